This is an optimization exercise on Yosys and OpenROAD, whose aim is small area and a short achievable clock period, not a production implementation.
RTL that was checked went through simulation tests only; none was proved equivalent to the original.
Order is by start time. A run may have started before the one above it ended, and the first run may already hold edits.
The series may have gaps, and a smaller design here may also do less where the tests do not look.
Function not checked in runs 2 to 19, 21, 25 to 31, 34 and 36 to 41: the RTL went through the layout flow alone.

==> flow/design.v <==
module perceptron_ctrl (
    input      clk,
    input      reset,
    input  [1:0] W1W0b_en_i,
    output     en_egress,
    output     en_ingress,
    input      val_i,
    output     rdy_o,
    output reg val_o,
    input      rdy_i
);
reg  val_o_reg;
wire reset_internal;
assign rdy_o = ((rdy_i || (~(val_o && val_o_reg)))) && (~reset_internal);
assign en_ingress  = rdy_o;
assign en_egress = rdy_i || (!val_o);
assign reset_internal = reset || (|W1W0b_en_i);
always @ (posedge clk)
begin
  if (reset_internal == 1)
  begin
    val_o_reg <= 0;
    val_o     <= 0;
  end else begin
    if (en_ingress == 1) begin
      val_o_reg <= (val_i && rdy_o);
    end
    if (en_egress == 1) begin
      val_o <= val_o_reg;
    end
  end
end
endmodule
module perceptron_dp #(
    parameter WIDTH = 16
  ) (
    input clk,
    input reset,
    input en_egress,
    input en_ingress,
    input  [1:0] W1W0b_en_i,
    input        b_i,
    input        W0_i,
    input        W1_i,
    input signed [WIDTH-1:0] X0_i,
    input signed [WIDTH-1:0] X1_i,
    output reg Y_o
);
reg  signed [WIDTH-1:0]     w0, w1, b;  
reg  signed [WIDTH-1:0]     x0, x1;     
wire signed [WIDTH*2+2-1:0] y;          
always @ (posedge clk)
begin
  if (reset == 1)
  begin
    w0 <= 0;
    w1 <= 0;
    b  <= 0;
  end else begin
    if (W1W0b_en_i == 2'b11)
    begin
      w1 <= {w1[WIDTH-2:0] , W1_i};
    end
    if (W1W0b_en_i == 2'b10)
    begin
      w0 <= {w0[WIDTH-2:0] , W0_i};
    end
    if (W1W0b_en_i == 2'b01)
    begin
      b <= {b[WIDTH-2:0] , b_i};
    end
  end
end
assign y = b + x0*w0 + x1*w1;
always @ (posedge clk)
begin
  if (reset == 1)
  begin
    x0  <= 0;
    x1  <= 0;
    Y_o <= 0;
  end else begin
    if (en_ingress == 1)
    begin
      x0 <= X0_i;
      x1 <= X1_i;
    end
    if (en_egress == 1) begin
      Y_o <= ~y[WIDTH*2+2-1];
    end
  end
end
endmodule
module perceptron_top #(
    parameter WIDTH = 16
  ) (
    input clk,
    input reset,
    input      val_i,
    output     rdy_o,
    output reg val_o,
    input      rdy_i,
    input  [1:0] W1W0b_en_i,
    input        b_i,
    input        W0_i,
    input        W1_i,
    input signed [WIDTH-1:0] X0_i,
    input signed [WIDTH-1:0] X1_i,
    output reg Y_o
);
wire en_egress;
wire en_ingress;
    perceptron_ctrl ctrl(
      .clk        (clk),
      .reset      (reset),
      .W1W0b_en_i (W1W0b_en_i),
      .en_egress  (en_egress),
      .en_ingress (en_ingress),
      .val_i      (val_i),
      .rdy_o      (rdy_o),
      .val_o      (val_o),
      .rdy_i      (rdy_i)
    );
    perceptron_dp #(WIDTH) dp(
      .clk        (clk),
      .reset      (reset),
      .en_egress  (en_egress),
      .en_ingress (en_ingress),
      .W1W0b_en_i (W1W0b_en_i),
      .b_i        (b_i),
      .W0_i       (W0_i),
      .W1_i       (W1_i),
      .X0_i       (X0_i),
      .X1_i       (X1_i),
      .Y_o        (Y_o)
    );
endmodule
==> flow/run.sh <==
#!/bin/bash
# synth_recipe.tcl (not shown) runs the flow's synth.tcl, then flattens the netlist and writes it again
# the make line also repeats each setting of config.mk as NAME=value (left out here)
make -C /OpenROAD-flow-scripts/flow DESIGN_CONFIG=/design/flow/config.mk WORK_HOME=/design/flow/orfs CLKGATE_MAP_FILE= SYNTH_SCRIPT=/design/flow/synth_recipe.tcl finish
==> flow/config.mk <==
export PLATFORM = sky130hd
export DESIGN_NAME = perceptron_top
export DESIGN_NICKNAME = perceptron_top
export VERILOG_FILES = /design/flow/design.v
export SDC_FILE = /design/flow/constraint.sdc
export NUM_CORES = 4
export LEC_CHECK = 0
export CAP_MARGIN = 20
export CORE_MARGIN = 2
export CORE_UTILIZATION = 40
export SLEW_MARGIN = 20
==> flow/constraint.sdc <==
create_clock -name core_clock -period 9.0 [get_ports {clk}]
set_input_delay 1.8000 -clock core_clock [delete_from_list [all_inputs] [get_ports {clk}]]
set_output_delay 1.8000 -clock core_clock [all_outputs]
set_load 0.01 [all_outputs]
==> results.json, run 1 <==
{
  "outcome": "timing/DRC/antenna clean",
  "avgSynthCellArea_um2": 8.95,
  "cp_num_buf_inv": 3,
  "endpoint_kind": "register",
  "fp.dieH_um": 248,
  "async_reset_ff_frac": 0,
  "synth_ff_type": "dfxtp_1",
  "setup_viol": 0,
  "firstDrtPassIters": 5,
  "port_buffers": 43,
  "grt_max_degree": 84,
  "grt_first_pass_wirelength_mm": 96.5,
  "cts_tree": "built",
  "die_w_um": 248,
  "drt-total-wl_mm": 57.3,
  "post_cts_buffers": 0,
  "relSlewSlack": 0.327,
  "ios": 44,
  "max_stage_delay_ns": 0.87,
  "ys_warn_count": 2,
  "layout-drive-gt1-share": 0.0193,
  "cp-start-kind": "register",
  "worstPathRequired_ns": 9.26,
  "cts_hold_buf": 0,
  "syn_inst": 2666,
  "cp_slowest_cell": "dfxtp_1",
  "synth_edf_count": 0,
  "ant_nets": 0,
  "vias": 17100,
  "finalCritPeriodShare": 0.936,
  "ff2ff_setup_slack_ns": 0.57,
  "place_hpwl_mm": 46.3,
  "period_needed_ns": 8.43,
  "grtUsageTotal": 0.199,
  "cp_max_fo": 18,
  "drcViolationCount": 0,
  "arrival_ns": 8.69,
  "via_per_inst": 5.01,
  "insertion_delay_ns": 0.37,
  "ys_ff_latch": 83,
  "design.die.area_um2": 61600,
  "layout_commonest_cell": "inv_1",
  "routedWlPerCell_um": 16.8,
  "report.final.slew_viol_count": 0,
  "grt_pass1_vias": 18800,
  "fp.coreArea_um2": 59000,
  "clk_path_buf_depth": 2,
  "nets": 3426,
  "fmax_mhz": 119,
  "path_common_cell": "fa_1",
  "fin_skew_ns": 0.0110,
  "critical_path.top_delay_family": "adder cells",
  "synth.distinct_cells": 53,
  "mostFrequentLayoutCells": "inv_1, fa_1, nand2_1",
  "grt_antenna_before_repair": 1,
  "cts_sinks": 83,
  "area_growth_pct": 6.21,
  "cts_buffers": 9,
  "fillCellCount": 5762,
  "max_cap_violations": 0,
  "first_iter_violations": 894,
  "start_util": 0.404,
  "rows": 89,
  "crit_type": "reg2reg",
  "fin_setup_tns_ns": 0,
  "clkTransAtPathRegs_ns": 0.07,
  "overflow": 0,
  "ys_seq_area_frac": 0.0697,
  "rsz0062_at_grt": "false",
  "hold_viol": 0,
  "syn-cell-area_um2": 23900,
  "cts_root_buffer": "clkbuf_16",
  "hold_class": "reg2reg",
  "worst_pin_slew_ns": 1.01,
  "gp_congestion": 0.862,
  "htree_levels": 3,
  "cts_resized": 0
}
==> layout make-up <==
type / instances / area [um2] / share of cell area
clock buffer: 10 / 239 / 0.00943
clock inverter: 6 / 93.8 / 0.00370
antenna: 1 / 2.50 / 0.0000988
tap: 773 / 967 / 0.0382
multi-input combinational: 1863 / 19500 / 0.769
sequential: 83 / 1660 / 0.0657
inverter: 615 / 2310 / 0.0911
timing repair buffer: 62 / 568 / 0.0224
==> worst paths after layout <==
path,startpoint,to,cells past startpoint
max,dp.w0[7],dp.Y_o,28
min,dp.b[0],dp.b[1],2
max reg2reg,dp.w0[7],dp.Y_o,28
min reg2reg,dp.b[0],dp.b[1],2
==> per-layer routing <==
layer / wire [um] / up-vias / GRT usage
met5: 0 / - / 0
met4: 1290 / 0 / 0.0511
met3: 1860 / 73 / 0.0138
met2: 28900 / 329 / 0.350
met1: 25300 / 8884 / 0.265
li1: - / 7799 / -
==> cells in the mapped netlist (all sizes together), types with 2 or more instances <==
master / n / area, um2
o211ai: 6 / 45.0
clkbuf: 104 / 390
o31ai: 3 / 27.5
dfxtp: 83 / 1660
fa: 555 / 11100
a2111oi: 3 / 51.3
nor2b: 13 / 81.3
nand3: 15 / 75.1
o22ai: 3 / 18.8
a21o: 29 / 218
a21oi: 132 / 668
a22o: 2 / 17.5
xor2: 17 / 149
a221oi: 2 / 23.8
inv: 615 / 2310
a211oi: 6 / 50.1
o21a: 10 / 75.1
a311oi: 2 / 17.5
or3: 3 / 18.8
o2111ai: 3 / 26.3
a21boi: 3 / 22.5
o21bai: 3 / 22.5
a31oi: 4 / 25.0
nand4: 5 / 31.3
and3: 5 / 31.3
nand3b: 2 / 15.0
nand2: 425 / 1600
o41ai: 2 / 17.5
nor3: 9 / 45.0
and2: 249 / 1560
ha: 196 / 2450
o21ai: 29 / 145
nor2: 43 / 161
or2: 2 / 12.5
xnor2: 55 / 482
nand2b: 19 / 119
==> per-stage QoR <==
stage	util	hold slack (ns)	area, um2	instances	worst slack, ns
after floorplan	-	0.445	23900	2666	1.40
after global placement	0.424	0.459	25000	3396	0.868
after detailed placement	0.424	0.473	25000	3396	0.672
after CTS	0.429	0.486	25300	3412	0.577
after global routing	0.429	0.520	25300	3412	0.0904
final	0.429	0.490	25300	3413	0.574
==> worst min-delay path: stages (launching register included) <==
cell     delay [ns]
dfxtp_1        0.33
nand2_1        0.06
a21oi_1        0.05
==> kinds of logic after synthesis <==
kind of cell,Yosys count,share of synthesized area
AND/OR/NAND/NOR,792,0.158
adder cells (fa/ha/maj),751,0.569
buffers and inverters,720,0.113
AO/OA/AOI/OAI,248,0.0643
flip-flops,83,0.0697
XOR/XNOR,72,0.0264
Power of run 1 is not shown: the default activity estimate is doubtful for this run.
--- run 2: outline of the changes from run 1 ---
flow/design.v: 137 -> 1165 lines; modules unchanged: 1
  perceptron_dp: edited, 60 -> 1088 lines, shown in part
  perceptron_top: edited, 44 -> 44 lines
==> module perceptron_dp, changes in run 2, first 73 of 1121 lines <==
@@ -1,6 +1,4 @@
-module perceptron_dp #(
-    parameter WIDTH = 16
-  ) (
+module perceptron_dp (
     input clk,
     input reset,
     input en_egress,
@@ -9,13 +7,12 @@
     input        b_i,
     input        W0_i,
     input        W1_i,
-    input signed [WIDTH-1:0] X0_i,
-    input signed [WIDTH-1:0] X1_i,
+    input  [15:0] X0_i,
+    input  [15:0] X1_i,
     output reg Y_o
 );
-reg  signed [WIDTH-1:0]     w0, w1, b;  
-reg  signed [WIDTH-1:0]     x0, x1;     
-wire signed [WIDTH*2+2-1:0] y;          
+reg [15:0] w0, w1, b;
+reg [15:0] x0, x1;
 always @ (posedge clk)
 begin
   if (reset == 1)
@@ -24,37 +21,1068 @@
     w1 <= 0;
     b  <= 0;
   end else begin
-    if (W1W0b_en_i == 2'b11)
-    begin
-      w1 <= {w1[WIDTH-2:0] , W1_i};
-    end
-    if (W1W0b_en_i == 2'b10)
-    begin
-      w0 <= {w0[WIDTH-2:0] , W0_i};
-    end
-    if (W1W0b_en_i == 2'b01)
-    begin
-      b <= {b[WIDTH-2:0] , b_i};
-    end
+    if (W1W0b_en_i == 2'b11) w1 <= {w1[14:0], W1_i};
+    if (W1W0b_en_i == 2'b10) w0 <= {w0[14:0], W0_i};
+    if (W1W0b_en_i == 2'b01) b  <= {b[14:0], b_i};
   end
 end
-assign y = b + x0*w0 + x1*w1;
 always @ (posedge clk)
 begin
-  if (reset == 1)
+  if (en_ingress == 1)
   begin
-    x0  <= 0;
-    x1  <= 0;
-    Y_o <= 0;
-  end else begin
-    if (en_ingress == 1)
-    begin
-      x0 <= X0_i;
-      x1 <= X1_i;
-    end
-    if (en_egress == 1) begin
-      Y_o <= ~y[WIDTH*2+2-1];
-    end
+    x0 <= X0_i;
+    x1 <= X1_i;
   end
 end
+wire one0_0, two0_0, p1, p2, p3, p4, p5, p6, p7, p8, p9, p10;
+wire p11, p12, p13, p14, p15, p16, p17, one0_1, two0_1, p18, p19, p20;
+wire p21, p22, p23, p24, p25, p26, p27, p28, p29, p30, p31, p32;
+wire p33, p34, one0_2, two0_2, p35, p36, p37, p38, p39, p40, p41, p42;
==> module perceptron_top, changes in run 2 <==
@@ -28,7 +28,7 @@
       .val_o      (val_o),
       .rdy_i      (rdy_i)
     );
-    perceptron_dp #(WIDTH) dp(
+    perceptron_dp dp(
       .clk        (clk),
       .reset      (reset),
       .en_egress  (en_egress),
==> results.json, run 2 <==
{
  "cp_max_fo": 23,
  "synth_top_family_by_area": "adder cells",
  "synth_xor_area_frac": 0.0241,
  "grt_pass1_vias": 19100,
  "arrival_ns": 7.09,
  "worstPathRequired_ns": 9.11,
  "worst_pin_slew_ns": 1.06,
  "fin_setup_tns_ns": 0,
  "clk_path_buf_depth": 2,
  "async_reset_ff_frac": 0,
  "cts_hold_buf": 0,
  "grt_antenna_before_repair": 0,
  "syn_inst": 3283,
  "first_iter_violations": 2476,
  "cp_num_buf_inv": 4,
  "synth.distinct_cells": 58,
  "cts_root_buffer": "clkbuf_16",
  "path_common_cell": "fa_1",
  "routedWlPerCell_um": 18.2,
  "layout-drive-gt1-share": 0.0418,
  "setup_viol": 0,
  "cp-start-kind": "register",
  "fin_skew_ns": 0.0128,
  "synth_top_cell_by_area": "fa_1",
  "ant_nets": 0,
  "hold_viol": 0,
  "relSlewSlack": 0.276,
  "crit_path_start": "dp.x0[6]",
  "fmax_mhz": 143,
  "post_cts_buffers": 0,
  "cp_cell_sequence": "inv_2, maj3_1, a22oi_1, o21ai_0, fa_1, inv_1, fa_1, fa_1, inv_1, fa_1, fa_1, inv_1, fa_1, nand2b_1, o2111ai_1, nor2_1, o21ba_1, a2111oi_0, o21ai_1",
  "rsz0062_at_grt": "false",
  "max_cap_violations": 0,
  "gp_congestion": 0.868,
  "vias": 21400,
  "insertion_delay_ns": 0.40,
  "rows": 85,
  "mostFrequentLayoutCells": "nand2_1, o21ai_0, a21oi_1",
  "diodes": 0,
  "nets": 3319,
  "design.die.area_um2": 56400,
  "finalCritPeriodShare": 0.775,
  "start_util": 0.405,
  "outcome": "timing/DRC/antenna clean",
  "layout_commonest_cell": "nand2_1",
  "fp.coreArea_um2": 53900,
  "grt_max_degree": 100,
  "cts_tree": "built",
  "grtUsageTotal": 0.240,
  "synth_edf_count": 33,
  "muxShareOfSynthArea": 0.000459,
  "avgSynthCellArea_um2": 6.65,
  "drt-total-wl_mm": 67.3,
  "max_stage_delay_ns": 1.04,
  "overflow": 0,
  "firstDrtPassIters": 7,
  "crit_type": "reg2reg",
  "critical_path.top_delay_family": "adder cells",
  "fp.dieH_um": 238,
  "ys_warn_count": 2,
  "place_hpwl_mm": 47.8,
  "clkTransAtPathRegs_ns": 0.08,
  "yosysMostFrequentCell": "nand2_1",
  "synth_ff_type": "dfxtp_1",
  "synth_common_cells": "nand2_1, o21ai_0, a21oi_1",
  "cts_sinks": 83,
  "die_w_um": 238,
  "cts_resized": 0,
  "synth_top_cell_area_share": 0.219,
  "worstReg2RegStart": "dp.x0[6]",
  "grt_first_pass_wirelength_mm": 108,
  "port_buffers": 43,
  "area_growth_pct": 2.75,
  "report.final.slew_viol_count": 0,
  "syn-cell-area_um2": 21800,
  "place_ws_ns": 2.08,
  "cts_buffers": 9,
  "synthTopCellsByArea": "fa_1, nand2_1, o21ai_0",
  "htree_levels": 3,
  "drcViolationCount": 0,
  "yosys.area_share.adder": 0.308,
  "synth-simple-area-share": 0.185,
  "cp_slowest_cell": "edfxtp_1",
  "via_per_inst": 5.78,
  "endpoint_kind": "register",
  "setup_slack_ns": 2.02,
  "ios": 44,
  "ys_seq_area_frac": 0.0913,
  "hold_class": "reg2reg",
  "period_needed_ns": 6.98,
  "synth_compound_area_frac": 0.274,
  "hp-start": "dp.b[0]",
  "ys_ff_latch": 83
}
-- run 2: cell types whose count changed in the layout (fill, tap and decap cells not counted), sizes merged, moves of 230 or more --
cell | previous run | this run
inv | 618 | 270
fa | 555 | 239
o21ai | 29 | 374
a21oi | 132 | 362
and2 | 249 | 2
nor2 | 43 | 360
-- run 2: cell families (layout without fill, tap and decap cells) --
group                      Yosys count  in the layout
AOI/OAI and AO/OA                 1045           1045
adders and majority gates          424            424
DFF                                 83             83
muxes                                1              1
buffers and inverters              667            395
xor gates and xnor gates            60             60
and+or+nand+nor                   1003           1003
-- run 2: path summary, 6_finish.rpt --
path / endpoint / slack (ns) / depth (start not counted)
worst max-delay path: dp.Y_o / 2.02 / 19
worst min-delay path: dp.b[1] / 0.48 / 2
worst max register to register: dp.Y_o / 2.02 / 19
worst min register to register: dp.b[1] / 0.48 / 2
-- run 2: layout make-up --
type	count	area, um2
repair buffers	107	926
flip-flops and latches	83	2030
fillers	5456	31500
inverters	272	1020
clock buffers	9	225
clock inverters	7	80.1
multi-input cells	2533	17300
well taps	696	871
-- run 2: worst min-delay path, delay by kind of cell, from the launching register on --
family,cells,cell delay (ns)
AOI/OAI and AO/OA,1,0.05
DFF,1,0.32
and+or+nand+nor,1,0.06
-- run 2: stage by stage --
stage | util | cells | cell area (um2) | hold WS, ns
after floorplan | - | 3283 | 21800 | 0.440
after global placement | 0.410 | 3690 | 22100 | 0.454
after detailed placement | 0.410 | 3690 | 22100 | 0.464
after CTS | 0.415 | 3706 | 22400 | 0.476
after global routing | 0.416 | 3707 | 22400 | 0.500
final | 0.416 | 3707 | 22400 | 0.476
-- run 2: per-layer routing --
layer / global-route usage / wire length [um] / part of all wire
met5: 0 / 0 / 0
met2: 0.363 / 29200 / 0.43
met4: 0.0663 / 1460 / 0.022
met1: 0.365 / 32200 / 0.48
met3: 0.0204 / 4450 / 0.066
Power of run 2 is not shown: the default activity estimate is doubtful for this run.
==> run 3, diff against run 2 <==
--- a/flow/config.mk
+++ b/flow/config.mk
@@ -8,4 +8,5 @@
 export CAP_MARGIN = 20
 export CORE_MARGIN = 2
 export CORE_UTILIZATION = 40
+export SETUP_SLACK_MARGIN = 4.0
 export SLEW_MARGIN = 20
==> results.json, run 3 <==
{
  "mostFrequentLayoutCells": "nand2_1, nor2_1, a21oi_1",
  "setup_slack_ns": 3.56,
  "firstDrtPassIters": 8,
  "ys_seq_area_frac": 0.0913,
  "crit_type": "reg2reg",
  "layout_commonest_cell": "nand2_1",
  "hp-start": "dp.b[5]",
  "first_iter_violations": 2641,
  "avgSynthCellArea_um2": 6.65,
  "overflow": 0,
  "fin_setup_tns_ns": 0,
  "synth_edf_count": 33,
  "cts_tree": "built",
  "hold_viol": 0,
  "synth.distinct_cells": 58,
  "start_util": 0.405,
  "finalCritPeriodShare": 0.605,
  "worst_pin_slew_ns": 0.781,
  "yosys.area_share.adder": 0.308,
  "synth_ff_type": "dfxtp_1",
  "fmax_mhz": 184,
  "diodes": 0,
  "port_buffers": 43,
  "htree_levels": 3,
  "gp_congestion": 0.839,
  "ant_nets": 0,
  "dpl_cell_area_um2": 22200,
  "grt_max_degree": 90,
  "arrival_ns": 5.61,
  "rows": 85,
  "die_w_um": 238,
  "synth_top_cell_by_area": "fa_1",
  "drcViolationCount": 0,
  "muxShareOfSynthArea": 0.000459,
  "period_needed_ns": 5.44,
  "async_reset_ff_frac": 0,
  "endpoint_kind": "register",
  "final_core_util": 0.444,
  "synth_common_cells": "nand2_1, o21ai_0, a21oi_1",
  "area_growth_pct": 9.74,
  "relSlewSlack": 0.479,
  "clkTransAtPathRegs_ns": 0.09,
  "place_ws_ns": 2.64,
  "synth_compound_area_frac": 0.274,
  "report.final.slew_viol_count": 0,
  "ys_warn_count": 2,
  "layout-drive-gt1-share": 0.0801,
  "synthTopCellsByArea": "fa_1, nand2_1, o21ai_0",
  "crit_path_start": "dp.w1[13]",
  "insertion_delay_ns": 0.41,
  "worstPathRequired_ns": 9.17,
  "setup_viol": 0,
  "yosysMostFrequentCell": "nand2_1",
  "synth-simple-area-share": 0.185,
  "cts_root_buffer": "clkbuf_16",
  "place_hpwl_mm": 47.5,
  "fp.coreArea_um2": 53900,
  "cts_buffers": 9,
  "vias": 22300,
  "synth_top_family_by_area": "adder cells",
  "ff2ff_setup_slack_ns": 3.56,
  "hold_class": "reg2reg",
  "worstReg2RegStart": "dp.w1[13]",
  "cp_max_fo": 11,
  "cp-start-kind": "register",
  "grt_pass1_vias": 20200,
  "max_cap_violations": 0,
  "cts_sinks": 83,
  "synth_top_cell_area_share": 0.219,
  "fillCellCount": 5290,
  "ys_ff_latch": 83,
  "outcome": "timing/DRC/antenna clean",
  "routedWlPerCell_um": 19.4,
  "fp.dieH_um": 238,
  "via_per_inst": 5.89,
  "fin_skew_ns": 0.0163,
  "fin_area_um2": 23900,
  "grt_first_pass_wirelength_mm": 116,
  "nets": 3392,
  "drt-total-wl_mm": 73.3,
  "synth_xor_area_frac": 0.0241,
  "ios": 44,
  "grtUsageTotal": 0.261,
  "grt_antenna_before_repair": 0,
  "clk_path_buf_depth": 2,
  "rsz0062_at_grt": "true",
  "design.die.area_um2": 56400,
  "syn_inst": 3283,
  "syn-cell-area_um2": 21800
}
## run 3: path summary, 6_finish.rpt
check                                to  cells after the start
worst max-delay path             dp.Y_o                     17
worst min-delay path            dp.b[6]                      2
worst max register to register   dp.Y_o                     17
worst min register to register  dp.b[6]                      2
## run 3: layer usage
| layer | up-vias | share of wire | global-route usage |
|---|---|---|---|
| li1 | 10600 | - | - |
| met3 | 99 | 0.078 | 0.0391 |
| met2 | 895 | 0.45 | 0.407 |
| met4 | 0 | 0.028 | 0.0804 |
| met5 | - | 0 | 0 |
| met1 | 10700 | 0.44 | 0.372 |
## run 3: kinds of logic after synthesis
group,Yosys count
AOI/OAI and AO/OA,1045
and+or+nand+nor,1003
buffers and inverters,667
adders and majority gates,424
DFF,83
xor gates and xnor gates,60
muxes,1
## run 3: repair_timing
| item | in CTS | in global routing |
|---|---|---|
| setup endpoints to repair | 2 | 2 |
| gates cloned | 9 | 0 |
| hold buffers | 0 | 0 |
| pin swaps | 11 | 6 |
| resized for setup | 137 | 35 |
| buffers inserted | 53 | 10 |
## run 3: per-stage QoR
stage	hold slack (ns)	cells
after detailed placement	0.467	3692
after global routing	0.498	3780
final	0.478	3780
after global placement	0.456	3690
after floorplan	0.440	3283
after CTS	0.478	3770
## run 3: cell type report
type                            instances  area, um2  area share
Clock buffer                            9        225     0.00941
Clock inverter                          7       80.1     0.00334
Inverter                              272       1070      0.0448
Multi-Input combinational cell       2533      17400       0.728
Sequential cell                        83       2070      0.0864
Tap cell                              696        871      0.0364
Timing Repair Buffer                  180       2190      0.0917
## run 3: critical path, stage by stage, from the launching register on
cell and delay, ns:
dfxtp_2 0.38, clkinvlp_4 0.37, fa_1 0.54, fa_1 0.50, fa_1 0.52, fa_1 0.18
inv_1 0.05, fa_1 0.35, inv_1 0.08, fa_1 0.45, fa_2 0.39, fa_1 0.53
a2bb2oi_2 0.14, nor2_1 0.06, o21ba_2 0.23, a2111oi_4 0.18, buf_4 0.19, o21ai_1 0.06
Power of run 3 is not shown: the default activity estimate is doubtful for this run.
==> run 4, diff against run 3 <==
--- a/flow/config.mk
+++ b/flow/config.mk
@@ -5,8 +5,9 @@
 export SDC_FILE = /design/flow/constraint.sdc
 export NUM_CORES = 4
 export LEC_CHECK = 0
+export ABC_CLOCK_PERIOD_IN_PS = 4000
 export CAP_MARGIN = 20
 export CORE_MARGIN = 2
 export CORE_UTILIZATION = 40
-export SETUP_SLACK_MARGIN = 4.0
+export SETUP_SLACK_MARGIN = 5.0
 export SLEW_MARGIN = 20
==> results.json, run 4 <==
{
  "cp_max_fo": 6,
  "port_buffers": 43,
  "fmax_mhz": 182,
  "finalCritPeriodShare": 0.610,
  "clk_path_buf_depth": 2,
  "fin_setup_tns_ns": 0,
  "setup_viol": 0,
  "hp-start": "dp.b[8]",
  "hold_viol": 0,
  "cp_num_buf_inv": 4,
  "rsz0062_at_grt": "true",
  "grt_pass1_vias": 19600,
  "cts_buffers": 9,
  "min_to": "dp.b[9]",
  "hold_slack_ns": 0.472,
  "fp.coreArea_um2": 53900,
  "yosysMostFrequentCell": "nand2_1",
  "path_common_cell": "fa_1",
  "syn-cell-area_um2": 21800,
  "ios": 44,
  "overflow": 0,
  "max_cap_violations": 0,
  "rows": 85,
  "mostFrequentLayoutCells": "nand2_1, nor2_1, a21oi_1",
  "cp_slowest_cell": "fa_1",
  "reg2reg_to": "dp.Y_o",
  "place_hpwl_mm": 47.6,
  "synth_ff_type": "dfxtp_1",
  "clkTransAtPathRegs_ns": 0.08,
  "drcViolationCount": 0,
  "via_per_inst": 5.91,
  "ys_ff_latch": 83,
  "cts_tree": "built",
  "ys_warn_count": 2,
  "insertion_delay_ns": 0.40,
  "min_path_cells": 2,
  "cp_cell_sequence": "clkinvlp_4, fa_1, fa_1, fa_1, fa_1, inv_1, fa_1, inv_1, fa_1, fa_2, fa_1, a2bb2oi_2, nor2_2, o21ba_4, a2111oi_4, buf_4, o21ai_1",
  "async_reset_ff_frac": 0,
  "critical_path.top_delay_family": "adder cells",
  "endpoint_kind": "register",
  "worstReg2RegStart": "dp.w1[13]",
  "design.die.area_um2": 56400,
  "gr-usage-met1": 0.384,
  "drt-total-wl_mm": 77.9,
  "ff2ff_setup_slack_ns": 3.51,
  "hold_class": "reg2reg",
  "layout-drive-gt1-share": 0.0989,
  "start_util": 0.405,
  "grt_use_met2": 0.390,
  "finalNonFillerCells": 3810,
  "place_ws_ns": 2.68,
  "area_growth_pct": 13.7,
  "routedWlPerCell_um": 20.5,
  "relSlewSlack": 0.435,
  "busiest_layer": "met2",
  "htree_levels": 3,
  "synth_top_cell_area_share": 0.219,
  "ant_nets": 0,
  "layout_commonest_cell": "nand2_1",
  "arrival_ns": 5.65,
  "vias": 22500,
  "cp-start-kind": "register",
  "reg2reg_depth": 17,
  "gp_congestion": 0.878,
  "worst_pin_slew_ns": 0.847,
  "synthTopCellsByArea": "fa_1, nand2_1, o21ai_0",
  "nets": 3422,
  "outcome": "timing/DRC/antenna clean",
  "report.final.slew_viol_count": 0,
  "syn_inst": 3283,
  "grtUsageTotal": 0.257,
  "avgSynthCellArea_um2": 6.65,
  "place_inst": 3693,
  "max_stage_delay_ns": 0.53,
  "period_needed_ns": 5.49,
  "synth_top_cell_by_area": "fa_1",
  "worstPathRequired_ns": 9.16,
  "cts_root_buffer": "clkbuf_16",
  "cts_sinks": 83,
  "synth_edf_count": 33,
  "first_iter_violations": 2703,
  "grt_first_pass_wirelength_mm": 114,
  "grt_antenna_before_repair": 0,
  "diodes": 0,
  "firstDrtPassIters": 6,
  "ys_seq_area_frac": 0.0913,
  "synth.distinct_cells": 58,
  "setup_slack_ns": 3.51,
  "grtUsageMet3": 0.0226,
  "fin_skew_ns": 0.0168,
  "crit_type": "reg2reg",
  "die_w_um": 238,
  "grt_max_degree": 90,
  "fp.dieH_um": 238,
  "crit_path_start": "dp.w1[13]",
  "synth_common_cells": "nand2_1, o21ai_0, a21oi_1"
}
run 4: timing repair:
| item | in CTS | in global routing |
|---|---|---|
| setup endpoints to repair | 18 | 2 |
| pin swaps | 2 | 9 |
| gates resized for setup | 146 | 115 |
| gates cloned | 8 | 22 |
| setup buffers | 32 | 39 |
| hold buffers | 0 | 0 |
run 4: how the worst max path moves through the flow:
stage	cells past startpoint	slack, ns	endpoint
after floorplan	2	3.93	rdy_o
after global placement	22	1.45	dp.Y_o
after detailed placement	23	2.68	dp.Y_o
after CTS	19	3.47	dp.Y_o
after global routing	17	3.36	dp.Y_o
final	17	3.51	dp.Y_o
run 4: cell families (layout without fill, tap and decap cells):
group | after synthesis | after routing | synth area share
AO/OA/AOI/OAI | 1045 | 1045 | 0.274
AND/OR/NAND/NOR | 1003 | 1003 | 0.185
buffers and inverters | 667 | 498 | 0.118
adder cells (fa/ha/maj) | 424 | 424 | 0.308
flip-flops | 83 | 83 | 0.0913
XOR/XNOR | 60 | 60 | 0.0241
multiplexers | 1 | 1 | 0.000459
run 4: metal layers:
layer  routed length (um)  share of wire  up-vias
met5                    0              0        -
met4                 2980          0.038        0
met3                 6120          0.079      130
met2                33800           0.43     1032
met1                35000           0.45    10700
li1                     -              -    10700
run 4: layout make-up:
type                    count  area (um2)
fillers                  5222       29100
inverters                 272        1080
clock inverters             5        36.3
multi-input cells        2533       17500
flip-flops and latches     83        2080
clock buffers              11         233
repair inverters            1        5.00
repair buffers            209        2980
well taps                 696         871
run 4: metrics by stage:
step	util	cell area [um2]
global route	0.460	24800
global placement	0.412	22200
detailed placement	0.413	22300
floorplan	-	22500
CTS	0.437	23600
finish	0.460	24800
run 4: worst min-delay path, delay by kind of cell, from the launching register on:
family | cells | cell delay [ns]
flops | 1 | 0.33
compound gates | 1 | 0.05
simple gates | 1 | 0.06
Power of run 4 is not shown: the default activity estimate is doubtful for this run.
## Run 5: large edit since run 4, in outline
flow/design.v: 1165 -> 1204 lines; modules unchanged: 0
  rdy_gate: new, 3 lines
  perceptron_ctrl: edited, 33 -> 31 lines, not shown
  perceptron_dp: edited, 1088 -> 1095 lines, shown in part
  booth_enc: new, 8 lines, not shown
  oai22m: new, 3 lines
  nor2m: new, 3 lines
  xor2m: new, 3 lines
  xnor2m: new, 3 lines
  maj3m: new, 3 lines
  fa: new, 4 lines
  ha: new, 4 lines
  perceptron_top: edited, 44 -> 44 lines, not shown
==> module rdy_gate as of run 5 <==
module rdy_gate (input rdy_i, input busy, input reset, input [1:0] en, output rdy);
  assign rdy = (rdy_i | ~busy) & ~(reset | en[1] | en[0]);
endmodule
==> module perceptron_dp, changes in run 5, first 29 of 2129 lines <==
@@ -9,10 +9,10 @@
     input        W1_i,
     input  [15:0] X0_i,
     input  [15:0] X1_i,
-    output reg Y_o
+    output Y_o
 );
 reg [15:0] w0, w1, b;
-reg [15:0] x0, x1;
+reg [15:0] xn0, xn1;    
 always @ (posedge clk)
 begin
   if (reset == 1)
@@ -30,1059 +30,1066 @@
 begin
   if (en_ingress == 1)
   begin
-    x0 <= X0_i;
-    x1 <= X1_i;
+    xn0 <= ~X0_i;
+    xn1 <= ~X1_i;
   end
 end
-wire one0_0, two0_0, p1, p2, p3, p4, p5, p6, p7, p8, p9, p10;
-wire p11, p12, p13, p14, p15, p16, p17, one0_1, two0_1, p18, p19, p20;
-wire p21, p22, p23, p24, p25, p26, p27, p28, p29, p30, p31, p32;
-wire p33, p34, one0_2, two0_2, p35, p36, p37, p38, p39, p40, p41, p42;
-wire p43, p44, p45, p46, p47, p48, p49, p50, p51, one0_3, two0_3, p52;
-wire p53, p54, p55, p56, p57, p58, p59, p60, p61, p62, p63, p64;
==> module oai22m as of run 5 <==
module oai22m (input a, input b, input c, input d, output y);
  assign y = ~((a | b) & (c | d));
endmodule
==> module nor2m as of run 5 <==
module nor2m (input a, input b, output y);
  assign y = ~(a | b);
endmodule
==> module xor2m as of run 5 <==
module xor2m (input a, input b, output y);
  assign y = a ^ b;
endmodule
==> module xnor2m as of run 5 <==
module xnor2m (input a, input b, output y);
  assign y = ~(a ^ b);
endmodule
==> module maj3m as of run 5 <==
module maj3m (input a, input b, input c, output y);
  assign y = (a & b) | (a & c) | (b & c);
endmodule
==> module fa as of run 5 <==
module fa (input a, input b, input c, output s, output co);
  assign s  = a ^ b ^ c;
  assign co = (a & b) | (a & c) | (b & c);
endmodule
==> module ha as of run 5 <==
module ha (input a, input b, output s, output co);
  assign s  = a ^ b;
  assign co = a & b;
endmodule
--- a/flow/config.mk
+++ b/flow/config.mk
@@ -5,9 +5,10 @@
 export SDC_FILE = /design/flow/constraint.sdc
 export NUM_CORES = 4
 export LEC_CHECK = 0
-export ABC_CLOCK_PERIOD_IN_PS = 4000
 export CAP_MARGIN = 20
 export CORE_MARGIN = 2
 export CORE_UTILIZATION = 40
-export SETUP_SLACK_MARGIN = 5.0
+export SETUP_SLACK_MARGIN = 4.5
 export SLEW_MARGIN = 20
+export SYNTH_HIERARCHICAL = 1
+export SYNTH_MINIMUM_KEEP_SIZE = 0
==> results.json, run 5 <==
{
  "routedWlPerCell_um": 22.9,
  "cp-start-kind": "register",
  "avgSynthCellArea_um2": 10.3,
  "cts_root_buffer": "clkbuf_16",
  "gp_congestion": 0.904,
  "period_needed_ns": 5.47,
  "port_buffers": 43,
  "max_cap_violations": 0,
  "cts_hold_buf": 0,
  "endpoint_kind": "register",
  "synth.distinct_cells": 43,
  "relSlewSlack": 0.464,
  "reg2reg_depth": 13,
  "max_stage_delay_ns": 0.87,
  "insertion_delay_ns": 0.38,
  "layout_commonest_cell": "xor2_1",
  "rsz0062_at_grt": "true",
  "outcome": "timing/DRC/antenna clean",
  "setup_viol": 0,
  "synth_edf_count": 33,
  "place_hpwl_mm": 30.9,
  "finalCritPeriodShare": 0.607,
  "critical_path.top_delay_family": "adder cells",
  "yosysMostFrequentCell": "xor2_1",
  "fp.coreArea_um2": 32700,
  "design.die.area_um2": 34800,
  "arrival_ns": 5.72,
  "report.final.slew_viol_count": 0,
  "async_reset_ff_frac": 0,
  "firstDrtPassIters": 7,
  "cp.depth": 13,
  "grt_pass1_vias": 12200,
  "synth_top_cell_by_area": "fa_1",
  "ys_warn_count": 8,
  "cts_sinks": 83,
  "drt-total-wl_mm": 45.4,
  "ios": 44,
  "drcViolationCount": 0,
  "grt_first_pass_wirelength_mm": 71.1,
  "overflow": 0,
  "final_core_util": 0.537,
  "synthTopCellsByArea": "fa_1, xor2_1, o22ai_1",
  "area_growth_pct": 31.6,
  "setup_slack_ns": 3.53,
  "fp.dieH_um": 187,
  "cp_max_fo": 16,
  "fmax_mhz": 183,
  "cp_cell_sequence": "o22ai_1, xor2_1, fa_1, fa_1, fa_1, fa_1, fa_1, fa_1, o22ai_1, or3_4, nor4_4, o221ai_2, nand4_1",
  "via_per_inst": 5.97,
  "nets": 1852,
  "reg2reg_to": "dp.y",
  "place_ws_ns": 2.92,
  "multi_input_comb_area_um2": 12000,
  "rows": 66,
  "register_area_um2": 2080,
  "worstPathRequired_ns": 9.25,
  "grt_max_degree": 53,
  "synth_common_cells": "xor2_1, o22ai_1, fa_1",
  "fin_setup_tns_ns": 0,
  "endpoint": "dp.y",
  "layout-drive-gt1-share": 0.236,
  "ant_nets": 0,
  "start_util": 0.408,
  "hold_class": "reg2reg",
  "first_iter_violations": 1076,
  "diodes": 0,
  "cts_buffers": 9,
  "mostFrequentLayoutCells": "xor2_1, o22ai_1, fa_1",
  "syn_inst": 1299,
  "cts_tree": "built",
  "vias": 11900,
  "fillCellCount": 2921,
  "ff2ff_setup_slack_ns": 3.53,
  "cp_num_buf_inv": 0,
  "path_common_cell": "fa_1",
  "ys_ff_latch": 83,
  "worst_pin_slew_ns": 0.804,
  "ys_seq_area_frac": 0.149,
  "clk_path_buf_depth": 2,
  "worstReg2RegStart": "dp.xn1[13]",
  "htree_levels": 3,
  "clkTransAtPathRegs_ns": 0.08,
  "crit_path_start": "dp.xn1[13]",
  "crit_type": "reg2reg",
  "syn-cell-area_um2": 13300,
  "grt_antenna_before_repair": 0,
  "hold_viol": 0,
  "fin_skew_ns": 0.0158,
  "die_w_um": 187,
  "synth_top_cell_area_share": 0.373,
  "synth_ff_type": "dfxtp_1",
  "grtUsageTotal": 0.267,
  "cp_slowest_cell": "edfxtp_1"
}
==> run 5: cell count changes in the layout (fill, tap and decap cells not counted), moves of 28 or more <==
cell,previous run,this run
buf_4,68,127
o211ai_1,119,3
o21ai_0,339,4
a21oi_1,355,54
nor2_1,356,59
xor2_1,29,251
nand3_1,60,17
nand2_1,504,120
o21ai_1,31,3
inv_1,253,39
maj3_1,146,3
o22ai_1,75,221
==> run 5: routing by layer <==
metal  track usage  part of all wire  vias up
met5             0                 0        -
met4         0.117             0.048        0
met3        0.0463             0.074      117
met2         0.451              0.50      617
met1         0.336              0.38     6014
li1              -                 -     5105
==> run 5: worst min path at each step <==
| stage | from | end | slack, ns | cells after the start |
|---|---|---|---|---|
| 3_3_place_gp | dp.b[15] | dp.b[15] | 0.44 | 2 |
| 3_5_place_dp | dp.b[15] | dp.b[15] | 0.45 | 2 |
| 6_report | dp.b[15] | dp.b[15] | 0.45 | 2 |
| 2_1_floorplan | dp.b[15] | dp.b[15] | 0.44 | 2 |
| 4_1_cts | dp.b[15] | dp.b[15] | 0.46 | 2 |
| 5_1_grt | dp.b[15] | dp.b[15] | 0.48 | 2 |
==> run 5: timing repair <==
| action | 4_1_cts | 5_1_grt |
|---|---|---|
| setup buffers | 150 | 32 |
| setup endpoints to repair | 2 | 2 |
| resized for setup | 73 | 21 |
| pin swaps | 38 | 18 |
==> run 5: Yosys stat by module, one instance, submodules excluded, excerpt <==
module,cell area (um2),copies in the design,cells inside
fa,20.0,249,1
ha,12.5,23,1
nor2m,3.75,32,1
rdy_gate,18.8,2,2
xor2m,8.76,256,1
perceptron_ctrl,109,1,8
oai22m,6.26,240,1
xnor2m,8.76,16,1
booth_enc,42.5,16,7
perceptron_dp,3240,1,359
==> run 5: layout make-up <==
type                    instances  share of cell area
multi-input cells            1178               0.685
repair buffers                228               0.136
flip-flops and latches         83               0.119
well taps                     442              0.0315
clock buffers                   9              0.0128
inverters                      39             0.00833
clock inverters                 7             0.00698
==> run 5: cells by family after synthesis <==
logic type      Yosys count  synth area share
other cells               2          0.000563
mux                       1          0.000750
simple gates            246            0.0857
xor+xnor                288             0.189
compound gates          349             0.162
flops                    83             0.149
buf+inv                  55            0.0159
fa+ha+maj               275             0.397
==> run 5: metrics by stage <==
stage	std cells	hold WS [ns]	cell area [um2]
after floorplan	1316	0.436	14000
after global placement	1788	0.445	14900
after detailed placement	1788	0.451	14900
after CTS	1954	0.461	17100
after global routing	1986	0.484	17600
final	1986	0.454	17600
==> run 5: tightest hold or removal path, delay by kind of cell (launching register included) <==
family | cells | cell delay, ns
compound gates | 1 | 0.05
simple gates | 1 | 0.05
flops | 1 | 0.31
Power of run 5 is not shown: the default activity estimate is doubtful for this run.
==> run 6, diff against run 5 <==
--- a/flow/design.v
+++ b/flow/design.v
@@ -169,9 +169,9 @@
 wire q1129, g1130, q1131, g1132, q1133, g1134, q1135, g1136, q1137, g1138, q1139, g1140;
 wire q1141, g1142, q1143, g1144, q1145, g1146, q1147, g1148, q1149, g1150, q1151, g1152;
 wire q1153, G1154, G1155, G1156, G1157, G1158, G1159, P1160, G1161, G1162, P1163, G1164;
-wire G1165, P1166, G1167, G1168, P1169, G1170, G1171, P1172, G1173, P1174, G1175, P1176;
-wire G1177, P1178, G1179, P1180, G1181, G1182, P1183, G1184, P1185, G1186, P1187, G1188;
-wire G1189, P1190, G1191, P1192, G1193, P1194, G1195, P1196, G1197, G1198, P1199, G1200;
+wire G1165, P1166, G1167, G1168, P1169, G1170, G1171, P1172, G1173, G1174, P1175, G1176;
+wire P1177, G1178, P1179, G1180, G1181, P1182, G1183, P1184, G1185, P1186, G1187, P1188;
+wire G1189, P1190, G1191, P1192, G1193, G1194, P1195, G1196, P1197, G1198, G1199, P1200;
 wire G1201;
 booth_enc u_enc0_0 (.wh(w0[1]), .wm(w0[0]), .wl(1'b0), .onen(onen0_0), .twon(twon0_0), .nzn(nzn0_0));
 nor2m u_sel1 (.a(xn0[0]), .b(onen0_0), .y(sel1));
@@ -1089,43 +1089,42 @@
 assign G1170 = g1108 | (q1109 & G1167);
 assign G1171 = G1168 | (P1169 & g1142);
 assign P1172 = P1169 & q1143;
-assign G1173 = g1112 | (q1113 & g1110);
-assign P1174 = q1113 & q1111;
-assign G1175 = g1116 | (q1117 & g1114);
-assign P1176 = q1117 & q1115;
-assign G1177 = g1136 | (q1137 & g1134);
-assign P1178 = q1137 & q1135;
-assign G1179 = g1140 | (q1141 & g1138);
-assign P1180 = q1141 & q1139;
-assign G1181 = G1173 | (P1174 & G1170);
-assign G1182 = g1118 | (q1119 & G1175);
-assign P1183 = q1119 & P1176;
-assign G1184 = G1177 | (P1178 & g1132);
-assign P1185 = P1178 & q1133;
-assign G1186 = G1171 | (P1172 & G1179);
-assign P1187 = P1172 & P1180;
-assign G1188 = G1182 | (P1183 & G1181);
-assign G1189 = G1184 | (P1185 & g1130);
-assign P1190 = P1185 & q1131;
-assign G1191 = g1122 | (q1123 & g1120);
-assign P1192 = q1123 & q1121;
-assign G1193 = g1126 | (q1127 & g1124);
-assign P1194 = q1127 & q1125;
-assign G1195 = G1189 | (P1190 & g1128);
-assign P1196 = P1190 & q1129;
-assign G1197 = G1191 | (P1192 & G1188);
-assign G1198 = G1195 | (P1196 & G1193);
-assign P1199 = P1196 & P1194;
-assign G1200 = G1198 | (P1199 & G1197);
-assign G1201 = G1186 | (P1187 & G1200);
-wire sign = 1'b1 ^ G1201;
-reg y;
+assign G1173 = g1110 | (q1111 & G1170);
+assign G1174 = g1114 | (q1115 & g1112);
+assign P1175 = q1115 & q1113;
+assign G1176 = g1136 | (q1137 & g1134);
+assign P1177 = q1137 & q1135;
+assign G1178 = g1140 | (q1141 & g1138);
+assign P1179 = q1141 & q1139;
+reg [26:0] cs;
 always @ (posedge clk)
 begin
   if (en_egress == 1)
-    y <= ~sign;
+    cs <= {P1172, G1171, P1179, G1178, P1177, G1176, q1133, g1132, q1131, g1130, q1129, g1128, q1127, g1126, q1125, g1124, q1123, g1122, q1121, g1120, q1119, g1118, q1117, g1116, P1175, G1174, G1173};
 end
-assign Y_o = y;
+assign G1180 = cs[1] | (cs[2] & cs[0]);
+assign G1181 = cs[5] | (cs[6] & cs[3]);
+assign P1182 = cs[6] & cs[4];
+assign G1183 = cs[9] | (cs[10] & cs[7]);
+assign P1184 = cs[10] & cs[8];
+assign G1185 = cs[13] | (cs[14] & cs[11]);
+assign P1186 = cs[14] & cs[12];
+assign G1187 = cs[17] | (cs[18] & cs[15]);
+assign P1188 = cs[18] & cs[16];
+assign G1189 = cs[21] | (cs[22] & cs[19]);
+assign P1190 = cs[22] & cs[20];
+assign G1191 = cs[25] | (cs[26] & cs[23]);
+assign P1192 = cs[26] & cs[24];
+assign G1193 = G1181 | (P1182 & G1180);
+assign G1194 = G1185 | (P1186 & G1183);
+assign P1195 = P1186 & P1184;
+assign G1196 = G1189 | (P1190 & G1187);
+assign P1197 = P1190 & P1188;
+assign G1198 = G1194 | (P1195 & G1193);
+assign G1199 = G1191 | (P1192 & G1196);
+assign P1200 = P1192 & P1197;
+assign G1201 = G1199 | (P1200 & G1198);
+assign Y_o = ~(1'b1 ^ G1201);
 endmodule
 module booth_enc (input wh, input wm, input wl,
                   output onen, output twon, output nzn);
--- a/flow/config.mk
+++ b/flow/config.mk
@@ -8,7 +8,7 @@
 export CAP_MARGIN = 20
 export CORE_MARGIN = 2
 export CORE_UTILIZATION = 40
-export SETUP_SLACK_MARGIN = 4.5
+export SETUP_SLACK_MARGIN = 5.0
 export SLEW_MARGIN = 20
 export SYNTH_HIERARCHICAL = 1
 export SYNTH_MINIMUM_KEEP_SIZE = 0
==> results.json, run 6 <==
{
  "syn-cell-area_um2": 14200,
  "grt_pass1_vias": 13200,
  "drt-total-wl_mm": 51.5,
  "cp-start-kind": "register",
  "cts_sinks": 109,
  "synth_common_cells": "xor2_1, fa_1, o22ai_1",
  "syn_inst": 1333,
  "synth_top_cell_area_share": 0.351,
  "layout_commonest_cell": "xor2_1",
  "fin_setup_tns_ns": 0,
  "cts_tree": "built",
  "hold_viol": 0,
  "insertion_delay_ns": 0.39,
  "hold_class": "reg2reg",
  "first_iter_violations": 1137,
  "cp_max_fo": 8,
  "finalCritPeriodShare": 0.526,
  "firstDrtPassIters": 6,
  "synth_top_family_by_area": "adder cells",
  "cts_root_buffer": "clkbuf_16",
  "cts_hold_buf": 0,
  "avgSynthCellArea_um2": 10.7,
  "largest_register_ffs": 27,
  "crit_type": "reg2reg",
  "synth_xor_area_frac": 0.178,
  "setup_viol": 0,
  "synth.distinct_cells": 46,
  "arrival_ns": 4.88,
  "drcViolationCount": 0,
  "synth_compound_area_frac": 0.151,
  "rsz0062_at_grt": "true",
  "synth-simple-area-share": 0.0863,
  "yosysMostFrequentCell": "xor2_1",
  "yosys.area_share.adder": 0.372,
  "fp.dieH_um": 192,
  "routedWlPerCell_um": 24.8,
  "mostFrequentLayoutCells": "xor2_1, o22ai_1, fa_1",
  "endpoint_kind": "register",
  "synthTopCellsByArea": "fa_1, xor2_1, edfxtp_1",
  "via_per_inst": 6.00,
  "nets": 1926,
  "place_hpwl_mm": 31.0,
  "port_buffers": 43,
  "relSlewSlack": 0.450,
  "ys_seq_area_frac": 0.195,
  "grt_max_degree": 53,
  "worstPathRequired_ns": 9.14,
  "grt_antenna_before_repair": 0,
  "rows": 69,
  "max_cap_violations": 0,
  "synth_ff_type": "edfxtp_1",
  "synth_edf_count": 59,
  "ys_ff_latch": 109,
  "layout-drive-gt1-share": 0.300,
  "ys_warn_count": 8,
  "outcome": "timing/DRC/antenna clean",
  "ant_nets": 0,
  "synth_top_cell_by_area": "fa_1",
  "clkTransAtPathRegs_ns": 0.09,
  "worst_pin_slew_ns": 0.825,
  "design.die.area_um2": 37000,
  "period_needed_ns": 4.74,
  "htree_levels": 3,
  "async_reset_ff_frac": 0,
  "grt_first_pass_wirelength_mm": 78.9,
  "muxShareOfSynthArea": 0.000704,
  "cts_buffers": 9,
  "fmax_mhz": 211,
  "regMostFlops": "dp.cs",
  "vias": 12500,
  "fin_skew_ns": 0.0203,
  "gp_congestion": 0.876,
  "start_util": 0.402,
  "fp.coreArea_um2": 35300,
  "report.final.slew_viol_count": 0,
  "area_growth_pct": 35.4,
  "diodes": 0,
  "ios": 44,
  "grtUsageTotal": 0.289,
  "overflow": 0,
  "die_w_um": 192,
  "clk_path_buf_depth": 2
}
==> run 6: modules after synthesis, one instance, submodules excluded, excerpt <==
module           cells  times used
perceptron_dp      393           1
perceptron_ctrl      8           1
booth_enc            7          16
fa                   1         249
rdy_gate             2           2
ha                   1          23
xnor2m               1          16
xor2m                1         256
oai22m               1         240
nor2m                1          32
==> run 6: per-stage QoR <==
step / utilization / instances / hold slack, ns / worst slack, ns / area, um2
after floorplan: - / 1350 / 0.436 / 4.18 / 15000
after global routing: 0.545 / 2079 / 0.502 / 4.14 / 19200
after global placement: 0.451 / 1849 / 0.447 / 3.63 / 15900
after detailed placement: 0.451 / 1849 / 0.455 / 3.64 / 15900
after CTS: 0.527 / 2040 / 0.469 / 4.30 / 18600
final: 0.545 / 2079 / 0.481 / 4.26 / 19200
==> run 6: cell type report <==
cell class | count | area, um2
multi-input combinational | 1188 | 12300
sequential | 109 | 2880
timing repair buffer | 268 | 3030
clock inverter | 7 | 75.1
clock buffer | 9 | 225
inverter | 37 | 141
tap | 461 | 577
fill | 2963 | 16100
==> run 6: kinds of logic (layout without fill, tap and decap cells) <==
| group | after synthesis | after routing |
|---|---|---|
| AO/OA/AOI/OAI | 347 | 347 |
| XOR/XNOR | 288 | 288 |
| adder cells (fa/ha/maj) | 273 | 273 |
| AND/OR/NAND/NOR | 260 | 260 |
| flip-flops | 109 | 109 |
| buffers and inverters | 53 | 321 |
| other | 2 | 19 |
| multiplexers | 1 | 1 |
==> run 6: path summary, 6_finish.rpt <==
path | cells past startpoint | endpoint | slack (ns) | startpoint
max | 13 | dp.cs[16] | 4.26 | dp.w1[3]
min | 2 | dp.b[15] | 0.48 | dp.b[15]
max reg2reg | 13 | dp.cs[16] | 4.26 | dp.w1[3]
min reg2reg | 2 | dp.b[15] | 0.48 | dp.b[15]
==> run 6: worst max-delay path, stage by stage, from the launching register on <==
cell,delay [ns]
dfxtp_4,0.38
buf_6,0.14
buf_12,0.15
or3_1,0.31
nand2_1,0.08
nor2_1,0.06
xnor2_1,0.19
fa_2,0.52
fa_2,0.36
fa_1,0.54
fa_1,0.45
fa_1,0.57
fa_2,0.44
or2_2,0.29
==> run 6: layer usage <==
layer	wire length, um	up-vias	share of wire	global-route usage
li1	-	5294	-	-
met1	19300	6245	0.37	0.360
met2	24100	737	0.47	0.464
met3	4900	198	0.095	0.0695
met4	3170	0	0.061	0.158
met5	0	-	0	0
==> run 6: timing repair <==
action,4_1_cts,5_1_grt
endpoints found under the setup margin,29,29
cloned,0,1
gates resized for setup,118,45
setup buffers,175,38
pin swaps,33,37
Power of run 6 is not shown: the default activity estimate is doubtful for this run.
==> run 7, diff against run 6 <==
--- a/flow/config.mk
+++ b/flow/config.mk
@@ -8,7 +8,7 @@
 export CAP_MARGIN = 20
 export CORE_MARGIN = 2
 export CORE_UTILIZATION = 40
-export SETUP_SLACK_MARGIN = 5.0
+export SETUP_SLACK_MARGIN = 4.0
 export SLEW_MARGIN = 20
 export SYNTH_HIERARCHICAL = 1
 export SYNTH_MINIMUM_KEEP_SIZE = 0
==> results.json, run 7 <==
{
  "insertion_delay_ns": 0.40,
  "port_buffers": 43,
  "ios": 44,
  "gp_congestion": 0.926,
  "nets": 1867,
  "design.die.area_um2": 37000,
  "cp-start-kind": "register",
  "syn-cell-area_um2": 14200,
  "grt_first_pass_wirelength_mm": 73.4,
  "clkTransAtPathRegs_ns": 0.08,
  "place_hpwl_mm": 31.9,
  "fmax_mhz": 202,
  "worst_pin_slew_ns": 1.08,
  "yosysMostFrequentCell": "xor2_1",
  "reg2reg_depth": 10,
  "cts_tree": "built",
  "firstDrtPassIters": 5,
  "fin_setup_tns_ns": 0,
  "relSlewSlack": 0.283,
  "vias": 12100,
  "fp.coreArea_um2": 35300,
  "synth_top_cell_area_share": 0.351,
  "grt_antenna_before_repair": 0,
  "rows": 69,
  "synth_common_cells": "xor2_1, fa_1, o22ai_1",
  "largest_register_ffs": 27,
  "outcome": "timing/DRC/antenna clean",
  "synth_edf_count": 59,
  "fin_skew_ns": 0.0182,
  "grt_max_degree": 53,
  "start_util": 0.402,
  "drcViolationCount": 0,
  "report.final.slew_viol_count": 0,
  "cts_hold_buf": 0,
  "cp_max_fo": 16,
  "cts_buffers": 9,
  "syn_inst": 1333,
  "grt_pass1_vias": 12300,
  "hold_slack_ns": 0.466,
  "ys_seq_area_frac": 0.195,
  "regMostFlops": "dp.cs",
  "period_needed_ns": 4.95,
  "die_w_um": 192,
  "layout_commonest_cell": "xor2_1",
  "routedWlPerCell_um": 23.9,
  "synth_top_cell_by_area": "fa_1",
  "setup_viol": 0,
  "overflow": 0,
  "finalCritPeriodShare": 0.550,
  "ys_ff_latch": 109,
  "diodes": 0,
  "endpoint_kind": "register",
  "cts_root_buffer": "clkbuf_16",
  "hold_class": "reg2reg",
  "arrival_ns": 5.09,
  "rsz0062_at_grt": "true",
  "ys_warn_count": 8,
  "layout-drive-gt1-share": 0.183,
  "worstPathRequired_ns": 9.13,
  "avgSynthCellArea_um2": 10.7,
  "mostFrequentLayoutCells": "xor2_1, o22ai_1, fa_1",
  "synth_ff_type": "edfxtp_1",
  "first_iter_violations": 1314,
  "async_reset_ff_frac": 0,
  "fp.dieH_um": 192,
  "synthTopCellsByArea": "fa_1, xor2_1, edfxtp_1",
  "crit_type": "reg2reg",
  "htree_levels": 3,
  "grtUsageTotal": 0.269,
  "clk_path_buf_depth": 2,
  "max_cap_violations": 0,
  "area_growth_pct": 24.3,
  "via_per_inst": 5.99,
  "cts_sinks": 109,
  "drt-total-wl_mm": 48.3,
  "ant_nets": 0,
  "synth.distinct_cells": 46,
  "min_path_cells": 2,
  "hold_viol": 0
}
## run 7: cell families after synthesis
kind of cell / Yosys count / synth area share
and+or+nand+nor: 260 / 0.0863
DFF: 109 / 0.195
muxes: 1 / 0.000704
xor gates and xnor gates: 288 / 0.178
other: 2 / 0.000529
buffers and inverters: 53 / 0.0170
adders and majority gates: 273 / 0.372
AOI/OAI and AO/OA: 347 / 0.151
## run 7: final timing paths
kind | startpoint | endpoint | slack [ns]
hold / removal | dp.b[15] | dp.b[15] | 0.47
setup reg to reg | dp.xn1[9] | dp.cs[16] | 4.05
setup / recovery | dp.xn1[9] | dp.cs[16] | 4.05
hold reg to reg | dp.b[15] | dp.b[15] | 0.47
## run 7: timing repair
| action | 4_1_cts | 5_1_grt |
|---|---|---|
| gates resized for setup | 24 | 39 |
| cloned | 0 | 0 |
| setup endpoints to repair | 28 | 20 |
| buffers inserted | 73 | 77 |
| hold endpoints to repair | 0 | 0 |
| pin swaps | 2 | 22 |
## run 7: layer usage
metal	up-vias	track usage	wire length, um	part of all wire
met5	-	0	0	0
met4	0	0.118	2270	0.047
met3	140	0.0487	4490	0.093
li1	5179	-	-	-
met2	727	0.440	23100	0.48
met1	6060	0.349	18400	0.38
## run 7: worst max-delay path, stage by stage (launching register included)
cell and delay, ns:
edfxtp_1 0.91, o22ai_1 0.19, xor2_1 0.20, fa_1 0.58
fa_1 0.45, fa_1 0.42, fa_2 0.36, fa_1 0.45
fa_1 0.39, fa_1 0.44, or2_2 0.31
## run 7: area by class of cell
type,count,area [um2]
Fill cell,3176,17700
Timing Repair Buffer,209,2090
Clock inverter,6,82.6
Clock buffer,10,229
Inverter,37,139
Tap cell,461,577
Sequential cell,109,2850
Multi-Input combinational cell,1188,11700
## run 7: per-stage QoR
| stage | util | area (um2) | cells | setup slack, ns |
|---|---|---|---|---|
| 2_1_floorplan | - | 14500 | 1350 | 4.00 |
| 3_3_place_gp | 0.439 | 15500 | 1853 | 3.51 |
| 6_report | 0.500 | 17700 | 2020 | 4.05 |
| 4_1_cts | 0.475 | 16800 | 1943 | 3.93 |
| 5_1_grt | 0.500 | 17700 | 2020 | 3.96 |
| 3_5_place_dp | 0.440 | 15500 | 1854 | 3.45 |
## run 7: modules after synthesis (local to each module, per instance), excerpt
module	copies in the design	cell area, um2	cells inside
booth_enc	16	42.5	7
perceptron_dp	1	4110	393
fa	249	20.0	1
perceptron_ctrl	1	109	8
rdy_gate	2	18.8	2
xor2m	256	8.76	1
nor2m	32	3.75	1
oai22m	240	6.26	1
ha	23	12.5	1
xnor2m	16	8.76	1
Power of run 7 is not shown: the default activity estimate is doubtful for this run.
==> run 8, diff against run 7 <==
--- a/flow/config.mk
+++ b/flow/config.mk
@@ -8,7 +8,8 @@
 export CAP_MARGIN = 20
 export CORE_MARGIN = 2
 export CORE_UTILIZATION = 40
-export SETUP_SLACK_MARGIN = 4.0
+export SETUP_SLACK_MARGIN = 5.0
 export SLEW_MARGIN = 20
 export SYNTH_HIERARCHICAL = 1
 export SYNTH_MINIMUM_KEEP_SIZE = 0
+export TNS_END_PERCENT = 0
==> results.json, run 8 <==
{
  "rows": 69,
  "worstReg2RegStart": "dp.w1[3]",
  "fin_skew_ns": 0.0148,
  "first_iter_violations": 1278,
  "design.die.area_um2": 37000,
  "avgSynthCellArea_um2": 10.7,
  "cts_hold_buf": 0,
  "regMostFlops": "dp.cs",
  "synth_top_cell_area_share": 0.351,
  "place_ws_ns": 3.62,
  "period_needed_ns": 4.78,
  "layout_commonest_cell": "xor2_1",
  "synth_ff_type": "edfxtp_1",
  "drcViolationCount": 0,
  "crit_type": "reg2reg",
  "finalCritPeriodShare": 0.531,
  "yosysMostFrequentCell": "xor2_1",
  "syn_inst": 1333,
  "worstPathRequired_ns": 9.14,
  "fillCellCount": 3070,
  "relSlewSlack": 0.441,
  "setup_slack_ns": 4.22,
  "rsz0062_at_grt": "true",
  "grt_first_pass_wirelength_mm": 75.3,
  "syn-cell-area_um2": 14200,
  "synth_edf_count": 59,
  "cts_buffers": 9,
  "diodes": 0,
  "cts_sinks": 109,
  "worst_pin_slew_ns": 0.839,
  "cts_tree": "built",
  "register_area_um2": 2860,
  "clk_path_buf_depth": 2,
  "ys_ff_latch": 109,
  "gp_congestion": 0.896,
  "grt_max_degree": 53,
  "reg2reg_to": "dp.cs[12]",
  "cts_root_buffer": "clkbuf_16",
  "fp.dieH_um": 192,
  "final_core_util": 0.516,
  "largest_register_ffs": 27,
  "setup_viol": 0,
  "port_buffers": 43,
  "area_growth_pct": 28.2,
  "layout-drive-gt1-share": 0.240,
  "via_per_inst": 6.06,
  "synthTopCellsByArea": "fa_1, xor2_1, edfxtp_1",
  "max_cap_violations": 0,
  "routedWlPerCell_um": 23.9,
  "cp_max_fo": 7,
  "ant_nets": 0,
  "multi_input_comb_area_um2": 12000,
  "nets": 1884,
  "min_to": "dp.b[15]",
  "hp-start": "dp.b[15]",
  "hold_class": "reg2reg",
  "outcome": "timing/DRC/antenna clean",
  "reg2reg_depth": 13,
  "hold_viol": 0,
  "arrival_ns": 4.92,
  "start_util": 0.402,
  "ios": 44,
  "report.final.slew_viol_count": 0,
  "synth_common_cells": "xor2_1, fa_1, o22ai_1",
  "firstDrtPassIters": 7,
  "grtUsageTotal": 0.274,
  "fmax_mhz": 209,
  "overflow": 0,
  "drt-total-wl_mm": 48.6,
  "min_path_cells": 2,
  "endpoint_kind": "register",
  "finalNonFillerCells": 2037,
  "ys_seq_area_frac": 0.195,
  "vias": 12300,
  "mostFrequentLayoutCells": "xor2_1, o22ai_1, fa_1",
  "async_reset_ff_frac": 0,
  "ys_warn_count": 8,
  "place_inst": 1848,
  "synth_top_cell_by_area": "fa_1",
  "clkTransAtPathRegs_ns": 0.09,
  "htree_levels": 3,
  "grt_pass1_vias": 12800,
  "cp-start-kind": "register",
  "insertion_delay_ns": 0.39,
  "ff2ff_setup_slack_ns": 4.22,
  "fin_setup_tns_ns": 0,
  "fp.coreArea_um2": 35300,
  "grt_antenna_before_repair": 0,
  "synth.distinct_cells": 46,
  "place_hpwl_mm": 31.4,
  "die_w_um": 192
}
==> run 8: worst max-delay path, cell delays in order, from the launching register on <==
cell	delay (ns)
dfxtp_4	0.40
and3b_2	0.24
a21oi_4	0.25
buf_4	0.17
buf_6	0.09
o22ai_1	0.08
xor2_1	0.22
fa_1	0.39
fa_1	0.55
fa_1	0.44
fa_1	0.51
fa_1	0.43
fa_1	0.47
or2_2	0.30
==> run 8: per-stage QoR <==
stage,hold slack (ns),area [um2]
3_5_place_dp,0.459,15800
4_1_cts,0.472,17900
6_report,0.480,18200
3_3_place_gp,0.445,15800
5_1_grt,0.512,18200
2_1_floorplan,0.436,14800
==> run 8: area by class of cell <==
type,count,share of cell area
clock buffer,10,0.0126
clock inverter,6,0.00330
inverter,37,0.00762
multi-input combinational,1188,0.660
sequential,109,0.157
tap,461,0.0317
timing repair buffer,226,0.128
==> run 8: cell families after synthesis <==
| kind of cell | count (synthesis) | synth area share |
|---|---|---|
| fa+ha+maj | 273 | 0.372 |
| xor+xnor | 288 | 0.178 |
| simple gates | 260 | 0.0863 |
| compound gates | 347 | 0.151 |
| flops | 109 | 0.195 |
| other cells | 2 | 0.000529 |
| buf+inv | 53 | 0.0170 |
| mux | 1 | 0.000704 |
==> run 8: worst max-delay path by stage <==
stage,from,end,depth (start not counted)
final,dp.w1[3],dp.cs[12],13
after global routing,dp.w1[3],dp.cs[12],13
after CTS,dp.w0[5],dp.cs[16],13
after detailed placement,dp.w0[5],dp.cs[16],10
after global placement,dp.w0[1],dp.cs[12],10
after floorplan,dp.w0[3],dp.cs[12],11
==> run 8: Yosys stat by module (local to each module, per instance), excerpt <==
module	flops+latches	times used	cells inside	cell area [um2]
booth_enc	0	16	7	42.5
fa	0	249	1	20.0
ha	0	23	1	12.5
xor2m	0	256	1	8.76
xnor2m	0	16	1	8.76
oai22m	0	240	1	6.26
nor2m	0	32	1	3.75
==> run 8: repair_timing <==
| item | CTS | global route |
|---|---|---|
| gates resized for setup | 60 | 31 |
| gates cloned | 1 | 0 |
| pin swaps | 30 | 25 |
| setup endpoints to repair | 29 | 29 |
| buffers inserted | 154 | 17 |
==> run 8: routing by layer <==
| layer | vias up | global-route usage | part of all wire |
|---|---|---|---|
| met5 | - | 0 | 0 |
| met4 | 0 | 0.142 | 0.058 |
| met3 | 181 | 0.0460 | 0.087 |
| met2 | 719 | 0.449 | 0.48 |
| met1 | 6234 | 0.349 | 0.38 |
| li1 | 5215 | - | - |
Power of run 8 is not shown: the default activity estimate is doubtful for this run.
==> run 9, diff against run 8 <==
--- a/flow/design.v
+++ b/flow/design.v
@@ -46,7 +46,9 @@
     output Y_o
 );
 reg [15:0] w0, w1, b;
-reg [15:0] xn0, xn1;    
+reg [15:0] x0, x1;      
+wire [15:0] xn0 = ~x0;  
+wire [15:0] xn1 = ~x1;
 always @ (posedge clk)
 begin
   if (reset == 1)
@@ -64,8 +66,8 @@
 begin
   if (en_ingress == 1)
   begin
-    xn0 <= ~X0_i;
-    xn1 <= ~X1_i;
+    x0 <= X0_i;
+    x1 <= X1_i;
   end
 end
 wire onen0_0, twon0_0, nzn0_0, sel1, p2, sel3, p4, sel5, p6, sel7, p8, sel9;
==> results.json, run 9 <==
{
  "rsz0062_at_grt": "true",
  "reg2reg_depth": 11,
  "first_iter_violations": 1359,
  "crit_type": "reg2reg",
  "synth.distinct_cells": 46,
  "fp.coreArea_um2": 34700,
  "grt_pass1_vias": 12800,
  "cts_hold_buf": 0,
  "yosysMostFrequentCell": "xor2_1",
  "ios": 44,
  "layout_commonest_cell": "xor2_1",
  "relSlewSlack": 0.295,
  "ys_seq_area_frac": 0.196,
  "hold_class": "reg2reg",
  "synth_ff_type": "edfxtp_1",
  "finalCritPeriodShare": 0.543,
  "place_hpwl_mm": 31.2,
  "worstPathRequired_ns": 9.14,
  "avgSynthCellArea_um2": 10.7,
  "cts_buffers": 9,
  "cts_tree": "built",
  "outcome": "timing/DRC/antenna clean",
  "clkTransAtPathRegs_ns": 0.08,
  "fmax_mhz": 204,
  "port_buffers": 43,
  "grt_max_degree": 53,
  "period_needed_ns": 4.89,
  "fp.dieH_um": 192,
  "fin_setup_tns_ns": 0,
  "rows": 68,
  "min_path_cells": 2,
  "regMostFlops": "dp.cs",
  "synthTopCellsByArea": "fa_1, xor2_1, edfxtp_1",
  "gp_congestion": 0.886,
  "syn-cell-area_um2": 14200,
  "mostFrequentLayoutCells": "xor2_1, o22ai_1, fa_1",
  "fin_skew_ns": 0.0202,
  "synth-simple-area-share": 0.0855,
  "synth_top_cell_by_area": "fa_1",
  "endpoint_kind": "register",
  "layout-drive-gt1-share": 0.217,
  "via_per_inst": 6.09,
  "reg2reg_to": "dp.cs[12]",
  "die_w_um": 192,
  "start_util": 0.408,
  "max_cap_violations": 0,
  "drcViolationCount": 0,
  "synth_compound_area_frac": 0.151,
  "worstReg2RegStart": "dp.x1[2]",
  "area_growth_pct": 27.1,
  "cp-start-kind": "register",
  "largest_register_ffs": 27,
  "design.die.area_um2": 36900,
  "synth_xor_area_frac": 0.178,
  "min_to": "dp.b[2]",
  "hold_viol": 0,
  "htree_levels": 3,
  "cts_sinks": 109,
  "clk_path_buf_depth": 2,
  "arrival_ns": 5.03,
  "ys_ff_latch": 109,
  "routedWlPerCell_um": 24.2,
  "grt_antenna_before_repair": 0,
  "async_reset_ff_frac": 0,
  "grt_first_pass_wirelength_mm": 75.1,
  "ant_nets": 0,
  "grtUsageTotal": 0.276,
  "synth_top_family_by_area": "adder cells",
  "vias": 12200,
  "worst_pin_slew_ns": 1.06,
  "firstDrtPassIters": 7,
  "cts_root_buffer": "clkbuf_16",
  "ff2ff_setup_slack_ns": 4.11,
  "syn_inst": 1326,
  "synth_edf_count": 59,
  "overflow": 0,
  "nets": 1853,
  "hp-start": "dp.b[1]",
  "drt-total-wl_mm": 48.4,
  "synth_top_cell_area_share": 0.352,
  "synth_common_cells": "xor2_1, fa_1, o22ai_1",
  "report.final.slew_viol_count": 0,
  "ys_warn_count": 8,
  "diodes": 0,
  "cp_max_fo": 16,
  "yosys.area_share.adder": 0.374,
  "insertion_delay_ns": 0.40,
  "setup_viol": 0,
  "muxShareOfSynthArea": 0.000706
}
==> run 9: cell count changes in the layout (fill, tap and decap cells not counted), sizes merged, moves of 3 or more <==
cell / change
inv: -19
o211ai: -3
a22oi: -3
a21o: +3
clkinvlp: +18
buf: -24
nor2: -5
==> run 9: metal layers <==
| metal | global-route usage | routed length, um | vias to the layer above |
|---|---|---|---|
| met5 | 0 | 0 | - |
| li1 | - | - | 5148 |
| met1 | 0.357 | 18300 | 6117 |
| met3 | 0.0470 | 4420 | 191 |
| met4 | 0.134 | 2930 | 0 |
| met2 | 0.449 | 22800 | 717 |
==> run 9: cell families (layout without fill, tap and decap cells) <==
kind of cell,count (synthesis),in the layout
and+or+nand+nor,255,255
buffers and inverters,53,255
AOI/OAI and AO/OA,343,343
adders and majority gates,275,275
muxes,1,1
xor gates and xnor gates,288,288
other,2,19
DFF,109,109
==> run 9: cell type report <==
| class | count | area [um2] |
|---|---|---|
| clock buffer | 9 | 225 |
| clock inverter | 7 | 86.3 |
| fill | 3066 | 16700 |
| inverter | 37 | 206 |
| multi-input combinational | 1181 | 11900 |
| sequential | 109 | 2860 |
| tap | 455 | 569 |
| timing repair buffer | 202 | 2190 |
==> run 9: critical path, stage by stage (launching register included) <==
cell and delay [ns]:
edfxtp_1 0.38, inv_1 0.56, o22ai_1 0.21, xor2_1 0.21, fa_1 0.46, fa_1 0.42
fa_1 0.43, fa_1 0.39, fa_1 0.45, fa_1 0.39, fa_1 0.44, or2_2 0.30
==> run 9: worst max path at each step <==
stage / start / to / depth (start not counted)
final: dp.x1[2] / dp.cs[12] / 11
after global routing: dp.w1[12] / dp.cs[25] / 16
after CTS: dp.w0[9] / dp.cs[25] / 16
after detailed placement: dp.w0[7] / dp.cs[25] / 14
after global placement: dp.w0[7] / dp.cs[25] / 14
after floorplan: dp.w1[7] / dp.cs[25] / 15
==> run 9: Yosys stat by module, one instance, submodules excluded, a selection <==
module / cell area, um2 / copies in the design / flip-flops and latches / cells
xnor2m: 8.76 / 16 / 0 / 1
nor2m: 3.75 / 32 / 0 / 1
ha: 12.5 / 23 / 0 / 1
oai22m: 6.26 / 240 / 0 / 1
rdy_gate: 18.8 / 2 / 0 / 2
fa: 20.0 / 249 / 0 / 1
perceptron_ctrl: 109 / 1 / 2 / 8
xor2m: 8.76 / 256 / 0 / 1
booth_enc: 42.5 / 16 / 0 / 7
perceptron_dp: 4070 / 1 / 107 / 386
==> run 9: what timing repair did <==
action,CTS,global route
gates resized for setup,56,12
endpoints found under the setup margin,29,29
pin swaps,28,11
buffers inserted,147,1
==> run 9: metrics by stage <==
stage | hold slack, ns | setup WS [ns] | cell area [um2] | utilization | instances
6_report | 0.504 | 4.11 | 18000 | 0.519 | 2000
5_1_grt | 0.523 | 3.99 | 18000 | 0.519 | 2000
4_1_cts | 0.469 | 4.15 | 18000 | 0.517 | 1999
3_5_place_dp | 0.457 | 3.54 | 15700 | 0.453 | 1836
3_3_place_gp | 0.445 | 3.60 | 15700 | 0.453 | 1835
2_1_floorplan | 0.436 | 4.10 | 14700 | - | 1343
Power of run 9 is not shown: the default activity estimate is doubtful for this run.
==> run 10, diff against run 9 <==
--- a/flow/config.mk
+++ b/flow/config.mk
@@ -8,7 +8,7 @@
 export CAP_MARGIN = 20
 export CORE_MARGIN = 2
 export CORE_UTILIZATION = 40
-export SETUP_SLACK_MARGIN = 5.0
+export SETUP_SLACK_MARGIN = 4.5
 export SLEW_MARGIN = 20
 export SYNTH_HIERARCHICAL = 1
 export SYNTH_MINIMUM_KEEP_SIZE = 0
==> results.json, run 10 <==
{
  "critical_path.top_delay_family": "adder cells",
  "ys_warn_count": 8,
  "vias": 12200,
  "fmax_mhz": 204,
  "hold_class": "reg2reg",
  "cp_cell_sequence": "inv_1, o22ai_1, xor2_1, fa_1, fa_1, fa_1, fa_1, fa_1, fa_1, fa_1, or2_2",
  "nets": 1853,
  "first_iter_violations": 1359,
  "synth_top_cell_by_area": "fa_1",
  "clkTransAtPathRegs_ns": 0.08,
  "synthTopCellsByArea": "fa_1, xor2_1, edfxtp_1",
  "fillCellCount": 3066,
  "clk_path_buf_depth": 2,
  "synth_common_cells": "xor2_1, fa_1, o22ai_1",
  "register_area_um2": 2860,
  "report.final.slew_viol_count": 0,
  "fp.coreArea_um2": 34700,
  "rsz0062_at_grt": "true",
  "setup_slack_ns": 4.11,
  "fin_setup_tns_ns": 0,
  "worstPathRequired_ns": 9.14,
  "syn-cell-area_um2": 14200,
  "path_common_cell": "fa_1",
  "endpoint_kind": "register",
  "firstDrtPassIters": 7,
  "synth_ff_type": "edfxtp_1",
  "place_ws_ns": 3.54,
  "outcome": "timing/DRC/antenna clean",
  "yosysMostFrequentCell": "xor2_1",
  "syn_inst": 1326,
  "cts_root_buffer": "clkbuf_16",
  "start_util": 0.408,
  "place_inst": 1836,
  "synth_top_cell_area_share": 0.352,
  "area_growth_pct": 27.1,
  "async_reset_ff_frac": 0,
  "multi_input_comb_area_um2": 11900,
  "cp_num_buf_inv": 1,
  "hold_viol": 0,
  "grtUsageTotal": 0.276,
  "ios": 44,
  "ant_nets": 0,
  "cp_max_fo": 16,
  "layout-drive-gt1-share": 0.217,
  "mostFrequentLayoutCells": "xor2_1, o22ai_1, fa_1",
  "die_w_um": 192,
  "diodes": 0,
  "fin_skew_ns": 0.0202,
  "place_hpwl_mm": 31.2,
  "max_cap_violations": 0,
  "finalNonFillerCells": 2000,
  "grt_max_degree": 53,
  "regMostFlops": "dp.cs",
  "min_path_cells": 2,
  "largest_register_ffs": 27,
  "cts_sinks": 109,
  "cts_hold_buf": 0,
  "period_needed_ns": 4.89,
  "relSlewSlack": 0.295,
  "ys_seq_area_frac": 0.196,
  "cts_tree": "built",
  "grt_antenna_before_repair": 0,
  "layout_commonest_cell": "xor2_1",
  "routedWlPerCell_um": 24.2,
  "via_per_inst": 6.09,
  "insertion_delay_ns": 0.40,
  "arrival_ns": 5.03,
  "overflow": 0,
  "grt_first_pass_wirelength_mm": 75.1,
  "gp_congestion": 0.886,
  "drt-total-wl_mm": 48.4,
  "crit_type": "reg2reg",
  "finalCritPeriodShare": 0.543,
  "drcViolationCount": 0,
  "fp.dieH_um": 192,
  "reg2reg_depth": 11,
  "worst_pin_slew_ns": 1.06,
  "ys_ff_latch": 109,
  "rows": 68,
  "max_stage_delay_ns": 0.56,
  "cp_slowest_cell": "inv_1",
  "cts_buffers": 9,
  "synth_edf_count": 59,
  "port_buffers": 43,
  "grt_pass1_vias": 12800,
  "design.die.area_um2": 36900,
  "avgSynthCellArea_um2": 10.7,
  "ff2ff_setup_slack_ns": 4.11,
  "cp-start-kind": "register",
  "htree_levels": 3,
  "synth.distinct_cells": 46,
  "cp.depth": 11,
  "setup_viol": 0
}
## run 10: logic make-up after synthesis
family / after synthesis / share of synthesized area
buffers and inverters: 53 / 0.0145
flip-flops: 109 / 0.196
AO/OA/AOI/OAI: 343 / 0.151
other: 2 / 0.000530
AND/OR/NAND/NOR: 255 / 0.0855
multiplexers: 1 / 0.000706
XOR/XNOR: 288 / 0.178
adder cells (fa/ha/maj): 275 / 0.374
## run 10: tightest hold or removal path, cell delays in order, from the launching register on
cell and delay (ns):
dfxtp_1 0.35, nand2_1 0.07, a21oi_1 0.05
## run 10: worst paths after layout
check	end	start
max	dp.cs[12]	dp.x1[2]
min	dp.b[2]	dp.b[1]
max reg2reg	dp.cs[12]	dp.x1[2]
min reg2reg	dp.b[2]	dp.b[1]
## run 10: what timing repair did
action                                  CTS  global route
buffers inserted                        147             1
pin swaps                                28            11
resized for setup                        56            12
endpoints found under the setup margin   29            29
## run 10: per-stage QoR
step | util | area, um2 | hold slack [ns]
final | 0.519 | 18000 | 0.504
after global routing | 0.519 | 18000 | 0.523
after CTS | 0.517 | 18000 | 0.469
after detailed placement | 0.453 | 15700 | 0.457
after global placement | 0.453 | 15700 | 0.445
after floorplan | - | 14700 | 0.436
## run 10: per-layer routing
layer	global-route usage	vias to the layer above	wire length [um]
li1	-	5148	-
met1	0.357	6117	18300
met5	0	-	0
met4	0.134	0	2930
met3	0.0470	191	4420
met2	0.449	717	22800
## run 10: layout make-up
type                            instances  area share
Inverter                               37      0.0115
Clock inverter                          7     0.00479
Timing Repair Buffer                  202       0.121
Clock buffer                            9      0.0125
Sequential cell                       109       0.159
Tap cell                              455      0.0316
Multi-Input combinational cell       1181       0.660
## run 10: Yosys stat by module, one instance, submodules excluded, excerpt
module | cells inside | area (um2) | flip-flops and latches
perceptron_dp | 386 | 4070 | 107
perceptron_ctrl | 8 | 109 | 2
booth_enc | 7 | 42.5 | 0
fa | 1 | 20.0 | 0
rdy_gate | 2 | 18.8 | 0
ha | 1 | 12.5 | 0
xnor2m | 1 | 8.76 | 0
xor2m | 1 | 8.76 | 0
oai22m | 1 | 6.26 | 0
nor2m | 1 | 3.75 | 0
Power of run 10 is not shown: the default activity estimate is doubtful for this run.
==> run 11, diff against run 10 <==
--- a/flow/design.v
+++ b/flow/design.v
@@ -165,14 +165,14 @@
 wire c1057, s1058, c1059, s1060, c1061, s1062, c1063, s1064, c1065, s1066, c1067, s1068;
 wire c1069, s1070, c1071, s1072, c1073, s1074, c1075, s1076, c1077, s1078, c1079, s1080;
 wire c1081, s1082, c1083, s1084, c1085, s1086, c1087, s1088, c1089, g1090, q1091, g1092;
-wire q1093, g1094, q1095, g1096, q1097, g1098, q1099, g1100, q1101, g1102, q1103, g1104;
-wire q1105, g1106, q1107, g1108, q1109, g1110, q1111, g1112, q1113, g1114, q1115, g1116;
-wire q1117, g1118, q1119, g1120, q1121, g1122, q1123, g1124, q1125, g1126, q1127, g1128;
-wire q1129, g1130, q1131, g1132, q1133, g1134, q1135, g1136, q1137, g1138, q1139, g1140;
-wire q1141, g1142, q1143, g1144, q1145, g1146, q1147, g1148, q1149, g1150, q1151, g1152;
-wire q1153, G1154, G1155, G1156, G1157, G1158, G1159, P1160, G1161, G1162, P1163, G1164;
-wire G1165, P1166, G1167, G1168, P1169, G1170, G1171, P1172, G1173, G1174, P1175, G1176;
-wire P1177, G1178, P1179, G1180, G1181, P1182, G1183, P1184, G1185, P1186, G1187, P1188;
+wire q1093, G1094, g1095, q1096, G1097, g1098, q1099, G1100, g1101, q1102, G1103, g1104;
+wire q1105, G1106, g1107, q1108, g1109, q1110, G1111, P1112, g1113, q1114, G1115, g1116;
+wire q1117, G1118, P1119, g1120, q1121, G1122, g1123, q1124, G1125, P1126, g1127, q1128;
+wire G1129, g1130, q1131, G1132, P1133, g1134, q1135, G1136, g1137, q1138, G1139, P1140;
+wire g1141, q1142, G1143, g1144, q1145, g1146, q1147, G1148, P1149, g1150, q1151, g1152;
+wire q1153, G1154, P1155, g1156, q1157, g1158, q1159, G1160, P1161, g1162, q1163, g1164;
+wire q1165, g1166, q1167, g1168, q1169, g1170, q1171, g1172, q1173, g1174, q1175, g1176;
+wire q1177, g1178, q1179, G1180, G1181, P1182, G1183, P1184, G1185, P1186, G1187, P1188;
 wire G1189, P1190, G1191, P1192, G1193, G1194, P1195, G1196, P1197, G1198, G1199, P1200;
 wire G1201;
 booth_enc u_enc0_0 (.wh(w0[1]), .wm(w0[0]), .wl(1'b0), .onen(onen0_0), .twon(twon0_0), .nzn(nzn0_0));
@@ -864,7 +864,8 @@
 fa u_s796 (.a(s790), .b(s792), .c(c763), .s(s796), .co(c797));
 fa u_s798 (.a(c765), .b(s794), .c(s796), .s(s798), .co(c799));
 ha u_s800 (.a(c767), .b(c769), .s(s800), .co(c801));
-fa u_s802 (.a(1'b1), .b(nb545), .c(c771), .s(s802), .co(c803));
+xnor2m u_s802 (.a(nb545), .b(c771), .y(s802));
+or2m u_c803 (.a(nb545), .b(c771), .y(c803));
 fa u_s804 (.a(p32), .b(p62), .c(p92), .s(s804), .co(c805));
 fa u_s806 (.a(p122), .b(p152), .c(p182), .s(s806), .co(c807));
 fa u_s808 (.a(p212), .b(p242), .c(p304), .s(s808), .co(c809));
@@ -880,7 +881,8 @@
 fa u_s828 (.a(c793), .b(s822), .c(s824), .s(s828), .co(c829));
 fa u_s830 (.a(c795), .b(s826), .c(s828), .s(s830), .co(c831));
 fa u_s832 (.a(c797), .b(s830), .c(c799), .s(s832), .co(c833));
-fa u_s834 (.a(1'b1), .b(p34), .c(p64), .s(s834), .co(c835));
+xnor2m u_s834 (.a(p34), .b(p64), .y(s834));
+or2m u_c835 (.a(p34), .b(p64), .y(c835));
 fa u_s836 (.a(p94), .b(p124), .c(p154), .s(s836), .co(c837));
 fa u_s838 (.a(p184), .b(p214), .c(p244), .s(s838), .co(c839));
 fa u_s840 (.a(p306), .b(p336), .c(p366), .s(s840), .co(c841));
@@ -910,7 +912,8 @@
 fa u_s888 (.a(c857), .b(s882), .c(s884), .s(s888), .co(c889));
 fa u_s890 (.a(c859), .b(s886), .c(s888), .s(s890), .co(c891));
 fa u_s892 (.a(c861), .b(s890), .c(c863), .s(s892), .co(c893));
-fa u_s894 (.a(1'b1), .b(p68), .c(p98), .s(s894), .co(c895));
+xnor2m u_s894 (.a(p68), .b(p98), .y(s894));
+or2m u_c895 (.a(p68), .b(p98), .y(c895));
 fa u_s896 (.a(p128), .b(p158), .c(p188), .s(s896), .co(c897));
 fa u_s898 (.a(p218), .b(p248), .c(p340), .s(s898), .co(c899));
 fa u_s900 (.a(p370), .b(p400), .c(p430), .s(s900), .co(c901));
@@ -936,7 +939,8 @@
 fa u_s940 (.a(c911), .b(c913), .c(s936), .s(s940), .co(c941));
 fa u_s942 (.a(s938), .b(c915), .c(s940), .s(s942), .co(c943));
 fa u_s944 (.a(c917), .b(s942), .c(c919), .s(s944), .co(c945));
-fa u_s946 (.a(1'b1), .b(p102), .c(p132), .s(s946), .co(c947));
+xnor2m u_s946 (.a(p102), .b(p132), .y(s946));
+or2m u_c947 (.a(p102), .b(p132), .y(c947));
 fa u_s948 (.a(p162), .b(p192), .c(p222), .s(s948), .co(c949));
 fa u_s950 (.a(p252), .b(p374), .c(p404), .s(s950), .co(c951));
 fa u_s952 (.a(p434), .b(p464), .c(p494), .s(s952), .co(c953));
@@ -958,7 +962,8 @@
 fa u_s984 (.a(s978), .b(c961), .c(s980), .s(s984), .co(c985));
 fa u_s986 (.a(c963), .b(s982), .c(c965), .s(s986), .co(c987));
 fa u_s988 (.a(s984), .b(c967), .c(s986), .s(s988), .co(c989));
-fa u_s990 (.a(1'b1), .b(p136), .c(p166), .s(s990), .co(c991));
+xnor2m u_s990 (.a(p136), .b(p166), .y(s990));
+or2m u_c991 (.a(p136), .b(p166), .y(c991));
 fa u_s992 (.a(p196), .b(p226), .c(p256), .s(s992), .co(c993));
 fa u_s994 (.a(p408), .b(p438), .c(p468), .s(s994), .co(c995));
 fa u_s996 (.a(p498), .b(p528), .c(c971), .s(s996), .co(c997));
@@ -976,7 +981,8 @@
 fa u_s1020 (.a(s1014), .b(s1016), .c(c1001), .s(s1020), .co(c1021));
 fa u_s1022 (.a(c1003), .b(s1018), .c(c1005), .s(s1022), .co(c1023));
 fa u_s1024 (.a(s1020), .b(c1007), .c(s1022), .s(s1024), .co(c1025));
-fa u_s1026 (.a(1'b1), .b(p170), .c(p200), .s(s1026), .co(c1027));
+xnor2m u_s1026 (.a(p170), .b(p200), .y(s1026));
+or2m u_c1027 (.a(p170), .b(p200), .y(c1027));
 fa u_s1028 (.a(p230), .b(p260), .c(p442), .s(s1028), .co(c1029));
 fa u_s1030 (.a(p472), .b(p502), .c(p532), .s(s1030), .co(c1031));
 fa u_s1032 (.a(c1011), .b(c1013), .c(s1026), .s(s1032), .co(c1033));
@@ -990,7 +996,8 @@
 fa u_s1048 (.a(s1042), .b(s1044), .c(c1033), .s(s1048), .co(c1049));
 fa u_s1050 (.a(s1046), .b(c1035), .c(s1048), .s(s1050), .co(c1051));
 fa u_s1052 (.a(c1037), .b(s1050), .c(c1039), .s(s1052), .co(c1053));
-fa u_s1054 (.a(1'b1), .b(p204), .c(p234), .s(s1054), .co(c1055));
+xnor2m u_s1054 (.a(p204), .b(p234), .y(s1054));
+or2m u_c1055 (.a(p204), .b(p234), .y(c1055));
 fa u_s1056 (.a(p264), .b(p476), .c(p506), .s(s1056), .co(c1057));
 fa u_s1058 (.a(p536), .b(c1043), .c(c1045), .s(s1058), .co(c1059));
 fa u_s1060 (.a(s1054), .b(s1056), .c(c1047), .s(s1060), .co(c1061));
@@ -1000,131 +1007,133 @@
 fa u_s1068 (.a(p538), .b(c1055), .c(c1057), .s(s1068), .co(c1069));
 fa u_s1070 (.a(s1066), .b(c1059), .c(s1068), .s(s1070), .co(c1071));
 fa u_s1072 (.a(c1061), .b(s1070), .c(c1063), .s(s1072), .co(c1073));
-fa u_s1074 (.a(1'b1), .b(p238), .c(p268), .s(s1074), .co(c1075));
+xnor2m u_s1074 (.a(p238), .b(p268), .y(s1074));
+or2m u_c1075 (.a(p238), .b(p268), .y(c1075));
 fa u_s1076 (.a(p510), .b(p540), .c(c1067), .s(s1076), .co(c1077));
 fa u_s1078 (.a(s1074), .b(c1069), .c(s1076), .s(s1078), .co(c1079));
 ha u_s1080 (.a(c1071), .b(s1078), .s(s1080), .co(c1081));
 fa u_s1082 (.a(p270), .b(p542), .c(c1075), .s(s1082), .co(c1083));
 fa u_s1084 (.a(c1077), .b(s1082), .c(c1079), .s(s1084), .co(c1085));
-fa u_s1086 (.a(1'b1), .b(p272), .c(p544), .s(s1086), .co(c1087));
+xnor2m u_s1086 (.a(p272), .b(p544), .y(s1086));
+or2m u_c1087 (.a(p272), .b(p544), .y(c1087));
 ha u_s1088 (.a(s1086), .b(c1083), .s(s1088), .co(c1089));
 assign g1090 = s546 & s548;
 assign q1091 = s546 | s548;
 assign g1092 = s550 & s552;
 assign q1093 = s550 | s552;
-assign g1094 = s558 & s560;
-assign q1095 = s558 | s560;
-assign g1096 = s566 & s568;
-assign q1097 = s566 | s568;
-assign g1098 = s578 & s580;
-assign q1099 = s578 | s580;
-assign g1100 = s590 & s592;
-assign q1101 = s590 | s592;
-assign g1102 = s606 & s608;
-assign q1103 = s606 | s608;
-assign g1104 = s622 & s624;
-assign q1105 = s622 | s624;
-assign g1106 = c625 & s644;
-assign q1107 = c625 | s644;
-assign g1108 = s662 & s664;
-assign q1109 = s662 | s664;
-assign g1110 = c665 & s688;
-assign q1111 = c665 | s688;
-assign g1112 = c689 & s712;
-assign q1113 = c689 | s712;
-assign g1114 = c713 & s740;
-assign q1115 = c713 | s740;
-assign g1116 = c741 & s768;
-assign q1117 = c741 | s768;
-assign g1118 = s798 & s800;
-assign q1119 = s798 | s800;
-assign g1120 = c801 & s832;
-assign q1121 = c801 | s832;
-assign g1122 = c833 & s864;
-assign q1123 = c833 | s864;
-assign g1124 = c865 & s892;
-assign q1125 = c865 | s892;
-assign g1126 = c893 & s920;
-assign q1127 = c893 | s920;
-assign g1128 = c921 & s944;
-assign q1129 = c921 | s944;
-assign g1130 = c945 & s968;
-assign q1131 = c945 | s968;
-assign g1132 = c969 & s988;
-assign q1133 = c969 | s988;
-assign g1134 = c989 & s1008;
-assign q1135 = c989 | s1008;
-assign g1136 = c1009 & s1024;
-assign q1137 = c1009 | s1024;
-assign g1138 = c1025 & s1040;
-assign q1139 = c1025 | s1040;
-assign g1140 = c1041 & s1052;
-assign q1141 = c1041 | s1052;
-assign g1142 = c1053 & s1064;
-assign q1143 = c1053 | s1064;
-assign g1144 = c1065 & s1072;
-assign q1145 = c1065 | s1072;
-assign g1146 = c1073 & s1080;
-assign q1147 = c1073 | s1080;
-assign g1148 = c1081 & s1084;
-assign q1149 = c1081 | s1084;
-assign g1150 = c1085 & s1088;
-assign q1151 = c1085 | s1088;
-assign g1152 = c1087 & c1089;
-assign q1153 = c1087 | c1089;
-assign G1154 = g1092 | (q1093 & g1090);
-assign G1155 = g1094 | (q1095 & G1154);
-assign G1156 = g1096 | (q1097 & G1155);
-assign G1157 = g1098 | (q1099 & G1156);
-assign G1158 = g1100 | (q1101 & G1157);
-assign G1159 = g1152 | (q1153 & g1150);
-assign P1160 = q1153 & q1151;
-assign G1161 = g1102 | (q1103 & G1158);
-assign G1162 = G1159 | (P1160 & g1148);
-assign P1163 = P1160 & q1149;
-assign G1164 = g1104 | (q1105 & G1161);
-assign G1165 = G1162 | (P1163 & g1146);
-assign P1166 = P1163 & q1147;
-assign G1167 = g1106 | (q1107 & G1164);
-assign G1168 = G1165 | (P1166 & g1144);
-assign P1169 = P1166 & q1145;
-assign G1170 = g1108 | (q1109 & G1167);
-assign G1171 = G1168 | (P1169 & g1142);
-assign P1172 = P1169 & q1143;
-assign G1173 = g1110 | (q1111 & G1170);
-assign G1174 = g1114 | (q1115 & g1112);
-assign P1175 = q1115 & q1113;
-assign G1176 = g1136 | (q1137 & g1134);
-assign P1177 = q1137 & q1135;
-assign G1178 = g1140 | (q1141 & g1138);
-assign P1179 = q1141 & q1139;
+assign G1094 = g1092 | (q1093 & g1090);
+assign g1095 = s558 & s560;
+assign q1096 = s558 | s560;
+assign G1097 = g1095 | (q1096 & G1094);
+assign g1098 = s566 & s568;
+assign q1099 = s566 | s568;
+assign G1100 = g1098 | (q1099 & G1097);
+assign g1101 = s578 & s580;
+assign q1102 = s578 | s580;
+assign G1103 = g1101 | (q1102 & G1100);
+assign g1104 = s590 & s592;
+assign q1105 = s590 | s592;
+assign G1106 = g1104 | (q1105 & G1103);
+assign g1107 = c1085 & s1088;
+assign q1108 = c1085 | s1088;
+assign g1109 = c1087 & c1089;
+assign q1110 = c1087 | c1089;
+assign G1111 = g1109 | (q1110 & g1107);
+assign P1112 = q1110 & q1108;
+assign g1113 = s606 & s608;
+assign q1114 = s606 | s608;
+assign G1115 = g1113 | (q1114 & G1106);
+assign g1116 = c1081 & s1084;
+assign q1117 = c1081 | s1084;
+assign G1118 = G1111 | (P1112 & g1116);
+assign P1119 = P1112 & q1117;
+assign g1120 = s622 & s624;
+assign q1121 = s622 | s624;
+assign G1122 = g1120 | (q1121 & G1115);
+assign g1123 = c1073 & s1080;
+assign q1124 = c1073 | s1080;
+assign G1125 = G1118 | (P1119 & g1123);
+assign P1126 = P1119 & q1124;
+assign g1127 = c625 & s644;
+assign q1128 = c625 | s644;
+assign G1129 = g1127 | (q1128 & G1122);
+assign g1130 = c1065 & s1072;
+assign q1131 = c1065 | s1072;
+assign G1132 = G1125 | (P1126 & g1130);
+assign P1133 = P1126 & q1131;
+assign g1134 = s662 & s664;
+assign q1135 = s662 | s664;
+assign G1136 = g1134 | (q1135 & G1129);
+assign g1137 = c1053 & s1064;
+assign q1138 = c1053 | s1064;
+assign G1139 = G1132 | (P1133 & g1137);
+assign P1140 = P1133 & q1138;
+assign g1141 = c665 & s688;
+assign q1142 = c665 | s688;
+assign G1143 = g1141 | (q1142 & G1136);
+assign g1144 = c689 & s712;
+assign q1145 = c689 | s712;
+assign g1146 = c713 & s740;
+assign q1147 = c713 | s740;
+assign G1148 = g1146 | (q1147 & g1144);
+assign P1149 = q1147 & q1145;
+assign g1150 = c989 & s1008;
+assign q1151 = c989 | s1008;
+assign g1152 = c1009 & s1024;
+assign q1153 = c1009 | s1024;
+assign G1154 = g1152 | (q1153 & g1150);
+assign P1155 = q1153 & q1151;
+assign g1156 = c1025 & s1040;
+assign q1157 = c1025 | s1040;
+assign g1158 = c1041 & s1052;
+assign q1159 = c1041 | s1052;
+assign G1160 = g1158 | (q1159 & g1156);
+assign P1161 = q1159 & q1157;
 reg [26:0] cs;
 always @ (posedge clk)
 begin
   if (en_egress == 1)
-    cs <= {P1172, G1171, P1179, G1178, P1177, G1176, q1133, g1132, q1131, g1130, q1129, g1128, q1127, g1126, q1125, g1124, q1123, g1122, q1121, g1120, q1119, g1118, q1117, g1116, P1175, G1174, G1173};
+    cs <= {P1140, G1139, P1161, G1160, P1155, G1154, s988, c969, s968, c945, s944, c921, s920, c893, s892, c865, s864, c833, s832, c801, s800, s798, s768, c741, P1149, G1148, G1143};
 end
+assign g1162 = cs[3] & cs[4];
+assign q1163 = cs[3] | cs[4];
+assign g1164 = cs[5] & cs[6];
+assign q1165 = cs[5] | cs[6];
+assign g1166 = cs[7] & cs[8];
+assign q1167 = cs[7] | cs[8];
+assign g1168 = cs[9] & cs[10];
+assign q1169 = cs[9] | cs[10];
+assign g1170 = cs[11] & cs[12];
+assign q1171 = cs[11] | cs[12];
+assign g1172 = cs[13] & cs[14];
+assign q1173 = cs[13] | cs[14];
+assign g1174 = cs[15] & cs[16];
+assign q1175 = cs[15] | cs[16];
+assign g1176 = cs[17] & cs[18];
+assign q1177 = cs[17] | cs[18];
+assign g1178 = cs[19] & cs[20];
+assign q1179 = cs[19] | cs[20];
 assign G1180 = cs[1] | (cs[2] & cs[0]);
-assign G1181 = cs[5] | (cs[6] & cs[3]);
-assign P1182 = cs[6] & cs[4];
-assign G1183 = cs[9] | (cs[10] & cs[7]);
-assign P1184 = cs[10] & cs[8];
-assign G1185 = cs[13] | (cs[14] & cs[11]);
-assign P1186 = cs[14] & cs[12];
-assign G1187 = cs[17] | (cs[18] & cs[15]);
-assign P1188 = cs[18] & cs[16];
-assign G1189 = cs[21] | (cs[22] & cs[19]);
-assign P1190 = cs[22] & cs[20];
-assign G1191 = cs[25] | (cs[26] & cs[23]);
-assign P1192 = cs[26] & cs[24];
-assign G1193 = G1181 | (P1182 & G1180);
-assign G1194 = G1185 | (P1186 & G1183);
-assign P1195 = P1186 & P1184;
-assign G1196 = G1189 | (P1190 & G1187);
-assign P1197 = P1190 & P1188;
+assign G1181 = cs[23] | (cs[24] & cs[21]);
+assign P1182 = cs[24] & cs[22];
+assign G1183 = g1164 | (q1165 & g1162);
+assign P1184 = q1165 & q1163;
+assign G1185 = g1168 | (q1169 & g1166);
+assign P1186 = q1169 & q1167;
+assign G1187 = g1172 | (q1173 & g1170);
+assign P1188 = q1173 & q1171;
+assign G1189 = g1176 | (q1177 & g1174);
+assign P1190 = q1177 & q1175;
+assign G1191 = G1181 | (P1182 & g1178);
+assign P1192 = P1182 & q1179;
+assign G1193 = G1183 | (P1184 & G1180);
+assign G1194 = G1187 | (P1188 & G1185);
+assign P1195 = P1188 & P1186;
+assign G1196 = G1191 | (P1192 & G1189);
+assign P1197 = P1192 & P1190;
 assign G1198 = G1194 | (P1195 & G1193);
-assign G1199 = G1191 | (P1192 & G1196);
-assign P1200 = P1192 & P1197;
+assign G1199 = cs[25] | (cs[26] & G1196);
+assign P1200 = cs[26] & P1197;
 assign G1201 = G1199 | (P1200 & G1198);
 assign Y_o = ~(1'b1 ^ G1201);
 endmodule
@@ -1155,6 +1164,9 @@
   assign s  = a ^ b ^ c;
   assign co = (a & b) | (a & c) | (b & c);
 endmodule
+module or2m (input a, input b, output y);
+  assign y = a | b;
+endmodule
 module ha (input a, input b, output s, output co);
   assign s  = a ^ b;
   assign co = a & b;
--- a/flow/config.mk
+++ b/flow/config.mk
@@ -8,8 +8,7 @@
 export CAP_MARGIN = 20
 export CORE_MARGIN = 2
 export CORE_UTILIZATION = 40
-export SETUP_SLACK_MARGIN = 4.5
+export SETUP_SLACK_MARGIN = 3.5
 export SLEW_MARGIN = 20
 export SYNTH_HIERARCHICAL = 1
 export SYNTH_MINIMUM_KEEP_SIZE = 0
-export TNS_END_PERCENT = 0
==> results.json, run 11 <==
{
  "outcome": "timing/DRC/antenna clean",
  "layout_commonest_cell": "xor2_1",
  "synth.distinct_cells": 47,
  "synth-simple-area-share": 0.0831,
  "relSlewSlack": 0.387,
  "routedWlPerCell_um": 23.7,
  "hold_class": "reg2reg",
  "fp.dieH_um": 192,
  "rows": 68,
  "largest_register_ffs": 27,
  "max_cap_violations": 0,
  "place_hpwl_mm": 32.4,
  "register_area_um2": 2830,
  "design.die.area_um2": 36800,
  "worstPathRequired_ns": 9.13,
  "cp_cell_sequence": "and3b_2, a21oi_1, buf_4, o22ai_1, xor2_1, fa_1, fa_1, fa_1, fa_1, fa_1, ha_1, o22ai_1, o21ai_1, or3_1, o22ai_1, nor3_2",
  "first_iter_violations": 1137,
  "crit_type": "reg2reg",
  "grt_max_degree": 53,
  "path_common_cell": "fa_1",
  "cp_num_buf_inv": 1,
  "synth_ff_type": "edfxtp_1",
  "ys_ff_latch": 109,
  "fmax_mhz": 190,
  "port_buffers": 43,
  "overflow": 0,
  "mostFrequentLayoutCells": "xor2_1, o22ai_1, fa_1",
  "worst_pin_slew_ns": 0.918,
  "setup_slack_ns": 3.75,
  "avgSynthCellArea_um2": 10.6,
  "grtUsageTotal": 0.246,
  "fin_setup_tns_ns": 0,
  "nets": 1735,
  "cts_root_buffer": "clkbuf_16",
  "cp_max_fo": 29,
  "report.final.slew_viol_count": 0,
  "dr_wl_met3_mm": 3.82,
  "ys_warn_count": 8,
  "endpoint_kind": "register",
  "topRoutingLayerUsed": "met4",
  "cts_buffers": 9,
  "cts_sinks": 109,
  "finalCritPeriodShare": 0.583,
  "rsz0062_at_grt": "true",
  "grt_pass1_vias": 11100,
  "synth_common_cells": "xor2_1, o22ai_1, fa_1",
  "htree_levels": 3,
  "period_needed_ns": 5.25,
  "cp_slowest_cell": "dfxtp_4",
  "critical_path.top_delay_family": "adder cells",
  "ys_seq_area_frac": 0.197,
  "synth_xor_area_frac": 0.184,
  "synth_top_cell_area_share": 0.341,
  "syn_inst": 1332,
  "yosys.area_share.adder": 0.363,
  "cts_hold_buf": 0,
  "regMostFlops": "dp.cs",
  "firstDrtPassIters": 8,
  "ant_nets": 0,
  "layout-drive-gt1-share": 0.0801,
  "drcViolationCount": 0,
  "cts_tree": "built",
  "multi_input_comb_area_um2": 11200,
  "start_util": 0.407,
  "vias": 11200,
  "clk_path_buf_depth": 2,
  "async_reset_ff_frac": 0,
  "synth_top_cell_by_area": "fa_1",
  "hold_viol": 0,
  "fillCellCount": 3213,
  "muxShareOfSynthArea": 0.000710,
  "fin_skew_ns": 0.0114,
  "synthTopCellsByArea": "fa_1, xor2_1, edfxtp_1",
  "via_per_inst": 5.93,
  "insertion_delay_ns": 0.38,
  "clkTransAtPathRegs_ns": 0.09,
  "setup_viol": 0,
  "drt-total-wl_mm": 44.9,
  "drt-met1-wl_mm": 18.6,
  "yosysMostFrequentCell": "xor2_1",
  "diodes": 0,
  "max_stage_delay_ns": 0.62,
  "cp-start-kind": "register",
  "die_w_um": 192,
  "finalNonFillerCells": 1891,
  "grt_first_pass_wirelength_mm": 67.0,
  "synth_top_family_by_area": "adder cells",
  "arrival_ns": 5.39,
  "route.met2.wl_mm": 20.4,
  "syn-cell-area_um2": 14100,
  "synth_edf_count": 59,
  "ios": 44,
  "synth_compound_area_frac": 0.157,
  "area_growth_pct": 13.3,
  "place_ws_ns": 2.99,
  "gp_congestion": 0.939,
  "grt_antenna_before_repair": 0,
  "place_inst": 1855,
  "fp.coreArea_um2": 34600
}
## run 11: changes by cell type after synthesis, sizes merged, moves of 4 or more
cell,previous run,this run
and2,12,2
fa,249,240
xnor2,32,41
buf,6,1
clkbuf,10,15
nor2,54,59
a21oi,71,75
nand2,118,114
## run 11: path summary, 6_finish.rpt
check,from,slack (ns),to,cells past startpoint
setup / recovery,dp.w0[3],3.75,dp.cs[0],16
hold / removal,dp.b[15],0.47,dp.b[15],2
hold reg to reg,dp.b[15],0.47,dp.b[15],2
setup reg to reg,dp.w0[3],3.75,dp.cs[0],16
## run 11: logic make-up (layout without fill, tap and decap cells)
group                    after synthesis  count (layout)
AO/OA/AOI/OAI                        356             356
XOR/XNOR                             297             297
adder cells (fa/ha/maj)              266             266
buffers and inverters                 53             148
flip-flops                           109             109
multiplexers                           1               1
other                                  1              10
AND/OR/NAND/NOR                      249             249
## run 11: worst min-delay path, cell delays in order, from the launching register on
cell and delay, ns:
dfxtp_1 0.32, nand2_1 0.05, a21oi_1 0.05
## run 11: timing repair
action | in CTS | in global routing
setup buffers | 0 | 20
gates resized for setup | 8 | 13
gates cloned | 0 | 0
setup endpoints to repair | 14 | 2
## run 11: area by class of cell
class | count | area share
Clock inverter | 7 | 0.00423
Inverter | 37 | 0.00869
Sequential cell | 109 | 0.177
Multi-Input combinational cell | 1179 | 0.702
Clock buffer | 9 | 0.0141
Tap cell | 455 | 0.0356
Timing Repair Buffer | 95 | 0.0578
## run 11: modules after synthesis, one instance, submodules excluded, a selection
module | flops+latches | copies in the design | cells
booth_enc | 0 | 16 | 7
ha | 0 | 23 | 1
nor2m | 0 | 32 | 1
or2m | 0 | 9 | 1
perceptron_ctrl | 2 | 1 | 8
perceptron_dp | 107 | 1 | 383
rdy_gate | 0 | 2 | 2
xnor2m | 0 | 25 | 1
xor2m | 0 | 256 | 1
## run 11: layer usage
| metal | vias to the layer above | GRT usage |
|---|---|---|
| met5 | - | 0 |
| met4 | 0 | 0.102 |
| li1 | 4958 | - |
| met2 | 549 | 0.379 |
| met1 | 5603 | 0.329 |
| met3 | 112 | 0.0627 |
## run 11: through the flow
step / hold slack, ns / cell area, um2 / utilization
after floorplan: 0.436 / 14200 / -
after global placement: 0.450 / 15300 / 0.443
after detailed placement: 0.461 / 15300 / 0.443
after CTS: 0.472 / 15700 / 0.452
after global routing: 0.502 / 16000 / 0.461
final: 0.471 / 16000 / 0.461
Power of run 11 is not shown: the default activity estimate is doubtful for this run.
==> run 12, diff against run 11 <==
--- a/flow/config.mk
+++ b/flow/config.mk
@@ -8,7 +8,7 @@
 export CAP_MARGIN = 20
 export CORE_MARGIN = 2
 export CORE_UTILIZATION = 40
-export SETUP_SLACK_MARGIN = 3.5
+export SETUP_SLACK_MARGIN = 4.5
 export SLEW_MARGIN = 20
 export SYNTH_HIERARCHICAL = 1
 export SYNTH_MINIMUM_KEEP_SIZE = 0
==> results.json, run 12 <==
{
  "rows": 68,
  "max_stage_delay_ns": 0.58,
  "relSlewSlack": 0.485,
  "synth_xor_area_frac": 0.184,
  "gp_congestion": 0.897,
  "report.final.slew_viol_count": 0,
  "path_common_cell": "fa_1",
  "layout-drive-gt1-share": 0.321,
  "design.die.area_um2": 36800,
  "fin_area_um2": 19000,
  "grt_first_pass_wirelength_mm": 77.1,
  "synth-simple-area-share": 0.0831,
  "setup_slack_ns": 4.26,
  "fp.dieH_um": 192,
  "avgSynthCellArea_um2": 10.6,
  "overflow": 0,
  "start_util": 0.407,
  "max_cap_violations": 0,
  "first_iter_violations": 1291,
  "routedWlPerCell_um": 24.5,
  "cts_tree": "built",
  "endpoint_kind": "register",
  "insertion_delay_ns": 0.38,
  "area_growth_pct": 34.5,
  "synthTopCellsByArea": "fa_1, xor2_1, edfxtp_1",
  "via_per_inst": 6.12,
  "nets": 1896,
  "cp_num_buf_inv": 3,
  "synth_top_family_by_area": "adder cells",
  "cp_slowest_cell": "fa_1",
  "regMostFlops": "dp.cs",
  "layout_commonest_cell": "xor2_1",
  "hold_class": "reg2reg",
  "synth_ff_type": "edfxtp_1",
  "arrival_ns": 4.88,
  "ys_warn_count": 8,
  "ant_nets": 0,
  "finalCritPeriodShare": 0.527,
  "place_hpwl_mm": 31.1,
  "syn_inst": 1332,
  "hold_viol": 0,
  "firstDrtPassIters": 6,
  "critical_path.top_delay_family": "adder cells",
  "cts_root_buffer": "clkbuf_16",
  "synth_edf_count": 59,
  "cp-start-kind": "register",
  "fp.coreArea_um2": 34600,
  "drcViolationCount": 0,
  "place_ws_ns": 3.57,
  "cp_max_fo": 4,
  "drt-total-wl_mm": 50.2,
  "yosysMostFrequentCell": "xor2_1",
  "ys_seq_area_frac": 0.197,
  "vias": 12500,
  "grt_antenna_before_repair": 0,
  "fmax_mhz": 211,
  "syn-cell-area_um2": 14100,
  "period_needed_ns": 4.74,
  "grtUsageTotal": 0.284,
  "fin_skew_ns": 0.0127,
  "mostFrequentLayoutCells": "xor2_1, o22ai_1, fa_1",
  "die_w_um": 192,
  "grt_max_degree": 53,
  "yosys.area_share.adder": 0.363,
  "dpl_cell_area_um2": 15600,
  "ys_ff_latch": 109,
  "synth_top_cell_by_area": "fa_1",
  "cp_cell_sequence": "buf_6, and3b_2, a21oi_4, buf_12, buf_12, o22ai_1, xor2_1, fa_1, fa_2, fa_1, fa_1, ha_4, o22ai_2, o21ai_2, or3_1, o22ai_2, nor3_2",
  "port_buffers": 43,
  "synth_common_cells": "xor2_1, o22ai_1, fa_1",
  "rsz0062_at_grt": "true",
  "crit_type": "reg2reg",
  "diodes": 0,
  "synth_top_cell_area_share": 0.341,
  "cts_hold_buf": 0,
  "htree_levels": 3,
  "grt_pass1_vias": 13100,
  "worstPathRequired_ns": 9.14,
  "async_reset_ff_frac": 0,
  "setup_viol": 0,
  "ios": 44,
  "muxShareOfSynthArea": 0.000710,
  "largest_register_ffs": 27,
  "synth.distinct_cells": 47,
  "cts_sinks": 109,
  "synth_compound_area_frac": 0.157,
  "cts_buffers": 9,
  "clk_path_buf_depth": 2,
  "worst_pin_slew_ns": 0.772,
  "fin_setup_tns_ns": 0,
  "outcome": "timing/DRC/antenna clean",
  "clkTransAtPathRegs_ns": 0.09
}
[run 12: final cells by class]
cell class	instances	area, um2
timing repair buffer	256	2610
clock buffer	10	239
clock inverter	6	88.8
inverter	37	251
multi-input combinational	1179	12300
fill	2924	15700
sequential	109	2870
tap	455	569
[run 12: metal layers]
metal / vias up / global-route usage / part of all wire
met5: - / 0 / 0
met4: 0 / 0.186 / 0.073
met3: 225 / 0.0493 / 0.083
met2: 755 / 0.462 / 0.47
met1: 6292 / 0.348 / 0.37
li1: 5276 / - / -
[run 12: through the flow]
stage / instances / utilization / hold WS [ns]
2_1_floorplan: 1341 / - / 0.436
3_3_place_gp: 1832 / 0.451 / 0.447
3_5_place_dp: 1832 / 0.451 / 0.466
4_1_cts: 2032 / 0.533 / 0.477
5_1_grt: 2052 / 0.548 / 0.495
6_report: 2052 / 0.548 / 0.479
[run 12: per-module statistics from Yosys (local to each module, per instance), a selection]
module           copies in the design  area, um2  flops+latches
perceptron_ctrl                     1        109              2
perceptron_dp                       1       4050            107
rdy_gate                            2       18.8              0
fa                                240       20.0              0
ha                                 23       12.5              0
xor2m                             256       8.76              0
booth_enc                          16       42.5              0
xnor2m                             25       8.76              0
[run 12: repair_timing]
action / in CTS / in global routing
setup buffers: 183 / 19
gates cloned: 1 / 0
pin swaps: 111 / 83
setup endpoints to repair: 29 / 24
resized for setup: 184 / 73
[run 12: final timing paths]
| path | slack (ns) | start | cells after the start | end |
|---|---|---|---|---|
| setup reg to reg | 4.26 | dp.w1[5] | 17 | dp.cs[0] |
| setup / recovery | 4.26 | dp.w1[5] | 17 | dp.cs[0] |
| hold / removal | 0.48 | dp.b[15] | 2 | dp.b[15] |
| hold reg to reg | 0.48 | dp.b[15] | 2 | dp.b[15] |
[run 12: kinds of logic after synthesis]
logic type      Yosys count
other cells               1
simple gates            249
xor+xnor                297
flops                   109
mux                       1
compound gates          356
fa+ha+maj               266
buf+inv                  53
[run 12: tightest hold or removal path, stage by stage (launching register included)]
cell and delay (ns):
dfxtp_1 0.32, nand2_1 0.05, a21oi_1 0.06
Power of run 12 is not shown: the default activity estimate is doubtful for this run.
--- run 13: outline of the changes from run 12 ---
flow/design.v: 1217 -> 1235 lines; modules unchanged: 11
  perceptron_dp: edited, 1105 -> 1122 lines, shown in part
  booth_enc: edited, 8 -> 9 lines
==> module perceptron_dp as of run 13, first 50 of 1122 lines <==
module perceptron_dp (
    input clk,
    input reset,
    input en_egress,
    input en_ingress,
    input  [1:0] W1W0b_en_i,
    input        b_i,
    input        W0_i,
    input        W1_i,
    input  [15:0] X0_i,
    input  [15:0] X1_i,
    output Y_o
);
reg [15:0] w0, w1, b;
reg [15:0] x0, x1;      
wire [15:0] xn0 = ~x0;  
wire [15:0] xn1 = ~x1;
always @ (posedge clk)
begin
  if (reset == 1)
  begin
    w0 <= 0;
    w1 <= 0;
    b  <= 0;
  end else begin
    if (W1W0b_en_i == 2'b11) w1 <= {w1[14:0], W1_i};
    if (W1W0b_en_i == 2'b10) w0 <= {w0[14:0], W0_i};
    if (W1W0b_en_i == 2'b01) b  <= {b[14:0], b_i};
  end
end
always @ (posedge clk)
begin
  if (en_ingress == 1)
  begin
    x0 <= X0_i;
    x1 <= X1_i;
  end
end
wire onen0_0, twon0_0, nzn0_0, negn0_0, sel1, p2, sel3, p4, sel5, p6, sel7, p8;
wire sel9, p10, sel11, p12, sel13, p14, sel15, p16, sel17, p18, sel19, p20;
wire sel21, p22, sel23, p24, sel25, p26, sel27, p28, sel29, p30, sel31, p32;
wire sel33, p34, onen0_1, twon0_1, nzn0_1, negn0_1, sel35, p36, sel37, p38, sel39, p40;
wire sel41, p42, sel43, p44, sel45, p46, sel47, p48, sel49, p50, sel51, p52;
wire sel53, p54, sel55, p56, sel57, p58, sel59, p60, sel61, p62, sel63, p64;
wire sel65, p66, sel67, p68, onen0_2, twon0_2, nzn0_2, negn0_2, sel69, p70, sel71, p72;
wire sel73, p74, sel75, p76, sel77, p78, sel79, p80, sel81, p82, sel83, p84;
wire sel85, p86, sel87, p88, sel89, p90, sel91, p92, sel93, p94, sel95, p96;
wire sel97, p98, sel99, p100, sel101, p102, onen0_3, twon0_3, nzn0_3, negn0_3, sel103, p104;
wire sel105, p106, sel107, p108, sel109, p110, sel111, p112, sel113, p114, sel115, p116;
wire sel117, p118, sel119, p120, sel121, p122, sel123, p124, sel125, p126, sel127, p128;
==> module booth_enc as of run 13 <==
module booth_enc (input wh, input wm, input wl,
                  output onen, output twon, output nzn, output negn);
  assign negn = ~wh;
  wire one = wm ^ wl;
  wire two = (wh ^ wm) & ~(wm ^ wl);
  assign onen = ~one;
  assign twon = ~two;
  assign nzn  = ~(one | two);
endmodule
--- a/flow/config.mk
+++ b/flow/config.mk
@@ -8,7 +8,7 @@
 export CAP_MARGIN = 20
 export CORE_MARGIN = 2
 export CORE_UTILIZATION = 40
-export SETUP_SLACK_MARGIN = 4.5
+export SETUP_SLACK_MARGIN = 3.5
 export SLEW_MARGIN = 20
 export SYNTH_HIERARCHICAL = 1
 export SYNTH_MINIMUM_KEEP_SIZE = 0
==> results.json, run 13 <==
{
  "ios": 44,
  "period_needed_ns": 5.23,
  "first_iter_violations": 1261,
  "design.die.area_um2": 39000,
  "cp_max_fo": 10,
  "post_cts_buffers": 0,
  "cts_hold_buf": 0,
  "firstDrtPassIters": 5,
  "fin_skew_ns": 0.0200,
  "ant_nets": 0,
  "outcome": "timing/DRC/antenna clean",
  "synth.distinct_cells": 45,
  "finalCritPeriodShare": 0.581,
  "cp_cell_sequence": "clkdlybuf4s50_1, a2111oi_2, clkdlybuf4s50_1",
  "place_hpwl_mm": 32.7,
  "cts_buffers": 17,
  "drcViolationCount": 0,
  "synthTopCellsByArea": "fa_1, xnor2_1, edfxtp_1",
  "vias": 11800,
  "endpoint_kind": "primary output",
  "grt_antenna_before_repair": 0,
  "yosysMostFrequentCell": "xnor2_1",
  "min_to": "dp.b[15]",
  "cp_slowest_cell": "clkdlybuf4s50_1",
  "largest_register_ffs": 50,
  "synth_edf_count": 82,
  "rows": 70,
  "ys_warn_count": 8,
  "max_cap_violations": 0,
  "worst_pin_slew_ns": 1.18,
  "min_path_cells": 2,
  "avgSynthCellArea_um2": 10.9,
  "grtUsageTotal": 0.239,
  "syn-cell-area_um2": 15000,
  "mostFrequentLayoutCells": "xnor2_1, o22ai_1, fa_1",
  "relSlewSlack": 0.208,
  "start_util": 0.408,
  "routedWlPerCell_um": 23.1,
  "synth_common_cells": "xnor2_1, o22ai_1, fa_1",
  "crit_type": "in2out",
  "synth_compound_area_frac": 0.157,
  "hold_viol": 0,
  "rsz0062_at_grt": "false",
  "fp.coreArea_um2": 36800,
  "async_reset_ff_frac": 0,
  "max_stage_delay_ns": 0.63,
  "layout-drive-gt1-share": 0.0584,
  "cts_root_buffer": "clkbuf_16",
  "muxShareOfSynthArea": 0.000668,
  "gp_congestion": 0.928,
  "area_growth_pct": 12.9,
  "regMostFlops": "dp.cs",
  "yosys.area_share.adder": 0.352,
  "ys_seq_area_frac": 0.231,
  "register_area_um2": 3460,
  "port_buffers": 43,
  "synth-simple-area-share": 0.0670,
  "layout_commonest_cell": "xnor2_1",
  "setup_viol": 0,
  "fmax_mhz": 191,
  "nets": 1779,
  "worstReg2RegStart": "dp.w1[7]",
  "fp.dieH_um": 198,
  "cp_num_buf_inv": 2,
  "fillCellCount": 3410,
  "insertion_delay_ns": 0.45,
  "synth_xor_area_frac": 0.174,
  "syn_inst": 1373,
  "ff2ff_setup_slack_ns": 3.90,
  "overflow": 0,
  "cts_resized": 0,
  "synth_top_cell_by_area": "fa_1",
  "multi_input_comb_area_um2": 11400,
  "clk_path_buf_depth": 2,
  "grt_first_pass_wirelength_mm": 70.8,
  "fin_setup_tns_ns": 0,
  "cts_sinks": 132,
  "grt_pass1_vias": 12100,
  "clkTransAtPathRegs_ns": 0.08,
  "arrival_ns": 3.43,
  "synth_top_cell_area_share": 0.321,
  "htree_levels": 4,
  "critical_path.top_delay_family": "buffers and inverters",
  "reg2reg_depth": 10,
  "cts_tree": "built",
  "hp-start": "dp.b[15]",
  "via_per_inst": 6.06,
  "synth_ff_type": "edfxtp_1",
  "report.final.slew_viol_count": 0,
  "ys_ff_latch": 132,
  "diodes": 0,
  "die_w_um": 198,
  "path_common_cell": "clkdlybuf4s50_1",
  "cp-start-kind": "primary input",
  "drt-total-wl_mm": 44.8,
  "reg2reg_to": "dp.cs[29]",
  "hold_class": "reg2reg",
  "grt_max_degree": 53,
  "synth_top_family_by_area": "adder cells",
  "worstPathRequired_ns": 7.20
}
[run 13: changes by cell type after synthesis, sizes merged, moves of 5 or more]
cell and delta:
edfxtp +23, and3 +15, or3 -18, nand3 -14
xnor2 +241, o22a -5, xor2 -240, inv +16
ha +15, nand2 -10, a21o +15
[run 13: per-stage QoR]
stage                     area, um2  hold slack, ns  worst slack, ns   util  instances
after floorplan               15000           0.436             4.38      -       1380
after global placement        16300           0.453             3.80  0.443       1909
after detailed placement      16300           0.451             3.78  0.443       1909
after CTS                     16900           0.463             3.77  0.460       1941
after global routing          16900           0.494             3.66  0.460       1941
final                         16900           0.459             3.77  0.460       1941
[run 13: layout make-up]
| class | count | share of cell area |
|---|---|---|
| Clock buffer | 17 | 0.0251 |
| Clock inverter | 15 | 0.0121 |
| Inverter | 53 | 0.0118 |
| Multi-Input combinational cell | 1179 | 0.671 |
| Sequential cell | 132 | 0.205 |
| Tap cell | 468 | 0.0346 |
| Timing Repair Buffer | 77 | 0.0402 |
[run 13: logic make-up after synthesis]
logic type | count (synthesis)
compound gates | 376
xor+xnor | 298
fa+ha+maj | 278
simple gates | 218
flops | 132
buf+inv | 69
other cells | 1
mux | 1
[run 13: worst max path at each step]
stage | end | from | cells past startpoint | slack [ns]
3_5_place_dp | rdy_o | W1W0b_en_i[0] | 3 | 3.78
3_3_place_gp | rdy_o | W1W0b_en_i[0] | 3 | 3.80
2_1_floorplan | dp.cs[29] | dp.w0[7] | 10 | 4.38
6_report | rdy_o | W1W0b_en_i[0] | 3 | 3.77
4_1_cts | rdy_o | W1W0b_en_i[0] | 3 | 3.77
5_1_grt | rdy_o | W1W0b_en_i[0] | 3 | 3.66
[run 13: tightest hold or removal path, cell delays in order, from the launching register on]
cell	delay, ns
dfxtp_1	0.32
nand2_1	0.05
a21oi_1	0.05
[run 13: per-layer routing]
metal	wire [um]	track usage	vias up
li1	-	-	5087
met1	18600	0.326	5932
met2	20500	0.379	653
met3	4170	0.0430	99
met4	1580	0.0950	0
met5	0	0	-
[run 13: Yosys stat by module, one instance, submodules excluded, a selection]
module	copies in the design	flops+latches
oai22m	240	0
xnor2m	265	0
fa	240	0
booth_enc	16	0
perceptron_dp	1	130
xor2m	16	0
rdy_gate	2	0
nor2m	32	0
perceptron_ctrl	1	2
ha	38	0
or2m	9	0
Power of run 13 is not shown: the default activity estimate is doubtful for this run.
--- run 14: outline of the changes from run 13 ---
flow/design.v: 1235 -> 1220 lines; modules unchanged: 12
  perceptron_dp: edited, 1122 -> 1107 lines, shown in part
==> module perceptron_dp, changes in run 14, first 20 of 636 lines <==
@@ -131,19 +131,17 @@
 wire c1041, s1042, c1043, s1044, c1045, s1046, c1047, s1048, c1049, s1050, c1051, s1052;
 wire c1053, s1054, c1055, s1056, c1057, s1058, c1059, s1060, c1061, s1062, c1063, s1064;
 wire c1065, s1066, c1067, s1068, c1069, s1070, c1071, s1072, c1073, s1074, c1075, s1076;
-wire c1077, s1078, c1079, s1080, c1081, s1082, c1083, g1084, q1085, g1086, q1087, G1088;
-wire g1089, q1090, G1091, g1092, q1093, G1094, g1095, q1096, G1097, g1098, q1099, G1100;
-wire g1101, q1102, G1103, g1104, q1105, G1106, g1107, q1108, G1109, s1110, c1111, s1112;
-wire c1113, s1114, c1115, s1116, c1117, s1118, c1119, s1120, c1121, s1122, c1123, s1124;
-wire c1125, s1126, c1127, s1128, c1129, s1130, c1131, s1132, c1133, s1134, c1135, s1136;
-wire c1137, s1138, c1139, s1140, c1141, s1142, c1143, s1144, c1145, g1146, q1147, g1148;
+wire c1077, s1078, c1079, s1080, c1081, s1082, c1083, s1084, c1085, s1086, c1087, s1088;
+wire c1089, g1090, q1091, g1092, q1093, G1094, g1095, q1096, G1097, g1098, q1099, G1100;
+wire g1101, q1102, G1103, g1104, q1105, G1106, g1107, q1108, g1109, q1110, G1111, P1112;
+wire g1113, q1114, G1115, g1116, q1117, G1118, P1119, g1120, q1121, G1122, g1123, q1124;
+wire G1125, P1126, g1127, q1128, G1129, g1130, q1131, G1132, P1133, g1134, q1135, g1136;
+wire q1137, g1138, q1139, g1140, q1141, g1142, q1143, g1144, q1145, g1146, q1147, g1148;
 wire q1149, g1150, q1151, g1152, q1153, g1154, q1155, g1156, q1157, g1158, q1159, g1160;
-wire q1161, g1162, q1163, g1164, q1165, g1166, q1167, g1168, q1169, g1170, q1171, g1172;
-wire q1173, g1174, q1175, g1176, q1177, g1178, q1179, g1180, q1181, g1182, q1183, g1184;
-wire q1185, g1186, q1187, g1188, q1189, G1190, G1191, P1192, G1193, P1194, G1195, G1196;
--- a/flow/config.mk
+++ b/flow/config.mk
@@ -8,7 +8,7 @@
 export CAP_MARGIN = 20
 export CORE_MARGIN = 2
 export CORE_UTILIZATION = 40
-export SETUP_SLACK_MARGIN = 3.5
+export SETUP_SLACK_MARGIN = 4.5
 export SLEW_MARGIN = 20
 export SYNTH_HIERARCHICAL = 1
 export SYNTH_MINIMUM_KEEP_SIZE = 0
==> results.json, run 14 <==
{
  "path_common_cell": "fa_1",
  "hold_class": "reg2reg",
  "grt_antenna_before_repair": 0,
  "firstDrtPassIters": 5,
  "yosys.area_share.adder": 0.355,
  "fp.dieH_um": 194,
  "synth_top_cell_area_share": 0.333,
  "synth_common_cells": "xnor2_1, o22ai_1, fa_1",
  "setup_viol": 0,
  "drt-total-wl_mm": 49.2,
  "fin_setup_tns_ns": 0,
  "finalCritPeriodShare": 0.509,
  "cts_sinks": 121,
  "syn-cell-area_um2": 14400,
  "fillCellCount": 2991,
  "rows": 69,
  "clkTransAtPathRegs_ns": 0.07,
  "synth_ff_type": "edfxtp_1",
  "cp_max_fo": 8,
  "grt_pass1_vias": 12900,
  "endpoint_kind": "register",
  "cp_slowest_cell": "fa_2",
  "grt_first_pass_wirelength_mm": 75.6,
  "hold_viol": 0,
  "port_buffers": 43,
  "synth_top_cell_by_area": "fa_1",
  "ant_nets": 0,
  "regMostFlops": "dp.cs",
  "muxShareOfSynthArea": 0.000693,
  "routedWlPerCell_um": 23.8,
  "first_iter_violations": 1283,
  "ys_seq_area_frac": 0.217,
  "cts_hold_buf": 0,
  "arrival_ns": 4.77,
  "design.die.area_um2": 37600,
  "max_cap_violations": 0,
  "ios": 44,
  "ys_warn_count": 8,
  "crit_type": "reg2reg",
  "place_hpwl_mm": 32.3,
  "relSlewSlack": 0.329,
  "start_util": 0.406,
  "fp.coreArea_um2": 35600,
  "area_growth_pct": 32.9,
  "report.final.slew_viol_count": 0,
  "min_path_cells": 2,
  "htree_levels": 4,
  "rsz0062_at_grt": "true",
  "synth_top_family_by_area": "adder cells",
  "fin_skew_ns": 0.0140,
  "vias": 12600,
  "synth_xor_area_frac": 0.180,
  "avgSynthCellArea_um2": 10.8,
  "outcome": "timing/DRC/antenna clean",
  "ys_ff_latch": 121,
  "async_reset_ff_frac": 0,
  "cp_num_buf_inv": 1,
  "grtUsageTotal": 0.262,
  "overflow": 0,
  "die_w_um": 194,
  "cp.depth": 11,
  "synth.distinct_cells": 44,
  "nets": 1893,
  "clk_path_buf_depth": 2,
  "synth-simple-area-share": 0.0694,
  "cts_root_buffer": "clkbuf_16",
  "cp_cell_sequence": "and3b_2, buf_6, a21oi_4, o22ai_2, xnor2_2, fa_2, fa_1, fa_1, fa_1, fa_1, fa_2",
  "cts_buffers": 17,
  "via_per_inst": 6.09,
  "layout_commonest_cell": "xnor2_1",
  "worst_pin_slew_ns": 1.00,
  "yosysMostFrequentCell": "xnor2_1",
  "insertion_delay_ns": 0.45,
  "cp-start-kind": "register",
  "drcViolationCount": 0,
  "period_needed_ns": 4.58,
  "cts_tree": "built",
  "critical_path.top_delay_family": "adder cells",
  "fmax_mhz": 218,
  "diodes": 0,
  "synth_compound_area_frac": 0.159,
  "synthTopCellsByArea": "fa_1, xnor2_1, edfxtp_1",
  "largest_register_ffs": 39,
  "mostFrequentLayoutCells": "xnor2_1, o22ai_1, fa_1",
  "grt_max_degree": 53,
  "gp_congestion": 0.919,
  "reg2reg_depth": 11,
  "syn_inst": 1341,
  "max_stage_delay_ns": 0.64,
  "layout-drive-gt1-share": 0.277,
  "synth_edf_count": 71,
  "worstPathRequired_ns": 9.19
}
-- run 14: what timing repair did --
| item | in CTS | in global routing |
|---|---|---|
| gates resized for setup | 139 | 99 |
| pin swaps | 64 | 76 |
| setup buffers | 152 | 26 |
| endpoints found under the setup margin | 32 | 20 |
| cloned | 1 | 0 |
-- run 14: final timing paths --
| kind | start | end | slack (ns) |
|---|---|---|---|
| setup / recovery | dp.w0[3] | dp.cs[18] | 4.42 |
| hold / removal | dp.b[7] | dp.b[7] | 0.50 |
| hold reg to reg | dp.b[7] | dp.b[7] | 0.50 |
| setup reg to reg | dp.w0[3] | dp.cs[18] | 4.42 |
-- run 14: worst register-to-register path: stages (launching register included) --
cell and delay (ns):
dfxtp_4 0.39, and3b_2 0.25, buf_6 0.13, a21oi_4 0.18, o22ai_2 0.12, xnor2_2 0.20
fa_2 0.64, fa_1 0.46, fa_1 0.53, fa_1 0.51, fa_1 0.51, fa_2 0.42
-- run 14: cells by family (layout without fill, tap and decap cells) --
kind of cell / count (synthesis) / count (layout)
adders and majority gates: 267 / 267
and+or+nand+nor: 218 / 218
xor gates and xnor gates: 297 / 297
muxes: 1 / 1
buffers and inverters: 69 / 322
DFF: 121 / 121
AOI/OAI and AO/OA: 367 / 368
other: 1 / 8
-- run 14: per-layer routing --
| metal | track usage | routed length [um] | up-vias |
|---|---|---|---|
| li1 | - | - | 5294 |
| met1 | 0.347 | 19600 | 6354 |
| met2 | 0.419 | 22800 | 756 |
| met3 | 0.0482 | 4320 | 167 |
| met4 | 0.118 | 2470 | 0 |
| met5 | 0 | 0 | - |
-- run 14: modules after synthesis (local to each module, per instance), excerpt --
| module | flops+latches | cells inside |
|---|---|---|
| perceptron_dp | 119 | 392 |
| perceptron_ctrl | 2 | 8 |
| oai22m | 0 | 1 |
| xnor2m | 0 | 1 |
| or2m | 0 | 1 |
| xor2m | 0 | 1 |
| fa | 0 | 1 |
| rdy_gate | 0 | 2 |
| ha | 0 | 1 |
| nor2m | 0 | 1 |
| booth_enc | 0 | 7 |
-- run 14: final cells by class --
cell class                 count  area (um2)  area share
clock buffer                  18         450      0.0235
tap                          461         577      0.0301
sequential                   121        3230       0.168
timing repair buffer         237        2430       0.127
multi-input combinational   1159       12000       0.624
inverter                      53         334      0.0174
clock inverter                14         194      0.0101
-- run 14: stage by stage --
step / instance area, um2 / util / hold WS (ns) / setup slack, ns / cells
after floorplan: 14800 / - / 0.436 / 4.51 / 1348
after global placement: 15800 / 0.445 / 0.451 / 3.79 / 1852
after detailed placement: 15800 / 0.445 / 0.479 / 3.78 / 1852
after CTS: 18500 / 0.520 / 0.488 / 4.47 / 2037
after global routing: 19200 / 0.540 / 0.519 / 4.33 / 2063
final: 19200 / 0.540 / 0.501 / 4.42 / 2063
Power of run 14 is not shown: the default activity estimate is doubtful for this run.
==> run 15, diff against run 14 <==
--- a/flow/config.mk
+++ b/flow/config.mk
@@ -8,7 +8,7 @@
 export CAP_MARGIN = 20
 export CORE_MARGIN = 2
 export CORE_UTILIZATION = 40
-export SETUP_SLACK_MARGIN = 4.5
+export SETUP_SLACK_MARGIN = 3.5
 export SLEW_MARGIN = 20
 export SYNTH_HIERARCHICAL = 1
 export SYNTH_MINIMUM_KEEP_SIZE = 0
==> results.json, run 15 <==
{
  "ys_ff_latch": 121,
  "critical_path.top_delay_family": "adder cells",
  "endpoint_kind": "register",
  "syn-cell-area_um2": 14400,
  "cp_max_fo": 15,
  "via_per_inst": 5.98,
  "die_w_um": 194,
  "clk_path_buf_depth": 2,
  "place_hpwl_mm": 32.3,
  "grtUsageTotal": 0.240,
  "rows": 69,
  "synth_common_cells": "xnor2_1, o22ai_1, fa_1",
  "gp_congestion": 0.944,
  "largest_register_ffs": 39,
  "mostFrequentLayoutCells": "xnor2_1, o22ai_1, fa_1",
  "fp.dieH_um": 194,
  "cts_sinks": 121,
  "vias": 11400,
  "synth_edf_count": 71,
  "grt_max_degree": 53,
  "drt-total-wl_mm": 44.5,
  "report.final.slew_viol_count": 0,
  "grt_pass1_vias": 11500,
  "design.die.area_um2": 37600,
  "htree_levels": 4,
  "area_growth_pct": 13.5,
  "ys_seq_area_frac": 0.217,
  "nets": 1737,
  "hold_class": "reg2reg",
  "layout_commonest_cell": "xnor2_1",
  "routedWlPerCell_um": 23.3,
  "post_cts_buffers": 0,
  "fin_skew_ns": 0.0135,
  "yosysMostFrequentCell": "xnor2_1",
  "regMostFlops": "dp.cs",
  "ys_warn_count": 8,
  "setup_viol": 0,
  "firstDrtPassIters": 5,
  "relSlewSlack": 0.300,
  "synth_top_cell_by_area": "fa_1",
  "avgSynthCellArea_um2": 10.8,
  "cp_num_buf_inv": 0,
  "syn_inst": 1341,
  "start_util": 0.406,
  "arrival_ns": 5.50,
  "synth_top_cell_area_share": 0.333,
  "cts_hold_buf": 0,
  "period_needed_ns": 5.33,
  "outcome": "timing/DRC/antenna clean",
  "finalCritPeriodShare": 0.592,
  "layout-drive-gt1-share": 0.0629,
  "cts_resized": 0,
  "insertion_delay_ns": 0.44,
  "grt_antenna_before_repair": 1,
  "synthTopCellsByArea": "fa_1, xnor2_1, edfxtp_1",
  "drcViolationCount": 0,
  "diodes": 0,
  "grt_first_pass_wirelength_mm": 69.3,
  "crit_type": "reg2reg",
  "hold_viol": 0,
  "port_buffers": 43,
  "setup_slack_ns": 3.67,
  "cts_tree": "built",
  "cp_slowest_cell": "a21oi_2",
  "fillCellCount": 3359,
  "synth.distinct_cells": 44,
  "cp_cell_sequence": "and3b_1, a21oi_2, o22ai_1, xnor2_1, fa_1, fa_1, fa_1, fa_1, fa_1, fa_1, fa_1",
  "max_stage_delay_ns": 0.74,
  "final_core_util": 0.461,
  "place_ws_ns": 3.78,
  "fin_setup_tns_ns": 0,
  "first_iter_violations": 1377,
  "ios": 44,
  "ant_nets": 0,
  "worst_pin_slew_ns": 1.05,
  "clkTransAtPathRegs_ns": 0.06,
  "path_common_cell": "fa_1",
  "synth_ff_type": "edfxtp_1",
  "rsz0062_at_grt": "false",
  "cts_root_buffer": "clkbuf_16",
  "worstPathRequired_ns": 9.17,
  "max_cap_violations": 0,
  "async_reset_ff_frac": 0,
  "fp.coreArea_um2": 35600,
  "cp-start-kind": "register",
  "fmax_mhz": 188,
  "overflow": 0,
  "cts_buffers": 17,
  "hold_slack_ns": 0.491
}
run 15: through the flow:
step                cell area [um2]  std cells
finish                        16400       1907
global route                  16400       1907
CTS                           16400       1907
detailed placement            15800       1875
global placement              15800       1875
floorplan                     14500       1348
run 15: layer usage:
| layer | GRT usage | routed length [um] | share of wire | up-vias |
|---|---|---|---|---|
| met5 | 0 | 17 | 0.00038 | - |
| met4 | 0.0732 | 1040 | 0.023 | 2 |
| met3 | 0.0473 | 3920 | 0.088 | 71 |
| met2 | 0.375 | 20600 | 0.46 | 571 |
| met1 | 0.338 | 18900 | 0.43 | 5799 |
| li1 | - | - | - | 4966 |
run 15: path summary, 6_finish.rpt:
check / cells past startpoint / end / from / slack [ns]
setup reg to reg: 11 / dp.cs[22] / dp.w1[7] / 3.67
setup / recovery: 11 / dp.cs[22] / dp.w1[7] / 3.67
hold / removal: 2 / dp.b[15] / dp.b[15] / 0.49
hold reg to reg: 2 / dp.b[15] / dp.b[15] / 0.49
run 15: modules after synthesis (local to each module, per instance), excerpt:
module / flops+latches / cell area (um2)
oai22m: 0 / 6.26
perceptron_dp: 119 / 4370
perceptron_ctrl: 2 / 109
or2m: 0 / 6.26
fa: 0 / 20.0
rdy_gate: 0 / 18.8
xor2m: 0 / 8.76
booth_enc: 0 / 43.8
xnor2m: 0 / 8.76
ha: 0 / 12.5
nor2m: 0 / 3.75
run 15: worst reg2reg max path, cell delays in order, from the launching register on:
cell and delay, ns:
dfxtp_1 0.54, and3b_1 0.23, a21oi_2 0.74, o22ai_1 0.24
xnor2_1 0.26, fa_1 0.48, fa_1 0.43, fa_1 0.40
fa_1 0.42, fa_1 0.46, fa_1 0.40, fa_1 0.46
run 15: kinds of logic after synthesis:
| family | synth area share |
|---|---|
| flops | 0.217 |
| mux | 0.000693 |
| compound gates | 0.159 |
| xor+xnor | 0.180 |
| other cells | 0.000260 |
| buf+inv | 0.0184 |
| simple gates | 0.0694 |
| fa+ha+maj | 0.355 |
run 15: final cells by class:
cell class,instances,area (um2),share of cell area
tap,461,577,0.0352
timing repair buffer,82,718,0.0438
sequential,121,3130,0.191
multi-input combinational,1158,11100,0.680
inverter,53,199,0.0121
clock inverter,15,201,0.0123
clock buffer,17,425,0.0259
Power of run 15 is not shown: the default activity estimate is doubtful for this run.
==> run 16, diff against run 15 <==
==> flow/design.v: back to that of run 13 <==
==> flow/flow/run.sh (new file) <==
#!/bin/bash
# The standard layout (standard.sh, unchanged synthesis and steps), with
# the port buffers made of a plain buffer cell instead of the delay buffer
# that buffer_ports picks by default.  ORFS keeps each step's log under
# orfs/logs/; make's own output goes to make.log here.
set -euo pipefail
bash standard.sh BUFFER_PORTS_ARGS="-buffer_cell sky130_fd_sc_hd__buf_2" finish > make.log 2>&1
==> flow/standard.sh (new file) <==
#!/bin/bash
# synth_recipe.tcl (not shown) runs the flow's synth.tcl, then flattens the netlist and writes it again
# the make line also repeats each setting of config.mk as NAME=value (left out here)
make -C /OpenROAD-flow-scripts/flow DESIGN_CONFIG=/design/flow/config.mk WORK_HOME=/design/flow/orfs CLKGATE_MAP_FILE= SYNTH_SCRIPT=/design/flow/synth_recipe.tcl "${@:-finish}"
removed: flow/run.sh
==> results.json, run 16 <==
{
  "port_buffers": 43,
  "cp-start-kind": "register",
  "grt_antenna_before_repair": 0,
  "cts_buffers": 17,
  "via_per_inst": 6.00,
  "fillCellCount": 3451,
  "post_cts_buffers": 0,
  "overflow": 0,
  "clk_path_buf_depth": 2,
  "dpl_cell_area_um2": 16100,
  "grtUsageTotal": 0.246,
  "cts_sinks": 132,
  "layout_commonest_cell": "xnor2_1",
  "synth_ff_type": "edfxtp_1",
  "arrival_ns": 5.22,
  "drt-total-wl_mm": 45.2,
  "fp.dieH_um": 198,
  "syn_inst": 1373,
  "hold_viol": 0,
  "fp.coreArea_um2": 36800,
  "crit_type": "reg2reg",
  "vias": 11700,
  "ant_nets": 0,
  "synth_edf_count": 82,
  "place_hpwl_mm": 33.4,
  "cts_tree": "built",
  "place_ws_ns": 4.02,
  "endpoint_kind": "register",
  "fmax_mhz": 199,
  "avgSynthCellArea_um2": 10.9,
  "start_util": 0.408,
  "design.die.area_um2": 39000,
  "cts_hold_buf": 0,
  "period_needed_ns": 5.03,
  "final_core_util": 0.454,
  "worstReg2RegStart": "dp.w1[9]",
  "dr_wl_met3_mm": 3.94,
  "drt-met1-wl_mm": 18.6,
  "grt_max_degree": 53,
  "clkTransAtPathRegs_ns": 0.06,
  "fin_skew_ns": 0.00931,
  "max_cap_violations": 0,
  "finalCritPeriodShare": 0.559,
  "async_reset_ff_frac": 0,
  "synth_common_cells": "xnor2_1, o22ai_1, fa_1",
  "firstDrtPassIters": 7,
  "ff2ff_setup_slack_ns": 3.97,
  "insertion_delay_ns": 0.46,
  "fin_setup_tns_ns": 0,
  "worstPathRequired_ns": 9.19,
  "cts_root_buffer": "clkbuf_16",
  "worst_pin_slew_ns": 1.15,
  "yosysMostFrequentCell": "xnor2_1",
  "cts_resized": 0,
  "diodes": 0,
  "area_growth_pct": 11.4,
  "synth_top_cell_by_area": "fa_1",
  "synth.distinct_cells": 45,
  "synth_top_cell_area_share": 0.321,
  "cp_max_fo": 15,
  "fin_area_um2": 16700,
  "first_iter_violations": 1250,
  "die_w_um": 198,
  "hp-start": "dp.b[15]",
  "largest_register_ffs": 50,
  "rows": 70,
  "route.met2.wl_mm": 21.4,
  "nets": 1781,
  "hold_class": "reg2reg",
  "layout-drive-gt1-share": 0.0875,
  "regMostFlops": "dp.cs",
  "gp_congestion": 0.959,
  "ios": 44,
  "routedWlPerCell_um": 23.3,
  "mostFrequentLayoutCells": "xnor2_1, o22ai_1, fa_1",
  "ys_ff_latch": 132,
  "topRoutingLayerUsed": "met4",
  "grt_first_pass_wirelength_mm": 71.9,
  "ys_seq_area_frac": 0.231,
  "syn-cell-area_um2": 15000,
  "drcViolationCount": 0,
  "setup_viol": 0,
  "crit_path_start": "dp.w1[9]",
  "grt_pass1_vias": 12200,
  "synthTopCellsByArea": "fa_1, xnor2_1, edfxtp_1",
  "relSlewSlack": 0.231,
  "setup_slack_ns": 3.97,
  "outcome": "timing/DRC/antenna clean",
  "rsz0062_at_grt": "false",
  "htree_levels": 4,
  "report.final.slew_viol_count": 0,
  "ys_warn_count": 8
}
run 16: worst paths after layout:
check	to	cells past startpoint
worst min-delay path	dp.b[15]	2
worst max register to register	dp.cs[23]	10
worst max-delay path	dp.cs[23]	10
worst min register to register	dp.b[15]	2
run 16: cell families after synthesis:
family / Yosys count / share of synthesized area
buf+inv: 69 / 0.0177
flops: 132 / 0.231
other cells: 1 / 0.000250
compound gates: 376 / 0.157
simple gates: 218 / 0.0670
fa+ha+maj: 278 / 0.352
mux: 1 / 0.000668
xor+xnor: 298 / 0.174
run 16: final cells by class:
cell class | instances | area, um2 | share of cell area
Clock buffer | 18 | 450 | 0.0270
Clock inverter | 14 | 161 | 0.00966
Inverter | 53 | 199 | 0.0119
Multi-Input combinational cell | 1179 | 11400 | 0.680
Sequential cell | 132 | 3460 | 0.207
Tap cell | 468 | 586 | 0.0351
Timing Repair Buffer | 79 | 489 | 0.0293
run 16: Yosys stat by module, one instance, submodules excluded, a selection:
module / times used / flops+latches
xnor2m: 265 / 0
rdy_gate: 2 / 0
perceptron_dp: 1 / 130
ha: 38 / 0
booth_enc: 16 / 0
oai22m: 240 / 0
nor2m: 32 / 0
perceptron_ctrl: 1 / 2
fa: 240 / 0
run 16: per-stage QoR:
stage / hold WS (ns) / cells
2_1_floorplan: 0.436 / 1380
3_3_place_gp: 0.459 / 1909
3_5_place_dp: 0.469 / 1909
4_1_cts: 0.478 / 1941
5_1_grt: 0.524 / 1943
6_report: 0.473 / 1943
run 16: routing by layer:
metal,track usage,vias up
met2,0.398,549
met3,0.0536,95
met1,0.325,5917
met4,0.0911,0
met5,0,-
li1,-,5093
run 16: worst max-delay path, cell delays in order, from the launching register on:
cell     delay, ns
dfxtp_1       0.55
and3b_1       0.23
a21oi_2       0.82
o22ai_1       0.23
xnor2_1       0.21
fa_1          0.48
fa_1          0.46
fa_1          0.46
fa_1          0.40
fa_1          0.51
fa_1          0.41
Power of run 16 is not shown: the default activity estimate is doubtful for this run.
## Run 17: large edit since run 16, in outline
flow/design.v: 1235 -> 1202 lines; modules unchanged: 10
  perceptron_dp: edited, 1122 -> 1096 lines, shown in part
  booth_enc: edited, 9 -> 5 lines
  removed: maj3m
==> module perceptron_dp, changes in run 17, first 44 of 2039 lines <==
@@ -12,9 +12,6 @@
     output Y_o
 );
 reg [15:0] w0, w1, b;
-reg [15:0] x0, x1;      
-wire [15:0] xn0 = ~x0;  
-wire [15:0] xn1 = ~x1;
 always @ (posedge clk)
 begin
   if (reset == 1)
@@ -28,711 +25,701 @@
     if (W1W0b_en_i == 2'b01) b  <= {b[14:0], b_i};
   end
 end
+wire [15:0] wn0 = ~w0;
+wire [15:0] wn1 = ~w1;
+wire [7:0] neg0_d, one0_d, two0_d, neg1_d, one1_d, two1_d;
+genvar gi;
+generate for (gi = 0; gi < 8; gi = gi + 1) begin : g_enc
+  booth_enc u_e0 (.xh(X0_i[2*gi+1]), .xm(X0_i[2*gi]), .xl(gi == 0 ? 1'b0 : X0_i[(gi == 0 ? 0 : 2*gi-1)]),
+                  .neg(neg0_d[gi]), .one(one0_d[gi]), .two(two0_d[gi]));
+  booth_enc u_e1 (.xh(X1_i[2*gi+1]), .xm(X1_i[2*gi]), .xl(gi == 0 ? 1'b0 : X1_i[(gi == 0 ? 0 : 2*gi-1)]),
+                  .neg(neg1_d[gi]), .one(one1_d[gi]), .two(two1_d[gi]));
+end endgenerate
+reg [7:0] neg0, one0, two0, neg1, one1, two1;
 always @ (posedge clk)
 begin
   if (en_ingress == 1)
   begin
-    x0 <= X0_i;
-    x1 <= X1_i;
+    neg0 <= neg0_d; one0 <= one0_d; two0 <= two0_d;
+    neg1 <= neg1_d; one1 <= one1_d; two1 <= two1_d;
   end
 end
-wire onen0_0, twon0_0, nzn0_0, negn0_0, sel1, p2, sel3, p4, sel5, p6, sel7, p8;
-wire sel9, p10, sel11, p12, sel13, p14, sel15, p16, sel17, p18, sel19, p20;
-wire sel21, p22, sel23, p24, sel25, p26, sel27, p28, sel29, p30, sel31, p32;
-wire sel33, p34, onen0_1, twon0_1, nzn0_1, negn0_1, sel35, p36, sel37, p38, sel39, p40;
-wire sel41, p42, sel43, p44, sel45, p46, sel47, p48, sel49, p50, sel51, p52;
-wire sel53, p54, sel55, p56, sel57, p58, sel59, p60, sel61, p62, sel63, p64;
-wire sel65, p66, sel67, p68, onen0_2, twon0_2, nzn0_2, negn0_2, sel69, p70, sel71, p72;
+wire [7:0] onen0 = ~one0, twon0 = ~two0, negn0 = ~neg0;
+wire [7:0] onen1 = ~one1, twon1 = ~two1, negn1 = ~neg1;
==> module booth_enc as of run 17 <==
module booth_enc (input xh, input xm, input xl, output neg, output one, output two);
  assign neg = xh;
  assign one = xm ^ xl;
  assign two = (xh ^ xm) & ~(xm ^ xl);
endmodule
==> results.json, run 17 <==
{
  "grt_pass1_vias": 11200,
  "cts_tree": "built",
  "arrival_ns": 5.20,
  "finalNonFillerCells": 1884,
  "yosys.area_share.adder": 0.348,
  "endpoint_kind": "register",
  "nets": 1707,
  "die_w_um": 196,
  "cts_hold_buf": 0,
  "outcome": "timing/DRC/antenna clean",
  "worst_pin_slew_ns": 1.17,
  "overflow": 0,
  "relSlewSlack": 0.222,
  "grtUsageMet3": 0.0837,
  "grt_max_degree": 53,
  "synth-simple-area-share": 0.0616,
  "largest_register_ffs": 27,
  "cts_sinks": 125,
  "insertion_delay_ns": 0.45,
  "worstPathRequired_ns": 9.18,
  "drt-total-wl_mm": 44.6,
  "grt_antenna_before_repair": 0,
  "cp-start-kind": "register",
  "syn_inst": 1365,
  "area_growth_pct": 8.70,
  "yosysMostFrequentCell": "xnor2_1",
  "synth_top_cell_by_area": "fa_1",
  "design.die.area_um2": 38400,
  "clkTransAtPathRegs_ns": 0.08,
  "period_needed_ns": 5.02,
  "ant_nets": 0,
  "synth_xor_area_frac": 0.177,
  "async_reset_ff_frac": 0,
  "regMostFlops": "dp.cs",
  "layout-drive-gt1-share": 0.0720,
  "busiest_layer": "met1",
  "htree_levels": 4,
  "avgSynthCellArea_um2": 10.8,
  "routedWlPerCell_um": 23.7,
  "muxShareOfSynthArea": 0.000679,
  "grt_use_met2": 0.334,
  "ys_warn_count": 8,
  "synth_top_family_by_area": "adder cells",
  "firstDrtPassIters": 5,
  "post_cts_buffers": 0,
  "crit_type": "reg2reg",
  "fp.dieH_um": 196,
  "first_iter_violations": 1506,
  "hold_viol": 0,
  "synthTopCellsByArea": "fa_1, xnor2_1, edfxtp_1",
  "grt_first_pass_wirelength_mm": 68.8,
  "setup_viol": 0,
  "layout_commonest_cell": "xnor2_1",
  "drcViolationCount": 0,
  "synth.distinct_cells": 47,
  "max_cap_violations": 0,
  "syn-cell-area_um2": 14700,
  "fin_setup_tns_ns": 0,
  "rows": 70,
  "ys_seq_area_frac": 0.221,
  "diodes": 0,
  "mostFrequentLayoutCells": "xnor2_1, o22ai_1, fa_1",
  "grtUsageTotal": 0.237,
  "cp_max_fo": 17,
  "fmax_mhz": 199,
  "port_buffers": 43,
  "cts_buffers": 17,
  "gp_congestion": 0.926,
  "via_per_inst": 6.02,
  "fp.coreArea_um2": 36400,
  "report.final.slew_viol_count": 0,
  "cts_root_buffer": "clkbuf_16",
  "dpl_cell_area_um2": 15400,
  "finalCritPeriodShare": 0.558,
  "synth_compound_area_frac": 0.158,
  "gr-usage-met1": 0.346,
  "place_hpwl_mm": 32.5,
  "place_inst": 1852,
  "hold_class": "reg2reg",
  "ys_ff_latch": 125,
  "vias": 11300,
  "start_util": 0.404,
  "fin_skew_ns": 0.0259,
  "synth_top_cell_area_share": 0.326,
  "cts_resized": 0,
  "clk_path_buf_depth": 2,
  "ios": 44,
  "rsz0062_at_grt": "false",
  "synth_edf_count": 75,
  "synth_ff_type": "edfxtp_1",
  "fin_area_um2": 16000,
  "synth_common_cells": "xnor2_1, o22ai_1, fa_1"
}
==> run 17: routing by layer <==
metal	routed length, um	share of wire
met1	19300	0.43
met2	18500	0.41
met3	6100	0.14
met4	776	0.017
met5	0	0
==> run 17: cell type report <==
class | count | area (um2)
well taps | 468 | 586
fillers | 3455 | 20400
repair buffers | 46 | 238
inverters | 84 | 315
flip-flops and latches | 125 | 3250
clock buffers | 17 | 425
multi-input cells | 1129 | 11000
clock inverters | 15 | 191
==> run 17: worst paths after layout <==
check	startpoint	to	slack, ns	cells after the start
worst max-delay path	dp.neg1[4]	dp.cs[23]	3.98	11
worst min-delay path	dp.w1[15]	dp.w1[15]	0.46	2
worst max register to register	dp.neg1[4]	dp.cs[23]	3.98	11
worst min register to register	dp.w1[15]	dp.w1[15]	0.46	2
==> run 17: cells by family (layout without fill, tap and decap cells) <==
family,Yosys count,count (layout)
compound gates,365,365
xor+xnor,297,297
fa+ha+maj,266,266
simple gates,194,194
flops,125,125
buf+inv,116,162
other cells,1,6
mux,1,1
==> run 17: modules after synthesis, one instance, submodules excluded, a selection <==
| module | area (um2) | flops+latches | copies in the design |
|---|---|---|---|
| xnor2m | 8.76 | 0 | 265 |
| rdy_gate | 18.8 | 0 | 2 |
| xor2m | 8.76 | 0 | 16 |
| booth_enc | 38.8 | 0 | 16 |
| oai22m | 6.26 | 0 | 256 |
| or2m | 6.26 | 0 | 9 |
==> run 17: stage by stage <==
stage	util	setup WS, ns	hold WS [ns]
after floorplan	-	3.51	0.436
after global placement	0.423	4.13	0.443
after detailed placement	0.423	4.08	0.455
after CTS	0.439	4.07	0.465
after global routing	0.440	3.85	0.488
final	0.440	3.98	0.461
==> run 17: worst max-delay path, stage by stage (launching register included) <==
cell,delay (ns)
edfxtp_1,0.43
inv_1,0.85
xnor2_1,0.25
fa_1,0.54
fa_1,0.40
fa_1,0.39
fa_1,0.46
fa_1,0.39
fa_1,0.44
a31oi_1,0.19
nor2_1,0.07
maj3_1,0.34
Power of run 17 is not shown: the default activity estimate is doubtful for this run.
==> run 18, diff against run 17 <==
--- a/flow/design.v
+++ b/flow/design.v
@@ -174,13 +174,13 @@
 wire q1093, G1094, g1095, q1096, G1097, g1098, q1099, G1100, g1101, q1102, G1103, g1104;
 wire q1105, g1106, q1107, G1108, P1109, g1110, q1111, G1112, g1113, q1114, G1115, P1116;
 wire g1117, q1118, G1119, g1120, q1121, G1122, g1123, q1124, G1125, P1126, g1127, q1128;
-wire G1129, g1130, q1131, G1132, P1133, g1134, q1135, g1136, q1137, G1138, P1139, g1140;
-wire q1141, G1142, g1143, q1144, g1145, q1146, G1147, P1148, g1149, q1150, G1151, P1152;
-wire g1153, q1154, g1155, q1156, G1157, P1158, g1159, q1160, g1161, q1162, G1163, P1164;
-wire g1165, q1166, g1167, q1168, g1169, q1170, g1171, q1172, g1173, q1174, g1175, q1176;
-wire g1177, q1178, g1179, q1180, G1181, G1182, P1183, G1184, P1185, G1186, P1187, G1188;
-wire P1189, G1190, P1191, G1192, P1193, G1194, G1195, P1196, G1197, P1198, G1199, G1200;
-wire P1201, G1202;
+wire G1129, g1130, q1131, G1132, P1133, g1134, q1135, g1136, q1137, g1138, q1139, g1140;
+wire q1141, g1142, q1143, g1144, q1145, g1146, q1147, g1148, q1149, g1150, q1151, g1152;
+wire q1153, g1154, q1155, g1156, q1157, g1158, q1159, g1160, q1161, g1162, q1163, g1164;
+wire q1165, g1166, q1167, g1168, q1169, G1170, G1171, P1172, G1173, P1174, G1175, P1176;
+wire G1177, P1178, G1179, P1180, G1181, P1182, G1183, P1184, G1185, P1186, G1187, P1188;
+wire G1189, G1190, P1191, G1192, P1193, G1194, P1195, G1196, P1197, G1198, G1199, P1200;
+wire G1201, G1202;
 nor2m u_sel1 (.a(wn0[0]), .b(onen0[0]), .y(sel1));
 xnor2m u_p2 (.a(sel1), .b(negn0[0]), .y(p2));
 oai22m u_sel3 (.a(wn0[1]), .b(onen0[0]), .c(wn0[0]), .d(twon0[0]), .y(sel3));
@@ -1051,81 +1051,81 @@
 assign q1131 = c1065 | s1072;
 assign G1132 = G1125 | (P1126 & g1130);
 assign P1133 = P1126 & q1131;
-assign g1134 = c1041 & s1052;
-assign q1135 = c1041 | s1052;
-assign g1136 = c1053 & s1064;
-assign q1137 = c1053 | s1064;
-assign G1138 = g1136 | (q1137 & g1134);
-assign P1139 = q1137 & q1135;
-assign g1140 = s662 & s664;
-assign q1141 = s662 | s664;
-assign G1142 = g1140 | (q1141 & G1129);
-assign g1143 = c665 & s688;
-assign q1144 = c665 | s688;
-assign g1145 = c689 & s712;
-assign q1146 = c689 | s712;
-assign G1147 = g1145 | (q1146 & g1143);
-assign P1148 = q1146 & q1144;
-assign g1149 = c1025 & s1040;
-assign q1150 = c1025 | s1040;
-assign G1151 = G1138 | (P1139 & g1149);
-assign P1152 = P1139 & q1150;
-assign g1153 = c989 & s1008;
-assign q1154 = c989 | s1008;
-assign g1155 = c1009 & s1024;
-assign q1156 = c1009 | s1024;
-assign G1157 = g1155 | (q1156 & g1153);
-assign P1158 = q1156 & q1154;
-assign g1159 = c713 & s740;
-assign q1160 = c713 | s740;
-assign g1161 = c741 & s768;
-assign q1162 = c741 | s768;
-assign G1163 = g1161 | (q1162 & g1159);
-assign P1164 = q1162 & q1160;
-reg [26:0] cs;
+reg [38:0] cs;
 always @ (posedge clk)
 begin
   if (en_egress == 1)
-    cs <= {P1133, G1132, P1152, G1151, P1158, G1157, s988, c969, s968, c945, s944, c921, s920, c893, s892, c865, s864, c833, s832, c801, s800, s798, P1164, G1163, P1148, G1147, G1142};
+    cs <= {P1133, G1132, s1064, c1053, s1052, c1041, s1040, c1025, s1024, c1009, s1008, c989, s988, c969, s968, c945, s944, c921, s920, c893, s892, c865, s864, c833, s832, c801, s800, s798, s768, c741, s740, c713, s712, c689, s688, c665, s664, s662, G1129};
 end
-assign g1165 = cs[5] & cs[6];
-assign q1166 = cs[5] | cs[6];
-assign g1167 = cs[7] & cs[8];
-assign q1168 = cs[7] | cs[8];
-assign g1169 = cs[9] & cs[10];
-assign q1170 = cs[9] | cs[10];
-assign g1171 = cs[11] & cs[12];
-assign q1172 = cs[11] | cs[12];
-assign g1173 = cs[13] & cs[14];
-assign q1174 = cs[13] | cs[14];
-assign g1175 = cs[15] & cs[16];
-assign q1176 = cs[15] | cs[16];
-assign g1177 = cs[17] & cs[18];
-assign q1178 = cs[17] | cs[18];
-assign g1179 = cs[19] & cs[20];
-assign q1180 = cs[19] | cs[20];
-assign G1181 = cs[1] | (cs[2] & cs[0]);
-assign G1182 = cs[23] | (cs[24] & cs[21]);
-assign P1183 = cs[24] & cs[22];
-assign G1184 = g1165 | (q1166 & cs[3]);
-assign P1185 = q1166 & cs[4];
-assign G1186 = g1169 | (q1170 & g1167);
-assign P1187 = q1170 & q1168;
-assign G1188 = g1173 | (q1174 & g1171);
-assign P1189 = q1174 & q1172;
-assign G1190 = g1177 | (q1178 & g1175);
-assign P1191 = q1178 & q1176;
-assign G1192 = G1182 | (P1183 & g1179);
-assign P1193 = P1183 & q1180;
-assign G1194 = G1184 | (P1185 & G1181);
-assign G1195 = G1188 | (P1189 & G1186);
-assign P1196 = P1189 & P1187;
-assign G1197 = G1192 | (P1193 & G1190);
-assign P1198 = P1193 & P1191;
-assign G1199 = G1195 | (P1196 & G1194);
-assign G1200 = cs[25] | (cs[26] & G1197);
-assign P1201 = cs[26] & P1198;
-assign G1202 = G1200 | (P1201 & G1199);
+assign g1134 = cs[1] & cs[2];
+assign q1135 = cs[1] | cs[2];
+assign g1136 = cs[3] & cs[4];
+assign q1137 = cs[3] | cs[4];
+assign g1138 = cs[5] & cs[6];
+assign q1139 = cs[5] | cs[6];
+assign g1140 = cs[7] & cs[8];
+assign q1141 = cs[7] | cs[8];
+assign g1142 = cs[9] & cs[10];
+assign q1143 = cs[9] | cs[10];
+assign g1144 = cs[11] & cs[12];
+assign q1145 = cs[11] | cs[12];
+assign g1146 = cs[13] & cs[14];
+assign q1147 = cs[13] | cs[14];
+assign g1148 = cs[15] & cs[16];
+assign q1149 = cs[15] | cs[16];
+assign g1150 = cs[17] & cs[18];
+assign q1151 = cs[17] | cs[18];
+assign g1152 = cs[19] & cs[20];
+assign q1153 = cs[19] | cs[20];
+assign g1154 = cs[21] & cs[22];
+assign q1155 = cs[21] | cs[22];
+assign g1156 = cs[23] & cs[24];
+assign q1157 = cs[23] | cs[24];
+assign g1158 = cs[25] & cs[26];
+assign q1159 = cs[25] | cs[26];
+assign g1160 = cs[27] & cs[28];
+assign q1161 = cs[27] | cs[28];
+assign g1162 = cs[29] & cs[30];
+assign q1163 = cs[29] | cs[30];
+assign g1164 = cs[31] & cs[32];
+assign q1165 = cs[31] | cs[32];
+assign g1166 = cs[33] & cs[34];
+assign q1167 = cs[33] | cs[34];
+assign g1168 = cs[35] & cs[36];
+assign q1169 = cs[35] | cs[36];
+assign G1170 = g1134 | (q1135 & cs[0]);
+assign G1171 = g1138 | (q1139 & g1136);
+assign P1172 = q1139 & q1137;
+assign G1173 = g1142 | (q1143 & g1140);
+assign P1174 = q1143 & q1141;
+assign G1175 = g1146 | (q1147 & g1144);
+assign P1176 = q1147 & q1145;
+assign G1177 = g1150 | (q1151 & g1148);
+assign P1178 = q1151 & q1149;
+assign G1179 = g1154 | (q1155 & g1152);
+assign P1180 = q1155 & q1153;
+assign G1181 = g1158 | (q1159 & g1156);
+assign P1182 = q1159 & q1157;
+assign G1183 = g1162 | (q1163 & g1160);
+assign P1184 = q1163 & q1161;
+assign G1185 = g1166 | (q1167 & g1164);
+assign P1186 = q1167 & q1165;
+assign G1187 = cs[37] | (cs[38] & g1168);
+assign P1188 = cs[38] & q1169;
+assign G1189 = G1171 | (P1172 & G1170);
+assign G1190 = G1175 | (P1176 & G1173);
+assign P1191 = P1176 & P1174;
+assign G1192 = G1179 | (P1180 & G1177);
+assign P1193 = P1180 & P1178;
+assign G1194 = G1183 | (P1184 & G1181);
+assign P1195 = P1184 & P1182;
+assign G1196 = G1187 | (P1188 & G1185);
+assign P1197 = P1188 & P1186;
+assign G1198 = G1190 | (P1191 & G1189);
+assign G1199 = G1194 | (P1195 & G1192);
+assign P1200 = P1195 & P1193;
+assign G1201 = G1199 | (P1200 & G1198);
+assign G1202 = G1196 | (P1197 & G1201);
 assign Y_o = ~(1'b1 ^ G1202);
 endmodule
 module booth_enc (input xh, input xm, input xl, output neg, output one, output two);
==> results.json, run 18 <==
{
  "rsz0062_at_grt": "false",
  "insertion_delay_ns": 0.44,
  "diodes": 0,
  "synthTopCellsByArea": "fa_1, edfxtp_1, xnor2_1",
  "synth.distinct_cells": 48,
  "ys_warn_count": 8,
  "report.final.slew_viol_count": 0,
  "worstReg2RegStart": "dp.neg1[3]",
  "synth_top_cell_area_share": 0.319,
  "crit_type": "reg2reg",
  "dpl_cell_area_um2": 15800,
  "fmax_mhz": 206,
  "path_common_cell": "fa_1",
  "cp-start-kind": "register",
  "worstPathRequired_ns": 9.18,
  "fin_setup_tns_ns": 0,
  "vias": 11200,
  "rows": 71,
  "nets": 1716,
  "min_to": "dp.b[15]",
  "synth_common_cells": "xnor2_1, o22ai_1, fa_1",
  "overflow": 0,
  "layout_commonest_cell": "xnor2_1",
  "clkTransAtPathRegs_ns": 0.07,
  "mostFrequentLayoutCells": "xnor2_1, o22ai_1, fa_1",
  "fp.dieH_um": 198,
  "htree_levels": 4,
  "synth_top_cell_by_area": "fa_1",
  "endpoint_kind": "register",
  "yosysMostFrequentCell": "xnor2_1",
  "hold_class": "reg2reg",
  "fp.coreArea_um2": 37400,
  "post_cts_buffers": 0,
  "max_stage_delay_ns": 0.76,
  "crit_path_start": "dp.neg1[3]",
  "arrival_ns": 5.04,
  "synth_ff_type": "edfxtp_1",
  "finalCritPeriodShare": 0.540,
  "cp_max_fo": 17,
  "drt-total-wl_mm": 43.9,
  "layout-drive-gt1-share": 0.0737,
  "period_needed_ns": 4.86,
  "ios": 44,
  "cp_cell_sequence": "inv_1, xnor2_1, fa_1, fa_1, fa_1, fa_1, fa_1, fa_1, fa_1",
  "grt_antenna_before_repair": 0,
  "avgSynthCellArea_um2": 11.0,
  "setup_viol": 0,
  "cts_tree": "built",
  "cts_sinks": 137,
  "port_buffers": 43,
  "gp_congestion": 0.927,
  "outcome": "timing/DRC/antenna clean",
  "min_path_cells": 2,
  "regMostFlops": "dp.cs",
  "ys_seq_area_frac": 0.240,
  "fillCellCount": 3557,
  "ff2ff_setup_slack_ns": 4.14,
  "syn_inst": 1372,
  "hp-start": "dp.b[15]",
  "relSlewSlack": 0.284,
  "place_hpwl_mm": 32.0,
  "hold_viol": 0,
  "fin_area_um2": 16400,
  "cts_buffers": 17,
  "via_per_inst": 5.80,
  "cts_hold_buf": 0,
  "cts_root_buffer": "clkbuf_16",
  "firstDrtPassIters": 7,
  "syn-cell-area_um2": 15100,
  "design.die.area_um2": 39200,
  "start_util": 0.403,
  "reg2reg_to": "dp.cs[22]",
  "ant_nets": 0,
  "cts_resized": 0,
  "grt_max_degree": 53,
  "routedWlPerCell_um": 22.7,
  "clk_path_buf_depth": 2,
  "cp_num_buf_inv": 1,
  "max_cap_violations": 0,
  "reg2reg_depth": 9,
  "cp_slowest_cell": "inv_1",
  "critical_path.top_delay_family": "adder cells",
  "first_iter_violations": 989,
  "drcViolationCount": 0,
  "grtUsageTotal": 0.234,
  "grt_pass1_vias": 11500,
  "area_growth_pct": 8.79,
  "worst_pin_slew_ns": 1.07,
  "synth_edf_count": 87,
  "grt_first_pass_wirelength_mm": 69.0,
  "largest_register_ffs": 39,
  "ys_ff_latch": 137,
  "die_w_um": 198,
  "async_reset_ff_frac": 0,
  "fin_skew_ns": 0.0161
}
[run 18: cell count changes in the layout (fill, tap and decap cells not counted), sizes merged, moves of 3 or more]
cell      change
nand3         +3
edfxtp       +12
nor3          +3
clkinv        -6
nor2          -3
o22a          -3
clkinvlp      +4
nand4         -4
[run 18: cell families (layout without fill, tap and decap cells)]
family | after synthesis | in the layout | share of synthesized area
other cells | 1 | 6 | 0.000249
mux | 1 | 1 | 0.000665
xor+xnor | 297 | 297 | 0.173
simple gates | 190 | 190 | 0.0586
compound gates | 363 | 363 | 0.154
fa+ha+maj | 266 | 266 | 0.340
flops | 137 | 137 | 0.240
buf+inv | 117 | 164 | 0.0336
[run 18: how the worst max path moves through the flow]
| stage | cells after the start | slack, ns | to |
|---|---|---|---|
| 2_1_floorplan | 3 | 3.51 | ctrl.val_o_reg |
| 3_3_place_gp | 9 | 4.20 | dp.cs[22] |
| 3_5_place_dp | 9 | 4.19 | dp.cs[22] |
| 4_1_cts | 9 | 4.17 | dp.cs[22] |
| 5_1_grt | 9 | 3.96 | dp.cs[22] |
| 6_report | 9 | 4.14 | dp.cs[22] |
[run 18: per-layer routing]
metal | wire (um) | up-vias | GRT usage
li1 | - | 4917 | -
met1 | 19500 | 5636 | 0.338
met2 | 18900 | 597 | 0.350
met3 | 4490 | 80 | 0.0540
met4 | 982 | 0 | 0.0721
met5 | 0 | - | 0
[run 18: layout make-up]
type | count | area (um2) | area share
Timing Repair Buffer | 48 | 253 | 0.0154
Multi-Input combinational cell | 1123 | 11000 | 0.670
Clock buffer | 19 | 443 | 0.0270
Sequential cell | 137 | 3610 | 0.221
Tap cell | 511 | 639 | 0.0390
Inverter | 85 | 319 | 0.0195
Clock inverter | 12 | 141 | 0.00863
[run 18: stage by stage]
stage | utilization | cells | worst slack (ns) | hold WS [ns]
final | 0.438 | 1935 | 4.14 | 0.453
after floorplan | - | 1377 | 3.51 | 0.436
after detailed placement | 0.422 | 1904 | 4.19 | 0.448
after global placement | 0.422 | 1904 | 4.20 | 0.442
after global routing | 0.438 | 1935 | 3.96 | 0.468
after CTS | 0.438 | 1935 | 4.17 | 0.456
[run 18: worst min-delay path: stages (launching register included)]
cell and delay (ns):
dfxtp_1 0.31, nand2_1 0.05, a21oi_1 0.05
[run 18: Yosys stat by module (local to each module, per instance), a selection]
module           cell area, um2  flops+latches
rdy_gate                   18.8              0
nor2m                      3.75              0
or2m                       6.26              0
fa                         20.0              0
perceptron_ctrl             109              2
oai22m                     6.26              0
ha                         12.5              0
xor2m                      8.76              0
booth_enc                  38.8              0
perceptron_dp              5020            135
xnor2m                     8.76              0
Power of run 18 is not shown: the default activity estimate is doubtful for this run.
==> run 19, diff against run 18 <==
--- a/flow/config.mk
+++ b/flow/config.mk
@@ -8,7 +8,7 @@
 export CAP_MARGIN = 20
 export CORE_MARGIN = 2
 export CORE_UTILIZATION = 40
-export SETUP_SLACK_MARGIN = 3.5
+export SETUP_SLACK_MARGIN = 4.2
 export SLEW_MARGIN = 20
 export SYNTH_HIERARCHICAL = 1
 export SYNTH_MINIMUM_KEEP_SIZE = 0
==> results.json, run 19 <==
{
  "hold_class": "reg2reg",
  "crit_type": "reg2reg",
  "fin_skew_ns": 0.0126,
  "grt_pass1_vias": 11600,
  "start_util": 0.403,
  "nets": 1738,
  "drcViolationCount": 0,
  "ant_nets": 0,
  "area_growth_pct": 10.8,
  "async_reset_ff_frac": 0,
  "report.final.slew_viol_count": 0,
  "fp.dieH_um": 198,
  "grt_first_pass_wirelength_mm": 69.2,
  "cts_root_buffer": "clkbuf_16",
  "grt_max_degree": 53,
  "synth_ff_type": "edfxtp_1",
  "worstReg2RegStart": "dp.w1[3]",
  "largest_register_ffs": 39,
  "overflow": 0,
  "multi_input_comb_area_um2": 11000,
  "insertion_delay_ns": 0.44,
  "fin_setup_tns_ns": 0,
  "ff2ff_setup_slack_ns": 4.23,
  "syn-cell-area_um2": 15100,
  "outcome": "timing/DRC/antenna clean",
  "setup_viol": 0,
  "max_cap_violations": 0,
  "firstDrtPassIters": 5,
  "die_w_um": 198,
  "yosysMostFrequentCell": "xnor2_1",
  "routedWlPerCell_um": 22.4,
  "synth_top_cell_by_area": "fa_1",
  "layout_commonest_cell": "xnor2_1",
  "fp.coreArea_um2": 37400,
  "synthTopCellsByArea": "fa_1, edfxtp_1, xnor2_1",
  "cp-start-kind": "register",
  "ys_warn_count": 8,
  "syn_inst": 1372,
  "ys_ff_latch": 137,
  "rsz0062_at_grt": "true",
  "first_iter_violations": 947,
  "reg2reg_to": "dp.cs[22]",
  "mostFrequentLayoutCells": "xnor2_1, o22ai_1, fa_1",
  "cp_max_fo": 16,
  "via_per_inst": 5.77,
  "diodes": 0,
  "fin_area_um2": 16700,
  "grtUsageTotal": 0.235,
  "hold_viol": 0,
  "ios": 44,
  "htree_levels": 4,
  "worst_pin_slew_ns": 0.994,
  "finalCritPeriodShare": 0.530,
  "layout-drive-gt1-share": 0.105,
  "place_hpwl_mm": 32.2,
  "synth.distinct_cells": 48,
  "drt-total-wl_mm": 43.9,
  "vias": 11300,
  "cts_buffers": 17,
  "register_area_um2": 3610,
  "clk_path_buf_depth": 2,
  "worstPathRequired_ns": 9.18,
  "relSlewSlack": 0.337,
  "clkTransAtPathRegs_ns": 0.07,
  "avgSynthCellArea_um2": 11.0,
  "dpl_cell_area_um2": 15800,
  "cts_tree": "built",
  "regMostFlops": "dp.cs",
  "synth_edf_count": 87,
  "synth_top_cell_area_share": 0.319,
  "arrival_ns": 4.95,
  "crit_path_start": "dp.w1[3]",
  "endpoint_kind": "register",
  "rows": 71,
  "grt_antenna_before_repair": 0,
  "cts_sinks": 137,
  "period_needed_ns": 4.77,
  "port_buffers": 43,
  "endpoint": "dp.cs[22]",
  "gp_congestion": 0.926,
  "ys_seq_area_frac": 0.240,
  "fillCellCount": 3548,
  "synth_common_cells": "xnor2_1, o22ai_1, fa_1",
  "design.die.area_um2": 39200,
  "fmax_mhz": 210,
  "reg2reg_depth": 10
}
-- run 19: per-layer routing --
metal | wire [um] | part of all wire | global-route usage | vias up
met2 | 19400 | 0.44 | 0.351 | 592
li1 | - | - | - | 4970
met4 | 626 | 0.014 | 0.0546 | 0
met1 | 18800 | 0.43 | 0.341 | 5665
met5 | 0 | 0 | 0 | -
met3 | 5170 | 0.12 | 0.0615 | 65
-- run 19: worst min-delay path by stage --
| stage | start | to | slack (ns) | cells after the start |
|---|---|---|---|---|
| after global routing | dp.w1[15] | dp.w1[15] | 0.48 | 2 |
| final | dp.b[15] | dp.b[15] | 0.46 | 2 |
| after floorplan | dp.b[15] | dp.b[15] | 0.44 | 2 |
| after global placement | dp.b[15] | dp.b[15] | 0.44 | 2 |
| after detailed placement | dp.w1[15] | dp.w1[15] | 0.45 | 2 |
| after CTS | dp.w1[15] | dp.w1[15] | 0.46 | 2 |
-- run 19: timing repair --
action	4_1_cts	5_1_grt
gates resized for setup	2	20
pin swaps	0	0
hold buffers	0	0
setup endpoints to repair	2	10
cloned	0	1
buffers inserted	0	19
-- run 19: cell type report --
type,count,share of cell area
Timing Repair Buffer,69,0.0269
Clock inverter,15,0.0103
Sequential cell,137,0.217
Inverter,85,0.0241
Timing Repair inverter,1,0.000300
Clock buffer,17,0.0255
Tap cell,511,0.0383
Multi-Input combinational cell,1123,0.658
-- run 19: metrics by stage --
| stage | setup WS, ns | cells | util | hold slack (ns) |
|---|---|---|---|---|
| final | 4.23 | 1958 | 0.446 | 0.455 |
| after global routing | 4.19 | 1958 | 0.446 | 0.478 |
| after CTS | 4.24 | 1938 | 0.439 | 0.456 |
| after detailed placement | 4.19 | 1906 | 0.423 | 0.447 |
| after global placement | 4.27 | 1906 | 0.423 | 0.444 |
| after floorplan | 4.66 | 1377 | - | 0.436 |
-- run 19: Yosys stat by module (local to each module, per instance), a selection --
module,cells inside,times used,area [um2]
ha,1,23,12.5
fa,1,240,20.0
booth_enc,5,16,38.8
nor2m,1,16,3.75
xnor2m,1,265,8.76
rdy_gate,2,2,18.8
perceptron_dp,455,1,5020
perceptron_ctrl,8,1,109
or2m,1,9,6.26
oai22m,1,256,6.26
xor2m,1,16,8.76
-- run 19: critical path, stage by stage, from the launching register on --
cell and delay [ns]:
dfxtp_1 0.32, inv_1 0.71, o22ai_1 0.19, xnor2_1 0.20
fa_1 0.42, fa_1 0.46, fa_1 0.49, fa_1 0.44
fa_1 0.46, fa_1 0.40, fa_1 0.43
-- run 19: kinds of logic (layout without fill, tap and decap cells) --
logic type / after synthesis / in the layout / synth area share
AND/OR/NAND/NOR: 190 / 190 / 0.0586
AO/OA/AOI/OAI: 363 / 363 / 0.154
adder cells (fa/ha/maj): 266 / 266 / 0.340
flip-flops: 137 / 137 / 0.240
XOR/XNOR: 297 / 297 / 0.173
buffers and inverters: 117 / 187 / 0.0336
other: 1 / 6 / 0.000249
multiplexers: 1 / 1 / 0.000665
Power of run 19 is not shown: the default activity estimate is doubtful for this run.
==> run 20, diff against run 19 <==
--- a/flow/design.v
+++ b/flow/design.v
@@ -46,18 +46,17 @@
     output Y_o
 );
 reg [15:0] w0, w1, b;
+wire sh_w1 = ~reset & (W1W0b_en_i == 2'b11);
+wire sh_w0 = ~reset & (W1W0b_en_i == 2'b10);
+wire sh_b  = ~reset & (W1W0b_en_i == 2'b01);
+wire ho_w1 = ~reset & ~(W1W0b_en_i == 2'b11);
+wire ho_w0 = ~reset & ~(W1W0b_en_i == 2'b10);
+wire ho_b  = ~reset & ~(W1W0b_en_i == 2'b01);
 always @ (posedge clk)
 begin
-  if (reset == 1)
-  begin
-    w0 <= 0;
-    w1 <= 0;
-    b  <= 0;
-  end else begin
-    if (W1W0b_en_i == 2'b11) w1 <= {w1[14:0], W1_i};
-    if (W1W0b_en_i == 2'b10) w0 <= {w0[14:0], W0_i};
-    if (W1W0b_en_i == 2'b01) b  <= {b[14:0], b_i};
-  end
+  w1 <= ({w1[14:0], W1_i} & {16{sh_w1}}) | (w1 & {16{ho_w1}});
+  w0 <= ({w0[14:0], W0_i} & {16{sh_w0}}) | (w0 & {16{ho_w0}});
+  b  <= ({b[14:0],  b_i}  & {16{sh_b}})  | (b  & {16{ho_b}});
 end
 wire [15:0] wn0 = ~w0;
 wire [15:0] wn1 = ~w1;
--- a/flow/config.mk
+++ b/flow/config.mk
@@ -8,7 +8,7 @@
 export CAP_MARGIN = 20
 export CORE_MARGIN = 2
 export CORE_UTILIZATION = 40
-export SETUP_SLACK_MARGIN = 4.2
+export SETUP_SLACK_MARGIN = 3.5
 export SLEW_MARGIN = 20
 export SYNTH_HIERARCHICAL = 1
 export SYNTH_MINIMUM_KEEP_SIZE = 0
==> results.json, run 20 <==
{
  "synth_ff_type": "edfxtp_1",
  "grtUsageMet3": 0.0453,
  "synth_top_cell_by_area": "fa_1",
  "relSlewSlack": 0.294,
  "grtUsageTotal": 0.233,
  "largest_register_ffs": 39,
  "cts_sinks": 137,
  "layout-drive-gt1-share": 0.0729,
  "port_buffers": 43,
  "hold_viol": 0,
  "grt_use_met2": 0.352,
  "arrival_ns": 5.00,
  "fin_skew_ns": 0.0125,
  "grt_max_degree": 53,
  "diodes": 0,
  "synth_common_cells": "xnor2_1, o22ai_1, fa_1",
  "async_reset_ff_frac": 0,
  "clkTransAtPathRegs_ns": 0.07,
  "fp.dieH_um": 198,
  "drt-total-wl_mm": 43.7,
  "nets": 1718,
  "cts_resized": 0,
  "fin_setup_tns_ns": 0,
  "cp_cell_sequence": "inv_1, xnor2_1, fa_1, fa_1, fa_1, fa_1, fa_1, fa_1, fa_1",
  "ys_ff_latch": 137,
  "yosysMostFrequentCell": "xnor2_1",
  "vias": 11200,
  "cp-start-kind": "register",
  "cts_hold_buf": 0,
  "rows": 71,
  "regMostFlops": "dp.cs",
  "multi_input_comb_area_um2": 11000,
  "cts_buffers": 17,
  "cts_tree": "built",
  "register_area_um2": 3610,
  "firstDrtPassIters": 5,
  "htree_levels": 4,
  "via_per_inst": 5.91,
  "setup_viol": 0,
  "overflow": 0,
  "drcViolationCount": 0,
  "grt_first_pass_wirelength_mm": 68.4,
  "grt_antenna_before_repair": 0,
  "crit_type": "reg2reg",
  "max_stage_delay_ns": 0.72,
  "mostFrequentLayoutCells": "xnor2_1, o22ai_1, fa_1",
  "outcome": "timing/DRC/antenna clean",
  "report.final.slew_viol_count": 0,
  "cp_max_fo": 17,
  "path_common_cell": "fa_1",
  "routedWlPerCell_um": 23.0,
  "die_w_um": 198,
  "ant_nets": 0,
  "post_cts_buffers": 0,
  "first_iter_violations": 902,
  "synth_edf_count": 87,
  "fmax_mhz": 207,
  "grt_pass1_vias": 11600,
  "finalCritPeriodShare": 0.535,
  "syn-cell-area_um2": 15000,
  "worstPathRequired_ns": 9.18,
  "max_cap_violations": 0,
  "area_growth_pct": 8.86,
  "avgSynthCellArea_um2": 11.0,
  "synth.distinct_cells": 42,
  "place_hpwl_mm": 31.9,
  "design.die.area_um2": 39200,
  "fillCellCount": 3528,
  "cts_root_buffer": "clkbuf_16",
  "ys_warn_count": 8,
  "insertion_delay_ns": 0.44,
  "period_needed_ns": 4.82,
  "busiest_layer": "met2",
  "synthTopCellsByArea": "fa_1, edfxtp_1, xnor2_1",
  "gp_congestion": 0.934,
  "rsz0062_at_grt": "false",
  "start_util": 0.403,
  "layout_commonest_cell": "xnor2_1",
  "cp_slowest_cell": "inv_1",
  "worst_pin_slew_ns": 1.06,
  "syn_inst": 1371,
  "fp.coreArea_um2": 37300,
  "clk_path_buf_depth": 2,
  "gr-usage-met1": 0.334,
  "synth_top_cell_area_share": 0.319,
  "endpoint_kind": "register",
  "ys_seq_area_frac": 0.240,
  "hold_class": "reg2reg",
  "ios": 44
}
==> run 20: changes by cell type after synthesis, sizes merged, moves of 2 or more <==
cell / previous run / this run
o31ai: 2 / 0
o2111ai: 0 / 2
nor3: 5 / 8
a21oi: 55 / 57
clkbuf: 10 / 15
nand3: 3 / 0
buf: 22 / 17
o211ai: 2 / 0
nor2: 28 / 32
nand2: 102 / 97
==> run 20: layout make-up <==
| type | count | area share |
|---|---|---|
| multi-input combinational | 1123 | 0.670 |
| sequential | 137 | 0.221 |
| tap | 474 | 0.0362 |
| clock buffer | 18 | 0.0262 |
| inverter | 84 | 0.0193 |
| timing repair buffer | 51 | 0.0168 |
| clock inverter | 14 | 0.0111 |
==> run 20: cell families (layout without fill, tap and decap cells) <==
family / Yosys count / count (layout) / share of synthesized area
multiplexers: 1 / 1 / 0.000665
AND/OR/NAND/NOR: 189 / 189 / 0.0584
flip-flops: 137 / 137 / 0.240
adder cells (fa/ha/maj): 265 / 265 / 0.340
buffers and inverters: 116 / 167 / 0.0329
XOR/XNOR: 297 / 297 / 0.173
AO/OA/AOI/OAI: 365 / 365 / 0.155
other: 1 / 6 / 0.000249
==> run 20: path summary, 6_finish.rpt <==
kind              startpoint   endpoint  slack (ns)  depth (start not counted)
setup reg to reg  dp.neg0[2]  dp.cs[22]        4.18                          9
hold reg to reg    dp.w1[15]  dp.w1[15]        0.45                          2
setup / recovery  dp.neg0[2]  dp.cs[22]        4.18                          9
hold / removal     dp.w1[15]  dp.w1[15]        0.45                          2
==> run 20: per-stage QoR <==
| stage | std cells | cell area, um2 | utilization | setup WS [ns] | hold slack, ns |
|---|---|---|---|---|---|
| CTS | 1901 | 16400 | 0.439 | 4.22 | 0.457 |
| global placement | 1869 | 15800 | 0.423 | 4.25 | 0.443 |
| finish | 1901 | 16400 | 0.439 | 4.18 | 0.455 |
| global route | 1901 | 16400 | 0.439 | 4.00 | 0.485 |
| detailed placement | 1869 | 15800 | 0.423 | 4.23 | 0.449 |
| floorplan | 1376 | 15100 | - | 3.51 | 0.436 |
==> run 20: worst max-delay path, delay by kind of cell, from the launching register on <==
family                   cells  cell delay [ns]
XOR/XNOR                     1             0.22
buffers and inverters        1             0.72
flip-flops                   1             0.42
adder cells (fa/ha/maj)      7             3.19
==> run 20: layer usage <==
| layer | vias to the layer above | wire [um] | part of all wire |
|---|---|---|---|
| met4 | 0 | 879 | 0.020 |
| li1 | 4932 | - | - |
| met1 | 5635 | 19100 | 0.44 |
| met5 | - | 0 | 0 |
| met2 | 588 | 19300 | 0.44 |
| met3 | 74 | 4440 | 0.10 |
==> run 20: modules after synthesis (local to each module, per instance), a selection <==
| module | cells inside | cell area, um2 |
|---|---|---|
| booth_enc | 5 | 38.8 |
| oai22m | 1 | 6.26 |
| or2m | 1 | 6.26 |
| perceptron_ctrl | 8 | 109 |
| perceptron_dp | 454 | 5010 |
| xor2m | 1 | 8.76 |
Power of run 20 is not shown: the default activity estimate is doubtful for this run.
==> run 21: too many edits to list; what changed since run 20 <==
flow/design.v: 1201 -> 1219 lines; modules unchanged: 11
  perceptron_dp: edited, 1095 -> 1110 lines, shown in part
  invm: new, 3 lines
==> module perceptron_dp, changes in run 21, first 39 of 1338 lines <==
@@ -24,8 +24,11 @@
   w0 <= ({w0[14:0], W0_i} & {16{sh_w0}}) | (w0 & {16{ho_w0}});
   b  <= ({b[14:0],  b_i}  & {16{sh_b}})  | (b  & {16{ho_b}});
 end
-wire [15:0] wn0 = ~w0;
-wire [15:0] wn1 = ~w1;
+wire [15:0] wn0a, wn0b, wn1a, wn1b;
+invm u_wn0a [15:0] (.a(w0), .y(wn0a));
+invm u_wn0b [15:0] (.a(w0), .y(wn0b));
+invm u_wn1a [15:0] (.a(w1), .y(wn1a));
+invm u_wn1b [15:0] (.a(w1), .y(wn1b));
 wire [7:0] neg0_d, one0_d, two0_d, neg1_d, one1_d, two1_d;
 genvar gi;
 generate for (gi = 0; gi < 8; gi = gi + 1) begin : g_enc
@@ -43,8 +46,20 @@
     neg1 <= neg1_d; one1 <= one1_d; two1 <= two1_d;
   end
 end
-wire [7:0] onen0 = ~one0, twon0 = ~two0, negn0 = ~neg0;
-wire [7:0] onen1 = ~one1, twon1 = ~two1, negn1 = ~neg1;
+wire [7:0] onen0a, twon0a, negn0a, onen1a, twon1a, negn1a;
+wire [7:0] onen0b, twon0b, negn0b, onen1b, twon1b, negn1b;
+invm u_onen0a [7:0] (.a(one0), .y(onen0a));
+invm u_twon0a [7:0] (.a(two0), .y(twon0a));
+invm u_negn0a [7:0] (.a(neg0), .y(negn0a));
+invm u_onen1a [7:0] (.a(one1), .y(onen1a));
+invm u_twon1a [7:0] (.a(two1), .y(twon1a));
+invm u_negn1a [7:0] (.a(neg1), .y(negn1a));
+invm u_onen0b [7:0] (.a(one0), .y(onen0b));
+invm u_twon0b [7:0] (.a(two0), .y(twon0b));
+invm u_negn0b [7:0] (.a(neg0), .y(negn0b));
+invm u_onen1b [7:0] (.a(one1), .y(onen1b));
+invm u_twon1b [7:0] (.a(two1), .y(twon1b));
+invm u_negn1b [7:0] (.a(neg1), .y(negn1b));
 wire sel1, p2, sel3, p4, sel5, p6, sel7, p8, sel9, p10, sel11, p12;
 wire sel13, p14, sel15, p16, sel17, p18, sel19, p20, sel21, p22, sel23, p24;
 wire sel25, p26, sel27, p28, sel29, p30, sel31, p32, sel33, p34, sel35, p36;
@@ -139,557 +154,557 @@
 wire q1093, G1094, g1095, q1096, G1097, g1098, q1099, G1100, g1101, q1102, G1103, g1104;
==> module invm as of run 21 <==
module invm (input a, output y);
  assign y = ~a;
endmodule
==> results.json, run 21 <==
{
  "outcome": "timing/DRC/antenna clean",
  "cp-start-kind": "register",
  "fp.dieH_um": 200,
  "dpl_cell_area_um2": 16000,
  "diodes": 0,
  "cp_cell_sequence": "inv_1, xnor2_1, fa_1, fa_1, fa_1, fa_1, fa_1, fa_1, fa_1",
  "fillCellCount": 3640,
  "finalCritPeriodShare": 0.512,
  "max_cap_violations": 0,
  "design.die.area_um2": 39800,
  "worstReg2RegStart": "dp.neg0[3]",
  "hold_viol": 0,
  "endpoint_kind": "register",
  "grtUsageTotal": 0.228,
  "via_per_inst": 5.58,
  "crit_path_start": "dp.neg0[3]",
  "rows": 71,
  "rsz0062_at_grt": "false",
  "reg2reg_depth": 9,
  "crit_type": "reg2reg",
  "synth_top_cell_by_area": "fa_1",
  "synth_top_cell_area_share": 0.314,
  "report.final.slew_viol_count": 0,
  "fin_skew_ns": 0.0125,
  "yosysMostFrequentCell": "xnor2_1",
  "largest_register_ffs": 37,
  "gp_congestion": 0.946,
  "ys_ff_latch": 135,
  "cts_hold_buf": 0,
  "synth_edf_count": 85,
  "port_buffers": 43,
  "ff2ff_setup_slack_ns": 4.39,
  "nets": 1791,
  "hold_class": "reg2reg",
  "mostFrequentLayoutCells": "xnor2_1, o22ai_1, fa_1",
  "max_stage_delay_ns": 0.53,
  "clkTransAtPathRegs_ns": 0.06,
  "cts_root_buffer": "clkbuf_16",
  "area_growth_pct": 8.70,
  "first_iter_violations": 1250,
  "path_common_cell": "fa_1",
  "synth_ff_type": "edfxtp_1",
  "arrival_ns": 4.77,
  "synth.distinct_cells": 41,
  "synthTopCellsByArea": "fa_1, edfxtp_1, xnor2_1",
  "relSlewSlack": 0.318,
  "grt_antenna_before_repair": 0,
  "fmax_mhz": 217,
  "cts_resized": 0,
  "ys_warn_count": 8,
  "drcViolationCount": 0,
  "htree_levels": 4,
  "drt-total-wl_mm": 43.9,
  "ios": 44,
  "place_inst": 1979,
  "setup_viol": 0,
  "overflow": 0,
  "hp-start": "dp.b[15]",
  "ant_nets": 0,
  "grt_pass1_vias": 11000,
  "layout-drive-gt1-share": 0.0687,
  "cts_buffers": 17,
  "ys_seq_area_frac": 0.232,
  "cp_slowest_cell": "edfxtp_1",
  "fp.coreArea_um2": 37700,
  "min_to": "dp.b[15]",
  "post_cts_buffers": 0,
  "worst_pin_slew_ns": 1.02,
  "period_needed_ns": 4.61,
  "syn_inst": 1451,
  "cts_sinks": 135,
  "syn-cell-area_um2": 15300,
  "firstDrtPassIters": 6,
  "layout_commonest_cell": "xnor2_1",
  "routedWlPerCell_um": 21.8,
  "min_path_cells": 2,
  "grt_max_degree": 53,
  "finalNonFillerCells": 2011,
  "vias": 11200,
  "clk_path_buf_depth": 2,
  "reg2reg_to": "dp.cs[22]",
  "synth_common_cells": "xnor2_1, o22ai_1, fa_1",
  "cts_tree": "built",
  "worstPathRequired_ns": 9.17,
  "place_hpwl_mm": 36.1,
  "async_reset_ff_frac": 0,
  "cp_max_fo": 9,
  "grt_first_pass_wirelength_mm": 66.7,
  "avgSynthCellArea_um2": 10.5,
  "insertion_delay_ns": 0.44,
  "fin_area_um2": 16600,
  "start_util": 0.406,
  "die_w_um": 200,
  "regMostFlops": "dp.cs",
  "fin_setup_tns_ns": 0
}
run 21: kinds of logic (layout without fill, tap and decap cells):
family / after synthesis / after routing / synth area share
AOI/OAI and AO/OA: 366 / 366 / 0.151
muxes: 1 / 1 / 0.000654
other: 1 / 6 / 0.000245
adders and majority gates: 268 / 268 / 0.336
DFF: 135 / 135 / 0.232
and+or+nand+nor: 185 / 185 / 0.0563
xor gates and xnor gates: 297 / 297 / 0.170
buffers and inverters: 198 / 242 / 0.0525
run 21: worst max-delay path, delay by kind of cell, from the launching register on:
| family | cells | cell delay, ns |
|---|---|---|
| flip-flops | 1 | 0.53 |
| adder cells (fa/ha/maj) | 7 | 3.20 |
| buffers and inverters | 1 | 0.43 |
| XOR/XNOR | 1 | 0.18 |
run 21: how the worst max path moves through the flow:
stage	to	slack, ns
floorplan	ctrl.val_o_reg	3.51
global placement	rdy_o	4.41
detailed placement	rdy_o	4.41
CTS	rdy_o	4.41
global route	dp.cs[22]	4.29
finish	dp.cs[22]	4.39
run 21: modules after synthesis, one instance, submodules excluded, a selection:
| module | flops+latches | cell area (um2) | times used | cells inside |
|---|---|---|---|---|
| rdy_gate | 0 | 18.8 | 2 | 2 |
| booth_enc | 0 | 38.8 | 16 | 5 |
| ha | 0 | 12.5 | 23 | 1 |
| xnor2m | 0 | 8.76 | 265 | 1 |
| nor2m | 0 | 3.75 | 16 | 1 |
| perceptron_dp | 133 | 4660 | 1 | 374 |
| perceptron_ctrl | 2 | 109 | 1 | 8 |
| fa | 0 | 20.0 | 240 | 1 |
| xor2m | 0 | 8.76 | 16 | 1 |
| oai22m | 0 | 6.26 | 256 | 1 |
| invm | 0 | 3.75 | 160 | 1 |
| or2m | 0 | 6.26 | 9 | 1 |
run 21: final cells by class:
class                      count  area [um2]  area share
inverter                     166         623      0.0375
sequential                   135        3550       0.214
timing repair buffer          44         223      0.0134
clock inverter                12         124     0.00745
tap                          511         639      0.0385
multi-input combinational   1123       11000       0.660
clock buffer                  20         489      0.0294
run 21: metrics by stage:
step / utilization / hold slack [ns] / setup WS, ns
2_1_floorplan: - / 0.436 / 3.51
3_3_place_gp: 0.425 / 0.450 / 4.41
3_5_place_dp: 0.425 / 0.462 / 4.41
4_1_cts: 0.441 / 0.471 / 4.41
5_1_grt: 0.441 / 0.496 / 4.29
6_report: 0.441 / 0.470 / 4.39
run 21: metal layers:
metal	part of all wire	vias to the layer above	wire, um	global-route usage
met5	0	-	0	0
met4	0.018	0	769	0.0538
met3	0.093	61	4070	0.0542
met2	0.44	524	19400	0.350
met1	0.45	5581	19600	0.328
li1	-	5065	-	-
Power of run 21 is not shown: the default activity estimate is doubtful for this run.
==> run 22, diff against run 21 <==
--- a/flow/design.v
+++ b/flow/design.v
@@ -52,11 +52,15 @@
 wire ho_w1 = ~reset & ~(W1W0b_en_i == 2'b11);
 wire ho_w0 = ~reset & ~(W1W0b_en_i == 2'b10);
 wire ho_b  = ~reset & ~(W1W0b_en_i == 2'b01);
+wire [15:0] w1_d, w0_d, b_d;
+ao22m u_w1d [15:0] (.a({w1[14:0], W1_i}), .b(sh_w1), .c(w1), .d(ho_w1), .y(w1_d));
+ao22m u_w0d [15:0] (.a({w0[14:0], W0_i}), .b(sh_w0), .c(w0), .d(ho_w0), .y(w0_d));
+ao22m u_bd  [15:0] (.a({b[14:0],  b_i}),  .b(sh_b),  .c(b),  .d(ho_b),  .y(b_d));
 always @ (posedge clk)
 begin
-  w1 <= ({w1[14:0], W1_i} & {16{sh_w1}}) | (w1 & {16{ho_w1}});
-  w0 <= ({w0[14:0], W0_i} & {16{sh_w0}}) | (w0 & {16{ho_w0}});
-  b  <= ({b[14:0],  b_i}  & {16{sh_b}})  | (b  & {16{ho_b}});
+  w1 <= w1_d;
+  w0 <= w0_d;
+  b  <= b_d;
 end
 wire [15:0] wn0a, wn0b, wn1a, wn1b;
 invm u_wn0a [15:0] (.a(w0), .y(wn0a));
@@ -1147,6 +1151,9 @@
   assign one = xm ^ xl;
   assign two = (xh ^ xm) & ~(xm ^ xl);
 endmodule
+module ao22m (input a, input b, input c, input d, output y);
+  assign y = (a & b) | (c & d);
+endmodule
 module invm (input a, output y);
   assign y = ~a;
 endmodule
==> results.json, run 22 <==
{
  "place_hpwl_mm": 35.4,
  "firstDrtPassIters": 5,
  "syn_inst": 1337,
  "rsz0062_at_grt": "false",
  "hold_viol": 0,
  "gp_congestion": 0.980,
  "grtUsageMet3": 0.0402,
  "mostFrequentLayoutCells": "xnor2_1, o22ai_1, fa_1",
  "fp.dieH_um": 198,
  "synth_top_cell_by_area": "fa_1",
  "fp.coreArea_um2": 37400,
  "cts_hold_buf": 0,
  "cp-start-kind": "register",
  "rows": 71,
  "period_needed_ns": 4.56,
  "clk_path_buf_depth": 2,
  "via_per_inst": 5.69,
  "drcViolationCount": 0,
  "async_reset_ff_frac": 0,
  "diodes": 0,
  "ys_seq_area_frac": 0.236,
  "relSlewSlack": 0.524,
  "cts_tree": "built",
  "worst_pin_slew_ns": 0.714,
  "first_iter_violations": 1263,
  "synthTopCellsByArea": "fa_1, edfxtp_1, xnor2_1",
  "fin_setup_tns_ns": 0,
  "nets": 1699,
  "avgSynthCellArea_um2": 11.3,
  "synth_common_cells": "xnor2_1, o22ai_1, fa_1",
  "grt_antenna_before_repair": 0,
  "synth_ff_type": "edfxtp_1",
  "design.die.area_um2": 39200,
  "yosysMostFrequentCell": "xnor2_1",
  "post_cts_buffers": 0,
  "ant_nets": 0,
  "vias": 10900,
  "ys_warn_count": 8,
  "syn-cell-area_um2": 15100,
  "die_w_um": 198,
  "clkTransAtPathRegs_ns": 0.06,
  "synth.distinct_cells": 42,
  "grt_first_pass_wirelength_mm": 67.4,
  "layout-drive-gt1-share": 0.0746,
  "synth_top_cell_area_share": 0.319,
  "fillCellCount": 3495,
  "cts_root_buffer": "clkbuf_16",
  "cts_sinks": 135,
  "area_growth_pct": 9.41,
  "largest_register_ffs": 37,
  "gr-usage-met1": 0.326,
  "setup_viol": 0,
  "synth_edf_count": 85,
  "fin_skew_ns": 0.0116,
  "grt_pass1_vias": 11100,
  "ys_ff_latch": 135,
  "layout_commonest_cell": "xnor2_1",
  "report.final.slew_viol_count": 0,
  "busiest_layer": "met2",
  "worstPathRequired_ns": 9.18,
  "max_cap_violations": 0,
  "outcome": "timing/DRC/antenna clean",
  "grt_use_met2": 0.362,
  "finalCritPeriodShare": 0.507,
  "cts_resized": 0,
  "routedWlPerCell_um": 22.7,
  "crit_type": "reg2reg",
  "ios": 44,
  "drt-total-wl_mm": 43.5,
  "grt_max_degree": 50,
  "hold_class": "reg2reg",
  "insertion_delay_ns": 0.44,
  "grtUsageTotal": 0.231,
  "overflow": 0,
  "start_util": 0.402,
  "regMostFlops": "dp.cs",
  "cts_buffers": 17,
  "htree_levels": 4,
  "arrival_ns": 4.74,
  "endpoint_kind": "register",
  "fmax_mhz": 219,
  "port_buffers": 43,
  "cp_max_fo": 9
}
[run 22: cells by family after synthesis]
kind of cell | after synthesis | synth area share
AOI/OAI and AO/OA | 368 | 0.168
DFF | 135 | 0.236
other | 1 | 0.000249
muxes | 1 | 0.000665
and+or+nand+nor | 85 | 0.0313
xor gates and xnor gates | 297 | 0.173
adders and majority gates | 268 | 0.342
buffers and inverters | 182 | 0.0494
[run 22: per-module statistics from Yosys (local to each module, per instance), a selection]
| module | times used | cells | flip-flops and latches | cell area [um2] |
|---|---|---|---|---|
| ao22m | 48 | 1 | 0 | 8.76 |
| fa | 240 | 1 | 0 | 20.0 |
| ha | 23 | 1 | 0 | 12.5 |
| invm | 160 | 1 | 0 | 3.75 |
| xnor2m | 265 | 1 | 0 | 8.76 |
| xor2m | 16 | 1 | 0 | 8.76 |
[run 22: worst max-delay path: stages (launching register included)]
cell	delay [ns]
edfxtp_1	0.51
inv_1	0.44
xnor2_1	0.24
fa_1	0.47
fa_1	0.44
fa_1	0.44
fa_1	0.46
fa_1	0.47
fa_1	0.40
fa_1	0.43
[run 22: worst paths after layout]
path         slack (ns)  startpoint  cells after the start   endpoint
max                4.44  dp.neg0[5]                      9  dp.cs[14]
max reg2reg        4.44  dp.neg0[5]                      9  dp.cs[14]
min                0.48    dp.b[15]                      1   dp.b[15]
min reg2reg        0.48    dp.b[15]                      1   dp.b[15]
[run 22: per-stage QoR]
stage,std cells,instance area (um2),utilization,setup slack [ns],hold slack [ns]
global placement,1887,15900,0.425,4.50,0.463
finish,1919,16500,0.440,4.44,0.480
floorplan,1342,15100,-,3.51,0.442
global route,1919,16500,0.440,4.30,0.492
CTS,1919,16500,0.440,4.48,0.485
detailed placement,1887,15900,0.425,4.49,0.465
[run 22: cell type report]
| class | count | area, um2 | area share |
|---|---|---|---|
| flip-flops and latches | 135 | 3550 | 0.216 |
| well taps | 511 | 639 | 0.0388 |
| clock inverters | 9 | 125 | 0.00760 |
| clock buffers | 23 | 468 | 0.0284 |
| inverters | 166 | 623 | 0.0378 |
| repair buffers | 50 | 268 | 0.0163 |
| multi-input cells | 1025 | 10800 | 0.655 |
[run 22: layer usage]
layer / routed length (um) / part of all wire
met1: 19200 / 0.44
met2: 19500 / 0.45
met3: 3790 / 0.087
met4: 1030 / 0.024
met5: 0 / 0
Power of run 22 is not shown: the default activity estimate is doubtful for this run.
==> run 23, diff against run 22 <==
==> flow/flow/run.sh (replaced) <==
#!/bin/bash
# The standard layout (standard.sh: unchanged synthesis and steps), with
#  - the port buffers made of a plain buffer cell instead of the delay buffer
#    that buffer_ports picks by default, and
#  - setup repair limited to resizing gates and swapping pins (no buffer
#    insertion or gate cloning).
# ORFS keeps each step's full log under orfs/logs/; make's own output goes to
# make.log here.
set -euo pipefail
bash standard.sh BUFFER_PORTS_ARGS="-buffer_cell sky130_fd_sc_hd__buf_2" \
  SETUP_MOVE_SEQUENCE="unbuffer,sizeup,swap" finish > make.log 2>&1
--- a/flow/config.mk
+++ b/flow/config.mk
@@ -8,7 +8,7 @@
 export CAP_MARGIN = 20
 export CORE_MARGIN = 2
 export CORE_UTILIZATION = 40
-export SETUP_SLACK_MARGIN = 3.5
+export SETUP_SLACK_MARGIN = 4.6
 export SLEW_MARGIN = 20
 export SYNTH_HIERARCHICAL = 1
 export SYNTH_MINIMUM_KEEP_SIZE = 0
==> results.json, run 23 <==
{
  "outcome": "timing/DRC/antenna clean",
  "synth_top_cell_area_share": 0.319,
  "syn_inst": 1337,
  "cp_num_buf_inv": 1,
  "cts_tree": "built",
  "routedWlPerCell_um": 23.2,
  "ys_seq_area_frac": 0.236,
  "fin_setup_tns_ns": 0,
  "layout-drive-gt1-share": 0.118,
  "fp.coreArea_um2": 37400,
  "synth_common_cells": "xnor2_1, o22ai_1, fa_1",
  "layout_commonest_cell": "o22ai_1",
  "synthTopCellsByArea": "fa_1, edfxtp_1, xnor2_1",
  "largest_register_ffs": 37,
  "via_per_inst": 5.70,
  "firstDrtPassIters": 6,
  "cts_sinks": 135,
  "avgSynthCellArea_um2": 11.3,
  "port_buffers": 43,
  "cp_cell_sequence": "clkinvlp_4, xnor2_1, fa_2, fa_1, fa_1, fa_1, fa_1, fa_2",
  "ys_warn_count": 8,
  "yosysMostFrequentCell": "xnor2_1",
  "crit_type": "reg2reg",
  "worstPathRequired_ns": 9.18,
  "htree_levels": 4,
  "first_iter_violations": 1492,
  "worst_pin_slew_ns": 0.708,
  "drt-total-wl_mm": 44.6,
  "endpoint_kind": "register",
  "period_needed_ns": 4.41,
  "drcViolationCount": 0,
  "synth.distinct_cells": 42,
  "report.final.slew_viol_count": 0,
  "max_stage_delay_ns": 0.61,
  "busiest_layer": "met2",
  "place_hpwl_mm": 36.3,
  "diodes": 0,
  "gr-usage-met1": 0.331,
  "rows": 71,
  "cp_max_fo": 8,
  "path_common_cell": "fa_1",
  "ios": 44,
  "post_cts_buffers": 0,
  "ant_nets": 0,
  "gp_congestion": 1.00,
  "die_w_um": 198,
  "synth_ff_type": "edfxtp_1",
  "mostFrequentLayoutCells": "o22ai_1, xnor2_1, fa_1",
  "fin_skew_ns": 0.0117,
  "hold_viol": 0,
  "grt_use_met2": 0.364,
  "synth_top_cell_by_area": "fa_1",
  "multi_input_comb_area_um2": 11000,
  "finalCritPeriodShare": 0.489,
  "syn-cell-area_um2": 15100,
  "design.die.area_um2": 39200,
  "grt_first_pass_wirelength_mm": 68.6,
  "max_cap_violations": 0,
  "fillCellCount": 3499,
  "relSlewSlack": 0.528,
  "async_reset_ff_frac": 0,
  "setup_viol": 0,
  "grt_max_degree": 50,
  "cts_root_buffer": "clkbuf_16",
  "grtUsageTotal": 0.236,
  "fp.dieH_um": 198,
  "overflow": 0,
  "clk_path_buf_depth": 2,
  "register_area_um2": 3550,
  "area_growth_pct": 11.1,
  "cts_hold_buf": 0,
  "nets": 1699,
  "critical_path.top_delay_family": "adder cells",
  "grt_antenna_before_repair": 0,
  "grt_pass1_vias": 11300,
  "synth_edf_count": 85,
  "cp_slowest_cell": "fa_2",
  "clkTransAtPathRegs_ns": 0.07,
  "cp-start-kind": "register",
  "hold_class": "reg2reg",
  "start_util": 0.402,
  "cts_buffers": 17,
  "rsz0062_at_grt": "true",
  "arrival_ns": 4.59,
  "fmax_mhz": 227,
  "insertion_delay_ns": 0.43,
  "grtUsageMet3": 0.0523,
  "vias": 10900,
  "regMostFlops": "dp.cs",
  "ys_ff_latch": 135
}
run 23: cell count changes in the layout (fill, tap and decap cells not counted), sizes merged:
cell      delta
clkinvlp     +6
clkinv       +1
inv          -2
clkbuf       -5
run 23: final cells by class:
class,count,share of cell area
well taps,511,0.0382
clock inverters,14,0.0103
inverters,166,0.0386
multi-input cells,1025,0.659
repair buffers,50,0.0160
flip-flops and latches,135,0.212
clock buffers,18,0.0257
run 23: modules after synthesis, one instance, submodules excluded, excerpt:
| module | area, um2 | copies in the design | cells |
|---|---|---|---|
| invm | 3.75 | 160 | 1 |
| booth_enc | 38.8 | 16 | 5 |
| perceptron_dp | 3990 | 1 | 212 |
| ao22m | 8.76 | 48 | 1 |
| nor2m | 3.75 | 16 | 1 |
| perceptron_ctrl | 109 | 1 | 8 |
| oai22m | 6.26 | 256 | 1 |
| xnor2m | 8.76 | 265 | 1 |
| xor2m | 8.76 | 16 | 1 |
| rdy_gate | 18.8 | 2 | 2 |
| or2m | 6.26 | 9 | 1 |
| fa | 20.0 | 240 | 1 |
run 23: logic make-up after synthesis:
logic type | synth area share
buf+inv | 0.0494
mux | 0.000665
simple gates | 0.0313
other cells | 0.000249
xor+xnor | 0.173
compound gates | 0.168
fa+ha+maj | 0.342
flops | 0.236
run 23: worst paths after layout:
| check | slack (ns) | depth (start not counted) | start | to |
|---|---|---|---|---|
| worst max-delay path | 4.59 | 8 | dp.neg0[3] | dp.cs[18] |
| worst min-delay path | 0.48 | 1 | dp.b[15] | dp.b[15] |
| worst max register to register | 4.59 | 8 | dp.neg0[3] | dp.cs[18] |
| worst min register to register | 0.48 | 1 | dp.b[15] | dp.b[15] |
run 23: layer usage:
layer	part of all wire	up-vias
met5	0	-
met4	0.027	0
met3	0.096	80
met2	0.45	538
met1	0.43	5478
li1	-	4839
run 23: through the flow:
step	setup slack (ns)	std cells	cell area, um2	hold slack, ns	util
finish	4.59	1919	16700	0.484	0.447
global route	4.51	1919	16700	0.531	0.447
CTS	4.58	1919	16600	0.485	0.443
detailed placement	4.46	1887	15900	0.461	0.425
global placement	4.52	1887	15900	0.467	0.425
floorplan	4.89	1342	15100	0.442	-
run 23: repair_timing:
item / in CTS / in global routing
pin swaps: 11 / 19
setup endpoints to repair: 8 / 13
resized for setup: 26 / 34
Power of run 23 is not shown: the default activity estimate is doubtful for this run.
==> run 24, diff against run 23 <==
--- a/flow/flow/run.sh
+++ b/flow/flow/run.sh
@@ -7,5 +7,5 @@
 # ORFS keeps each step's full log under orfs/logs/; make's own output goes to
 # make.log here.
 set -euo pipefail
-bash standard.sh BUFFER_PORTS_ARGS="-buffer_cell sky130_fd_sc_hd__buf_2" \
+bash standard.sh BUFFER_PORTS_ARGS="-buffer_cell sky130_fd_sc_hd__buf_1" \
   SETUP_MOVE_SEQUENCE="unbuffer,sizeup,swap" finish > make.log 2>&1
--- a/flow/config.mk
+++ b/flow/config.mk
@@ -7,7 +7,8 @@
 export LEC_CHECK = 0
 export CAP_MARGIN = 20
 export CORE_MARGIN = 2
-export CORE_UTILIZATION = 40
+export CORE_UTILIZATION = 55
+export CTS_BUF_LIST = sky130_fd_sc_hd__clkbuf_8
 export SETUP_SLACK_MARGIN = 4.6
 export SLEW_MARGIN = 20
 export SYNTH_HIERARCHICAL = 1
==> results.json, run 24 <==
{
  "synth_compound_area_frac": 0.168,
  "rsz0062_at_grt": "true",
  "cts_sinks": 135,
  "yosysMostFrequentCell": "xnor2_1",
  "cp_slowest_cell": "fa_1",
  "ys_seq_area_frac": 0.236,
  "worstReg2RegStart": "dp.neg0[0]",
  "insertion_delay_ns": 0.46,
  "synth_top_family_by_area": "adder cells",
  "finalCritPeriodShare": 0.486,
  "mostFrequentLayoutCells": "o22ai_1, xnor2_1, fa_1",
  "cp_max_fo": 8,
  "drcViolationCount": 0,
  "layout-drive-gt1-share": 0.0803,
  "max_cap_violations": 0,
  "avgSynthCellArea_um2": 11.3,
  "grt_first_pass_wirelength_mm": 64.3,
  "gp_congestion": 0.994,
  "synth_common_cells": "xnor2_1, o22ai_1, fa_1",
  "htree_levels": 4,
  "crit_path_start": "dp.neg0[0]",
  "first_iter_violations": 1213,
  "clk_path_buf_depth": 2,
  "start_util": 0.560,
  "setup_viol": 0,
  "synth.distinct_cells": 42,
  "reg2reg_to": "dp.cs[18]",
  "synth_xor_area_frac": 0.173,
  "max_stage_delay_ns": 0.52,
  "muxShareOfSynthArea": 0.000665,
  "relSlewSlack": 0.333,
  "routedWlPerCell_um": 24.1,
  "async_reset_ff_frac": 0,
  "design.die.area_um2": 28700,
  "synth_top_cell_by_area": "fa_1",
  "rows": 60,
  "reg2reg_depth": 9,
  "cts_buffers": 17,
  "synth_edf_count": 85,
  "area_growth_pct": 7.61,
  "post_cts_buffers": 0,
  "min_path_cells": 1,
  "ios": 44,
  "fp.dieH_um": 169,
  "ff2ff_setup_slack_ns": 4.62,
  "period_needed_ns": 4.38,
  "critical_path.top_delay_family": "adder cells",
  "report.final.slew_viol_count": 0,
  "fmax_mhz": 228,
  "syn_inst": 1337,
  "fillCellCount": 2295,
  "fin_skew_ns": 0.0209,
  "port_buffers": 43,
  "worstPathRequired_ns": 9.21,
  "ys_warn_count": 8,
  "nets": 1698,
  "min_to": "dp.b[15]",
  "grt_pass1_vias": 10700,
  "ant_nets": 0,
  "synth_ff_type": "edfxtp_1",
  "path_common_cell": "fa_1",
  "synth-simple-area-share": 0.0313,
  "clkTransAtPathRegs_ns": 0.10,
  "hp-start": "dp.b[15]",
  "hold_class": "reg2reg",
  "grtUsageTotal": 0.303,
  "yosys.area_share.adder": 0.342,
  "cts_root_buffer": "clkbuf_8",
  "syn-cell-area_um2": 15100,
  "endpoint_kind": "register",
  "die_w_um": 169,
  "drt-total-wl_mm": 42.2,
  "grt_max_degree": 50,
  "fp.coreArea_um2": 26900,
  "place_hpwl_mm": 34.7,
  "ys_ff_latch": 135,
  "vias": 10800,
  "diodes": 0,
  "synth_top_cell_area_share": 0.319,
  "overflow": 0,
  "via_per_inst": 6.17,
  "fin_setup_tns_ns": 0,
  "cp_num_buf_inv": 1,
  "firstDrtPassIters": 5,
  "outcome": "timing/DRC/antenna clean",
  "arrival_ns": 4.59,
  "layout_commonest_cell": "o22ai_1",
  "regMostFlops": "dp.cs",
  "largest_register_ffs": 37,
  "cp-start-kind": "register",
  "worst_pin_slew_ns": 0.997,
  "cts_tree": "built",
  "cp_cell_sequence": "inv_1, xnor2_1, fa_1, fa_1, fa_2, fa_1, fa_1, fa_1, fa_1",
  "crit_type": "reg2reg",
  "hold_viol": 0,
  "grt_antenna_before_repair": 1,
  "synthTopCellsByArea": "fa_1, edfxtp_1, xnor2_1"
}
-- run 24: cell counts after synthesis --
Identical to the previous run, type by type.
-- run 24: worst max-delay path by stage --
stage | endpoint | cells past startpoint | slack, ns
floorplan | ctrl.val_o_reg | 4 | 4.89
global placement | dp.cs[22] | 9 | 4.53
detailed placement | dp.cs[14] | 9 | 4.52
CTS | dp.cs[14] | 9 | 4.59
global route | dp.cs[26] | 8 | 4.53
finish | dp.cs[18] | 9 | 4.62
-- run 24: what timing repair did --
item / in CTS / in global routing
resized for setup: 21 / 27
hold buffers: 0 / 0
pin swaps: 8 / 13
endpoints found under the setup margin: 5 / 11
-- run 24: metal layers --
layer,wire (um),vias to the layer above,part of all wire,global-route usage
li1,-,4839,-,-
met1,19300,5332,0.46,0.476
met2,17800,560,0.42,0.439
met3,4280,51,0.10,0.0550
met4,822,0,0.019,0.0650
met5,0,-,0,0
-- run 24: cells by family (layout without fill, tap and decap cells) --
group / Yosys count / after routing
compound gates: 368 / 368
xor+xnor: 297 / 297
fa+ha+maj: 268 / 268
buf+inv: 182 / 247
flops: 135 / 135
mux: 1 / 1
other cells: 1 / 6
simple gates: 85 / 85
-- run 24: final cells by class --
class,count,area (um2),area share
flip-flops and latches,135,3550,0.219
well taps,341,427,0.0263
clock inverters,15,183,0.0113
repair buffers,49,208,0.0128
clock buffers,17,234,0.0144
multi-input cells,1025,11000,0.676
inverters,166,638,0.0394
-- run 24: through the flow --
stage | hold slack [ns] | cell area, um2 | util | instances | worst slack (ns)
finish | 0.499 | 16200 | 0.603 | 1748 | 4.62
global route | 0.527 | 16200 | 0.603 | 1748 | 4.53
CTS | 0.492 | 16100 | 0.599 | 1748 | 4.59
detailed placement | 0.461 | 15600 | 0.581 | 1716 | 4.52
global placement | 0.470 | 15600 | 0.581 | 1716 | 4.53
floorplan | 0.442 | 15100 | - | 1342 | 4.89
-- run 24: per-module statistics from Yosys (local to each module, per instance), a selection --
module | cells inside | area (um2) | flops+latches
xnor2m | 1 | 8.76 | 0
xor2m | 1 | 8.76 | 0
rdy_gate | 2 | 18.8 | 0
ao22m | 1 | 8.76 | 0
fa | 1 | 20.0 | 0
or2m | 1 | 6.26 | 0
perceptron_ctrl | 8 | 109 | 2
invm | 1 | 3.75 | 0
ha | 1 | 12.5 | 0
perceptron_dp | 212 | 3990 | 133
booth_enc | 5 | 38.8 | 0
nor2m | 1 | 3.75 | 0
oai22m | 1 | 6.26 | 0
Power of run 24 is not shown: the default activity estimate is doubtful for this run.
==> run 25, diff against run 24 <==
--- a/flow/design.v
+++ b/flow/design.v
@@ -193,12 +193,12 @@
 wire q1105, g1106, q1107, G1108, P1109, g1110, q1111, G1112, g1113, q1114, G1115, P1116;
 wire g1117, q1118, G1119, g1120, q1121, G1122, g1123, q1124, G1125, P1126, g1127, q1128;
 wire G1129, g1130, q1131, G1132, P1133, g1134, q1135, g1136, q1137, G1138, P1139, g1140;
-wire q1141, g1142, q1143, g1144, q1145, g1146, q1147, g1148, q1149, g1150, q1151, g1152;
-wire q1153, g1154, q1155, g1156, q1157, g1158, q1159, g1160, q1161, g1162, q1163, g1164;
-wire q1165, g1166, q1167, g1168, q1169, g1170, q1171, G1172, P1173, G1174, G1175, P1176;
-wire G1177, P1178, G1179, P1180, G1181, P1182, G1183, P1184, G1185, P1186, G1187, P1188;
-wire G1189, P1190, G1191, G1192, P1193, G1194, P1195, G1196, P1197, G1198, G1199, P1200;
-wire G1201, G1202;
+wire q1141, G1142, g1143, q1144, g1145, q1146, G1147, P1148, g1149, q1150, g1151, q1152;
+wire g1153, q1154, g1155, q1156, g1157, q1158, g1159, q1160, g1161, q1162, g1163, q1164;
+wire g1165, q1166, g1167, q1168, g1169, q1170, g1171, q1172, g1173, q1174, G1175, G1176;
+wire P1177, G1178, P1179, G1180, P1181, G1182, P1183, G1184, P1185, G1186, P1187, G1188;
+wire P1189, G1190, P1191, G1192, G1193, P1194, G1195, P1196, G1197, P1198, G1199, G1200;
+wire P1201, G1202;
 nor2m u_sel1 (.a(wn0a[0]), .b(onen0a[0]), .y(sel1));
 xnor2m u_p2 (.a(sel1), .b(negn0a[0]), .y(p2));
 oai22m u_sel3 (.a(wn0a[1]), .b(onen0a[0]), .c(wn0a[0]), .d(twon0a[0]), .y(sel3));
@@ -1075,75 +1075,75 @@
 assign q1137 = c1053 | s1064;
 assign G1138 = g1136 | (q1137 & g1134);
 assign P1139 = q1137 & q1135;
-reg [36:0] cs;
+assign g1140 = s662 & s664;
+assign q1141 = s662 | s664;
+assign G1142 = g1140 | (q1141 & G1129);
+assign g1143 = c665 & s688;
+assign q1144 = c665 | s688;
+assign g1145 = c689 & s712;
+assign q1146 = c689 | s712;
+assign G1147 = g1145 | (q1146 & g1143);
+assign P1148 = q1146 & q1144;
+reg [32:0] cs;
 always @ (posedge clk)
 begin
   if (en_egress == 1)
-    cs <= {P1133, G1132, P1139, G1138, s1040, c1025, s1024, c1009, s1008, c989, s988, c969, s968, c945, s944, c921, s920, c893, s892, c865, s864, c833, s832, c801, s800, s798, s768, c741, s740, c713, s712, c689, s688, c665, s664, s662, G1129};
+    cs <= {P1133, G1132, P1139, G1138, s1040, c1025, s1024, c1009, s1008, c989, s988, c969, s968, c945, s944, c921, s920, c893, s892, c865, s864, c833, s832, c801, s800, s798, s768, c741, s740, c713, P1148, G1147, G1142};
 end
-assign g1140 = cs[1] & cs[2];
-assign q1141 = cs[1] | cs[2];
-assign g1142 = cs[3] & cs[4];
-assign q1143 = cs[3] | cs[4];
-assign g1144 = cs[5] & cs[6];
-assign q1145 = cs[5] | cs[6];
-assign g1146 = cs[7] & cs[8];
-assign q1147 = cs[7] | cs[8];
-assign g1148 = cs[9] & cs[10];
-assign q1149 = cs[9] | cs[10];
-assign g1150 = cs[11] & cs[12];
-assign q1151 = cs[11] | cs[12];
-assign g1152 = cs[13] & cs[14];
-assign q1153 = cs[13] | cs[14];
-assign g1154 = cs[15] & cs[16];
-assign q1155 = cs[15] | cs[16];
-assign g1156 = cs[17] & cs[18];
-assign q1157 = cs[17] | cs[18];
-assign g1158 = cs[19] & cs[20];
-assign q1159 = cs[19] | cs[20];
-assign g1160 = cs[21] & cs[22];
-assign q1161 = cs[21] | cs[22];
-assign g1162 = cs[23] & cs[24];
-assign q1163 = cs[23] | cs[24];
-assign g1164 = cs[25] & cs[26];
-assign q1165 = cs[25] | cs[26];
-assign g1166 = cs[27] & cs[28];
-assign q1167 = cs[27] | cs[28];
-assign g1168 = cs[29] & cs[30];
-assign q1169 = cs[29] | cs[30];
-assign g1170 = cs[31] & cs[32];
-assign q1171 = cs[31] | cs[32];
-assign G1172 = cs[35] | (cs[36] & cs[33]);
-assign P1173 = cs[36] & cs[34];
-assign G1174 = g1140 | (q1141 & cs[0]);
-assign G1175 = g1144 | (q1145 & g1142);
-assign P1176 = q1145 & q1143;
-assign G1177 = g1148 | (q1149 & g1146);
-assign P1178 = q1149 & q1147;
-assign G1179 = g1152 | (q1153 & g1150);
-assign P1180 = q1153 & q1151;
-assign G1181 = g1156 | (q1157 & g1154);
-assign P1182 = q1157 & q1155;
-assign G1183 = g1160 | (q1161 & g1158);
-assign P1184 = q1161 & q1159;
-assign G1185 = g1164 | (q1165 & g1162);
-assign P1186 = q1165 & q1163;
-assign G1187 = g1168 | (q1169 & g1166);
-assign P1188 = q1169 & q1167;
-assign G1189 = G1172 | (P1173 & g1170);
-assign P1190 = P1173 & q1171;
-assign G1191 = G1175 | (P1176 & G1174);
-assign G1192 = G1179 | (P1180 & G1177);
-assign P1193 = P1180 & P1178;
-assign G1194 = G1183 | (P1184 & G1181);
-assign P1195 = P1184 & P1182;
-assign G1196 = G1187 | (P1188 & G1185);
-assign P1197 = P1188 & P1186;
-assign G1198 = G1192 | (P1193 & G1191);
-assign G1199 = G1196 | (P1197 & G1194);
-assign P1200 = P1197 & P1195;
-assign G1201 = G1199 | (P1200 & G1198);
-assign G1202 = G1189 | (P1190 & G1201);
+assign g1149 = cs[3] & cs[4];
+assign q1150 = cs[3] | cs[4];
+assign g1151 = cs[5] & cs[6];
+assign q1152 = cs[5] | cs[6];
+assign g1153 = cs[7] & cs[8];
+assign q1154 = cs[7] | cs[8];
+assign g1155 = cs[9] & cs[10];
+assign q1156 = cs[9] | cs[10];
+assign g1157 = cs[11] & cs[12];
+assign q1158 = cs[11] | cs[12];
+assign g1159 = cs[13] & cs[14];
+assign q1160 = cs[13] | cs[14];
+assign g1161 = cs[15] & cs[16];
+assign q1162 = cs[15] | cs[16];
+assign g1163 = cs[17] & cs[18];
+assign q1164 = cs[17] | cs[18];
+assign g1165 = cs[19] & cs[20];
+assign q1166 = cs[19] | cs[20];
+assign g1167 = cs[21] & cs[22];
+assign q1168 = cs[21] | cs[22];
+assign g1169 = cs[23] & cs[24];
+assign q1170 = cs[23] | cs[24];
+assign g1171 = cs[25] & cs[26];
+assign q1172 = cs[25] | cs[26];
+assign g1173 = cs[27] & cs[28];
+assign q1174 = cs[27] | cs[28];
+assign G1175 = cs[1] | (cs[2] & cs[0]);
+assign G1176 = cs[31] | (cs[32] & cs[29]);
+assign P1177 = cs[32] & cs[30];
+assign G1178 = g1151 | (q1152 & g1149);
+assign P1179 = q1152 & q1150;
+assign G1180 = g1155 | (q1156 & g1153);
+assign P1181 = q1156 & q1154;
+assign G1182 = g1159 | (q1160 & g1157);
+assign P1183 = q1160 & q1158;
+assign G1184 = g1163 | (q1164 & g1161);
+assign P1185 = q1164 & q1162;
+assign G1186 = g1167 | (q1168 & g1165);
+assign P1187 = q1168 & q1166;
+assign G1188 = g1171 | (q1172 & g1169);
+assign P1189 = q1172 & q1170;
+assign G1190 = G1176 | (P1177 & g1173);
+assign P1191 = P1177 & q1174;
+assign G1192 = G1178 | (P1179 & G1175);
+assign G1193 = G1182 | (P1183 & G1180);
+assign P1194 = P1183 & P1181;
+assign G1195 = G1186 | (P1187 & G1184);
+assign P1196 = P1187 & P1185;
+assign G1197 = G1190 | (P1191 & G1188);
+assign P1198 = P1191 & P1189;
+assign G1199 = G1193 | (P1194 & G1192);
+assign G1200 = G1197 | (P1198 & G1195);
+assign P1201 = P1198 & P1196;
+assign G1202 = G1200 | (P1201 & G1199);
 assign Y_o = ~(1'b1 ^ G1202);
 endmodule
 module booth_enc (input xh, input xm, input xl, output neg, output one, output two);
==> results.json, run 25 <==
{
  "outcome": "timing/DRC/antenna clean",
  "insertion_delay_ns": 0.49,
  "synth_common_cells": "xnor2_1, o22ai_1, fa_1",
  "dr_wl_met3_mm": 4.58,
  "layout_commonest_cell": "o22ai_1",
  "min_to": "dp.b[15]",
  "cp_slowest_cell": "fa_1",
  "max_cap_violations": 0,
  "crit_type": "reg2reg",
  "finalCritPeriodShare": 0.497,
  "worst_pin_slew_ns": 1.00,
  "period_needed_ns": 4.48,
  "ys_warn_count": 8,
  "cts_buffers": 17,
  "min_path_cells": 1,
  "cts_root_buffer": "clkbuf_8",
  "reg2reg_to": "dp.cs[10]",
  "async_reset_ff_frac": 0,
  "port_buffers": 43,
  "routedWlPerCell_um": 24.4,
  "cp_num_buf_inv": 1,
  "design.die.area_um2": 28500,
  "synth_top_cell_area_share": 0.321,
  "arrival_ns": 4.67,
  "fin_setup_tns_ns": 0,
  "ios": 44,
  "ff2ff_setup_slack_ns": 4.52,
  "hp-start": "dp.b[15]",
  "start_util": 0.558,
  "place_hpwl_mm": 34.9,
  "drcViolationCount": 0,
  "cp-start-kind": "register",
  "clk_path_buf_depth": 2,
  "grt_pass1_vias": 10800,
  "htree_levels": 4,
  "worstReg2RegStart": "dp.neg0[5]",
  "grt_max_degree": 50,
  "endpoint_kind": "register",
  "grtUsageTotal": 0.310,
  "cp_cell_sequence": "clkinvlp_4, xnor2_1, fa_1, fa_1, fa_1, fa_1, fa_1, fa_1",
  "diodes": 0,
  "grt_first_pass_wirelength_mm": 64.8,
  "die_w_um": 169,
  "nets": 1697,
  "fmax_mhz": 223,
  "synth.distinct_cells": 46,
  "synthTopCellsByArea": "fa_1, edfxtp_1, xnor2_1",
  "via_per_inst": 6.24,
  "rows": 60,
  "fp.dieH_um": 169,
  "mostFrequentLayoutCells": "o22ai_1, xnor2_1, fa_1",
  "drt-met1-wl_mm": 19.0,
  "drt-total-wl_mm": 42.6,
  "rsz0062_at_grt": "true",
  "grt_antenna_before_repair": 0,
  "gp_congestion": 1.02,
  "setup_viol": 0,
  "regMostFlops": "dp.cs",
  "first_iter_violations": 1064,
  "vias": 10900,
  "synth_ff_type": "edfxtp_1",
  "fillCellCount": 2259,
  "reg2reg_depth": 8,
  "fin_skew_ns": 0.0391,
  "syn_inst": 1336,
  "largest_register_ffs": 33,
  "ys_ff_latch": 131,
  "cp_max_fo": 9,
  "post_cts_buffers": 0,
  "synth_top_cell_by_area": "fa_1",
  "report.final.slew_viol_count": 0,
  "max_stage_delay_ns": 0.57,
  "worstPathRequired_ns": 9.20,
  "area_growth_pct": 8.29,
  "cts_tree": "built",
  "cts_hold_buf": 0,
  "cts_sinks": 131,
  "critical_path.top_delay_family": "adder cells",
  "syn-cell-area_um2": 15000,
  "fp.coreArea_um2": 26800,
  "overflow": 0,
  "crit_path_start": "dp.neg0[5]",
  "yosysMostFrequentCell": "xnor2_1",
  "layout-drive-gt1-share": 0.0917,
  "clkTransAtPathRegs_ns": 0.10,
  "firstDrtPassIters": 8,
  "topRoutingLayerUsed": "met4",
  "hold_class": "reg2reg",
  "ant_nets": 0,
  "avgSynthCellArea_um2": 11.2,
  "relSlewSlack": 0.331,
  "hold_viol": 0,
  "synth_edf_count": 81,
  "route.met2.wl_mm": 18.0,
  "path_common_cell": "fa_1",
  "ys_seq_area_frac": 0.229
}
## run 25: worst max-delay path by stage
stage | slack, ns | endpoint | cells after the start
2_1_floorplan | 4.89 | ctrl.val_o_reg | 4
3_3_place_gp | 4.54 | dp.cs[18] | 9
3_5_place_dp | 4.48 | dp.cs[18] | 9
4_1_cts | 4.58 | dp.cs[18] | 8
5_1_grt | 4.45 | dp.cs[10] | 8
6_report | 4.52 | dp.cs[10] | 8
## run 25: through the flow
step / hold WS (ns) / utilization / cells / cell area, um2 / setup WS (ns)
floorplan: 0.442 / - / 1341 / 15000 / 4.89
global placement: 0.467 / 0.579 / 1715 / 15500 / 4.54
detailed placement: 0.466 / 0.579 / 1715 / 15500 / 4.48
CTS: 0.496 / 0.599 / 1747 / 16100 / 4.58
global route: 0.538 / 0.604 / 1747 / 16200 / 4.45
finish: 0.494 / 0.604 / 1747 / 16200 / 4.52
## run 25: layout make-up
cell class	instances	area, um2	share of cell area
Inverter	166	649	0.0401
Multi-Input combinational cell	1028	11100	0.683
Tap cell	341	427	0.0263
Sequential cell	131	3430	0.212
Timing Repair Buffer	49	210	0.0130
Clock inverter	15	184	0.0114
Clock buffer	17	234	0.0144
## run 25: logic make-up after synthesis
family | count (synthesis) | synth area share
DFF | 131 | 0.229
and+or+nand+nor | 85 | 0.0317
adders and majority gates | 265 | 0.342
xor gates and xnor gates | 297 | 0.174
other | 1 | 0.000251
buffers and inverters | 182 | 0.0497
AOI/OAI and AO/OA | 374 | 0.173
muxes | 1 | 0.000669
## run 25: routing by layer
layer | GRT usage | vias to the layer above
li1 | - | 4846
met1 | 0.464 | 5431
met2 | 0.455 | 565
met3 | 0.0788 | 64
met4 | 0.0708 | 0
met5 | 0 | -
## run 25: Yosys stat by module (local to each module, per instance), excerpt
module,cells inside,flip-flops and latches,times used,area (um2)
perceptron_dp,211,129,1,3900
perceptron_ctrl,8,2,1,109
booth_enc,5,0,16,38.8
rdy_gate,2,0,2,18.8
ha,1,0,23,12.5
xor2m,1,0,16,8.76
ao22m,1,0,48,8.76
xnor2m,1,0,265,8.76
or2m,1,0,9,6.26
invm,1,0,160,3.75
## run 25: repair_timing
item                       CTS  global route
setup endpoints to repair    8            16
resized for setup           28            35
pin swaps                   11             4
Power of run 25 is not shown: the default activity estimate is doubtful for this run.
==> run 26: too many edits to list; what changed since run 25 <==
flow/design.v: 1226 -> 1216 lines; modules unchanged: 12
  perceptron_dp: edited, 1114 -> 1102 lines, shown in part
  booth_enc: edited, 5 -> 4 lines
  ao221m: new, 3 lines
==> module perceptron_dp, changes in run 26, first 41 of 1557 lines <==
@@ -11,59 +11,47 @@
     input  [15:0] X1_i,
     output Y_o
 );
-reg [15:0] w0, w1, b;
+reg [15:0] wn0, wn1, b;
 wire sh_w1 = ~reset & (W1W0b_en_i == 2'b11);
 wire sh_w0 = ~reset & (W1W0b_en_i == 2'b10);
 wire sh_b  = ~reset & (W1W0b_en_i == 2'b01);
 wire ho_w1 = ~reset & ~(W1W0b_en_i == 2'b11);
 wire ho_w0 = ~reset & ~(W1W0b_en_i == 2'b10);
 wire ho_b  = ~reset & ~(W1W0b_en_i == 2'b01);
-wire [15:0] w1_d, w0_d, b_d;
-ao22m u_w1d [15:0] (.a({w1[14:0], W1_i}), .b(sh_w1), .c(w1), .d(ho_w1), .y(w1_d));
-ao22m u_w0d [15:0] (.a({w0[14:0], W0_i}), .b(sh_w0), .c(w0), .d(ho_w0), .y(w0_d));
-ao22m u_bd  [15:0] (.a({b[14:0],  b_i}),  .b(sh_b),  .c(b),  .d(ho_b),  .y(b_d));
+wire [15:0] wn1_d, wn0_d, b_d;
+ao221m u_w1d [15:0] (.a({wn1[14:0], ~W1_i}), .b(sh_w1), .c(wn1), .d(ho_w1), .e(reset), .y(wn1_d));
+ao221m u_w0d [15:0] (.a({wn0[14:0], ~W0_i}), .b(sh_w0), .c(wn0), .d(ho_w0), .e(reset), .y(wn0_d));
+ao22m  u_bd  [15:0] (.a({b[14:0],  b_i}),  .b(sh_b),  .c(b),  .d(ho_b),  .y(b_d));
 always @ (posedge clk)
 begin
-  w1 <= w1_d;
-  w0 <= w0_d;
-  b  <= b_d;
+  wn1 <= wn1_d;
+  wn0 <= wn0_d;
+  b   <= b_d;
 end
-wire [15:0] wn0a, wn0b, wn1a, wn1b;
-invm u_wn0a [15:0] (.a(w0), .y(wn0a));
-invm u_wn0b [15:0] (.a(w0), .y(wn0b));
-invm u_wn1a [15:0] (.a(w1), .y(wn1a));
-invm u_wn1b [15:0] (.a(w1), .y(wn1b));
 wire [7:0] neg0_d, one0_d, two0_d, neg1_d, one1_d, two1_d;
 genvar gi;
 generate for (gi = 0; gi < 8; gi = gi + 1) begin : g_enc
   booth_enc u_e0 (.xh(X0_i[2*gi+1]), .xm(X0_i[2*gi]), .xl(gi == 0 ? 1'b0 : X0_i[(gi == 0 ? 0 : 2*gi-1)]),
-                  .neg(neg0_d[gi]), .one(one0_d[gi]), .two(two0_d[gi]));
+                  .one(one0_d[gi]), .two(two0_d[gi]));
+  assign neg0_d[gi] = X0_i[2*gi+1];
==> module booth_enc as of run 26 <==
module booth_enc (input xh, input xm, input xl, output one, output two);
  assign one = xm ^ xl;
  assign two = (xh ^ xm) & ~(xm ^ xl);
endmodule
==> module ao221m as of run 26 <==
module ao221m (input a, input b, input c, input d, input e, output y);
  assign y = (a & b) | (c & d) | e;
endmodule
==> results.json, run 26 <==
{
  "setup_viol": 0,
  "synth_top_cell_area_share": 0.339,
  "fillCellCount": 2102,
  "clkTransAtPathRegs_ns": 0.11,
  "max_cap_violations": 0,
  "outcome": "timing/DRC/antenna clean",
  "drt-total-wl_mm": 43.6,
  "ant_nets": 0,
  "fin_skew_ns": 0.0202,
  "grt_pass1_vias": 11600,
  "ys_seq_area_frac": 0.195,
  "cts_buffers": 17,
  "regMostFlops": "dp.cs",
  "ff2ff_setup_slack_ns": 4.70,
  "fp.dieH_um": 165,
  "htree_levels": 4,
  "mostFrequentLayoutCells": "xor2_1, o22ai_1, fa_1",
  "async_reset_ff_frac": 0,
  "first_iter_violations": 1374,
  "yosysMostFrequentCell": "xor2_1",
  "design.die.area_um2": 27100,
  "largest_register_ffs": 27,
  "grt_first_pass_wirelength_mm": 69.0,
  "finalNonFillerCells": 1678,
  "cp-start-kind": "register",
  "place_hpwl_mm": 31.6,
  "crit_type": "reg2reg",
  "layout-drive-gt1-share": 0.119,
  "period_needed_ns": 4.30,
  "fmax_mhz": 233,
  "port_buffers": 43,
  "cts_tree": "built",
  "synth_common_cells": "xor2_1, o22ai_1, fa_1",
  "start_util": 0.562,
  "avgSynthCellArea_um2": 11.4,
  "grtUsageMet3": 0.0608,
  "synth.distinct_cells": 44,
  "endpoint_kind": "register",
  "cp_max_fo": 18,
  "cts_sinks": 125,
  "report.final.slew_viol_count": 0,
  "drcViolationCount": 0,
  "fin_setup_tns_ns": 0,
  "diodes": 0,
  "gp_congestion": 0.998,
  "busiest_layer": "met2",
  "overflow": 0,
  "ys_ff_latch": 125,
  "ys_warn_count": 8,
  "insertion_delay_ns": 0.48,
  "relSlewSlack": 0.333,
  "cts_root_buffer": "clkbuf_8",
  "synth_top_cell_by_area": "fa_1",
  "syn_inst": 1241,
  "hold_class": "reg2reg",
  "die_w_um": 165,
  "synth_ff_type": "dfxtp_1",
  "grt_max_degree": 50,
  "ios": 44,
  "place_inst": 1646,
  "hold_viol": 0,
  "syn-cell-area_um2": 14200,
  "cts_hold_buf": 0,
  "fp.coreArea_um2": 25300,
  "gr-usage-met1": 0.489,
  "grtUsageTotal": 0.343,
  "worstPathRequired_ns": 9.21,
  "firstDrtPassIters": 6,
  "synth_edf_count": 27,
  "worst_pin_slew_ns": 1.00,
  "nets": 1639,
  "finalCritPeriodShare": 0.477,
  "area_growth_pct": 11.0,
  "layout_commonest_cell": "xor2_1",
  "rows": 58,
  "grt_antenna_before_repair": 0,
  "synthTopCellsByArea": "fa_1, xor2_1, dfxtp_1",
  "rsz0062_at_grt": "true",
  "clk_path_buf_depth": 2,
  "routedWlPerCell_um": 26.0,
  "grt_use_met2": 0.525,
  "via_per_inst": 6.83,
  "arrival_ns": 4.51,
  "vias": 11500
}
## run 26: cell types whose count changed after synthesis, moves of 3 or more
cell      delta
xor2_1     +240
nor2_1       +3
inv_1      -124
a221o_1     +34
dfxtp_1     +48
buf_4       -16
o22ai_1      +3
a21oi_1      +3
xnor2_1    -240
edfxtp_1    -54
a22o_1      +15
## run 26: final cells by class
class	count	area [um2]	area share
multi-input cells	1079	11300	0.720
flip-flops and latches	125	2990	0.190
repair buffers	70	422	0.0268
well taps	330	413	0.0262
clock buffers	17	234	0.0149
clock inverters	15	193	0.0122
inverters	42	158	0.0100
## run 26: kinds of logic (layout without fill, tap and decap cells)
logic type / count (synthesis) / count (layout) / synth area share
flip-flops: 125 / 125 / 0.195
multiplexers: 1 / 1 / 0.000706
AO/OA/AOI/OAI: 425 / 425 / 0.215
buffers and inverters: 42 / 144 / 0.0111
adder cells (fa/ha/maj): 266 / 266 / 0.361
other: 1 / 6 / 0.000264
XOR/XNOR: 297 / 297 / 0.183
AND/OR/NAND/NOR: 84 / 84 / 0.0329
## run 26: path summary, 6_finish.rpt
kind,start,endpoint,depth (start not counted)
setup reg to reg,dp.onen1[0],dp.cs[12],8
hold reg to reg,dp.twon1[1],dp.twon1[1],1
setup / recovery,dp.onen1[0],dp.cs[12],8
hold / removal,dp.twon1[1],dp.twon1[1],1
## run 26: metal layers
| metal | routed length, um | part of all wire | vias to the layer above |
|---|---|---|---|
| li1 | - | - | 4865 |
| met1 | 18200 | 0.42 | 5793 |
| met2 | 19700 | 0.45 | 655 |
| met3 | 3950 | 0.091 | 141 |
| met4 | 1840 | 0.042 | 0 |
| met5 | 0 | 0 | - |
## run 26: worst max-delay path, stage by stage (launching register included)
cell	delay, ns
dfxtp_2	0.65
o22ai_1	0.21
xor2_1	0.28
fa_1	0.52
fa_1	0.48
fa_1	0.46
fa_1	0.53
fa_1	0.44
fa_1	0.45
## run 26: modules after synthesis, one instance, submodules excluded, excerpt
module           area (um2)  flops+latches
ao221m                 10.0              0
xor2m                  8.76              0
perceptron_dp          3390            123
perceptron_ctrl         109              2
xnor2m                 8.76              0
fa                     20.0              0
booth_enc              31.3              0
oai22m                 6.26              0
nor2m                  3.75              0
ha                     12.5              0
ao22m                  8.76              0
## run 26: metrics by stage
stage          worst slack, ns  hold slack [ns]  cell area [um2]  utilization
2_1_floorplan             4.32            0.442            14200            -
4_1_cts                   4.54            0.491            15500        0.615
6_report                  4.70            0.492            15700        0.623
5_1_grt                   4.56            0.508            15700        0.623
3_5_place_dp              4.13            0.464            15000        0.594
3_3_place_gp              4.16            0.458            15000        0.594
## run 26: repair_timing
action | in CTS | in global routing
setup endpoints to repair | 25 | 14
buffers inserted | 0 | 0
gates resized for setup | 75 | 66
pin swaps | 0 | 5
Power of run 26 is not shown: default switching activity piles up to over one toggle a cycle in this logic, so the estimate is an artifact.
==> run 27, diff against run 26 <==
--- a/flow/design.v
+++ b/flow/design.v
@@ -181,12 +181,12 @@
 wire q1105, g1106, q1107, G1108, P1109, g1110, q1111, G1112, g1113, q1114, G1115, P1116;
 wire g1117, q1118, G1119, g1120, q1121, G1122, g1123, q1124, G1125, P1126, g1127, q1128;
 wire G1129, g1130, q1131, G1132, P1133, g1134, q1135, g1136, q1137, G1138, P1139, g1140;
-wire q1141, G1142, g1143, q1144, G1145, P1146, g1147, q1148, g1149, q1150, G1151, P1152;
-wire g1153, q1154, g1155, q1156, G1157, P1158, g1159, q1160, g1161, q1162, G1163, P1164;
-wire g1165, q1166, g1167, q1168, g1169, q1170, g1171, q1172, g1173, q1174, g1175, q1176;
-wire g1177, q1178, g1179, q1180, G1181, G1182, P1183, G1184, P1185, G1186, P1187, G1188;
-wire P1189, G1190, P1191, G1192, P1193, G1194, G1195, P1196, G1197, P1198, G1199, G1200;
-wire P1201, G1202;
+wire q1141, G1142, g1143, q1144, g1145, q1146, g1147, q1148, g1149, q1150, g1151, q1152;
+wire g1153, q1154, g1155, q1156, g1157, q1158, g1159, q1160, g1161, q1162, g1163, q1164;
+wire g1165, q1166, g1167, q1168, g1169, q1170, g1171, q1172, G1173, P1174, G1175, G1176;
+wire P1177, G1178, P1179, G1180, P1181, G1182, P1183, G1184, P1185, G1186, P1187, G1188;
+wire P1189, G1190, G1191, P1192, G1193, P1194, G1195, P1196, G1197, G1198, P1199, G1200;
+wire G1201;
 nor2m u_sel1 (.a(wn0[0]), .b(onen0[0]), .y(sel1));
 xor2m u_p2 (.a(sel1), .b(neg0[0]), .y(p2));
 oai22m u_sel3 (.a(wn0[1]), .b(onen0[0]), .c(wn0[0]), .d(twon0[0]), .y(sel3));
@@ -1066,73 +1066,72 @@
 assign g1140 = s662 & s664;
 assign q1141 = s662 | s664;
 assign G1142 = g1140 | (q1141 & G1129);
-assign g1143 = c1025 & s1040;
-assign q1144 = c1025 | s1040;
-assign G1145 = G1138 | (P1139 & g1143);
-assign P1146 = P1139 & q1144;
-assign g1147 = c665 & s688;
-assign q1148 = c665 | s688;
-assign g1149 = c689 & s712;
-assign q1150 = c689 | s712;
-assign G1151 = g1149 | (q1150 & g1147);
-assign P1152 = q1150 & q1148;
-assign g1153 = c989 & s1008;
-assign q1154 = c989 | s1008;
-assign g1155 = c1009 & s1024;
-assign q1156 = c1009 | s1024;
-assign G1157 = g1155 | (q1156 & g1153);
-assign P1158 = q1156 & q1154;
-assign g1159 = c713 & s740;
-assign q1160 = c713 | s740;
-assign g1161 = c741 & s768;
-assign q1162 = c741 | s768;
-assign G1163 = g1161 | (q1162 & g1159);
-assign P1164 = q1162 & q1160;
-reg [26:0] cs;
+reg [34:0] cs;
 always @ (posedge clk)
 begin
   if (en_egress == 1)
-    cs <= {P1133, G1132, P1146, G1145, P1158, G1157, s988, c969, s968, c945, s944, c921, s920, c893, s892, c865, s864, c833, s832, c801, s800, c769, P1164, G1163, P1152, G1151, G1142};
+    cs <= {P1133, G1132, P1139, G1138, s1040, c1025, s1024, c1009, s1008, c989, s988, c969, s968, c945, s944, c921, s920, c893, s892, c865, s864, c833, s832, c801, s800, c769, s768, c741, s740, c713, s712, c689, s688, c665, G1142};
 end
-assign g1165 = cs[5] & cs[6];
-assign q1166 = cs[5] | cs[6];
-assign g1167 = cs[7] & cs[8];
-assign q1168 = cs[7] | cs[8];
-assign g1169 = cs[9] & cs[10];
-assign q1170 = cs[9] | cs[10];
-assign g1171 = cs[11] & cs[12];
-assign q1172 = cs[11] | cs[12];
-assign g1173 = cs[13] & cs[14];
-assign q1174 = cs[13] | cs[14];
-assign g1175 = cs[15] & cs[16];
-assign q1176 = cs[15] | cs[16];
-assign g1177 = cs[17] & cs[18];
-assign q1178 = cs[17] | cs[18];
-assign g1179 = cs[19] & cs[20];
-assign q1180 = cs[19] | cs[20];
-assign G1181 = cs[1] | (cs[2] & cs[0]);
-assign G1182 = cs[23] | (cs[24] & cs[21]);
-assign P1183 = cs[24] & cs[22];
-assign G1184 = g1165 | (q1166 & cs[3]);
-assign P1185 = q1166 & cs[4];
-assign G1186 = g1169 | (q1170 & g1167);
-assign P1187 = q1170 & q1168;
-assign G1188 = g1173 | (q1174 & g1171);
-assign P1189 = q1174 & q1172;
-assign G1190 = g1177 | (q1178 & g1175);
-assign P1191 = q1178 & q1176;
-assign G1192 = G1182 | (P1183 & g1179);
-assign P1193 = P1183 & q1180;
-assign G1194 = G1184 | (P1185 & G1181);
+assign g1143 = cs[1] & cs[2];
+assign q1144 = cs[1] | cs[2];
+assign g1145 = cs[3] & cs[4];
+assign q1146 = cs[3] | cs[4];
+assign g1147 = cs[5] & cs[6];
+assign q1148 = cs[5] | cs[6];
+assign g1149 = cs[7] & cs[8];
+assign q1150 = cs[7] | cs[8];
+assign g1151 = cs[9] & cs[10];
+assign q1152 = cs[9] | cs[10];
+assign g1153 = cs[11] & cs[12];
+assign q1154 = cs[11] | cs[12];
+assign g1155 = cs[13] & cs[14];
+assign q1156 = cs[13] | cs[14];
+assign g1157 = cs[15] & cs[16];
+assign q1158 = cs[15] | cs[16];
+assign g1159 = cs[17] & cs[18];
+assign q1160 = cs[17] | cs[18];
+assign g1161 = cs[19] & cs[20];
+assign q1162 = cs[19] | cs[20];
+assign g1163 = cs[21] & cs[22];
+assign q1164 = cs[21] | cs[22];
+assign g1165 = cs[23] & cs[24];
+assign q1166 = cs[23] | cs[24];
+assign g1167 = cs[25] & cs[26];
+assign q1168 = cs[25] | cs[26];
+assign g1169 = cs[27] & cs[28];
+assign q1170 = cs[27] | cs[28];
+assign g1171 = cs[29] & cs[30];
+assign q1172 = cs[29] | cs[30];
+assign G1173 = cs[33] | (cs[34] & cs[31]);
+assign P1174 = cs[34] & cs[32];
+assign G1175 = g1143 | (q1144 & cs[0]);
+assign G1176 = g1147 | (q1148 & g1145);
+assign P1177 = q1148 & q1146;
+assign G1178 = g1151 | (q1152 & g1149);
+assign P1179 = q1152 & q1150;
+assign G1180 = g1155 | (q1156 & g1153);
+assign P1181 = q1156 & q1154;
+assign G1182 = g1159 | (q1160 & g1157);
+assign P1183 = q1160 & q1158;
+assign G1184 = g1163 | (q1164 & g1161);
+assign P1185 = q1164 & q1162;
+assign G1186 = g1167 | (q1168 & g1165);
+assign P1187 = q1168 & q1166;
+assign G1188 = g1171 | (q1172 & g1169);
+assign P1189 = q1172 & q1170;
+assign G1190 = G1176 | (P1177 & G1175);
+assign G1191 = G1180 | (P1181 & G1178);
+assign P1192 = P1181 & P1179;
+assign G1193 = G1184 | (P1185 & G1182);
+assign P1194 = P1185 & P1183;
 assign G1195 = G1188 | (P1189 & G1186);
 assign P1196 = P1189 & P1187;
-assign G1197 = G1192 | (P1193 & G1190);
-assign P1198 = P1193 & P1191;
-assign G1199 = G1195 | (P1196 & G1194);
-assign G1200 = cs[25] | (cs[26] & G1197);
-assign P1201 = cs[26] & P1198;
-assign G1202 = G1200 | (P1201 & G1199);
-assign Y_o = ~(1'b1 ^ G1202);
+assign G1197 = G1191 | (P1192 & G1190);
+assign G1198 = G1195 | (P1196 & G1193);
+assign P1199 = P1196 & P1194;
+assign G1200 = G1198 | (P1199 & G1197);
+assign G1201 = G1173 | (P1174 & G1200);
+assign Y_o = ~(1'b1 ^ G1201);
 endmodule
 module booth_enc (input xh, input xm, input xl, output one, output two);
   assign one = xm ^ xl;
==> results.json, run 27 <==
{
  "syn-cell-area_um2": 14400,
  "drt-total-wl_mm": 44.7,
  "worst_pin_slew_ns": 1.02,
  "fmax_mhz": 230,
  "design.die.area_um2": 27400,
  "setup_slack_ns": 4.65,
  "synthTopCellsByArea": "fa_1, xor2_1, dfxtp_1",
  "largest_register_ffs": 35,
  "place_hpwl_mm": 31.9,
  "synth_ff_type": "dfxtp_1",
  "fp.coreArea_um2": 25800,
  "fin_skew_ns": 0.0167,
  "synth_top_cell_area_share": 0.335,
  "max_cap_violations": 0,
  "layout-drive-gt1-share": 0.112,
  "ios": 44,
  "via_per_inst": 6.76,
  "crit_type": "in2out",
  "ff2ff_setup_slack_ns": 4.69,
  "routedWlPerCell_um": 26.3,
  "clk_path_buf_depth": 2,
  "period_needed_ns": 4.35,
  "grt_antenna_before_repair": 0,
  "vias": 11500,
  "clkTransAtPathRegs_ns": 0.09,
  "async_reset_ff_frac": 0,
  "grt_max_degree": 50,
  "nets": 1655,
  "first_iter_violations": 1297,
  "grt_first_pass_wirelength_mm": 69.7,
  "setup_viol": 0,
  "avgSynthCellArea_um2": 11.6,
  "synth_common_cells": "xor2_1, o22ai_1, fa_1",
  "grt_pass1_vias": 11900,
  "report.final.slew_viol_count": 0,
  "rsz0062_at_grt": "false",
  "die_w_um": 166,
  "area_growth_pct": 11.1,
  "synth_edf_count": 35,
  "gp_congestion": 0.941,
  "insertion_delay_ns": 0.47,
  "htree_levels": 4,
  "max_stage_delay_ns": 0.38,
  "yosysMostFrequentCell": "xor2_1",
  "fin_setup_tns_ns": 0,
  "hold_viol": 0,
  "regMostFlops": "dp.cs",
  "endpoint_kind": "primary output",
  "finalCritPeriodShare": 0.483,
  "cp_cell_sequence": "buf_2, a2111oi_2, buf_1",
  "cts_tree": "built",
  "fp.dieH_um": 166,
  "start_util": 0.556,
  "cts_root_buffer": "clkbuf_8",
  "layout_commonest_cell": "xor2_1",
  "critical_path.top_delay_family": "compound AO/OA/AOI/OAI gates",
  "cp_slowest_cell": "a2111oi_2",
  "overflow": 0,
  "ys_ff_latch": 133,
  "cp_max_fo": 8,
  "cts_sinks": 133,
  "rows": 59,
  "hold_class": "reg2reg",
  "arrival_ns": 2.55,
  "ys_seq_area_frac": 0.210,
  "drcViolationCount": 0,
  "mostFrequentLayoutCells": "xor2_1, o22ai_1, fa_1",
  "cts_buffers": 17,
  "ys_warn_count": 8,
  "port_buffers": 43,
  "ant_nets": 0,
  "worstPathRequired_ns": 7.20,
  "cp-start-kind": "primary input",
  "diodes": 0,
  "grtUsageTotal": 0.344,
  "cts_hold_buf": 0,
  "synth_top_cell_by_area": "fa_1",
  "relSlewSlack": 0.318,
  "place_ws_ns": 4.27,
  "synth.distinct_cells": 43,
  "syn_inst": 1240,
  "firstDrtPassIters": 5,
  "post_cts_buffers": 0,
  "cp_num_buf_inv": 2,
  "outcome": "timing/DRC/antenna clean"
}
## run 27: per-stage QoR
| step | instances | area (um2) | utilization | hold slack [ns] |
|---|---|---|---|---|
| 5_1_grt | 1699 | 16000 | 0.618 | 0.504 |
| 4_1_cts | 1699 | 15800 | 0.612 | 0.484 |
| 6_report | 1699 | 16000 | 0.618 | 0.486 |
| 3_3_place_gp | 1666 | 15300 | 0.592 | 0.457 |
| 3_5_place_dp | 1667 | 15300 | 0.593 | 0.460 |
| 2_1_floorplan | 1245 | 14400 | - | 0.442 |
## run 27: area by class of cell
type	count	area, um2
multi-input combinational	1071	11200
fill	2177	9880
sequential	133	3140
timing repair buffer	87	568
tap	335	419
clock buffer	17	234
clock inverter	15	205
inverter	41	154
## run 27: worst register-to-register path: cells and delay by family (launching register included)
kind	cells	cell delay (ns)
DFF	1	0.64
xor gates and xnor gates	1	0.18
adders and majority gates	7	3.10
AOI/OAI and AO/OA	1	0.16
## run 27: kinds of logic after synthesis
logic type                 Yosys count  synth area share
and+or+nand+nor                     85            0.0328
muxes                                1          0.000697
DFF                                133             0.210
adders and majority gates          264             0.355
AOI/OAI and AO/OA                  418             0.209
other                                1          0.000261
xor gates and xnor gates           297             0.181
buffers and inverters               41            0.0107
## run 27: modules after synthesis (local to each module, per instance), a selection
module           copies in the design  cells
ao221m                             32      1
ao22m                              64      1
fa                                240      1
ha                                 23      1
nor2m                              16      1
oai22m                            256      1
or2m                                9      1
perceptron_ctrl                     1      8
perceptron_dp                       1    243
rdy_gate                            2      2
xnor2m                             25      1
xor2m                             256      1
## run 27: per-layer routing
layer,GRT usage,wire length [um],share of wire,vias to the layer above
met3,0.0500,3340,0.075,153
met4,0.171,2510,0.056,0
met1,0.456,17800,0.40,5815
met2,0.552,21000,0.47,631
li1,-,-,-,4892
met5,0,0,0,-
## run 27: path summary, 6_finish.rpt
kind / from / endpoint / depth (start not counted)
max: W1W0b_en_i[0] / rdy_o / 3
min: dp.neg1[0] / dp.neg1[0] / 1
max reg2reg: dp.wn0[4] / dp.cs[20] / 9
min reg2reg: dp.neg1[0] / dp.neg1[0] / 1
## run 27: timing repair
action | 4_1_cts | 5_1_grt
pin swaps | 0 | 1
hold endpoints to repair | 0 | 0
resized for setup | 47 | 49
setup endpoints to repair | 14 | 9
Power of run 27 is left out for the same reason.
==> run 28, diff against run 27 <==
--- a/flow/design.v
+++ b/flow/design.v
@@ -46,16 +46,16 @@
     output Y_o
 );
 reg [15:0] wn0, wn1, b;
-wire sh_w1 = ~reset & (W1W0b_en_i == 2'b11);
-wire sh_w0 = ~reset & (W1W0b_en_i == 2'b10);
-wire sh_b  = ~reset & (W1W0b_en_i == 2'b01);
-wire ho_w1 = ~reset & ~(W1W0b_en_i == 2'b11);
-wire ho_w0 = ~reset & ~(W1W0b_en_i == 2'b10);
-wire ho_b  = ~reset & ~(W1W0b_en_i == 2'b01);
+wire shn_w1 = ~(~reset & (W1W0b_en_i == 2'b11));
+wire shn_w0 = ~(~reset & (W1W0b_en_i == 2'b10));
+wire hon_w1 = reset | (W1W0b_en_i == 2'b11);
+wire hon_w0 = reset | (W1W0b_en_i == 2'b10);
+wire sh_b   = ~reset & (W1W0b_en_i == 2'b01);
+wire ho_b   = ~reset & ~(W1W0b_en_i == 2'b01);
 wire [15:0] wn1_d, wn0_d, b_d;
-ao221m u_w1d [15:0] (.a({wn1[14:0], ~W1_i}), .b(sh_w1), .c(wn1), .d(ho_w1), .e(reset), .y(wn1_d));
-ao221m u_w0d [15:0] (.a({wn0[14:0], ~W0_i}), .b(sh_w0), .c(wn0), .d(ho_w0), .e(reset), .y(wn0_d));
-ao22m  u_bd  [15:0] (.a({b[14:0],  b_i}),  .b(sh_b),  .c(b),  .d(ho_b),  .y(b_d));
+oa22m u_w1d [15:0] (.a({wn1[14:0], ~W1_i}), .b(shn_w1), .c(wn1), .d(hon_w1), .y(wn1_d));
+oa22m u_w0d [15:0] (.a({wn0[14:0], ~W0_i}), .b(shn_w0), .c(wn0), .d(hon_w0), .y(wn0_d));
+ao22m u_bd  [15:0] (.a({b[14:0],  b_i}),   .b(sh_b),   .c(b),   .d(ho_b),   .y(b_d));
 always @ (posedge clk)
 begin
   wn1 <= wn1_d;
@@ -181,12 +181,12 @@
 wire q1105, g1106, q1107, G1108, P1109, g1110, q1111, G1112, g1113, q1114, G1115, P1116;
 wire g1117, q1118, G1119, g1120, q1121, G1122, g1123, q1124, G1125, P1126, g1127, q1128;
 wire G1129, g1130, q1131, G1132, P1133, g1134, q1135, g1136, q1137, G1138, P1139, g1140;
-wire q1141, G1142, g1143, q1144, g1145, q1146, g1147, q1148, g1149, q1150, g1151, q1152;
-wire g1153, q1154, g1155, q1156, g1157, q1158, g1159, q1160, g1161, q1162, g1163, q1164;
-wire g1165, q1166, g1167, q1168, g1169, q1170, g1171, q1172, G1173, P1174, G1175, G1176;
-wire P1177, G1178, P1179, G1180, P1181, G1182, P1183, G1184, P1185, G1186, P1187, G1188;
-wire P1189, G1190, G1191, P1192, G1193, P1194, G1195, P1196, G1197, G1198, P1199, G1200;
-wire G1201;
+wire q1141, G1142, g1143, q1144, G1145, P1146, g1147, q1148, g1149, q1150, G1151, P1152;
+wire g1153, q1154, g1155, q1156, G1157, P1158, g1159, q1160, g1161, q1162, G1163, P1164;
+wire g1165, q1166, g1167, q1168, g1169, q1170, g1171, q1172, g1173, q1174, g1175, q1176;
+wire g1177, q1178, g1179, q1180, G1181, G1182, P1183, G1184, P1185, G1186, P1187, G1188;
+wire P1189, G1190, P1191, G1192, P1193, G1194, G1195, P1196, G1197, P1198, G1199, G1200;
+wire P1201, G1202;
 nor2m u_sel1 (.a(wn0[0]), .b(onen0[0]), .y(sel1));
 xor2m u_p2 (.a(sel1), .b(neg0[0]), .y(p2));
 oai22m u_sel3 (.a(wn0[1]), .b(onen0[0]), .c(wn0[0]), .d(twon0[0]), .y(sel3));
@@ -1066,72 +1066,73 @@
 assign g1140 = s662 & s664;
 assign q1141 = s662 | s664;
 assign G1142 = g1140 | (q1141 & G1129);
-reg [34:0] cs;
+assign g1143 = c1025 & s1040;
+assign q1144 = c1025 | s1040;
+assign G1145 = G1138 | (P1139 & g1143);
+assign P1146 = P1139 & q1144;
+assign g1147 = c665 & s688;
+assign q1148 = c665 | s688;
+assign g1149 = c689 & s712;
+assign q1150 = c689 | s712;
+assign G1151 = g1149 | (q1150 & g1147);
+assign P1152 = q1150 & q1148;
+assign g1153 = c989 & s1008;
+assign q1154 = c989 | s1008;
+assign g1155 = c1009 & s1024;
+assign q1156 = c1009 | s1024;
+assign G1157 = g1155 | (q1156 & g1153);
+assign P1158 = q1156 & q1154;
+assign g1159 = c713 & s740;
+assign q1160 = c713 | s740;
+assign g1161 = c741 & s768;
+assign q1162 = c741 | s768;
+assign G1163 = g1161 | (q1162 & g1159);
+assign P1164 = q1162 & q1160;
+reg [26:0] cs;
 always @ (posedge clk)
 begin
   if (en_egress == 1)
-    cs <= {P1133, G1132, P1139, G1138, s1040, c1025, s1024, c1009, s1008, c989, s988, c969, s968, c945, s944, c921, s920, c893, s892, c865, s864, c833, s832, c801, s800, c769, s768, c741, s740, c713, s712, c689, s688, c665, G1142};
+    cs <= {P1133, G1132, P1146, G1145, P1158, G1157, s988, c969, s968, c945, s944, c921, s920, c893, s892, c865, s864, c833, s832, c801, s800, c769, P1164, G1163, P1152, G1151, G1142};
 end
-assign g1143 = cs[1] & cs[2];
-assign q1144 = cs[1] | cs[2];
-assign g1145 = cs[3] & cs[4];
-assign q1146 = cs[3] | cs[4];
-assign g1147 = cs[5] & cs[6];
-assign q1148 = cs[5] | cs[6];
-assign g1149 = cs[7] & cs[8];
-assign q1150 = cs[7] | cs[8];
-assign g1151 = cs[9] & cs[10];
-assign q1152 = cs[9] | cs[10];
-assign g1153 = cs[11] & cs[12];
-assign q1154 = cs[11] | cs[12];
-assign g1155 = cs[13] & cs[14];
-assign q1156 = cs[13] | cs[14];
-assign g1157 = cs[15] & cs[16];
-assign q1158 = cs[15] | cs[16];
-assign g1159 = cs[17] & cs[18];
-assign q1160 = cs[17] | cs[18];
-assign g1161 = cs[19] & cs[20];
-assign q1162 = cs[19] | cs[20];
-assign g1163 = cs[21] & cs[22];
-assign q1164 = cs[21] | cs[22];
-assign g1165 = cs[23] & cs[24];
-assign q1166 = cs[23] | cs[24];
-assign g1167 = cs[25] & cs[26];
-assign q1168 = cs[25] | cs[26];
-assign g1169 = cs[27] & cs[28];
-assign q1170 = cs[27] | cs[28];
-assign g1171 = cs[29] & cs[30];
-assign q1172 = cs[29] | cs[30];
-assign G1173 = cs[33] | (cs[34] & cs[31]);
-assign P1174 = cs[34] & cs[32];
-assign G1175 = g1143 | (q1144 & cs[0]);
-assign G1176 = g1147 | (q1148 & g1145);
-assign P1177 = q1148 & q1146;
-assign G1178 = g1151 | (q1152 & g1149);
-assign P1179 = q1152 & q1150;
-assign G1180 = g1155 | (q1156 & g1153);
-assign P1181 = q1156 & q1154;
-assign G1182 = g1159 | (q1160 & g1157);
-assign P1183 = q1160 & q1158;
-assign G1184 = g1163 | (q1164 & g1161);
-assign P1185 = q1164 & q1162;
-assign G1186 = g1167 | (q1168 & g1165);
-assign P1187 = q1168 & q1166;
-assign G1188 = g1171 | (q1172 & g1169);
-assign P1189 = q1172 & q1170;
-assign G1190 = G1176 | (P1177 & G1175);
-assign G1191 = G1180 | (P1181 & G1178);
-assign P1192 = P1181 & P1179;
-assign G1193 = G1184 | (P1185 & G1182);
-assign P1194 = P1185 & P1183;
+assign g1165 = cs[5] & cs[6];
+assign q1166 = cs[5] | cs[6];
+assign g1167 = cs[7] & cs[8];
+assign q1168 = cs[7] | cs[8];
+assign g1169 = cs[9] & cs[10];
+assign q1170 = cs[9] | cs[10];
+assign g1171 = cs[11] & cs[12];
+assign q1172 = cs[11] | cs[12];
+assign g1173 = cs[13] & cs[14];
+assign q1174 = cs[13] | cs[14];
+assign g1175 = cs[15] & cs[16];
+assign q1176 = cs[15] | cs[16];
+assign g1177 = cs[17] & cs[18];
+assign q1178 = cs[17] | cs[18];
+assign g1179 = cs[19] & cs[20];
+assign q1180 = cs[19] | cs[20];
+assign G1181 = cs[1] | (cs[2] & cs[0]);
+assign G1182 = cs[23] | (cs[24] & cs[21]);
+assign P1183 = cs[24] & cs[22];
+assign G1184 = g1165 | (q1166 & cs[3]);
+assign P1185 = q1166 & cs[4];
+assign G1186 = g1169 | (q1170 & g1167);
+assign P1187 = q1170 & q1168;
+assign G1188 = g1173 | (q1174 & g1171);
+assign P1189 = q1174 & q1172;
+assign G1190 = g1177 | (q1178 & g1175);
+assign P1191 = q1178 & q1176;
+assign G1192 = G1182 | (P1183 & g1179);
+assign P1193 = P1183 & q1180;
+assign G1194 = G1184 | (P1185 & G1181);
 assign G1195 = G1188 | (P1189 & G1186);
 assign P1196 = P1189 & P1187;
-assign G1197 = G1191 | (P1192 & G1190);
-assign G1198 = G1195 | (P1196 & G1193);
-assign P1199 = P1196 & P1194;
-assign G1200 = G1198 | (P1199 & G1197);
-assign G1201 = G1173 | (P1174 & G1200);
-assign Y_o = ~(1'b1 ^ G1201);
+assign G1197 = G1192 | (P1193 & G1190);
+assign P1198 = P1193 & P1191;
+assign G1199 = G1195 | (P1196 & G1194);
+assign G1200 = cs[25] | (cs[26] & G1197);
+assign P1201 = cs[26] & P1198;
+assign G1202 = G1200 | (P1201 & G1199);
+assign Y_o = ~(1'b1 ^ G1202);
 endmodule
 module booth_enc (input xh, input xm, input xl, output one, output two);
   assign one = xm ^ xl;
@@ -1140,8 +1141,8 @@
 module ao22m (input a, input b, input c, input d, output y);
   assign y = (a & b) | (c & d);
 endmodule
-module ao221m (input a, input b, input c, input d, input e, output y);
-  assign y = (a & b) | (c & d) | e;
+module oa22m (input a, input b, input c, input d, output y);
+  assign y = (a | b) & (c | d);
 endmodule
 module invm (input a, output y);
   assign y = ~a;
==> results.json, run 28 <==
{
  "firstDrtPassIters": 5,
  "grtUsageTotal": 0.336,
  "cp_max_fo": 17,
  "yosysMostFrequentCell": "xor2_1",
  "period_needed_ns": 4.33,
  "diodes": 0,
  "fin_setup_tns_ns": 0,
  "largest_register_ffs": 27,
  "arrival_ns": 4.55,
  "drcViolationCount": 0,
  "grt_antenna_before_repair": 0,
  "hp-start": "dp.b[15]",
  "fmax_mhz": 231,
  "port_buffers": 43,
  "endpoint_kind": "register",
  "place_hpwl_mm": 31.6,
  "cp_slowest_cell": "dfxtp_2",
  "area_growth_pct": 10.7,
  "cp_cell_sequence": "o22ai_1, xor2_1, fa_1, fa_1, fa_1, fa_1, fa_1, fa_2, a31oi_1, nor2_1, maj3_1",
  "synthTopCellsByArea": "fa_1, xor2_1, dfxtp_1",
  "max_cap_violations": 0,
  "synth_ff_type": "dfxtp_1",
  "worstReg2RegStart": "dp.twon1[7]",
  "cts_root_buffer": "clkbuf_8",
  "synth_top_cell_by_area": "fa_1",
  "synth_top_cell_area_share": 0.340,
  "ant_nets": 0,
  "relSlewSlack": 0.289,
  "synth.distinct_cells": 45,
  "cts_buffers": 17,
  "mostFrequentLayoutCells": "xor2_1, o22ai_1, fa_1",
  "hold_viol": 0,
  "grt_pass1_vias": 11500,
  "max_stage_delay_ns": 0.62,
  "grt_max_degree": 50,
  "drt-total-wl_mm": 43.5,
  "ys_warn_count": 8,
  "fp.coreArea_um2": 25200,
  "gp_congestion": 0.930,
  "syn_inst": 1239,
  "routedWlPerCell_um": 26.0,
  "ys_seq_area_frac": 0.196,
  "cts_tree": "built",
  "ys_ff_latch": 125,
  "async_reset_ff_frac": 0,
  "cp-start-kind": "register",
  "overflow": 0,
  "crit_path_start": "dp.twon1[7]",
  "worstPathRequired_ns": 9.22,
  "htree_levels": 4,
  "first_iter_violations": 966,
  "fp.dieH_um": 164,
  "layout-drive-gt1-share": 0.116,
  "cts_sinks": 125,
  "grt_first_pass_wirelength_mm": 67.5,
  "vias": 11200,
  "setup_viol": 0,
  "avgSynthCellArea_um2": 11.4,
  "die_w_um": 164,
  "design.die.area_um2": 27000,
  "ff2ff_setup_slack_ns": 4.67,
  "clk_path_buf_depth": 2,
  "via_per_inst": 6.67,
  "report.final.slew_viol_count": 0,
  "fin_skew_ns": 0.0219,
  "clkTransAtPathRegs_ns": 0.09,
  "insertion_delay_ns": 0.47,
  "nets": 1635,
  "dpl_cell_area_um2": 14900,
  "ios": 44,
  "crit_type": "reg2reg",
  "rows": 58,
  "path_common_cell": "fa_1",
  "syn-cell-area_um2": 14100,
  "post_cts_buffers": 0,
  "start_util": 0.561,
  "rsz0062_at_grt": "true",
  "synth_common_cells": "xor2_1, o22ai_1, fa_1",
  "worst_pin_slew_ns": 1.06,
  "fin_area_um2": 15600,
  "critical_path.top_delay_family": "adder cells",
  "fillCellCount": 2133,
  "outcome": "timing/DRC/antenna clean",
  "finalCritPeriodShare": 0.481,
  "synth_edf_count": 27,
  "cp_num_buf_inv": 0,
  "regMostFlops": "dp.cs",
  "cts_hold_buf": 0,
  "layout_commonest_cell": "xor2_1",
  "hold_class": "reg2reg"
}
-- run 28: area by class of cell --
cell class	count	area (um2)	share of cell area
clock buffers	17	234	0.0150
inverters	40	150	0.00960
clock inverters	15	171	0.0110
flip-flops and latches	125	2980	0.190
well taps	330	413	0.0264
repair buffers	68	433	0.0277
multi-input cells	1079	11300	0.720
-- run 28: modules after synthesis, one instance, submodules excluded, a selection --
module	cell area, um2	copies in the design
booth_enc	31.3	16
fa	20.0	240
oa22m	8.76	32
oai22m	6.26	256
or2m	6.26	9
perceptron_ctrl	109	1
perceptron_dp	3370	1
rdy_gate	18.8	2
-- run 28: stage by stage --
stage / hold WS [ns] / setup WS [ns] / instances / utilization
2_1_floorplan: 0.442 / 4.32 / 1244 / -
4_1_cts: 0.484 / 4.54 / 1674 / 0.614
5_1_grt: 0.524 / 4.57 / 1674 / 0.621
6_report: 0.492 / 4.67 / 1674 / 0.621
3_5_place_dp: 0.459 / 4.14 / 1642 / 0.593
3_3_place_gp: 0.458 / 4.20 / 1642 / 0.593
-- run 28: logic make-up after synthesis --
logic type,Yosys count,share of synthesized area
adder cells (fa/ha/maj),266,0.363
XOR/XNOR,297,0.184
buffers and inverters,40,0.0106
multiplexers,1,0.000708
other,1,0.000265
AND/OR/NAND/NOR,89,0.0357
flip-flops,125,0.196
AO/OA/AOI/OAI,420,0.210
-- run 28: routing by layer --
metal	wire length [um]	GRT usage	vias to the layer above
met5	0	0	-
met4	1990	0.140	0
met3	3280	0.0503	112
met2	20700	0.548	562
met1	17500	0.448	5686
li1	-	-	4813
-- run 28: path summary, 6_finish.rpt --
check	end	cells after the start
hold / removal	dp.b[15]	1
hold reg to reg	dp.b[15]	1
setup reg to reg	dp.cs[23]	11
setup / recovery	dp.cs[23]	11
-- run 28: what timing repair did --
item,in CTS,in global routing
gates resized for setup,77,65
setup endpoints to repair,23,16
pin swaps,0,2
Power of run 28 is not shown: the default activity estimate is doubtful for this run.
==> run 29, diff against run 28 <==
--- a/flow/design.v
+++ b/flow/design.v
@@ -46,16 +46,16 @@
     output Y_o
 );
 reg [15:0] wn0, wn1, b;
-wire shn_w1 = ~(~reset & (W1W0b_en_i == 2'b11));
-wire shn_w0 = ~(~reset & (W1W0b_en_i == 2'b10));
-wire hon_w1 = reset | (W1W0b_en_i == 2'b11);
-wire hon_w0 = reset | (W1W0b_en_i == 2'b10);
-wire sh_b   = ~reset & (W1W0b_en_i == 2'b01);
-wire ho_b   = ~reset & ~(W1W0b_en_i == 2'b01);
+wire sh_w1 = ~reset & (W1W0b_en_i == 2'b11);
+wire sh_w0 = ~reset & (W1W0b_en_i == 2'b10);
+wire sh_b  = ~reset & (W1W0b_en_i == 2'b01);
+wire ho_w1 = ~reset & ~(W1W0b_en_i == 2'b11);
+wire ho_w0 = ~reset & ~(W1W0b_en_i == 2'b10);
+wire ho_b  = ~reset & ~(W1W0b_en_i == 2'b01);
 wire [15:0] wn1_d, wn0_d, b_d;
-oa22m u_w1d [15:0] (.a({wn1[14:0], ~W1_i}), .b(shn_w1), .c(wn1), .d(hon_w1), .y(wn1_d));
-oa22m u_w0d [15:0] (.a({wn0[14:0], ~W0_i}), .b(shn_w0), .c(wn0), .d(hon_w0), .y(wn0_d));
-ao22m u_bd  [15:0] (.a({b[14:0],  b_i}),   .b(sh_b),   .c(b),   .d(ho_b),   .y(b_d));
+ao221m u_w1d [15:0] (.a({wn1[14:0], ~W1_i}), .b(sh_w1), .c(wn1), .d(ho_w1), .e(reset), .y(wn1_d));
+ao221m u_w0d [15:0] (.a({wn0[14:0], ~W0_i}), .b(sh_w0), .c(wn0), .d(ho_w0), .e(reset), .y(wn0_d));
+ao22m  u_bd  [15:0] (.a({b[14:0],  b_i}),  .b(sh_b),  .c(b),  .d(ho_b),  .y(b_d));
 always @ (posedge clk)
 begin
   wn1 <= wn1_d;
@@ -1141,8 +1141,8 @@
 module ao22m (input a, input b, input c, input d, output y);
   assign y = (a & b) | (c & d);
 endmodule
-module oa22m (input a, input b, input c, input d, output y);
-  assign y = (a | b) & (c | d);
+module ao221m (input a, input b, input c, input d, input e, output y);
+  assign y = (a & b) | (c & d) | e;
 endmodule
 module invm (input a, output y);
   assign y = ~a;
--- a/flow/config.mk
+++ b/flow/config.mk
@@ -9,7 +9,7 @@
 export CORE_MARGIN = 2
 export CORE_UTILIZATION = 55
 export CTS_BUF_LIST = sky130_fd_sc_hd__clkbuf_8
-export SETUP_SLACK_MARGIN = 4.6
+export SETUP_SLACK_MARGIN = 4.9
 export SLEW_MARGIN = 20
 export SYNTH_HIERARCHICAL = 1
 export SYNTH_MINIMUM_KEEP_SIZE = 0
==> results.json, run 29 <==
{
  "reg2reg_depth": 9,
  "grt_first_pass_wirelength_mm": 69.6,
  "setup_viol": 0,
  "area_growth_pct": 16.1,
  "endpoint_kind": "primary output",
  "min_path_cells": 1,
  "fp.coreArea_um2": 25300,
  "cp_max_fo": 3,
  "outcome": "timing/DRC/antenna clean",
  "reg2reg_to": "dp.cs[8]",
  "fillCellCount": 2009,
  "clk_path_buf_depth": 2,
  "crit_path_start": "rdy_i",
  "routedWlPerCell_um": 26.5,
  "grt_max_degree": 50,
  "worstPathRequired_ns": 7.20,
  "avgSynthCellArea_um2": 11.4,
  "fmax_mhz": 237,
  "ys_warn_count": 8,
  "firstDrtPassIters": 6,
  "htree_levels": 4,
  "nets": 1639,
  "grt_pass1_vias": 11700,
  "ios": 44,
  "max_cap_violations": 0,
  "endpoint": "rdy_o",
  "design.die.area_um2": 27100,
  "cts_buffers": 17,
  "ant_nets": 0,
  "synthTopCellsByArea": "fa_1, xor2_1, dfxtp_1",
  "ys_seq_area_frac": 0.195,
  "ys_ff_latch": 125,
  "drcViolationCount": 0,
  "syn-cell-area_um2": 14200,
  "synth.distinct_cells": 44,
  "port_buffers": 43,
  "first_iter_violations": 1465,
  "drt-total-wl_mm": 44.5,
  "fin_skew_ns": 0.0181,
  "period_needed_ns": 4.21,
  "via_per_inst": 6.89,
  "synth_ff_type": "dfxtp_1",
  "clkTransAtPathRegs_ns": 0.09,
  "diodes": 0,
  "grtUsageTotal": 0.345,
  "rows": 58,
  "overflow": 0,
  "rsz0062_at_grt": "true",
  "vias": 11600,
  "hold_viol": 0,
  "gp_congestion": 0.998,
  "cts_sinks": 125,
  "hold_class": "reg2reg",
  "cts_hold_buf": 0,
  "worstReg2RegStart": "dp.onen0[2]",
  "mostFrequentLayoutCells": "xor2_1, o22ai_1, fa_1",
  "layout-drive-gt1-share": 0.201,
  "multi_input_comb_area_um2": 11900,
  "finalCritPeriodShare": 0.468,
  "yosysMostFrequentCell": "xor2_1",
  "grt_antenna_before_repair": 1,
  "synth_top_cell_area_share": 0.339,
  "synth_edf_count": 27,
  "async_reset_ff_frac": 0,
  "largest_register_ffs": 27,
  "report.final.slew_viol_count": 0,
  "place_hpwl_mm": 31.6,
  "cp-start-kind": "primary input",
  "start_util": 0.562,
  "cts_root_buffer": "clkbuf_8",
  "synth_top_cell_by_area": "fa_1",
  "worst_pin_slew_ns": 1.04,
  "layout_commonest_cell": "xor2_1",
  "regMostFlops": "dp.cs",
  "insertion_delay_ns": 0.48,
  "crit_type": "in2out",
  "syn_inst": 1241,
  "relSlewSlack": 0.308,
  "fin_setup_tns_ns": 0,
  "die_w_um": 165,
  "ff2ff_setup_slack_ns": 4.82,
  "arrival_ns": 2.41,
  "synth_common_cells": "xor2_1, o22ai_1, fa_1",
  "register_area_um2": 3020,
  "cts_tree": "built",
  "fp.dieH_um": 165
}
==> run 29: cell types whose count changed after synthesis, sizes merged, moves of 3 or more <==
cell / previous run / this run
o22a: 36 / 4
a221o: 1 / 35
nand3: 4 / 0
a21oi: 11 / 14
==> run 29: layout make-up <==
| type | instances | share of cell area |
|---|---|---|
| Sequential cell | 125 | 0.183 |
| Tap cell | 330 | 0.0251 |
| Clock buffer | 17 | 0.0142 |
| Inverter | 42 | 0.00972 |
| Multi-Input combinational cell | 1079 | 0.722 |
| Clock inverter | 15 | 0.0117 |
| Timing Repair Buffer | 70 | 0.0343 |
==> run 29: through the flow <==
| stage | setup WS [ns] | utilization | instances | instance area (um2) | hold slack, ns |
|---|---|---|---|---|---|
| finish | 4.79 | 0.652 | 1678 | 16500 | 0.495 |
| global route | 4.71 | 0.652 | 1678 | 16500 | 0.526 |
| CTS | 4.81 | 0.634 | 1678 | 16000 | 0.505 |
| detailed placement | 4.13 | 0.594 | 1646 | 15000 | 0.464 |
| global placement | 4.16 | 0.594 | 1646 | 15000 | 0.458 |
| floorplan | 4.32 | - | 1246 | 14200 | 0.442 |
==> run 29: how the worst min path moves through the flow <==
stage	startpoint	endpoint	slack (ns)
after floorplan	dp.b[15]	dp.b[15]	0.44
final	dp.b[15]	dp.b[15]	0.50
after global placement	dp.neg1[1]	dp.neg1[1]	0.46
after global routing	dp.b[15]	dp.b[15]	0.53
after detailed placement	dp.twon1[1]	dp.twon1[1]	0.46
after CTS	dp.b[15]	dp.b[15]	0.50
==> run 29: cells by family (layout without fill, tap and decap cells) <==
kind of cell               count (synthesis)  count (layout)  share of synthesized area
other                                      1               6                   0.000264
AOI/OAI and AO/OA                        425             425                      0.215
and+or+nand+nor                           84              84                     0.0329
buffers and inverters                     42             144                     0.0111
muxes                                      1               1                   0.000706
adders and majority gates                266             266                      0.361
DFF                                      125             125                      0.195
xor gates and xnor gates                 297             297                      0.183
==> run 29: timing repair <==
item,in CTS,in global routing
resized for setup,214,93
setup buffers,0,0
endpoints found under the setup margin,28,20
pin swaps,11,37
==> run 29: worst max-delay path, stage by stage <==
cell	delay [ns]
buf_8	0.08
inv_4	0.03
a2111oi_4	0.32
buf_2	0.18
==> run 29: routing by layer <==
| metal | global-route usage | share of wire |
|---|---|---|
| met1 | 0.489 | 0.42 |
| met2 | 0.532 | 0.46 |
| met3 | 0.0620 | 0.086 |
| met4 | 0.130 | 0.039 |
| met5 | 0 | 0 |
==> run 29: per-module statistics from Yosys, one instance, submodules excluded, a selection <==
module / flip-flops and latches / area (um2) / cells inside
fa: 0 / 20.0 / 1
ao22m: 0 / 8.76 / 1
oai22m: 0 / 6.26 / 1
or2m: 0 / 6.26 / 1
nor2m: 0 / 3.75 / 1
xor2m: 0 / 8.76 / 1
Power of run 29 is left out: the tool's default activity adds up to more than one toggle a clock period on the data nets, which glitch-free logic cannot reach.
==> run 30, diff against run 29 <==
--- a/flow/design.v
+++ b/flow/design.v
@@ -46,16 +46,16 @@
     output Y_o
 );
 reg [15:0] wn0, wn1, b;
-wire sh_w1 = ~reset & (W1W0b_en_i == 2'b11);
-wire sh_w0 = ~reset & (W1W0b_en_i == 2'b10);
-wire sh_b  = ~reset & (W1W0b_en_i == 2'b01);
-wire ho_w1 = ~reset & ~(W1W0b_en_i == 2'b11);
-wire ho_w0 = ~reset & ~(W1W0b_en_i == 2'b10);
-wire ho_b  = ~reset & ~(W1W0b_en_i == 2'b01);
+wire shn_w1 = ~(~reset & (W1W0b_en_i == 2'b11));
+wire shn_w0 = ~(~reset & (W1W0b_en_i == 2'b10));
+wire hon_w1 = reset | (W1W0b_en_i == 2'b11);
+wire hon_w0 = reset | (W1W0b_en_i == 2'b10);
+wire sh_b   = ~reset & (W1W0b_en_i == 2'b01);
+wire ho_b   = ~reset & ~(W1W0b_en_i == 2'b01);
 wire [15:0] wn1_d, wn0_d, b_d;
-ao221m u_w1d [15:0] (.a({wn1[14:0], ~W1_i}), .b(sh_w1), .c(wn1), .d(ho_w1), .e(reset), .y(wn1_d));
-ao221m u_w0d [15:0] (.a({wn0[14:0], ~W0_i}), .b(sh_w0), .c(wn0), .d(ho_w0), .e(reset), .y(wn0_d));
-ao22m  u_bd  [15:0] (.a({b[14:0],  b_i}),  .b(sh_b),  .c(b),  .d(ho_b),  .y(b_d));
+oa22m u_w1d [15:0] (.a({wn1[14:0], ~W1_i}), .b(shn_w1), .c(wn1), .d(hon_w1), .y(wn1_d));
+oa22m u_w0d [15:0] (.a({wn0[14:0], ~W0_i}), .b(shn_w0), .c(wn0), .d(hon_w0), .y(wn0_d));
+ao22m u_bd  [15:0] (.a({b[14:0],  b_i}),   .b(sh_b),   .c(b),   .d(ho_b),   .y(b_d));
 always @ (posedge clk)
 begin
   wn1 <= wn1_d;
@@ -1089,11 +1089,12 @@
 assign G1163 = g1161 | (q1162 & g1159);
 assign P1164 = q1162 & q1160;
 reg [26:0] cs;
+wire [26:0] cs_new = {P1133, G1132, P1146, G1145, P1158, G1157, s988, c969, s968, c945, s944, c921, s920, c893, s892, c865, s864, c833, s832, c801, s800, c769, P1164, G1163, P1152, G1151, G1142};
+wire [26:0] cs_d;
+wire eg_hold = ~en_egress;
+ao22m u_hcs [26:0] (.a(cs_new), .b(en_egress), .c(cs), .d(eg_hold), .y(cs_d));
 always @ (posedge clk)
-begin
-  if (en_egress == 1)
-    cs <= {P1133, G1132, P1146, G1145, P1158, G1157, s988, c969, s968, c945, s944, c921, s920, c893, s892, c865, s864, c833, s832, c801, s800, c769, P1164, G1163, P1152, G1151, G1142};
-end
+  cs <= cs_d;
 assign g1165 = cs[5] & cs[6];
 assign q1166 = cs[5] | cs[6];
 assign g1167 = cs[7] & cs[8];
@@ -1141,8 +1142,8 @@
 module ao22m (input a, input b, input c, input d, output y);
   assign y = (a & b) | (c & d);
 endmodule
-module ao221m (input a, input b, input c, input d, input e, output y);
-  assign y = (a & b) | (c & d) | e;
+module oa22m (input a, input b, input c, input d, output y);
+  assign y = (a | b) & (c | d);
 endmodule
 module invm (input a, output y);
   assign y = ~a;
--- a/flow/config.mk
+++ b/flow/config.mk
@@ -9,7 +9,7 @@
 export CORE_MARGIN = 2
 export CORE_UTILIZATION = 55
 export CTS_BUF_LIST = sky130_fd_sc_hd__clkbuf_8
-export SETUP_SLACK_MARGIN = 4.9
+export SETUP_SLACK_MARGIN = 4.6
 export SLEW_MARGIN = 20
 export SYNTH_HIERARCHICAL = 1
 export SYNTH_MINIMUM_KEEP_SIZE = 0
==> results.json, run 30 <==
{
  "cp-start-kind": "primary input",
  "layout_commonest_cell": "xor2_1",
  "fmax_mhz": 232,
  "cp_max_fo": 10,
  "cts_sinks": 125,
  "worst_pin_slew_ns": 0.971,
  "relSlewSlack": 0.350,
  "layout-drive-gt1-share": 0.136,
  "synth_edf_count": 0,
  "cts_tree": "built",
  "place_hpwl_mm": 31.1,
  "vias": 11400,
  "fillCellCount": 2093,
  "crit_path_start": "reset",
  "routedWlPerCell_um": 25.9,
  "clk_path_buf_depth": 2,
  "ant_nets": 0,
  "ys_ff_latch": 125,
  "setup_viol": 0,
  "synth_ff_type": "dfxtp_1",
  "mostFrequentLayoutCells": "xor2_1, o22ai_1, fa_1",
  "largest_register_ffs": 27,
  "grt_first_pass_wirelength_mm": 69.5,
  "clkTransAtPathRegs_ns": 0.10,
  "grt_pass1_vias": 11800,
  "worstReg2RegStart": "dp.neg0[6]",
  "ios": 44,
  "firstDrtPassIters": 5,
  "via_per_inst": 6.71,
  "drcViolationCount": 0,
  "fp.coreArea_um2": 25200,
  "synth_common_cells": "xor2_1, o22ai_1, fa_1",
  "post_cts_buffers": 0,
  "nets": 1661,
  "syn_inst": 1267,
  "report.final.slew_viol_count": 0,
  "period_needed_ns": 4.31,
  "rows": 58,
  "cts_root_buffer": "clkbuf_8",
  "hold_viol": 0,
  "hp-start": "dp.cs[1]",
  "start_util": 0.560,
  "design.die.area_um2": 26900,
  "register_area_um2": 2730,
  "avgSynthCellArea_um2": 11.1,
  "area_growth_pct": 12.6,
  "crit_type": "in2out",
  "worstPathRequired_ns": 7.20,
  "die_w_um": 164,
  "ys_warn_count": 8,
  "cts_buffers": 17,
  "synth_top_cell_by_area": "fa_1",
  "ys_seq_area_frac": 0.177,
  "fin_setup_tns_ns": 0,
  "drt-total-wl_mm": 44.1,
  "multi_input_comb_area_um2": 11700,
  "outcome": "timing/DRC/antenna clean",
  "overflow": 0,
  "finalCritPeriodShare": 0.479,
  "fin_skew_ns": 0.0211,
  "insertion_delay_ns": 0.47,
  "synth.distinct_cells": 44,
  "endpoint_kind": "primary output",
  "grt_max_degree": 50,
  "port_buffers": 43,
  "syn-cell-area_um2": 14100,
  "synth_top_cell_area_share": 0.341,
  "htree_levels": 4,
  "rsz0062_at_grt": "true",
  "grt_antenna_before_repair": 0,
  "max_cap_violations": 0,
  "arrival_ns": 2.51,
  "yosysMostFrequentCell": "xor2_1",
  "first_iter_violations": 1199,
  "regMostFlops": "dp.cs",
  "fp.dieH_um": 164,
  "synthTopCellsByArea": "fa_1, dfxtp_1, xor2_1",
  "diodes": 0,
  "grtUsageTotal": 0.344,
  "gp_congestion": 0.918,
  "cts_hold_buf": 0,
  "hold_class": "reg2reg",
  "async_reset_ff_frac": 0
}
-- run 30: cell types whose count changed in the layout (fill, tap and decap cells not counted), sizes merged, moves of 3 or more --
cell	delta
buf	-4
a22o	+27
dfxtp	+27
o22a	+32
a221o	-34
nand3	+4
clkinv	+5
inv	-4
a21oi	-3
edfxtp	-27
-- run 30: cell type report --
| cell class | instances | area share |
|---|---|---|
| inverters | 41 | 0.00970 |
| multi-input cells | 1106 | 0.737 |
| clock buffers | 17 | 0.0147 |
| repair buffers | 66 | 0.0277 |
| well taps | 330 | 0.0260 |
| flip-flops and latches | 125 | 0.172 |
| clock inverters | 15 | 0.0121 |
-- run 30: stage by stage --
| step | worst slack, ns | utilization | std cells | hold WS (ns) | instance area (um2) |
|---|---|---|---|---|---|
| after floorplan | 4.32 | - | 1272 | 0.435 | 14100 |
| after global placement | 4.09 | 0.591 | 1668 | 0.453 | 14900 |
| after detailed placement | 4.06 | 0.591 | 1668 | 0.458 | 14900 |
| after CTS | 4.58 | 0.617 | 1700 | 0.486 | 15500 |
| after global routing | 4.58 | 0.630 | 1700 | 0.496 | 15900 |
| final | 4.69 | 0.630 | 1700 | 0.481 | 15900 |
-- run 30: worst max-delay path, cell delays in order --
cell       delay, ns
buf_1           0.25
a2111oi_2       0.28
buf_1           0.18
-- run 30: per-module statistics from Yosys (local to each module, per instance), excerpt --
module           flops+latches  cell area (um2)  cells inside  copies in the design
perceptron_dp              123             3100           243                     1
perceptron_ctrl              2              109             8                     1
rdy_gate                     0             18.8             2                     2
oa22m                        0             8.76             1                    32
or2m                         0             6.26             1                     9
oai22m                       0             6.26             1                   256
-- run 30: layer usage --
metal	up-vias	global-route usage	part of all wire
met5	-	0	0
met4	0	0.168	0.053
met3	131	0.0442	0.066
met2	570	0.560	0.48
met1	5771	0.455	0.40
li1	4937	-	-
-- run 30: worst paths after layout --
check,end,slack [ns],cells past startpoint
min,dp.cs[1],0.48,1
min reg2reg,dp.cs[1],0.48,1
max,rdy_o,4.69,3
max reg2reg,dp.cs[12],4.72,10
-- run 30: cell families (layout without fill, tap and decap cells) --
logic type	count (synthesis)	in the layout	share of synthesized area
compound gates	447	447	0.227
xor+xnor	297	297	0.184
fa+ha+maj	266	266	0.363
flops	125	125	0.177
simple gates	89	89	0.0358
buf+inv	41	139	0.0109
other cells	1	6	0.000266
mux	1	1	0.000710
-- run 30: repair_timing --
item                                    4_1_cts  5_1_grt
endpoints found under the setup margin       25       17
resized for setup                           114       82
pin swaps                                     0       20
Power of run 30 is not shown: the default activity estimate is doubtful for this run.
==> run 31, diff against run 30 <==
--- a/flow/design.v
+++ b/flow/design.v
@@ -1,6 +1,12 @@
 module rdy_gate (input rdy_i, input busy, input reset, input [1:0] en, output rdy);
   assign rdy = (rdy_i | ~busy) & ~(reset | en[1] | en[0]);
 endmodule
+module nor3m (input a, input b, input c, output y);
+  assign y = ~(a | b | c);
+endmodule
+module ao_en (input a, input b, input c, output y);
+  assign y = (a | ~b) & c;
+endmodule
 module perceptron_ctrl (
     input        clk,
     input        reset,
@@ -13,10 +19,12 @@
     input        rdy_i
 );
 reg  val_o_reg;
-wire reset_internal = reset | (|W1W0b_en_i);
 wire busy = val_o & val_o_reg;
 rdy_gate u_rdy_port (.rdy_i(rdy_i), .busy(busy), .reset(reset), .en(W1W0b_en_i), .rdy(rdy_o));
-rdy_gate u_rdy_int  (.rdy_i(rdy_i), .busy(busy), .reset(reset), .en(W1W0b_en_i), .rdy(en_ingress));
+wire go;    
+nor3m u_go (.a(reset), .b(W1W0b_en_i[1]), .c(W1W0b_en_i[0]), .y(go));
+ao_en u_en_in (.a(rdy_i), .b(busy), .c(go), .y(en_ingress));
+wire reset_internal = ~go;
 assign en_egress = rdy_i | ~val_o;
 always @ (posedge clk)
 begin
==> results.json, run 31 <==
{
  "grt_first_pass_wirelength_mm": 69.0,
  "design.die.area_um2": 26900,
  "endpoint_kind": "register",
  "max_cap_violations": 0,
  "start_util": 0.559,
  "fin_skew_ns": 0.0182,
  "first_iter_violations": 1227,
  "cts_tree": "built",
  "cp_max_fo": 25,
  "drcViolationCount": 0,
  "synth_common_cells": "xor2_1, o22ai_1, fa_1",
  "cts_root_buffer": "clkbuf_8",
  "min_to": "dp.cs[0]",
  "syn-cell-area_um2": 14100,
  "fin_setup_tns_ns": 0,
  "yosysMostFrequentCell": "xor2_1",
  "finalNonFillerCells": 1688,
  "grt_max_degree": 50,
  "fp.dieH_um": 164,
  "htree_levels": 4,
  "avgSynthCellArea_um2": 11.1,
  "ff2ff_setup_slack_ns": 4.69,
  "diodes": 0,
  "synth_top_cell_by_area": "fa_1",
  "clk_path_buf_depth": 2,
  "arrival_ns": 4.68,
  "drt-total-wl_mm": 44.0,
  "crit_type": "reg2reg",
  "regMostFlops": "dp.cs",
  "clkTransAtPathRegs_ns": 0.10,
  "syn_inst": 1268,
  "cts_hold_buf": 0,
  "port_buffers": 43,
  "ios": 44,
  "grt_antenna_before_repair": 0,
  "worst_pin_slew_ns": 0.929,
  "place_hpwl_mm": 31.6,
  "fillCellCount": 2155,
  "rows": 58,
  "rsz0062_at_grt": "true",
  "cts_buffers": 17,
  "fp.coreArea_um2": 25200,
  "gp_congestion": 0.912,
  "nets": 1649,
  "overflow": 0,
  "ys_ff_latch": 125,
  "fmax_mhz": 232,
  "cp-start-kind": "register",
  "reg2reg_to": "dp.cs[23]",
  "reg2reg_depth": 12,
  "largest_register_ffs": 27,
  "hold_viol": 0,
  "synth_edf_count": 0,
  "via_per_inst": 6.69,
  "ys_seq_area_frac": 0.178,
  "ys_warn_count": 8,
  "async_reset_ff_frac": 0,
  "synth_ff_type": "dfxtp_1",
  "firstDrtPassIters": 5,
  "place_inst": 1656,
  "worstReg2RegStart": "dp.wn0[15]",
  "cts_sinks": 125,
  "routedWlPerCell_um": 26.1,
  "insertion_delay_ns": 0.47,
  "layout_commonest_cell": "xor2_1",
  "die_w_um": 164,
  "grt_pass1_vias": 11600,
  "relSlewSlack": 0.380,
  "hp-start": "dp.cs[0]",
  "worstPathRequired_ns": 9.36,
  "synthTopCellsByArea": "fa_1, dfxtp_1, xor2_1",
  "post_cts_buffers": 0,
  "ant_nets": 0,
  "outcome": "timing/DRC/antenna clean",
  "period_needed_ns": 4.31,
  "report.final.slew_viol_count": 0,
  "finalCritPeriodShare": 0.479,
  "synth_top_cell_area_share": 0.341,
  "hold_class": "reg2reg",
  "grtUsageTotal": 0.345,
  "setup_viol": 0,
  "min_path_cells": 1,
  "mostFrequentLayoutCells": "xor2_1, o22ai_1, fa_1",
  "vias": 11300,
  "area_growth_pct": 10.6,
  "layout-drive-gt1-share": 0.127,
  "synth.distinct_cells": 46
}
[run 31: cell count changes after synthesis, sizes merged]
cell	delta
a2111oi	-2
a21boi	+2
nor2b	+1
nor3	+1
nor4	-1
[run 31: worst max-delay path: stages (launching register included)]
cell and delay [ns]:
dfxtp_4 0.53, o22ai_1 0.13, xor2_1 0.18, fa_1 0.47, fa_1 0.43, fa_1 0.41, fa_1 0.50, fa_2 0.37
fa_2 0.36, a31oi_1 0.19, nor2_1 0.06, maj3_1 0.35, a22o_1 0.24
[run 31: metrics by stage]
stage	hold slack, ns	setup WS (ns)	utilization	cell area (um2)
after floorplan	0.435	4.63	-	14100
after global placement	0.452	4.08	0.587	14800
after detailed placement	0.455	4.02	0.587	14800
after CTS	0.480	4.61	0.611	15400
after global routing	0.495	4.55	0.619	15600
final	0.479	4.69	0.619	15600
[run 31: per-layer routing]
metal  share of wire  global-route usage  wire, um
met5               0                   0         0
met4           0.047               0.141      2070
met3           0.069              0.0455      3060
met2            0.48               0.569     21000
met1            0.41               0.461     17900
[run 31: layout make-up]
cell class | instances | area [um2] | share of cell area
repair buffers | 53 | 254 | 0.0163
flip-flops and latches | 125 | 2750 | 0.177
clock inverters | 15 | 166 | 0.0107
multi-input cells | 1107 | 11600 | 0.745
inverters | 41 | 154 | 0.00988
clock buffers | 17 | 234 | 0.0150
well taps | 330 | 413 | 0.0265
[run 31: per-module statistics from Yosys (local to each module, per instance), excerpt]
module	area, um2	flops+latches	cells inside
perceptron_dp	3100	123	243
perceptron_ctrl	92.6	2	8
booth_enc	31.3	0	4
fa	20.0	0	1
rdy_gate	18.8	0	2
ha	12.5	0	1
ao_en	11.3	0	2
nor3m	10.0	0	1
ao22m	8.76	0	1
oa22m	8.76	0	1
xnor2m	8.76	0	1
xor2m	8.76	0	1
oai22m	6.26	0	1
or2m	6.26	0	1
nor2m	3.75	0	1
[run 31: what timing repair did]
| item | 4_1_cts | 5_1_grt |
|---|---|---|
| pin swaps | 2 | 11 |
| gates resized for setup | 107 | 51 |
| endpoints found under the hold margin | 0 | 0 |
| endpoints found under the setup margin | 24 | 15 |
[run 31: worst max-delay path by stage]
stage | startpoint | end | slack, ns | depth (start not counted)
floorplan | dp.onen0[5] | dp.cs[23] | 4.63 | 12
global placement | dp.onen0[5] | dp.cs[23] | 4.08 | 12
detailed placement | dp.onen0[5] | dp.cs[23] | 4.02 | 12
CTS | dp.neg1[6] | dp.cs[12] | 4.61 | 9
global route | dp.onen0[4] | dp.cs[23] | 4.55 | 12
finish | dp.wn0[15] | dp.cs[23] | 4.69 | 12
[run 31: cells by family (layout without fill, tap and decap cells)]
logic type	count (synthesis)	count (layout)	share of synthesized area
mux	1	1	0.000711
other cells	1	6	0.000266
flops	125	125	0.178
compound gates	447	447	0.226
simple gates	90	90	0.0365
buf+inv	41	126	0.0109
fa+ha+maj	266	266	0.364
xor+xnor	297	297	0.185
Power of run 31 is not shown: the default activity estimate is doubtful for this run.
==> run 32, diff against run 31 <==
--- a/flow/design.v
+++ b/flow/design.v
@@ -70,25 +70,25 @@
   wn0 <= wn0_d;
   b   <= b_d;
 end
-wire [7:0] neg0_d, one0_d, two0_d, neg1_d, one1_d, two1_d;
+wire [7:0] neg0_d, onen0_d, twon0_d, neg1_d, onen1_d, twon1_d;
 genvar gi;
 generate for (gi = 0; gi < 8; gi = gi + 1) begin : g_enc
   booth_enc u_e0 (.xh(X0_i[2*gi+1]), .xm(X0_i[2*gi]), .xl(gi == 0 ? 1'b0 : X0_i[(gi == 0 ? 0 : 2*gi-1)]),
-                  .one(one0_d[gi]), .two(two0_d[gi]));
+                  .onen(onen0_d[gi]), .twon(twon0_d[gi]));
   assign neg0_d[gi] = X0_i[2*gi+1];
   booth_enc u_e1 (.xh(X1_i[2*gi+1]), .xm(X1_i[2*gi]), .xl(gi == 0 ? 1'b0 : X1_i[(gi == 0 ? 0 : 2*gi-1)]),
-                  .one(one1_d[gi]), .two(two1_d[gi]));
+                  .onen(onen1_d[gi]), .twon(twon1_d[gi]));
   assign neg1_d[gi] = X1_i[2*gi+1];
 end endgenerate
 reg [7:0] neg0, onen0, twon0, neg1, onen1, twon1;
 wire [7:0] neg0_n, onen0_n, twon0_n, neg1_n, onen1_n, twon1_n;
 wire en_hold = ~en_ingress;
 ao22m u_hneg0 [7:0] (.a(neg0_d), .b(en_ingress), .c(neg0), .d(en_hold), .y(neg0_n));
-ao22m u_honen0 [7:0] (.a(~one0_d), .b(en_ingress), .c(onen0), .d(en_hold), .y(onen0_n));
-ao22m u_htwon0 [7:0] (.a(~two0_d), .b(en_ingress), .c(twon0), .d(en_hold), .y(twon0_n));
+ao22m u_honen0 [7:0] (.a(onen0_d), .b(en_ingress), .c(onen0), .d(en_hold), .y(onen0_n));
+ao22m u_htwon0 [7:0] (.a(twon0_d), .b(en_ingress), .c(twon0), .d(en_hold), .y(twon0_n));
 ao22m u_hneg1 [7:0] (.a(neg1_d), .b(en_ingress), .c(neg1), .d(en_hold), .y(neg1_n));
-ao22m u_honen1 [7:0] (.a(~one1_d), .b(en_ingress), .c(onen1), .d(en_hold), .y(onen1_n));
-ao22m u_htwon1 [7:0] (.a(~two1_d), .b(en_ingress), .c(twon1), .d(en_hold), .y(twon1_n));
+ao22m u_honen1 [7:0] (.a(onen1_d), .b(en_ingress), .c(onen1), .d(en_hold), .y(onen1_n));
+ao22m u_htwon1 [7:0] (.a(twon1_d), .b(en_ingress), .c(twon1), .d(en_hold), .y(twon1_n));
 always @ (posedge clk)
 begin
   neg0 <= neg0_n; onen0 <= onen0_n; twon0 <= twon0_n;
@@ -1143,9 +1143,9 @@
 assign G1202 = G1200 | (P1201 & G1199);
 assign Y_o = ~(1'b1 ^ G1202);
 endmodule
-module booth_enc (input xh, input xm, input xl, output one, output two);
-  assign one = xm ^ xl;
-  assign two = (xh ^ xm) & ~(xm ^ xl);
+module booth_enc (input xh, input xm, input xl, output onen, output twon);
+  assign onen = ~(xm ^ xl);
+  assign twon = ~((xh ^ xm) & ~(xm ^ xl));
 endmodule
 module ao22m (input a, input b, input c, input d, output y);
   assign y = (a & b) | (c & d);
==> results.json, run 32 <==
{
  "outcome": "timing/DRC/antenna clean",
  "fp.dieH_um": 163,
  "ys_seq_area_frac": 0.179,
  "relSlewSlack": 0.341,
  "fin_setup_tns_ns": 0,
  "regMostFlops": "dp.cs",
  "cts_buffers": 17,
  "gp_congestion": 0.907,
  "avgSynthCellArea_um2": 11.3,
  "fp.coreArea_um2": 25000,
  "design.die.area_um2": 26600,
  "ios": 44,
  "grt_pass1_vias": 11600,
  "syn-cell-area_um2": 13900,
  "overflow": 0,
  "clk_path_buf_depth": 2,
  "finalNonFillerCells": 1657,
  "worst_pin_slew_ns": 0.988,
  "hold_viol": 0,
  "fillCellCount": 2124,
  "synth_top_cell_area_share": 0.345,
  "place_hpwl_mm": 31.7,
  "ant_nets": 0,
  "period_needed_ns": 4.34,
  "endpoint_kind": "primary output",
  "grt_max_degree": 50,
  "diodes": 0,
  "synth_ff_type": "dfxtp_1",
  "cts_root_buffer": "clkbuf_8",
  "cp_max_fo": 3,
  "die_w_um": 163,
  "fin_skew_ns": 0.0197,
  "setup_viol": 0,
  "place_ws_ns": 4.02,
  "max_cap_violations": 0,
  "grtUsageTotal": 0.351,
  "grt_first_pass_wirelength_mm": 69.5,
  "setup_slack_ns": 4.66,
  "multi_input_comb_area_um2": 11600,
  "synth_edf_count": 0,
  "yosysMostFrequentCell": "o22ai_1",
  "layout-drive-gt1-share": 0.129,
  "ys_warn_count": 8,
  "synth.distinct_cells": 48,
  "vias": 11200,
  "hold_class": "reg2reg",
  "final_core_util": 0.617,
  "start_util": 0.557,
  "first_iter_violations": 1260,
  "cts_tree": "built",
  "clkTransAtPathRegs_ns": 0.10,
  "ys_ff_latch": 125,
  "report.final.slew_viol_count": 0,
  "fmax_mhz": 230,
  "syn_inst": 1234,
  "nets": 1618,
  "synthTopCellsByArea": "fa_1, dfxtp_1, xor2_1",
  "insertion_delay_ns": 0.48,
  "arrival_ns": 2.54,
  "port_buffers": 43,
  "cp-start-kind": "primary input",
  "drcViolationCount": 0,
  "via_per_inst": 6.78,
  "finalCritPeriodShare": 0.482,
  "layout_commonest_cell": "xor2_1",
  "async_reset_ff_frac": 0,
  "cts_sinks": 125,
  "synth_top_cell_by_area": "fa_1",
  "largest_register_ffs": 27,
  "area_growth_pct": 10.8,
  "synth_common_cells": "o22ai_1, xor2_1, fa_1",
  "drt-total-wl_mm": 44.3,
  "firstDrtPassIters": 6,
  "routedWlPerCell_um": 26.8,
  "rows": 58,
  "crit_type": "in2out",
  "mostFrequentLayoutCells": "xor2_1, o22ai_1, fa_1",
  "place_inst": 1625,
  "htree_levels": 4,
  "rsz0062_at_grt": "true",
  "grt_antenna_before_repair": 0,
  "register_area_um2": 2760,
  "worstPathRequired_ns": 7.20,
  "cts_hold_buf": 0
}
[run 32: worst paths after layout]
kind	startpoint	to	slack [ns]	cells after the start
max	rdy_i	rdy_o	4.66	4
min	ctrl.val_o_reg	ctrl.val_o	0.48	2
max reg2reg	dp.neg1[6]	dp.cs[12]	4.67	9
min reg2reg	ctrl.val_o_reg	ctrl.val_o	0.48	2
[run 32: worst max-delay path, cell delays in order]
cell       delay (ns)
buf_1            0.13
inv_1            0.09
a2111oi_4        0.32
buf_1            0.19
[run 32: timing repair]
item	in CTS	in global routing
setup buffers	0	0
gates cloned	0	0
setup endpoints to repair	25	14
pin swaps	2	7
gates resized for setup	103	52
endpoints found under the hold margin	0	0
[run 32: kinds of logic (layout without fill, tap and decap cells)]
| group | count (synthesis) | count (layout) | share of synthesized area |
|---|---|---|---|
| other | 1 | 6 | 0.000269 |
| XOR/XNOR | 297 | 297 | 0.187 |
| adder cells (fa/ha/maj) | 266 | 266 | 0.367 |
| AND/OR/NAND/NOR | 90 | 90 | 0.0356 |
| buffers and inverters | 9 | 97 | 0.00242 |
| AO/OA/AOI/OAI | 445 | 445 | 0.227 |
| multiplexers | 1 | 1 | 0.000718 |
| flip-flops | 125 | 125 | 0.179 |
[run 32: cell type report]
| class | instances | area share |
|---|---|---|
| clock buffer | 17 | 0.0151 |
| clock inverter | 15 | 0.0110 |
| inverter | 9 | 0.00219 |
| multi-input combinational | 1105 | 0.749 |
| sequential | 125 | 0.179 |
| tap | 330 | 0.0267 |
| timing repair buffer | 56 | 0.0176 |
[run 32: through the flow]
step	hold slack, ns	area (um2)
after floorplan	0.435	14000
after global placement	0.451	14700
after detailed placement	0.457	14700
after CTS	0.475	15300
after global routing	0.503	15400
final	0.476	15400
[run 32: modules after synthesis, one instance, submodules excluded, a selection]
module / cells / flops+latches / area (um2) / times used
ao22m: 1 / 0 / 8.76 / 91
nor3m: 1 / 0 / 10.0 / 1
booth_enc: 4 / 0 / 30.0 / 16
fa: 1 / 0 / 20.0 / 240
xor2m: 1 / 0 / 8.76 / 256
ha: 1 / 0 / 12.5 / 23
nor2m: 1 / 0 / 3.75 / 16
ao_en: 2 / 0 / 11.3 / 1
rdy_gate: 2 / 0 / 18.8 / 1
oa22m: 1 / 0 / 8.76 / 32
xnor2m: 1 / 0 / 8.76 / 25
or2m: 1 / 0 / 6.26 / 9
[run 32: routing by layer]
layer | GRT usage | routed length, um | vias to the layer above
li1 | - | - | 4839
met5 | 0 | 0 | -
met4 | 0.189 | 2730 | 0
met2 | 0.575 | 21200 | 627
met3 | 0.0498 | 3130 | 143
met1 | 0.452 | 17200 | 5633
Power of run 32 is not shown: the default activity estimate is doubtful for this run.
==> run 33, diff against run 32 <==
--- a/flow/config.mk
+++ b/flow/config.mk
@@ -7,7 +7,7 @@
 export LEC_CHECK = 0
 export CAP_MARGIN = 20
 export CORE_MARGIN = 2
-export CORE_UTILIZATION = 55
+export CORE_UTILIZATION = 68
 export CTS_BUF_LIST = sky130_fd_sc_hd__clkbuf_8
 export SETUP_SLACK_MARGIN = 4.6
 export SLEW_MARGIN = 20
==> results.json, run 33 <==
{
  "dpl_cell_area_um2": 14600,
  "busiest_layer": "met2",
  "grt_use_met2": 0.660,
  "fillCellCount": 1344,
  "crit_type": "reg2reg",
  "finalCritPeriodShare": 0.483,
  "cp_slowest_cell": "dfxtp_4",
  "fp.coreArea_um2": 20200,
  "hold_slack_ns": 0.478,
  "layout_commonest_cell": "xor2_1",
  "synth_edf_count": 0,
  "relSlewSlack": 0.391,
  "ff2ff_setup_slack_ns": 4.65,
  "diodes": 0,
  "cts_tree": "built",
  "grt_pass1_vias": 12100,
  "design.die.area_um2": 21700,
  "worstPathRequired_ns": 9.36,
  "post_cts_buffers": 0,
  "cp_num_buf_inv": 0,
  "fp.dieH_um": 147,
  "insertion_delay_ns": 0.48,
  "cp_cell_sequence": "fa_1, fa_2, fa_2, fa_2, fa_1, fa_1, ha_4, a31oi_2, nor2_1, a22o_1",
  "ys_warn_count": 8,
  "rows": 52,
  "mostFrequentLayoutCells": "xor2_1, o22ai_1, fa_1",
  "worst_pin_slew_ns": 0.911,
  "ys_seq_area_frac": 0.179,
  "reg2reg_depth": 10,
  "ios": 44,
  "fin_skew_ns": 0.0256,
  "layout-drive-gt1-share": 0.155,
  "ys_ff_latch": 125,
  "outcome": "timing/DRC/antenna clean",
  "grt_first_pass_wirelength_mm": 68.0,
  "syn-cell-area_um2": 13900,
  "hold_viol": 0,
  "gr-usage-met1": 0.532,
  "grtUsageTotal": 0.414,
  "endpoint_kind": "register",
  "drcViolationCount": 0,
  "synth_ff_type": "dfxtp_1",
  "hold_class": "reg2reg",
  "nets": 1615,
  "place_hpwl_mm": 30.3,
  "overflow": 0,
  "port_buffers": 43,
  "avgSynthCellArea_um2": 11.3,
  "async_reset_ff_frac": 0,
  "critical_path.top_delay_family": "adder cells",
  "cts_root_buffer": "clkbuf_8",
  "drt-total-wl_mm": 43.4,
  "fin_setup_tns_ns": 0,
  "clkTransAtPathRegs_ns": 0.11,
  "synth_common_cells": "o22ai_1, xor2_1, fa_1",
  "cp_max_fo": 19,
  "yosysMostFrequentCell": "o22ai_1",
  "die_w_um": 147,
  "multi_input_comb_area_um2": 11800,
  "arrival_ns": 4.72,
  "synthTopCellsByArea": "fa_1, dfxtp_1, xor2_1",
  "fmax_mhz": 230,
  "cts_sinks": 125,
  "synth_top_cell_area_share": 0.345,
  "grt_max_degree": 50,
  "largest_register_ffs": 27,
  "grt_antenna_before_repair": 0,
  "first_iter_violations": 1589,
  "synth.distinct_cells": 48,
  "cp.depth": 10,
  "max_cap_violations": 0,
  "cp-start-kind": "register",
  "period_needed_ns": 4.35,
  "clk_path_buf_depth": 2,
  "cts_buffers": 17,
  "report.final.slew_viol_count": 0,
  "firstDrtPassIters": 8,
  "syn_inst": 1234,
  "routedWlPerCell_um": 27.2,
  "grtUsageMet3": 0.0727,
  "gp_congestion": 0.997,
  "via_per_inst": 7.33,
  "start_util": 0.691,
  "synth_top_cell_by_area": "fa_1",
  "ant_nets": 0,
  "cts_hold_buf": 0,
  "setup_viol": 0,
  "min_path_cells": 2,
  "max_stage_delay_ns": 0.61,
  "fin_area_um2": 15600,
  "regMostFlops": "dp.cs",
  "register_area_um2": 2770,
  "area_growth_pct": 12.0,
  "vias": 11700,
  "htree_levels": 4,
  "rsz0062_at_grt": "true"
}
## run 33: through the flow
| step | setup WS (ns) | instances | util |
|---|---|---|---|
| 6_report | 4.65 | 1594 | 0.774 |
| 5_1_grt | 4.52 | 1594 | 0.774 |
| 4_1_cts | 4.59 | 1594 | 0.753 |
| 3_5_place_dp | 4.08 | 1562 | 0.722 |
| 3_3_place_gp | 4.14 | 1562 | 0.722 |
| 2_1_floorplan | 4.63 | 1239 | - |
## run 33: Yosys stat by module (local to each module, per instance), a selection
module,flops+latches,cell area [um2]
rdy_gate,0,18.8
oa22m,0,8.76
booth_enc,0,30.0
ao_en,0,11.3
fa,0,20.0
ao22m,0,8.76
## run 33: path summary, 6_finish.rpt
check | startpoint | endpoint
worst max-delay path | dp.neg1[6] | dp.cs[3]
worst min-delay path | ctrl.val_o_reg | ctrl.val_o
worst max register to register | dp.neg1[6] | dp.cs[3]
worst min register to register | ctrl.val_o_reg | ctrl.val_o
## run 33: worst register-to-register path, cell delays in order, from the launching register on
cell     delay [ns]
dfxtp_4        0.61
fa_1           0.56
fa_2           0.56
fa_2           0.45
fa_2           0.37
fa_1           0.46
fa_1           0.56
ha_4           0.21
a31oi_2        0.15
nor2_1         0.06
a22o_1         0.24
## run 33: routing by layer
metal | wire, um | part of all wire
met1 | 15500 | 0.36
met2 | 20900 | 0.48
met3 | 4060 | 0.094
met4 | 3000 | 0.069
met5 | 0 | 0
## run 33: cell families after synthesis
kind of cell / after synthesis / synth area share
multiplexers: 1 / 0.000718
adder cells (fa/ha/maj): 266 / 0.367
buffers and inverters: 9 / 0.00242
AO/OA/AOI/OAI: 445 / 0.227
other: 1 / 0.000269
XOR/XNOR: 297 / 0.187
AND/OR/NAND/NOR: 90 / 0.0356
flip-flops: 125 / 0.179
## run 33: area by class of cell
cell class              count  share of cell area
clock buffers              17              0.0150
clock inverters            15              0.0119
inverters                   9             0.00216
multi-input cells        1105               0.754
flip-flops and latches    125               0.177
well taps                 270              0.0216
repair buffers             53              0.0184
## run 33: repair_timing
item | 4_1_cts | 5_1_grt
gates resized for setup | 109 | 97
pin swaps | 1 | 29
endpoints found under the setup margin | 24 | 18
Power of run 33 is not shown: the default activity estimate is doubtful for this run.
==> run 34, diff against run 33 <==
--- a/flow/design.v
+++ b/flow/design.v
@@ -1,5 +1,17 @@
 module rdy_gate (input rdy_i, input busy, input reset, input [1:0] en, output rdy);
-  assign rdy = (rdy_i | ~busy) & ~(reset | en[1] | en[0]);
+  wire t1, t2;
+  nor2c  u_t1 (.a(reset), .b(en[1]), .y(t1));
+  rdy_t2 u_t2 (.a(en[0]), .b(busy), .c(rdy_i), .y(t2));
+  and2c  u_rd (.a(t1), .b(t2), .y(rdy));
+endmodule
+module nor2c (input a, input b, output y);
+  assign y = ~(a | b);
+endmodule
+module rdy_t2 (input a, input b, input c, output y);
+  assign y = ~(a | (b & ~c));
+endmodule
+module and2c (input a, input b, output y);
+  assign y = a & b;
 endmodule
 module nor3m (input a, input b, input c, output y);
   assign y = ~(a | b | c);
--- a/flow/config.mk
+++ b/flow/config.mk
@@ -7,7 +7,7 @@
 export LEC_CHECK = 0
 export CAP_MARGIN = 20
 export CORE_MARGIN = 2
-export CORE_UTILIZATION = 68
+export CORE_UTILIZATION = 55
 export CTS_BUF_LIST = sky130_fd_sc_hd__clkbuf_8
 export SETUP_SLACK_MARGIN = 4.6
 export SLEW_MARGIN = 20
==> results.json, run 34 <==
{
  "grt_antenna_before_repair": 0,
  "grt_first_pass_wirelength_mm": 68.1,
  "ys_warn_count": 8,
  "place_hpwl_mm": 31.3,
  "arrival_ns": 4.71,
  "ys_ff_latch": 125,
  "largest_register_ffs": 27,
  "synth_top_cell_area_share": 0.344,
  "insertion_delay_ns": 0.47,
  "post_cts_buffers": 0,
  "start_util": 0.557,
  "max_cap_violations": 0,
  "diodes": 0,
  "layout_commonest_cell": "xor2_1",
  "synth_top_family_by_area": "adder cells",
  "worst_pin_slew_ns": 1.02,
  "synth_compound_area_frac": 0.227,
  "grt_pass1_vias": 11500,
  "synth-simple-area-share": 0.0363,
  "die_w_um": 163,
  "synth.distinct_cells": 47,
  "regMostFlops": "dp.cs",
  "yosysMostFrequentCell": "o22ai_1",
  "fp.coreArea_um2": 25000,
  "fin_setup_tns_ns": 0,
  "fin_skew_ns": 0.0237,
  "syn_inst": 1236,
  "synth_common_cells": "o22ai_1, xor2_1, fa_1",
  "final_core_util": 0.615,
  "fp.dieH_um": 163,
  "finalCritPeriodShare": 0.482,
  "vias": 11300,
  "cp-start-kind": "register",
  "cts_buffers": 17,
  "worstPathRequired_ns": 9.38,
  "outcome": "timing/DRC/antenna clean",
  "setup_viol": 0,
  "firstDrtPassIters": 5,
  "hold_viol": 0,
  "clkTransAtPathRegs_ns": 0.10,
  "clk_path_buf_depth": 2,
  "layout-drive-gt1-share": 0.123,
  "yosys.area_share.adder": 0.367,
  "overflow": 0,
  "area_growth_pct": 10.4,
  "endpoint_kind": "register",
  "design.die.area_um2": 26600,
  "fmax_mhz": 231,
  "hold_class": "reg2reg",
  "cts_tree": "built",
  "cp_max_fo": 18,
  "first_iter_violations": 1184,
  "synth_edf_count": 0,
  "ios": 44,
  "routedWlPerCell_um": 26.3,
  "report.final.slew_viol_count": 0,
  "synth_ff_type": "dfxtp_1",
  "gp_congestion": 0.907,
  "async_reset_ff_frac": 0,
  "relSlewSlack": 0.321,
  "synthTopCellsByArea": "fa_1, dfxtp_1, xor2_1",
  "grt_max_degree": 49,
  "syn-cell-area_um2": 13900,
  "drcViolationCount": 0,
  "rsz0062_at_grt": "true",
  "drt-total-wl_mm": 43.7,
  "rows": 58,
  "mostFrequentLayoutCells": "xor2_1, o22ai_1, fa_1",
  "cts_sinks": 125,
  "nets": 1620,
  "ant_nets": 0,
  "crit_type": "reg2reg",
  "cts_root_buffer": "clkbuf_8",
  "ys_seq_area_frac": 0.179,
  "via_per_inst": 6.80,
  "grtUsageTotal": 0.342,
  "htree_levels": 4,
  "avgSynthCellArea_um2": 11.3,
  "synth_top_cell_by_area": "fa_1",
  "synth_xor_area_frac": 0.187,
  "fillCellCount": 2159,
  "period_needed_ns": 4.34,
  "port_buffers": 43,
  "muxShareOfSynthArea": 0.000718
}
run 34: final timing paths:
| path | depth (start not counted) | start | end | slack, ns |
|---|---|---|---|---|
| worst max-delay path | 12 | dp.wn1[8] | dp.cs[23] | 4.66 |
| worst max register to register | 12 | dp.wn1[8] | dp.cs[23] | 4.66 |
| worst min-delay path | 2 | ctrl.val_o_reg | ctrl.val_o | 0.47 |
| worst min register to register | 2 | ctrl.val_o_reg | ctrl.val_o | 0.47 |
run 34: modules after synthesis (local to each module, per instance), excerpt:
module | flip-flops and latches | cells inside | times used
perceptron_ctrl | 2 | 8 | 1
booth_enc | 0 | 4 | 16
fa | 0 | 1 | 240
rdy_t2 | 0 | 2 | 1
ha | 0 | 1 | 23
ao_en | 0 | 2 | 1
nor3m | 0 | 1 | 1
xor2m | 0 | 1 | 256
oa22m | 0 | 1 | 32
ao22m | 0 | 1 | 91
xnor2m | 0 | 1 | 25
or2m | 0 | 1 | 9
oai22m | 0 | 1 | 256
and2c | 0 | 1 | 1
nor2m | 0 | 1 | 16
nor2c | 0 | 1 | 1
run 34: final cells by class:
class | instances | area, um2 | area share
Clock inverter | 15 | 166 | 0.0108
Inverter | 9 | 33.8 | 0.00219
Clock buffer | 17 | 234 | 0.0152
Tap cell | 330 | 413 | 0.0268
Timing Repair Buffer | 56 | 278 | 0.0180
Multi-Input combinational cell | 1107 | 11500 | 0.749
Sequential cell | 125 | 2750 | 0.178
run 34: logic make-up after synthesis:
logic type	Yosys count
AOI/OAI and AO/OA	445
xor gates and xnor gates	297
adders and majority gates	266
buffers and inverters	9
DFF	125
muxes	1
other	1
and+or+nand+nor	92
run 34: routing by layer:
| layer | vias up | global-route usage | part of all wire |
|---|---|---|---|
| li1 | 4844 | - | - |
| met4 | 0 | 0.172 | 0.055 |
| met2 | 575 | 0.563 | 0.48 |
| met3 | 125 | 0.0475 | 0.066 |
| met1 | 5744 | 0.444 | 0.40 |
| met5 | - | 0 | 0 |
run 34: worst max-delay path: stages, from the launching register on:
cell     delay [ns]
dfxtp_2        0.59
o22ai_1        0.15
xor2_1         0.19
fa_1           0.46
fa_1           0.40
fa_1           0.45
fa_1           0.47
fa_2           0.35
fa_2           0.37
a31oi_1        0.18
nor2_1         0.06
maj3_1         0.35
a22o_1         0.23
run 34: repair_timing:
item	4_1_cts	5_1_grt
pin swaps	0	7
setup endpoints to repair	24	17
resized for setup	82	62
cloned	0	0
hold buffers	0	0
run 34: per-stage QoR:
step                      instances  hold WS (ns)  cell area, um2  setup WS, ns
after floorplan                1241         0.435           14000          4.63
after global placement         1627         0.453           14700          4.04
after detailed placement       1627         0.451           14700          4.06
after CTS                      1659         0.477           15200          4.46
after global routing           1659         0.495           15400          4.54
final                          1659         0.469           15400          4.66
Power of run 34 is not shown: the default activity estimate is doubtful for this run.
==> run 35, diff against run 34 <==
--- a/flow/design.v
+++ b/flow/design.v
@@ -1,17 +1,5 @@
 module rdy_gate (input rdy_i, input busy, input reset, input [1:0] en, output rdy);
-  wire t1, t2;
-  nor2c  u_t1 (.a(reset), .b(en[1]), .y(t1));
-  rdy_t2 u_t2 (.a(en[0]), .b(busy), .c(rdy_i), .y(t2));
-  and2c  u_rd (.a(t1), .b(t2), .y(rdy));
-endmodule
-module nor2c (input a, input b, output y);
-  assign y = ~(a | b);
-endmodule
-module rdy_t2 (input a, input b, input c, output y);
-  assign y = ~(a | (b & ~c));
-endmodule
-module and2c (input a, input b, output y);
-  assign y = a & b;
+  assign rdy = (rdy_i | ~busy) & ~(reset | en[1] | en[0]);
 endmodule
 module nor3m (input a, input b, input c, output y);
   assign y = ~(a | b | c);
--- a/flow/config.mk
+++ b/flow/config.mk
@@ -9,7 +9,7 @@
 export CORE_MARGIN = 2
 export CORE_UTILIZATION = 55
 export CTS_BUF_LIST = sky130_fd_sc_hd__clkbuf_8
-export SETUP_SLACK_MARGIN = 4.6
+export SETUP_SLACK_MARGIN = 4.3
 export SLEW_MARGIN = 20
 export SYNTH_HIERARCHICAL = 1
 export SYNTH_MINIMUM_KEEP_SIZE = 0
==> results.json, run 35 <==
{
  "outcome": "timing/DRC/antenna clean",
  "synth.distinct_cells": 48,
  "vias": 11100,
  "post_cts_buffers": 0,
  "grt_max_degree": 50,
  "max_cap_violations": 0,
  "die_w_um": 163,
  "gp_congestion": 0.958,
  "diodes": 0,
  "reg2reg_depth": 12,
  "cts_root_buffer": "clkbuf_8",
  "relSlewSlack": 0.332,
  "fin_setup_tns_ns": 0,
  "rsz0062_at_grt": "true",
  "clk_path_buf_depth": 2,
  "synth_edf_count": 0,
  "muxShareOfSynthArea": 0.000718,
  "hold_viol": 0,
  "fin_area_um2": 15300,
  "largest_register_ffs": 27,
  "nets": 1627,
  "synth_common_cells": "o22ai_1, xor2_1, fa_1",
  "register_area_um2": 2600,
  "fillCellCount": 2160,
  "drcViolationCount": 0,
  "insertion_delay_ns": 0.48,
  "ys_warn_count": 8,
  "regMostFlops": "dp.cs",
  "clkTransAtPathRegs_ns": 0.11,
  "ys_seq_area_frac": 0.179,
  "firstDrtPassIters": 5,
  "synthTopCellsByArea": "fa_1, dfxtp_1, xor2_1",
  "synth_xor_area_frac": 0.187,
  "synth_top_cell_area_share": 0.345,
  "place_hpwl_mm": 32.0,
  "overflow": 0,
  "layout_commonest_cell": "o22ai_1",
  "yosysMostFrequentCell": "o22ai_1",
  "hold_class": "reg2reg",
  "syn-cell-area_um2": 13900,
  "arrival_ns": 4.97,
  "finalCritPeriodShare": 0.512,
  "fp.coreArea_um2": 25000,
  "async_reset_ff_frac": 0,
  "area_growth_pct": 9.43,
  "cts_sinks": 125,
  "dpl_cell_area_um2": 14700,
  "worstPathRequired_ns": 9.36,
  "fin_skew_ns": 0.0327,
  "via_per_inst": 6.65,
  "cts_tree": "built",
  "synth_ff_type": "dfxtp_1",
  "rows": 58,
  "first_iter_violations": 1086,
  "grt_pass1_vias": 11500,
  "design.die.area_um2": 26600,
  "mostFrequentLayoutCells": "o22ai_1, xor2_1, fa_1",
  "cts_hold_buf": 0,
  "min_path_cells": 2,
  "crit_type": "reg2reg",
  "yosys.area_share.adder": 0.367,
  "ant_nets": 0,
  "cts_buffers": 17,
  "layout-drive-gt1-share": 0.112,
  "ys_ff_latch": 125,
  "fp.dieH_um": 163,
  "synth_top_cell_by_area": "fa_1",
  "period_needed_ns": 4.61,
  "synth_top_family_by_area": "adder cells",
  "synth_compound_area_frac": 0.227,
  "endpoint_kind": "register",
  "drt-total-wl_mm": 43.7,
  "synth-simple-area-share": 0.0356,
  "report.final.slew_viol_count": 0,
  "ios": 44,
  "routedWlPerCell_um": 26.2,
  "htree_levels": 4,
  "grt_first_pass_wirelength_mm": 68.4,
  "cp_max_fo": 18,
  "setup_viol": 0,
  "avgSynthCellArea_um2": 11.3,
  "grtUsageTotal": 0.344,
  "port_buffers": 43,
  "start_util": 0.557,
  "worst_pin_slew_ns": 0.998,
  "cp-start-kind": "register",
  "fmax_mhz": 217,
  "multi_input_comb_area_um2": 11400,
  "grt_antenna_before_repair": 0,
  "syn_inst": 1234
}
-- run 35: changes by cell type in the layout (fill, tap and decap cells not counted), sizes merged --
| cell | change |
|---|---|
| a2111oi | +1 |
| a21oi | -1 |
| and2 | -1 |
| buf | +9 |
| clkinv | +5 |
| clkinvlp | -1 |
| inv | -4 |
| nor2 | -1 |
-- run 35: critical path, cell delays in order (launching register included) --
cell,delay (ns)
dfxtp_2,0.62
o22ai_1,0.18
xor2_1,0.19
fa_1,0.55
fa_1,0.46
fa_1,0.39
fa_1,0.46
fa_1,0.42
fa_1,0.43
a31oi_1,0.19
nor2_1,0.06
maj3_1,0.35
a22o_1,0.23
-- run 35: layout make-up --
cell class / instances / share of cell area
Sequential cell: 125 / 0.170
Timing Repair Buffer: 65 / 0.0214
Inverter: 9 / 0.00221
Tap cell: 330 / 0.0271
Clock inverter: 15 / 0.0131
Multi-Input combinational cell: 1105 / 0.750
Clock buffer: 17 / 0.0153
-- run 35: kinds of logic after synthesis --
logic type | count (synthesis)
and+or+nand+nor | 90
DFF | 125
adders and majority gates | 266
muxes | 1
other | 1
AOI/OAI and AO/OA | 445
xor gates and xnor gates | 297
buffers and inverters | 9
-- run 35: routing by layer --
| metal | wire [um] | up-vias | GRT usage |
|---|---|---|---|
| li1 | - | 4833 | - |
| met1 | 17900 | 5594 | 0.458 |
| met2 | 20500 | 545 | 0.551 |
| met3 | 3040 | 112 | 0.0477 |
| met4 | 2320 | 0 | 0.175 |
| met5 | 0 | - | 0 |
-- run 35: what timing repair did --
action / CTS / global route
resized for setup: 52 / 21
pin swaps: 0 / 0
endpoints found under the hold margin: 0 / 0
endpoints found under the setup margin: 9 / 14
-- run 35: per-module statistics from Yosys, one instance, submodules excluded, a selection --
module / area (um2) / times used / flip-flops and latches
fa: 20.0 / 240 / 0
perceptron_ctrl: 92.6 / 1 / 2
rdy_gate: 18.8 / 1 / 0
ao_en: 11.3 / 1 / 0
nor3m: 10.0 / 1 / 0
ha: 12.5 / 23 / 0
xor2m: 8.76 / 256 / 0
-- run 35: worst paths after layout --
path	startpoint	to	slack [ns]
hold reg to reg	ctrl.val_o_reg	ctrl.val_o	0.47
setup / recovery	dp.onen0[4]	dp.cs[23]	4.39
setup reg to reg	dp.onen0[4]	dp.cs[23]	4.39
hold / removal	ctrl.val_o_reg	ctrl.val_o	0.47
-- run 35: through the flow --
stage	hold WS, ns	instances	setup slack, ns	utilization
after CTS	0.476	1666	4.30	0.608
after global placement	0.456	1634	4.09	0.588
after floorplan	0.435	1239	4.50	-
final	0.471	1666	4.39	0.609
after global routing	0.496	1666	4.26	0.609
after detailed placement	0.455	1634	4.03	0.588
Power of run 35 is not shown: the default activity estimate is doubtful for this run.
==> run 36, diff against run 35 <==
--- a/flow/design.v
+++ b/flow/design.v
@@ -1,5 +1,17 @@
 module rdy_gate (input rdy_i, input busy, input reset, input [1:0] en, output rdy);
-  assign rdy = (rdy_i | ~busy) & ~(reset | en[1] | en[0]);
+  wire t1, t2;
+  nor2c  u_t1 (.a(reset), .b(en[1]), .y(t1));
+  rdy_t2 u_t2 (.a(en[0]), .b(busy), .c(rdy_i), .y(t2));
+  and2c  u_rd (.a(t1), .b(t2), .y(rdy));
+endmodule
+module nor2c (input a, input b, output y);
+  assign y = ~(a | b);
+endmodule
+module rdy_t2 (input a, input b, input c, output y);
+  assign y = ~(a | (b & ~c));
+endmodule
+module and2c (input a, input b, output y);
+  assign y = a & b;
 endmodule
 module nor3m (input a, input b, input c, output y);
   assign y = ~(a | b | c);
@@ -189,12 +201,12 @@
 wire q1105, g1106, q1107, G1108, P1109, g1110, q1111, G1112, g1113, q1114, G1115, P1116;
 wire g1117, q1118, G1119, g1120, q1121, G1122, g1123, q1124, G1125, P1126, g1127, q1128;
 wire G1129, g1130, q1131, G1132, P1133, g1134, q1135, g1136, q1137, G1138, P1139, g1140;
-wire q1141, G1142, g1143, q1144, G1145, P1146, g1147, q1148, g1149, q1150, G1151, P1152;
-wire g1153, q1154, g1155, q1156, G1157, P1158, g1159, q1160, g1161, q1162, G1163, P1164;
-wire g1165, q1166, g1167, q1168, g1169, q1170, g1171, q1172, g1173, q1174, g1175, q1176;
-wire g1177, q1178, g1179, q1180, G1181, G1182, P1183, G1184, P1185, G1186, P1187, G1188;
-wire P1189, G1190, P1191, G1192, P1193, G1194, G1195, P1196, G1197, P1198, G1199, G1200;
-wire P1201, G1202;
+wire q1141, G1142, g1143, q1144, g1145, q1146, g1147, q1148, g1149, q1150, g1151, q1152;
+wire g1153, q1154, g1155, q1156, g1157, q1158, g1159, q1160, g1161, q1162, g1163, q1164;
+wire g1165, q1166, g1167, q1168, g1169, q1170, g1171, q1172, G1173, P1174, G1175, G1176;
+wire P1177, G1178, P1179, G1180, P1181, G1182, P1183, G1184, P1185, G1186, P1187, G1188;
+wire P1189, G1190, G1191, P1192, G1193, P1194, G1195, P1196, G1197, G1198, P1199, G1200;
+wire G1201;
 nor2m u_sel1 (.a(wn0[0]), .b(onen0[0]), .y(sel1));
 xor2m u_p2 (.a(sel1), .b(neg0[0]), .y(p2));
 oai22m u_sel3 (.a(wn0[1]), .b(onen0[0]), .c(wn0[0]), .d(twon0[0]), .y(sel3));
@@ -1074,74 +1086,73 @@
 assign g1140 = s662 & s664;
 assign q1141 = s662 | s664;
 assign G1142 = g1140 | (q1141 & G1129);
-assign g1143 = c1025 & s1040;
-assign q1144 = c1025 | s1040;
-assign G1145 = G1138 | (P1139 & g1143);
-assign P1146 = P1139 & q1144;
-assign g1147 = c665 & s688;
-assign q1148 = c665 | s688;
-assign g1149 = c689 & s712;
-assign q1150 = c689 | s712;
-assign G1151 = g1149 | (q1150 & g1147);
-assign P1152 = q1150 & q1148;
-assign g1153 = c989 & s1008;
-assign q1154 = c989 | s1008;
-assign g1155 = c1009 & s1024;
-assign q1156 = c1009 | s1024;
-assign G1157 = g1155 | (q1156 & g1153);
-assign P1158 = q1156 & q1154;
-assign g1159 = c713 & s740;
-assign q1160 = c713 | s740;
-assign g1161 = c741 & s768;
-assign q1162 = c741 | s768;
-assign G1163 = g1161 | (q1162 & g1159);
-assign P1164 = q1162 & q1160;
-reg [26:0] cs;
-wire [26:0] cs_new = {P1133, G1132, P1146, G1145, P1158, G1157, s988, c969, s968, c945, s944, c921, s920, c893, s892, c865, s864, c833, s832, c801, s800, c769, P1164, G1163, P1152, G1151, G1142};
-wire [26:0] cs_d;
+reg [34:0] cs;
+wire [34:0] cs_new = {P1133, G1132, P1139, G1138, s1040, c1025, s1024, c1009, s1008, c989, s988, c969, s968, c945, s944, c921, s920, c893, s892, c865, s864, c833, s832, c801, s800, c769, s768, c741, s740, c713, s712, c689, s688, c665, G1142};
+wire [34:0] cs_d;
 wire eg_hold = ~en_egress;
-ao22m u_hcs [26:0] (.a(cs_new), .b(en_egress), .c(cs), .d(eg_hold), .y(cs_d));
+ao22m u_hcs [34:0] (.a(cs_new), .b(en_egress), .c(cs), .d(eg_hold), .y(cs_d));
 always @ (posedge clk)
   cs <= cs_d;
-assign g1165 = cs[5] & cs[6];
-assign q1166 = cs[5] | cs[6];
-assign g1167 = cs[7] & cs[8];
-assign q1168 = cs[7] | cs[8];
-assign g1169 = cs[9] & cs[10];
-assign q1170 = cs[9] | cs[10];
-assign g1171 = cs[11] & cs[12];
-assign q1172 = cs[11] | cs[12];
-assign g1173 = cs[13] & cs[14];
-assign q1174 = cs[13] | cs[14];
-assign g1175 = cs[15] & cs[16];
-assign q1176 = cs[15] | cs[16];
-assign g1177 = cs[17] & cs[18];
-assign q1178 = cs[17] | cs[18];
-assign g1179 = cs[19] & cs[20];
-assign q1180 = cs[19] | cs[20];
-assign G1181 = cs[1] | (cs[2] & cs[0]);
-assign G1182 = cs[23] | (cs[24] & cs[21]);
-assign P1183 = cs[24] & cs[22];
-assign G1184 = g1165 | (q1166 & cs[3]);
-assign P1185 = q1166 & cs[4];
-assign G1186 = g1169 | (q1170 & g1167);
-assign P1187 = q1170 & q1168;
-assign G1188 = g1173 | (q1174 & g1171);
-assign P1189 = q1174 & q1172;
-assign G1190 = g1177 | (q1178 & g1175);
-assign P1191 = q1178 & q1176;
-assign G1192 = G1182 | (P1183 & g1179);
-assign P1193 = P1183 & q1180;
-assign G1194 = G1184 | (P1185 & G1181);
+assign g1143 = cs[1] & cs[2];
+assign q1144 = cs[1] | cs[2];
+assign g1145 = cs[3] & cs[4];
+assign q1146 = cs[3] | cs[4];
+assign g1147 = cs[5] & cs[6];
+assign q1148 = cs[5] | cs[6];
+assign g1149 = cs[7] & cs[8];
+assign q1150 = cs[7] | cs[8];
+assign g1151 = cs[9] & cs[10];
+assign q1152 = cs[9] | cs[10];
+assign g1153 = cs[11] & cs[12];
+assign q1154 = cs[11] | cs[12];
+assign g1155 = cs[13] & cs[14];
+assign q1156 = cs[13] | cs[14];
+assign g1157 = cs[15] & cs[16];
+assign q1158 = cs[15] | cs[16];
+assign g1159 = cs[17] & cs[18];
+assign q1160 = cs[17] | cs[18];
+assign g1161 = cs[19] & cs[20];
+assign q1162 = cs[19] | cs[20];
+assign g1163 = cs[21] & cs[22];
+assign q1164 = cs[21] | cs[22];
+assign g1165 = cs[23] & cs[24];
+assign q1166 = cs[23] | cs[24];
+assign g1167 = cs[25] & cs[26];
+assign q1168 = cs[25] | cs[26];
+assign g1169 = cs[27] & cs[28];
+assign q1170 = cs[27] | cs[28];
+assign g1171 = cs[29] & cs[30];
+assign q1172 = cs[29] | cs[30];
+assign G1173 = cs[33] | (cs[34] & cs[31]);
+assign P1174 = cs[34] & cs[32];
+assign G1175 = g1143 | (q1144 & cs[0]);
+assign G1176 = g1147 | (q1148 & g1145);
+assign P1177 = q1148 & q1146;
+assign G1178 = g1151 | (q1152 & g1149);
+assign P1179 = q1152 & q1150;
+assign G1180 = g1155 | (q1156 & g1153);
+assign P1181 = q1156 & q1154;
+assign G1182 = g1159 | (q1160 & g1157);
+assign P1183 = q1160 & q1158;
+assign G1184 = g1163 | (q1164 & g1161);
+assign P1185 = q1164 & q1162;
+assign G1186 = g1167 | (q1168 & g1165);
+assign P1187 = q1168 & q1166;
+assign G1188 = g1171 | (q1172 & g1169);
+assign P1189 = q1172 & q1170;
+assign G1190 = G1176 | (P1177 & G1175);
+assign G1191 = G1180 | (P1181 & G1178);
+assign P1192 = P1181 & P1179;
+assign G1193 = G1184 | (P1185 & G1182);
+assign P1194 = P1185 & P1183;
 assign G1195 = G1188 | (P1189 & G1186);
 assign P1196 = P1189 & P1187;
-assign G1197 = G1192 | (P1193 & G1190);
-assign P1198 = P1193 & P1191;
-assign G1199 = G1195 | (P1196 & G1194);
-assign G1200 = cs[25] | (cs[26] & G1197);
-assign P1201 = cs[26] & P1198;
-assign G1202 = G1200 | (P1201 & G1199);
-assign Y_o = ~(1'b1 ^ G1202);
+assign G1197 = G1191 | (P1192 & G1190);
+assign G1198 = G1195 | (P1196 & G1193);
+assign P1199 = P1196 & P1194;
+assign G1200 = G1198 | (P1199 & G1197);
+assign G1201 = G1173 | (P1174 & G1200);
+assign Y_o = ~(1'b1 ^ G1201);
 endmodule
 module booth_enc (input xh, input xm, input xl, output onen, output twon);
   assign onen = ~(xm ^ xl);
--- a/flow/config.mk
+++ b/flow/config.mk
@@ -9,7 +9,7 @@
 export CORE_MARGIN = 2
 export CORE_UTILIZATION = 55
 export CTS_BUF_LIST = sky130_fd_sc_hd__clkbuf_8
-export SETUP_SLACK_MARGIN = 4.3
+export SETUP_SLACK_MARGIN = 4.6
 export SLEW_MARGIN = 20
 export SYNTH_HIERARCHICAL = 1
 export SYNTH_MINIMUM_KEEP_SIZE = 0
==> results.json, run 36 <==
{
  "crit_type": "reg2reg",
  "grtUsageTotal": 0.344,
  "cp_max_fo": 18,
  "port_buffers": 43,
  "synth_top_cell_by_area": "fa_1",
  "fin_area_um2": 15800,
  "min_path_cells": 1,
  "htree_levels": 4,
  "gp_congestion": 0.950,
  "synth_ff_type": "dfxtp_1",
  "min_to": "dp.wn1[1]",
  "outcome": "timing/DRC/antenna clean",
  "die_w_um": 164,
  "rows": 58,
  "mostFrequentLayoutCells": "o22ai_1, xor2_1, fa_1",
  "ios": 44,
  "routedWlPerCell_um": 26.2,
  "first_iter_violations": 1294,
  "place_hpwl_mm": 32.2,
  "worstPathRequired_ns": 9.37,
  "rsz0062_at_grt": "false",
  "synth_top_cell_area_share": 0.339,
  "cts_hold_buf": 0,
  "via_per_inst": 6.74,
  "diodes": 0,
  "firstDrtPassIters": 6,
  "synthTopCellsByArea": "fa_1, dfxtp_1, xor2_1",
  "design.die.area_um2": 27000,
  "grt_max_degree": 50,
  "syn_inst": 1251,
  "reg2reg_to": "dp.cs[12]",
  "crit_path_start": "dp.wn0[4]",
  "layout-drive-gt1-share": 0.116,
  "cts_buffers": 17,
  "drt-total-wl_mm": 44.7,
  "layout_commonest_cell": "o22ai_1",
  "fin_setup_tns_ns": 0,
  "synth_edf_count": 0,
  "grt_first_pass_wirelength_mm": 69.2,
  "reg2reg_depth": 10,
  "synth_common_cells": "o22ai_1, xor2_1, fa_1",
  "grt_pass1_vias": 11700,
  "cts_tree": "built",
  "grt_antenna_before_repair": 0,
  "fp.dieH_um": 164,
  "period_needed_ns": 4.34,
  "fin_skew_ns": 0.0207,
  "max_cap_violations": 0,
  "yosysMostFrequentCell": "o22ai_1",
  "endpoint_kind": "register",
  "hold_class": "reg2reg",
  "clkTransAtPathRegs_ns": 0.10,
  "cp-start-kind": "register",
  "dpl_cell_area_um2": 15100,
  "worst_pin_slew_ns": 0.988,
  "arrival_ns": 4.71,
  "nets": 1663,
  "ys_warn_count": 8,
  "cts_sinks": 133,
  "hp-start": "dp.wn1[1]",
  "regMostFlops": "dp.cs",
  "finalCritPeriodShare": 0.482,
  "async_reset_ff_frac": 0,
  "fmax_mhz": 231,
  "drcViolationCount": 0,
  "area_growth_pct": 11.5,
  "fp.coreArea_um2": 25300,
  "ff2ff_setup_slack_ns": 4.66,
  "overflow": 0,
  "clk_path_buf_depth": 2,
  "synth.distinct_cells": 42,
  "start_util": 0.561,
  "fillCellCount": 2127,
  "avgSynthCellArea_um2": 11.3,
  "largest_register_ffs": 35,
  "cts_root_buffer": "clkbuf_8",
  "report.final.slew_viol_count": 0,
  "ys_seq_area_frac": 0.188,
  "insertion_delay_ns": 0.47,
  "relSlewSlack": 0.339,
  "hold_viol": 0,
  "syn-cell-area_um2": 14200,
  "ant_nets": 0,
  "ys_ff_latch": 133,
  "worstReg2RegStart": "dp.wn0[4]",
  "setup_viol": 0,
  "vias": 11500
}
[run 36: cell count changes after synthesis, sizes merged, moves of 3 or more]
cell,before,now
dfxtp,125,133
a22oi,4,7
nor3,4,7
o21ai,4,8
a22o,91,100
nand3,4,1
[run 36: cells by family after synthesis]
group,synth area share
fa+ha+maj,0.361
simple gates,0.0340
xor+xnor,0.184
other cells,0.000265
flops,0.188
compound gates,0.229
buf+inv,0.00292
mux,0.000707
[run 36: Yosys stat by module, one instance, submodules excluded, a selection]
module / flops+latches / cell area [um2]
oai22m: 0 / 6.26
oa22m: 0 / 8.76
xor2m: 0 / 8.76
and2c: 0 / 6.26
fa: 0 / 20.0
ao22m: 0 / 8.76
ha: 0 / 12.5
xnor2m: 0 / 8.76
rdy_t2: 0 / 12.5
nor2m: 0 / 3.75
nor2c: 0 / 3.75
perceptron_ctrl: 2 / 92.6
perceptron_dp: 131 / 3130
ao_en: 0 / 11.3
[run 36: worst max-delay path: stages, from the launching register on]
cell,delay (ns)
dfxtp_2,0.60
o22ai_1,0.18
xor2_1,0.19
fa_1,0.45
fa_1,0.46
fa_1,0.47
fa_1,0.39
fa_1,0.45
fa_1,0.39
fa_1,0.43
a22o_1,0.23
[run 36: how the worst max path moves through the flow]
stage	endpoint	slack, ns	cells after the start
2_1_floorplan	dp.cs[20]	4.65	9
3_3_place_gp	dp.cs[16]	4.33	10
3_5_place_dp	dp.cs[16]	4.34	10
4_1_cts	dp.cs[16]	4.55	10
5_1_grt	dp.cs[12]	4.61	10
6_report	dp.cs[12]	4.66	10
[run 36: final cells by class]
cell class,count,area [um2],share of cell area
well taps,330,413,0.0261
clock buffers,17,234,0.0148
flip-flops and latches,133,2830,0.179
clock inverters,15,205,0.0130
multi-input cells,1112,11500,0.729
inverters,11,41.3,0.00261
repair buffers,84,557,0.0353
[run 36: what timing repair did]
| item | in CTS | in global routing |
|---|---|---|
| pin swaps | 0 | 2 |
| setup buffers | 0 | 0 |
| gates resized for setup | 53 | 65 |
| setup endpoints to repair | 17 | 11 |
[run 36: through the flow]
step / util / setup slack, ns / std cells / hold WS, ns
final: 0.625 / 4.66 / 1702 / 0.470
after global routing: 0.625 / 4.61 / 1702 / 0.485
after CTS: 0.618 / 4.55 / 1702 / 0.474
after detailed placement: 0.598 / 4.34 / 1670 / 0.452
after global placement: 0.597 / 4.33 / 1669 / 0.445
after floorplan: - / 4.65 / 1256 / 0.436
[run 36: layer usage]
metal	up-vias	routed length (um)	part of all wire	GRT usage
met5	-	0	0	0
met4	0	2300	0.052	0.155
met3	130	3860	0.086	0.0635
met2	657	21200	0.47	0.557
met1	5738	17300	0.39	0.453
li1	4952	-	-	-
Power of run 36 is not shown: the default activity estimate is doubtful for this run.
==> run 37, diff against run 36 <==
--- a/flow/design.v
+++ b/flow/design.v
@@ -200,13 +200,13 @@
 wire q1093, G1094, g1095, q1096, G1097, g1098, q1099, G1100, g1101, q1102, G1103, g1104;
 wire q1105, g1106, q1107, G1108, P1109, g1110, q1111, G1112, g1113, q1114, G1115, P1116;
 wire g1117, q1118, G1119, g1120, q1121, G1122, g1123, q1124, G1125, P1126, g1127, q1128;
-wire G1129, g1130, q1131, G1132, P1133, g1134, q1135, g1136, q1137, G1138, P1139, g1140;
-wire q1141, G1142, g1143, q1144, g1145, q1146, g1147, q1148, g1149, q1150, g1151, q1152;
-wire g1153, q1154, g1155, q1156, g1157, q1158, g1159, q1160, g1161, q1162, g1163, q1164;
-wire g1165, q1166, g1167, q1168, g1169, q1170, g1171, q1172, G1173, P1174, G1175, G1176;
-wire P1177, G1178, P1179, G1180, P1181, G1182, P1183, G1184, P1185, G1186, P1187, G1188;
-wire P1189, G1190, G1191, P1192, G1193, P1194, G1195, P1196, G1197, G1198, P1199, G1200;
-wire G1201;
+wire G1129, g1130, q1131, G1132, P1133, g1134, q1135, g1136, q1137, g1138, q1139, g1140;
+wire q1141, g1142, q1143, g1144, q1145, g1146, q1147, g1148, q1149, g1150, q1151, g1152;
+wire q1153, g1154, q1155, g1156, q1157, g1158, q1159, g1160, q1161, g1162, q1163, g1164;
+wire q1165, g1166, q1167, g1168, q1169, G1170, G1171, P1172, G1173, P1174, G1175, P1176;
+wire G1177, P1178, G1179, P1180, G1181, P1182, G1183, P1184, G1185, P1186, G1187, P1188;
+wire G1189, G1190, P1191, G1192, P1193, G1194, P1195, G1196, P1197, G1198, G1199, P1200;
+wire G1201, G1202;
 nor2m u_sel1 (.a(wn0[0]), .b(onen0[0]), .y(sel1));
 xor2m u_p2 (.a(sel1), .b(neg0[0]), .y(p2));
 oai22m u_sel3 (.a(wn0[1]), .b(onen0[0]), .c(wn0[0]), .d(twon0[0]), .y(sel3));
@@ -1077,82 +1077,83 @@
 assign q1131 = c1065 | s1072;
 assign G1132 = G1125 | (P1126 & g1130);
 assign P1133 = P1126 & q1131;
-assign g1134 = c1041 & s1052;
-assign q1135 = c1041 | s1052;
-assign g1136 = c1053 & s1064;
-assign q1137 = c1053 | s1064;
-assign G1138 = g1136 | (q1137 & g1134);
-assign P1139 = q1137 & q1135;
-assign g1140 = s662 & s664;
-assign q1141 = s662 | s664;
-assign G1142 = g1140 | (q1141 & G1129);
-reg [34:0] cs;
-wire [34:0] cs_new = {P1133, G1132, P1139, G1138, s1040, c1025, s1024, c1009, s1008, c989, s988, c969, s968, c945, s944, c921, s920, c893, s892, c865, s864, c833, s832, c801, s800, c769, s768, c741, s740, c713, s712, c689, s688, c665, G1142};
-wire [34:0] cs_d;
+reg [38:0] cs;
+wire [38:0] cs_new = {P1133, G1132, s1064, c1053, s1052, c1041, s1040, c1025, s1024, c1009, s1008, c989, s988, c969, s968, c945, s944, c921, s920, c893, s892, c865, s864, c833, s832, c801, s800, c769, s768, c741, s740, c713, s712, c689, s688, c665, s664, s662, G1129};
+wire [38:0] cs_d;
 wire eg_hold = ~en_egress;
-ao22m u_hcs [34:0] (.a(cs_new), .b(en_egress), .c(cs), .d(eg_hold), .y(cs_d));
+ao22m u_hcs [38:0] (.a(cs_new), .b(en_egress), .c(cs), .d(eg_hold), .y(cs_d));
 always @ (posedge clk)
   cs <= cs_d;
-assign g1143 = cs[1] & cs[2];
-assign q1144 = cs[1] | cs[2];
-assign g1145 = cs[3] & cs[4];
-assign q1146 = cs[3] | cs[4];
-assign g1147 = cs[5] & cs[6];
-assign q1148 = cs[5] | cs[6];
-assign g1149 = cs[7] & cs[8];
-assign q1150 = cs[7] | cs[8];
-assign g1151 = cs[9] & cs[10];
-assign q1152 = cs[9] | cs[10];
-assign g1153 = cs[11] & cs[12];
-assign q1154 = cs[11] | cs[12];
-assign g1155 = cs[13] & cs[14];
-assign q1156 = cs[13] | cs[14];
-assign g1157 = cs[15] & cs[16];
-assign q1158 = cs[15] | cs[16];
-assign g1159 = cs[17] & cs[18];
-assign q1160 = cs[17] | cs[18];
-assign g1161 = cs[19] & cs[20];
-assign q1162 = cs[19] | cs[20];
-assign g1163 = cs[21] & cs[22];
-assign q1164 = cs[21] | cs[22];
-assign g1165 = cs[23] & cs[24];
-assign q1166 = cs[23] | cs[24];
-assign g1167 = cs[25] & cs[26];
-assign q1168 = cs[25] | cs[26];
-assign g1169 = cs[27] & cs[28];
-assign q1170 = cs[27] | cs[28];
-assign g1171 = cs[29] & cs[30];
-assign q1172 = cs[29] | cs[30];
-assign G1173 = cs[33] | (cs[34] & cs[31]);
-assign P1174 = cs[34] & cs[32];
-assign G1175 = g1143 | (q1144 & cs[0]);
-assign G1176 = g1147 | (q1148 & g1145);
-assign P1177 = q1148 & q1146;
-assign G1178 = g1151 | (q1152 & g1149);
-assign P1179 = q1152 & q1150;
-assign G1180 = g1155 | (q1156 & g1153);
-assign P1181 = q1156 & q1154;
-assign G1182 = g1159 | (q1160 & g1157);
-assign P1183 = q1160 & q1158;
-assign G1184 = g1163 | (q1164 & g1161);
-assign P1185 = q1164 & q1162;
-assign G1186 = g1167 | (q1168 & g1165);
-assign P1187 = q1168 & q1166;
-assign G1188 = g1171 | (q1172 & g1169);
-assign P1189 = q1172 & q1170;
-assign G1190 = G1176 | (P1177 & G1175);
-assign G1191 = G1180 | (P1181 & G1178);
-assign P1192 = P1181 & P1179;
-assign G1193 = G1184 | (P1185 & G1182);
-assign P1194 = P1185 & P1183;
-assign G1195 = G1188 | (P1189 & G1186);
-assign P1196 = P1189 & P1187;
-assign G1197 = G1191 | (P1192 & G1190);
-assign G1198 = G1195 | (P1196 & G1193);
-assign P1199 = P1196 & P1194;
-assign G1200 = G1198 | (P1199 & G1197);
-assign G1201 = G1173 | (P1174 & G1200);
-assign Y_o = ~(1'b1 ^ G1201);
+assign g1134 = cs[1] & cs[2];
+assign q1135 = cs[1] | cs[2];
+assign g1136 = cs[3] & cs[4];
+assign q1137 = cs[3] | cs[4];
+assign g1138 = cs[5] & cs[6];
+assign q1139 = cs[5] | cs[6];
+assign g1140 = cs[7] & cs[8];
+assign q1141 = cs[7] | cs[8];
+assign g1142 = cs[9] & cs[10];
+assign q1143 = cs[9] | cs[10];
+assign g1144 = cs[11] & cs[12];
+assign q1145 = cs[11] | cs[12];
+assign g1146 = cs[13] & cs[14];
+assign q1147 = cs[13] | cs[14];
+assign g1148 = cs[15] & cs[16];
+assign q1149 = cs[15] | cs[16];
+assign g1150 = cs[17] & cs[18];
+assign q1151 = cs[17] | cs[18];
+assign g1152 = cs[19] & cs[20];
+assign q1153 = cs[19] | cs[20];
+assign g1154 = cs[21] & cs[22];
+assign q1155 = cs[21] | cs[22];
+assign g1156 = cs[23] & cs[24];
+assign q1157 = cs[23] | cs[24];
+assign g1158 = cs[25] & cs[26];
+assign q1159 = cs[25] | cs[26];
+assign g1160 = cs[27] & cs[28];
+assign q1161 = cs[27] | cs[28];
+assign g1162 = cs[29] & cs[30];
+assign q1163 = cs[29] | cs[30];
+assign g1164 = cs[31] & cs[32];
+assign q1165 = cs[31] | cs[32];
+assign g1166 = cs[33] & cs[34];
+assign q1167 = cs[33] | cs[34];
+assign g1168 = cs[35] & cs[36];
+assign q1169 = cs[35] | cs[36];
+assign G1170 = g1134 | (q1135 & cs[0]);
+assign G1171 = g1138 | (q1139 & g1136);
+assign P1172 = q1139 & q1137;
+assign G1173 = g1142 | (q1143 & g1140);
+assign P1174 = q1143 & q1141;
+assign G1175 = g1146 | (q1147 & g1144);
+assign P1176 = q1147 & q1145;
+assign G1177 = g1150 | (q1151 & g1148);
+assign P1178 = q1151 & q1149;
+assign G1179 = g1154 | (q1155 & g1152);
+assign P1180 = q1155 & q1153;
+assign G1181 = g1158 | (q1159 & g1156);
+assign P1182 = q1159 & q1157;
+assign G1183 = g1162 | (q1163 & g1160);
+assign P1184 = q1163 & q1161;
+assign G1185 = g1166 | (q1167 & g1164);
+assign P1186 = q1167 & q1165;
+assign G1187 = cs[37] | (cs[38] & g1168);
+assign P1188 = cs[38] & q1169;
+assign G1189 = G1171 | (P1172 & G1170);
+assign G1190 = G1175 | (P1176 & G1173);
+assign P1191 = P1176 & P1174;
+assign G1192 = G1179 | (P1180 & G1177);
+assign P1193 = P1180 & P1178;
+assign G1194 = G1183 | (P1184 & G1181);
+assign P1195 = P1184 & P1182;
+assign G1196 = G1187 | (P1188 & G1185);
+assign P1197 = P1188 & P1186;
+assign G1198 = G1190 | (P1191 & G1189);
+assign G1199 = G1194 | (P1195 & G1192);
+assign P1200 = P1195 & P1193;
+assign G1201 = G1199 | (P1200 & G1198);
+assign G1202 = G1196 | (P1197 & G1201);
+assign Y_o = ~(1'b1 ^ G1202);
 endmodule
 module booth_enc (input xh, input xm, input xl, output onen, output twon);
   assign onen = ~(xm ^ xl);
==> results.json, run 37 <==
{
  "outcome": "timing/DRC/antenna clean",
  "cp_max_fo": 16,
  "layout_commonest_cell": "o22ai_1",
  "avgSynthCellArea_um2": 11.4,
  "ant_nets": 0,
  "syn_inst": 1247,
  "port_buffers": 43,
  "setup_viol": 0,
  "crit_path_start": "dp.wn1[6]",
  "grtUsageTotal": 0.347,
  "clk_path_buf_depth": 2,
  "ios": 44,
  "endpoint_kind": "register",
  "area_growth_pct": 11.0,
  "place_hpwl_mm": 32.0,
  "drcViolationCount": 0,
  "ys_warn_count": 8,
  "cts_buffers": 17,
  "cts_hold_buf": 0,
  "clkTransAtPathRegs_ns": 0.12,
  "start_util": 0.563,
  "worstReg2RegStart": "dp.wn1[6]",
  "finalCritPeriodShare": 0.482,
  "register_area_um2": 2960,
  "largest_register_ffs": 39,
  "layout-drive-gt1-share": 0.119,
  "grt_first_pass_wirelength_mm": 69.7,
  "fp.dieH_um": 165,
  "ys_ff_latch": 137,
  "synth_edf_count": 0,
  "via_per_inst": 6.83,
  "fin_setup_tns_ns": 0,
  "insertion_delay_ns": 0.48,
  "relSlewSlack": 0.337,
  "mostFrequentLayoutCells": "o22ai_1, xor2_1, fa_1",
  "grt_antenna_before_repair": 0,
  "rsz0062_at_grt": "true",
  "regMostFlops": "dp.cs",
  "cp-start-kind": "register",
  "hold_viol": 0,
  "synth.distinct_cells": 51,
  "hp-start": "ctrl.val_o_reg",
  "fmax_mhz": 231,
  "period_needed_ns": 4.34,
  "fin_skew_ns": 0.0262,
  "gp_congestion": 0.969,
  "fillCellCount": 2127,
  "crit_type": "reg2reg",
  "syn-cell-area_um2": 14300,
  "async_reset_ff_frac": 0,
  "synth_common_cells": "o22ai_1, xor2_1, fa_1",
  "vias": 11600,
  "design.die.area_um2": 27200,
  "drt-total-wl_mm": 44.9,
  "grt_pass1_vias": 11700,
  "arrival_ns": 4.73,
  "first_iter_violations": 1186,
  "yosysMostFrequentCell": "o22ai_1",
  "synth_top_cell_area_share": 0.337,
  "synth_top_cell_by_area": "fa_1",
  "cts_root_buffer": "clkbuf_8",
  "htree_levels": 4,
  "cts_tree": "built",
  "report.final.slew_viol_count": 0,
  "post_cts_buffers": 0,
  "nets": 1652,
  "max_cap_violations": 0,
  "worst_pin_slew_ns": 0.995,
  "routedWlPerCell_um": 26.5,
  "worstPathRequired_ns": 9.39,
  "firstDrtPassIters": 8,
  "cts_sinks": 137,
  "synth_ff_type": "dfxtp_1",
  "synthTopCellsByArea": "fa_1, dfxtp_1, xor2_1",
  "hold_class": "reg2reg",
  "fp.coreArea_um2": 25300,
  "grt_max_degree": 50,
  "overflow": 0,
  "die_w_um": 165,
  "rows": 58,
  "multi_input_comb_area_um2": 11500,
  "ys_seq_area_frac": 0.192
}
==> run 37: changes by cell type in the layout (fill, tap and decap cells not counted), sizes merged, moves of 3 or more <==
| cell | before | now |
|---|---|---|
| o21ai | 8 | 5 |
| buf | 84 | 77 |
| inv | 19 | 15 |
| dfxtp | 133 | 137 |
| nor2 | 46 | 37 |
| nor3 | 7 | 3 |
| clkinv | 4 | 9 |
| a22o | 100 | 104 |
| nand2 | 0 | 3 |
==> run 37: final cells by class <==
class / count / area share
multi-input cells: 1106 / 0.728
clock inverters: 15 / 0.0122
well taps: 330 / 0.0261
repair buffers: 77 / 0.0296
flip-flops and latches: 137 / 0.187
inverters: 9 / 0.00213
clock buffers: 17 / 0.0148
diodes: 1 / 0.000158
==> run 37: repair_timing <==
| item | CTS | global route |
|---|---|---|
| resized for setup | 58 | 72 |
| hold endpoints to repair | 0 | 0 |
| pin swaps | 0 | 1 |
| gates cloned | 0 | 0 |
| endpoints found under the setup margin | 17 | 12 |
==> run 37: logic make-up (layout without fill, tap and decap cells) <==
group / Yosys count / after routing / share of synthesized area
DFF: 137 / 137 / 0.192
xor gates and xnor gates: 297 / 297 / 0.182
AOI/OAI and AO/OA: 456 / 456 / 0.231
and+or+nand+nor: 79 / 79 / 0.0312
other: 1 / 7 / 0.000263
adders and majority gates: 267 / 267 / 0.360
buffers and inverters: 9 / 118 / 0.00237
muxes: 1 / 1 / 0.000702
==> run 37: routing by layer <==
layer / track usage / part of all wire / vias up
met2: 0.566 / 0.47 / 709
met4: 0.171 / 0.057 / 0
li1: - / - / 4939
met1: 0.448 / 0.39 / 5749
met3: 0.0607 / 0.087 / 166
met5: 0 / 0 / -
==> run 37: critical path, cell delays in order (launching register included) <==
cell and delay [ns]:
dfxtp_1 0.38, buf_6 0.22, o22ai_1 0.13, xor2_1 0.18, fa_1 0.46, fa_1 0.48, fa_1 0.48, fa_1 0.40
fa_1 0.45, fa_1 0.39, fa_1 0.43, a22o_1 0.24
==> run 37: metrics by stage <==
| stage | hold WS, ns | std cells | setup slack, ns | cell area (um2) | utilization |
|---|---|---|---|---|---|
| 3_5_place_dp | 0.460 | 1659 | 4.24 | 15100 | 0.598 |
| 5_1_grt | 0.491 | 1691 | 4.57 | 15800 | 0.625 |
| 4_1_cts | 0.479 | 1691 | 4.56 | 15600 | 0.618 |
| 3_3_place_gp | 0.450 | 1659 | 4.28 | 15100 | 0.598 |
| 2_1_floorplan | 0.440 | 1252 | 4.65 | 14300 | - |
| 6_report | 0.473 | 1692 | 4.66 | 15800 | 0.625 |
==> run 37: Yosys stat by module (local to each module, per instance), a selection <==
module / times used / cells
perceptron_dp: 1 / 208
perceptron_ctrl: 1 / 8
fa: 240 / 1
ha: 23 / 1
ao_en: 1 / 2
nor3m: 1 / 1
oa22m: 32 / 1
xor2m: 256 / 1
and2c: 1 / 1
oai22m: 256 / 1
nor2m: 16 / 1
==> run 37: final timing paths <==
check	endpoint	slack, ns	depth (start not counted)
worst min-delay path	ctrl.val_o	0.47	2
worst max register to register	dp.cs[22]	4.66	11
worst min register to register	ctrl.val_o	0.47	2
worst max-delay path	dp.cs[22]	4.66	11
Power of run 37 is not shown: the default activity estimate is doubtful for this run.
==> run 38, diff against run 37 <==
==> flow/design.v: back to that of run 34 <==
--- a/flow/config.mk
+++ b/flow/config.mk
@@ -9,7 +9,7 @@
 export CORE_MARGIN = 2
 export CORE_UTILIZATION = 55
 export CTS_BUF_LIST = sky130_fd_sc_hd__clkbuf_8
-export SETUP_SLACK_MARGIN = 4.6
+export SETUP_SLACK_MARGIN = 4.45
 export SLEW_MARGIN = 20
 export SYNTH_HIERARCHICAL = 1
 export SYNTH_MINIMUM_KEEP_SIZE = 0
==> results.json, run 38 <==
{
  "fp.dieH_um": 163,
  "async_reset_ff_frac": 0,
  "outcome": "timing/DRC/antenna clean",
  "ios": 44,
  "nets": 1631,
  "fin_setup_tns_ns": 0,
  "area_growth_pct": 10.9,
  "grtUsageTotal": 0.346,
  "fin_area_um2": 15500,
  "period_needed_ns": 4.47,
  "report.final.slew_viol_count": 0,
  "hold_viol": 0,
  "cp_slowest_cell": "fa_1",
  "synth_ff_type": "dfxtp_1",
  "worst_pin_slew_ns": 1.01,
  "grt_antenna_before_repair": 0,
  "synthTopCellsByArea": "fa_1, dfxtp_1, xor2_1",
  "start_util": 0.557,
  "fin_skew_ns": 0.0254,
  "grt_first_pass_wirelength_mm": 69.1,
  "setup_viol": 0,
  "routedWlPerCell_um": 26.3,
  "crit_type": "reg2reg",
  "synth_common_cells": "o22ai_1, xor2_1, fa_1",
  "finalCritPeriodShare": 0.497,
  "layout_commonest_cell": "o22ai_1",
  "avgSynthCellArea_um2": 11.3,
  "rsz0062_at_grt": "true",
  "cts_root_buffer": "clkbuf_8",
  "cts_tree": "built",
  "critical_path.top_delay_family": "adder cells",
  "yosysMostFrequentCell": "o22ai_1",
  "arrival_ns": 4.83,
  "cp_num_buf_inv": 1,
  "dpl_cell_area_um2": 14700,
  "post_cts_buffers": 0,
  "syn-cell-area_um2": 13900,
  "hold_class": "reg2reg",
  "insertion_delay_ns": 0.48,
  "rows": 58,
  "cts_hold_buf": 0,
  "drcViolationCount": 0,
  "htree_levels": 4,
  "cp_max_fo": 13,
  "cts_buffers": 17,
  "endpoint_kind": "register",
  "regMostFlops": "dp.cs",
  "clkTransAtPathRegs_ns": 0.11,
  "via_per_inst": 6.70,
  "largest_register_ffs": 27,
  "max_cap_violations": 0,
  "layout-drive-gt1-share": 0.116,
  "ys_seq_area_frac": 0.179,
  "vias": 11200,
  "clk_path_buf_depth": 2,
  "relSlewSlack": 0.323,
  "place_hpwl_mm": 31.2,
  "ys_ff_latch": 125,
  "drt-total-wl_mm": 43.9,
  "grt_max_degree": 50,
  "mostFrequentLayoutCells": "o22ai_1, xor2_1, fa_1",
  "synth_edf_count": 0,
  "syn_inst": 1236,
  "cts_sinks": 125,
  "grt_pass1_vias": 11800,
  "worstPathRequired_ns": 9.36,
  "die_w_um": 163,
  "ys_warn_count": 8,
  "synth_top_cell_by_area": "fa_1",
  "path_common_cell": "fa_1",
  "fp.coreArea_um2": 25000,
  "ant_nets": 0,
  "port_buffers": 43,
  "max_stage_delay_ns": 0.48,
  "cp-start-kind": "register",
  "cp_cell_sequence": "buf_6, fa_1, fa_1, fa_1, fa_1, fa_1, fa_1, fa_1, fa_1, a22o_1",
  "synth_top_cell_area_share": 0.344,
  "first_iter_violations": 1116,
  "design.die.area_um2": 26600,
  "synth.distinct_cells": 47,
  "firstDrtPassIters": 5,
  "fmax_mhz": 223,
  "gp_congestion": 0.907,
  "diodes": 0,
  "overflow": 0
}
==> run 38: path summary, 6_finish.rpt <==
kind / startpoint / to / slack (ns) / cells after the start
min: dp.cs[2] / dp.cs[2] / 0.48 / 1
min reg2reg: dp.cs[2] / dp.cs[2] / 0.48 / 1
max reg2reg: dp.neg1[6] / dp.cs[12] / 4.53 / 10
max: dp.neg1[6] / dp.cs[12] / 4.53 / 10
==> run 38: cell families (layout without fill, tap and decap cells) <==
kind of cell,after synthesis,after routing,synth area share
adder cells (fa/ha/maj),266,266,0.367
buffers and inverters,9,108,0.00242
multiplexers,1,1,0.000718
XOR/XNOR,297,297,0.187
AND/OR/NAND/NOR,92,92,0.0363
other,1,6,0.000269
flip-flops,125,125,0.179
AO/OA/AOI/OAI,445,445,0.227
==> run 38: modules after synthesis (local to each module, per instance), a selection <==
module     flip-flops and latches  area [um2]  times used
oai22m                          0        6.26         256
ha                              0        12.5          23
ao_en                           0        11.3           1
xnor2m                          0        8.76          25
and2c                           0        6.26           1
nor3m                           0        10.0           1
rdy_t2                          0        12.5           1
nor2c                           0        3.75           1
or2m                            0        6.26           9
booth_enc                       0        30.0          16
==> run 38: final cells by class <==
type,count,area (um2)
fillers,2150,9560
clock buffers,17,234
multi-input cells,1107,11500
clock inverters,15,225
repair buffers,67,387
inverters,9,33.8
well taps,330,413
flip-flops and latches,125,2710
==> run 38: what timing repair did <==
item	CTS	global route
pin swaps	0	4
resized for setup	65	68
endpoints found under the setup margin	18	11
==> run 38: through the flow <==
step / setup WS, ns / util / instances / hold WS, ns
finish: 4.53 / 0.618 / 1670 / 0.485
global placement: 4.09 / 0.589 / 1638 / 0.452
floorplan: 4.50 / - / 1241 / 0.435
CTS: 4.40 / 0.610 / 1670 / 0.484
detailed placement: 4.01 / 0.589 / 1638 / 0.450
global route: 4.43 / 0.618 / 1670 / 0.501
==> run 38: routing by layer <==
layer / wire length [um] / GRT usage / vias up / part of all wire
met4: 2200 / 0.169 / 0 / 0.050
met3: 3060 / 0.0409 / 120 / 0.070
met2: 21300 / 0.575 / 574 / 0.49
li1: - / - / 4858 / -
met1: 17400 / 0.451 / 5633 / 0.39
met5: 0 / 0 / - / 0
==> run 38: worst register-to-register path: stages (launching register included) <==
cell and delay (ns):
dfxtp_2 0.47, buf_6 0.26, fa_1 0.49, fa_1 0.41, fa_1 0.39, fa_1 0.42, fa_1 0.39, fa_1 0.46
fa_1 0.39, fa_1 0.44, a22o_1 0.23
Power of run 38 is not shown: the default activity estimate is doubtful for this run.
==> run 39, diff against run 38 <==
--- a/flow/config.mk
+++ b/flow/config.mk
@@ -9,7 +9,7 @@
 export CORE_MARGIN = 2
 export CORE_UTILIZATION = 55
 export CTS_BUF_LIST = sky130_fd_sc_hd__clkbuf_8
-export SETUP_SLACK_MARGIN = 4.45
+export SETUP_SLACK_MARGIN = 4.75
 export SLEW_MARGIN = 20
 export SYNTH_HIERARCHICAL = 1
 export SYNTH_MINIMUM_KEEP_SIZE = 0
==> results.json, run 39 <==
{
  "outcome": "timing/DRC/antenna clean",
  "hold_viol": 0,
  "ant_nets": 0,
  "fp.coreArea_um2": 25000,
  "insertion_delay_ns": 0.48,
  "synth_top_cell_area_share": 0.344,
  "fin_skew_ns": 0.0332,
  "grt_first_pass_wirelength_mm": 70.2,
  "relSlewSlack": 0.378,
  "fmax_mhz": 231,
  "vias": 11400,
  "via_per_inst": 6.92,
  "busiest_layer": "met2",
  "fillCellCount": 2104,
  "setup_slack_ns": 4.68,
  "worst_pin_slew_ns": 0.934,
  "drcViolationCount": 0,
  "worstReg2RegStart": "dp.neg0[6]",
  "synth_top_cell_by_area": "fa_1",
  "period_needed_ns": 4.32,
  "ff2ff_setup_slack_ns": 4.68,
  "regMostFlops": "dp.cs",
  "cts_sinks": 125,
  "grtUsageTotal": 0.352,
  "syn_inst": 1236,
  "endpoint_kind": "register",
  "ys_ff_latch": 125,
  "min_to": "dp.cs[2]",
  "grt_antenna_before_repair": 0,
  "async_reset_ff_frac": 0,
  "arrival_ns": 4.67,
  "grt_use_met2": 0.577,
  "reg2reg_depth": 9,
  "finalCritPeriodShare": 0.480,
  "die_w_um": 163,
  "design.die.area_um2": 26600,
  "cp-start-kind": "register",
  "drt-total-wl_mm": 45.1,
  "reg2reg_to": "dp.cs[4]",
  "ys_seq_area_frac": 0.179,
  "cts_buffers": 17,
  "rsz0062_at_grt": "true",
  "overflow": 0,
  "place_hpwl_mm": 30.7,
  "port_buffers": 43,
  "nets": 1613,
  "place_inst": 1620,
  "first_iter_violations": 1238,
  "worstPathRequired_ns": 9.35,
  "finalNonFillerCells": 1652,
  "synth_ff_type": "dfxtp_1",
  "diodes": 0,
  "cts_tree": "built",
  "grt_pass1_vias": 11800,
  "gp_congestion": 0.884,
  "gr-usage-met1": 0.452,
  "mostFrequentLayoutCells": "xor2_1, o22ai_1, fa_1",
  "report.final.slew_viol_count": 0,
  "fp.dieH_um": 163,
  "avgSynthCellArea_um2": 11.3,
  "crit_type": "reg2reg",
  "hp-start": "dp.cs[2]",
  "htree_levels": 4,
  "largest_register_ffs": 27,
  "rows": 58,
  "setup_viol": 0,
  "start_util": 0.557,
  "hold_slack_ns": 0.478,
  "routedWlPerCell_um": 27.3,
  "cp_max_fo": 19,
  "fin_setup_tns_ns": 0,
  "clkTransAtPathRegs_ns": 0.10,
  "layout-drive-gt1-share": 0.191,
  "clk_path_buf_depth": 2,
  "grt_max_degree": 51,
  "ys_warn_count": 8,
  "synth_edf_count": 0,
  "synth.distinct_cells": 47,
  "firstDrtPassIters": 5,
  "cts_root_buffer": "clkbuf_8",
  "layout_commonest_cell": "xor2_1",
  "syn-cell-area_um2": 13900,
  "ios": 44,
  "hold_class": "reg2reg",
  "area_growth_pct": 13.5,
  "place_ws_ns": 4.20,
  "max_cap_violations": 0,
  "synth_common_cells": "o22ai_1, xor2_1, fa_1",
  "yosysMostFrequentCell": "o22ai_1",
  "synthTopCellsByArea": "fa_1, dfxtp_1, xor2_1",
  "min_path_cells": 1,
  "grtUsageMet3": 0.0510
}
## run 39: worst max-delay path, cell delays in order (launching register included)
cell and delay [ns]:
dfxtp_4 0.63, fa_1 0.53, fa_2 0.55, fa_1 0.44, fa_2 0.36, fa_1 0.51, fa_1 0.42, ha_1 0.30
o22a_1 0.22, a22o_1 0.23
## run 39: cells by family (layout without fill, tap and decap cells)
kind of cell             Yosys count  count (layout)  share of synthesized area
flip-flops                       125             125                      0.179
buffers and inverters              9              90                    0.00242
AO/OA/AOI/OAI                    445             445                      0.227
XOR/XNOR                         297             297                      0.187
AND/OR/NAND/NOR                   92              92                     0.0363
other                              1               6                   0.000269
adder cells (fa/ha/maj)          266             266                      0.367
multiplexers                       1               1                   0.000718
## run 39: worst max-delay path by stage
stage                      startpoint   endpoint  slack (ns)  cells after the start
after global routing      dp.onen1[4]  dp.cs[23]        4.57                     12
after detailed placement  dp.onen1[7]  dp.cs[23]        4.20                     12
after CTS                  dp.neg1[6]   dp.cs[4]        4.69                      9
final                      dp.neg0[6]   dp.cs[4]        4.68                      9
after global placement    dp.onen1[7]  dp.cs[23]        4.22                     12
after floorplan            dp.wn0[13]  dp.cs[23]        4.75                     12
## run 39: repair_timing
action	CTS	global route
hold buffers	0	0
resized for setup	113	99
setup buffers	0	0
pin swaps	5	39
endpoints found under the setup margin	26	19
gates cloned	0	0
## run 39: per-layer routing
metal  part of all wire  vias to the layer above
met5                  0                        -
met4              0.056                        0
met3              0.082                      137
met2               0.49                      674
met1               0.37                     5793
li1                   -                     4821
## run 39: final cells by class
type / count / area, um2 / share of cell area
clock buffers: 17 / 234 / 0.0148
inverters: 9 / 33.8 / 0.00213
well taps: 330 / 413 / 0.0261
multi-input cells: 1107 / 12000 / 0.755
flip-flops and latches: 125 / 2790 / 0.176
clock inverters: 15 / 190 / 0.0120
repair buffers: 49 / 219 / 0.0138
## run 39: Yosys stat by module, one instance, submodules excluded, a selection
| module | cell area [um2] | flops+latches | times used |
|---|---|---|---|
| perceptron_ctrl | 92.6 | 2 | 1 |
| fa | 20.0 | 0 | 240 |
| and2c | 6.26 | 0 | 1 |
| ao22m | 8.76 | 0 | 91 |
| booth_enc | 30.0 | 0 | 16 |
| perceptron_dp | 2980 | 123 | 1 |
| or2m | 6.26 | 0 | 9 |
| xor2m | 8.76 | 0 | 256 |
| ao_en | 11.3 | 0 | 1 |
| ha | 12.5 | 0 | 23 |
| rdy_t2 | 12.5 | 0 | 1 |
## run 39: stage by stage
stage                util  cell area [um2]
floorplan               -            14000
detailed placement  0.586            14700
global route        0.632            15800
global placement    0.586            14700
CTS                 0.614            15400
finish              0.632            15800
Power of run 39 is not shown: the default activity estimate is doubtful for this run.
==> run 40, diff against run 39 <==
--- a/flow/design.v
+++ b/flow/design.v
@@ -1109,12 +1109,13 @@
 assign G1163 = g1161 | (q1162 & g1159);
 assign P1164 = q1162 & q1160;
 reg [26:0] cs;
-wire [26:0] cs_new = {P1133, G1132, P1146, G1145, P1158, G1157, s988, c969, s968, c945, s944, c921, s920, c893, s892, c865, s864, c833, s832, c801, s800, c769, P1164, G1163, P1152, G1151, G1142};
-wire [26:0] cs_d;
-wire eg_hold = ~en_egress;
-ao22m u_hcs [26:0] (.a(cs_new), .b(en_egress), .c(cs), .d(eg_hold), .y(cs_d));
+reg eg_q, y_hold;
 always @ (posedge clk)
-  cs <= cs_d;
+begin
+  cs     <= {P1133, G1132, P1146, G1145, P1158, G1157, s988, c969, s968, c945, s944, c921, s920, c893, s892, c865, s864, c833, s832, c801, s800, c769, P1164, G1163, P1152, G1151, G1142};
+  eg_q   <= en_egress;
+  y_hold <= Y_o;
+end
 assign g1165 = cs[5] & cs[6];
 assign q1166 = cs[5] | cs[6];
 assign g1167 = cs[7] & cs[8];
@@ -1153,7 +1154,8 @@
 assign G1200 = cs[25] | (cs[26] & G1197);
 assign P1201 = cs[26] & P1198;
 assign G1202 = G1200 | (P1201 & G1199);
-assign Y_o = ~(1'b1 ^ G1202);
+wire y_new = ~(1'b1 ^ G1202);
+mux2m u_ysel (.a(y_new), .b(y_hold), .s(eg_q), .y(Y_o));
 endmodule
 module booth_enc (input xh, input xm, input xl, output onen, output twon);
   assign onen = ~(xm ^ xl);
@@ -1162,6 +1164,9 @@
 module ao22m (input a, input b, input c, input d, output y);
   assign y = (a & b) | (c & d);
 endmodule
+module mux2m (input a, input b, input s, output y);
+  assign y = s ? a : b;
+endmodule
 module oa22m (input a, input b, input c, input d, output y);
   assign y = (a | b) & (c | d);
 endmodule
--- a/flow/config.mk
+++ b/flow/config.mk
@@ -9,7 +9,7 @@
 export CORE_MARGIN = 2
 export CORE_UTILIZATION = 55
 export CTS_BUF_LIST = sky130_fd_sc_hd__clkbuf_8
-export SETUP_SLACK_MARGIN = 4.75
+export SETUP_SLACK_MARGIN = 4.6
 export SLEW_MARGIN = 20
 export SYNTH_HIERARCHICAL = 1
 export SYNTH_MINIMUM_KEEP_SIZE = 0
==> results.json, run 40 <==
{
  "outcome": "timing/DRC/antenna clean",
  "syn-cell-area_um2": 13800,
  "largest_register_ffs": 27,
  "synth.distinct_cells": 48,
  "routedWlPerCell_um": 26.2,
  "clk_path_buf_depth": 2,
  "async_reset_ff_frac": 0,
  "cts_root_buffer": "clkbuf_8",
  "die_w_um": 162,
  "fin_skew_ns": 0.0264,
  "cts_buffers": 17,
  "overflow": 0,
  "report.final.slew_viol_count": 0,
  "design.die.area_um2": 26300,
  "crit_path_start": "dp.neg1[4]",
  "cts_tree": "built",
  "firstDrtPassIters": 6,
  "syn_inst": 1213,
  "synth_xor_area_frac": 0.189,
  "hp-start": "ctrl.val_o",
  "synth_top_cell_by_area": "fa_1",
  "regMostFlops": "dp.cs",
  "arrival_ns": 4.76,
  "ys_warn_count": 8,
  "rsz0062_at_grt": "true",
  "layout_commonest_cell": "o22ai_1",
  "synthTopCellsByArea": "fa_1, dfxtp_1, xor2_1",
  "cp_max_fo": 11,
  "clkTransAtPathRegs_ns": 0.11,
  "first_iter_violations": 1389,
  "synth_ff_type": "dfxtp_1",
  "htree_levels": 4,
  "nets": 1613,
  "synth_edf_count": 0,
  "hold_viol": 0,
  "hold_class": "reg2reg",
  "ys_ff_latch": 127,
  "rows": 57,
  "cp-start-kind": "register",
  "gp_congestion": 0.941,
  "fp.coreArea_um2": 24500,
  "area_growth_pct": 9.62,
  "yosysMostFrequentCell": "o22ai_1",
  "grt_max_degree": 51,
  "grtUsageTotal": 0.343,
  "ant_nets": 0,
  "via_per_inst": 6.72,
  "relSlewSlack": 0.428,
  "synth-simple-area-share": 0.0376,
  "synth_compound_area_frac": 0.212,
  "setup_viol": 0,
  "crit_type": "reg2reg",
  "drcViolationCount": 0,
  "worstReg2RegStart": "dp.neg1[4]",
  "start_util": 0.563,
  "ios": 44,
  "avgSynthCellArea_um2": 11.3,
  "synth_top_family_by_area": "adder cells",
  "synth_common_cells": "o22ai_1, xor2_1, fa_1",
  "layout-drive-gt1-share": 0.115,
  "drt-total-wl_mm": 43.2,
  "grt_antenna_before_repair": 0,
  "grt_first_pass_wirelength_mm": 67.8,
  "endpoint_kind": "register",
  "cts_sinks": 127,
  "ff2ff_setup_slack_ns": 4.61,
  "worstPathRequired_ns": 9.37,
  "insertion_delay_ns": 0.49,
  "max_cap_violations": 0,
  "muxShareOfSynthArea": 0.00182,
  "fillCellCount": 2071,
  "finalCritPeriodShare": 0.487,
  "fp.dieH_um": 162,
  "mostFrequentLayoutCells": "o22ai_1, xor2_1, fa_1",
  "ys_seq_area_frac": 0.185,
  "yosys.area_share.adder": 0.372,
  "place_hpwl_mm": 31.1,
  "fin_setup_tns_ns": 0,
  "diodes": 0,
  "worst_pin_slew_ns": 0.856,
  "cts_hold_buf": 0,
  "period_needed_ns": 4.39,
  "vias": 11100,
  "synth_top_cell_area_share": 0.349,
  "fmax_mhz": 228,
  "grt_pass1_vias": 11400,
  "port_buffers": 43
}
-- run 40: per-layer routing --
| metal | part of all wire | global-route usage | up-vias |
|---|---|---|---|
| met5 | 0 | 0 | - |
| met4 | 0.051 | 0.158 | 0 |
| met3 | 0.077 | 0.0575 | 131 |
| met2 | 0.47 | 0.551 | 593 |
| met1 | 0.40 | 0.459 | 5593 |
| li1 | - | - | 4751 |
-- run 40: layout make-up --
type	count	area, um2	share of cell area
Inverter	9	33.8	0.00224
Clock buffer	17	234	0.0155
Clock inverter	15	183	0.0121
Sequential cell	127	2630	0.174
Tap cell	324	405	0.0269
Multi-Input combinational cell	1082	11200	0.744
Timing Repair Buffer	72	383	0.0254
-- run 40: per-stage QoR --
stage / instance area, um2 / utilization / worst slack, ns / hold WS, ns / std cells
2_1_floorplan: 13800 / - / 4.71 / 0.439 / 1218
3_3_place_gp: 14600 / 0.596 / 4.29 / 0.437 / 1614
3_5_place_dp: 14600 / 0.596 / 4.26 / 0.437 / 1614
4_1_cts: 15100 / 0.616 / 4.61 / 0.462 / 1646
5_1_grt: 15100 / 0.617 / 4.48 / 0.485 / 1646
6_report: 15100 / 0.617 / 4.61 / 0.460 / 1646
-- run 40: modules after synthesis, one instance, submodules excluded, a selection --
module           cells inside  cell area [um2]  copies in the design  flip-flops and latches
xor2m                       1             8.76                   256                       0
ao22m                       1             8.76                    64                       0
booth_enc                   4             30.0                    16                       0
nor2c                       1             3.75                     1                       0
oa22m                       1             8.76                    32                       0
perceptron_ctrl             8             92.6                     1                       2
or2m                        1             6.26                     9                       0
mux2m                       1             15.0                     1                       0
perceptron_dp             212             3020                     1                     125
oai22m                      1             6.26                   256                       0
xnor2m                      1             8.76                    25                       0
nor2m                       1             3.75                    16                       0
ao_en                       2             11.3                     1                       0
rdy_t2                      2             12.5                     1                       0
nor3m                       1             10.0                     1                       0
-- run 40: cells by family after synthesis --
family | count (synthesis)
xor gates and xnor gates | 297
AOI/OAI and AO/OA | 417
DFF | 127
other | 1
adders and majority gates | 266
buffers and inverters | 9
muxes | 2
and+or+nand+nor | 94
-- run 40: what timing repair did --
action / CTS / global route
setup endpoints to repair: 19 / 13
cloned: 0 / 0
buffers inserted: 0 / 0
gates resized for setup: 52 / 14
endpoints found under the hold margin: 0 / 0
-- run 40: path summary, 6_finish.rpt --
check | end | depth (start not counted)
max | dp.cs[23] | 11
min | dp.eg_q | 1
max reg2reg | dp.cs[23] | 11
min reg2reg | dp.eg_q | 1
-- run 40: critical path, cell delays in order, from the launching register on --
cell     delay (ns)
dfxtp_2        0.61
buf_4          0.33
xor2_1         0.23
fa_1           0.44
fa_1           0.41
fa_1           0.40
fa_1           0.46
fa_1           0.39
fa_1           0.42
a31oi_1        0.18
nor2_1         0.06
maj3_1         0.34
Power of run 40 is not shown: the default activity estimate is doubtful for this run.
==> run 41, diff against run 40 <==
--- a/flow/design.v
+++ b/flow/design.v
@@ -201,12 +201,12 @@
 wire q1105, g1106, q1107, G1108, P1109, g1110, q1111, G1112, g1113, q1114, G1115, P1116;
 wire g1117, q1118, G1119, g1120, q1121, G1122, g1123, q1124, G1125, P1126, g1127, q1128;
 wire G1129, g1130, q1131, G1132, P1133, g1134, q1135, g1136, q1137, G1138, P1139, g1140;
-wire q1141, G1142, g1143, q1144, G1145, P1146, g1147, q1148, g1149, q1150, G1151, P1152;
-wire g1153, q1154, g1155, q1156, G1157, P1158, g1159, q1160, g1161, q1162, G1163, P1164;
-wire g1165, q1166, g1167, q1168, g1169, q1170, g1171, q1172, g1173, q1174, g1175, q1176;
-wire g1177, q1178, g1179, q1180, G1181, G1182, P1183, G1184, P1185, G1186, P1187, G1188;
-wire P1189, G1190, P1191, G1192, P1193, G1194, G1195, P1196, G1197, P1198, G1199, G1200;
-wire P1201, G1202;
+wire q1141, G1142, g1143, q1144, g1145, q1146, g1147, q1148, g1149, q1150, g1151, q1152;
+wire g1153, q1154, g1155, q1156, g1157, q1158, g1159, q1160, g1161, q1162, g1163, q1164;
+wire g1165, q1166, g1167, q1168, g1169, q1170, g1171, q1172, G1173, P1174, G1175, G1176;
+wire P1177, G1178, P1179, G1180, P1181, G1182, P1183, G1184, P1185, G1186, P1187, G1188;
+wire P1189, G1190, G1191, P1192, G1193, P1194, G1195, P1196, G1197, G1198, P1199, G1200;
+wire G1201;
 nor2m u_sel1 (.a(wn0[0]), .b(onen0[0]), .y(sel1));
 xor2m u_p2 (.a(sel1), .b(neg0[0]), .y(p2));
 oai22m u_sel3 (.a(wn0[1]), .b(onen0[0]), .c(wn0[0]), .d(twon0[0]), .y(sel3));
@@ -1086,75 +1086,74 @@
 assign g1140 = s662 & s664;
 assign q1141 = s662 | s664;
 assign G1142 = g1140 | (q1141 & G1129);
-assign g1143 = c1025 & s1040;
-assign q1144 = c1025 | s1040;
-assign G1145 = G1138 | (P1139 & g1143);
-assign P1146 = P1139 & q1144;
-assign g1147 = c665 & s688;
-assign q1148 = c665 | s688;
-assign g1149 = c689 & s712;
-assign q1150 = c689 | s712;
-assign G1151 = g1149 | (q1150 & g1147);
-assign P1152 = q1150 & q1148;
-assign g1153 = c989 & s1008;
-assign q1154 = c989 | s1008;
-assign g1155 = c1009 & s1024;
-assign q1156 = c1009 | s1024;
-assign G1157 = g1155 | (q1156 & g1153);
-assign P1158 = q1156 & q1154;
-assign g1159 = c713 & s740;
-assign q1160 = c713 | s740;
-assign g1161 = c741 & s768;
-assign q1162 = c741 | s768;
-assign G1163 = g1161 | (q1162 & g1159);
-assign P1164 = q1162 & q1160;
-reg [26:0] cs;
+reg [34:0] cs;
 reg eg_q, y_hold;
 always @ (posedge clk)
 begin
-  cs     <= {P1133, G1132, P1146, G1145, P1158, G1157, s988, c969, s968, c945, s944, c921, s920, c893, s892, c865, s864, c833, s832, c801, s800, c769, P1164, G1163, P1152, G1151, G1142};
+  cs     <= {P1133, G1132, P1139, G1138, s1040, c1025, s1024, c1009, s1008, c989, s988, c969, s968, c945, s944, c921, s920, c893, s892, c865, s864, c833, s832, c801, s800, c769, s768, c741, s740, c713, s712, c689, s688, c665, G1142};
   eg_q   <= en_egress;
   y_hold <= Y_o;
 end
-assign g1165 = cs[5] & cs[6];
-assign q1166 = cs[5] | cs[6];
-assign g1167 = cs[7] & cs[8];
-assign q1168 = cs[7] | cs[8];
-assign g1169 = cs[9] & cs[10];
-assign q1170 = cs[9] | cs[10];
-assign g1171 = cs[11] & cs[12];
-assign q1172 = cs[11] | cs[12];
-assign g1173 = cs[13] & cs[14];
-assign q1174 = cs[13] | cs[14];
-assign g1175 = cs[15] & cs[16];
-assign q1176 = cs[15] | cs[16];
-assign g1177 = cs[17] & cs[18];
-assign q1178 = cs[17] | cs[18];
-assign g1179 = cs[19] & cs[20];
-assign q1180 = cs[19] | cs[20];
-assign G1181 = cs[1] | (cs[2] & cs[0]);
-assign G1182 = cs[23] | (cs[24] & cs[21]);
-assign P1183 = cs[24] & cs[22];
-assign G1184 = g1165 | (q1166 & cs[3]);
-assign P1185 = q1166 & cs[4];
-assign G1186 = g1169 | (q1170 & g1167);
-assign P1187 = q1170 & q1168;
-assign G1188 = g1173 | (q1174 & g1171);
-assign P1189 = q1174 & q1172;
-assign G1190 = g1177 | (q1178 & g1175);
-assign P1191 = q1178 & q1176;
-assign G1192 = G1182 | (P1183 & g1179);
-assign P1193 = P1183 & q1180;
-assign G1194 = G1184 | (P1185 & G1181);
+assign g1143 = cs[1] & cs[2];
+assign q1144 = cs[1] | cs[2];
+assign g1145 = cs[3] & cs[4];
+assign q1146 = cs[3] | cs[4];
+assign g1147 = cs[5] & cs[6];
+assign q1148 = cs[5] | cs[6];
+assign g1149 = cs[7] & cs[8];
+assign q1150 = cs[7] | cs[8];
+assign g1151 = cs[9] & cs[10];
+assign q1152 = cs[9] | cs[10];
+assign g1153 = cs[11] & cs[12];
+assign q1154 = cs[11] | cs[12];
+assign g1155 = cs[13] & cs[14];
+assign q1156 = cs[13] | cs[14];
+assign g1157 = cs[15] & cs[16];
+assign q1158 = cs[15] | cs[16];
+assign g1159 = cs[17] & cs[18];
+assign q1160 = cs[17] | cs[18];
+assign g1161 = cs[19] & cs[20];
+assign q1162 = cs[19] | cs[20];
+assign g1163 = cs[21] & cs[22];
+assign q1164 = cs[21] | cs[22];
+assign g1165 = cs[23] & cs[24];
+assign q1166 = cs[23] | cs[24];
+assign g1167 = cs[25] & cs[26];
+assign q1168 = cs[25] | cs[26];
+assign g1169 = cs[27] & cs[28];
+assign q1170 = cs[27] | cs[28];
+assign g1171 = cs[29] & cs[30];
+assign q1172 = cs[29] | cs[30];
+assign G1173 = cs[33] | (cs[34] & cs[31]);
+assign P1174 = cs[34] & cs[32];
+assign G1175 = g1143 | (q1144 & cs[0]);
+assign G1176 = g1147 | (q1148 & g1145);
+assign P1177 = q1148 & q1146;
+assign G1178 = g1151 | (q1152 & g1149);
+assign P1179 = q1152 & q1150;
+assign G1180 = g1155 | (q1156 & g1153);
+assign P1181 = q1156 & q1154;
+assign G1182 = g1159 | (q1160 & g1157);
+assign P1183 = q1160 & q1158;
+assign G1184 = g1163 | (q1164 & g1161);
+assign P1185 = q1164 & q1162;
+assign G1186 = g1167 | (q1168 & g1165);
+assign P1187 = q1168 & q1166;
+assign G1188 = g1171 | (q1172 & g1169);
+assign P1189 = q1172 & q1170;
+assign G1190 = G1176 | (P1177 & G1175);
+assign G1191 = G1180 | (P1181 & G1178);
+assign P1192 = P1181 & P1179;
+assign G1193 = G1184 | (P1185 & G1182);
+assign P1194 = P1185 & P1183;
 assign G1195 = G1188 | (P1189 & G1186);
 assign P1196 = P1189 & P1187;
-assign G1197 = G1192 | (P1193 & G1190);
-assign P1198 = P1193 & P1191;
-assign G1199 = G1195 | (P1196 & G1194);
-assign G1200 = cs[25] | (cs[26] & G1197);
-assign P1201 = cs[26] & P1198;
-assign G1202 = G1200 | (P1201 & G1199);
-wire y_new = ~(1'b1 ^ G1202);
+assign G1197 = G1191 | (P1192 & G1190);
+assign G1198 = G1195 | (P1196 & G1193);
+assign P1199 = P1196 & P1194;
+assign G1200 = G1198 | (P1199 & G1197);
+assign G1201 = G1173 | (P1174 & G1200);
+wire y_new = ~(1'b1 ^ G1201);
 mux2m u_ysel (.a(y_new), .b(y_hold), .s(eg_q), .y(Y_o));
 endmodule
 module booth_enc (input xh, input xm, input xl, output onen, output twon);
==> results.json, run 41 <==
{
  "drcViolationCount": 0,
  "worst_pin_slew_ns": 1.01,
  "cp_max_fo": 12,
  "vias": 11000,
  "regMostFlops": "dp.cs",
  "rsz0062_at_grt": "false",
  "hold_slack_ns": 0.484,
  "synth_top_cell_by_area": "fa_1",
  "report.final.slew_viol_count": 0,
  "grt_first_pass_wirelength_mm": 67.9,
  "setup_viol": 0,
  "reg2reg_depth": 10,
  "design.die.area_um2": 26600,
  "ios": 44,
  "via_per_inst": 6.63,
  "start_util": 0.555,
  "hold_class": "reg2reg",
  "fin_setup_tns_ns": 0,
  "crit_path_start": "dp.onen1[1]",
  "synth_top_cell_area_share": 0.346,
  "drt-total-wl_mm": 43.0,
  "cp-start-kind": "register",
  "mostFrequentLayoutCells": "o22ai_1, xor2_1, fa_1",
  "fp.dieH_um": 163,
  "grtUsageTotal": 0.342,
  "register_area_um2": 2770,
  "syn-cell-area_um2": 13900,
  "crit_type": "reg2reg",
  "finalCritPeriodShare": 0.480,
  "nets": 1623,
  "place_hpwl_mm": 31.0,
  "htree_levels": 4,
  "multi_input_comb_area_um2": 11200,
  "worstPathRequired_ns": 9.36,
  "ys_seq_area_frac": 0.194,
  "largest_register_ffs": 35,
  "worstReg2RegStart": "dp.onen1[1]",
  "cts_tree": "built",
  "ys_ff_latch": 135,
  "endpoint": "dp.cs[12]",
  "cts_hold_buf": 0,
  "period_needed_ns": 4.32,
  "layout_commonest_cell": "o22ai_1",
  "grt_antenna_before_repair": 0,
  "clkTransAtPathRegs_ns": 0.10,
  "fin_area_um2": 15300,
  "reg2reg_to": "dp.cs[12]",
  "cts_resized": 36,
  "fin_skew_ns": 0.0147,
  "insertion_delay_ns": 0.47,
  "avgSynthCellArea_um2": 11.4,
  "die_w_um": 163,
  "relSlewSlack": 0.326,
  "gp_congestion": 0.918,
  "yosysMostFrequentCell": "o22ai_1",
  "ys_warn_count": 8,
  "area_growth_pct": 9.94,
  "port_buffers": 43,
  "rows": 58,
  "ff2ff_setup_slack_ns": 4.68,
  "firstDrtPassIters": 5,
  "synthTopCellsByArea": "fa_1, dfxtp_1, xor2_1",
  "first_iter_violations": 1058,
  "fmax_mhz": 231,
  "grt_max_degree": 50,
  "fp.coreArea_um2": 25000,
  "cts_buffers": 17,
  "syn_inst": 1218,
  "async_reset_ff_frac": 0,
  "outcome": "timing/DRC/antenna clean",
  "diodes": 0,
  "synth.distinct_cells": 43,
  "cts_root_buffer": "clkbuf_8",
  "max_cap_violations": 0,
  "synth_ff_type": "dfxtp_1",
  "synth_edf_count": 0,
  "endpoint_kind": "register",
  "fillCellCount": 2172,
  "layout-drive-gt1-share": 0.110,
  "cts_sinks": 135,
  "hold_viol": 0,
  "post_cts_buffers": 0,
  "overflow": 0,
  "clk_path_buf_depth": 2,
  "routedWlPerCell_um": 25.9,
  "synth_common_cells": "o22ai_1, xor2_1, fa_1",
  "arrival_ns": 4.68,
  "ant_nets": 0,
  "grt_pass1_vias": 11600,
  "dpl_cell_area_um2": 14800
}
==> run 41: changes by cell type after synthesis, moves of 3 or more <==
cell	previous run	this run
a21oi_1	14	8
a22oi_1	4	7
nand2_1	4	0
o21ai_0	3	8
nor3_1	3	6
dfxtp_1	127	135
==> run 41: critical path, cell delays in order, from the launching register on <==
cell     delay, ns
dfxtp_1       0.60
buf_4         0.31
o22ai_1       0.13
xor2_1        0.18
fa_1          0.39
fa_1          0.45
fa_1          0.47
fa_1          0.39
fa_1          0.45
fa_1          0.39
fa_1          0.44
==> run 41: kinds of logic (layout without fill, tap and decap cells) <==
kind of cell / count (synthesis) / in the layout / synth area share
muxes: 2 / 2 / 0.00180
xor gates and xnor gates: 297 / 297 / 0.187
and+or+nand+nor: 88 / 88 / 0.0346
other: 1 / 6 / 0.000270
adders and majority gates: 265 / 265 / 0.368
AOI/OAI and AO/OA: 420 / 420 / 0.212
DFF: 135 / 135 / 0.194
buffers and inverters: 10 / 119 / 0.00270
==> run 41: area by class of cell <==
| cell class | instances | area share |
|---|---|---|
| timing repair buffer | 77 | 0.0275 |
| inverter | 10 | 0.00246 |
| sequential | 135 | 0.181 |
| clock inverter | 15 | 0.0129 |
| multi-input combinational | 1078 | 0.734 |
| tap | 330 | 0.0270 |
| clock buffer | 17 | 0.0153 |
==> run 41: routing by layer <==
metal,wire (um),global-route usage,share of wire,vias up
met5,0,0,0,-
met4,2200,0.160,0.051,0
met3,2680,0.0415,0.062,113
met2,20300,0.560,0.47,543
met1,17800,0.457,0.41,5597
li1,-,-,-,4768
==> run 41: stage by stage <==
step                      utilization  std cells  setup WS, ns
final                           0.611       1662          4.68
after global routing            0.611       1662          4.60
after CTS                       0.609       1662          4.59
after detailed placement        0.590       1630          4.43
after global placement          0.590       1630          4.49
after floorplan                     -       1223          4.73
==> run 41: per-module statistics from Yosys, one instance, submodules excluded, a selection <==
module         times used  area [um2]  cells  flops+latches
ao_en                   1        11.3      2              0
nor3m                   1        10.0      1              0
oai22m                256        6.26      1              0
or2m                    9        6.26      1              0
oa22m                  32        8.76      1              0
fa                    240        20.0      1              0
ao22m                  64        8.76      1              0
perceptron_dp           1        3160    217            133
xnor2m                 25        8.76      1              0
rdy_t2                  1        12.5      2              0
nor2c                   1        3.75      1              0
booth_enc              16        30.0      4              0
nor2m                  16        3.75      1              0
==> run 41: worst min path at each step <==
stage	cells past startpoint	endpoint	from	slack, ns
after floorplan	2	ctrl.val_o	ctrl.val_o_reg	0.44
after global placement	1	dp.neg0[2]	dp.neg0[2]	0.46
after detailed placement	1	dp.neg1[2]	dp.neg1[2]	0.46
after CTS	1	dp.neg0[2]	dp.neg0[2]	0.49
after global routing	1	dp.y_hold	dp.y_hold	0.50
final	2	ctrl.val_o	ctrl.val_o_reg	0.48
Power of run 41 is not shown: the default activity estimate is doubtful for this run.
==> run 42, diff against run 41 <==
--- a/flow/design.v
+++ b/flow/design.v
@@ -201,12 +201,12 @@
 wire q1105, g1106, q1107, G1108, P1109, g1110, q1111, G1112, g1113, q1114, G1115, P1116;
 wire g1117, q1118, G1119, g1120, q1121, G1122, g1123, q1124, G1125, P1126, g1127, q1128;
 wire G1129, g1130, q1131, G1132, P1133, g1134, q1135, g1136, q1137, G1138, P1139, g1140;
-wire q1141, G1142, g1143, q1144, g1145, q1146, g1147, q1148, g1149, q1150, g1151, q1152;
+wire q1141, G1142, g1143, q1144, G1145, P1146, g1147, q1148, g1149, q1150, G1151, P1152;
 wire g1153, q1154, g1155, q1156, g1157, q1158, g1159, q1160, g1161, q1162, g1163, q1164;
-wire g1165, q1166, g1167, q1168, g1169, q1170, g1171, q1172, G1173, P1174, G1175, G1176;
-wire P1177, G1178, P1179, G1180, P1181, G1182, P1183, G1184, P1185, G1186, P1187, G1188;
-wire P1189, G1190, G1191, P1192, G1193, P1194, G1195, P1196, G1197, G1198, P1199, G1200;
-wire G1201;
+wire g1165, q1166, g1167, q1168, g1169, q1170, g1171, q1172, g1173, q1174, g1175, q1176;
+wire G1177, G1178, P1179, G1180, P1181, G1182, P1183, G1184, P1185, G1186, P1187, G1188;
+wire P1189, G1190, P1191, G1192, G1193, P1194, G1195, P1196, G1197, P1198, G1199, G1200;
+wire P1201, G1202;
 nor2m u_sel1 (.a(wn0[0]), .b(onen0[0]), .y(sel1));
 xor2m u_p2 (.a(sel1), .b(neg0[0]), .y(p2));
 oai22m u_sel3 (.a(wn0[1]), .b(onen0[0]), .c(wn0[0]), .d(twon0[0]), .y(sel3));
@@ -1086,51 +1086,51 @@
 assign g1140 = s662 & s664;
 assign q1141 = s662 | s664;
 assign G1142 = g1140 | (q1141 & G1129);
-reg [34:0] cs;
+assign g1143 = c1025 & s1040;
+assign q1144 = c1025 | s1040;
+assign G1145 = G1138 | (P1139 & g1143);
+assign P1146 = P1139 & q1144;
+assign g1147 = c665 & s688;
+assign q1148 = c665 | s688;
+assign g1149 = c689 & s712;
+assign q1150 = c689 | s712;
+assign G1151 = g1149 | (q1150 & g1147);
+assign P1152 = q1150 & q1148;
+reg [30:0] cs;
 reg eg_q, y_hold;
 always @ (posedge clk)
 begin
-  cs     <= {P1133, G1132, P1139, G1138, s1040, c1025, s1024, c1009, s1008, c989, s988, c969, s968, c945, s944, c921, s920, c893, s892, c865, s864, c833, s832, c801, s800, c769, s768, c741, s740, c713, s712, c689, s688, c665, G1142};
+  cs     <= {P1133, G1132, P1146, G1145, s1024, c1009, s1008, c989, s988, c969, s968, c945, s944, c921, s920, c893, s892, c865, s864, c833, s832, c801, s800, c769, s768, c741, s740, c713, P1152, G1151, G1142};
   eg_q   <= en_egress;
   y_hold <= Y_o;
 end
-assign g1143 = cs[1] & cs[2];
-assign q1144 = cs[1] | cs[2];
-assign g1145 = cs[3] & cs[4];
-assign q1146 = cs[3] | cs[4];
-assign g1147 = cs[5] & cs[6];
-assign q1148 = cs[5] | cs[6];
-assign g1149 = cs[7] & cs[8];
-assign q1150 = cs[7] | cs[8];
-assign g1151 = cs[9] & cs[10];
-assign q1152 = cs[9] | cs[10];
-assign g1153 = cs[11] & cs[12];
-assign q1154 = cs[11] | cs[12];
-assign g1155 = cs[13] & cs[14];
-assign q1156 = cs[13] | cs[14];
-assign g1157 = cs[15] & cs[16];
-assign q1158 = cs[15] | cs[16];
-assign g1159 = cs[17] & cs[18];
-assign q1160 = cs[17] | cs[18];
-assign g1161 = cs[19] & cs[20];
-assign q1162 = cs[19] | cs[20];
-assign g1163 = cs[21] & cs[22];
-assign q1164 = cs[21] | cs[22];
-assign g1165 = cs[23] & cs[24];
-assign q1166 = cs[23] | cs[24];
-assign g1167 = cs[25] & cs[26];
-assign q1168 = cs[25] | cs[26];
-assign g1169 = cs[27] & cs[28];
-assign q1170 = cs[27] | cs[28];
-assign g1171 = cs[29] & cs[30];
-assign q1172 = cs[29] | cs[30];
-assign G1173 = cs[33] | (cs[34] & cs[31]);
-assign P1174 = cs[34] & cs[32];
-assign G1175 = g1143 | (q1144 & cs[0]);
-assign G1176 = g1147 | (q1148 & g1145);
-assign P1177 = q1148 & q1146;
-assign G1178 = g1151 | (q1152 & g1149);
-assign P1179 = q1152 & q1150;
+assign g1153 = cs[3] & cs[4];
+assign q1154 = cs[3] | cs[4];
+assign g1155 = cs[5] & cs[6];
+assign q1156 = cs[5] | cs[6];
+assign g1157 = cs[7] & cs[8];
+assign q1158 = cs[7] | cs[8];
+assign g1159 = cs[9] & cs[10];
+assign q1160 = cs[9] | cs[10];
+assign g1161 = cs[11] & cs[12];
+assign q1162 = cs[11] | cs[12];
+assign g1163 = cs[13] & cs[14];
+assign q1164 = cs[13] | cs[14];
+assign g1165 = cs[15] & cs[16];
+assign q1166 = cs[15] | cs[16];
+assign g1167 = cs[17] & cs[18];
+assign q1168 = cs[17] | cs[18];
+assign g1169 = cs[19] & cs[20];
+assign q1170 = cs[19] | cs[20];
+assign g1171 = cs[21] & cs[22];
+assign q1172 = cs[21] | cs[22];
+assign g1173 = cs[23] & cs[24];
+assign q1174 = cs[23] | cs[24];
+assign g1175 = cs[25] & cs[26];
+assign q1176 = cs[25] | cs[26];
+assign G1177 = cs[1] | (cs[2] & cs[0]);
+assign G1178 = cs[29] | (cs[30] & cs[27]);
+assign P1179 = cs[30] & cs[28];
 assign G1180 = g1155 | (q1156 & g1153);
 assign P1181 = q1156 & q1154;
 assign G1182 = g1159 | (q1160 & g1157);
@@ -1141,19 +1141,20 @@
 assign P1187 = q1168 & q1166;
 assign G1188 = g1171 | (q1172 & g1169);
 assign P1189 = q1172 & q1170;
-assign G1190 = G1176 | (P1177 & G1175);
-assign G1191 = G1180 | (P1181 & G1178);
-assign P1192 = P1181 & P1179;
+assign G1190 = g1175 | (q1176 & g1173);
+assign P1191 = q1176 & q1174;
+assign G1192 = G1180 | (P1181 & G1177);
 assign G1193 = G1184 | (P1185 & G1182);
 assign P1194 = P1185 & P1183;
 assign G1195 = G1188 | (P1189 & G1186);
 assign P1196 = P1189 & P1187;
-assign G1197 = G1191 | (P1192 & G1190);
-assign G1198 = G1195 | (P1196 & G1193);
-assign P1199 = P1196 & P1194;
-assign G1200 = G1198 | (P1199 & G1197);
-assign G1201 = G1173 | (P1174 & G1200);
-wire y_new = ~(1'b1 ^ G1201);
+assign G1197 = G1178 | (P1179 & G1190);
+assign P1198 = P1179 & P1191;
+assign G1199 = G1193 | (P1194 & G1192);
+assign G1200 = G1197 | (P1198 & G1195);
+assign P1201 = P1198 & P1196;
+assign G1202 = G1200 | (P1201 & G1199);
+wire y_new = ~(1'b1 ^ G1202);
 mux2m u_ysel (.a(y_new), .b(y_hold), .s(eg_q), .y(Y_o));
 endmodule
 module booth_enc (input xh, input xm, input xl, output onen, output twon);
==> results.json, run 42 <==
{
  "outcome": "timing/DRC/antenna clean",
  "clkTransAtPathRegs_ns": 0.11,
  "cts_hold_buf": 0,
  "avgSynthCellArea_um2": 11.4,
  "fp.coreArea_um2": 24500,
  "max_cap_violations": 0,
  "cts_root_buffer": "clkbuf_8",
  "clk_path_buf_depth": 2,
  "synthTopCellsByArea": "fa_1, dfxtp_1, xor2_1",
  "ios": 44,
  "nets": 1610,
  "worstPathRequired_ns": 9.36,
  "syn-cell-area_um2": 13800,
  "fmax_mhz": 234,
  "syn_inst": 1211,
  "grt_antenna_before_repair": 1,
  "setup_viol": 0,
  "routedWlPerCell_um": 26.4,
  "cts_tree": "built",
  "fp.dieH_um": 162,
  "grt_pass1_vias": 11500,
  "gp_congestion": 0.910,
  "area_growth_pct": 10.8,
  "ff2ff_setup_slack_ns": 4.73,
  "report.final.slew_viol_count": 0,
  "insertion_delay_ns": 0.48,
  "synth_common_cells": "o22ai_1, xor2_1, fa_1",
  "vias": 11000,
  "async_reset_ff_frac": 0,
  "ys_ff_latch": 131,
  "synth_top_cell_area_share": 0.348,
  "grt_first_pass_wirelength_mm": 68.1,
  "first_iter_violations": 1108,
  "place_hpwl_mm": 30.3,
  "cts_sinks": 131,
  "die_w_um": 162,
  "via_per_inst": 6.70,
  "drcViolationCount": 0,
  "synth_top_cell_by_area": "fa_1",
  "place_inst": 1611,
  "mostFrequentLayoutCells": "o22ai_1, xor2_1, fa_1",
  "design.die.area_um2": 26400,
  "period_needed_ns": 4.27,
  "hold_viol": 0,
  "drt-total-wl_mm": 43.5,
  "synth.distinct_cells": 45,
  "synth_ff_type": "dfxtp_1",
  "start_util": 0.565,
  "yosysMostFrequentCell": "o22ai_1",
  "overflow": 0,
  "firstDrtPassIters": 5,
  "grtUsageTotal": 0.345,
  "worst_pin_slew_ns": 1.10,
  "finalNonFillerCells": 1644,
  "finalCritPeriodShare": 0.474,
  "ant_nets": 0,
  "cp-start-kind": "register",
  "max_stage_delay_ns": 0.61,
  "fin_setup_tns_ns": 0,
  "port_buffers": 43,
  "grt_max_degree": 51,
  "layout_commonest_cell": "o22ai_1",
  "fin_skew_ns": 0.0250,
  "crit_type": "reg2reg",
  "largest_register_ffs": 31,
  "cp_cell_sequence": "o22ai_1, xor2_1, fa_1, fa_1, fa_1, fa_1, ha_4, a222oi_1, o21ai_1, a21oi_1, nor2_1, maj3_1",
  "path_common_cell": "fa_1",
  "synth_edf_count": 0,
  "layout-drive-gt1-share": 0.117,
  "ys_seq_area_frac": 0.190,
  "rsz0062_at_grt": "true",
  "ys_warn_count": 8,
  "cp_slowest_cell": "dfxtp_2",
  "final_core_util": 0.625,
  "htree_levels": 4,
  "rows": 57,
  "hold_class": "reg2reg",
  "regMostFlops": "dp.cs",
  "relSlewSlack": 0.264,
  "arrival_ns": 4.63,
  "cp_max_fo": 17,
  "endpoint_kind": "register",
  "cts_buffers": 17
}
==> run 42: changes by cell type in the layout (fill, tap and decap cells not counted), sizes merged, moves of 2 or more <==
cell,delta
dfxtp,-4
a21oi,+3
buf,-7
o22ai,+2
nor3,-4
nor2,+3
a22oi,-4
a32oi,-2
maj3,+2
o21ai,-5
==> run 42: per-stage QoR <==
stage	hold slack, ns	instance area [um2]	worst slack (ns)
floorplan	0.439	13800	4.71
global placement	0.441	14600	4.31
detailed placement	0.442	14600	4.24
CTS	0.471	15100	4.61
global route	0.489	15300	4.59
finish	0.466	15300	4.73
==> run 42: path summary, 6_finish.rpt <==
check | startpoint | endpoint | cells past startpoint
worst max-delay path | dp.twon1[0] | dp.cs[0] | 12
worst min-delay path | ctrl.val_o | dp.eg_q | 1
worst max register to register | dp.twon1[0] | dp.cs[0] | 12
worst min register to register | ctrl.val_o | dp.eg_q | 1
==> run 42: layout make-up <==
| class | instances | area, um2 |
|---|---|---|
| Clock buffer | 17 | 234 |
| Inverter | 9 | 33.8 |
| Clock inverter | 15 | 204 |
| Sequential cell | 131 | 2800 |
| Timing Repair Buffer | 71 | 399 |
| Tap cell | 324 | 405 |
| Fill cell | 2005 | 9160 |
| Antenna cell | 1 | 2.50 |
| Multi-Input combinational cell | 1076 | 11200 |
==> run 42: timing repair <==
action | in CTS | in global routing
hold endpoints to repair | 0 | 0
setup buffers | 0 | 0
pin swaps | 2 | 3
setup endpoints to repair | 18 | 3
gates resized for setup | 59 | 53
==> run 42: worst max-delay path: cells and delay by family (launching register included) <==
family / cells / cell delay [ns]
flops: 1 / 0.61
compound gates: 4 / 0.75
simple gates: 1 / 0.07
xor+xnor: 1 / 0.19
fa+ha+maj: 6 / 2.54
==> run 42: kinds of logic (layout without fill, tap and decap cells) <==
kind of cell | count (synthesis) | count (layout) | synth area share
multiplexers | 2 | 2 | 0.00181
other | 1 | 7 | 0.000272
XOR/XNOR | 297 | 297 | 0.188
adder cells (fa/ha/maj) | 267 | 267 | 0.372
AND/OR/NAND/NOR | 89 | 89 | 0.0349
AO/OA/AOI/OAI | 415 | 415 | 0.211
buffers and inverters | 9 | 112 | 0.00245
flip-flops | 131 | 131 | 0.190
==> run 42: Yosys stat by module, one instance, submodules excluded, excerpt <==
module	cell area (um2)	flops+latches	cells
oa22m	8.76	0	1
nor3m	10.0	0	1
or2m	6.26	0	1
booth_enc	30.0	0	4
xnor2m	8.76	0	1
ao22m	8.76	0	1
mux2m	15.0	0	1
rdy_t2	12.5	0	2
xor2m	8.76	0	1
==> run 42: per-layer routing <==
| layer | vias up | part of all wire | global-route usage | wire (um) |
|---|---|---|---|---|
| met2 | 585 | 0.46 | 0.534 | 20000 |
| met4 | 0 | 0.051 | 0.170 | 2210 |
| li1 | 4731 | - | - | - |
| met5 | - | 0 | 0 | 0 |
| met3 | 128 | 0.084 | 0.0652 | 3640 |
| met1 | 5574 | 0.41 | 0.469 | 17700 |
Power of run 42 is not shown: the default activity estimate is doubtful for this run.

-- static timing again, ports no longer ideal --
In the flow no input, the clock included, has a driving cell. The finished layouts below were timed again as built, in two steps. Step 1 sets driving cells, clkbuf_16 on the clock port and buf_2 on the other inputs (assumed; they add their load-dependent delay and slew). Step 2 also shifts input and output timing later by t, the mid clock arrival at the registers, as if the neighbouring blocks saw the same clock. Three values: ideal, step 1, step 2; two values: the first two.
run | shift t [ns] | setup slack, ns | hold slack, ns | pins driven straight from the clock port
run 1 | 0.410 | 0.574 / 0.574 / 0.574 | 0.490 / 0.490 / 0.490 | 1
run 2 | 0.455 | 2.021 / 2.021 / 2.021 | 0.476 / 0.476 / 0.476 | 1
run 3 | 0.455 | 3.556 / 3.556 / 3.556 | 0.478 / 0.478 / 0.478 | 1
run 4 | 0.457 | 3.510 / 3.510 / 3.510 | 0.472 / 0.472 / 0.472 | 1
run 5 | 0.420 | 3.533 / 3.533 / 3.533 | 0.454 / 0.454 / 0.454 | 1
run 6 | 0.442 | 4.262 / 4.262 / 4.262 | 0.481 / 0.481 / 0.481 | 1
run 7 | 0.437 | 4.046 / 4.046 / 4.046 | 0.466 / 0.466 / 0.466 | 1
run 8 | 0.436 | 4.221 / 4.221 / 4.221 | 0.480 / 0.480 / 0.480 | 1
run 9 | 0.441 | 4.110 / 4.110 / 4.110 | 0.504 / 0.504 / 0.504 | 1
run 10 | 0.441 | 4.110 / 4.110 / 4.110 | 0.504 / 0.504 / 0.504 | 1
run 11 | 0.425 | 3.749 / 3.740 / 3.740 | 0.471 / 0.471 / 0.471 | 1
run 12 | 0.433 | 4.260 / 4.260 / 4.260 | 0.479 / 0.479 / 0.479 | 1
run 13 | 0.492 | 3.768 / 3.746 / 3.746 | 0.459 / 0.459 / 0.459 | 1
run 14 | 0.487 | 4.420 / 4.420 / 4.420 | 0.501 / 0.501 / 0.501 | 1
run 15 | 0.486 | 3.674 / 3.674 / 3.674 | 0.491 / 0.491 / 0.491 | 1
run 16 | 0.507 | 3.971 / 3.971 / 3.971 | 0.473 / 0.473 / 0.473 | 1
run 17 | 0.493 | 3.979 / 3.979 / 3.979 | 0.461 / 0.461 / 0.461 | 1
run 18 | 0.487 | 4.139 / 4.139 / 4.139 | 0.453 / 0.453 / 0.453 | 1
run 19 | 0.488 | 4.229 / 4.229 / 4.229 | 0.455 / 0.455 / 0.455 | 1
run 20 | 0.489 | 4.181 / 4.181 / 4.181 | 0.455 / 0.455 / 0.455 | 1
run 21 | 0.478 | 4.394 / 4.393 / 4.393 | 0.470 / 0.470 / 0.470 | 1
run 22 | 0.478 | 4.436 / 4.436 / 4.436 | 0.480 / 0.480 / 0.480 | 1
run 23 | 0.474 | 4.595 / 4.595 / 4.595 | 0.484 / 0.484 / 0.484 | 1
run 24 | 0.497 | 4.623 / 4.623 / 4.623 | 0.499 / 0.499 / 0.499 | 1
run 25 | 0.516 | 4.525 / 4.525 / 4.525 | 0.494 / 0.494 / 0.494 | 1
run 26 | 0.516 | 4.705 / 4.690 / 4.690 | 0.492 / 0.492 / 0.492 | 1
run 27 | 0.508 | 4.649 / 4.630 / 4.630 | 0.486 / 0.486 / 0.486 | 1
run 28 | 0.506 | 4.673 / 4.672 / 4.672 | 0.492 / 0.492 / 0.492 | 1
run 29 | 0.514 | 4.785 / 4.731 / 4.731 | 0.495 / 0.495 / 0.495 | 1
run 30 | 0.500 | 4.692 / 4.671 / 4.671 | 0.481 / 0.481 / 0.481 | 1
run 31 | 0.504 | 4.687 / 4.667 / 4.667 | 0.479 / 0.479 / 0.479 | 1
run 32 | 0.518 | 4.662 / 4.638 / 4.638 | 0.476 / 0.476 / 0.476 | 1
run 33 | 0.518 | 4.649 / 4.649 / 4.649 | 0.478 / 0.478 / 0.478 | 1
run 34 | 0.505 | 4.663 / 4.663 / 4.663 | 0.469 / 0.469 / 0.469 | 1
run 35 | 0.508 | 4.388 / 4.388 / 4.388 | 0.471 / 0.471 / 0.471 | 1
run 36 | 0.514 | 4.662 / 4.662 / 4.662 | 0.470 / 0.470 / 0.470 | 1
run 37 | 0.517 | 4.664 / 4.664 / 4.664 | 0.473 / 0.473 / 0.473 | 1
run 38 | 0.514 | 4.526 / 4.526 / 4.526 | 0.485 / 0.485 / 0.485 | 1
run 39 | 0.511 | 4.677 / 4.677 / 4.677 | 0.478 / 0.478 / 0.478 | 1
run 40 | 0.530 | 4.614 / 4.614 / 4.614 | 0.460 / 0.460 / 0.460 | 1
run 41 | 0.514 | 4.677 / 4.661 / 4.677 | 0.484 / 0.484 / 0.484 | 1
run 42 | 0.512 | 4.730 / 4.686 / 4.718 | 0.466 / 0.466 / 0.466 | 1
After both steps setup and hold are still met in every run listed. For run 29, which loses most, drivers alone change the setup slack by -0.054 ns; drivers and shift together by -0.054 ns.
